Context: an optimization exercise on an open-source flow, tuned for small area and a short achievable clock period. The choices shown serve that exercise and are no tape-out recipe.
Where RTL was checked, it was by simulation tests only, not by an equivalence proof against the original.
Runs are listed by start time; runs that overlapped did not see each other's results, and the first one shown may already differ from the original design.
Some runs may be left out. An edit can pass the tests and still lose a function that they never use.
The RTL of runs 9 to 14, 18, 20 to 26, 30 to 36, 38 and 39 was laid out without a check of its function.

==> flow/design.v <==
module LDL_crc32_d8 (
  input      [ 7:0] data,
  input      [31:0] crc_in,
  output reg [31:0] crc_out
);
always @(*) begin
    crc_out[0] = crc_in[24] ^ crc_in[30] ^ data[0] ^ data[6];
    crc_out[1] = crc_in[24] ^ crc_in[25] ^ crc_in[30] ^ crc_in[31] ^ data[0] ^ data[1] ^ data[6] ^ data[7];
    crc_out[2] = crc_in[24] ^ crc_in[25] ^ crc_in[26] ^ crc_in[30] ^ crc_in[31] ^ data[0] ^ data[1] ^ data[2] ^ data[6] ^ data[7];
    crc_out[3] = crc_in[25] ^ crc_in[26] ^ crc_in[27] ^ crc_in[31] ^ data[1] ^ data[2] ^ data[3] ^ data[7];
    crc_out[4] = crc_in[24] ^ crc_in[26] ^ crc_in[27] ^ crc_in[28] ^ crc_in[30] ^ data[0] ^ data[2] ^ data[3] ^ data[4] ^ data[6];
    crc_out[5] = crc_in[24] ^ crc_in[25] ^ crc_in[27] ^ crc_in[28] ^ crc_in[29] ^ crc_in[30] ^ crc_in[31] ^ data[0] ^ data[1] ^ data[3] ^ data[4] ^ data[5] ^ data[6] ^ data[7];
    crc_out[6] = crc_in[25] ^ crc_in[26] ^ crc_in[28] ^ crc_in[29] ^ crc_in[30] ^ crc_in[31] ^ data[1] ^ data[2] ^ data[4] ^ data[5] ^ data[6] ^ data[7];
    crc_out[7] = crc_in[24] ^ crc_in[26] ^ crc_in[27] ^ crc_in[29] ^ crc_in[31] ^ data[0] ^ data[2] ^ data[3] ^ data[5] ^ data[7];
    crc_out[8] = crc_in[0] ^ crc_in[24] ^ crc_in[25] ^ crc_in[27] ^ crc_in[28] ^ data[0] ^ data[1] ^ data[3] ^ data[4];
    crc_out[9] = crc_in[1] ^ crc_in[25] ^ crc_in[26] ^ crc_in[28] ^ crc_in[29] ^ data[1] ^ data[2] ^ data[4] ^ data[5];
    crc_out[10] = crc_in[2] ^ crc_in[24] ^ crc_in[26] ^ crc_in[27] ^ crc_in[29] ^ data[0] ^ data[2] ^ data[3] ^ data[5];
    crc_out[11] = crc_in[3] ^ crc_in[24] ^ crc_in[25] ^ crc_in[27] ^ crc_in[28] ^ data[0] ^ data[1] ^ data[3] ^ data[4];
    crc_out[12] = crc_in[4] ^ crc_in[24] ^ crc_in[25] ^ crc_in[26] ^ crc_in[28] ^ crc_in[29] ^ crc_in[30] ^ data[0] ^ data[1] ^ data[2] ^ data[4] ^ data[5] ^ data[6];
    crc_out[13] = crc_in[5] ^ crc_in[25] ^ crc_in[26] ^ crc_in[27] ^ crc_in[29] ^ crc_in[30] ^ crc_in[31] ^ data[1] ^ data[2] ^ data[3] ^ data[5] ^ data[6] ^ data[7];
    crc_out[14] = crc_in[6] ^ crc_in[26] ^ crc_in[27] ^ crc_in[28] ^ crc_in[30] ^ crc_in[31] ^ data[2] ^ data[3] ^ data[4] ^ data[6] ^ data[7];
    crc_out[15] = crc_in[7] ^ crc_in[27] ^ crc_in[28] ^ crc_in[29] ^ crc_in[31] ^ data[3] ^ data[4] ^ data[5] ^ data[7];
    crc_out[16] = crc_in[8] ^ crc_in[24] ^ crc_in[28] ^ crc_in[29] ^ data[0] ^ data[4] ^ data[5];
    crc_out[17] = crc_in[9] ^ crc_in[25] ^ crc_in[29] ^ crc_in[30] ^ data[1] ^ data[5] ^ data[6];
    crc_out[18] = crc_in[10] ^ crc_in[26] ^ crc_in[30] ^ crc_in[31] ^ data[2] ^ data[6] ^ data[7];
    crc_out[19] = crc_in[11] ^ crc_in[27] ^ crc_in[31] ^ data[3] ^ data[7];
    crc_out[20] = crc_in[12] ^ crc_in[28] ^ data[4];
    crc_out[21] = crc_in[13] ^ crc_in[29] ^ data[5];
    crc_out[22] = crc_in[14] ^ crc_in[24] ^ data[0];
    crc_out[23] = crc_in[15] ^ crc_in[24] ^ crc_in[25] ^ crc_in[30] ^ data[0] ^ data[1] ^ data[6];
    crc_out[24] = crc_in[16] ^ crc_in[25] ^ crc_in[26] ^ crc_in[31] ^ data[1] ^ data[2] ^ data[7];
    crc_out[25] = crc_in[17] ^ crc_in[26] ^ crc_in[27] ^ data[2] ^ data[3];
    crc_out[26] = crc_in[18] ^ crc_in[24] ^ crc_in[27] ^ crc_in[28] ^ crc_in[30] ^ data[0] ^ data[3] ^ data[4] ^ data[6];
    crc_out[27] = crc_in[19] ^ crc_in[25] ^ crc_in[28] ^ crc_in[29] ^ crc_in[31] ^ data[1] ^ data[4] ^ data[5] ^ data[7];
    crc_out[28] = crc_in[20] ^ crc_in[26] ^ crc_in[29] ^ crc_in[30] ^ data[2] ^ data[5] ^ data[6];
    crc_out[29] = crc_in[21] ^ crc_in[27] ^ crc_in[30] ^ crc_in[31] ^ data[3] ^ data[6] ^ data[7];
    crc_out[30] = crc_in[22] ^ crc_in[28] ^ crc_in[31] ^ data[4] ^ data[7];
    crc_out[31] = crc_in[23] ^ crc_in[29] ^ data[5];
end  
endmodule  
module LDL_crc32_dn
#(parameter
  NUM = 4
)(
  input  [NUM -1:0][7:0] data ,
  input  [$clog2(NUM) -1:0]  bnum,  
  input  [31:0]          crc_in,
  output [31:0]          crc_out
);
wire [NUM-1:0][ 7:0]  d_inv;
wire [NUM  :0][31:0]  connect;
generate
    genvar i;
    for (i=0; i<NUM; i++) begin  
        assign  d_inv[i] = {data[i][0], data[i][1], data[i][2], data[i][3],
                            data[i][4], data[i][5], data[i][6], data[i][7]};
        LDL_crc32_d8  crc32_d8 (
            .data                   ( d_inv[i]               ),  
            .crc_in                 ( connect[i+1]           ),  
            .crc_out                ( connect[i]             )   
        );
    end
endgenerate
assign  connect[NUM] = crc_in;
wire [$clog2(NUM) -1:0]  sel = (bnum == 0) ? 0 : (NUM - bnum);
assign  crc_out = connect[sel];
endmodule  
module LDL_crc32_dn_check
#(parameter
  NUM = 16
)(
  input  [8*NUM -1:0]        data,  
  input  [$clog2(NUM) -1:0]  bnum,  
  input         valid,
  input         eof  ,
  output reg    err  ,
  input         rst_n,
  input         clk
);
reg  [31:0]  crc_in ;
wire [31:0]  crc_out;
always @(posedge clk) begin
    if (!rst_n) begin
        crc_in  <=  '1;
        err  <=  0;
    end
    else if (valid) begin
        crc_in  <= eof ? '1 : crc_out;
        err  <= eof ? (crc_out != 32'hc704dd7b) : 0;
    end
    else
        err  <=  0;
end
LDL_crc32_dn #(
        .NUM                    ( NUM                    )
    ) crc32_dn (
        .data                   ( data                   ),  
        .bnum                   ( eof ? bnum : 0         ),  
        .crc_in                 ( crc_in                 ),  
        .crc_out                ( crc_out                )   
    );
endmodule  
==> flow/run.sh <==
#!/bin/bash
# synth_recipe.tcl (not shown) runs the flow's synth.tcl, then flattens the netlist and writes it again
# the make line also repeats each setting of config.mk as NAME=value (left out here)
make -C /OpenROAD-flow-scripts/flow DESIGN_CONFIG=/design/flow/config.mk WORK_HOME=/design/flow/orfs CLKGATE_MAP_FILE= SYNTH_SCRIPT=/design/flow/synth_recipe.tcl finish
==> flow/config.mk <==
export PLATFORM = sky130hd
export DESIGN_NAME = LDL_crc32_dn_check
export DESIGN_NICKNAME = LDL_crc32_dn_check
export VERILOG_FILES = /design/flow/design.v
export SDC_FILE = /design/flow/constraint.sdc
export NUM_CORES = 4
export LEC_CHECK = 0
export CAP_MARGIN = 20
export CORE_MARGIN = 2
export CORE_UTILIZATION = 40
export SLEW_MARGIN = 20
==> flow/constraint.sdc <==
create_clock -name core_clock -period 24.0 [get_ports {clk}]
set_input_delay 4.8000 -clock core_clock [delete_from_list [all_inputs] [get_ports {clk}]]
set_output_delay 4.8000 -clock core_clock [all_outputs]
set_load 0.01 [all_outputs]
==> summary.txt, run 1 <==
Worst setup path
  – Critical path's largest stage delay: 0.89 ns
  – R2R cell count: 31
  – Slowest CP cell: xnor2_1
  – Reg2reg start: crc_in[27]
  – Required @ worst endpoint: 24.14 ns
  – Critical path type: in2reg
  – Startpoint Class: input port
  – Worst-path fanout max: 16
  – CP arrival: 21.92 ns
  – Most used cell, CP: xnor3_1
  – CP endpoint kind: flop
  – Crit. Startpoint: data[124]

CTS
  – Clock net sink count: 33
  – Later-pin clock latency in the skew report: 0.27 ns
  – CTS tree: yes
  – TritonCTS Buffers: 5
  – Depth of the CTS H-tree: 2
  – Post-CTS sizing: 0
  – CTS clk-pin slew, worst paths: 0.05 ns
  – CTS Buffer Depth: 2
  – Cts hold-fix bufs: 0
  – Setup bufs post-CTS: 0
  – Root buffer cell: clkbuf_16

Logic synthesis
  – Combinational family with the most area after synthesis: XOR/XNOR gates
  – Netlist cell types: 70
  – Top cell type's share of synthesized area: 30.2%
  – Synth async-reset ratio: 0%
  – Synth Area in Simple Gates: 4.12%
  – Mux share of post-synthesis cell area: 5.94%
  – YS warnings: 3
  – XOR/XNOR share of the synthesized area: 79.7%
  – Synth Area in Compound Gates: 5.81%
  – Post-synth top area cell: xnor3_1
  – Synth Flop Type: dfxtp_1
  – Largest cells by area after synthesis: xnor3_1 30%, xnor2_1 23%, xor2_1 8.1%
  – Syn Std Cell Area: 0.0294 sq mm
  – Adder-Cell Fraction of Synth Area: 0.0426%
  – Syn avg cell area: 11.6 sq um
  – Gate Count Post-Synth: 2542
  – Post-synth EDFFs: 0
  – Register bit total from synthesis: 33
  – Syn nets: 2679
  – Sequential-to-total area share from yosys stat: 2.25%

Finish
  – Final instance area: 0.0319 sq mm
  – Layout Area Growth over Synthesis: 8.56%
  – Most common cell after layout, fill and taps aside: xnor2_1
  – Commonest cells after routing, fill and taps aside: 782 x xnor2_1, 394 x xnor3_1, 271 x xor2_1, 140 x nand2_1, 135 x clkdlybuf4s50_1
  – Filler Cell Count: 6898
  – Share of cells above drive strength 1: 12.2%
  – Post-Layout Cell Count: 3561
  – Layout net count: 2735

Hold path
  – Hold Crit Depth: 2
  – Worst Hold Class: reg2reg
  – Origin of the worst min-delay path: crc_in[19]

Placed design
  – Post-DP HPWL: 98.7 mm
  – Port Buffer Count: 136
  – DP Area: 0.0317 sq mm
  – GP Congestion: 1.02
  – Placed insts: 3550

STA
  – Slew @ Worst Pin: 1.21 ns
  – # setup viols final: 0
  – Final hold violations: 0
  – Fin Hold WS: 0.497 ns
  – Post-route setup TNS: 0 ns
  – RSZ-0062 raised after global routing: no
  – Min Tclk post-route: 21.78 ns
  – Fin. max-slew vios: 0
  – Worst Clk Skew: 0.00404 ns
  – Slew headroom: 18.6%
  – Final period utilization: 90.8%
  – Fmax: 45.9 MHz

GRT
  – Number of global-route vias before repair: 20800
  – Grt total ovfl: 0
  – Antenna violations before repair: 7
  – Largest net degree at the start of global routing: 71
  – Total global-route track usage: 30.9%
  – First-pass GRT wire length: 165 mm

Route
  – Antenna-violating nets left: 0
  – DRC viols: 0
  – Routed WL per cell: 33.2 um
  – Final WL: 118 mm
  – Drt pass-1 iters: 5
  – Vias per inst: 5.85
  – Vias: 20800
  – First DRT Iteration DRCs: 2529

Die
  – I/O pins: 137
  – Row count: 99
  – Die height: 275 um
  – Die area: 0.0757 sq mm
  – Core ar.: 0.0728 sq mm
  – Starting Density: 40.4%
  – Die width: 275 um

Flow run
  – Max-cap check violation count: 0

Run status
  – Status: timing/DRC/antenna clean
registers in the layout (all words and copies together) (netlist names):
name and count:
err 1, crc_in 32
cell type report:
type	instances	area (sq um)	area share, %
Timing Repair Buffer	171	1620	5.07
Multi-Input combinational cell	2375	28200	88.4
Antenna cell	3	7.51	0.0235
Clock buffer	7	143	0.447
Tap cell	959	1200	3.76
Inverter	12	50.0	0.157
Clock inverter	1	30.0	0.0941
Sequential cell	33	661	2.07
final timing paths:
path	to	slack (ns)
worst max register to register	err	6.88
worst min-delay path	crc_in[19]	0.50
worst max-delay path	err	2.22
worst min register to register	crc_in[19]	0.50
routing by layer:
metal,track usage (%),share of wire (%),up-vias
met5,0,0.045,-
met4,9.35,3.5,8
met3,5.12,9.4,204
met2,48.4,45,1219
met1,43.6,42,10600
li1,-,-,8819
cells by family after synthesis:
family	Yosys count
buf+inv	134
flops	33
fa+ha+maj	1
simple gates	295
compound gates	286
mux	89
xor+xnor	1704
critical path: cells and delay by family:
kind	cells	cell delay, ns
compound gates	3	1.02
buf+inv	2	0.79
xor+xnor	26	14.94
simple gates	1	0.29
Yosys cell counts (all sizes together) (33+ instances only):
| cell type | count |
|---|---|
| clkbuf | 74 |
| nand2 | 140 |
| buf | 48 |
| xor3 | 74 |
| xnor3 | 440 |
| xor2 | 323 |
| mux4 | 68 |
| o21ai | 122 |
| nor2 | 112 |
| a21oi | 75 |
| xnor2 | 867 |
| dfxtp | 33 |
metrics by stage:
step	worst slack, ns	util [%]
5_1_grt	1.98	43.8
4_1_cts	2.56	43.8
3_3_place_gp	2.45	43.6
6_report	2.22	43.8
3_5_place_dp	2.33	43.6
2_1_floorplan	7.29	-
Power of run 1 is not shown: default switching activity piles up to over one toggle a cycle in this logic, so the estimate is an artifact.
==> run 2: too many edits to list; what changed since run 1 <==
flow/design.v: 102 -> 1060 lines; modules unchanged: 2
  LDL_crc32_dn_check: edited, 35 -> 993 lines, shown in part
==> module LDL_crc32_dn_check, changes in run 2, first 24 of 1015 lines <==
@@ -1,6 +1,3 @@
-module LDL_crc32_dn_check
-#(parameter
-  NUM = 16
-)(
+module LDL_crc32_dn_check #(parameter NUM = 16)(
   input  [8*NUM -1:0]        data,  
   input  [$clog2(NUM) -1:0]  bnum,  
@@ -11,25 +8,986 @@
   input         clk
 );
-reg  [31:0]  crc_in ;
-wire [31:0]  crc_out;
+reg  [31:0] s;       
+wire [15:0] en;      
+assign en[0] = 1'b1;
+assign en[1] = !eof || (bnum == 4'd0) || (bnum > 4'd1);
+assign en[2] = !eof || (bnum == 4'd0) || (bnum > 4'd2);
+assign en[3] = !eof || (bnum == 4'd0) || (bnum > 4'd3);
+assign en[4] = !eof || (bnum == 4'd0) || (bnum > 4'd4);
+assign en[5] = !eof || (bnum == 4'd0) || (bnum > 4'd5);
+assign en[6] = !eof || (bnum == 4'd0) || (bnum > 4'd6);
+assign en[7] = !eof || (bnum == 4'd0) || (bnum > 4'd7);
+assign en[8] = !eof || (bnum == 4'd0) || (bnum > 4'd8);
==> run 2 against run 1 <==
Effect of this change:
- sequential share of layout area rose by 2.2 points
- first-iteration DRC count fell by 27%
- global-route usage grew 10 points
- clock-buffer cell count down 2
- die area decreased by 53%
- critical endpoint unchanged
- worst setup slack better by 10 ns
- still clean on timing, DRC and antenna
- synthesized area fell by 54%
- cell area fell by 51%
- maximum frequency rose by 91%
- sequential cell count did not move
- highest routed layer is now met4
- wire length fell by 38%
- core utilization grew 2.8 points
==> summary.txt, run 2 <==
Run status
  – Status: timing/DRC/antenna clean (unchanged)

GRT
  – Grt total ovfl: 0 (unchanged)
  – First-pass GRT wire length: 98.3 mm (was 165 mm)
  – Total global-route track usage: 41.4% (was 30.9%)
  – Antenna violations before repair: 1 (was 7)
  – Number of global-route vias before repair: 11500 (was 20800)
  – Largest net degree at the start of global routing: 92 (was 71)

Finish
  – Most flops, register: s (was crc_in)
  – Antenna diodes: 0 (was 3)
  – Commonest cells after routing, fill and taps aside: 425 x xnor2_1, 197 x xor2_1, 140 x nand2_1, 132 x clkdlybuf4s50_1, 126 x xnor3_1 (was 782 x xnor2_1, 394 x xnor3_1, 271 x xor2_1, 140 x nand2_1, 135 x clkdlybuf4s50_1)
  – Layout Area Growth over Synthesis: 15.4% (was 8.56%)
  – Layout net count: 1728 (was 2735)
  – Share of cells above drive strength 1: 6.24% (was 12.2%)
  – Max reg flops: 32 (unchanged)
  – Most common cell after layout, fill and taps aside: xnor2_1 (unchanged)
  – Largest regs: s (32), err (1) (was crc_in (32), err (1))

Die
  – Row count: 67 (was 99)
  – Starting Density: 40.4% (about the same)
  – Die height: 188 um (was 275 um)
  – I/O pins: 137 (unchanged)
  – Die width: 188 um (was 275 um)
  – Core ar.: 0.0334 sq mm (was 0.0728 sq mm)
  – Die area: 0.0353 sq mm (was 0.0757 sq mm)

Worst setup path
  – Crit. Startpoint: bnum[1] (was data[124])
  – Startpoint Class: input port (unchanged)
  – Required @ worst endpoint: 24.15 ns (was 24.14 ns)
  – Worst-path fanout max: 34 (was 16)
  – CP endpoint kind: flop (unchanged)
  – Reg2reg start: s[5] (was crc_in[27])
  – CP cell instances: clkdlybuf4s50_1 -> inv_1 -> ha_1 -> buf_4 -> or3b_1 -> buf_4 -> a31oi_1 -> xnor2_1 -> xor3_1 -> xor3_1 -> xnor3_1 -> xnor3_1 -> xnor2_1 -> nor4b_2 -> nand4_1 -> nor4_1 -> a41oi_1
  – R2R Setup Slk: 18.74 ns (was 6.88 ns)
  – Slowest CP cell: xnor2_1 (unchanged)
  – CP arrival: 11.55 ns (was 21.92 ns)
  – R2R cell count: 12 (was 31)
  – Critical path's largest stage delay: 1.12 ns (was 0.89 ns)
  – Critical path type: in2reg (unchanged)

Route
  – Met2 WL: 30.9 mm (was 53.4 mm)
  – Final WL: 73.8 mm (was 118 mm)
  – DR top layer: met4 (was met5)
  – Antenna-violating nets left: 0 (unchanged)
  – First DRT Iteration DRCs: 1834 (was 2529)
  – Vias per inst: 5.97 (was 5.85)
  – Routed WL per cell: 36.2 um (was 33.2 um)
  – Drt pass-1 iters: 5 (unchanged)
  – DRC viols: 0 (unchanged)
  – Vias: 12100 (was 20800)
  – Routed length on met1: 30.2 mm (was 49.5 mm)
  – Metal3 WL: 8.56 mm (was 11.1 mm)

Logic synthesis
  – Post-synth EDFFs: 0 (unchanged)
  – Synth Flop Type: dfxtp_1 (unchanged)
  – Post-synth top area cell: xnor2_1 (was xnor3_1)
  – Syn Std Cell Area: 0.0135 sq mm (was 0.0294 sq mm)
  – Register bit total from synthesis: 33 (unchanged)
  – Syn avg cell area: 9.12 sq um (was 11.6 sq um)
  – Synth async-reset ratio: 0% (unchanged)
  – YS warnings: 1 (was 3)
  – Syn nets: 1624 (was 2679)
  – Top-count cell post-synth: xnor2_1 (unchanged)
  – Gate Count Post-Synth: 1482 (was 2542)
  – Synth top cells by count: 428 x xnor2_1, 198 x xor2_1, 140 x nand2_1, 126 x xnor3_1, 64 x o21ai_0 (was 787 x xnor2_1, 394 x xnor3_1, 272 x xor2_1, 140 x nand2_1, 118 x o21ai_0)
  – Top cell type's share of synthesized area: 27.7% (was 30.2%)
  – Largest cells by area after synthesis: xnor2_1 28%, xnor3_1 21%, xor2_1 13% (was xnor3_1 30%, xnor2_1 23%, xor2_1 8.1%)
  – Netlist cell types: 79 (was 70)
  – Sequential-to-total area share from yosys stat: 4.89% (was 2.25%)

STA
  – RSZ-0062 raised after global routing: no (unchanged)
  – Post-route setup TNS: 0 ns (unchanged)
  – Fmax: 87.7 MHz (was 45.9 MHz)
  – Final hold violations: 0 (unchanged)
  – Min Tclk post-route: 11.40 ns (was 21.78 ns)
  – # setup viols final: 0 (unchanged)
  – Final period utilization: 47.5% (was 90.8%)
  – Slew headroom: 14.3% (was 18.6%)
  – Fin. max-slew vios: 0 (unchanged)
  – Slew @ Worst Pin: 1.28 ns (was 1.21 ns)
  – Worst Clk Skew: 0.00560 ns (was 0.00404 ns)

Placed design
  – Post-DP HPWL: 63.8 mm (was 98.7 mm)
  – GP Congestion: 1.11 (was 1.02)
  – Port Buffer Count: 136 (unchanged)

CTS
  – Post-CTS sizing: 0 (unchanged)
  – Depth of the CTS H-tree: 2 (unchanged)
  – Cts hold-fix bufs: 0 (unchanged)
  – Later-pin clock latency in the skew report: 0.30 ns (was 0.27 ns)
  – Clock net sink count: 33 (unchanged)
  – TritonCTS Buffers: 5 (unchanged)
  – Root buffer cell: clkbuf_16 (unchanged)
  – CTS clk-pin slew, worst paths: 0.06 ns (was 0.05 ns)
  – CTS tree: yes (unchanged)
  – CTS Buffer Depth: 2 (unchanged)
  – Setup bufs post-CTS: 0 (unchanged)

Hold path
  – Hold Crit Depth: 2 (unchanged)
  – Worst Hold Class: reg2reg (unchanged)
  – Origin of the worst min-delay path: s[1] (was crc_in[19])

Flow run
  – Max-cap check violation count: 0 (unchanged)
run 2: logic make-up (layout without fill, tap and decap cells):
family                   count (synthesis)  in the layout  synth area share, %
AO/OA/AOI/OAI                          251            251                 12.3
multiplexers                            13             13                0.972
XOR/XNOR                               791            791                 67.9
AND/OR/NAND/NOR                        271            271                 9.69
flip-flops                              33             33                 4.89
adder cells (fa/ha/maj)                  6              6                0.555
buffers and inverters                  117            222                 3.68
run 2: routing by layer:
layer	up-vias	GRT usage [%]
met1	5991	56.6
met2	823	61.1
met4	0	18.7
met5	-	0
met3	146	10.7
li1	5185	-
run 2: area by class of cell:
type / instances / area, sq um
clock buffer: 5 / 125
clock inverter: 3 / 46.3
fill: 3270 / 17800
inverter: 33 / 124
multi-input combinational: 1332 / 12400
sequential: 33 / 661
tap: 448 / 561
timing repair buffer: 181 / 1680
run 2: per-stage QoR:
stage	area, sq um	hold WS (ns)	util (%)	setup WS, ns	cells
after global routing	15600	0.525	46.6	12.49	2035
after floorplan	13500	0.464	-	14.64	1482
after global placement	15400	0.480	46.1	12.55	2026
after detailed placement	15400	0.487	46.1	12.59	2027
after CTS	15600	0.504	46.6	12.90	2035
final	15600	0.504	46.6	12.60	2035
run 2: path summary, 6_finish.rpt:
path,end
worst min-delay path,s[1]
worst max register to register,err
worst max-delay path,err
worst min register to register,s[1]
run 2: worst max-delay path: cells and delay by family:
family                   cells  cell delay [ns]
XOR/XNOR                     6             3.30
adder cells (fa/ha/maj)      1             0.25
AND/OR/NAND/NOR              4             0.89
AO/OA/AOI/OAI                2             0.48
buffers and inverters        4             1.80
Power of run 2 is left out for the same reason.
## Run 3: large edit since run 2, in outline
flow/design.v: 1060 -> 1108 lines; modules unchanged: 2
  LDL_crc32_dn_check: edited, 993 -> 1038 lines, shown in part
  crc_x2: new, 3 lines
==> module LDL_crc32_dn_check as of run 3, first 16 of 1038 lines <==
module LDL_crc32_dn_check #(parameter NUM = 16)(
  input  [8*NUM -1:0]        data,  
  input  [$clog2(NUM) -1:0]  bnum,  
  input         valid,
  input         eof  ,
  output reg    err  ,
  input         rst_n,
  input         clk
);
reg  [31:0] s;       
wire [15:1] en;
assign en[1] = !eof || (bnum == 4'd0) || (bnum > 4'd1);
assign en[2] = !eof || (bnum == 4'd0) || (bnum > 4'd2);
assign en[3] = !eof || (bnum == 4'd0) || (bnum > 4'd3);
assign en[4] = !eof || (bnum == 4'd0) || (bnum > 4'd4);
assign en[5] = !eof || (bnum == 4'd0) || (bnum > 4'd5);
==> module crc_x2 as of run 3 <==
module crc_x2 (input a, input b, output y);
assign y = a ^ b;
endmodule
--- a/flow/config.mk
+++ b/flow/config.mk
@@ -10,2 +10,4 @@
 export CORE_UTILIZATION = 40
 export SLEW_MARGIN = 20
+export SYNTH_HIERARCHICAL = 1
+export SYNTH_MINIMUM_KEEP_SIZE = 0
==> run 3 against run 2 <==
Effect of this change:
- still clean on timing, DRC and antenna
- non-clock buffer count fell by 19
- global-route usage grew 0.96 points
- synthesized cell count is 13% lower
- final cell count fell by 14%
- synthesized area decreased by 23%
- sequential cell count unchanged
- via count down 18%
- die area shrank 22%
- maximum frequency down 4.0%
- cell area shrank 20%
- wire length decreased by 21%
==> summary.txt, run 3 <==
STA
  – Slew headroom: 21.5% (was 14.3%)
  – Min Tclk post-route: 11.87 ns (was 11.40 ns)
  – Post-route setup TNS: 0 ns (unchanged)
  – Setup WS post-layout: 12.13 ns (was 12.60 ns)
  – RSZ-0062 raised after global routing: no (unchanged)
  – # setup viols final: 0 (unchanged)
  – Fin. max-slew vios: 0 (unchanged)
  – Final period utilization: 49.5% (was 47.5%)
  – Final hold violations: 0 (unchanged)
  – Fmax: 84.2 MHz (was 87.7 MHz)
  – Slew @ Worst Pin: 1.17 ns (was 1.28 ns)
  – Worst Clk Skew: 0.00744 ns (was 0.00560 ns)

Die
  – Die area: 0.0274 sq mm (was 0.0353 sq mm)
  – Row count: 59 (was 67)
  – Die height: 166 um (was 188 um)
  – Die width: 166 um (was 188 um)
  – I/O pins: 137 (unchanged)
  – Starting Density: 40.4% (about the same)
  – Core ar.: 0.0258 sq mm (was 0.0334 sq mm)

Worst setup path
  – CP endpoint kind: flop (unchanged)
  – CP arrival: 12.06 ns (was 11.55 ns)
  – Worst-path fanout max: 24 (was 34)
  – Startpoint Class: input port (unchanged)
  – Critical path type: in2reg (unchanged)
  – Required @ worst endpoint: 24.19 ns (was 24.15 ns)

Finish
  – Layout net count: 1566 (was 1728)
  – Antenna diodes: 0 (unchanged)
  – Share of cells above drive strength 1: 3.94% (was 6.24%)
  – Most flops, register: s (unchanged)
  – Most common cell after layout, fill and taps aside: xor2_1 (was xnor2_1)
  – Layout Area Growth over Synthesis: 19.0% (was 15.4%)
  – Max reg flops: 32 (unchanged)
  – Commonest cells after routing, fill and taps aside: 879 x xor2_1, 141 x nand2_1, 135 x clkdlybuf4s50_1, 33 x dfxtp_1, 31 x o22ai_1 (was 425 x xnor2_1, 197 x xor2_1, 140 x nand2_1, 132 x clkdlybuf4s50_1, 126 x xnor3_1)
  – Largest regs: s (32), err (1) (unchanged)
  – Final instance area: 0.0124 sq mm (was 0.0156 sq mm)

CTS
  – CTS clk-pin slew, worst paths: 0.06 ns (about the same)
  – CTS Buffer Depth: 2 (unchanged)
  – Clock net sink count: 33 (unchanged)
  – Later-pin clock latency in the skew report: 0.30 ns (about the same)
  – Setup bufs post-CTS: 0 (unchanged)
  – Post-CTS sizing: 0 (unchanged)
  – TritonCTS Buffers: 5 (unchanged)
  – Cts hold-fix bufs: 0 (unchanged)
  – Depth of the CTS H-tree: 2 (unchanged)
  – Root buffer cell: clkbuf_16 (unchanged)
  – CTS tree: yes (unchanged)

Flow run
  – Max-cap check violation count: 0 (unchanged)

Logic synthesis
  – Syn avg cell area: 8.08 sq um (was 9.12 sq um)
  – Top cell type's share of synthesized area: 73.9% (was 27.7%)
  – Gate Count Post-Synth: 1291 (was 1482)
  – Top-count cell post-synth: xor2_1 (was xnor2_1)
  – Synth Flop Type: dfxtp_1 (unchanged)
  – Synth top cells by count: 881 x xor2_1, 141 x nand2_1, 33 x dfxtp_1, 31 x o22ai_1, 26 x clkbuf_1 (was 428 x xnor2_1, 198 x xor2_1, 140 x nand2_1, 126 x xnor3_1, 64 x o21ai_0)
  – Synth async-reset ratio: 0% (unchanged)
  – Post-synth EDFFs: 0 (unchanged)
  – Netlist cell types: 53 (was 79)
  – Syn Std Cell Area: 0.0104 sq mm (was 0.0135 sq mm)
  – Register bit total from synthesis: 33 (unchanged)
  – Syn nets: 1435 (was 1624)
  – Post-synth top area cell: xor2_1 (was xnor2_1)
  – Largest cells by area after synthesis: xor2_1 74%, dfxtp_1 6.3%, nand2_1 5.1% (was xnor2_1 28%, xnor3_1 21%, xor2_1 13%)
  – YS warnings: 7 (was 1)
  – Sequential-to-total area share from yosys stat: 6.33% (was 4.89%)

Route
  – Routed WL per cell: 33.1 um (was 36.2 um)
  – DRC viols: 0 (unchanged)
  – Final WL: 58.2 mm (was 73.8 mm)
  – Antenna-violating nets left: 0 (unchanged)
  – First DRT Iteration DRCs: 1250 (was 1834)
  – Vias: 9989 (was 12100)
  – Vias per inst: 5.68 (was 5.97)
  – Drt pass-1 iters: 6 (was 5)

GRT
  – Antenna violations before repair: 1 (unchanged)
  – Total global-route track usage: 42.3% (was 41.4%)
  – Number of global-route vias before repair: 9927 (was 11500)
  – Largest net degree at the start of global routing: 46 (was 92)
  – First-pass GRT wire length: 77.7 mm (was 98.3 mm)
  – Grt total ovfl: 0 (unchanged)

Placed design
  – Worst setup slack after placement: 11.99 ns (was 12.59 ns)
  – GP Congestion: 1.15 (was 1.11)
  – Port Buffer Count: 136 (unchanged)
  – DP Area: 0.0123 sq mm (was 0.0154 sq mm)
  – Post-DP HPWL: 50.9 mm (was 63.8 mm)

Hold path
  – Worst Hold Class: reg2reg (unchanged)

Run status
  – Status: timing/DRC/antenna clean (unchanged)
## run 3: layout make-up
class / instances / area [sq um]
Fill cell: 2697 / 13400
Inverter: 7 / 26.3
Clock buffer: 5 / 125
Clock inverter: 3 / 46.3
Sequential cell: 33 / 661
Tap cell: 335 / 419
Timing Repair Buffer: 162 / 1550
Multi-Input combinational cell: 1213 / 9590
## run 3: worst paths after layout
check / from / slack, ns / cells after the start / end
worst min-delay path: s[28] / 0.51 / 2 / s[28]
worst max-delay path: bnum[0] / 12.13 / 16 / err
worst max register to register: s[8] / 18.91 / 11 / err
worst min register to register: s[28] / 0.51 / 2 / s[28]
## run 3: modules after synthesis, one instance, submodules excluded
module,flops+latches,cells inside,times used
LDL_crc32_dn_check,33,442,1
crc_x2,0,1,849
## run 3: worst max-delay path: stages
cell             delay [ns]
clkdlybuf4s50_1        0.82
inv_1                  0.30
ha_1                   0.42
or4b_4                 0.81
o21ai_2                0.23
xor2_1                 0.70
xor2_1                 0.75
xor2_1                 0.64
xor2_1                 0.46
xor2_1                 0.59
xor2_1                 0.30
xor2_1                 0.11
xor2_1                 0.19
nor4_1                 0.45
nand4_1                0.17
o2111a_1               0.27
## run 3: cells by family (layout without fill, tap and decap cells)
logic type | count (synthesis) | after routing | share of synthesized area, %
buffers and inverters | 45 | 177 | 1.95
xor gates and xnor gates | 882 | 882 | 74.0
AOI/OAI and AO/OA | 120 | 120 | 7.86
adders and majority gates | 8 | 8 | 0.959
and+or+nand+nor | 199 | 199 | 8.37
muxes | 4 | 4 | 0.515
DFF | 33 | 33 | 6.33
## run 3: stage by stage
step / hold WS (ns) / cells / util (%)
after CTS: 0.509 / 1758 / 48.1
after global routing: 0.527 / 1758 / 48.1
final: 0.512 / 1758 / 48.1
after floorplan: 0.472 / 1291 / -
after global placement: 0.482 / 1750 / 47.4
after detailed placement: 0.495 / 1750 / 47.4
## run 3: metal layers
layer	vias up	wire, um	global-route usage (%)
met4	2	5520	33.8
met5	-	15	0
li1	4371	-	-
met2	660	24900	65.4
met3	218	4940	7.54
met1	4738	22800	51.5
Power of run 3 is not shown: the default activity estimate is doubtful for this run.
==> run 4, diff against run 3 <==
--- a/flow/config.mk
+++ b/flow/config.mk
@@ -6,8 +6,8 @@
 export NUM_CORES = 4
 export LEC_CHECK = 0
-export CAP_MARGIN = 20
+export CAP_MARGIN = 60
 export CORE_MARGIN = 2
-export CORE_UTILIZATION = 40
-export SLEW_MARGIN = 20
+export CORE_UTILIZATION = 70
+export SLEW_MARGIN = 60
 export SYNTH_HIERARCHICAL = 1
 export SYNTH_MINIMUM_KEEP_SIZE = 0
==> run 4 against run 3 <==
Effect of this change:
- the flow now stops in global routing
- synthesized area unchanged
- synthesized cell count stayed put
==> summary.txt, run 4 <==
Logic synthesis
  – Adder-Cell Fraction of Synth Area: 0.959% (unchanged)
  – Register bit total from synthesis: 33 (unchanged)
  – Largest cells by area after synthesis: xor2_1 74%, dfxtp_1 6.3%, nand2_1 5.1% (unchanged)
  – XOR/XNOR share of the synthesized area: 74.0% (unchanged)
  – Top cell type's share of synthesized area: 73.9% (unchanged)
  – Netlist cell types: 53 (unchanged)
  – Syn avg cell area: 8.08 sq um (unchanged)
  – Synth Area in Simple Gates: 8.37% (unchanged)
  – Post-synth top area cell: xor2_1 (unchanged)
  – Top-count cell post-synth: xor2_1 (unchanged)
  – Sequential-to-total area share from yosys stat: 6.33% (unchanged)
  – Syn nets: 1435 (unchanged)
  – Synth Flop Type: dfxtp_1 (unchanged)
  – YS warnings: 7 (unchanged)
  – Synth Area in Compound Gates: 7.86% (unchanged)
  – Synth top cells by count: 881 x xor2_1, 141 x nand2_1, 33 x dfxtp_1, 31 x o22ai_1, 26 x clkbuf_1 (unchanged)
  – Gate Count Post-Synth: 1291 (unchanged)
  – Combinational family with the most area after synthesis: XOR/XNOR gates (unchanged)
  – Mux share of post-synthesis cell area: 0.515% (unchanged)
  – Synth async-reset ratio: 0% (unchanged)
  – Post-synth EDFFs: 0 (unchanged)
  – Syn Std Cell Area: 0.0104 sq mm (unchanged)

CTS
  – Post-CTS sizing: 0 (unchanged)
  – Root buffer cell: clkbuf_16 (unchanged)
  – Depth of the CTS H-tree: 2 (unchanged)
  – Clock net sink count: 33 (unchanged)
  – TritonCTS Buffers: 5 (unchanged)
  – CTS Buffer Depth: 2 (unchanged)
  – Setup bufs post-CTS: 0 (unchanged)
  – Cts hold-fix bufs: 0 (unchanged)

Die
  – Die height: 126 um (was 166 um)
  – I/O pins: 137 (unchanged)
  – Row count: 44 (was 59)
  – Die width: 126 um (was 166 um)
  – Starting Density: 71.8% (was 40.4%)

Placed design
  – Port Buffer Count: 136 (unchanged)
  – GP Congestion: 1.33 (was 1.15)
  – Post-DP HPWL: 39.5 mm (was 50.9 mm)

Run status
  – Status: stopped before the end (was timing/DRC/antenna clean)
  – Run Error: [ERROR GRT-0232] Routing congestion too high. Check the congestion heatmap in the GUI.
  – Halt Stage: global routing

GRT
  – Grt total ovfl: 4
  – Total global-route track usage: 71.7%
  – Largest net degree at the start of global routing: 46
-- run 4: cell counts after synthesis --
No cell type changed its count.
-- run 4: kinds of logic after synthesis --
group	after synthesis
xor gates and xnor gates	882
and+or+nand+nor	199
muxes	4
adders and majority gates	8
DFF	33
AOI/OAI and AO/OA	120
buffers and inverters	45
-- run 4: how the worst max path moves through the flow --
stage | startpoint | end | slack (ns)
2_1_floorplan | bnum[1] | err | 14.91
3_3_place_gp | bnum[0] | err | 12.47
3_5_place_dp | bnum[0] | err | 12.72
4_1_cts | bnum[0] | err | 12.93
-- run 4: layer usage --
metal | GRT usage [%] | GRT overflow
met5 | 21.1 | 0
met4 | 64.9 | 3
met3 | 56.7 | 0
met2 | 89.0 | 1
met1 | 73.6 | 0
-- run 4: metrics by stage --
step                area (sq um)  hold WS, ns  utilization, %  std cells  worst slack, ns
detailed placement         12300        0.491            84.9       1591            12.72
global placement           12000        0.483            82.3       1587            12.47
CTS                        12500        0.508            86.0       1598            12.93
floorplan                  10400        0.472               -       1291            14.91
-- run 4: per-module statistics from Yosys (local to each module, per instance) --
module / cell area [sq um] / cells inside
LDL_crc32_dn_check: 3000 / 442
crc_x2: 8.76 / 1
==> run 5, diff against run 4 <==
--- a/flow/config.mk
+++ b/flow/config.mk
@@ -6,8 +6,9 @@
 export NUM_CORES = 4
 export LEC_CHECK = 0
-export CAP_MARGIN = 60
+export ABC_CLOCK_PERIOD_IN_PS = 1500
+export CAP_MARGIN = 20
 export CORE_MARGIN = 2
-export CORE_UTILIZATION = 70
-export SLEW_MARGIN = 60
+export CORE_UTILIZATION = 50
+export SLEW_MARGIN = 20
 export SYNTH_HIERARCHICAL = 1
 export SYNTH_MINIMUM_KEEP_SIZE = 0
==> run 5 against run 4 <==
Effect of this change:
- synthesized area stayed put
- now clean on timing, DRC and antenna
- synthesized cell count stayed put
==> summary.txt, run 5 <==
Run status
  – Status: timing/DRC/antenna clean (was stopped before the end)

Route
  – First DRT Iteration DRCs: 1343
  – Antenna-violating nets left: 0
  – Final WL: 53.5 mm
  – Vias per inst: 5.98
  – Drt pass-1 iters: 6
  – DRC viols: 0
  – Routed WL per cell: 31.7 um
  – Vias: 10100

Logic synthesis
  – Netlist cell types: 53 (unchanged)
  – Synth async-reset ratio: 0% (unchanged)
  – Gate Count Post-Synth: 1291 (unchanged)
  – Syn Std Cell Area: 0.0104 sq mm (unchanged)
  – Syn nets: 1435 (unchanged)
  – Post-synth top area cell: xor2_1 (unchanged)
  – Sequential-to-total area share from yosys stat: 6.33% (unchanged)
  – Register bit total from synthesis: 33 (unchanged)
  – Top cell type's share of synthesized area: 73.9% (unchanged)
  – Synth Flop Type: dfxtp_1 (unchanged)
  – Largest cells by area after synthesis: xor2_1 74%, dfxtp_1 6.3%, nand2_1 5.1% (unchanged)
  – Top-count cell post-synth: xor2_1 (unchanged)
  – YS warnings: 7 (unchanged)
  – Synth top cells by count: 881 x xor2_1, 141 x nand2_1, 33 x dfxtp_1, 31 x o22ai_1, 26 x clkbuf_1 (unchanged)
  – Syn avg cell area: 8.08 sq um (unchanged)
  – Post-synth EDFFs: 0 (unchanged)

Die
  – Die area: 0.0220 sq mm
  – Die height: 148 um (was 126 um)
  – Row count: 52 (was 44)
  – Die width: 148 um (was 126 um)
  – Core ar.: 0.0204 sq mm
  – I/O pins: 137 (unchanged)
  – Starting Density: 51.3% (was 71.8%)

Finish
  – Share of cells above drive strength 1: 3.39%
  – Largest regs: s (32), err (1)
  – Final instance area: 0.0123 sq mm
  – Commonest cells after routing, fill and taps aside: 879 x xor2_1, 141 x nand2_1, 135 x clkdlybuf4s50_1, 33 x dfxtp_1, 31 x o22ai_1
  – Antenna diodes: 0
  – Filler Cell Count: 1907
  – Layout net count: 1559
  – Most common cell after layout, fill and taps aside: xor2_1
  – Layout Area Growth over Synthesis: 17.5%
  – Max reg flops: 32
  – Most flops, register: s

Worst setup path
  – Worst-path fanout max: 16
  – Startpoint Class: input port
  – CP arrival: 11.80 ns
  – Crit. Startpoint: bnum[0]
  – FF-to-FF End: err
  – Reg2reg start: s[6]
  – Required @ worst endpoint: 24.17 ns
  – Last element of the critical path: err
  – R2R cell count: 12
  – R2R Setup Slk: 18.58 ns
  – CP endpoint kind: flop
  – Critical path type: in2reg

STA
  – Final hold violations: 0
  – Slew headroom: 16.1%
  – Final period utilization: 48.5%
  – Min Tclk post-route: 11.63 ns
  – Post-route setup TNS: 0 ns
  – # setup viols final: 0
  – Setup WS post-layout: 12.37 ns
  – Slew @ Worst Pin: 1.25 ns
  – Fin. max-slew vios: 0
  – Fmax: 86.0 MHz
  – Worst Clk Skew: 0.00264 ns
  – RSZ-0062 raised after global routing: no

Placed design
  – Worst setup slack after placement: 12.29 ns (was 12.72 ns)
  – Post-DP HPWL: 46.2 mm (was 39.5 mm)
  – Port Buffer Count: 136 (unchanged)
  – GP Congestion: 1.20 (was 1.33)
  – DP Area: 0.0121 sq mm (was 0.0123 sq mm)

CTS
  – Setup bufs post-CTS: 0 (unchanged)
  – Clock net sink count: 33 (unchanged)
  – Depth of the CTS H-tree: 2 (unchanged)
  – TritonCTS Buffers: 5 (unchanged)
  – CTS tree: yes
  – CTS clk-pin slew, worst paths: 0.05 ns
  – Root buffer cell: clkbuf_16 (unchanged)
  – Post-CTS sizing: 0 (unchanged)
  – Later-pin clock latency in the skew report: 0.28 ns
  – CTS Buffer Depth: 2 (unchanged)
  – Cts hold-fix bufs: 0 (unchanged)

Hold path
  – Worst Hold Class: reg2reg
  – Origin of the worst min-delay path: s[25]

GRT
  – Number of global-route vias before repair: 10200
  – Grt total ovfl: 0
  – First-pass GRT wire length: 73.1 mm
  – Total global-route track usage: 47.9%
  – Largest net degree at the start of global routing: 46
  – Antenna violations before repair: 0

Flow run
  – Max-cap check violation count: 0
## run 5: cell counts after synthesis
Identical to the previous run, type by type.
## run 5: worst max-delay path, stage by stage
cell and delay, ns:
clkdlybuf4s50_1 0.69, inv_1 0.42, ha_1 0.45, or3b_1 0.54, o211ai_1 0.40, nand2_1 0.34, xor2_1 0.57, xor2_1 0.74
xor2_1 0.63, xor2_1 0.41, xor2_1 0.21, xor2_1 0.40, xor2_1 0.27, xor2_1 0.14, nor4_1 0.29, nand4_1 0.17
o2111a_1 0.29
## run 5: worst min path at each step
stage | end | slack, ns | depth (start not counted)
3_5_place_dp | s[12] | 0.49 | 2
5_1_grt | s[2] | 0.53 | 2
2_1_floorplan | s[0] | 0.47 | 2
4_1_cts | s[12] | 0.51 | 2
3_3_place_gp | s[14] | 0.48 | 2
6_report | s[25] | 0.51 | 2
## run 5: final cells by class
| class | instances | area (sq um) | area share, % |
|---|---|---|---|
| Tap cell | 270 | 338 | 2.75 |
| Clock buffer | 6 | 139 | 1.13 |
| Inverter | 7 | 26.3 | 0.214 |
| Timing Repair Buffer | 155 | 1500 | 12.2 |
| Clock inverter | 1 | 7.51 | 0.0612 |
| Multi-Input combinational cell | 1213 | 9600 | 78.2 |
| Sequential cell | 33 | 661 | 5.39 |
## run 5: through the flow
stage | utilization (%) | hold WS, ns | std cells
floorplan | - | 0.472 | 1291
global placement | 59.5 | 0.481 | 1678
detailed placement | 59.5 | 0.492 | 1678
CTS | 60.2 | 0.505 | 1685
global route | 60.2 | 0.525 | 1685
finish | 60.2 | 0.506 | 1685
## run 5: cells by family after synthesis
| family | Yosys count | share of synthesized area, % |
|---|---|---|
| xor+xnor | 882 | 74.0 |
| flops | 33 | 6.33 |
| buf+inv | 45 | 1.95 |
| fa+ha+maj | 8 | 0.959 |
| simple gates | 199 | 8.37 |
| mux | 4 | 0.515 |
| compound gates | 120 | 7.86 |
## run 5: routing by layer
| layer | global-route usage, % | share of wire [%] | routed length (um) |
|---|---|---|---|
| met1 | 56.8 | 37 | 19700 |
| met3 | 12.2 | 11 | 6040 |
| met4 | 40.9 | 10 | 5610 |
| met2 | 72.1 | 41 | 22100 |
| met5 | 0 | 0 | 0 |
## run 5: per-module statistics from Yosys (local to each module, per instance)
| module | copies in the design | cells inside |
|---|---|---|
| LDL_crc32_dn_check | 1 | 442 |
| crc_x2 | 849 | 1 |
Power of run 5 is not shown: the default activity estimate is doubtful for this run.
==> run 6, diff against run 5 <==
--- a/flow/config.mk
+++ b/flow/config.mk
@@ -6,9 +6,8 @@
 export NUM_CORES = 4
 export LEC_CHECK = 0
-export ABC_CLOCK_PERIOD_IN_PS = 1500
-export CAP_MARGIN = 20
+export CAP_MARGIN = 70
 export CORE_MARGIN = 2
 export CORE_UTILIZATION = 50
-export SLEW_MARGIN = 20
+export SLEW_MARGIN = 70
 export SYNTH_HIERARCHICAL = 1
 export SYNTH_MINIMUM_KEEP_SIZE = 0
==> run 6 against run 5 <==
Effect of this change:
- core utilization is 11 points higher
- hold slack gained 0.010 ns
- maximum frequency grew 11%
- cell area increased by 19%
- synthesized cell count is the same
- worst setup slack improved by 1.1 ns
- die area unchanged
- final cell count is 0.89% higher
- wire length is 2.2% higher
- non-clock buffer count is 15 higher
- global-route usage grew 1.2 points
==> summary.txt, run 6 <==
Run status
  – Status: timing/DRC/antenna clean (unchanged)

Logic synthesis
  – Sequential-to-total area share from yosys stat: 6.33% (unchanged)
  – Synth top cells by count: 881 x xor2_1, 141 x nand2_1, 33 x dfxtp_1, 31 x o22ai_1, 26 x clkbuf_1 (unchanged)
  – Register bit total from synthesis: 33 (unchanged)
  – Syn nets: 1435 (unchanged)
  – Syn avg cell area: 8.08 sq um (unchanged)
  – Post-synth top area cell: xor2_1 (unchanged)
  – Netlist cell types: 53 (unchanged)
  – Top-count cell post-synth: xor2_1 (unchanged)
  – Post-synth EDFFs: 0 (unchanged)
  – Syn Std Cell Area: 0.0104 sq mm (unchanged)
  – Top cell type's share of synthesized area: 73.9% (unchanged)
  – Largest cells by area after synthesis: xor2_1 74%, dfxtp_1 6.3%, nand2_1 5.1% (unchanged)
  – Synth async-reset ratio: 0% (unchanged)
  – Synth Flop Type: dfxtp_1 (unchanged)
  – Gate Count Post-Synth: 1291 (unchanged)
  – YS warnings: 7 (unchanged)

Die
  – Die area: 0.0220 sq mm (unchanged)
  – I/O pins: 137 (unchanged)
  – Die height: 148 um (unchanged)
  – Starting Density: 51.3% (unchanged)
  – Row count: 52 (unchanged)
  – Die width: 148 um (unchanged)
  – Core ar.: 0.0204 sq mm (unchanged)

Hold path
  – Hold Crit Depth: 2 (unchanged)
  – Worst Hold Class: reg2reg (unchanged)

CTS
  – TritonCTS Buffers: 5 (unchanged)
  – Clock net sink count: 33 (unchanged)
  – Setup bufs post-CTS: 0 (unchanged)
  – CTS tree: yes (unchanged)
  – CTS Buffer Depth: 2 (unchanged)
  – Post-CTS sizing: 0 (unchanged)
  – Root buffer cell: clkbuf_16 (unchanged)
  – Later-pin clock latency in the skew report: 0.28 ns (about the same)
  – Cts hold-fix bufs: 0 (unchanged)
  – Depth of the CTS H-tree: 2 (unchanged)
  – CTS clk-pin slew, worst paths: 0.06 ns (was 0.05 ns)

Worst setup path
  – Required @ worst endpoint: 24.17 ns (about the same)
  – Critical path type: in2reg (unchanged)
  – Worst-path fanout max: 16 (unchanged)
  – CP endpoint kind: flop (unchanged)
  – R2R cell count: 12 (unchanged)
  – CP arrival: 10.68 ns (was 11.80 ns)
  – Startpoint Class: input port (unchanged)

Finish
  – Max reg flops: 32 (unchanged)
  – Antenna diodes: 0 (unchanged)
  – Largest regs: s (32), err (1) (unchanged)
  – Most flops, register: s (unchanged)
  – Filler Cell Count: 1592 (was 1907)
  – Commonest cells after routing, fill and taps aside: 716 x xor2_1, 133 x clkdlybuf4s50_1, 125 x nand2_1, 97 x xor2_2, 68 x xor2_4 (was 879 x xor2_1, 141 x nand2_1, 135 x clkdlybuf4s50_1, 33 x dfxtp_1, 31 x o22ai_1)
  – Layout net count: 1574 (was 1559)
  – Share of cells above drive strength 1: 18.3% (was 3.39%)
  – Layout Area Growth over Synthesis: 39.5% (was 17.5%)
  – Most common cell after layout, fill and taps aside: xor2_1 (unchanged)

STA
  – RSZ-0062 raised after global routing: no (unchanged)
  – Final period utilization: 43.8% (was 48.5%)
  – # setup viols final: 0 (unchanged)
  – Min Tclk post-route: 10.51 ns (was 11.63 ns)
  – Fin. max-slew vios: 0 (unchanged)
  – Slew @ Worst Pin: 0.527 ns (was 1.25 ns)
  – Slew headroom: 64.7% (was 16.1%)
  – Post-route setup TNS: 0 ns (unchanged)
  – Final hold violations: 0 (unchanged)
  – Fmax: 95.2 MHz (was 86.0 MHz)
  – Worst Clk Skew: 0.00660 ns (was 0.00264 ns)

Placed design
  – GP Congestion: 1.20 (unchanged)
  – Post-DP HPWL: 47.7 mm (was 46.2 mm)
  – Port Buffer Count: 136 (unchanged)

GRT
  – Grt total ovfl: 0 (unchanged)
  – Total global-route track usage: 49.1% (was 47.9%)
  – Largest net degree at the start of global routing: 46 (unchanged)
  – First-pass GRT wire length: 74.4 mm (was 73.1 mm)
  – Antenna violations before repair: 0 (unchanged)
  – Number of global-route vias before repair: 10500 (was 10200)

Route
  – Drt pass-1 iters: 6 (unchanged)
  – First DRT Iteration DRCs: 1395 (was 1343)
  – Vias: 10300 (was 10100)
  – Final WL: 54.6 mm (was 53.5 mm)
  – Antenna-violating nets left: 0 (unchanged)
  – DRC viols: 0 (unchanged)
  – Routed WL per cell: 32.1 um (was 31.7 um)
  – Vias per inst: 6.06 (was 5.98)

Flow run
  – Max-cap check violation count: 0 (unchanged)
run 6: cell count changes in the layout (fill, tap and decap cells not counted), sizes merged:
cell and delta:
buf +16, bufinv +1, clkdlybuf4s50 -2, clkinv +1
clkinvlp -1
run 6: layout make-up:
type | count | area (sq um) | area share [%]
Tap cell | 270 | 338 | 2.32
Clock buffer | 5 | 125 | 0.859
Clock inverter | 2 | 35.0 | 0.241
Sequential cell | 33 | 661 | 4.54
Inverter | 7 | 28.8 | 0.198
Timing Repair Buffer | 170 | 1590 | 10.9
Multi-Input combinational cell | 1213 | 11800 | 81.0
run 6: worst max-delay path, stage by stage:
cell and delay [ns]:
buf_2 0.20, inv_1 0.33, ha_1 0.47, or3b_1 0.59
o211ai_1 0.29, buf_1 0.27, nand2_1 0.29, xor2_4 0.46
xor2_4 0.38, xor2_2 0.40, xor2_1 0.43, xor2_1 0.21
xor2_1 0.40, xor2_1 0.25, xor2_1 0.13, nor4_1 0.32
nand4_1 0.17, o2111a_1 0.28
run 6: cell families (layout without fill, tap and decap cells):
group / after synthesis / in the layout / synth area share [%]
buf+inv: 45 / 184 / 1.95
compound gates: 120 / 120 / 7.86
fa+ha+maj: 8 / 8 / 0.959
flops: 33 / 33 / 6.33
xor+xnor: 882 / 882 / 74.0
simple gates: 199 / 199 / 8.37
mux: 4 / 4 / 0.515
run 6: stage by stage:
stage / cell area, sq um / std cells / hold slack, ns / utilization, % / setup WS (ns)
2_1_floorplan: 10400 / 1291 / 0.472 / - / 14.91
3_3_place_gp: 12100 / 1678 / 0.481 / 59.5 / 12.46
3_5_place_dp: 14100 / 1688 / 0.502 / 69.2 / 13.10
4_1_cts: 14200 / 1695 / 0.516 / 70.0 / 13.38
5_1_grt: 14600 / 1700 / 0.544 / 71.5 / 13.36
6_report: 14600 / 1700 / 0.516 / 71.5 / 13.49
run 6: path summary, 6_finish.rpt:
check / start / slack (ns) / endpoint
max reg2reg: s[6] / 19.78 / err
max: bnum[0] / 13.49 / err
min: s[18] / 0.52 / s[18]
min reg2reg: s[18] / 0.52 / s[18]
run 6: per-module statistics from Yosys, one instance, submodules excluded:
module | cells | cell area (sq um) | flip-flops and latches
crc_x2 | 1 | 8.76 | 0
LDL_crc32_dn_check | 442 | 3000 | 33
run 6: layer usage:
layer / GRT usage (%) / wire length [um]
met5: 0 / 0
met2: 73.7 / 22700
met1: 59.0 / 19300
met4: 43.3 / 6380
met3: 10.8 / 6310
Power of run 6 is not shown: the default activity estimate is doubtful for this run.
==> run 7, diff against run 6 <==
==> flow/flow/run.sh (new file) <==
#!/bin/bash
set -euo pipefail
bash standard.sh SETUP_SLACK_MARGIN=17 finish > make_finish.log 2>&1
==> flow/standard.sh (new file) <==
#!/bin/bash
# synth_recipe.tcl (not shown) runs the flow's synth.tcl, then flattens the netlist and writes it again
# the make line also repeats each setting of config.mk as NAME=value (left out here)
make -C /OpenROAD-flow-scripts/flow DESIGN_CONFIG=/design/flow/config.mk WORK_HOME=/design/flow/orfs CLKGATE_MAP_FILE= SYNTH_SCRIPT=/design/flow/synth_recipe.tcl "${@:-finish}"
--- a/flow/config.mk
+++ b/flow/config.mk
@@ -6,8 +6,9 @@
 export NUM_CORES = 4
 export LEC_CHECK = 0
-export CAP_MARGIN = 70
+export ABC_CLOCK_PERIOD_IN_PS = 1500
+export CAP_MARGIN = 20
 export CORE_MARGIN = 2
 export CORE_UTILIZATION = 50
-export SLEW_MARGIN = 70
+export SLEW_MARGIN = 20
 export SYNTH_HIERARCHICAL = 1
 export SYNTH_MINIMUM_KEEP_SIZE = 0
removed: flow/run.sh
==> run 7 against run 6 <==
Effect of this change:
- the run now fails in global routing
- synthesized cell count unchanged
- synthesized area unchanged
==> summary.txt, run 7 <==
Logic synthesis
  – Syn avg cell area: 8.08 sq um (unchanged)
  – YS warnings: 7 (unchanged)
  – Synth top cells by count: 881 x xor2_1, 141 x nand2_1, 33 x dfxtp_1, 31 x o22ai_1, 26 x clkbuf_1 (unchanged)
  – Gate Count Post-Synth: 1291 (unchanged)
  – Syn nets: 1435 (unchanged)
  – Syn Std Cell Area: 0.0104 sq mm (unchanged)
  – Post-synth EDFFs: 0 (unchanged)
  – Post-synth top area cell: xor2_1 (unchanged)
  – Netlist cell types: 53 (unchanged)
  – Largest cells by area after synthesis: xor2_1 74%, dfxtp_1 6.3%, nand2_1 5.1% (unchanged)
  – Top cell type's share of synthesized area: 73.9% (unchanged)
  – Synth async-reset ratio: 0% (unchanged)
  – Top-count cell post-synth: xor2_1 (unchanged)
  – Synth Flop Type: dfxtp_1 (unchanged)
  – Register bit total from synthesis: 33 (unchanged)
  – Sequential-to-total area share from yosys stat: 6.33% (unchanged)

Placed design
  – Port Buffer Count: 136 (unchanged)
  – GP Congestion: 1.17 (was 1.20)
  – DP Area: 0.0127 sq mm (was 0.0141 sq mm)
  – Worst setup slack after placement: 12.73 ns (was 13.10 ns)
  – Post-DP HPWL: 45.1 mm (was 47.7 mm)

Run status
  – Halt Stage: global routing
  – Status: stopped before the end (was timing/DRC/antenna clean)
  – Run Error: [ERROR GRT-0116] Global routing finished with congestion. Check the congestion regions in the DRC Viewer.

CTS
  – Clock net sink count: 33 (unchanged)
  – Cts hold-fix bufs: 0 (unchanged)
  – Depth of the CTS H-tree: 2 (unchanged)
  – Root buffer cell: clkbuf_16 (unchanged)
  – CTS Buffer Depth: 2 (unchanged)
  – TritonCTS Buffers: 5 (unchanged)

GRT
  – First-pass GRT wire length: 116 mm
  – Total global-route track usage: 74.2%
  – Grt total ovfl: 42
  – Largest net degree at the start of global routing: 36
  – Number of global-route vias before repair: 15400

Die
  – I/O pins: 137 (unchanged)
  – Row count: 52 (unchanged)
  – Die height: 148 um (unchanged)
  – Starting Density: 51.3% (unchanged)
  – Die width: 148 um (unchanged)
-- run 7: modules after synthesis, one instance, submodules excluded --
| module | flip-flops and latches | copies in the design |
|---|---|---|
| LDL_crc32_dn_check | 33 | 1 |
| crc_x2 | 0 | 849 |
-- run 7: what timing repair did --
action / CTS
cloned: 10
resized for setup: 546
buffers inserted: 234
pin swaps: 238
endpoints found under the setup margin: 33
-- run 7: cell families after synthesis --
logic type,share of synthesized area [%]
AOI/OAI and AO/OA,7.86
xor gates and xnor gates,74.0
adders and majority gates,0.959
buffers and inverters,1.95
DFF,6.33
muxes,0.515
and+or+nand+nor,8.37
-- run 7: routing by layer --
| layer | overflow | track usage (%) |
|---|---|---|
| met3 | 0 | 58.0 |
| met5 | 0 | 17.7 |
| met1 | 0 | 74.2 |
| met2 | 17 | 91.2 |
| met4 | 25 | 75.9 |
-- run 7: worst max-delay path by stage --
stage,startpoint,to,slack [ns],cells past startpoint
after detailed placement,bnum[0],err,12.73,15
after CTS,bnum[0],err,15.35,19
after global placement,bnum[0],err,12.73,15
after floorplan,bnum[0],err,15.33,17
-- run 7: through the flow --
| step | utilization, % | std cells |
|---|---|---|
| after floorplan | - | 1291 |
| after global placement | 62.4 | 1675 |
| after detailed placement | 62.4 | 1675 |
| after CTS | 93.5 | 1927 |
==> run 8, diff against run 7 <==
==> flow/flow/run.sh (replaced) <==
#!/bin/bash
set -euo pipefail
bash standard.sh SETUP_SLACK_MARGIN=14 finish > make_finish.log 2>&1
==> run 8 against run 7 <==
Effect of this change:
- synthesized cell count unchanged
- the run now finishes clean
- synthesized area unchanged
==> summary.txt, run 8 <==
Run status
  – Status: timing/DRC/antenna clean (was stopped before the end)

Worst setup path
  – CP cell instances: clkdlybuf4s15_1 -> inv_1 -> ha_4 -> nand2b_1 -> xnor2_2 -> o21ai_0 -> xor2_2 -> xor2_1 -> xor2_1 -> xor2_1 -> xor2_1 -> xor2_1 -> xor2_1 -> nor4_1 -> nand4_1 -> o2111a_1
  – Worst path bufs/invs: 2
  – CP arrival: 10.23 ns
  – Startpoint Class: input port
  – FF-to-FF End: err
  – Reg2reg start: s[6]
  – Required @ worst endpoint: 24.17 ns
  – Worst-path fanout max: 12
  – CP endpoint kind: flop
  – Slowest CP cell: o21ai_0
  – Most used cell, CP: xor2_1
  – Levels on crit path: 16
  – Critical path type: in2reg
  – Crit. Startpoint: bnum[1]
  – R2R Setup Slk: 19.63 ns
  – Last element of the critical path: err
  – R2R cell count: 13
  – Critical path's largest stage delay: 0.89 ns
  – Worst path top cell family by delay: XOR/XNOR gates

Logic synthesis
  – Synth top cells by count: 881 x xor2_1, 141 x nand2_1, 33 x dfxtp_1, 31 x o22ai_1, 26 x clkbuf_1 (unchanged)
  – Netlist cell types: 53 (unchanged)
  – Top cell type's share of synthesized area: 73.9% (unchanged)
  – Register bit total from synthesis: 33 (unchanged)
  – Synth async-reset ratio: 0% (unchanged)
  – Post-synth top area cell: xor2_1 (unchanged)
  – Synth Flop Type: dfxtp_1 (unchanged)
  – Gate Count Post-Synth: 1291 (unchanged)
  – Sequential-to-total area share from yosys stat: 6.33% (unchanged)
  – YS warnings: 7 (unchanged)
  – Largest cells by area after synthesis: xor2_1 74%, dfxtp_1 6.3%, nand2_1 5.1% (unchanged)
  – Syn nets: 1435 (unchanged)
  – Top-count cell post-synth: xor2_1 (unchanged)
  – Syn avg cell area: 8.08 sq um (unchanged)
  – Syn Std Cell Area: 0.0104 sq mm (unchanged)
  – Post-synth EDFFs: 0 (unchanged)

Finish
  – Filler Cell Count: 1722
  – Share of cells above drive strength 1: 13.8%
  – Util after Layout: 67.0%
  – Layout net count: 1575
  – Max reg flops: 32
  – Register area: 661 sq um
  – Commonest cells after routing, fill and taps aside: 767 x xor2_1, 133 x clkdlybuf4s50_1, 131 x nand2_1, 88 x xor2_2, 33 x dfxtp_1
  – Post-Layout Cell Count: 1701
  – Most common cell after layout, fill and taps aside: xor2_1
  – Largest regs: s (32), err (1)
  – Multi-input logic area: 0.0108 sq mm
  – Most flops, register: s
  – Layout Area Growth over Synthesis: 30.7%
  – Antenna diodes: 0

STA
  – # setup viols final: 0
  – Final hold violations: 0
  – Final period utilization: 41.9%
  – Min Tclk post-route: 10.05 ns
  – Slew @ Worst Pin: 1.07 ns
  – Fin. max-slew vios: 0
  – Post-route setup TNS: 0 ns
  – Worst Clk Skew: 0.00257 ns
  – Slew headroom: 28.5%
  – RSZ-0062 raised after global routing: no
  – Fmax: 99.5 MHz

Route
  – Final WL: 55.9 mm
  – Vias: 10400
  – First DRT Iteration DRCs: 1437
  – Metal3 WL: 7.53 mm
  – Drt pass-1 iters: 6
  – Vias per inst: 6.11
  – DR top layer: met4
  – Antenna-violating nets left: 0
  – Routed WL per cell: 32.9 um
  – DRC viols: 0
  – Met2 WL: 23.0 mm
  – Routed length on met1: 19.4 mm

Placed design
  – Post-DP HPWL: 46.2 mm (was 45.1 mm)
  – GP Congestion: 1.20 (was 1.17)
  – Placed insts: 1678 (was 1675)
  – Port Buffer Count: 136 (unchanged)

Die
  – Die height: 148 um (unchanged)
  – Row count: 52 (unchanged)
  – Starting Density: 51.3% (unchanged)
  – Die width: 148 um (unchanged)
  – I/O pins: 137 (unchanged)
  – Die area: 0.0220 sq mm
  – Core ar.: 0.0204 sq mm

CTS
  – CTS clk-pin slew, worst paths: 0.05 ns
  – Later-pin clock latency in the skew report: 0.28 ns
  – Depth of the CTS H-tree: 2 (unchanged)
  – TritonCTS Buffers: 5 (unchanged)
  – Root buffer cell: clkbuf_16 (unchanged)
  – Clock net sink count: 33 (unchanged)
  – Cts hold-fix bufs: 0 (unchanged)
  – CTS Buffer Depth: 2 (unchanged)
  – CTS tree: yes

GRT
  – Antenna violations before repair: 0
  – Grt total ovfl: 0
  – Largest net degree at the start of global routing: 47
  – Total global-route track usage: 50.5%
  – First-pass GRT wire length: 76.4 mm
  – Number of global-route vias before repair: 10400

Flow run
  – Max-cap check violation count: 0

Hold path
  – Hold Crit Depth: 2
  – Worst Hold Class: reg2reg
  – Origin of the worst min-delay path: s[25]
[run 8: cell families after synthesis]
group	synth area share, %
buffers and inverters	1.95
DFF	6.33
AOI/OAI and AO/OA	7.86
adders and majority gates	0.959
xor gates and xnor gates	74.0
and+or+nand+nor	8.37
muxes	0.515
[run 8: per-module statistics from Yosys, one instance, submodules excluded]
| module | area [sq um] | flip-flops and latches | cells |
|---|---|---|---|
| LDL_crc32_dn_check | 3000 | 33 | 442 |
| crc_x2 | 8.76 | 0 | 1 |
[run 8: per-layer routing]
layer,vias to the layer above,GRT usage [%]
li1,4304,-
met1,4824,59.5
met2,974,75.5
met3,297,16.8
met4,0,39.6
met5,-,0
[run 8: cell type report]
cell class	instances	share of cell area [%]
Multi-Input combinational cell	1214	79.5
Timing Repair Buffer	170	11.9
Sequential cell	33	4.84
Tap cell	270	2.48
Clock buffer	6	1.02
Inverter	7	0.238
Clock inverter	1	0.0550
[run 8: worst min-delay path by stage]
stage | slack (ns) | endpoint
floorplan | 0.47 | s[0]
global placement | 0.48 | s[14]
detailed placement | 0.49 | s[12]
CTS | 0.51 | s[2]
global route | 0.53 | s[2]
finish | 0.50 | s[25]
[run 8: worst reg2reg max path, delay by kind of cell (launching register included)]
family	cells	cell delay, ns
AOI/OAI and AO/OA	1	0.28
DFF	1	0.37
buffers and inverters	1	0.18
and+or+nand+nor	2	0.50
xor gates and xnor gates	9	2.93
[run 8: stage by stage]
stage / hold WS, ns / area (sq um) / setup WS [ns]
6_report: 0.504 / 13600 / 13.95
5_1_grt: 0.525 / 13600 / 13.99
4_1_cts: 0.505 / 13400 / 14.00
3_5_place_dp: 0.492 / 12100 / 12.29
3_3_place_gp: 0.481 / 12100 / 12.46
2_1_floorplan: 0.472 / 10400 / 14.91
[run 8: what timing repair did]
action	in CTS	in global routing
resized for setup	143	33
endpoints found under the setup margin	33	4
setup buffers	11	4
gates cloned	1	0
pin swaps	12	1
Power of run 8 is not shown: the default activity estimate is doubtful for this run.
## Run 9: large edit since run 8, in outline
flow/design.v: 1108 -> 1098 lines; modules unchanged: 3
  LDL_crc32_dn_check: edited, 1038 -> 1028 lines, shown in part
==> module LDL_crc32_dn_check, changes in run 9, first 16 of 1705 lines <==
@@ -10,20 +10,27 @@
 reg  [31:0] s;       
 wire [15:1] en;
-assign en[1] = !eof || (bnum == 4'd0) || (bnum > 4'd1);
-assign en[2] = !eof || (bnum == 4'd0) || (bnum > 4'd2);
-assign en[3] = !eof || (bnum == 4'd0) || (bnum > 4'd3);
-assign en[4] = !eof || (bnum == 4'd0) || (bnum > 4'd4);
-assign en[5] = !eof || (bnum == 4'd0) || (bnum > 4'd5);
-assign en[6] = !eof || (bnum == 4'd0) || (bnum > 4'd6);
-assign en[7] = !eof || (bnum == 4'd0) || (bnum > 4'd7);
-assign en[8] = !eof || (bnum == 4'd0) || (bnum > 4'd8);
-assign en[9] = !eof || (bnum == 4'd0) || (bnum > 4'd9);
-assign en[10] = !eof || (bnum == 4'd0) || (bnum > 4'd10);
-assign en[11] = !eof || (bnum == 4'd0) || (bnum > 4'd11);
-assign en[12] = !eof || (bnum == 4'd0) || (bnum > 4'd12);
-assign en[13] = !eof || (bnum == 4'd0) || (bnum > 4'd13);
==> run 9 against run 8 <==
Effect of this change:
- critical path depth increased by 1
- sequential share of layout area increased by 0.15 points
- synthesized cell count decreased by 1.2%
- final cell count decreased by 1.5%
- core utilization decreased by 1.6 points
- non-clock buffer count decreased by 15
- synthesized area decreased by 1.3%
- sequential cell count unchanged
- largest cell class unchanged
- highest routed layer unchanged
==> summary.txt, run 9 <==
GRT
  – Number of global-route vias before repair: 9842 (was 10400)
  – Grt total ovfl: 0 (unchanged)
  – First-pass GRT wire length: 69.7 mm (was 76.4 mm)
  – Total global-route track usage: 45.7% (was 50.5%)
  – Antenna violations before repair: 0 (unchanged)
  – Largest net degree at the start of global routing: 48 (was 47)

STA
  – Slew headroom: 27.7% (was 28.5%)
  – Final hold violations: 0 (unchanged)
  – Post-route setup TNS: 0 ns (unchanged)
  – Final period utilization: 41.5% (was 41.9%)
  – Fmax: 100 MHz (was 99.5 MHz)
  – Slew @ Worst Pin: 1.08 ns (was 1.07 ns)
  – RSZ-0062 raised after global routing: no (unchanged)
  – Min Tclk post-route: 9.96 ns (was 10.05 ns)

Finish
  – Most flops, register: s (unchanged)
  – Filler Cell Count: 1769 (was 1722)
  – Layout net count: 1549 (was 1575)
  – Max reg flops: 32 (unchanged)
  – Antenna diodes: 0 (unchanged)
  – Share of cells above drive strength 1: 12.5% (was 13.8%)
  – Commonest cells after routing, fill and taps aside: 762 x xor2_1, 138 x nand2_1, 133 x clkdlybuf4s50_1, 79 x xor2_2, 33 x dfxtp_1 (was 767 x xor2_1, 133 x clkdlybuf4s50_1, 131 x nand2_1, 88 x xor2_2, 33 x dfxtp_1)
  – Most common cell after layout, fill and taps aside: xor2_1 (unchanged)

Logic synthesis
  – Netlist cell types: 53 (unchanged)
  – Syn nets: 1419 (was 1435)
  – Post-synth top area cell: xor2_1 (unchanged)
  – Post-synth EDFFs: 0 (unchanged)
  – Syn Std Cell Area: 0.0103 sq mm (was 0.0104 sq mm)
  – Register bit total from synthesis: 33 (unchanged)
  – Gate Count Post-Synth: 1275 (was 1291)
  – Synth top cells by count: 856 x xor2_1, 155 x nand2_1, 33 x dfxtp_1, 32 x o22ai_1, 16 x clkbuf_1 (was 881 x xor2_1, 141 x nand2_1, 33 x dfxtp_1, 31 x o22ai_1, 26 x clkbuf_1)
  – Synth async-reset ratio: 0% (unchanged)
  – Top-count cell post-synth: xor2_1 (unchanged)
  – Synth Flop Type: dfxtp_1 (unchanged)
  – Top cell type's share of synthesized area: 72.8% (was 73.9%)
  – Sequential-to-total area share from yosys stat: 6.41% (was 6.33%)
  – Largest cells by area after synthesis: xor2_1 73%, dfxtp_1 6.4%, nand2_1 5.6% (was xor2_1 74%, dfxtp_1 6.3%, nand2_1 5.1%)

CTS
  – TritonCTS Buffers: 5 (unchanged)
  – CTS clk-pin slew, worst paths: 0.06 ns (was 0.05 ns)
  – CTS Buffer Depth: 2 (unchanged)
  – CTS tree: yes (unchanged)
  – Clock net sink count: 33 (unchanged)
  – Later-pin clock latency in the skew report: 0.28 ns (about the same)

Placed design
  – GP Congestion: 1.19 (was 1.20)
  – Post-DP HPWL: 43.9 mm (was 46.2 mm)

Die
  – Die width: 148 um (about the same)
  – Starting Density: 50.9% (was 51.3%)
  – Row count: 52 (unchanged)
  – Die area: 0.0218 sq mm (was 0.0220 sq mm)
  – Core ar.: 0.0202 sq mm (was 0.0204 sq mm)
  – I/O pins: 137 (unchanged)

Worst setup path
  – Startpoint Class: input port (unchanged)
  – CP cell instances: clkdlybuf4s15_1 -> inv_2 -> ha_2 -> or3b_4 -> nand3_2 -> nand2_1 -> xor2_2 -> xor2_1 -> xor2_1 -> xor2_1 -> xor2_1 -> xor2_1 -> xor2_1 -> xor2_1 -> nor4_2 -> nand4_1 -> o2111a_1 (was clkdlybuf4s15_1 -> inv_1 -> ha_4 -> nand2b_1 -> xnor2_2 -> o21ai_0 -> xor2_2 -> xor2_1 -> xor2_1 -> xor2_1 -> xor2_1 -> xor2_1 -> xor2_1 -> nor4_1 -> nand4_1 -> o2111a_1)
  – Worst path top cell family by delay: XOR/XNOR gates (unchanged)
  – Reg2reg start: s[6] (unchanged)
  – FF-to-FF End: err (unchanged)
  – Critical path's largest stage delay: 0.50 ns (was 0.89 ns)
  – R2R Setup Slk: 19.36 ns (was 19.63 ns)
  – Worst path bufs/invs: 2 (unchanged)
  – Critical path type: in2reg (unchanged)
  – Required @ worst endpoint: 24.17 ns (about the same)
  – Crit. Startpoint: bnum[0] (was bnum[1])

Route
  – Vias per inst: 5.90 (was 6.11)
  – DRC viols: 0 (unchanged)
  – Vias: 9888 (was 10400)
  – First DRT Iteration DRCs: 1522 (was 1437)

Hold path
  – Worst Hold Class: reg2reg (unchanged)
  – Origin of the worst min-delay path: s[20] (was s[25])
  – Hold Crit Depth: 2 (unchanged)
  – Worst Hold Path EP: s[20] (was s[25])

Run status
  – Status: timing/DRC/antenna clean (unchanged)

Flow run
  – Max-cap check violation count: 0 (unchanged)
run 9: cell count changes after synthesis, sizes merged, moves of 5 or more:
cell and change:
nand2 +23, o21ai -21, xor2 -17, clkbuf -9
o311ai -5
run 9: modules after synthesis (local to each module, per instance):
module	flip-flops and latches	cells inside	copies in the design	area, sq um
LDL_crc32_dn_check	33	443	1	3020
crc_x2	0	1	832	8.76
run 9: final cells by class:
class | instances | area [sq um] | area share, %
well taps | 270 | 338 | 2.55
clock inverters | 2 | 35.0 | 0.265
repair buffers | 155 | 1510 | 11.4
clock buffers | 5 | 125 | 0.946
flip-flops and latches | 33 | 661 | 4.99
inverters | 6 | 22.5 | 0.170
multi-input cells | 1204 | 10500 | 79.6
run 9: metrics by stage:
step	cell area (sq um)	hold slack (ns)	setup slack, ns	cells	utilization, %
2_1_floorplan	10300	0.472	14.95	1275	-
3_3_place_gp	11900	0.482	12.27	1661	59.0
3_5_place_dp	11900	0.487	12.41	1661	59.0
4_1_cts	12900	0.501	14.01	1671	63.9
5_1_grt	13200	0.536	14.00	1675	65.4
6_report	13200	0.502	14.04	1675	65.4
run 9: kinds of logic after synthesis:
family	Yosys count	share of synthesized area, %
compound gates	90	5.98
xor+xnor	864	74.0
mux	2	0.194
buf+inv	38	1.76
flops	33	6.41
fa+ha+maj	8	0.972
simple gates	240	10.7
run 9: repair_timing:
action	in CTS	in global routing
pin swaps	2	6
resized for setup	113	38
setup buffers	3	4
setup endpoints to repair	30	1
run 9: worst register-to-register path, cell delays in order (launching register included):
cell      delay [ns]
dfxtp_1         0.34
xor2_1          0.79
xor2_1          0.54
xor2_1          0.31
xor2_1          0.39
xor2_1          0.42
xor2_1          0.23
xor2_1          0.34
xor2_1          0.23
nor4_2          0.48
nand4_1         0.21
o2111a_1        0.27
run 9: layer usage:
metal | global-route usage [%] | vias up | routed length (um)
met5 | 0 | - | 0
met4 | 33.8 | 0 | 4950
met3 | 12.5 | 234 | 6260
met2 | 68.6 | 826 | 21000
met1 | 56.0 | 4634 | 18700
li1 | - | 4194 | -
run 9: how the worst max path moves through the flow:
stage               end  cells after the start
global route        err                     17
CTS                 err                     17
detailed placement  err                     17
floorplan           err                     18
global placement    err                     17
finish              err                     17
Power of run 9 is not shown: the default activity estimate is doubtful for this run.
==> run 10, diff against run 9 <==
==> flow/run.sh (new file) <==
#!/bin/bash
# synth_recipe.tcl (not shown) runs the flow's synth.tcl, then flattens the netlist and writes it again
# the make line also repeats each setting of config.mk as NAME=value (left out here)
make -C /OpenROAD-flow-scripts/flow DESIGN_CONFIG=/design/flow/config.mk WORK_HOME=/design/flow/orfs CLKGATE_MAP_FILE= SYNTH_SCRIPT=/design/flow/synth_recipe.tcl finish
removed: flow/flow/run.sh
removed: flow/standard.sh
==> run 10 against run 9 <==
Effect of this change:
- still clean
- worst setup slack got worse by 1.6 ns
- first-iteration DRC count shrank 4.9%
- non-clock buffer count is 7 lower
- core utilization down 5.6 points
- hold slack improved by 0.0058 ns
- global-route usage decreased by 0.76 points
- sequential share of layout area rose by 0.47 points
- critical path depth did not move
- synthesized area unchanged
- clock skew about the same
- die area stayed put
- synthesized cell count is the same
- largest cell class unchanged
- highest routed layer unchanged
==> summary.txt, run 10 <==
STA
  – Slew @ Worst Pin: 1.12 ns (was 1.08 ns)
  – Final period utilization: 48.2% (was 41.5%)
  – Fin Hold WS: 0.508 ns (was 0.502 ns)
  – Worst Clk Skew: 0.00587 ns (was 0.00627 ns)
  – RSZ-0062 raised after global routing: no (unchanged)
  – Min Tclk post-route: 11.56 ns (was 9.96 ns)
  – Fin. max-slew vios: 0 (unchanged)
  – Post-route setup TNS: 0 ns (unchanged)
  – # setup viols final: 0 (unchanged)
  – Final hold violations: 0 (unchanged)
  – Fmax: 86.5 MHz (was 100 MHz)
  – Slew headroom: 25.3% (was 27.7%)

Finish
  – Most flops, register: s (unchanged)
  – Commonest cells after routing, fill and taps aside: 856 x xor2_1, 155 x nand2_1, 135 x clkdlybuf4s50_1, 33 x dfxtp_1, 32 x o22ai_1 (was 762 x xor2_1, 138 x nand2_1, 133 x clkdlybuf4s50_1, 79 x xor2_2, 33 x dfxtp_1)
  – Antenna diodes: 0 (unchanged)
  – Filler Cell Count: 1909 (was 1769)
  – Largest regs: s (32), err (1) (unchanged)
  – Max reg flops: 32 (unchanged)
  – Most common cell after layout, fill and taps aside: xor2_1 (unchanged)
  – Register area: 661 sq um (unchanged)
  – Multi-input logic area: 0.00946 sq mm (was 0.0105 sq mm)
  – Layout Area Growth over Synthesis: 17.3% (was 28.4%)
  – Share of cells above drive strength 1: 3.36% (was 12.5%)
  – Layout net count: 1542 (was 1549)

Die
  – Row count: 52 (unchanged)
  – I/O pins: 137 (unchanged)
  – Die area: 0.0218 sq mm (unchanged)
  – Die width: 148 um (unchanged)
  – Die height: 148 um (unchanged)
  – Starting Density: 50.9% (unchanged)
  – Core ar.: 0.0202 sq mm (unchanged)

Logic synthesis
  – Post-synth EDFFs: 0 (unchanged)
  – Top cell type's share of synthesized area: 72.8% (unchanged)
  – Largest cells by area after synthesis: xor2_1 73%, dfxtp_1 6.4%, nand2_1 5.6% (unchanged)
  – Gate Count Post-Synth: 1275 (unchanged)
  – Register bit total from synthesis: 33 (unchanged)
  – Syn nets: 1419 (unchanged)
  – Synth top cells by count: 856 x xor2_1, 155 x nand2_1, 33 x dfxtp_1, 32 x o22ai_1, 16 x clkbuf_1 (unchanged)
  – Synth async-reset ratio: 0% (unchanged)
  – YS warnings: 7 (unchanged)
  – Synth Flop Type: dfxtp_1 (unchanged)
  – Syn Std Cell Area: 0.0103 sq mm (unchanged)
  – Syn avg cell area: 8.08 sq um (unchanged)
  – Netlist cell types: 53 (unchanged)
  – Top-count cell post-synth: xor2_1 (unchanged)
  – Sequential-to-total area share from yosys stat: 6.41% (unchanged)
  – Post-synth top area cell: xor2_1 (unchanged)

GRT
  – Total global-route track usage: 44.9% (was 45.7%)
  – Number of global-route vias before repair: 9726 (was 9842)
  – Antenna violations before repair: 0 (unchanged)
  – Grt total ovfl: 0 (unchanged)
  – Largest net degree at the start of global routing: 48 (unchanged)
  – First-pass GRT wire length: 68.8 mm (was 69.7 mm)

Placed design
  – Port Buffer Count: 136 (unchanged)
  – Post-DP HPWL: 43.9 mm (unchanged)
  – GP Congestion: 1.19 (unchanged)

Hold path
  – Hold Crit Depth: 2 (unchanged)
  – Worst Hold Class: reg2reg (unchanged)

CTS
  – Cts hold-fix bufs: 0 (unchanged)
  – Depth of the CTS H-tree: 2 (unchanged)
  – Root buffer cell: clkbuf_16 (unchanged)
  – TritonCTS Buffers: 5 (unchanged)
  – Clock net sink count: 33 (unchanged)
  – CTS Buffer Depth: 2 (unchanged)
  – Setup bufs post-CTS: 0 (was 3)
  – Post-CTS sizing: 0 (was 113)
  – CTS clk-pin slew, worst paths: 0.06 ns (about the same)
  – Later-pin clock latency in the skew report: 0.28 ns (about the same)
  – CTS tree: yes (unchanged)

Run status
  – Status: timing/DRC/antenna clean (unchanged)

Route
  – Routed WL per cell: 30.1 um (was 30.4 um)
  – First DRT Iteration DRCs: 1447 (was 1522)
  – Drt pass-1 iters: 5 (unchanged)
  – Final WL: 50.2 mm (was 50.9 mm)
  – Antenna-violating nets left: 0 (unchanged)
  – Vias: 9768 (was 9888)
  – DRC viols: 0 (unchanged)
  – Vias per inst: 5.86 (was 5.90)

Worst setup path
  – Required @ worst endpoint: 24.18 ns (was 24.17 ns)
  – Most used cell, CP: xor2_1 (unchanged)
  – Worst-path fanout max: 15 (unchanged)
  – Critical path's largest stage delay: 0.75 ns (was 0.50 ns)
  – CP endpoint kind: flop (unchanged)
  – CP arrival: 11.73 ns (was 10.14 ns)
  – Critical path type: in2reg (unchanged)
  – CP cell instances: clkdlybuf4s50_1 -> inv_1 -> ha_1 -> or3b_1 -> o211ai_2 -> nand2_1 -> xor2_1 -> xor2_1 -> xor2_1 -> xor2_1 -> xor2_1 -> xor2_1 -> xor2_1 -> xor2_1 -> nor4_1 -> nand4_1 -> o2111a_1 (was clkdlybuf4s15_1 -> inv_2 -> ha_2 -> or3b_4 -> nand3_2 -> nand2_1 -> xor2_2 -> xor2_1 -> xor2_1 -> xor2_1 -> xor2_1 -> xor2_1 -> xor2_1 -> xor2_1 -> nor4_2 -> nand4_1 -> o2111a_1)
  – R2R cell count: 11 (unchanged)
  – R2R Setup Slk: 19.13 ns (was 19.36 ns)
  – Startpoint Class: input port (unchanged)
  – Slowest CP cell: xor2_1 (was or3b_4)

Flow run
  – Max-cap check violation count: 0 (unchanged)
[run 10: worst max-delay path: cells and delay by family]
family	cells	cell delay [ns]
and+or+nand+nor	4	1.93
xor gates and xnor gates	8	2.90
buffers and inverters	2	0.98
AOI/OAI and AO/OA	2	0.69
adders and majority gates	1	0.41
[run 10: metal layers]
metal  vias to the layer above  wire [um]  GRT usage (%)
li1                       4250          -              -
met3                       208       5360           9.10
met4                         0       4270           30.9
met5                         -          0              0
met1                      4527      19500           57.2
met2                       783      21000           68.2
[run 10: final cells by class]
class | instances | share of cell area, %
multi-input cells | 1204 | 78.3
repair buffers | 148 | 12.0
flip-flops and latches | 33 | 5.47
well taps | 270 | 2.79
clock buffers | 5 | 1.04
clock inverters | 2 | 0.290
inverters | 6 | 0.186
[run 10: worst paths after layout]
| check | startpoint | end |
|---|---|---|
| setup / recovery | bnum[0] | err |
| hold / removal | s[14] | s[14] |
| setup reg to reg | s[6] | err |
| hold reg to reg | s[14] | s[14] |
[run 10: metrics by stage]
stage               cell area (sq um)  instances  utilization [%]  setup WS [ns]
detailed placement              11900       1661             59.0          12.41
global route                    12100       1668             59.7          12.42
global placement                11900       1661             59.0          12.27
CTS                             12100       1668             59.8          12.70
floorplan                       10300       1275                -          14.95
finish                          12100       1668             59.7          12.44
[run 10: kinds of logic after synthesis]
family,synth area share (%)
DFF,6.41
xor gates and xnor gates,74.0
adders and majority gates,0.972
and+or+nand+nor,10.7
buffers and inverters,1.76
AOI/OAI and AO/OA,5.98
muxes,0.194
[run 10: modules after synthesis (local to each module, per instance)]
module	cells inside	copies in the design
LDL_crc32_dn_check	443	1
crc_x2	1	832
Power of run 10 is not shown: the default activity estimate is doubtful for this run.
==> run 11, diff against run 10 <==
==> flow/flow/run.sh (new file) <==
#!/bin/bash
set -euo pipefail
export BUFFER_PORTS_ARGS="-buffer_cell sky130_fd_sc_hd__buf_1"
bash standard.sh SETUP_SLACK_MARGIN=0 finish > make_finish.log 2>&1
==> flow/standard.sh (new file) <==
#!/bin/bash
# synth_recipe.tcl (not shown) runs the flow's synth.tcl, then flattens the netlist and writes it again
# the make line also repeats each setting of config.mk as NAME=value (left out here)
make -C /OpenROAD-flow-scripts/flow DESIGN_CONFIG=/design/flow/config.mk WORK_HOME=/design/flow/orfs CLKGATE_MAP_FILE= SYNTH_SCRIPT=/design/flow/synth_recipe.tcl "${@:-finish}"
removed: flow/run.sh
==> run 11 against run 10 <==
Effect of this change:
- still clean on timing, DRC and antenna
- worst setup slack better by 0.47 ns
- synthesized cell count unchanged
- clock skew up 0.0012 ns
- die area unchanged
- final cell count grew 0.12%
- critical path depth is 1 lower
- wire length grew 0.51%
- register-to-register slack gained 0.05 ns
- clock-buffer cell count unchanged
- first-iteration DRC count grew 1.7%
- sequential share of layout area increased by 0.38 points
- sequential cell count stayed put
- critical endpoint unchanged
==> summary.txt, run 11 <==
Run status
  – Status: timing/DRC/antenna clean (unchanged)

CTS
  – Setup bufs post-CTS: 0 (unchanged)
  – Depth of the CTS H-tree: 2 (unchanged)
  – Clock net sink count: 33 (unchanged)
  – Later-pin clock latency in the skew report: 0.28 ns (about the same)
  – Root buffer cell: clkbuf_16 (unchanged)
  – CTS tree: yes (unchanged)
  – CTS Buffer Depth: 2 (unchanged)
  – TritonCTS Buffers: 5 (unchanged)
  – CTS clk-pin slew, worst paths: 0.06 ns (about the same)

Finish
  – Most flops, register: s (unchanged)
  – Register area: 661 sq um (unchanged)
  – Filler Cell Count: 2025 (was 1909)
  – Largest regs: s (32), err (1) (unchanged)
  – Share of cells above drive strength 1: 3.71% (was 3.36%)
  – Layout net count: 1543 (was 1542)
  – Max reg flops: 32 (unchanged)
  – Layout Area Growth over Synthesis: 9.64% (was 17.3%)
  – Multi-input logic area: 0.00947 sq mm (was 0.00946 sq mm)
  – Most common cell after layout, fill and taps aside: xor2_1 (unchanged)

Logic synthesis
  – Netlist cell types: 53 (unchanged)
  – Syn nets: 1419 (unchanged)
  – Post-synth EDFFs: 0 (unchanged)
  – Adder-Cell Fraction of Synth Area: 0.972% (unchanged)
  – Synth async-reset ratio: 0% (unchanged)
  – Sequential-to-total area share from yosys stat: 6.41% (unchanged)
  – Register bit total from synthesis: 33 (unchanged)
  – Syn Std Cell Area: 0.0103 sq mm (unchanged)
  – Mux share of post-synthesis cell area: 0.194% (unchanged)
  – Synth Area in Compound Gates: 5.98% (unchanged)
  – Top-count cell post-synth: xor2_1 (unchanged)
  – Largest cells by area after synthesis: xor2_1 73%, dfxtp_1 6.4%, nand2_1 5.6% (unchanged)
  – Gate Count Post-Synth: 1275 (unchanged)
  – YS warnings: 7 (unchanged)
  – Synth Area in Simple Gates: 10.7% (unchanged)
  – Post-synth top area cell: xor2_1 (unchanged)
  – XOR/XNOR share of the synthesized area: 74.0% (unchanged)

Placed design
  – Post-DP HPWL: 44.0 mm (was 43.9 mm)
  – GP Congestion: 1.13 (was 1.19)

Hold path
  – Worst Hold Path EP: s[7] (was s[14])
  – Origin of the worst min-delay path: s[7] (was s[14])

Die
  – Row count: 52 (unchanged)
  – Die width: 148 um (unchanged)
  – Core ar.: 0.0202 sq mm (unchanged)

Route
  – Antenna-violating nets left: 0 (unchanged)
  – Routed WL per cell: 30.2 um (was 30.1 um)
  – Vias per inst: 5.83 (was 5.86)
  – Drt pass-1 iters: 5 (unchanged)

GRT
  – Total global-route track usage: 45.3% (was 44.9%)
  – Number of global-route vias before repair: 9415 (was 9726)
  – Antenna violations before repair: 0 (unchanged)
  – Grt total ovfl: 0 (unchanged)
  – Largest net degree at the start of global routing: 48 (unchanged)

Worst setup path
  – Most used cell, CP: xor2_1 (unchanged)
  – Required @ worst endpoint: 24.18 ns (about the same)
  – FF-to-FF End: err (unchanged)
  – CP endpoint kind: flop (unchanged)
  – Worst-path fanout max: 15 (unchanged)
  – CP cell instances: buf_1 -> inv_1 -> ha_1 -> or4b_1 -> nand2_2 -> xor2_2 -> xor2_1 -> xor2_1 -> xor2_1 -> xor2_1 -> xor2_1 -> xor2_1 -> xor2_1 -> nor4_1 -> nand4_1 -> o2111a_1 (was clkdlybuf4s50_1 -> inv_1 -> ha_1 -> or3b_1 -> o211ai_2 -> nand2_1 -> xor2_1 -> xor2_1 -> xor2_1 -> xor2_1 -> xor2_1 -> xor2_1 -> xor2_1 -> xor2_1 -> nor4_1 -> nand4_1 -> o2111a_1)
  – CP arrival: 11.26 ns (was 11.73 ns)
  – Reg2reg start: s[19] (was s[6])
  – Startpoint Class: input port (unchanged)

STA
  – Final hold violations: 0 (unchanged)
  – # setup viols final: 0 (unchanged)
  – Min Tclk post-route: 11.09 ns (was 11.56 ns)
  – Fin Hold WS: 0.500 ns (was 0.508 ns)
  – Post-route setup TNS: 0 ns (unchanged)
  – Fin. max-slew vios: 0 (unchanged)
  – Final period utilization: 46.2% (was 48.2%)
  – RSZ-0062 raised after global routing: no (unchanged)
  – Slew headroom: 21.4% (was 25.3%)
## run 11: stage by stage
step / util, % / instance area [sq um] / instances / setup WS [ns]
global placement: 54.8 / 11100 / 1662 / 12.81
global route: 55.8 / 11300 / 1670 / 12.82
detailed placement: 54.8 / 11100 / 1662 / 12.77
finish: 55.8 / 11300 / 1670 / 12.91
CTS: 55.8 / 11300 / 1670 / 13.04
floorplan: - / 10300 / 1275 / 14.95
## run 11: worst max-delay path: cells and delay by family
family / cells / cell delay [ns]
buffers and inverters: 2 / 0.74
AOI/OAI and AO/OA: 1 / 0.26
xor gates and xnor gates: 8 / 3.47
and+or+nand+nor: 4 / 1.57
adders and majority gates: 1 / 0.38
## run 11: cell families (layout without fill, tap and decap cells)
logic type	Yosys count	in the layout
xor+xnor	864	864
compound gates	90	90
buf+inv	38	163
mux	2	2
simple gates	240	240
fa+ha+maj	8	8
flops	33	33
## run 11: layout make-up
type / instances / share of cell area (%)
Tap cell: 270 / 2.99
Sequential cell: 33 / 5.85
Timing Repair Buffer: 149 / 5.41
Clock buffer: 5 / 1.11
Inverter: 6 / 0.199
Clock inverter: 3 / 0.609
Multi-Input combinational cell: 1204 / 83.8
## run 11: layer usage
| metal | up-vias | wire (um) | share of wire (%) | GRT usage [%] |
|---|---|---|---|---|
| li1 | 4255 | - | - | - |
| met1 | 4528 | 20200 | 40 | 59.6 |
| met2 | 767 | 20700 | 41 | 66.5 |
| met3 | 187 | 5440 | 11 | 8.92 |
| met4 | 0 | 4150 | 8.2 | 31.0 |
| met5 | - | 0 | 0 | 0 |
## run 11: per-module statistics from Yosys, one instance, submodules excluded
module / cells / area, sq um
crc_x2: 1 / 8.76
LDL_crc32_dn_check: 443 / 3020
## run 11: worst max-delay path by stage
stage               startpoint  endpoint  slack, ns
floorplan              bnum[0]       err      14.95
finish                 bnum[0]       err      12.91
detailed placement     bnum[0]       err      12.77
global route           bnum[0]       err      12.82
global placement       bnum[0]       err      12.81
CTS                    bnum[0]       err      13.04
Power of run 11 is not shown: the default activity estimate is doubtful for this run.
==> run 12, diff against run 11 <==
==> flow/flow/run.sh (replaced) <==
#!/bin/bash
set -euo pipefail
export BUFFER_PORTS_ARGS="-buffer_cell sky130_fd_sc_hd__buf_1"
bash standard.sh SETUP_SLACK_MARGIN=14 finish > make_finish.log 2>&1
==> run 12 against run 11 <==
Effect of this change:
- clock-buffer cell count stayed put
- synthesized area did not move
- die area unchanged
- critical endpoint unchanged
- wire length increased by 0.30%
- synthesized cell count unchanged
- via count is 1.2% lower
- sequential cell count stayed put
==> summary.txt, run 12 <==
Worst setup path
  – Critical path's largest stage delay: 0.52 ns (was 0.84 ns)
  – CP endpoint kind: flop (unchanged)
  – Slowest CP cell: or3b_4 (was or4b_1)
  – Most used cell, CP: xor2_1 (unchanged)
  – CP cell instances: buf_2 -> inv_1 -> ha_1 -> or3b_4 -> o211ai_2 -> nand2_1 -> xor2_4 -> xor2_2 -> xor2_1 -> xor2_1 -> xor2_1 -> xor2_1 -> xor2_1 -> xor2_1 -> nor4_1 -> nand4_1 -> o2111a_1 (was buf_1 -> inv_1 -> ha_1 -> or4b_1 -> nand2_2 -> xor2_2 -> xor2_1 -> xor2_1 -> xor2_1 -> xor2_1 -> xor2_1 -> xor2_1 -> xor2_1 -> nor4_1 -> nand4_1 -> o2111a_1)
  – CP arrival: 10.08 ns (was 11.26 ns)
  – Startpoint Class: input port (unchanged)
  – Worst-path fanout max: 15 (unchanged)
  – Required @ worst endpoint: 24.18 ns (about the same)
  – Worst path bufs/invs: 2 (unchanged)
  – Critical path type: in2reg (unchanged)
  – Worst path top cell family by delay: XOR/XNOR gates (unchanged)

Die
  – Die width: 148 um (unchanged)
  – Core ar.: 0.0202 sq mm (unchanged)
  – Die height: 148 um (unchanged)
  – Starting Density: 50.9% (unchanged)
  – Die area: 0.0218 sq mm (unchanged)
  – I/O pins: 137 (unchanged)
  – Row count: 52 (unchanged)

Logic synthesis
  – Top cell type's share of synthesized area: 72.8% (unchanged)
  – Synth Flop Type: dfxtp_1 (unchanged)
  – Largest cells by area after synthesis: xor2_1 73%, dfxtp_1 6.4%, nand2_1 5.6% (unchanged)
  – Netlist cell types: 53 (unchanged)
  – Top-count cell post-synth: xor2_1 (unchanged)
  – YS warnings: 7 (unchanged)
  – Synth top cells by count: 856 x xor2_1, 155 x nand2_1, 33 x dfxtp_1, 32 x o22ai_1, 16 x clkbuf_1 (unchanged)
  – Gate Count Post-Synth: 1275 (unchanged)
  – Syn nets: 1419 (unchanged)
  – Synth async-reset ratio: 0% (unchanged)
  – Sequential-to-total area share from yosys stat: 6.41% (unchanged)
  – Post-synth top area cell: xor2_1 (unchanged)
  – Syn avg cell area: 8.08 sq um (unchanged)
  – Syn Std Cell Area: 0.0103 sq mm (unchanged)
  – Register bit total from synthesis: 33 (unchanged)
  – Post-synth EDFFs: 0 (unchanged)

Placed design
  – Post-DP HPWL: 44.0 mm (unchanged)
  – Port Buffer Count: 136 (unchanged)
  – GP Congestion: 1.13 (unchanged)

STA
  – # setup viols final: 0 (unchanged)
  – Slew @ Worst Pin: 1.07 ns (was 1.18 ns)
  – Slew headroom: 28.5% (was 21.4%)
  – Post-route setup TNS: 0 ns (unchanged)
  – Fmax: 101 MHz (was 90.2 MHz)
  – Final hold violations: 0 (unchanged)
  – Fin. max-slew vios: 0 (unchanged)
  – Min Tclk post-route: 9.90 ns (was 11.09 ns)
  – Final period utilization: 41.3% (was 46.2%)
  – RSZ-0062 raised after global routing: no (unchanged)
  – Worst Clk Skew: 0.00642 ns (was 0.00707 ns)

GRT
  – Antenna violations before repair: 0 (unchanged)
  – First-pass GRT wire length: 69.2 mm (was 68.9 mm)
  – GRT busiest layer: met2 (unchanged)
  – Met1 Usage GRT: 58.8% (was 59.6%)
  – Largest net degree at the start of global routing: 48 (unchanged)
  – Grt total ovfl: 0 (unchanged)
  – GR met2 Demand/Resource: 67.9% (was 66.5%)
  – Number of global-route vias before repair: 9463 (was 9415)
  – Total global-route track usage: 45.7% (was 45.3%)
  – Grt met3 use: 11.0% (was 8.92%)

Route
  – Antenna-violating nets left: 0 (unchanged)
  – Vias: 9616 (was 9737)
  – Routed WL per cell: 30.3 um (was 30.2 um)
  – First DRT Iteration DRCs: 1309 (was 1472)
  – DRC viols: 0 (unchanged)
  – Drt pass-1 iters: 6 (was 5)
  – Vias per inst: 5.76 (was 5.83)
  – Final WL: 50.6 mm (was 50.4 mm)

Finish
  – Most flops, register: s (unchanged)
  – Most common cell after layout, fill and taps aside: xor2_1 (unchanged)
  – Largest regs: s (32), err (1) (unchanged)
  – Layout net count: 1543 (unchanged)
  – Filler Cell Count: 1974 (was 2025)
  – Antenna diodes: 0 (unchanged)
  – Share of cells above drive strength 1: 7.93% (was 3.71%)
  – Commonest cells after routing, fill and taps aside: 811 x xor2_1, 150 x nand2_1, 132 x buf_1, 43 x xor2_2, 33 x dfxtp_1 (was 855 x xor2_1, 155 x nand2_1, 134 x buf_1, 33 x dfxtp_1, 32 x o22ai_1)
  – Layout Area Growth over Synthesis: 14.5% (was 9.64%)
  – Max reg flops: 32 (unchanged)

CTS
  – Depth of the CTS H-tree: 2 (unchanged)
  – Clock net sink count: 33 (unchanged)
  – CTS Buffer Depth: 2 (unchanged)
  – Root buffer cell: clkbuf_16 (unchanged)
  – Later-pin clock latency in the skew report: 0.28 ns (about the same)
  – CTS clk-pin slew, worst paths: 0.06 ns (about the same)
  – TritonCTS Buffers: 5 (unchanged)
  – Setup bufs post-CTS: 0 (unchanged)
  – CTS tree: yes (unchanged)

Run status
  – Status: timing/DRC/antenna clean (unchanged)

Hold path
  – Worst Hold Class: reg2reg (unchanged)

Flow run
  – Max-cap check violation count: 0 (unchanged)
[run 12: cell counts after synthesis]
Identical to the previous run, type by type.
[run 12: final timing paths]
check	slack (ns)	cells past startpoint	startpoint	to
max	14.10	17	bnum[0]	err
min	0.50	2	s[7]	s[7]
max reg2reg	19.67	11	s[1]	err
min reg2reg	0.50	2	s[7]	s[7]
[run 12: metal layers]
| metal | routed length, um | share of wire, % |
|---|---|---|
| met1 | 19900 | 39 |
| met2 | 21100 | 42 |
| met3 | 5680 | 11 |
| met4 | 3960 | 7.8 |
| met5 | 0 | 0 |
[run 12: cell type report]
class | count | area, sq um | area share (%)
multi-input combinational | 1204 | 9970 | 84.5
sequential | 33 | 661 | 5.60
timing repair buffer | 149 | 613 | 5.20
tap | 270 | 338 | 2.86
clock buffer | 5 | 125 | 1.06
clock inverter | 3 | 68.8 | 0.583
inverter | 6 | 22.5 | 0.191
[run 12: what timing repair did]
action | 4_1_cts | 5_1_grt
endpoints found under the hold margin | 0 | 0
resized for setup | 43 | 28
setup endpoints to repair | 15 | 2
pin swaps | 1 | 1
hold buffers | 0 | 0
[run 12: logic make-up after synthesis]
logic type / after synthesis / share of synthesized area [%]
adders and majority gates: 8 / 0.972
xor gates and xnor gates: 864 / 74.0
AOI/OAI and AO/OA: 90 / 5.98
DFF: 33 / 6.41
and+or+nand+nor: 240 / 10.7
buffers and inverters: 38 / 1.76
muxes: 2 / 0.194
[run 12: stage by stage]
stage,utilization [%],hold slack [ns],cell area (sq um),instances,worst slack (ns)
CTS,57.3,0.500,11600,1670,14.01
detailed placement,54.8,0.486,11100,1662,12.77
global placement,54.8,0.484,11100,1662,12.81
global route,58.3,0.523,11800,1670,14.03
floorplan,-,0.472,10300,1275,14.95
finish,58.3,0.503,11800,1670,14.10
[run 12: per-module statistics from Yosys (local to each module, per instance)]
| module | times used | cells | cell area [sq um] | flops+latches |
|---|---|---|---|---|
| LDL_crc32_dn_check | 1 | 443 | 3020 | 33 |
| crc_x2 | 832 | 1 | 8.76 | 0 |
[run 12: tightest hold or removal path, delay by kind of cell (launching register included)]
kind	cells	cell delay [ns]
flops	1	0.34
compound gates	1	0.08
simple gates	1	0.06
Power of run 12 is not shown: the default activity estimate is doubtful for this run.
--- run 13: outline of the changes from run 12 ---
flow/design.v: 1098 -> 1392 lines; modules unchanged: 3
  LDL_crc32_dn_check: edited, 1028 -> 1291 lines, shown in part
  crc_lanes: new, 25 lines, not shown
  crc_nand2: new, 3 lines
  crc_nor2: new, 3 lines
==> module LDL_crc32_dn_check as of run 13, first 19 of 1291 lines <==
module LDL_crc32_dn_check #(parameter NUM = 16)(
  input  [8*NUM -1:0]        data,  
  input  [$clog2(NUM) -1:0]  bnum,  
  input         valid,
  input         eof  ,
  output reg    err  ,
  input         rst_n,
  input         clk
);
reg  [31:0] s;       
wire [15:1] en, dis;
crc_lanes u_lanes (.eof(eof), .bnum(bnum), .en(en), .dis(dis));
wire [1025:0] t;
assign t[0] = ~data[120] ^ s[0];
assign t[1] = ~data[121] ^ s[1];
assign t[2] = ~data[122] ^ s[2];
assign t[3] = ~data[123] ^ s[3];
assign t[4] = ~data[124] ^ s[4];
assign t[5] = ~data[125] ^ s[5];
==> module crc_nand2 as of run 13 <==
module crc_nand2 (input a, input b, output y);
assign y = ~(a & b);
endmodule
==> module crc_nor2 as of run 13 <==
module crc_nor2 (input a, input b, output y);
assign y = ~(a | b);
endmodule
==> run 13 against run 12 <==
Effect of this change:
- critical path depth did not move
- clock-buffer cell count did not move
- global-route usage rose by 2.0 points
==> summary.txt, run 13 <==
Run status
  – Status: timing/DRC/antenna clean (unchanged)

STA
  – Slew @ Worst Pin: 1.19 ns (was 1.07 ns)
  – # setup viols final: 0 (unchanged)
  – Post-route setup TNS: 0 ns (unchanged)
  – Fin. max-slew vios: 0 (unchanged)
  – Slew headroom: 20.2% (was 28.5%)
  – Final period utilization: 41.7% (was 41.3%)
  – Final hold violations: 0 (unchanged)
  – Fmax: 99.9 MHz (was 101 MHz)

Logic synthesis
  – Register bit total from synthesis: 33 (unchanged)
  – Synth top cells by count: 906 x xor2_1, 87 x nand2_1, 77 x nor2_1, 33 x dfxtp_1, 17 x o22ai_1 (was 856 x xor2_1, 155 x nand2_1, 33 x dfxtp_1, 32 x o22ai_1, 16 x clkbuf_1)
  – Netlist cell types: 36 (was 53)
  – Mux share of post-synthesis cell area: 0% (was 0.194%)
  – Post-synth EDFFs: 0 (unchanged)
  – Combinational family with the most area after synthesis: XOR/XNOR gates (unchanged)
  – Post-synth top area cell: xor2_1 (unchanged)
  – Top-count cell post-synth: xor2_1 (unchanged)
  – Synth Flop Type: dfxtp_1 (unchanged)
  – YS warnings: 8 (was 7)
  – Largest cells by area after synthesis: xor2_1 79%, dfxtp_1 6.6%, nand2_1 3.3% (was xor2_1 73%, dfxtp_1 6.4%, nand2_1 5.6%)
  – Syn avg cell area: 8.29 sq um (was 8.08 sq um)
  – Syn Std Cell Area: 0.0100 sq mm (was 0.0103 sq mm)
  – XOR/XNOR share of the synthesized area: 79.9% (was 74.0%)
  – Synth async-reset ratio: 0% (unchanged)

GRT
  – Antenna violations before repair: 0 (unchanged)
  – Total global-route track usage: 47.7% (was 45.7%)
  – Number of global-route vias before repair: 9416 (was 9463)
  – First-pass GRT wire length: 70.1 mm (was 69.2 mm)
  – Grt total ovfl: 0 (unchanged)

Route
  – DRC viols: 0 (unchanged)
  – Antenna-violating nets left: 0 (unchanged)
  – First DRT Iteration DRCs: 1212 (was 1309)
  – Vias: 9340 (was 9616)
  – Drt pass-1 iters: 7 (was 6)
  – Vias per inst: 5.74 (was 5.76)
  – Final WL: 52.0 mm (was 50.6 mm)

Finish
  – Share of cells above drive strength 1: 4.48% (was 7.93%)
  – Most common cell after layout, fill and taps aside: xor2_1 (unchanged)
  – Filler Cell Count: 1900 (was 1974)
  – Util after Layout: 57.4% (was 58.3%)
  – Layout net count: 1500 (was 1543)
  – Largest regs: s (32), err (1) (unchanged)
  – Max reg flops: 32 (unchanged)
  – Commonest cells after routing, fill and taps aside: 891 x xor2_1, 136 x buf_1, 87 x nand2_1, 74 x nor2_1, 33 x dfxtp_1 (was 811 x xor2_1, 150 x nand2_1, 132 x buf_1, 43 x xor2_2, 33 x dfxtp_1)
  – Final instance area: 0.0112 sq mm (was 0.0118 sq mm)

Hold path
  – Worst Hold Class: reg2reg (unchanged)
  – Origin of the worst min-delay path: s[2] (was s[7])

Die
  – Die area: 0.0212 sq mm (was 0.0218 sq mm)
  – I/O pins: 137 (unchanged)
  – Row count: 51 (was 52)
  – Starting Density: 51.2% (was 50.9%)

Worst setup path
  – FF-to-FF End: err (unchanged)
  – CP cell instances: buf_1 -> inv_1 -> ha_1 -> a21oi_2 -> o21a_1 -> nor2_1 -> xor2_2 -> xor2_1 -> xor2_1 -> xor2_1 -> xor2_1 -> xor2_1 -> xor2_1 -> xor2_1 -> nor4bb_1 -> nand4_1 -> o2111a_1 (was buf_2 -> inv_1 -> ha_1 -> or3b_4 -> o211ai_2 -> nand2_1 -> xor2_4 -> xor2_2 -> xor2_1 -> xor2_1 -> xor2_1 -> xor2_1 -> xor2_1 -> xor2_1 -> nor4_1 -> nand4_1 -> o2111a_1)
  – Worst path top cell family by delay: XOR/XNOR gates (unchanged)
  – Required @ worst endpoint: 24.17 ns (was 24.18 ns)
  – Critical path's largest stage delay: 0.64 ns (was 0.52 ns)
  – Slowest CP cell: xor2_1 (was or3b_4)
  – R2R cell count: 12 (was 11)
  – Reg2reg start: s[4] (was s[1])
  – Last element of the critical path: err (unchanged)
  – Worst path bufs/invs: 2 (unchanged)

CTS
  – CTS clk-pin slew, worst paths: 0.06 ns (about the same)
  – Clock net sink count: 33 (unchanged)
  – Later-pin clock latency in the skew report: 0.29 ns (was 0.28 ns)
  – TritonCTS Buffers: 5 (unchanged)
  – Root buffer cell: clkbuf_16 (unchanged)
  – CTS Buffer Depth: 2 (unchanged)
  – CTS tree: yes (unchanged)

Flow run
  – Max-cap check violation count: 0 (unchanged)

Placed design
  – Port Buffer Count: 136 (unchanged)
  – GP Congestion: 1.19 (was 1.13)
-- run 13: worst min-delay path by stage --
stage | cells after the start | slack [ns] | end
2_1_floorplan | 2 | 0.45 | s[10]
3_3_place_gp | 2 | 0.46 | s[8]
3_5_place_dp | 2 | 0.47 | s[2]
4_1_cts | 2 | 0.49 | s[10]
5_1_grt | 2 | 0.52 | s[21]
6_report | 2 | 0.49 | s[2]
-- run 13: metrics by stage --
stage                     hold WS [ns]  setup WS (ns)
after floorplan                  0.453          15.38
after global placement           0.464          13.53
after detailed placement         0.475          13.47
after CTS                        0.488          14.03
after global routing             0.522          14.02
final                            0.491          13.99
-- run 13: what timing repair did --
item | in CTS | in global routing
gates resized for setup | 3 | 21
endpoints found under the setup margin | 1 | 2
buffers inserted | 0 | 0
hold buffers | 0 | 0
-- run 13: final cells by class --
| type | count | area [sq um] | area share (%) |
|---|---|---|---|
| Clock buffer | 5 | 125 | 1.11 |
| Timing Repair Buffer | 159 | 683 | 6.07 |
| Clock inverter | 3 | 46.3 | 0.412 |
| Tap cell | 265 | 332 | 2.95 |
| Multi-Input combinational cell | 1153 | 9370 | 83.3 |
| Inverter | 8 | 32.5 | 0.289 |
| Sequential cell | 33 | 661 | 5.87 |
-- run 13: worst min-delay path: cells and delay by family, from the launching register on --
family             cells  cell delay [ns]
DFF                    1             0.34
AOI/OAI and AO/OA      1             0.07
and+or+nand+nor        1             0.05
-- run 13: metal layers --
layer  share of wire [%]  GRT usage [%]
met1                  38           58.7
met2                  41           72.9
met5                   0              0
met3                  11           9.66
met4                  10           36.8
-- run 13: cells by family after synthesis --
logic type,after synthesis
and+or+nand+nor,186
buffers and inverters,23
DFF,33
AOI/OAI and AO/OA,49
xor gates and xnor gates,914
adders and majority gates,4
-- run 13: per-module statistics from Yosys, one instance, submodules excluded --
module	cells	area, sq um
LDL_crc32_dn_check	154	1500
crc_lanes	53	347
crc_x2	1	8.76
crc_nand2	1	3.75
crc_nor2	1	3.75
Power of run 13 is not shown: the default activity estimate is doubtful for this run.
==> run 14, diff against run 13 <==
==> flow/flow/run.sh (replaced) <==
#!/bin/bash
set -euo pipefail
export BUFFER_PORTS_ARGS="-buffer_cell sky130_fd_sc_hd__buf_1"
bash standard.sh SETUP_SLACK_MARGIN=16 finish > make_finish.log 2>&1
==> run 14 against run 13 <==
Effect of this change:
- the flow now stops in global routing
- synthesized area unchanged
- synthesized cell count is the same
==> summary.txt, run 14 <==
Run status
  – Status: stopped before the end (was timing/DRC/antenna clean)
  – Halt Stage: global routing
  – Run Error: [ERROR GRT-0232] Routing congestion too high. Check the congestion heatmap in the GUI.

Logic synthesis
  – Synth Flop Type: dfxtp_1 (unchanged)
  – Top-count cell post-synth: xor2_1 (unchanged)
  – Largest cells by area after synthesis: xor2_1 79%, dfxtp_1 6.6%, nand2_1 3.3% (unchanged)
  – YS warnings: 8 (unchanged)
  – Post-synth EDFFs: 0 (unchanged)
  – Register bit total from synthesis: 33 (unchanged)
  – Syn Std Cell Area: 0.0100 sq mm (unchanged)
  – Netlist cell types: 36 (unchanged)
  – Syn avg cell area: 8.29 sq um (unchanged)
  – Synth async-reset ratio: 0% (unchanged)
  – Post-synth top area cell: xor2_1 (unchanged)
  – Top cell type's share of synthesized area: 79.2% (unchanged)
  – Syn nets: 1349 (unchanged)
  – Synth top cells by count: 906 x xor2_1, 87 x nand2_1, 77 x nor2_1, 33 x dfxtp_1, 17 x o22ai_1 (unchanged)
  – Gate Count Post-Synth: 1209 (unchanged)
  – Sequential-to-total area share from yosys stat: 6.59% (unchanged)

Die
  – Die height: 146 um (unchanged)
  – I/O pins: 137 (unchanged)
  – Starting Density: 51.2% (unchanged)
  – Die width: 146 um (unchanged)
  – Row count: 51 (unchanged)

GRT
  – Largest net degree at the start of global routing: 36
  – Total global-route track usage: 70.9%
  – Grt total ovfl: 180

CTS
  – Cts hold-fix bufs: 0 (unchanged)
  – Root buffer cell: clkbuf_16 (unchanged)
  – CTS Buffer Depth: 2 (unchanged)
  – Depth of the CTS H-tree: 2 (unchanged)
  – TritonCTS Buffers: 5 (unchanged)
  – Clock net sink count: 33 (unchanged)

STA
  – Worst_ep grt: err$_SDFF_PN0_/D
  – Worst EP Category: sequential cell input

Placed design
  – Port Buffer Count: 136 (unchanged)
  – GP Congestion: 1.21 (was 1.19)
  – Post-DP HPWL: 46.1 mm (was 45.7 mm)
  – Placed insts: 1608 (was 1618)
-- run 14: cell counts after synthesis --
No cell type changed its count.
-- run 14: worst max path at each step --
stage               startpoint  end  slack [ns]  depth (start not counted)
floorplan              bnum[1]  err       15.86                         15
global placement       bnum[1]  err       13.94                         16
detailed placement     bnum[1]  err       13.87                         16
CTS                    bnum[1]  err       15.50                         19
-- run 14: timing repair --
action	4_1_cts
resized for setup	395
hold endpoints to repair	0
pin swaps	132
gates cloned	1
buffers inserted	172
endpoints found under the setup margin	33
-- run 14: stage by stage --
step	hold slack, ns	util [%]	worst slack [ns]	instance area (sq um)
after CTS	0.493	82.8	15.50	16200
after detailed placement	0.478	59.4	13.87	11600
after global placement	0.466	59.4	13.94	11600
after floorplan	0.453	-	15.86	10800
-- run 14: logic make-up after synthesis --
kind of cell	share of synthesized area [%]
xor gates and xnor gates	79.9
buffers and inverters	1.39
DFF	6.59
AOI/OAI and AO/OA	3.66
adders and majority gates	0.499
and+or+nand+nor	7.98
-- run 14: metal layers --
layer	GRT overflow	GRT usage [%]
met1	2	72.3
met2	98	91.8
met3	0	47.9
met4	80	74.8
met5	0	2.27
-- run 14: Yosys stat by module (local to each module, per instance) --
module              copies in the design  flip-flops and latches  cell area (sq um)  cells
crc_nor2                              71                       0               3.75      1
crc_nand2                             49                       0               3.75      1
crc_lanes                              1                       0                347     53
LDL_crc32_dn_check                     1                      33               1500    154
crc_x2                               882                       0               8.76      1
==> run 15, diff against run 14 <==
--- a/flow/design.v
+++ b/flow/design.v
@@ -1358,27 +1358,79 @@
 endmodule
 module crc_lanes (input eof, input [3:0] bnum, output [15:1] en, output [15:1] dis);
-reg  [15:1] keep;
-always @(*) begin
-    case (bnum)
-    4'd1: keep = 15'h0000;
-    4'd2: keep = 15'h0001;
-    4'd3: keep = 15'h0003;
-    4'd4: keep = 15'h0007;
-    4'd5: keep = 15'h000f;
-    4'd6: keep = 15'h001f;
-    4'd7: keep = 15'h003f;
-    4'd8: keep = 15'h007f;
-    4'd9: keep = 15'h00ff;
-    4'd10: keep = 15'h01ff;
-    4'd11: keep = 15'h03ff;
-    4'd12: keep = 15'h07ff;
-    4'd13: keep = 15'h0fff;
-    4'd14: keep = 15'h1fff;
-    4'd15: keep = 15'h3fff;
-    default: keep = 15'h7fff;
-    endcase
-end
-assign en  = keep | {15{!eof}};
-assign dis = ~en;
+crc_lane1 u1 (.eof(eof), .bnum(bnum), .en(en[1]), .dis(dis[1]));
+crc_lane2 u2 (.eof(eof), .bnum(bnum), .en(en[2]), .dis(dis[2]));
+crc_lane3 u3 (.eof(eof), .bnum(bnum), .en(en[3]), .dis(dis[3]));
+crc_lane4 u4 (.eof(eof), .bnum(bnum), .en(en[4]), .dis(dis[4]));
+crc_lane5 u5 (.eof(eof), .bnum(bnum), .en(en[5]), .dis(dis[5]));
+crc_lane6 u6 (.eof(eof), .bnum(bnum), .en(en[6]), .dis(dis[6]));
+crc_lane7 u7 (.eof(eof), .bnum(bnum), .en(en[7]), .dis(dis[7]));
+crc_lane8 u8 (.eof(eof), .bnum(bnum), .en(en[8]), .dis(dis[8]));
+crc_lane9 u9 (.eof(eof), .bnum(bnum), .en(en[9]), .dis(dis[9]));
+crc_lane10 u10 (.eof(eof), .bnum(bnum), .en(en[10]), .dis(dis[10]));
+crc_lane11 u11 (.eof(eof), .bnum(bnum), .en(en[11]), .dis(dis[11]));
+crc_lane12 u12 (.eof(eof), .bnum(bnum), .en(en[12]), .dis(dis[12]));
+crc_lane13 u13 (.eof(eof), .bnum(bnum), .en(en[13]), .dis(dis[13]));
+crc_lane14 u14 (.eof(eof), .bnum(bnum), .en(en[14]), .dis(dis[14]));
+crc_lane15 u15 (.eof(eof), .bnum(bnum), .en(en[15]), .dis(dis[15]));
+endmodule
+module crc_lane1 (input eof, input [3:0] bnum, output en, output dis);
+assign dis = eof && (bnum != 4'd0) && (bnum <= 4'd1);
+assign en  = !dis;
+endmodule
+module crc_lane2 (input eof, input [3:0] bnum, output en, output dis);
+assign dis = eof && (bnum != 4'd0) && (bnum <= 4'd2);
+assign en  = !dis;
+endmodule
+module crc_lane3 (input eof, input [3:0] bnum, output en, output dis);
+assign dis = eof && (bnum != 4'd0) && (bnum <= 4'd3);
+assign en  = !dis;
+endmodule
+module crc_lane4 (input eof, input [3:0] bnum, output en, output dis);
+assign dis = eof && (bnum != 4'd0) && (bnum <= 4'd4);
+assign en  = !dis;
+endmodule
+module crc_lane5 (input eof, input [3:0] bnum, output en, output dis);
+assign dis = eof && (bnum != 4'd0) && (bnum <= 4'd5);
+assign en  = !dis;
+endmodule
+module crc_lane6 (input eof, input [3:0] bnum, output en, output dis);
+assign dis = eof && (bnum != 4'd0) && (bnum <= 4'd6);
+assign en  = !dis;
+endmodule
+module crc_lane7 (input eof, input [3:0] bnum, output en, output dis);
+assign dis = eof && (bnum != 4'd0) && (bnum <= 4'd7);
+assign en  = !dis;
+endmodule
+module crc_lane8 (input eof, input [3:0] bnum, output en, output dis);
+assign dis = eof && (bnum != 4'd0) && (bnum <= 4'd8);
+assign en  = !dis;
+endmodule
+module crc_lane9 (input eof, input [3:0] bnum, output en, output dis);
+assign dis = eof && (bnum != 4'd0) && (bnum <= 4'd9);
+assign en  = !dis;
+endmodule
+module crc_lane10 (input eof, input [3:0] bnum, output en, output dis);
+assign dis = eof && (bnum != 4'd0) && (bnum <= 4'd10);
+assign en  = !dis;
+endmodule
+module crc_lane11 (input eof, input [3:0] bnum, output en, output dis);
+assign dis = eof && (bnum != 4'd0) && (bnum <= 4'd11);
+assign en  = !dis;
+endmodule
+module crc_lane12 (input eof, input [3:0] bnum, output en, output dis);
+assign dis = eof && (bnum != 4'd0) && (bnum <= 4'd12);
+assign en  = !dis;
+endmodule
+module crc_lane13 (input eof, input [3:0] bnum, output en, output dis);
+assign dis = eof && (bnum != 4'd0) && (bnum <= 4'd13);
+assign en  = !dis;
+endmodule
+module crc_lane14 (input eof, input [3:0] bnum, output en, output dis);
+assign dis = eof && (bnum != 4'd0) && (bnum <= 4'd14);
+assign en  = !dis;
+endmodule
+module crc_lane15 (input eof, input [3:0] bnum, output en, output dis);
+assign dis = eof && (bnum != 4'd0) && (bnum <= 4'd15);
+assign en  = !dis;
 endmodule
 module crc_nand2 (input a, input b, output y);
==> flow/flow/run.sh (replaced) <==
#!/bin/bash
set -euo pipefail
export BUFFER_PORTS_ARGS="-buffer_cell sky130_fd_sc_hd__buf_1"
bash standard.sh SETUP_SLACK_MARGIN=14 finish > make_finish.log 2>&1
==> run 15 against run 14 <==
Effect of this change:
- now clean on timing, DRC and antenna
- synthesized area grew 0.70%
- synthesized cell count grew 0.33%
==> summary.txt, run 15 <==
Run status
  – Status: timing/DRC/antenna clean (was stopped before the end)

STA
  – Slew headroom: 31.1%
  – # setup viols final: 0
  – Post-route setup TNS: 0 ns
  – Worst Clk Skew: 0.00396 ns
  – RSZ-0062 raised after global routing: no
  – Final period utilization: 41.7%
  – Final hold violations: 0
  – Min Tclk post-route: 10.01 ns
  – Fin. max-slew vios: 0
  – Fmax: 99.9 MHz
  – Slew @ Worst Pin: 1.03 ns

Hold path
  – Worst Hold Class: reg2reg

Worst setup path
  – Worst-path fanout max: 27
  – Required @ worst endpoint: 24.17 ns
  – CP endpoint kind: flop
  – CP arrival: 10.17 ns
  – Critical path type: in2reg
  – Startpoint Class: input port

CTS
  – CTS clk-pin slew, worst paths: 0.05 ns
  – CTS tree: yes
  – Clock net sink count: 33 (unchanged)
  – Setup bufs post-CTS: 0 (was 172)
  – Later-pin clock latency in the skew report: 0.28 ns
  – CTS Buffer Depth: 2 (unchanged)
  – Root buffer cell: clkbuf_16 (unchanged)
  – TritonCTS Buffers: 5 (unchanged)
  – Cts hold-fix bufs: 0 (unchanged)
  – Depth of the CTS H-tree: 2 (unchanged)

Route
  – DRC viols: 0
  – Drt pass-1 iters: 5
  – Antenna-violating nets left: 0
  – First DRT Iteration DRCs: 1261
  – Routed WL per cell: 32.1 um
  – Vias per inst: 5.87
  – Vias: 9625
  – Final WL: 52.7 mm

Finish
  – Antenna diodes: 0
  – Share of cells above drive strength 1: 4.07%
  – Layout net count: 1510
  – Max reg flops: 32
  – Post-Layout Cell Count: 1640
  – Commonest cells after routing, fill and taps aside: 898 x xor2_1, 135 x buf_1, 84 x nand2_1, 72 x nor2_1, 33 x dfxtp_1
  – Largest regs: s (32), err (1)
  – Most common cell after layout, fill and taps aside: xor2_1
  – Layout Area Growth over Synthesis: 12.3%
  – Most flops, register: s

GRT
  – Grt met3 use: 12.8%
  – First-pass GRT wire length: 70.5 mm
  – GRT busiest layer: met2
  – Number of global-route vias before repair: 9289
  – Met1 Usage GRT: 59.1%
  – Antenna violations before repair: 0
  – GR met2 Demand/Resource: 68.8%
  – Largest net degree at the start of global routing: 36
  – Grt total ovfl: 0
  – Total global-route track usage: 47.4%

Logic synthesis
  – Syn avg cell area: 8.32 sq um (was 8.29 sq um)
  – Post-synth top area cell: xor2_1 (unchanged)
  – Synth top cells by count: 907 x xor2_1, 84 x nand2_1, 72 x nor2_1, 33 x dfxtp_1, 17 x o22ai_1 (was 906 x xor2_1, 87 x nand2_1, 77 x nor2_1, 33 x dfxtp_1, 17 x o22ai_1)
  – Largest cells by area after synthesis: xor2_1 79%, dfxtp_1 6.5%, nand2_1 3.1% (was xor2_1 79%, dfxtp_1 6.6%, nand2_1 3.3%)
  – Sequential-to-total area share from yosys stat: 6.55% (was 6.59%)
  – Syn nets: 1349 (unchanged)
  – Synth Flop Type: dfxtp_1 (unchanged)
  – Top cell type's share of synthesized area: 78.7% (was 79.2%)
  – Register bit total from synthesis: 33 (unchanged)
  – Top-count cell post-synth: xor2_1 (unchanged)
  – Netlist cell types: 40 (was 36)
  – Synth async-reset ratio: 0% (unchanged)
  – Gate Count Post-Synth: 1213 (was 1209)
  – YS warnings: 7 (was 8)
  – Post-synth EDFFs: 0 (unchanged)
  – Syn Std Cell Area: 0.0101 sq mm (was 0.0100 sq mm)

Die
  – I/O pins: 137 (unchanged)
  – Row count: 51 (unchanged)
  – Die width: 146 um (about the same)
  – Die area: 0.0213 sq mm
  – Die height: 146 um (about the same)
  – Starting Density: 51.3% (was 51.2%)
  – Core ar.: 0.0197 sq mm

Placed design
  – Placed insts: 1632 (was 1608)
  – Post-DP HPWL: 46.1 mm (about the same)
  – Port Buffer Count: 136 (unchanged)
  – GP Congestion: 1.16 (was 1.21)

Flow run
  – Max-cap check violation count: 0
## run 15: cell type report
type	instances	area, sq um
tap	265	332
inverter	2	7.51
sequential	33	661
clock inverter	3	17.5
multi-input combinational	1166	9450
clock buffer	5	125
fill	1962	8320
timing repair buffer	166	737
## run 15: path summary, 6_finish.rpt
check,from,endpoint,slack (ns),cells past startpoint
hold reg to reg,s[25],s[25],0.50,2
hold / removal,s[25],s[25],0.50,2
setup / recovery,bnum[1],err,13.99,16
setup reg to reg,s[4],err,19.30,12
## run 15: routing by layer
layer / wire, um / part of all wire (%)
met5: 0 / 0
met4: 5200 / 9.9
met3: 6200 / 12
met2: 21000 / 40
met1: 20300 / 38
## run 15: logic make-up (layout without fill, tap and decap cells)
| group | after synthesis | count (layout) | share of synthesized area, % |
|---|---|---|---|
| xor+xnor | 915 | 915 | 79.4 |
| simple gates | 204 | 204 | 9.51 |
| compound gates | 45 | 45 | 3.42 |
| flops | 33 | 33 | 6.55 |
| buf+inv | 14 | 176 | 0.855 |
| mux | 2 | 2 | 0.248 |
## run 15: worst max-delay path, stage by stage
cell      delay [ns]
buf_1           0.06
buf_4           0.27
xor2_1          0.20
and3_1          0.61
nor2_1          0.16
xor2_1          0.67
xor2_1          0.61
xor2_1          0.35
xor2_1          0.49
xor2_1          0.35
xor2_1          0.41
xor2_1          0.21
xor2_1          0.25
nor4bb_1        0.29
nand4_1         0.14
o2111a_1        0.26
## run 15: timing repair
action	in CTS	in global routing
endpoints found under the setup margin	1	1
endpoints found under the hold margin	0	0
resized for setup	2	10
## run 15: through the flow
step	hold slack [ns]	utilization [%]	setup slack, ns	cell area [sq um]
after detailed placement	0.484	56.4	13.66	11100
after CTS	0.501	57.2	14.02	11200
after global placement	0.467	56.4	13.64	11100
after global routing	0.529	57.7	14.00	11300
after floorplan	0.453	-	15.39	10100
final	0.500	57.7	13.99	11300
## run 15: modules after synthesis, one instance, submodules excluded, excerpt
module / cells inside / flip-flops and latches / times used
crc_lane8: 5 / 0 / 1
crc_lane5: 4 / 0 / 1
crc_lane2: 4 / 0 / 1
crc_lane7: 3 / 0 / 1
crc_lane10: 5 / 0 / 1
crc_x2: 1 / 0 / 882
crc_lane1: 3 / 0 / 1
crc_lane12: 4 / 0 / 1
crc_nand2: 1 / 0 / 49
crc_lane3: 3 / 0 / 1
crc_lane11: 4 / 0 / 1
crc_nor2: 1 / 0 / 71
LDL_crc32_dn_check: 154 / 33 / 1
crc_lane13: 4 / 0 / 1
Power of run 15 is not shown: the default activity estimate is doubtful for this run.
==> run 16, diff against run 15 <==
==> flow/flow/run.sh (replaced) <==
#!/bin/bash
set -euo pipefail
export BUFFER_PORTS_ARGS="-buffer_cell sky130_fd_sc_hd__buf_1"
bash standard.sh SETUP_SLACK_MARGIN=15 finish > make_finish.log 2>&1
==> run 16 against run 15 <==
Effect of this change:
- via count up 5.4%
- still clean
- sequential cell count did not move
- synthesized cell count did not move
- wire length rose by 4.1%
- non-clock buffer count rose by 47
- critical path depth is 1 lower
- largest cell class unchanged
==> summary.txt, run 16 <==
Die
  – Die height: 146 um (unchanged)
  – Die width: 146 um (unchanged)
  – Starting Density: 51.3% (unchanged)
  – Core ar.: 0.0197 sq mm (unchanged)
  – Row count: 51 (unchanged)
  – I/O pins: 137 (unchanged)

GRT
  – Number of global-route vias before repair: 9753 (was 9289)
  – First-pass GRT wire length: 73.1 mm (was 70.5 mm)
  – Largest net degree at the start of global routing: 36 (unchanged)

CTS
  – CTS tree: yes (unchanged)
  – CTS Buffer Depth: 2 (unchanged)
  – TritonCTS Buffers: 5 (unchanged)
  – Clock net sink count: 33 (unchanged)
  – Depth of the CTS H-tree: 2 (unchanged)
  – Root buffer cell: clkbuf_16 (unchanged)

STA
  – Final period utilization: 38.3% (was 41.7%)
  – Post-route setup TNS: 0 ns (unchanged)
  – # setup viols final: 0 (unchanged)
  – Slew headroom: 11.7% (was 31.1%)
  – RSZ-0062 raised after global routing: no (unchanged)
  – Worst Clk Skew: 0.00402 ns (was 0.00396 ns)
  – Min Tclk post-route: 9.19 ns (was 10.01 ns)
  – Slew @ Worst Pin: 1.32 ns (was 1.03 ns)
  – Fmax: 109 MHz (was 99.9 MHz)

Finish
  – Antenna diodes: 0 (unchanged)
  – Final instance area: 0.0141 sq mm (was 0.0113 sq mm)
  – Share of cells above drive strength 1: 23.8% (was 4.07%)
  – Layout Area Growth over Synthesis: 39.4% (was 12.3%)
  – Most flops, register: s (unchanged)
  – Largest regs: s (32), err (1) (unchanged)
  – Commonest cells after routing, fill and taps aside: 721 x xor2_1, 135 x buf_1, 120 x xor2_2, 80 x nand2_1, 71 x buf_4 (was 898 x xor2_1, 135 x buf_1, 84 x nand2_1, 72 x nor2_1, 33 x dfxtp_1)
  – Layout net count: 1557 (was 1510)
  – Most common cell after layout, fill and taps aside: xor2_1 (unchanged)
  – Filler Cell Count: 1584 (was 1962)

Worst setup path
  – Most used cell, CP: xor2_1 (unchanged)
  – CP arrival: 9.36 ns (was 10.17 ns)
  – Slowest CP cell: xor2_1 (unchanged)
  – Worst-path fanout max: 27 (unchanged)
  – Required @ worst endpoint: 24.17 ns (about the same)
  – Worst path bufs/invs: 2 (unchanged)
  – Critical path type: in2reg (unchanged)
  – CP endpoint kind: flop (unchanged)

Logic synthesis
  – Top-count cell post-synth: xor2_1 (unchanged)
  – YS warnings: 7 (unchanged)
  – Mux share of post-synthesis cell area: 0.248% (unchanged)
  – Netlist cell types: 40 (unchanged)
  – Synth Flop Type: dfxtp_1 (unchanged)
  – Synth top cells by count: 907 x xor2_1, 84 x nand2_1, 72 x nor2_1, 33 x dfxtp_1, 17 x o22ai_1 (unchanged)
  – Syn avg cell area: 8.32 sq um (unchanged)
  – Synth Area in Compound Gates: 3.42% (unchanged)
  – Sequential-to-total area share from yosys stat: 6.55% (unchanged)
  – Synth async-reset ratio: 0% (unchanged)
  – Largest cells by area after synthesis: xor2_1 79%, dfxtp_1 6.5%, nand2_1 3.1% (unchanged)
  – Post-synth EDFFs: 0 (unchanged)
  – Adder-Cell Fraction of Synth Area: 0% (unchanged)
  – Synth Area in Simple Gates: 9.51% (unchanged)
  – Top cell type's share of synthesized area: 78.7% (unchanged)
  – Syn nets: 1349 (unchanged)
  – Register bit total from synthesis: 33 (unchanged)
  – Syn Std Cell Area: 0.0101 sq mm (unchanged)

Route
  – Vias: 10100 (was 9625)
  – Drt pass-1 iters: 6 (was 5)
  – Vias per inst: 6.01 (was 5.87)
  – Antenna-violating nets left: 0 (unchanged)
  – DRC viols: 0 (unchanged)
  – Routed WL per cell: 32.5 um (was 32.1 um)

Hold path
  – Worst Hold Class: reg2reg (unchanged)

Placed design
  – DP Area: 0.0111 sq mm (unchanged)
  – Post-DP HPWL: 46.1 mm (unchanged)
  – GP Congestion: 1.16 (unchanged)

Run status
  – Status: timing/DRC/antenna clean (unchanged)
[run 16: cell count changes in the layout (fill, tap and decap cells not counted), sizes merged]
cell / change
buf: +46
clkbuf: +1
[run 16: area by class of cell]
cell class	count	area [sq um]	area share (%)
clock inverters	3	17.5	0.125
inverters	2	7.51	0.0534
flip-flops and latches	33	661	4.70
multi-input cells	1166	11800	83.7
repair buffers	213	1150	8.18
clock buffers	5	125	0.890
well taps	265	332	2.36
[run 16: stage by stage]
step | hold slack (ns) | worst slack [ns]
after floorplan | 0.453 | 15.39
after global placement | 0.467 | 13.64
after detailed placement | 0.484 | 13.66
after CTS | 0.502 | 15.00
after global routing | 0.529 | 14.94
final | 0.504 | 14.81
[run 16: per-module statistics from Yosys, one instance, submodules excluded, a selection]
module,cell area [sq um],times used,cells
LDL_crc32_dn_check,1500,1,154
crc_lane1,17.5,1,3
crc_lane10,37.5,1,5
crc_lane13,23.8,1,4
crc_lane15,20.0,1,2
crc_lane2,23.8,1,4
crc_lane8,53.8,1,5
crc_lane9,27.5,1,4
crc_nor2,3.75,71,1
crc_x2,8.76,882,1
[run 16: kinds of logic after synthesis]
family,Yosys count
xor gates and xnor gates,915
AOI/OAI and AO/OA,45
muxes,2
DFF,33
and+or+nand+nor,204
buffers and inverters,14
[run 16: timing repair]
| item | in CTS | in global routing |
|---|---|---|
| buffers inserted | 13 | 34 |
| endpoints found under the setup margin | 30 | 1 |
| hold buffers | 0 | 0 |
| gates resized for setup | 198 | 141 |
| pin swaps | 9 | 40 |
[run 16: layer usage]
metal | share of wire [%] | GRT usage, %
met1 | 35 | 60.5
met2 | 40 | 70.4
met3 | 14 | 16.3
met4 | 11 | 39.7
met5 | 0 | 0
[run 16: tightest hold or removal path: cells and delay by family (launching register included)]
family             cells  cell delay, ns
and+or+nand+nor        1            0.06
DFF                    1            0.35
AOI/OAI and AO/OA      1            0.07
[run 16: worst paths after layout]
check        slack [ns]    end  depth (start not counted)     from
max               14.81    err                         15  bnum[1]
min                0.50  s[25]                          2    s[25]
max reg2reg       19.77    err                         11     s[0]
min reg2reg        0.50  s[25]                          2    s[25]
Power of run 16 is not shown: the default activity estimate is doubtful for this run.
==> run 17, diff against run 16 <==
==> flow/flow/run.sh (replaced) <==
#!/bin/bash
set -euo pipefail
export BUFFER_PORTS_ARGS="-buffer_cell sky130_fd_sc_hd__buf_1"
bash standard.sh SETUP_SLACK_MARGIN=14 finish > make_finish.log 2>&1
--- a/flow/config.mk
+++ b/flow/config.mk
@@ -9,5 +9,6 @@
 export CAP_MARGIN = 20
 export CORE_MARGIN = 2
-export CORE_UTILIZATION = 50
+export CORE_UTILIZATION = 60
+export PLACE_DENSITY = 0.7
 export SLEW_MARGIN = 20
 export SYNTH_HIERARCHICAL = 1
==> run 17 against run 16 <==
Effect of this change:
- highest routed layer is now met5
- via count is 5.1% lower
- wire length is 11% lower
- synthesized cell count stayed put
- critical path depth is 2 lower
- non-clock buffer count is 62 lower
- synthesized area stayed put
- first-iteration DRC count is 3.1% higher
- largest cell class unchanged
- final cell count is 6.3% lower
- maximum frequency is 8.0% lower
- worst setup slack worse by 0.80 ns
==> summary.txt, run 17 <==
CTS
  – CTS tree: yes (unchanged)
  – Cts hold-fix bufs: 0 (unchanged)
  – Root buffer cell: clkbuf_16 (unchanged)
  – CTS Buffer Depth: 2 (unchanged)
  – Setup bufs post-CTS: 0 (was 13)
  – TritonCTS Buffers: 5 (unchanged)
  – Post-CTS sizing: 15 (was 198)
  – Clock net sink count: 33 (unchanged)
  – Depth of the CTS H-tree: 2 (unchanged)
  – CTS clk-pin slew, worst paths: 0.05 ns (about the same)
  – Later-pin clock latency in the skew report: 0.29 ns (was 0.28 ns)

Logic synthesis
  – Post-synth EDFFs: 0 (unchanged)
  – YS warnings: 7 (unchanged)
  – Syn Std Cell Area: 0.0101 sq mm (unchanged)
  – Syn nets: 1349 (unchanged)
  – Synth async-reset ratio: 0% (unchanged)
  – Synth top cells by count: 907 x xor2_1, 84 x nand2_1, 72 x nor2_1, 33 x dfxtp_1, 17 x o22ai_1 (unchanged)
  – Largest cells by area after synthesis: xor2_1 79%, dfxtp_1 6.5%, nand2_1 3.1% (unchanged)
  – Netlist cell types: 40 (unchanged)
  – Sequential-to-total area share from yosys stat: 6.55% (unchanged)
  – Syn avg cell area: 8.32 sq um (unchanged)
  – Post-synth top area cell: xor2_1 (unchanged)
  – Synth Flop Type: dfxtp_1 (unchanged)
  – Gate Count Post-Synth: 1213 (unchanged)
  – Register bit total from synthesis: 33 (unchanged)
  – Top cell type's share of synthesized area: 78.7% (unchanged)
  – Top-count cell post-synth: xor2_1 (unchanged)

Finish
  – Most common cell after layout, fill and taps aside: xor2_1 (unchanged)
  – Most flops, register: s (unchanged)
  – Share of cells above drive strength 1: 4.12% (was 23.8%)
  – Layout Area Growth over Synthesis: 11.9% (was 39.4%)
  – Largest regs: s (32), err (1) (unchanged)
  – Commonest cells after routing, fill and taps aside: 890 x xor2_1, 132 x buf_1, 84 x nand2_1, 71 x nor2_1, 33 x dfxtp_1 (was 721 x xor2_1, 135 x buf_1, 120 x xor2_2, 80 x nand2_1, 71 x buf_4)
  – Layout net count: 1495 (was 1557)
  – Post-Layout Cell Count: 1580 (was 1687)
  – Util after Layout: 68.4% (was 71.5%)
  – Final instance area: 0.0113 sq mm (was 0.0141 sq mm)
  – Filler Cell Count: 1427 (was 1584)
  – Antenna diodes: 0 (unchanged)
  – Max reg flops: 32 (unchanged)

STA
  – # setup viols final: 0 (unchanged)
  – RSZ-0062 raised after global routing: no (unchanged)
  – Post-route setup TNS: 0 ns (unchanged)
  – Slew @ Worst Pin: 1.05 ns (was 1.32 ns)
  – Fin. max-slew vios: 0 (unchanged)
  – Slew headroom: 28.8% (was 11.7%)
  – Final hold violations: 0 (unchanged)
  – Worst Clk Skew: 0.00279 ns (was 0.00402 ns)
  – Final period utilization: 41.6% (was 38.3%)
  – Min Tclk post-route: 9.99 ns (was 9.19 ns)
  – Fmax: 100 MHz (was 109 MHz)

Placed design
  – GP Congestion: 1.23 (was 1.16)
  – DP Area: 0.0109 sq mm (was 0.0111 sq mm)
  – Placed insts: 1572 (was 1632)
  – Post-DP HPWL: 41.9 mm (was 46.1 mm)
  – Port Buffer Count: 136 (unchanged)

GRT
  – Largest net degree at the start of global routing: 36 (unchanged)
  – Number of global-route vias before repair: 9360 (was 9753)
  – Antenna violations before repair: 0 (unchanged)
  – First-pass GRT wire length: 66.4 mm (was 73.1 mm)
  – Grt total ovfl: 0 (unchanged)
  – Total global-route track usage: 53.8% (was 49.3%)

Route
  – Final WL: 48.6 mm (was 54.8 mm)
  – Vias: 9620 (was 10100)
  – Vias per inst: 6.09 (was 6.01)
  – Antenna-violating nets left: 0 (unchanged)
  – Drt pass-1 iters: 11 (was 6)
  – Routed WL per cell: 30.7 um (was 32.5 um)
  – DRC viols: 0 (unchanged)
  – First DRT Iteration DRCs: 1360 (was 1319)

Run status
  – Status: timing/DRC/antenna clean (unchanged)

Die
  – Die height: 134 um (was 146 um)
  – Die width: 134 um (was 146 um)
  – I/O pins: 137 (unchanged)
  – Die area: 0.0179 sq mm (was 0.0213 sq mm)
  – Row count: 47 (was 51)
  – Core ar.: 0.0165 sq mm (was 0.0197 sq mm)
  – Starting Density: 61.1% (was 51.3%)

Worst setup path
  – CP arrival: 10.17 ns (was 9.36 ns)
  – Required @ worst endpoint: 24.18 ns (was 24.17 ns)
  – Critical path type: in2reg (unchanged)
  – CP endpoint kind: flop (unchanged)
  – Startpoint Class: input port (unchanged)
  – Worst-path fanout max: 27 (unchanged)

Hold path
  – Worst Hold Class: reg2reg (unchanged)

Flow run
  – Max-cap check violation count: 0 (unchanged)
## run 17: cell counts after synthesis
Identical to the previous run, type by type.
## run 17: worst paths after layout
| check | start | endpoint | slack (ns) | cells after the start |
|---|---|---|---|---|
| worst max-delay path | bnum[2] | err | 14.01 | 13 |
| worst min-delay path | s[2] | s[2] | 0.49 | 2 |
| worst max register to register | s[4] | err | 19.55 | 12 |
| worst min register to register | s[2] | s[2] | 0.49 | 2 |
## run 17: cell type report
type                       instances  area, sq um  area share (%)
clock buffer                       5          125            1.11
inverter                           2         7.51          0.0665
tap                              220          275            2.44
sequential                        33          661            5.85
timing repair buffer             151          641            5.67
multi-input combinational       1166         9520            84.3
clock inverter                     3         68.8           0.609
## run 17: cell families (layout without fill, tap and decap cells)
| logic type | Yosys count | count (layout) | share of synthesized area, % |
|---|---|---|---|
| AO/OA/AOI/OAI | 45 | 45 | 3.42 |
| multiplexers | 2 | 2 | 0.248 |
| buffers and inverters | 14 | 161 | 0.855 |
| flip-flops | 33 | 33 | 6.55 |
| XOR/XNOR | 915 | 915 | 79.4 |
| AND/OR/NAND/NOR | 204 | 204 | 9.51 |
## run 17: modules after synthesis (local to each module, per instance), a selection
| module | times used | cells | flops+latches |
|---|---|---|---|
| crc_nand2 | 49 | 1 | 0 |
| crc_lane3 | 1 | 3 | 0 |
| crc_nor2 | 71 | 1 | 0 |
| crc_lane8 | 1 | 5 | 0 |
| crc_x2 | 882 | 1 | 0 |
| crc_lane7 | 1 | 3 | 0 |
| crc_lane5 | 1 | 4 | 0 |
| crc_lane4 | 1 | 4 | 0 |
| crc_lane12 | 1 | 4 | 0 |
| crc_lane6 | 1 | 4 | 0 |
| crc_lane14 | 1 | 4 | 0 |
| crc_lane15 | 1 | 2 | 0 |
## run 17: metal layers
layer  vias to the layer above  GRT usage, %  share of wire, %
met5                         -          3.89              0.19
met4                         2          47.2                11
met3                       262          17.6                14
met2                       901          77.5                40
met1                      4369          63.4                35
li1                       4086             -                 -
## run 17: through the flow
step	worst slack (ns)	hold slack, ns
CTS	14.01	0.490
finish	14.01	0.490
floorplan	15.39	0.453
global placement	13.02	0.464
global route	13.96	0.530
detailed placement	12.88	0.476
## run 17: critical path: stages
cell and delay, ns:
clkdlybuf4s15_2 0.42, or4_4 0.62, and3_1 0.36, nor2_1 0.72, xor2_1 0.70, xor2_1 0.41, xor2_1 0.36, xor2_1 0.52
xor2_1 0.25, xor2_1 0.21, nor4bb_1 0.37, nand4_1 0.14, o2111a_1 0.27
Power of run 17 is not shown: the default activity estimate is doubtful for this run.
==> run 18, diff against run 17 <==
--- a/flow/design.v
+++ b/flow/design.v
@@ -1358,79 +1358,84 @@
 endmodule
 module crc_lanes (input eof, input [3:0] bnum, output [15:1] en, output [15:1] dis);
-crc_lane1 u1 (.eof(eof), .bnum(bnum), .en(en[1]), .dis(dis[1]));
-crc_lane2 u2 (.eof(eof), .bnum(bnum), .en(en[2]), .dis(dis[2]));
-crc_lane3 u3 (.eof(eof), .bnum(bnum), .en(en[3]), .dis(dis[3]));
-crc_lane4 u4 (.eof(eof), .bnum(bnum), .en(en[4]), .dis(dis[4]));
-crc_lane5 u5 (.eof(eof), .bnum(bnum), .en(en[5]), .dis(dis[5]));
-crc_lane6 u6 (.eof(eof), .bnum(bnum), .en(en[6]), .dis(dis[6]));
-crc_lane7 u7 (.eof(eof), .bnum(bnum), .en(en[7]), .dis(dis[7]));
-crc_lane8 u8 (.eof(eof), .bnum(bnum), .en(en[8]), .dis(dis[8]));
-crc_lane9 u9 (.eof(eof), .bnum(bnum), .en(en[9]), .dis(dis[9]));
-crc_lane10 u10 (.eof(eof), .bnum(bnum), .en(en[10]), .dis(dis[10]));
-crc_lane11 u11 (.eof(eof), .bnum(bnum), .en(en[11]), .dis(dis[11]));
-crc_lane12 u12 (.eof(eof), .bnum(bnum), .en(en[12]), .dis(dis[12]));
-crc_lane13 u13 (.eof(eof), .bnum(bnum), .en(en[13]), .dis(dis[13]));
-crc_lane14 u14 (.eof(eof), .bnum(bnum), .en(en[14]), .dis(dis[14]));
-crc_lane15 u15 (.eof(eof), .bnum(bnum), .en(en[15]), .dis(dis[15]));
-endmodule
-module crc_lane1 (input eof, input [3:0] bnum, output en, output dis);
-assign dis = eof && (bnum != 4'd0) && (bnum <= 4'd1);
-assign en  = !dis;
-endmodule
-module crc_lane2 (input eof, input [3:0] bnum, output en, output dis);
-assign dis = eof && (bnum != 4'd0) && (bnum <= 4'd2);
-assign en  = !dis;
-endmodule
-module crc_lane3 (input eof, input [3:0] bnum, output en, output dis);
-assign dis = eof && (bnum != 4'd0) && (bnum <= 4'd3);
-assign en  = !dis;
-endmodule
-module crc_lane4 (input eof, input [3:0] bnum, output en, output dis);
-assign dis = eof && (bnum != 4'd0) && (bnum <= 4'd4);
-assign en  = !dis;
-endmodule
-module crc_lane5 (input eof, input [3:0] bnum, output en, output dis);
-assign dis = eof && (bnum != 4'd0) && (bnum <= 4'd5);
-assign en  = !dis;
-endmodule
-module crc_lane6 (input eof, input [3:0] bnum, output en, output dis);
-assign dis = eof && (bnum != 4'd0) && (bnum <= 4'd6);
-assign en  = !dis;
-endmodule
-module crc_lane7 (input eof, input [3:0] bnum, output en, output dis);
-assign dis = eof && (bnum != 4'd0) && (bnum <= 4'd7);
-assign en  = !dis;
-endmodule
-module crc_lane8 (input eof, input [3:0] bnum, output en, output dis);
-assign dis = eof && (bnum != 4'd0) && (bnum <= 4'd8);
-assign en  = !dis;
-endmodule
-module crc_lane9 (input eof, input [3:0] bnum, output en, output dis);
-assign dis = eof && (bnum != 4'd0) && (bnum <= 4'd9);
-assign en  = !dis;
-endmodule
-module crc_lane10 (input eof, input [3:0] bnum, output en, output dis);
-assign dis = eof && (bnum != 4'd0) && (bnum <= 4'd10);
-assign en  = !dis;
-endmodule
-module crc_lane11 (input eof, input [3:0] bnum, output en, output dis);
-assign dis = eof && (bnum != 4'd0) && (bnum <= 4'd11);
-assign en  = !dis;
-endmodule
-module crc_lane12 (input eof, input [3:0] bnum, output en, output dis);
-assign dis = eof && (bnum != 4'd0) && (bnum <= 4'd12);
-assign en  = !dis;
-endmodule
-module crc_lane13 (input eof, input [3:0] bnum, output en, output dis);
-assign dis = eof && (bnum != 4'd0) && (bnum <= 4'd13);
-assign en  = !dis;
-endmodule
-module crc_lane14 (input eof, input [3:0] bnum, output en, output dis);
-assign dis = eof && (bnum != 4'd0) && (bnum <= 4'd14);
-assign en  = !dis;
-endmodule
-module crc_lane15 (input eof, input [3:0] bnum, output en, output dis);
-assign dis = eof && (bnum != 4'd0) && (bnum <= 4'd15);
-assign en  = !dis;
+wire [3:0] b = bnum;
+wire q, p, nb3, w10, w21, w210, x10;
+crc_fn_q  u_q  (.b(b), .e(eof), .y(q));           
+crc_fn_p  u_p  (.b(b), .e(eof), .y(p));           
+crc_fn_or2 u_w10 (.a(b[1]), .b(b[0]), .y(w10));
+crc_fn_or2 u_w21 (.a(b[2]), .b(b[1]), .y(w21));
+crc_fn_or3 u_w210 (.a(b[2]), .b(b[1]), .c(b[0]), .y(w210));
+crc_fn_a21o u_x10 (.a1(b[1]), .a2(b[0]), .b1(b[2]), .y(x10));
+crc_fn_nor3  u_d1  (.a(p), .b(b[2]), .c(b[1]), .y(dis[1]));
+crc_fn_a211oi u_d2 (.a1(b[1]), .a2(b[0]), .b1(b[2]), .c1(p), .y(dis[2]));
+crc_fn_nor2  u_d3  (.a(p), .b(b[2]), .y(dis[3]));
+crc_fn_a21oi u_d4  (.a1(b[2]), .a2(w10), .b1(p), .y(dis[4]));
+crc_fn_a21oi u_d5  (.a1(b[2]), .a2(b[1]), .b1(p), .y(dis[5]));
+crc_fn_a31oi u_d6  (.a1(b[2]), .a2(b[1]), .a3(b[0]), .b1(p), .y(dis[6]));
+crc_fn_d7    u_d7  (.b(b), .e(eof), .y(dis[7]));   
+crc_fn_a21oi u_d8  (.a1(b[3]), .a2(w210), .b1(q), .y(dis[8]));
+crc_fn_a21oi u_d9  (.a1(b[3]), .a2(w21), .b1(q), .y(dis[9]));
+crc_fn_a21oi u_d10 (.a1(b[3]), .a2(x10), .b1(q), .y(dis[10]));
+crc_fn_a21oi u_d11 (.a1(b[3]), .a2(b[2]), .b1(q), .y(dis[11]));
+crc_fn_a31oi u_d12 (.a1(b[3]), .a2(b[2]), .a3(w10), .b1(q), .y(dis[12]));
+crc_fn_a31oi u_d13 (.a1(b[3]), .a2(b[2]), .a3(b[1]), .b1(q), .y(dis[13]));
+crc_fn_a41oi u_d14 (.a1(b[3]), .a2(b[2]), .a3(b[1]), .a4(b[0]), .b1(q), .y(dis[14]));
+crc_fn_d15   u_d15 (.b(b), .e(eof), .y(dis[15]));  
+crc_fn_inv u_e1 (.a(dis[1]), .y(en[1]));
+crc_fn_inv u_e2 (.a(dis[2]), .y(en[2]));
+crc_fn_inv u_e3 (.a(dis[3]), .y(en[3]));
+crc_fn_inv u_e4 (.a(dis[4]), .y(en[4]));
+crc_fn_inv u_e5 (.a(dis[5]), .y(en[5]));
+crc_fn_inv u_e6 (.a(dis[6]), .y(en[6]));
+crc_fn_inv u_e7 (.a(dis[7]), .y(en[7]));
+crc_fn_inv u_e8 (.a(dis[8]), .y(en[8]));
+crc_fn_inv u_e9 (.a(dis[9]), .y(en[9]));
+crc_fn_inv u_e10 (.a(dis[10]), .y(en[10]));
+crc_fn_inv u_e11 (.a(dis[11]), .y(en[11]));
+crc_fn_inv u_e12 (.a(dis[12]), .y(en[12]));
+crc_fn_inv u_e13 (.a(dis[13]), .y(en[13]));
+crc_fn_inv u_e14 (.a(dis[14]), .y(en[14]));
+crc_fn_inv u_e15 (.a(dis[15]), .y(en[15]));
+endmodule
+module crc_fn_q (input [3:0] b, input e, output y);
+assign y = ~(e & (b[3] | b[2] | b[1] | b[0]));
+endmodule
+module crc_fn_p (input [3:0] b, input e, output y);
+assign y = ~(e & ~b[3] & (b[2] | b[1] | b[0]));
+endmodule
+module crc_fn_d7 (input [3:0] b, input e, output y);
+assign y = e & ~b[3] & (b[2] | b[1] | b[0]);
+endmodule
+module crc_fn_d15 (input [3:0] b, input e, output y);
+assign y = e & (b[3] | b[2] | b[1] | b[0]);
+endmodule
+module crc_fn_or2 (input a, input b, output y);
+assign y = a | b;
+endmodule
+module crc_fn_or3 (input a, input b, input c, output y);
+assign y = a | b | c;
+endmodule
+module crc_fn_nor2 (input a, input b, output y);
+assign y = ~(a | b);
+endmodule
+module crc_fn_nor3 (input a, input b, input c, output y);
+assign y = ~(a | b | c);
+endmodule
+module crc_fn_a21o (input a1, input a2, input b1, output y);
+assign y = (a1 & a2) | b1;
+endmodule
+module crc_fn_a21oi (input a1, input a2, input b1, output y);
+assign y = ~((a1 & a2) | b1);
+endmodule
+module crc_fn_a31oi (input a1, input a2, input a3, input b1, output y);
+assign y = ~((a1 & a2 & a3) | b1);
+endmodule
+module crc_fn_a41oi (input a1, input a2, input a3, input a4, input b1, output y);
+assign y = ~((a1 & a2 & a3 & a4) | b1);
+endmodule
+module crc_fn_a211oi (input a1, input a2, input b1, input c1, output y);
+assign y = ~((a1 & a2) | b1 | c1);
+endmodule
+module crc_fn_inv (input a, output y);
+assign y = ~a;
 endmodule
 module crc_nand2 (input a, input b, output y);
--- a/flow/config.mk
+++ b/flow/config.mk
@@ -9,6 +9,6 @@
 export CAP_MARGIN = 20
 export CORE_MARGIN = 2
-export CORE_UTILIZATION = 60
-export PLACE_DENSITY = 0.7
+export CORE_UTILIZATION = 50
+export PLACE_DENSITY = 0.75
 export SLEW_MARGIN = 20
 export SYNTH_HIERARCHICAL = 1
==> run 18 against run 17 <==
Effect of this change:
- hold slack gained 0.0029 ns
- sequential cell count unchanged
- register-to-register slack worse by 0.25 ns
- global-route usage down 7.5 points
- clock skew rose by 0.0061 ns
- die area grew 18%
- final cell count grew 2.4%
- synthesized area down 1.5%
- clock-buffer cell count unchanged
- sequential share of layout area about the same
- core utilization fell by 10 points
- highest routed layer is now met4
==> summary.txt, run 18 <==
Finish
  – Max reg flops: 32 (unchanged)
  – Post-Layout Cell Count: 1618 (was 1580)
  – Layout Area Growth over Synthesis: 13.7% (was 11.9%)
  – Layout net count: 1488 (was 1495)
  – Commonest cells after routing, fill and taps aside: 887 x xor2_1, 132 x buf_1, 81 x nand2_1, 70 x nor2_1, 33 x dfxtp_1 (was 890 x xor2_1, 132 x buf_1, 84 x nand2_1, 71 x nor2_1, 33 x dfxtp_1)
  – Largest regs: s (32), err (1) (unchanged)

STA
  – Fin Hold WS: 0.493 ns (was 0.490 ns)
  – Worst Clk Skew: 0.00889 ns (was 0.00279 ns)
  – Post-route setup TNS: 0 ns (unchanged)
  – RSZ-0062 raised after global routing: no (unchanged)
  – Slew headroom: 23.7% (was 28.8%)
  – Final hold violations: 0 (unchanged)
  – Fmax: 99.6 MHz (was 100 MHz)
  – # setup viols final: 0 (unchanged)
  – Fin. max-slew vios: 0 (unchanged)
  – Slew @ Worst Pin: 1.14 ns (was 1.05 ns)

Route
  – Final WL: 50.1 mm (was 48.6 mm)
  – DR top layer: met4 (was met5)
  – Metal3 WL: 5.68 mm (was 6.85 mm)
  – Drt pass-1 iters: 7 (was 11)
  – Met2 WL: 20.6 mm (was 19.4 mm)
  – Vias per inst: 5.53 (was 6.09)
  – DRC viols: 0 (unchanged)
  – Vias: 8940 (was 9620)
  – Antenna-violating nets left: 0 (unchanged)

Logic synthesis
  – Register bit total from synthesis: 33 (unchanged)
  – Post-synth EDFFs: 0 (unchanged)
  – Synth Flop Type: dfxtp_1 (unchanged)
  – Top-count cell post-synth: xor2_1 (unchanged)
  – YS warnings: 7 (unchanged)
  – Synth Area in Compound Gates: 4.03% (was 3.42%)
  – Adder-Cell Fraction of Synth Area: 0% (unchanged)
  – XOR/XNOR share of the synthesized area: 80.5% (was 79.4%)
  – Post-synth top area cell: xor2_1 (unchanged)
  – Synth async-reset ratio: 0% (unchanged)
  – Combinational family with the most area after synthesis: XOR/XNOR gates (unchanged)
  – Syn Std Cell Area: 0.00994 sq mm (was 0.0101 sq mm)
  – Synth Area in Simple Gates: 7.40% (was 9.51%)
  – Top cell type's share of synthesized area: 79.8% (was 78.7%)
  – Syn nets: 1330 (was 1349)
  – Synth top cells by count: 906 x xor2_1, 81 x nand2_1, 72 x nor2_1, 33 x dfxtp_1, 17 x o22ai_1 (was 907 x xor2_1, 84 x nand2_1, 72 x nor2_1, 33 x dfxtp_1, 17 x o22ai_1)
  – Mux share of post-synthesis cell area: 0% (was 0.248%)
  – Syn avg cell area: 8.33 sq um (was 8.32 sq um)

GRT
  – Largest net degree at the start of global routing: 36 (unchanged)
  – Number of global-route vias before repair: 8810 (was 9360)
  – Total global-route track usage: 46.3% (was 53.8%)
  – Antenna violations before repair: 0 (unchanged)

Die
  – Die height: 145 um (was 134 um)
  – Core ar.: 0.0195 sq mm (was 0.0165 sq mm)
  – Starting Density: 51.1% (was 61.1%)
  – Row count: 51 (was 47)
  – I/O pins: 137 (unchanged)

Worst setup path
  – Most used cell, CP: xor2_1 (unchanged)
  – Required @ worst endpoint: 24.18 ns (about the same)
  – Worst-path fanout max: 10 (was 27)
  – Worst path top cell family by delay: XOR/XNOR gates (unchanged)
  – Critical path's largest stage delay: 0.64 ns (was 0.72 ns)
  – Startpoint Class: input port (unchanged)
  – CP arrival: 10.21 ns (was 10.17 ns)

CTS
  – Cts hold-fix bufs: 0 (unchanged)
  – CTS tree: yes (unchanged)
  – CTS clk-pin slew, worst paths: 0.06 ns (was 0.05 ns)
  – Root buffer cell: clkbuf_16 (unchanged)
  – Depth of the CTS H-tree: 2 (unchanged)
  – Clock net sink count: 33 (unchanged)
  – CTS Buffer Depth: 2 (unchanged)

Placed design
  – Port Buffer Count: 136 (unchanged)
  – GP Congestion: 1.23 (about the same)

Flow run
  – Max-cap check violation count: 0 (unchanged)

Hold path
  – Worst Hold Class: reg2reg (unchanged)

Run status
  – Status: timing/DRC/antenna clean (unchanged)
==> run 18: cell types whose count changed after synthesis, moves of 4 or more <==
cell,delta
nand3_1,-8
a21oi_2,+6
and3_1,-6
inv_1,+14
or4_1,-4
==> run 18: repair_timing <==
item | in CTS | in global routing
gates cloned | 0 | 0
pin swaps | 0 | 1
gates resized for setup | 21 | 12
setup buffers | 0 | 3
setup endpoints to repair | 5 | 1
==> run 18: cell families after synthesis <==
group	after synthesis
AOI/OAI and AO/OA	48
xor gates and xnor gates	914
buffers and inverters	28
DFF	33
and+or+nand+nor	171
==> run 18: final timing paths <==
| path | startpoint | cells after the start | endpoint |
|---|---|---|---|
| setup / recovery | eof | 15 | err |
| hold reg to reg | s[2] | 2 | s[2] |
| hold / removal | s[2] | 2 | s[2] |
| setup reg to reg | s[4] | 12 | err |
==> run 18: layer usage <==
metal,up-vias,global-route usage [%]
li1,3992,-
met1,4069,57.2
met2,662,68.9
met3,217,11.5
met4,0,35.1
met5,-,0
==> run 18: worst min-delay path, stage by stage, from the launching register on <==
cell       delay, ns
dfxtp_1         0.34
o2bb2ai_1       0.06
nand2_1         0.05
==> run 18: area by class of cell <==
cell class                 count  area, sq um  area share, %
timing repair buffer         163          731           6.46
tap                          265          332           2.93
multi-input combinational   1133         9350           82.7
clock inverter                 3         46.3          0.410
inverter                      16         60.1          0.531
clock buffer                   5          125           1.11
sequential                    33          661           5.84
==> run 18: modules after synthesis, one instance, submodules excluded, a selection <==
module / cells / cell area (sq um) / flops+latches
crc_fn_a21o: 1 / 7.51 / 0
crc_fn_or3: 1 / 6.26 / 0
crc_x2: 1 / 8.76 / 0
crc_fn_a41oi: 1 / 16.3 / 0
crc_fn_a21oi: 1 / 8.76 / 0
crc_fn_a31oi: 1 / 6.26 / 0
crc_nand2: 1 / 3.75 / 0
==> run 18: per-stage QoR <==
| step | setup slack [ns] | cell area (sq um) | utilization [%] |
|---|---|---|---|
| CTS | 14.05 | 11200 | 57.5 |
| floorplan | 15.30 | 9940 | - |
| detailed placement | 13.08 | 10900 | 56.0 |
| global route | 13.99 | 11300 | 58.1 |
| global placement | 13.00 | 10900 | 56.0 |
| finish | 13.96 | 11300 | 58.1 |
Power of run 18 is not shown: the default activity estimate is doubtful for this run.
==> run 19, diff against run 18 <==
==> flow/design.v: back to that of run 15 <==
==> run 19 against run 18 <==
Effect of this change:
- cell area fell by 0.72%
- worst setup slack improved by 0.17 ns
- still clean
- wire length rose by 1.1%
- non-clock buffer count fell by 2
- register-to-register slack got worse by 0.16 ns
- largest cell class unchanged
- critical path depth rose by 1
- die area rose by 1.5%
- via count rose by 5.7%
- first-iteration DRC count rose by 31%
==> summary.txt, run 19 <==
Run status
  – Status: timing/DRC/antenna clean (unchanged)

Logic synthesis
  – Top cell type's share of synthesized area: 78.7% (was 79.8%)
  – Post-synth top area cell: xor2_1 (unchanged)
  – Syn avg cell area: 8.32 sq um (was 8.33 sq um)
  – Sequential-to-total area share from yosys stat: 6.55% (was 6.65%)
  – Mux share of post-synthesis cell area: 0.248% (was 0%)
  – Adder-Cell Fraction of Synth Area: 0% (unchanged)
  – Gate Count Post-Synth: 1213 (was 1194)
  – Post-synth EDFFs: 0 (unchanged)
  – Syn Std Cell Area: 0.0101 sq mm (was 0.00994 sq mm)
  – Syn nets: 1349 (was 1330)
  – Synth Flop Type: dfxtp_1 (unchanged)
  – Synth Area in Compound Gates: 3.42% (was 4.03%)
  – Largest cells by area after synthesis: xor2_1 79%, dfxtp_1 6.5%, nand2_1 3.1% (was xor2_1 80%, dfxtp_1 6.6%, nand2_1 3.1%)
  – Register bit total from synthesis: 33 (unchanged)
  – Netlist cell types: 40 (was 31)

CTS
  – Clock net sink count: 33 (unchanged)
  – Cts hold-fix bufs: 0 (unchanged)
  – CTS tree: yes (unchanged)
  – Post-CTS sizing: 0 (was 21)
  – Setup bufs post-CTS: 0 (unchanged)
  – Root buffer cell: clkbuf_16 (unchanged)
  – CTS Buffer Depth: 2 (unchanged)
  – Depth of the CTS H-tree: 2 (unchanged)
  – TritonCTS Buffers: 5 (unchanged)

Route
  – Routed WL per cell: 31.0 um (about the same)
  – Antenna-violating nets left: 0 (unchanged)
  – DRC viols: 0 (unchanged)
  – Drt pass-1 iters: 6 (was 7)
  – Final WL: 50.7 mm (was 50.1 mm)
  – Vias: 9451 (was 8940)

STA
  – Final hold violations: 0 (unchanged)
  – Fmax: 101 MHz (was 99.6 MHz)
  – Post-route setup TNS: 0 ns (unchanged)
  – Final period utilization: 41.1% (was 41.8%)
  – Worst Clk Skew: 0.00419 ns (was 0.00889 ns)
  – Min Tclk post-route: 9.87 ns (was 10.04 ns)
  – Slew @ Worst Pin: 1.19 ns (was 1.14 ns)
  – RSZ-0062 raised after global routing: no (unchanged)
  – Slew headroom: 20.1% (was 23.7%)

Worst setup path
  – Reg2reg start: s[4] (unchanged)
  – R2R Setup Slk: 19.14 ns (was 19.30 ns)
  – Critical path's largest stage delay: 0.49 ns (was 0.64 ns)
  – CP endpoint kind: flop (unchanged)
  – Worst path bufs/invs: 2 (was 1)
  – R2R cell count: 12 (unchanged)
  – Crit. Startpoint: bnum[2] (was eof)
  – Most used cell, CP: xor2_1 (unchanged)
  – Required @ worst endpoint: 24.17 ns (was 24.18 ns)

Finish
  – Filler Cell Count: 1961 (was 1898)
  – Most common cell after layout, fill and taps aside: xor2_1 (unchanged)
  – Register area: 661 sq um (unchanged)
  – Layout Area Growth over Synthesis: 11.2% (was 13.7%)
  – Antenna diodes: 0 (unchanged)
  – Largest regs: s (32), err (1) (unchanged)

GRT
  – Number of global-route vias before repair: 9281 (was 8810)
  – GR met2 Demand/Resource: 68.0% (was 68.9%)
  – Antenna violations before repair: 0 (unchanged)
  – Met1 Usage GRT: 60.5% (was 57.2%)
  – Grt met3 use: 7.63% (was 11.5%)
  – Grt total ovfl: 0 (unchanged)
  – Total global-route track usage: 46.5% (was 46.3%)

Die
  – Core ar.: 0.0197 sq mm (was 0.0195 sq mm)
  – Die area: 0.0213 sq mm (was 0.0210 sq mm)
  – I/O pins: 137 (unchanged)
  – Row count: 51 (unchanged)
  – Die width: 146 um (was 145 um)

Hold path
  – Origin of the worst min-delay path: s[0] (was s[2])
  – Worst Hold Path EP: s[0] (was s[2])
  – Worst Hold Class: reg2reg (unchanged)

Flow run
  – Max-cap check violation count: 0 (unchanged)
[run 19: cell count changes after synthesis, moves of 4 or more]
cell,previous run,this run
a21oi_2,6,0
inv_1,16,2
nand3_1,0,8
and3_1,0,6
or4_1,0,4
[run 19: logic make-up after synthesis]
kind of cell,after synthesis
AO/OA/AOI/OAI,45
XOR/XNOR,915
buffers and inverters,14
flip-flops,33
multiplexers,2
AND/OR/NAND/NOR,204
[run 19: tightest hold or removal path: stages, from the launching register on]
cell       delay (ns)
dfxtp_1          0.34
o2bb2ai_1        0.06
nand2_1          0.05
[run 19: metrics by stage]
step / cell area (sq um) / std cells / setup slack [ns]
after global placement: 11000 / 1627 / 13.71
final: 11200 / 1635 / 14.13
after floorplan: 10100 / 1213 / 15.39
after CTS: 11200 / 1635 / 14.05
after detailed placement: 11000 / 1627 / 13.77
after global routing: 11200 / 1635 / 14.01
[run 19: cell type report]
type,instances,share of cell area [%]
multi-input combinational,1166,83.6
timing repair buffer,161,6.22
sequential,33,5.89
tap,265,2.95
clock buffer,5,1.11
clock inverter,3,0.156
inverter,2,0.0669
[run 19: Yosys stat by module (local to each module, per instance), excerpt]
module / flops+latches / times used / cells inside / area (sq um)
crc_lane7: 0 / 1 / 3 / 22.5
crc_lane13: 0 / 1 / 4 / 23.8
crc_lane15: 0 / 1 / 2 / 20.0
crc_lane6: 0 / 1 / 4 / 30.0
LDL_crc32_dn_check: 33 / 1 / 154 / 1500
crc_lane11: 0 / 1 / 4 / 22.5
[run 19: worst max path at each step]
stage / endpoint / cells past startpoint
after global routing: err / 16
after global placement: err / 16
after detailed placement: err / 16
after CTS: err / 16
final: err / 16
after floorplan: err / 13
[run 19: metal layers]
layer | vias to the layer above | part of all wire, % | wire [um]
li1 | 4119 | - | -
met1 | 4381 | 39 | 20000
met2 | 745 | 41 | 20600
met3 | 206 | 10 | 5210
met4 | 0 | 9.7 | 4930
met5 | - | 0 | 0
Power of run 19 is not shown: the default activity estimate is doubtful for this run.
==> run 20, diff against run 19 <==
==> flow/design.v: back to that of run 18 <==
==> flow/flow/run.sh (replaced) <==
#!/bin/bash
# Layout: the standard ORFS flow (standard.sh), unchanged synthesis, with these changes
# to how the rest of the layout is made:
#  - port buffers are sky130_fd_sc_hd__buf_1 cells (buffer_ports -buffer_cell) instead of
#    the delay-buffer cells buffer_ports picks by default;
#  - the delay cells (clkdlybuf4s*, dlygate*, dlymetal*) are not used by placement and
#    repair (added to DONT_USE_CELLS after synthesis);
set -euo pipefail
bash standard.sh synth > make_synth.log 2>&1
export BUFFER_PORTS_ARGS="-buffer_cell sky130_fd_sc_hd__buf_1"
export DONT_USE_CELLS="sky130_fd_sc_hd__clkdlybuf4s15_1 sky130_fd_sc_hd__clkdlybuf4s15_2 sky130_fd_sc_hd__clkdlybuf4s18_1 sky130_fd_sc_hd__clkdlybuf4s18_2 sky130_fd_sc_hd__clkdlybuf4s25_1 sky130_fd_sc_hd__clkdlybuf4s25_2 sky130_fd_sc_hd__clkdlybuf4s50_1 sky130_fd_sc_hd__clkdlybuf4s50_2 sky130_fd_sc_hd__dlygate4sd1_1 sky130_fd_sc_hd__dlygate4sd2_1 sky130_fd_sc_hd__dlygate4sd3_1 sky130_fd_sc_hd__dlymetal6s2s_1 sky130_fd_sc_hd__dlymetal6s4s_1 sky130_fd_sc_hd__dlymetal6s6s_1"
bash standard.sh SETUP_SLACK_MARGIN=14 finish > make_finish.log 2>&1
==> run 20 against run 19 <==
Effect of this change:
- via count shrank 5.4%
- sequential share of layout area is essentially flat
- clock skew grew 0.0047 ns
- wire length shrank 1.1%
- hold slack gained 0.0069 ns
- global-route usage shrank 0.23 points
- synthesized area shrank 1.5%
- non-clock buffer count grew 2
- die area shrank 1.4%
- maximum frequency shrank 1.7%
- critical path type unchanged
==> summary.txt, run 20 <==
Run status
  – Status: timing/DRC/antenna clean (unchanged)

GRT
  – Number of global-route vias before repair: 8810 (was 9281)
  – Antenna violations before repair: 0 (unchanged)
  – First-pass GRT wire length: 67.5 mm (was 68.9 mm)
  – Total global-route track usage: 46.3% (was 46.5%)
  – Grt total ovfl: 0 (unchanged)

CTS
  – CTS Buffer Depth: 2 (unchanged)
  – TritonCTS Buffers: 5 (unchanged)
  – Depth of the CTS H-tree: 2 (unchanged)
  – Later-pin clock latency in the skew report: 0.28 ns (about the same)
  – Root buffer cell: clkbuf_16 (unchanged)
  – Cts hold-fix bufs: 0 (unchanged)
  – CTS tree: yes (unchanged)
  – CTS clk-pin slew, worst paths: 0.06 ns (about the same)

Die
  – Die width: 145 um (was 146 um)
  – Die height: 145 um (was 146 um)
  – Die area: 0.0210 sq mm (was 0.0213 sq mm)
  – Core ar.: 0.0195 sq mm (was 0.0197 sq mm)
  – Row count: 51 (unchanged)
  – Starting Density: 51.1% (was 51.3%)

Worst setup path
  – Last element of the critical path: err (unchanged)
  – R2R cell count: 12 (unchanged)
  – Required @ worst endpoint: 24.18 ns (was 24.17 ns)
  – Critical path type: in2reg (unchanged)
  – Startpoint Class: input port (unchanged)
  – Crit. Startpoint: eof (was bnum[2])
  – CP endpoint kind: flop (unchanged)
  – FF-to-FF End: err (unchanged)
  – CP arrival: 10.21 ns (was 10.04 ns)
  – R2R Setup Slk: 19.30 ns (was 19.14 ns)

Logic synthesis
  – Synth top cells by count: 906 x xor2_1, 81 x nand2_1, 72 x nor2_1, 33 x dfxtp_1, 17 x o22ai_1 (was 907 x xor2_1, 84 x nand2_1, 72 x nor2_1, 33 x dfxtp_1, 17 x o22ai_1)
  – Synth async-reset ratio: 0% (unchanged)
  – Syn avg cell area: 8.33 sq um (was 8.32 sq um)
  – Top cell type's share of synthesized area: 79.8% (was 78.7%)
  – Post-synth EDFFs: 0 (unchanged)
  – Top-count cell post-synth: xor2_1 (unchanged)
  – Synth Flop Type: dfxtp_1 (unchanged)
  – Sequential-to-total area share from yosys stat: 6.65% (was 6.55%)
  – Gate Count Post-Synth: 1194 (was 1213)
  – Syn Std Cell Area: 0.00994 sq mm (was 0.0101 sq mm)
  – Post-synth top area cell: xor2_1 (unchanged)
  – Largest cells by area after synthesis: xor2_1 80%, dfxtp_1 6.6%, nand2_1 3.1% (was xor2_1 79%, dfxtp_1 6.5%, nand2_1 3.1%)
  – YS warnings: 7 (unchanged)

Flow run
  – Max-cap check violation count: 0 (unchanged)

Route
  – Final WL: 50.1 mm (was 50.7 mm)
  – DRC viols: 0 (unchanged)
  – Antenna-violating nets left: 0 (unchanged)
  – Routed WL per cell: 31.0 um (about the same)
  – First DRT Iteration DRCs: 986 (was 1289)

Finish
  – Layout net count: 1488 (was 1505)
  – Largest regs: s (32), err (1) (unchanged)
  – Max reg flops: 32 (unchanged)
  – Antenna diodes: 0 (unchanged)
  – Most common cell after layout, fill and taps aside: xor2_1 (unchanged)
  – Share of cells above drive strength 1: 5.54% (was 3.36%)
  – Layout Area Growth over Synthesis: 13.7% (was 11.2%)
  – Commonest cells after routing, fill and taps aside: 887 x xor2_1, 132 x buf_1, 81 x nand2_1, 70 x nor2_1, 33 x dfxtp_1 (was 903 x xor2_1, 136 x buf_1, 84 x nand2_1, 72 x nor2_1, 33 x dfxtp_1)

STA
  – Slew headroom: 23.7% (was 20.1%)
  – # setup viols final: 0 (unchanged)
  – Final hold violations: 0 (unchanged)
  – Final period utilization: 41.8% (was 41.1%)
  – Post-route setup TNS: 0 ns (unchanged)
  – RSZ-0062 raised after global routing: no (unchanged)
  – Fmax: 99.6 MHz (was 101 MHz)
  – Slew @ Worst Pin: 1.14 ns (was 1.19 ns)

Placed design
  – Port Buffer Count: 136 (unchanged)
  – DP Area: 0.0109 sq mm (was 0.0110 sq mm)
  – Post-DP HPWL: 44.3 mm (was 44.7 mm)

Hold path
  – Hold Crit Depth: 2 (unchanged)
  – Worst Hold Class: reg2reg (unchanged)
  – Worst Hold Path EP: s[2] (was s[0])
[run 20: changes by cell type after synthesis, moves of 4 or more]
cell / previous run / this run
or4_1: 4 / 0
and3_1: 6 / 0
inv_1: 2 / 16
a21oi_2: 0 / 6
nand3_1: 8 / 0
[run 20: timing repair]
item                       CTS  global route
setup endpoints to repair    5             1
gates resized for setup     21            12
pin swaps                    0             1
setup buffers                0             3
[run 20: cell type report]
cell class / instances / area [sq um] / share of cell area (%)
Timing Repair Buffer: 163 / 731 / 6.46
Tap cell: 265 / 332 / 2.93
Inverter: 16 / 60.1 / 0.531
Clock buffer: 5 / 125 / 1.11
Sequential cell: 33 / 661 / 5.84
Multi-Input combinational cell: 1133 / 9350 / 82.7
Clock inverter: 3 / 46.3 / 0.410
[run 20: cells by family (layout without fill, tap and decap cells)]
| logic type | Yosys count | count (layout) | share of synthesized area [%] |
|---|---|---|---|
| compound gates | 48 | 48 | 4.03 |
| xor+xnor | 914 | 914 | 80.5 |
| flops | 33 | 33 | 6.65 |
| simple gates | 171 | 171 | 7.40 |
| buf+inv | 28 | 187 | 1.40 |
[run 20: through the flow]
stage                     hold WS [ns]  setup WS, ns  util [%]  cells
after floorplan                  0.453         15.30         -   1194
after global placement           0.464         13.00      56.0   1607
after detailed placement         0.479         13.08      56.0   1607
after CTS                        0.494         14.05      57.5   1615
after global routing             0.506         13.99      58.1   1618
final                            0.493         13.96      58.1   1618
[run 20: worst max-delay path, cell delays in order]
cell and delay, ns:
clkdlybuf4s15_2 0.53, o311ai_4 0.28, a21oi_2 0.56, nor2_1 0.31, xor2_1 0.64, xor2_1 0.36, xor2_1 0.22, xor2_1 0.63
xor2_1 0.45, xor2_1 0.26, xor2_1 0.22, xor2_1 0.21, and4b_1 0.30, nand4_1 0.13, o2111a_1 0.27
[run 20: modules after synthesis, one instance, submodules excluded, excerpt]
module         flip-flops and latches  area (sq um)
crc_fn_inv                          0          3.75
crc_x2                              0          8.76
crc_fn_or3                          0          6.26
crc_fn_or2                          0          6.26
crc_fn_nor2                         0          3.75
crc_fn_p                            0          20.0
crc_fn_d7                           0          22.5
crc_nor2                            0          3.75
crc_fn_a211oi                       0          12.5
crc_fn_a21oi                        0          8.76
crc_fn_q                            0          16.3
crc_nand2                           0          3.75
[run 20: metal layers]
layer,vias up,track usage (%),routed length [um],part of all wire (%)
li1,3992,-,-,-
met5,-,0,0,0
met1,4069,57.2,19000,38
met4,0,35.1,4840,9.7
met3,217,11.5,5680,11
met2,662,68.9,20600,41
Power of run 20 is not shown: the default activity estimate is doubtful for this run.
--- run 21: outline of the changes from run 20 ---
flow/design.v: 1449 -> 1442 lines; modules unchanged: 20
  LDL_crc32_dn_check: edited, 1291 -> 1284 lines, shown in part
==> module LDL_crc32_dn_check as of run 21, first 29 of 1284 lines <==
module LDL_crc32_dn_check #(parameter NUM = 16)(
  input  [8*NUM -1:0]        data,  
  input  [$clog2(NUM) -1:0]  bnum,  
  input         valid,
  input         eof  ,
  output reg    err  ,
  input         rst_n,
  input         clk
);
reg  [31:0] s;       
wire [15:1] en, dis;
crc_lanes u_lanes (.eof(eof), .bnum(bnum), .en(en), .dis(dis));
wire [1018:0] t;
assign t[0] = ~data[120] ^ s[0];
assign t[1] = ~data[121] ^ s[1];
assign t[2] = ~data[122] ^ s[2];
assign t[3] = ~data[123] ^ s[3];
assign t[4] = ~data[124] ^ s[4];
assign t[5] = ~data[125] ^ s[5];
assign t[6] = ~data[126] ^ s[6];
assign t[7] = ~data[127] ^ s[7];
wire m8;
crc_nand2 n8 (.a(data[112]), .b(en[1]), .y(m8));
assign t[8] = m8 ^ s[8];
wire m9;
crc_nor2 n9 (.a(data[113]), .b(dis[1]), .y(m9));
assign t[9] = m9 ^ s[9];
wire m10;
crc_nor2 n10 (.a(data[114]), .b(dis[1]), .y(m10));
changed, not shown: flow/flow/run.sh
==> run 21 against run 20 <==
Effect of this change:
- die area shrank 0.78%
- critical path depth unchanged
- core utilization decreased by 0.086 points
- non-clock buffer count rose by 4
- sequential share of layout area about the same
- synthesized area decreased by 0.81%
- register-to-register slack worse by 0.43 ns
- worst setup slack improved by 0.036 ns
- critical endpoint unchanged
==> summary.txt, run 21 <==
Logic synthesis
  – Post-synth EDFFs: 0 (unchanged)
  – Top cell type's share of synthesized area: 79.9% (was 79.8%)
  – Top-count cell post-synth: xor2_1 (unchanged)
  – Syn Std Cell Area: 0.00986 sq mm (was 0.00994 sq mm)
  – Post-synth top area cell: xor2_1 (unchanged)
  – Synth async-reset ratio: 0% (unchanged)
  – Syn avg cell area: 8.29 sq um (was 8.33 sq um)
  – Synth Flop Type: dfxtp_1 (unchanged)
  – Largest cells by area after synthesis: xor2_1 80%, dfxtp_1 6.7%, nand2_1 3.2% (was xor2_1 80%, dfxtp_1 6.6%, nand2_1 3.1%)
  – Register bit total from synthesis: 33 (unchanged)
  – Gate Count Post-Synth: 1190 (was 1194)

Placed design
  – DP Area: 0.0108 sq mm (was 0.0109 sq mm)
  – Post-DP HPWL: 45.4 mm (was 44.3 mm)
  – GP Congestion: 1.17 (was 1.23)
  – Port Buffer Count: 136 (unchanged)

Route
  – Drt pass-1 iters: 7 (unchanged)
  – Antenna-violating nets left: 0 (unchanged)
  – Final WL: 52.0 mm (was 50.1 mm)
  – Vias: 9346 (was 8940)
  – Routed WL per cell: 32.2 um (was 31.0 um)
  – First DRT Iteration DRCs: 1413 (was 986)
  – DRC viols: 0 (unchanged)

Die
  – Die width: 144 um (was 145 um)
  – Core ar.: 0.0194 sq mm (was 0.0195 sq mm)
  – Starting Density: 50.8% (was 51.1%)
  – Die height: 144 um (was 145 um)
  – I/O pins: 137 (unchanged)
  – Row count: 51 (unchanged)

CTS
  – CTS Buffer Depth: 2 (unchanged)
  – TritonCTS Buffers: 5 (unchanged)
  – CTS tree: yes (unchanged)
  – Later-pin clock latency in the skew report: 0.28 ns (about the same)
  – Depth of the CTS H-tree: 2 (unchanged)
  – Root buffer cell: clkbuf_16 (unchanged)
  – Cts hold-fix bufs: 0 (unchanged)

GRT
  – Number of global-route vias before repair: 8986 (was 8810)
  – Total global-route track usage: 49.5% (was 46.3%)
  – Grt total ovfl: 0 (unchanged)
  – Antenna violations before repair: 0 (unchanged)
  – Largest net degree at the start of global routing: 26 (was 36)

Worst setup path
  – CP arrival: 10.15 ns (was 10.21 ns)
  – Worst-path fanout max: 17 (was 10)
  – Worst path top cell family by delay: XOR/XNOR gates (unchanged)
  – Required @ worst endpoint: 24.15 ns (was 24.18 ns)
  – Critical path type: in2reg (unchanged)
  – CP cell instances: buf_2 -> or3_1 -> a21oi_2 -> inv_1 -> nand2_1 -> xor2_1 -> xor2_2 -> xor2_1 -> xor2_1 -> xor2_1 -> xor2_1 -> xor2_1 -> nand4b_1 -> nor4_2 -> a31oi_1 (was clkdlybuf4s15_2 -> o311ai_4 -> a21oi_2 -> nor2_1 -> xor2_1 -> xor2_1 -> xor2_1 -> xor2_1 -> xor2_1 -> xor2_1 -> xor2_1 -> xor2_1 -> and4b_1 -> nand4_1 -> o2111a_1)
  – Critical path's largest stage delay: 0.73 ns (was 0.64 ns)
  – Startpoint Class: input port (unchanged)
  – Most used cell, CP: xor2_1 (unchanged)
  – CP endpoint kind: flop (unchanged)

STA
  – Slew @ Worst Pin: 1.29 ns (was 1.14 ns)
  – Final hold violations: 0 (unchanged)
  – Fin. max-slew vios: 0 (unchanged)
  – # setup viols final: 0 (unchanged)
  – Post-route setup TNS: 0 ns (unchanged)
  – Fin Hold WS: 0.492 ns (was 0.493 ns)
  – Slew headroom: 13.4% (was 23.7%)
  – Fmax: 100 MHz (was 99.6 MHz)
  – RSZ-0062 raised after global routing: no (unchanged)
  – Worst Clk Skew: 0.00243 ns (was 0.00889 ns)

Run status
  – Status: timing/DRC/antenna clean (unchanged)

Finish
  – Antenna diodes: 0 (unchanged)
  – Post-Layout Cell Count: 1617 (was 1618)
  – Most flops, register: s (unchanged)
  – Max reg flops: 32 (unchanged)
  – Share of cells above drive strength 1: 4.81% (was 5.54%)
  – Layout net count: 1488 (unchanged)
  – Largest regs: s (32), err (1) (unchanged)
  – Commonest cells after routing, fill and taps aside: 870 x xor2_1, 156 x buf_1, 83 x nand2_1, 71 x nor2_1, 33 x dfxtp_1 (was 887 x xor2_1, 132 x buf_1, 81 x nand2_1, 70 x nor2_1, 33 x dfxtp_1)
  – Layout Area Growth over Synthesis: 14.1% (was 13.7%)

Hold path
  – Worst Hold Class: reg2reg (unchanged)
==> run 21: worst register-to-register path, cell delays in order (launching register included) <==
cell and delay, ns:
dfxtp_1 0.37, xnor2_1 0.14, buf_1 0.59, xor2_1 0.69
xor2_1 0.64, xor2_2 0.48, xor2_1 0.36, xor2_1 0.29
xor2_1 0.20, xor2_1 0.21, xor2_1 0.14, or4b_4 0.53
nor4_2 0.26, a31oi_1 0.11
==> run 21: repair_timing <==
action / 4_1_cts / 5_1_grt
buffers inserted: 0 / 4
hold endpoints to repair: 0 / 0
setup endpoints to repair: 13 / 2
pin swaps: 0 / 2
resized for setup: 36 / 12
==> run 21: per-module statistics from Yosys, one instance, submodules excluded, a selection <==
module,cells,flops+latches,area (sq um)
crc_fn_a21oi,1,0,8.76
crc_fn_a31oi,1,0,6.26
crc_fn_nor2,1,0,3.75
crc_fn_or2,1,0,6.26
crc_fn_a41oi,1,0,16.3
crc_fn_d7,2,0,22.5
crc_fn_a21o,1,0,7.51
crc_fn_inv,1,0,3.75
crc_fn_q,1,0,16.3
crc_fn_p,2,0,20.0
crc_fn_nor3,1,0,10.0
==> run 21: per-stage QoR <==
| stage | util [%] | setup slack (ns) |
|---|---|---|
| floorplan | - | 14.86 |
| global placement | 55.4 | 12.71 |
| detailed placement | 55.4 | 12.72 |
| CTS | 57.4 | 14.00 |
| global route | 58.0 | 13.97 |
| finish | 58.0 | 14.00 |
==> run 21: layout make-up <==
cell class              count  area [sq um]
flip-flops and latches     33           661
clock buffers               7           143
inverters                  16          60.1
repair buffers            167           659
multi-input cells        1129          9400
well taps                 265           332
fillers                  1880          8150
==> run 21: path summary, 6_finish.rpt <==
check                from  slack [ns]  cells after the start    end
setup / recovery  bnum[2]       14.00                     15    err
hold / removal      s[25]        0.49                      2  s[25]
setup reg to reg     s[4]       18.87                     13    err
hold reg to reg     s[25]        0.49                      2  s[25]
==> run 21: cells by family (layout without fill, tap and decap cells) <==
logic type      Yosys count  count (layout)  share of synthesized area, %
xor+xnor                908             908                          80.6
simple gates            173             173                          7.51
buf+inv                  28             190                          1.13
flops                    33              33                          6.70
compound gates           48              48                          4.01
==> run 21: metal layers <==
layer | part of all wire (%) | wire length [um] | vias up | global-route usage [%]
li1 | - | - | 3973 | -
met1 | 38 | 19600 | 4331 | 61.7
met2 | 39 | 20500 | 812 | 71.0
met3 | 12 | 6490 | 230 | 12.5
met4 | 10 | 5430 | 0 | 41.5
met5 | 0 | 0 | - | 0
Power of run 21 is not shown: the default activity estimate is doubtful for this run.
==> run 22, diff against run 21 <==
--- a/flow/design.v
+++ b/flow/design.v
@@ -1374,19 +1374,22 @@
 crc_fn_a41oi u_d14 (.a1(b[3]), .a2(b[2]), .a3(b[1]), .a4(b[0]), .b1(q), .y(dis[14]));
 crc_fn_d15   u_d15 (.b(b), .e(eof), .y(dis[15]));  
-crc_fn_inv u_e1 (.a(dis[1]), .y(en[1]));
-crc_fn_inv u_e2 (.a(dis[2]), .y(en[2]));
-crc_fn_inv u_e3 (.a(dis[3]), .y(en[3]));
-crc_fn_inv u_e4 (.a(dis[4]), .y(en[4]));
-crc_fn_inv u_e5 (.a(dis[5]), .y(en[5]));
-crc_fn_inv u_e6 (.a(dis[6]), .y(en[6]));
-crc_fn_inv u_e7 (.a(dis[7]), .y(en[7]));
-crc_fn_inv u_e8 (.a(dis[8]), .y(en[8]));
-crc_fn_inv u_e9 (.a(dis[9]), .y(en[9]));
-crc_fn_inv u_e10 (.a(dis[10]), .y(en[10]));
-crc_fn_inv u_e11 (.a(dis[11]), .y(en[11]));
-crc_fn_inv u_e12 (.a(dis[12]), .y(en[12]));
-crc_fn_inv u_e13 (.a(dis[13]), .y(en[13]));
-crc_fn_inv u_e14 (.a(dis[14]), .y(en[14]));
-crc_fn_inv u_e15 (.a(dis[15]), .y(en[15]));
+wire q2, p2;
+crc_fn_q  u_q2 (.b(b), .e(eof), .y(q2));
+crc_fn_p  u_p2 (.b(b), .e(eof), .y(p2));
+crc_fn_or3 u_e1 (.a(p2), .b(b[2]), .c(b[1]), .y(en[1]));
+crc_fn_a211o u_e2 (.a1(b[1]), .a2(b[0]), .b1(b[2]), .c1(p2), .y(en[2]));
+crc_fn_or2 u_e3 (.a(p2), .b(b[2]), .y(en[3]));
+crc_fn_a21o u_e4 (.a1(b[2]), .a2(w10), .b1(p2), .y(en[4]));
+crc_fn_a21o u_e5 (.a1(b[2]), .a2(b[1]), .b1(p2), .y(en[5]));
+crc_fn_a31o u_e6 (.a1(b[2]), .a2(b[1]), .a3(b[0]), .b1(p2), .y(en[6]));
+crc_fn_p u_e7 (.b(b), .e(eof), .y(en[7]));
+crc_fn_a21o u_e8 (.a1(b[3]), .a2(w210), .b1(q2), .y(en[8]));
+crc_fn_a21o u_e9 (.a1(b[3]), .a2(w21), .b1(q2), .y(en[9]));
+crc_fn_a21o u_e10 (.a1(b[3]), .a2(x10), .b1(q2), .y(en[10]));
+crc_fn_a21o u_e11 (.a1(b[3]), .a2(b[2]), .b1(q2), .y(en[11]));
+crc_fn_a31o u_e12 (.a1(b[3]), .a2(b[2]), .a3(w10), .b1(q2), .y(en[12]));
+crc_fn_a31o u_e13 (.a1(b[3]), .a2(b[2]), .a3(b[1]), .b1(q2), .y(en[13]));
+crc_fn_a41o u_e14 (.a1(b[3]), .a2(b[2]), .a3(b[1]), .a4(b[0]), .b1(q2), .y(en[14]));
+crc_fn_q u_e15 (.b(b), .e(eof), .y(en[15]));
 endmodule
 module crc_fn_q (input [3:0] b, input e, output y);
@@ -1429,6 +1432,12 @@
 assign y = ~((a1 & a2) | b1 | c1);
 endmodule
-module crc_fn_inv (input a, output y);
-assign y = ~a;
+module crc_fn_a211o (input a1, input a2, input b1, input c1, output y);
+assign y = (a1 & a2) | b1 | c1;
+endmodule
+module crc_fn_a31o (input a1, input a2, input a3, input b1, output y);
+assign y = (a1 & a2 & a3) | b1;
+endmodule
+module crc_fn_a41o (input a1, input a2, input a3, input a4, input b1, output y);
+assign y = (a1 & a2 & a3 & a4) | b1;
 endmodule
 module crc_nand2 (input a, input b, output y);
==> run 22 against run 21 <==
Effect of this change:
- clock skew grew 0.0011 ns
- still clean
- cell area is 2.6% higher
- synthesized cell count grew 0.34%
- synthesized area is 1.2% higher
- core utilization up 1.1 points
- largest cell class unchanged
- via count increased by 1.4%
==> summary.txt, run 22 <==
Finish
  – Max reg flops: 32 (unchanged)
  – Most common cell after layout, fill and taps aside: xor2_1 (unchanged)
  – Share of cells above drive strength 1: 6.31% (was 4.81%)
  – Filler Cell Count: 1888 (was 1880)
  – Commonest cells after routing, fill and taps aside: 861 x xor2_1, 158 x buf_1, 83 x nand2_1, 68 x nor2_1, 37 x xor2_2 (was 870 x xor2_1, 156 x buf_1, 83 x nand2_1, 71 x nor2_1, 33 x dfxtp_1)
  – Largest regs: s (32), err (1) (unchanged)
  – Most flops, register: s (unchanged)
  – Layout net count: 1498 (was 1488)

CTS
  – Cts hold-fix bufs: 0 (unchanged)
  – CTS clk-pin slew, worst paths: 0.05 ns (about the same)
  – CTS tree: yes (unchanged)
  – Depth of the CTS H-tree: 2 (unchanged)
  – Root buffer cell: clkbuf_16 (unchanged)
  – CTS Buffer Depth: 2 (unchanged)
  – TritonCTS Buffers: 5 (unchanged)

Route
  – Drt pass-1 iters: 5 (was 7)
  – Antenna-violating nets left: 0 (unchanged)
  – Routed WL per cell: 32.7 um (was 32.2 um)
  – First DRT Iteration DRCs: 1198 (was 1413)
  – Final WL: 53.3 mm (was 52.0 mm)
  – Vias per inst: 5.82 (was 5.78)
  – Vias: 9474 (was 9346)

Die
  – Die area: 0.0211 sq mm (was 0.0209 sq mm)
  – I/O pins: 137 (unchanged)
  – Row count: 51 (unchanged)
  – Die height: 145 um (was 144 um)
  – Starting Density: 51.1% (was 50.8%)

Logic synthesis
  – Sequential-to-total area share from yosys stat: 6.62% (was 6.70%)
  – Synth Flop Type: dfxtp_1 (unchanged)
  – Largest cells by area after synthesis: xor2_1 79%, dfxtp_1 6.6%, nand2_1 3.1% (was xor2_1 80%, dfxtp_1 6.7%, nand2_1 3.2%)
  – Post-synth top area cell: xor2_1 (unchanged)
  – Syn avg cell area: 8.36 sq um (was 8.29 sq um)
  – Netlist cell types: 34 (was 31)
  – Top cell type's share of synthesized area: 79.0% (was 79.9%)
  – Gate Count Post-Synth: 1194 (was 1190)
  – YS warnings: 7 (unchanged)
  – Register bit total from synthesis: 33 (unchanged)
  – Synth async-reset ratio: 0% (unchanged)
  – Post-synth EDFFs: 0 (unchanged)
  – Top-count cell post-synth: xor2_1 (unchanged)

Placed design
  – Port Buffer Count: 136 (unchanged)
  – Post-DP HPWL: 46.5 mm (was 45.4 mm)

Hold path
  – Worst Hold Class: reg2reg (unchanged)
  – Worst Hold Path EP: s[8] (was s[25])
  – Hold Crit Depth: 2 (unchanged)

Worst setup path
  – Required @ worst endpoint: 24.15 ns (about the same)
  – Critical path's largest stage delay: 0.62 ns (was 0.73 ns)
  – CP arrival: 10.19 ns (was 10.15 ns)
  – CP endpoint kind: flop (unchanged)
  – R2R cell count: 13 (unchanged)
  – Slowest CP cell: xor2_1 (unchanged)
  – FF-to-FF End: err (unchanged)
  – Critical path type: in2reg (unchanged)
  – R2R Setup Slk: 18.88 ns (was 18.87 ns)
  – CP cell instances: buf_1 -> buf_2 -> o311ai_4 -> or3_1 -> nand2_1 -> xor2_2 -> xor2_1 -> xor2_1 -> xor2_1 -> xor2_1 -> xor2_1 -> xor2_1 -> or4bb_1 -> nor4_2 -> a31oi_1 (was buf_2 -> or3_1 -> a21oi_2 -> inv_1 -> nand2_1 -> xor2_1 -> xor2_2 -> xor2_1 -> xor2_1 -> xor2_1 -> xor2_1 -> xor2_1 -> nand4b_1 -> nor4_2 -> a31oi_1)
  – Most used cell, CP: xor2_1 (unchanged)
  – Worst-path fanout max: 10 (was 17)

STA
  – Slew @ Worst Pin: 1.03 ns (was 1.29 ns)
  – RSZ-0062 raised after global routing: no (unchanged)
  – Fmax: 99.6 MHz (was 100 MHz)
  – # setup viols final: 0 (unchanged)
  – Final period utilization: 41.8% (was 41.7%)
  – Worst Clk Skew: 0.00351 ns (was 0.00243 ns)
  – Post-route setup TNS: 0 ns (unchanged)
  – Final hold violations: 0 (unchanged)
  – Min Tclk post-route: 10.04 ns (was 10.0 ns)

GRT
  – Largest net degree at the start of global routing: 32 (was 26)
  – Grt total ovfl: 0 (unchanged)
  – First-pass GRT wire length: 71.0 mm (was 69.1 mm)

Run status
  – Status: timing/DRC/antenna clean (unchanged)

Flow run
  – Max-cap check violation count: 0 (unchanged)
## run 22: worst max-delay path: cells and delay by family
family | cells | cell delay [ns]
buffers and inverters | 2 | 0.58
XOR/XNOR | 7 | 2.86
AO/OA/AOI/OAI | 2 | 0.34
AND/OR/NAND/NOR | 4 | 1.57
## run 22: worst max-delay path by stage
stage,startpoint,endpoint,slack (ns),cells past startpoint
2_1_floorplan,bnum[2],err,14.88,14
3_3_place_gp,bnum[1],err,12.31,16
3_5_place_dp,bnum[1],err,12.41,16
4_1_cts,bnum[2],err,14.01,17
5_1_grt,bnum[1],err,14.00,18
6_report,eof,err,13.96,15
## run 22: stage by stage
| step | instance area, sq um | cells | hold slack (ns) | util (%) | worst slack, ns |
|---|---|---|---|---|---|
| 2_1_floorplan | 9980 | 1194 | 0.453 | - | 14.88 |
| 3_3_place_gp | 10900 | 1612 | 0.463 | 55.7 | 12.31 |
| 3_5_place_dp | 10900 | 1612 | 0.474 | 55.7 | 12.41 |
| 4_1_cts | 11400 | 1626 | 0.488 | 58.2 | 14.01 |
| 5_1_grt | 11500 | 1629 | 0.512 | 59.1 | 14.00 |
| 6_report | 11500 | 1629 | 0.489 | 59.1 | 13.96 |
## run 22: kinds of logic (layout without fill, tap and decap cells)
logic type	Yosys count	in the layout	synth area share [%]
flip-flops	33	33	6.62
AO/OA/AOI/OAI	63	63	5.52
XOR/XNOR	908	908	79.7
buffers and inverters	15	184	0.627
other	0	1	0
AND/OR/NAND/NOR	175	175	7.55
## run 22: what timing repair did
| item | 4_1_cts | 5_1_grt |
|---|---|---|
| pin swaps | 3 | 4 |
| setup endpoints to repair | 26 | 1 |
| buffers inserted | 6 | 2 |
| gates resized for setup | 44 | 24 |
## run 22: routing by layer
layer | global-route usage, % | share of wire, % | wire length (um) | up-vias
met4 | 43.4 | 12 | 6160 | 0
met2 | 70.4 | 39 | 21000 | 785
met1 | 60.1 | 38 | 20200 | 4404
met3 | 10.7 | 11 | 5920 | 250
met5 | 0 | 0 | 0 | -
li1 | - | - | - | 4035
## run 22: cell type report
class | count | area (sq um) | area share, %
Multi-Input combinational cell | 1146 | 9680 | 83.9
Tap cell | 265 | 332 | 2.87
Clock inverter | 1 | 30.0 | 0.260
Inverter | 3 | 11.3 | 0.0976
Timing Repair Buffer | 173 | 684 | 5.93
Antenna cell | 1 | 2.50 | 0.0217
Sequential cell | 33 | 661 | 5.72
Clock buffer | 7 | 143 | 1.24
Power of run 22 is not shown: the default activity estimate is doubtful for this run.
==> run 23, diff against run 22 <==
==> flow/design.v: back to that of run 21 <==
--- a/flow/flow/run.sh
+++ b/flow/flow/run.sh
@@ -11,3 +11,3 @@
 DU="sky130_fd_sc_hd__probe_p_8 sky130_fd_sc_hd__probec_p_8 sky130_fd_sc_hd__lpflow_bleeder_1 sky130_fd_sc_hd__lpflow_clkbufkapwr_1 sky130_fd_sc_hd__lpflow_clkbufkapwr_16 sky130_fd_sc_hd__lpflow_clkbufkapwr_2 sky130_fd_sc_hd__lpflow_clkbufkapwr_4 sky130_fd_sc_hd__lpflow_clkbufkapwr_8 sky130_fd_sc_hd__lpflow_clkinvkapwr_1 sky130_fd_sc_hd__lpflow_clkinvkapwr_16 sky130_fd_sc_hd__lpflow_clkinvkapwr_2 sky130_fd_sc_hd__lpflow_clkinvkapwr_4 sky130_fd_sc_hd__lpflow_clkinvkapwr_8 sky130_fd_sc_hd__lpflow_decapkapwr_12 sky130_fd_sc_hd__lpflow_decapkapwr_3 sky130_fd_sc_hd__lpflow_decapkapwr_4 sky130_fd_sc_hd__lpflow_decapkapwr_6 sky130_fd_sc_hd__lpflow_decapkapwr_8 sky130_fd_sc_hd__lpflow_inputiso0n_1 sky130_fd_sc_hd__lpflow_inputiso0p_1 sky130_fd_sc_hd__lpflow_inputiso1n_1 sky130_fd_sc_hd__lpflow_inputiso1p_1 sky130_fd_sc_hd__lpflow_inputisolatch_1 sky130_fd_sc_hd__lpflow_isobufsrc_1 sky130_fd_sc_hd__lpflow_isobufsrc_16 sky130_fd_sc_hd__lpflow_isobufsrc_2 sky130_fd_sc_hd__lpflow_isobufsrc_4 sky130_fd_sc_hd__lpflow_isobufsrc_8 sky130_fd_sc_hd__lpflow_isobufsrckapwr_16 sky130_fd_sc_hd__lpflow_lsbuf_lh_hl_isowell_tap_1 sky130_fd_sc_hd__lpflow_lsbuf_lh_hl_isowell_tap_2 sky130_fd_sc_hd__lpflow_lsbuf_lh_hl_isowell_tap_4 sky130_fd_sc_hd__lpflow_lsbuf_lh_isowell_4 sky130_fd_sc_hd__lpflow_lsbuf_lh_isowell_tap_1 sky130_fd_sc_hd__lpflow_lsbuf_lh_isowell_tap_2 sky130_fd_sc_hd__lpflow_lsbuf_lh_isowell_tap_4"
 DU="$DU sky130_fd_sc_hd__clkdlybuf4s15_1 sky130_fd_sc_hd__clkdlybuf4s15_2 sky130_fd_sc_hd__clkdlybuf4s18_1 sky130_fd_sc_hd__clkdlybuf4s18_2 sky130_fd_sc_hd__clkdlybuf4s25_1 sky130_fd_sc_hd__clkdlybuf4s25_2 sky130_fd_sc_hd__clkdlybuf4s50_1 sky130_fd_sc_hd__clkdlybuf4s50_2 sky130_fd_sc_hd__dlygate4sd1_1 sky130_fd_sc_hd__dlygate4sd2_1 sky130_fd_sc_hd__dlygate4sd3_1 sky130_fd_sc_hd__dlymetal6s2s_1 sky130_fd_sc_hd__dlymetal6s4s_1 sky130_fd_sc_hd__dlymetal6s6s_1"
-bash standard.sh "DONT_USE_CELLS=$DU" SETUP_SLACK_MARGIN=14 finish > make_finish.log 2>&1
+bash standard.sh "DONT_USE_CELLS=$DU" SETUP_SLACK_MARGIN=13 finish > make_finish.log 2>&1
==> run 23 against run 22 <==
Effect of this change:
- still clean
- sequential cell count unchanged
- maximum frequency down 8.3%
- hold slack better by 0.00063 ns
- critical path depth is 1 higher
- die area shrank 1.2%
==> summary.txt, run 23 <==
Logic synthesis
  – Post-synth EDFFs: 0 (unchanged)
  – Syn Std Cell Area: 0.00986 sq mm (was 0.00998 sq mm)
  – Netlist cell types: 31 (was 34)
  – Post-synth top area cell: xor2_1 (unchanged)
  – Top-count cell post-synth: xor2_1 (unchanged)
  – Synth async-reset ratio: 0% (unchanged)
  – YS warnings: 7 (unchanged)
  – Register bit total from synthesis: 33 (unchanged)
  – Syn avg cell area: 8.29 sq um (was 8.36 sq um)
  – Synth Flop Type: dfxtp_1 (unchanged)
  – Syn nets: 1326 (was 1330)

Route
  – Met2 WL: 20.9 mm (was 21.0 mm)
  – Final WL: 51.7 mm (was 53.3 mm)
  – Vias: 9246 (was 9474)
  – First DRT Iteration DRCs: 1384 (was 1198)
  – DRC viols: 0 (unchanged)
  – Drt pass-1 iters: 6 (was 5)
  – Metal3 WL: 6.06 mm (was 5.92 mm)
  – Antenna-violating nets left: 0 (unchanged)
  – Routed length on met1: 19.8 mm (was 20.2 mm)
  – Routed WL per cell: 32.0 um (was 32.7 um)

GRT
  – Number of global-route vias before repair: 8930 (was 9333)
  – Antenna violations before repair: 0 (was 1)
  – Total global-route track usage: 49.2% (was 48.6%)
  – First-pass GRT wire length: 68.6 mm (was 71.0 mm)
  – Largest net degree at the start of global routing: 26 (was 32)

Die
  – Die area: 0.0209 sq mm (was 0.0211 sq mm)
  – I/O pins: 137 (unchanged)
  – Row count: 51 (unchanged)
  – Die width: 144 um (was 145 um)
  – Starting Density: 50.8% (was 51.1%)
  – Die height: 144 um (was 145 um)

STA
  – Post-route setup TNS: 0 ns (unchanged)
  – Final period utilization: 45.6% (was 41.8%)
  – RSZ-0062 raised after global routing: no (unchanged)
  – Worst Clk Skew: 0.00302 ns (was 0.00351 ns)
  – Fin. max-slew vios: 0 (unchanged)
  – # setup viols final: 0 (unchanged)
  – Fmax: 91.3 MHz (was 99.6 MHz)
  – Slew @ Worst Pin: 1.21 ns (was 1.03 ns)
  – Min Tclk post-route: 10.95 ns (was 10.04 ns)
  – Final hold violations: 0 (unchanged)

Placed design
  – Post-DP HPWL: 45.4 mm (was 46.5 mm)
  – Port Buffer Count: 136 (unchanged)
  – GP Congestion: 1.17 (was 1.21)

Finish
  – Layout net count: 1484 (was 1498)
  – Most common cell after layout, fill and taps aside: xor2_1 (unchanged)
  – Layout Area Growth over Synthesis: 10.7% (was 15.6%)
  – Share of cells above drive strength 1: 1.85% (was 6.31%)
  – Most flops, register: s (unchanged)
  – Largest regs: s (32), err (1) (unchanged)
  – Commonest cells after routing, fill and taps aside: 898 x xor2_1, 162 x buf_1, 83 x nand2_1, 72 x nor2_1, 33 x dfxtp_1 (was 861 x xor2_1, 158 x buf_1, 83 x nand2_1, 68 x nor2_1, 37 x xor2_2)

CTS
  – Later-pin clock latency in the skew report: 0.28 ns (about the same)
  – CTS tree: yes (unchanged)
  – TritonCTS Buffers: 5 (unchanged)
  – CTS Buffer Depth: 2 (unchanged)
  – Root buffer cell: clkbuf_16 (unchanged)
  – Clock net sink count: 33 (unchanged)
  – Depth of the CTS H-tree: 2 (unchanged)
  – CTS clk-pin slew, worst paths: 0.05 ns (about the same)

Worst setup path
  – Worst path bufs/invs: 2 (unchanged)
  – Slowest CP cell: nor3_4 (was xor2_1)
  – Required @ worst endpoint: 24.15 ns (about the same)
  – Worst path top cell family by delay: XOR/XNOR gates (unchanged)
  – Most used cell, CP: xor2_1 (unchanged)
  – Critical path type: in2reg (unchanged)
  – CP cell instances: buf_1 -> o311ai_2 -> nor3_4 -> inv_1 -> nand2_1 -> xor2_2 -> xor2_1 -> xor2_1 -> xor2_1 -> xor2_1 -> xor2_1 -> xor2_1 -> xor2_1 -> or4b_4 -> nor4_2 -> a31oi_1 (was buf_1 -> buf_2 -> o311ai_4 -> or3_1 -> nand2_1 -> xor2_2 -> xor2_1 -> xor2_1 -> xor2_1 -> xor2_1 -> xor2_1 -> xor2_1 -> or4bb_1 -> nor4_2 -> a31oi_1)
  – Worst-path fanout max: 14 (was 10)
  – CP arrival: 11.10 ns (was 10.19 ns)

Hold path
  – Worst Hold Class: reg2reg (unchanged)

Run status
  – Status: timing/DRC/antenna clean (unchanged)
run 23: worst paths after layout:
check | from | end | slack, ns | cells after the start
worst max-delay path | bnum[1] | err | 13.05 | 16
worst min-delay path | s[25] | s[25] | 0.49 | 2
worst max register to register | s[4] | err | 18.66 | 13
worst min register to register | s[25] | s[25] | 0.49 | 2
run 23: worst min-delay path, stage by stage (launching register included):
cell and delay [ns]:
dfxtp_1 0.34, o2bb2ai_1 0.07, nand2_1 0.05
run 23: cell families (layout without fill, tap and decap cells):
| group | Yosys count | count (layout) | synth area share (%) |
|---|---|---|---|
| AOI/OAI and AO/OA | 48 | 48 | 4.01 |
| xor gates and xnor gates | 908 | 908 | 80.6 |
| buffers and inverters | 28 | 186 | 1.13 |
| DFF | 33 | 33 | 6.70 |
| and+or+nand+nor | 173 | 173 | 7.51 |
run 23: layout make-up:
type | instances | area (sq um)
Inverter | 16 | 60.1
Multi-Input combinational cell | 1129 | 9110
Timing Repair Buffer | 163 | 613
Clock buffer | 7 | 143
Fill cell | 1910 | 8480
Sequential cell | 33 | 661
Tap cell | 265 | 332
run 23: metal layers:
layer	vias to the layer above	track usage, %
met1	4273	61.8
met4	0	38.1
li1	3988	-
met5	-	0
met2	763	72.1
met3	222	11.7
run 23: timing repair:
action	4_1_cts	5_1_grt
gates resized for setup	0	3
endpoints found under the setup margin	0	1
hold buffers	0	0
run 23: per-module statistics from Yosys (local to each module, per instance), a selection:
module / cells inside / cell area, sq um
crc_fn_a41oi: 1 / 16.3
crc_fn_p: 2 / 20.0
crc_x2: 1 / 8.76
LDL_crc32_dn_check: 156 / 1470
crc_nor2: 1 / 3.75
crc_fn_a21o: 1 / 7.51
crc_fn_nor2: 1 / 3.75
crc_fn_a21oi: 1 / 8.76
crc_fn_a31oi: 1 / 6.26
crc_fn_inv: 1 / 3.75
run 23: stage by stage:
| step | hold slack, ns | instances | setup slack, ns | util [%] | area [sq um] |
|---|---|---|---|---|---|
| after floorplan | 0.453 | 1190 | 14.86 | - | 9860 |
| after global routing | 0.510 | 1613 | 13.03 | 56.3 | 10900 |
| after CTS | 0.488 | 1613 | 13.00 | 56.2 | 10900 |
| after global placement | 0.461 | 1606 | 12.71 | 55.4 | 10800 |
| after detailed placement | 0.474 | 1606 | 12.72 | 55.4 | 10800 |
| final | 0.490 | 1613 | 13.05 | 56.3 | 10900 |
Power of run 23 is not shown: the default activity estimate is doubtful for this run.
==> run 24, diff against run 23 <==
--- a/flow/flow/run.sh
+++ b/flow/flow/run.sh
@@ -11,3 +11,3 @@
 DU="sky130_fd_sc_hd__probe_p_8 sky130_fd_sc_hd__probec_p_8 sky130_fd_sc_hd__lpflow_bleeder_1 sky130_fd_sc_hd__lpflow_clkbufkapwr_1 sky130_fd_sc_hd__lpflow_clkbufkapwr_16 sky130_fd_sc_hd__lpflow_clkbufkapwr_2 sky130_fd_sc_hd__lpflow_clkbufkapwr_4 sky130_fd_sc_hd__lpflow_clkbufkapwr_8 sky130_fd_sc_hd__lpflow_clkinvkapwr_1 sky130_fd_sc_hd__lpflow_clkinvkapwr_16 sky130_fd_sc_hd__lpflow_clkinvkapwr_2 sky130_fd_sc_hd__lpflow_clkinvkapwr_4 sky130_fd_sc_hd__lpflow_clkinvkapwr_8 sky130_fd_sc_hd__lpflow_decapkapwr_12 sky130_fd_sc_hd__lpflow_decapkapwr_3 sky130_fd_sc_hd__lpflow_decapkapwr_4 sky130_fd_sc_hd__lpflow_decapkapwr_6 sky130_fd_sc_hd__lpflow_decapkapwr_8 sky130_fd_sc_hd__lpflow_inputiso0n_1 sky130_fd_sc_hd__lpflow_inputiso0p_1 sky130_fd_sc_hd__lpflow_inputiso1n_1 sky130_fd_sc_hd__lpflow_inputiso1p_1 sky130_fd_sc_hd__lpflow_inputisolatch_1 sky130_fd_sc_hd__lpflow_isobufsrc_1 sky130_fd_sc_hd__lpflow_isobufsrc_16 sky130_fd_sc_hd__lpflow_isobufsrc_2 sky130_fd_sc_hd__lpflow_isobufsrc_4 sky130_fd_sc_hd__lpflow_isobufsrc_8 sky130_fd_sc_hd__lpflow_isobufsrckapwr_16 sky130_fd_sc_hd__lpflow_lsbuf_lh_hl_isowell_tap_1 sky130_fd_sc_hd__lpflow_lsbuf_lh_hl_isowell_tap_2 sky130_fd_sc_hd__lpflow_lsbuf_lh_hl_isowell_tap_4 sky130_fd_sc_hd__lpflow_lsbuf_lh_isowell_4 sky130_fd_sc_hd__lpflow_lsbuf_lh_isowell_tap_1 sky130_fd_sc_hd__lpflow_lsbuf_lh_isowell_tap_2 sky130_fd_sc_hd__lpflow_lsbuf_lh_isowell_tap_4"
 DU="$DU sky130_fd_sc_hd__clkdlybuf4s15_1 sky130_fd_sc_hd__clkdlybuf4s15_2 sky130_fd_sc_hd__clkdlybuf4s18_1 sky130_fd_sc_hd__clkdlybuf4s18_2 sky130_fd_sc_hd__clkdlybuf4s25_1 sky130_fd_sc_hd__clkdlybuf4s25_2 sky130_fd_sc_hd__clkdlybuf4s50_1 sky130_fd_sc_hd__clkdlybuf4s50_2 sky130_fd_sc_hd__dlygate4sd1_1 sky130_fd_sc_hd__dlygate4sd2_1 sky130_fd_sc_hd__dlygate4sd3_1 sky130_fd_sc_hd__dlymetal6s2s_1 sky130_fd_sc_hd__dlymetal6s4s_1 sky130_fd_sc_hd__dlymetal6s6s_1"
-bash standard.sh "DONT_USE_CELLS=$DU" SETUP_SLACK_MARGIN=13 finish > make_finish.log 2>&1
+bash standard.sh "DONT_USE_CELLS=$DU" SETUP_SLACK_MARGIN=14.5 finish > make_finish.log 2>&1
==> run 24 against run 23 <==
Effect of this change:
- maximum frequency up 15%
- clock skew down 0.0019 ns
- hold slack gained 0.016 ns
- synthesized area unchanged
- highest routed layer unchanged
- still clean on timing, DRC and antenna
- synthesized cell count is the same
- non-clock buffer count increased by 19
- via count grew 2.4%
- register-to-register slack better by 0.64 ns
- critical path depth is 1 lower
- final cell count increased by 1.2%
- global-route usage up 0.46 points
==> summary.txt, run 24 <==
Finish
  – Layout net count: 1503 (was 1484)
  – Max reg flops: 32 (unchanged)
  – Layout Area Growth over Synthesis: 22.8% (was 10.7%)
  – Filler Cell Count: 1758 (was 1910)
  – Largest regs: s (32), err (1) (unchanged)
  – Most common cell after layout, fill and taps aside: xor2_1 (unchanged)
  – Commonest cells after routing, fill and taps aside: 810 x xor2_1, 154 x buf_1, 83 x nand2_1, 68 x xor2_2, 60 x nor2_1 (was 898 x xor2_1, 162 x buf_1, 83 x nand2_1, 72 x nor2_1, 33 x dfxtp_1)
  – Share of cells above drive strength 1: 11.3% (was 1.85%)
  – Register area: 661 sq um (unchanged)
  – Antenna diodes: 0 (unchanged)
  – Multi-input logic area: 0.0101 sq mm (was 0.00911 sq mm)

Logic synthesis
  – Top-count cell post-synth: xor2_1 (unchanged)
  – Synth async-reset ratio: 0% (unchanged)
  – Syn Std Cell Area: 0.00986 sq mm (unchanged)
  – Sequential-to-total area share from yosys stat: 6.70% (unchanged)
  – Post-synth EDFFs: 0 (unchanged)
  – Synth Flop Type: dfxtp_1 (unchanged)
  – Synth top cells by count: 900 x xor2_1, 83 x nand2_1, 72 x nor2_1, 33 x dfxtp_1, 17 x o22ai_1 (unchanged)
  – YS warnings: 7 (unchanged)
  – Largest cells by area after synthesis: xor2_1 80%, dfxtp_1 6.7%, nand2_1 3.2% (unchanged)
  – Gate Count Post-Synth: 1190 (unchanged)
  – Syn nets: 1326 (unchanged)
  – Post-synth top area cell: xor2_1 (unchanged)
  – Syn avg cell area: 8.29 sq um (unchanged)

STA
  – Slew headroom: 17.3% (was 18.9%)
  – Fin. max-slew vios: 0 (unchanged)
  – Fmax: 105 MHz (was 91.3 MHz)
  – RSZ-0062 raised after global routing: no (unchanged)
  – Min Tclk post-route: 9.53 ns (was 10.95 ns)
  – Worst Clk Skew: 0.00110 ns (was 0.00302 ns)
  – # setup viols final: 0 (unchanged)
  – Post-route setup TNS: 0 ns (unchanged)
  – Final hold violations: 0 (unchanged)
  – Slew @ Worst Pin: 1.24 ns (was 1.21 ns)

CTS
  – CTS tree: yes (unchanged)
  – CTS clk-pin slew, worst paths: 0.05 ns (about the same)
  – Clock net sink count: 33 (unchanged)
  – CTS Buffer Depth: 2 (unchanged)
  – Root buffer cell: clkbuf_16 (unchanged)

Worst setup path
  – Most used cell, CP: xor2_1 (unchanged)
  – CP arrival: 9.69 ns (was 11.10 ns)
  – Worst path top cell family by delay: XOR/XNOR gates (unchanged)
  – Slowest CP cell: xor2_2 (was nor3_4)
  – Critical path type: in2reg (unchanged)
  – CP cell instances: clkbuf_4 -> or3_1 -> a21oi_4 -> inv_1 -> nand2_1 -> xor2_2 -> xor2_2 -> xor2_1 -> xor2_1 -> xor2_1 -> xor2_1 -> xor2_1 -> nand4b_1 -> nor4_2 -> a31oi_1 (was buf_1 -> o311ai_2 -> nor3_4 -> inv_1 -> nand2_1 -> xor2_2 -> xor2_1 -> xor2_1 -> xor2_1 -> xor2_1 -> xor2_1 -> xor2_1 -> xor2_1 -> or4b_4 -> nor4_2 -> a31oi_1)
  – Critical path's largest stage delay: 0.58 ns (was 0.63 ns)
  – Worst path bufs/invs: 2 (unchanged)
  – Worst-path fanout max: 17 (was 14)
  – Startpoint Class: input port (unchanged)
  – Required @ worst endpoint: 24.15 ns (about the same)

GRT
  – GRT busiest layer: met2 (unchanged)
  – Total global-route track usage: 49.7% (was 49.2%)
  – Met1 Usage GRT: 60.8% (was 61.8%)
  – First-pass GRT wire length: 69.3 mm (was 68.6 mm)
  – Largest net degree at the start of global routing: 26 (unchanged)
  – GR met2 Demand/Resource: 72.4% (was 72.1%)

Hold path
  – Worst Hold Class: reg2reg (unchanged)

Route
  – Drt pass-1 iters: 5 (was 6)
  – Final WL: 53.0 mm (was 51.7 mm)
  – DRC viols: 0 (unchanged)
  – Antenna-violating nets left: 0 (unchanged)
  – Vias: 9470 (was 9246)

Die
  – Die height: 144 um (unchanged)
  – Starting Density: 50.8% (unchanged)
  – Die area: 0.0209 sq mm (unchanged)
  – Die width: 144 um (unchanged)
  – Row count: 51 (unchanged)

Placed design
  – Post-DP HPWL: 45.4 mm (unchanged)
  – GP Congestion: 1.17 (unchanged)

Flow run
  – Max-cap check violation count: 0 (unchanged)

Run status
  – Status: timing/DRC/antenna clean (unchanged)
-- run 24: cell counts after synthesis --
No cell type changed its count.
-- run 24: repair_timing --
action,CTS,global route
gates cloned,0,0
setup buffers,6,13
pin swaps,6,4
endpoints found under the setup margin,33,3
gates resized for setup,100,57
-- run 24: logic make-up (layout without fill, tap and decap cells) --
group                     after synthesis  in the layout  share of synthesized area, %
AOI/OAI and AO/OA                      48             48                          4.01
xor gates and xnor gates              908            908                          80.6
buffers and inverters                  28            205                          1.13
and+or+nand+nor                       173            173                          7.51
DFF                                    33             33                          6.70
-- run 24: final cells by class --
type / instances / share of cell area, %
multi-input combinational: 1129 / 83.7
timing repair buffer: 182 / 6.39
tap: 265 / 2.74
sequential: 33 / 5.45
inverter: 16 / 0.496
clock buffer: 7 / 1.18
-- run 24: modules after synthesis (local to each module, per instance), excerpt --
module	area (sq um)	times used	cells inside
LDL_crc32_dn_check	1470	1	156
crc_fn_a21o	7.51	1	1
crc_fn_a21oi	8.76	6	1
crc_fn_q	16.3	1	1
crc_fn_d7	22.5	1	2
crc_nand2	3.75	49	1
crc_fn_nor3	10.0	1	1
crc_fn_nor2	3.75	1	1
crc_x2	8.76	876	1
crc_fn_p	20.0	1	2
-- run 24: worst register-to-register path, cell delays in order (launching register included) --
cell     delay, ns
dfxtp_1       0.37
xnor2_1       0.14
buf_1         0.68
xor2_4        0.37
xor2_2        0.42
xor2_2        0.44
xor2_1        0.37
xor2_1        0.29
xor2_1        0.21
xor2_1        0.21
xor2_1        0.14
or4b_4        0.53
nor4_2        0.27
a31oi_1       0.12
-- run 24: stage by stage --
step | hold slack [ns] | cells | cell area [sq um] | utilization, % | setup WS [ns]
after detailed placement | 0.474 | 1606 | 10800 | 55.4 | 12.72
final | 0.506 | 1632 | 12100 | 62.4 | 14.47
after global placement | 0.461 | 1606 | 10800 | 55.4 | 12.71
after floorplan | 0.453 | 1190 | 9860 | - | 14.86
after global routing | 0.514 | 1632 | 12100 | 62.4 | 14.49
after CTS | 0.488 | 1619 | 11600 | 59.9 | 14.50
-- run 24: path summary, 6_finish.rpt --
kind	start	slack, ns	end	cells after the start
max	bnum[2]	14.47	err	15
min	s[25]	0.51	s[25]	2
max reg2reg	s[4]	19.30	err	13
min reg2reg	s[25]	0.51	s[25]	2
-- run 24: metal layers --
layer | vias up | part of all wire [%]
met1 | 4419 | 37
met5 | - | 0
met2 | 822 | 40
met3 | 276 | 12
met4 | 0 | 11
li1 | 3953 | -
Power of run 24 is not shown: the default activity estimate is doubtful for this run.
==> run 25, diff against run 24 <==
--- a/flow/flow/run.sh
+++ b/flow/flow/run.sh
@@ -11,3 +11,3 @@
 DU="sky130_fd_sc_hd__probe_p_8 sky130_fd_sc_hd__probec_p_8 sky130_fd_sc_hd__lpflow_bleeder_1 sky130_fd_sc_hd__lpflow_clkbufkapwr_1 sky130_fd_sc_hd__lpflow_clkbufkapwr_16 sky130_fd_sc_hd__lpflow_clkbufkapwr_2 sky130_fd_sc_hd__lpflow_clkbufkapwr_4 sky130_fd_sc_hd__lpflow_clkbufkapwr_8 sky130_fd_sc_hd__lpflow_clkinvkapwr_1 sky130_fd_sc_hd__lpflow_clkinvkapwr_16 sky130_fd_sc_hd__lpflow_clkinvkapwr_2 sky130_fd_sc_hd__lpflow_clkinvkapwr_4 sky130_fd_sc_hd__lpflow_clkinvkapwr_8 sky130_fd_sc_hd__lpflow_decapkapwr_12 sky130_fd_sc_hd__lpflow_decapkapwr_3 sky130_fd_sc_hd__lpflow_decapkapwr_4 sky130_fd_sc_hd__lpflow_decapkapwr_6 sky130_fd_sc_hd__lpflow_decapkapwr_8 sky130_fd_sc_hd__lpflow_inputiso0n_1 sky130_fd_sc_hd__lpflow_inputiso0p_1 sky130_fd_sc_hd__lpflow_inputiso1n_1 sky130_fd_sc_hd__lpflow_inputiso1p_1 sky130_fd_sc_hd__lpflow_inputisolatch_1 sky130_fd_sc_hd__lpflow_isobufsrc_1 sky130_fd_sc_hd__lpflow_isobufsrc_16 sky130_fd_sc_hd__lpflow_isobufsrc_2 sky130_fd_sc_hd__lpflow_isobufsrc_4 sky130_fd_sc_hd__lpflow_isobufsrc_8 sky130_fd_sc_hd__lpflow_isobufsrckapwr_16 sky130_fd_sc_hd__lpflow_lsbuf_lh_hl_isowell_tap_1 sky130_fd_sc_hd__lpflow_lsbuf_lh_hl_isowell_tap_2 sky130_fd_sc_hd__lpflow_lsbuf_lh_hl_isowell_tap_4 sky130_fd_sc_hd__lpflow_lsbuf_lh_isowell_4 sky130_fd_sc_hd__lpflow_lsbuf_lh_isowell_tap_1 sky130_fd_sc_hd__lpflow_lsbuf_lh_isowell_tap_2 sky130_fd_sc_hd__lpflow_lsbuf_lh_isowell_tap_4"
 DU="$DU sky130_fd_sc_hd__clkdlybuf4s15_1 sky130_fd_sc_hd__clkdlybuf4s15_2 sky130_fd_sc_hd__clkdlybuf4s18_1 sky130_fd_sc_hd__clkdlybuf4s18_2 sky130_fd_sc_hd__clkdlybuf4s25_1 sky130_fd_sc_hd__clkdlybuf4s25_2 sky130_fd_sc_hd__clkdlybuf4s50_1 sky130_fd_sc_hd__clkdlybuf4s50_2 sky130_fd_sc_hd__dlygate4sd1_1 sky130_fd_sc_hd__dlygate4sd2_1 sky130_fd_sc_hd__dlygate4sd3_1 sky130_fd_sc_hd__dlymetal6s2s_1 sky130_fd_sc_hd__dlymetal6s4s_1 sky130_fd_sc_hd__dlymetal6s6s_1"
-bash standard.sh "DONT_USE_CELLS=$DU" SETUP_SLACK_MARGIN=14.5 finish > make_finish.log 2>&1
+bash standard.sh "DONT_USE_CELLS=$DU" SETUP_SLACK_MARGIN=14 finish > make_finish.log 2>&1
--- a/flow/config.mk
+++ b/flow/config.mk
@@ -10,5 +10,5 @@
 export CORE_MARGIN = 2
 export CORE_UTILIZATION = 50
-export PLACE_DENSITY = 0.75
+export PLACE_DENSITY = 0.85
 export SLEW_MARGIN = 20
 export SYNTH_HIERARCHICAL = 1
==> run 25 against run 24 <==
Effect of this change:
- non-clock buffer count shrank 10
- first-iteration DRC count down 2.6%
- sequential share of layout area increased by 0.36 points
- synthesized area is the same
- critical endpoint unchanged
- clock-buffer cell count decreased by 2
- maximum frequency is 6.1% lower
- cell area fell by 6.1%
- sequential cell count is the same
- worst setup slack worse by 0.62 ns
- still clean on timing, DRC and antenna
==> summary.txt, run 25 <==
Run status
  – Status: timing/DRC/antenna clean (unchanged)

Worst setup path
  – Critical path's largest stage delay: 0.81 ns (was 0.58 ns)
  – Worst-path fanout max: 11 (was 17)
  – Slowest CP cell: o41ai_4 (was xor2_2)
  – Critical path type: in2reg (unchanged)
  – CP cell instances: clkbuf_2 -> o41ai_4 -> a31oi_2 -> buf_2 -> nor2_2 -> xor2_2 -> xor2_1 -> xor2_2 -> xor2_1 -> xor2_1 -> xor2_1 -> xor2_1 -> or4bb_1 -> nor4_1 -> a31oi_1 (was clkbuf_4 -> or3_1 -> a21oi_4 -> inv_1 -> nand2_1 -> xor2_2 -> xor2_2 -> xor2_1 -> xor2_1 -> xor2_1 -> xor2_1 -> xor2_1 -> nand4b_1 -> nor4_2 -> a31oi_1)
  – Required @ worst endpoint: 24.14 ns (was 24.15 ns)
  – Startpoint Class: input port (unchanged)
  – CP arrival: 10.30 ns (was 9.69 ns)
  – Most used cell, CP: xor2_1 (unchanged)
  – CP endpoint kind: flop (unchanged)

Die
  – I/O pins: 137 (unchanged)
  – Row count: 51 (unchanged)
  – Die area: 0.0209 sq mm (unchanged)
  – Die width: 144 um (unchanged)
  – Die height: 144 um (unchanged)
  – Starting Density: 50.8% (unchanged)
  – Core ar.: 0.0194 sq mm (unchanged)

Route
  – DRC viols: 0 (unchanged)
  – First DRT Iteration DRCs: 1209 (was 1241)
  – Vias per inst: 5.72 (was 5.80)
  – Final WL: 52.4 mm (was 53.0 mm)
  – Antenna-violating nets left: 0 (unchanged)
  – Routed WL per cell: 32.3 um (was 32.5 um)
  – Drt pass-1 iters: 5 (unchanged)
  – Vias: 9283 (was 9470)

Placed design
  – GP Congestion: 1.20 (was 1.17)
  – Post-DP HPWL: 46.1 mm (was 45.4 mm)
  – Worst setup slack after placement: 12.63 ns (was 12.72 ns)
  – Port Buffer Count: 136 (unchanged)

Logic synthesis
  – YS warnings: 7 (unchanged)
  – Post-synth EDFFs: 0 (unchanged)
  – Post-synth top area cell: xor2_1 (unchanged)
  – Syn Std Cell Area: 0.00986 sq mm (unchanged)
  – Register bit total from synthesis: 33 (unchanged)
  – Top cell type's share of synthesized area: 79.9% (unchanged)
  – Syn avg cell area: 8.29 sq um (unchanged)
  – Synth async-reset ratio: 0% (unchanged)
  – Top-count cell post-synth: xor2_1 (unchanged)
  – Gate Count Post-Synth: 1190 (unchanged)
  – Sequential-to-total area share from yosys stat: 6.70% (unchanged)
  – Synth Flop Type: dfxtp_1 (unchanged)
  – Netlist cell types: 31 (unchanged)
  – Synth top cells by count: 900 x xor2_1, 83 x nand2_1, 72 x nor2_1, 33 x dfxtp_1, 17 x o22ai_1 (unchanged)
  – Syn nets: 1326 (unchanged)
  – Largest cells by area after synthesis: xor2_1 80%, dfxtp_1 6.7%, nand2_1 3.2% (unchanged)

CTS
  – TritonCTS Buffers: 5 (unchanged)
  – CTS Buffer Depth: 2 (unchanged)
  – Root buffer cell: clkbuf_16 (unchanged)
  – Clock net sink count: 33 (unchanged)
  – CTS clk-pin slew, worst paths: 0.05 ns (about the same)
  – CTS tree: yes (unchanged)
  – Depth of the CTS H-tree: 2 (unchanged)
  – Later-pin clock latency in the skew report: 0.28 ns (about the same)
  – Cts hold-fix bufs: 0 (unchanged)

Hold path
  – Worst Hold Class: reg2reg (unchanged)

STA
  – # setup viols final: 0 (unchanged)
  – Fmax: 98.5 MHz (was 105 MHz)
  – Slew headroom: 31.5% (was 17.3%)
  – Fin. max-slew vios: 0 (unchanged)
  – Min Tclk post-route: 10.15 ns (was 9.53 ns)
  – RSZ-0062 raised after global routing: no (unchanged)
  – Setup WS post-layout: 13.85 ns (was 14.47 ns)
  – Worst Clk Skew: 0.00398 ns (was 0.00110 ns)
  – Final period utilization: 42.3% (was 39.7%)
  – Post-route setup TNS: 0 ns (unchanged)
  – Slew @ Worst Pin: 1.02 ns (was 1.24 ns)
  – Final hold violations: 0 (unchanged)

Flow run
  – Max-cap check violation count: 0 (unchanged)

Finish
  – Most flops, register: s (unchanged)
  – Commonest cells after routing, fill and taps aside: 862 x xor2_1, 158 x buf_1, 83 x nand2_1, 66 x nor2_1, 34 x xor2_2 (was 810 x xor2_1, 154 x buf_1, 83 x nand2_1, 68 x xor2_2, 60 x nor2_1)
  – Antenna diodes: 0 (unchanged)
  – Largest regs: s (32), err (1) (unchanged)
  – Max reg flops: 32 (unchanged)
  – Layout Area Growth over Synthesis: 15.3% (was 22.8%)
  – Share of cells above drive strength 1: 6.11% (was 11.3%)
  – Layout net count: 1493 (was 1503)
  – Most common cell after layout, fill and taps aside: xor2_1 (unchanged)

GRT
  – Grt total ovfl: 0 (unchanged)
  – Largest net degree at the start of global routing: 27 (was 26)
  – Number of global-route vias before repair: 9102 (was 9149)
  – Antenna violations before repair: 1 (was 0)
  – Total global-route track usage: 49.6% (was 49.7%)
  – First-pass GRT wire length: 69.0 mm (was 69.3 mm)
## run 25: cell type report
type	instances	area (sq um)
multi-input combinational	1129	9510
fill	1905	8030
timing repair buffer	172	669
sequential	33	661
tap	265	332
clock buffer	5	125
inverter	16	60.1
clock inverter	3	17.5
## run 25: modules after synthesis, one instance, submodules excluded, a selection
module,cells inside,cell area (sq um)
crc_fn_d7,2,22.5
crc_fn_a31oi,1,6.26
crc_fn_or2,1,6.26
crc_fn_q,1,16.3
crc_fn_or3,1,6.26
crc_fn_a21oi,1,8.76
LDL_crc32_dn_check,156,1470
crc_fn_p,2,20.0
crc_fn_a211oi,1,12.5
crc_fn_nor2,1,3.75
## run 25: per-layer routing
metal	routed length (um)	track usage, %
met1	19800	61.1
met4	5390	40.1
met5	0	0
met3	6010	11.8
met2	21200	73.4
## run 25: through the flow
stage               hold slack [ns]  instance area, sq um  util, %  std cells
finish                        0.493                 11400     58.6       1623
CTS                           0.489                 11100     57.4       1622
floorplan                     0.453                  9860        -       1190
global route                  0.507                 11400     58.6       1623
global placement              0.462                 10800     55.6       1612
detailed placement            0.475                 10800     55.6       1612
## run 25: worst paths after layout
check        slack, ns  cells past startpoint     from     to
max reg2reg      19.01                     14     s[4]    err
min reg2reg       0.49                      2    s[25]  s[25]
max              13.85                     15  bnum[3]    err
min               0.49                      2    s[25]  s[25]
## run 25: worst max-delay path: cells and delay by family
family	cells	cell delay, ns
buffers and inverters	2	0.62
AO/OA/AOI/OAI	3	1.30
AND/OR/NAND/NOR	3	1.26
XOR/XNOR	7	2.29
## run 25: what timing repair did
item,in CTS,in global routing
gates resized for setup,32,34
endpoints found under the setup margin,14,1
pin swaps,2,1
setup buffers,2,1
gates cloned,0,0
## run 25: cell families after synthesis
logic type,Yosys count,share of synthesized area [%]
buf+inv,28,1.13
compound gates,48,4.01
flops,33,6.70
simple gates,173,7.51
xor+xnor,908,80.6
Power of run 25 is not shown: the default activity estimate is doubtful for this run.
==> run 26, diff against run 25 <==
--- a/flow/config.mk
+++ b/flow/config.mk
@@ -9,6 +9,6 @@
 export CAP_MARGIN = 20
 export CORE_MARGIN = 2
-export CORE_UTILIZATION = 50
-export PLACE_DENSITY = 0.85
+export CORE_UTILIZATION = 40
+export PLACE_DENSITY = 0.8
 export SLEW_MARGIN = 20
 export SYNTH_HIERARCHICAL = 1
==> run 26 against run 25 <==
Effect of this change:
- still clean
- final cell count grew 3.3%
- sequential cell count stayed put
- register-to-register slack worse by 0.23 ns
- sequential share of layout area fell by 0.099 points
- synthesized area is the same
- maximum frequency grew 1.4%
- critical path type unchanged
- highest routed layer unchanged
==> summary.txt, run 26 <==
STA
  – Fmax: 99.9 MHz (was 98.5 MHz)
  – Slew headroom: 24.0% (was 31.5%)
  – Final hold violations: 0 (unchanged)
  – Slew @ Worst Pin: 1.14 ns (was 1.02 ns)
  – Post-route setup TNS: 0 ns (unchanged)
  – RSZ-0062 raised after global routing: no (unchanged)
  – Min Tclk post-route: 10.01 ns (was 10.15 ns)
  – Worst Clk Skew: 0.00434 ns (was 0.00398 ns)
  – Final period utilization: 41.7% (was 42.3%)
  – Fin. max-slew vios: 0 (unchanged)
  – # setup viols final: 0 (unchanged)

Worst setup path
  – Slowest CP cell: xor2_1 (was o41ai_4)
  – Worst-path fanout max: 14 (was 11)
  – Startpoint Class: input port (unchanged)
  – Required @ worst endpoint: 24.16 ns (was 24.14 ns)
  – Critical path's largest stage delay: 0.70 ns (was 0.81 ns)
  – CP endpoint kind: flop (unchanged)
  – CP cell instances: buf_2 -> o311ai_4 -> a21oi_2 -> buf_2 -> nor2_1 -> xor2_1 -> xor2_1 -> xor2_1 -> xor2_2 -> xor2_1 -> xor2_1 -> xor2_1 -> xor2_1 -> or4bb_1 -> nor4_1 -> a31oi_1 (was clkbuf_2 -> o41ai_4 -> a31oi_2 -> buf_2 -> nor2_2 -> xor2_2 -> xor2_1 -> xor2_2 -> xor2_1 -> xor2_1 -> xor2_1 -> xor2_1 -> or4bb_1 -> nor4_1 -> a31oi_1)
  – Most used cell, CP: xor2_1 (unchanged)
  – Critical path type: in2reg (unchanged)
  – CP arrival: 10.17 ns (was 10.30 ns)

Route
  – Final WL: 56.1 mm (was 52.4 mm)
  – Vias: 9054 (was 9283)
  – Routed WL per cell: 33.5 um (was 32.3 um)
  – Drt pass-1 iters: 5 (unchanged)
  – Vias per inst: 5.40 (was 5.72)
  – First DRT Iteration DRCs: 1106 (was 1209)
  – DRC viols: 0 (unchanged)
  – Antenna-violating nets left: 0 (unchanged)

Logic synthesis
  – Top cell type's share of synthesized area: 79.9% (unchanged)
  – Syn Std Cell Area: 0.00986 sq mm (unchanged)
  – Netlist cell types: 31 (unchanged)
  – Synth async-reset ratio: 0% (unchanged)
  – Synth Flop Type: dfxtp_1 (unchanged)
  – Gate Count Post-Synth: 1190 (unchanged)
  – Post-synth EDFFs: 0 (unchanged)
  – Register bit total from synthesis: 33 (unchanged)
  – Top-count cell post-synth: xor2_1 (unchanged)
  – Syn avg cell area: 8.29 sq um (unchanged)
  – Largest cells by area after synthesis: xor2_1 80%, dfxtp_1 6.7%, nand2_1 3.2% (unchanged)
  – Post-synth top area cell: xor2_1 (unchanged)
  – Synth top cells by count: 900 x xor2_1, 83 x nand2_1, 72 x nor2_1, 33 x dfxtp_1, 17 x o22ai_1 (unchanged)
  – Syn nets: 1326 (unchanged)
  – YS warnings: 7 (unchanged)
  – Sequential-to-total area share from yosys stat: 6.70% (unchanged)

GRT
  – First-pass GRT wire length: 73.9 mm (was 69.0 mm)
  – Number of global-route vias before repair: 8993 (was 9102)
  – Total global-route track usage: 42.5% (was 49.6%)
  – Antenna violations before repair: 0 (was 1)
  – Largest net degree at the start of global routing: 25 (was 27)
  – Grt total ovfl: 0 (unchanged)

CTS
  – CTS tree: yes (unchanged)
  – Later-pin clock latency in the skew report: 0.29 ns (was 0.28 ns)
  – Clock net sink count: 33 (unchanged)
  – CTS clk-pin slew, worst paths: 0.06 ns (was 0.05 ns)
  – Root buffer cell: clkbuf_16 (unchanged)
  – Cts hold-fix bufs: 0 (unchanged)
  – Depth of the CTS H-tree: 2 (unchanged)
  – TritonCTS Buffers: 5 (unchanged)
  – CTS Buffer Depth: 2 (unchanged)

Finish
  – Largest regs: s (32), err (1) (unchanged)
  – Share of cells above drive strength 1: 7.17% (was 6.11%)
  – Layout net count: 1487 (was 1493)
  – Post-Layout Cell Count: 1676 (was 1623)
  – Antenna diodes: 0 (unchanged)
  – Commonest cells after routing, fill and taps aside: 846 x xor2_1, 151 x buf_1, 83 x nand2_1, 68 x nor2_1, 47 x xor2_2 (was 862 x xor2_1, 158 x buf_1, 83 x nand2_1, 66 x nor2_1, 34 x xor2_2)
  – Util after Layout: 47.7% (was 58.6%)
  – Max reg flops: 32 (unchanged)
  – Most common cell after layout, fill and taps aside: xor2_1 (unchanged)
  – Layout Area Growth over Synthesis: 17.3% (was 15.3%)
  – Most flops, register: s (unchanged)

Placed design
  – GP Congestion: 1.13 (was 1.20)
  – Port Buffer Count: 136 (unchanged)
  – Placed insts: 1664 (was 1612)
  – Post-DP HPWL: 49.7 mm (was 46.1 mm)

Die
  – I/O pins: 137 (unchanged)
  – Die area: 0.0259 sq mm (was 0.0209 sq mm)
  – Die height: 161 um (was 144 um)
  – Starting Density: 40.7% (was 50.8%)
  – Row count: 57 (was 51)
  – Die width: 161 um (was 144 um)
  – Core ar.: 0.0242 sq mm (was 0.0194 sq mm)

Hold path
  – Worst Hold Class: reg2reg (unchanged)

Run status
  – Status: timing/DRC/antenna clean (unchanged)

Flow run
  – Max-cap check violation count: 0 (unchanged)
-- run 26: changes by cell type in the layout (fill, tap and decap cells not counted), sizes merged --
cell | before | now
buf | 167 | 162
clkinvlp | 1 | 0
-- run 26: cell type report --
type / instances / area (sq um)
well taps: 324 / 405
flip-flops and latches: 33 / 661
fillers: 2553 / 12700
clock inverters: 2 / 10.0
repair buffers: 166 / 648
clock buffers: 6 / 129
multi-input cells: 1129 / 9650
inverters: 16 / 60.1
-- run 26: critical path, delay by kind of cell --
family                    cells  cell delay (ns)
and+or+nand+nor               3             1.36
xor gates and xnor gates      8             2.75
buffers and inverters         2             0.53
AOI/OAI and AO/OA             3             0.69
-- run 26: per-module statistics from Yosys (local to each module, per instance), a selection --
module	cells inside	flops+latches
crc_fn_a21o	1	0
crc_fn_d7	2	0
crc_fn_inv	1	0
crc_fn_nor2	1	0
crc_fn_or3	1	0
crc_fn_p	2	0
crc_nand2	1	0
crc_nor2	1	0
-- run 26: routing by layer --
metal,global-route usage [%],wire length [um],up-vias
li1,-,-,3951
met1,54.3,22300,4318
met2,66.3,23900,616
met3,7.78,5440,169
met4,26.1,4400,0
met5,0,0,-
-- run 26: stage by stage --
stage	setup WS [ns]	hold WS, ns	cell area (sq um)
floorplan	14.86	0.453	9860
global placement	12.66	0.464	10800
detailed placement	12.69	0.474	10800
CTS	14.03	0.491	11300
global route	13.99	0.500	11600
finish	13.99	0.494	11600
-- run 26: path summary, 6_finish.rpt --
kind                               from   end  slack (ns)  cells after the start
worst min-delay path               s[3]  s[3]        0.49                      2
worst min register to register     s[3]  s[3]        0.49                      2
worst max register to register     s[4]   err       18.78                     14
worst max-delay path            bnum[1]   err       13.99                     16
-- run 26: cells by family (layout without fill, tap and decap cells) --
family	count (synthesis)	after routing	share of synthesized area (%)
AOI/OAI and AO/OA	48	48	4.01
xor gates and xnor gates	908	908	80.6
DFF	33	33	6.70
and+or+nand+nor	173	173	7.51
buffers and inverters	28	190	1.13
-- run 26: timing repair --
action,4_1_cts,5_1_grt
gates resized for setup,56,30
endpoints found under the setup margin,15,1
pin swaps,2,1
setup buffers,2,2
Power of run 26 is not shown: the default activity estimate is doubtful for this run.
==> run 27: too many edits to list; what changed since run 26 <==
flow/design.v: 1442 -> 1428 lines; modules unchanged: 20
  LDL_crc32_dn_check: edited, 1284 -> 1270 lines, not shown
--- a/flow/config.mk
+++ b/flow/config.mk
@@ -9,6 +9,6 @@
 export CAP_MARGIN = 20
 export CORE_MARGIN = 2
-export CORE_UTILIZATION = 40
-export PLACE_DENSITY = 0.8
+export CORE_UTILIZATION = 50
+export PLACE_DENSITY = 0.75
 export SLEW_MARGIN = 20
 export SYNTH_HIERARCHICAL = 1
==> run 27 against run 26 <==
Effect of this change:
- first-iteration DRC count is 6.4% higher
- hold slack better by 0.0017 ns
- worst setup slack worse by 0.092 ns
- critical path depth is 2 lower
- clock skew is 0.0032 ns higher
- wire length is 7.6% lower
- global-route usage is 7.3 points higher
- clock-buffer cell count is 1 higher
==> summary.txt, run 27 <==
Placed design
  – Placed insts: 1587 (was 1664)
  – GP Congestion: 1.19 (was 1.13)
  – Post-DP HPWL: 45.6 mm (was 49.7 mm)
  – DP Area: 0.0106 sq mm (was 0.0108 sq mm)
  – Port Buffer Count: 136 (unchanged)

Die
  – Starting Density: 50.5% (was 40.7%)
  – I/O pins: 137 (unchanged)
  – Die area: 0.0206 sq mm (was 0.0259 sq mm)
  – Row count: 51 (was 57)
  – Core ar.: 0.0193 sq mm (was 0.0242 sq mm)
  – Die height: 144 um (was 161 um)
  – Die width: 144 um (was 161 um)

Route
  – DRC viols: 0 (unchanged)
  – Drt pass-1 iters: 5 (unchanged)
  – Final WL: 51.8 mm (was 56.1 mm)
  – Vias per inst: 5.72 (was 5.40)
  – Vias: 9118 (was 9054)

STA
  – Fmax: 99.0 MHz (was 99.9 MHz)
  – Slew headroom: 23.3% (was 24.0%)
  – RSZ-0062 raised after global routing: no (unchanged)
  – # setup viols final: 0 (unchanged)
  – Final period utilization: 42.1% (was 41.7%)
  – Worst Clk Skew: 0.00755 ns (was 0.00434 ns)
  – Final hold violations: 0 (unchanged)
  – Post-route setup TNS: 0 ns (unchanged)
  – Slew @ Worst Pin: 1.14 ns (about the same)
  – Fin. max-slew vios: 0 (unchanged)
  – Fin Hold WS: 0.495 ns (was 0.494 ns)

Logic synthesis
  – YS warnings: 7 (unchanged)
  – Adder-Cell Fraction of Synth Area: 0% (unchanged)
  – Synth top cells by count: 886 x xor2_1, 83 x nand2_1, 72 x nor2_1, 33 x dfxtp_1, 17 x o22ai_1 (was 900 x xor2_1, 83 x nand2_1, 72 x nor2_1, 33 x dfxtp_1, 17 x o22ai_1)
  – Post-synth EDFFs: 0 (unchanged)
  – Register bit total from synthesis: 33 (unchanged)
  – Synth async-reset ratio: 0% (unchanged)
  – Synth Area in Compound Gates: 4.06% (was 4.01%)
  – Top cell type's share of synthesized area: 79.7% (was 79.9%)
  – XOR/XNOR share of the synthesized area: 80.4% (was 80.6%)
  – Syn Std Cell Area: 0.00974 sq mm (was 0.00986 sq mm)
  – Synth Area in Simple Gates: 7.61% (was 7.51%)
  – Top-count cell post-synth: xor2_1 (unchanged)
  – Sequential-to-total area share from yosys stat: 6.78% (was 6.70%)
  – Syn avg cell area: 8.28 sq um (was 8.29 sq um)
  – Mux share of post-synthesis cell area: 0% (unchanged)
  – Synth Flop Type: dfxtp_1 (unchanged)

Finish
  – Share of cells above drive strength 1: 5.19% (was 7.17%)
  – Layout net count: 1465 (was 1487)
  – Max reg flops: 32 (unchanged)
  – Layout Area Growth over Synthesis: 13.7% (was 17.3%)
  – Most flops, register: s (unchanged)
  – Post-Layout Cell Count: 1595 (was 1676)

Worst setup path
  – Startpoint Class: input port (unchanged)
  – Critical path type: in2reg (unchanged)
  – Worst path top cell family by delay: XOR/XNOR gates (unchanged)
  – Most used cell, CP: xor2_1 (unchanged)
  – Slowest CP cell: nor2_1 (was xor2_1)
  – Worst path bufs/invs: 2 (unchanged)
  – Worst-path fanout max: 17 (was 14)
  – CP endpoint kind: flop (unchanged)
  – CP arrival: 10.25 ns (was 10.17 ns)

GRT
  – Largest net degree at the start of global routing: 27 (was 25)
  – Grt total ovfl: 0 (unchanged)
  – Number of global-route vias before repair: 8982 (was 8993)
  – Total global-route track usage: 49.8% (was 42.5%)

CTS
  – CTS tree: yes (unchanged)
  – CTS Buffer Depth: 2 (unchanged)
  – Root buffer cell: clkbuf_16 (unchanged)
  – Depth of the CTS H-tree: 2 (unchanged)
  – CTS clk-pin slew, worst paths: 0.06 ns (about the same)
  – Clock net sink count: 33 (unchanged)

Flow run
  – Max-cap check violation count: 0 (unchanged)

Run status
  – Status: timing/DRC/antenna clean (unchanged)
## run 27: cell types whose count changed after synthesis, sizes merged
cell and delta:
xor2 -14
## run 27: cells by family (layout without fill, tap and decap cells)
family / after synthesis / after routing
simple gates: 173 / 173
xor+xnor: 894 / 894
compound gates: 48 / 48
buf+inv: 28 / 182
flops: 33 / 33
## run 27: tightest hold or removal path, stage by stage, from the launching register on
cell       delay (ns)
dfxtp_1          0.35
o2bb2ai_1        0.07
nand2_1          0.05
## run 27: final timing paths
kind,endpoint,from,slack [ns],cells past startpoint
setup / recovery,err,bnum[2],13.90,14
hold / removal,s[1],s[1],0.50,2
hold reg to reg,s[1],s[1],0.50,2
setup reg to reg,err,s[7],19.16,15
## run 27: cell type report
class | instances | area, sq um
sequential | 33 | 661
tap | 265 | 332
inverter | 16 | 60.1
timing repair buffer | 158 | 608
clock inverter | 1 | 30.0
clock buffer | 7 | 143
multi-input combinational | 1115 | 9240
fill | 1884 | 8200
## run 27: per-module statistics from Yosys, one instance, submodules excluded, a selection
module | copies in the design | cell area, sq um | flops+latches
crc_fn_d7 | 1 | 22.5 | 0
crc_fn_p | 1 | 20.0 | 0
crc_fn_a41oi | 1 | 16.3 | 0
crc_fn_nor3 | 1 | 10.0 | 0
crc_x2 | 862 | 8.76 | 0
crc_fn_a21oi | 6 | 8.76 | 0
crc_fn_or2 | 2 | 6.26 | 0
crc_fn_nor2 | 1 | 3.75 | 0
crc_nand2 | 49 | 3.75 | 0
## run 27: routing by layer
metal	global-route usage, %	wire, um	vias up
li1	-	-	3912
met1	62.5	19800	4214
met2	74.2	21100	776
met3	9.96	5760	216
met4	38.9	5090	0
met5	0	0	-
## run 27: through the flow
step / utilization, % / setup slack [ns]
after floorplan: - / 15.14
after global placement: 55.1 / 12.60
after detailed placement: 55.1 / 12.63
after CTS: 56.7 / 14.00
after global routing: 57.5 / 14.00
final: 57.5 / 13.90
## run 27: repair_timing
item,CTS,global route
buffers inserted,0,0
resized for setup,23,28
endpoints found under the setup margin,15,1
pin swaps,0,1
hold buffers,0,0
Power of run 27 is not shown: default switching activity piles up to over one toggle a cycle in this logic, so the estimate is an artifact.
==> run 28, diff against run 27 <==
--- a/flow/config.mk
+++ b/flow/config.mk
@@ -10,4 +10,5 @@
 export CORE_MARGIN = 2
 export CORE_UTILIZATION = 50
+export CTS_BUF_LIST = sky130_fd_sc_hd__clkbuf_4 sky130_fd_sc_hd__clkbuf_8
 export PLACE_DENSITY = 0.75
 export SLEW_MARGIN = 20
==> run 28 against run 27 <==
Effect of this change:
- wire length is 0.12% higher
- worst setup slack better by 0.011 ns
- die area unchanged
- core utilization fell by 0.42 points
- non-clock buffer count did not move
- highest routed layer unchanged
- clock skew increased by 0.0043 ns
- cell area shrank 0.72%
- hold slack gained 0.0017 ns
- register-to-register slack got worse by 0.24 ns
- sequential cell count unchanged
- synthesized area did not move
==> summary.txt, run 28 <==
STA
  – Setup WS post-layout: 13.91 ns (was 13.90 ns)
  – RSZ-0062 raised after global routing: no (unchanged)
  – Fmax: 99.1 MHz (was 99.0 MHz)
  – Fin Hold WS: 0.497 ns (was 0.495 ns)
  – # setup viols final: 0 (unchanged)
  – Final period utilization: 42.0% (was 42.1%)
  – Slew headroom: 23.9% (was 23.3%)
  – Worst Clk Skew: 0.0119 ns (was 0.00755 ns)
  – Final hold violations: 0 (unchanged)
  – Post-route setup TNS: 0 ns (unchanged)
  – Slew @ Worst Pin: 1.13 ns (was 1.14 ns)
  – Fin. max-slew vios: 0 (unchanged)
  – Min Tclk post-route: 10.09 ns (was 10.10 ns)

Logic synthesis
  – Register bit total from synthesis: 33 (unchanged)
  – YS warnings: 7 (unchanged)
  – Post-synth EDFFs: 0 (unchanged)
  – Gate Count Post-Synth: 1176 (unchanged)
  – Syn nets: 1312 (unchanged)
  – Synth Flop Type: dfxtp_1 (unchanged)
  – Top-count cell post-synth: xor2_1 (unchanged)
  – Netlist cell types: 31 (unchanged)
  – Largest cells by area after synthesis: xor2_1 80%, dfxtp_1 6.8%, nand2_1 3.2% (unchanged)
  – Top cell type's share of synthesized area: 79.7% (unchanged)
  – Synth top cells by count: 886 x xor2_1, 83 x nand2_1, 72 x nor2_1, 33 x dfxtp_1, 17 x o22ai_1 (unchanged)
  – Synth async-reset ratio: 0% (unchanged)
  – Post-synth top area cell: xor2_1 (unchanged)
  – Sequential-to-total area share from yosys stat: 6.78% (unchanged)
  – Syn avg cell area: 8.28 sq um (unchanged)
  – Syn Std Cell Area: 0.00974 sq mm (unchanged)

Finish
  – Layout Area Growth over Synthesis: 12.9% (was 13.7%)
  – Filler Cell Count: 1889 (was 1884)
  – Most common cell after layout, fill and taps aside: xor2_1 (unchanged)
  – Max reg flops: 32 (unchanged)
  – Layout net count: 1465 (unchanged)
  – Commonest cells after routing, fill and taps aside: 859 x xor2_1, 147 x buf_1, 83 x nand2_1, 68 x nor2_1, 33 x dfxtp_1 (was 858 x xor2_1, 146 x buf_1, 83 x nand2_1, 65 x nor2_1, 33 x dfxtp_1)
  – Share of cells above drive strength 1: 4.89% (was 5.19%)
  – Most flops, register: s (unchanged)
  – Register area: 661 sq um (unchanged)
  – Antenna diodes: 0 (unchanged)
  – Multi-input logic area: 0.00922 sq mm (was 0.00924 sq mm)
  – Largest regs: s (32), err (1) (unchanged)
  – Final instance area: 0.0110 sq mm (was 0.0111 sq mm)

Placed design
  – Post-DP HPWL: 45.6 mm (unchanged)
  – Worst setup slack after placement: 12.63 ns (unchanged)
  – GP Congestion: 1.19 (unchanged)
  – Port Buffer Count: 136 (unchanged)
  – DP Area: 0.0106 sq mm (unchanged)

CTS
  – Depth of the CTS H-tree: 2 (unchanged)
  – TritonCTS Buffers: 5 (unchanged)
  – CTS Buffer Depth: 2 (unchanged)
  – Cts hold-fix bufs: 0 (unchanged)
  – Root buffer cell: clkbuf_8 (was clkbuf_16)
  – Later-pin clock latency in the skew report: 0.30 ns (was 0.28 ns)
  – CTS tree: yes (unchanged)
  – Setup bufs post-CTS: 0 (unchanged)
  – CTS clk-pin slew, worst paths: 0.07 ns (was 0.06 ns)
  – Clock net sink count: 33 (unchanged)

Route
  – Vias: 9170 (was 9118)
  – Routed WL per cell: 32.5 um (about the same)
  – DRC viols: 0 (unchanged)
  – First DRT Iteration DRCs: 1205 (was 1177)
  – Vias per inst: 5.75 (was 5.72)
  – Drt pass-1 iters: 5 (unchanged)
  – Antenna-violating nets left: 0 (unchanged)
  – Final WL: 51.9 mm (was 51.8 mm)

Worst setup path
  – CP arrival: 10.25 ns (about the same)
  – Reg2reg start: s[7] (unchanged)
  – CP endpoint kind: flop (unchanged)
  – R2R Setup Slk: 18.92 ns (was 19.16 ns)
  – Worst-path fanout max: 17 (unchanged)
  – Required @ worst endpoint: 24.16 ns (was 24.14 ns)
  – Startpoint Class: input port (unchanged)
  – Crit. Startpoint: bnum[2] (unchanged)
  – Critical path type: in2reg (unchanged)

Die
  – Core ar.: 0.0193 sq mm (unchanged)
  – Die width: 144 um (unchanged)
  – I/O pins: 137 (unchanged)
  – Starting Density: 50.5% (unchanged)
  – Row count: 51 (unchanged)
  – Die area: 0.0206 sq mm (unchanged)
  – Die height: 144 um (unchanged)

Hold path
  – Origin of the worst min-delay path: s[1] (unchanged)
  – Worst Hold Class: reg2reg (unchanged)

Flow run
  – Max-cap check violation count: 0 (unchanged)

GRT
  – Antenna violations before repair: 0 (unchanged)
  – Largest net degree at the start of global routing: 27 (unchanged)
  – Grt total ovfl: 0 (unchanged)
  – First-pass GRT wire length: 68.8 mm (was 68.9 mm)
  – Total global-route track usage: 49.8% (about the same)
  – Number of global-route vias before repair: 9016 (was 8982)

Run status
  – Status: timing/DRC/antenna clean (unchanged)
## run 28: cell count changes in the layout (fill, tap and decap cells not counted), sizes merged
cell	before	now
buf	152	153
clkbuf	13	12
## run 28: logic make-up after synthesis
group / Yosys count / synth area share [%]
AO/OA/AOI/OAI: 48 / 4.06
XOR/XNOR: 894 / 80.4
buffers and inverters: 28 / 1.14
flip-flops: 33 / 6.78
AND/OR/NAND/NOR: 173 / 7.61
## run 28: through the flow
| stage | util, % | std cells |
|---|---|---|
| after floorplan | - | 1176 |
| after global placement | 55.1 | 1587 |
| after detailed placement | 55.1 | 1587 |
| after CTS | 56.4 | 1595 |
| after global routing | 57.1 | 1595 |
| final | 57.1 | 1595 |
## run 28: repair_timing
item | in CTS | in global routing
pin swaps | 0 | 0
endpoints found under the setup margin | 15 | 1
hold endpoints to repair | 0 | 0
resized for setup | 23 | 22
## run 28: routing by layer
metal	up-vias	GRT usage (%)	routed length, um	part of all wire (%)
met2	748	73.2	20900	40
met4	0	40.5	5340	10
met1	4255	61.6	20100	39
met3	250	11.8	5540	11
met5	-	0	0	0
li1	3917	-	-	-
## run 28: Yosys stat by module (local to each module, per instance), excerpt
module         cells  flops+latches
crc_fn_a41oi       1              0
crc_fn_a211oi      1              0
crc_fn_d7          2              0
crc_fn_or2         1              0
crc_fn_p           2              0
crc_fn_a21oi       1              0
crc_nor2           1              0
## run 28: worst paths after layout
kind,end,cells after the start
setup reg to reg,err,15
hold reg to reg,s[1],2
setup / recovery,err,15
hold / removal,s[1],2
## run 28: area by class of cell
class                      instances  share of cell area [%]
multi-input combinational       1115                    83.8
sequential                        33                    6.01
timing repair buffer             158                    5.52
tap                              265                    3.02
clock buffer                       7                   0.819
inverter                          16                   0.546
clock inverter                     1                   0.273
## run 28: critical path, stage by stage
cell and delay (ns):
buf_2 0.24, o41ai_4 0.67, a21oi_2 0.18, buf_1 0.29
nor2_1 0.58, xor2_2 0.47, xor2_1 0.66, xor2_1 0.31
xor2_1 0.20, xor2_1 0.23, xor2_1 0.45, xor2_1 0.22
or4bb_1 0.53, nor4_1 0.25, a31oi_1 0.14
Power of run 28 is left out for the same reason.
==> run 29, diff against run 28 <==
--- a/flow/config.mk
+++ b/flow/config.mk
@@ -9,5 +9,5 @@
 export CAP_MARGIN = 20
 export CORE_MARGIN = 2
-export CORE_UTILIZATION = 50
+export CORE_UTILIZATION = 55
 export CTS_BUF_LIST = sky130_fd_sc_hd__clkbuf_4 sky130_fd_sc_hd__clkbuf_8
 export PLACE_DENSITY = 0.75
==> run 29 against run 28 <==
Effect of this change:
- synthesized area did not move
- maximum frequency increased by 1.1%
- first-iteration DRC count decreased by 4.1%
==> summary.txt, run 29 <==
Logic synthesis
  – Synth Flop Type: dfxtp_1 (unchanged)
  – Netlist cell types: 31 (unchanged)
  – Synth Area in Compound Gates: 4.06% (unchanged)
  – Synth top cells by count: 886 x xor2_1, 83 x nand2_1, 72 x nor2_1, 33 x dfxtp_1, 17 x o22ai_1 (unchanged)
  – Post-synth EDFFs: 0 (unchanged)
  – Combinational family with the most area after synthesis: XOR/XNOR gates (unchanged)
  – Largest cells by area after synthesis: xor2_1 80%, dfxtp_1 6.8%, nand2_1 3.2% (unchanged)
  – Mux share of post-synthesis cell area: 0% (unchanged)
  – Register bit total from synthesis: 33 (unchanged)
  – Synth Area in Simple Gates: 7.61% (unchanged)
  – Synth async-reset ratio: 0% (unchanged)
  – Top-count cell post-synth: xor2_1 (unchanged)
  – Syn avg cell area: 8.28 sq um (unchanged)
  – Post-synth top area cell: xor2_1 (unchanged)
  – XOR/XNOR share of the synthesized area: 80.4% (unchanged)
  – Syn nets: 1312 (unchanged)
  – Syn Std Cell Area: 0.00974 sq mm (unchanged)
  – Adder-Cell Fraction of Synth Area: 0% (unchanged)
  – Gate Count Post-Synth: 1176 (unchanged)

CTS
  – CTS Buffer Depth: 2 (unchanged)
  – Depth of the CTS H-tree: 2 (unchanged)
  – Root buffer cell: clkbuf_8 (unchanged)
  – CTS tree: yes (unchanged)
  – Clock net sink count: 33 (unchanged)

GRT
  – Total global-route track usage: 51.4% (was 49.8%)
  – Antenna violations before repair: 0 (unchanged)
  – Grt total ovfl: 0 (unchanged)
  – First-pass GRT wire length: 64.9 mm (was 68.8 mm)

Flow run
  – Max-cap check violation count: 0 (unchanged)

Hold path
  – Hold Crit Depth: 2 (unchanged)
  – Worst Hold Class: reg2reg (unchanged)

Worst setup path
  – Critical path type: in2reg (unchanged)
  – Startpoint Class: input port (unchanged)
  – Required @ worst endpoint: 24.16 ns (about the same)
  – Slowest CP cell: xor2_1 (was o41ai_4)
  – CP endpoint kind: flop (unchanged)
  – CP arrival: 10.14 ns (was 10.25 ns)
  – Worst path top cell family by delay: XOR/XNOR gates (unchanged)
  – R2R Setup Slk: 18.75 ns (was 18.92 ns)
  – R2R cell count: 12 (was 15)
  – Worst-path fanout max: 17 (unchanged)
  – Levels on crit path: 16 (was 15)
  – Most used cell, CP: xor2_1 (unchanged)

Route
  – Vias per inst: 5.85 (was 5.75)
  – Routed WL per cell: 31.2 um (was 32.5 um)
  – First DRT Iteration DRCs: 1155 (was 1205)
  – Final WL: 48.5 mm (was 51.9 mm)

Die
  – I/O pins: 137 (unchanged)
  – Die height: 137 um (was 144 um)
  – Die width: 137 um (was 144 um)
  – Core ar.: 0.0173 sq mm (was 0.0193 sq mm)
  – Die area: 0.0188 sq mm (was 0.0206 sq mm)
  – Starting Density: 56.3% (was 50.5%)

Finish
  – Commonest cells after routing, fill and taps aside: 857 x xor2_1, 146 x buf_1, 83 x nand2_1, 68 x nor2_1, 33 x dfxtp_1 (was 859 x xor2_1, 147 x buf_1, 83 x nand2_1, 68 x nor2_1, 33 x dfxtp_1)
  – Layout net count: 1465 (unchanged)
  – Layout Area Growth over Synthesis: 12.8% (was 12.9%)
  – Max reg flops: 32 (unchanged)
  – Most common cell after layout, fill and taps aside: xor2_1 (unchanged)
  – Most flops, register: s (unchanged)

STA
  – Slew @ Worst Pin: 1.15 ns (was 1.13 ns)
  – Fin. max-slew vios: 0 (unchanged)
  – Final hold violations: 0 (unchanged)
  – Setup WS post-layout: 14.02 ns (was 13.91 ns)
  – Min Tclk post-route: 9.98 ns (was 10.09 ns)
  – Slew headroom: 22.5% (was 23.9%)
  – Final period utilization: 41.6% (was 42.0%)
  – RSZ-0062 raised after global routing: no (unchanged)
  – Worst Clk Skew: 0.00587 ns (was 0.0119 ns)

Placed design
  – GP Congestion: 1.20 (was 1.19)
  – Worst setup slack after placement: 12.78 ns (was 12.63 ns)

Run status
  – Status: timing/DRC/antenna clean (unchanged)
==> run 29: cell counts after synthesis <==
No cell type changed its count.
==> run 29: metrics by stage <==
stage / util (%) / cells / hold WS (ns) / cell area [sq um]
floorplan: - / 1176 / 0.453 / 9740
global placement: 61.0 / 1545 / 0.463 / 10600
detailed placement: 61.0 / 1545 / 0.480 / 10600
CTS: 62.6 / 1555 / 0.495 / 10800
global route: 63.5 / 1555 / 0.520 / 11000
finish: 63.5 / 1555 / 0.497 / 11000
==> run 29: kinds of logic (layout without fill, tap and decap cells) <==
logic type | after synthesis | count (layout)
compound gates | 48 | 48
simple gates | 173 | 173
flops | 33 | 33
buf+inv | 28 | 182
xor+xnor | 894 | 894
==> run 29: worst register-to-register path: cells and delay by family (launching register included) <==
kind | cells | cell delay (ns)
xor gates and xnor gates | 9 | 3.66
and+or+nand+nor | 2 | 0.97
DFF | 1 | 0.33
AOI/OAI and AO/OA | 1 | 0.16
==> run 29: per-module statistics from Yosys, one instance, submodules excluded, excerpt <==
module,flip-flops and latches,cells,area [sq um],times used
crc_fn_nor2,0,1,3.75,1
crc_x2,0,1,8.76,862
crc_fn_d15,0,1,11.3,1
crc_fn_a211oi,0,1,12.5,1
crc_fn_or3,0,1,6.26,1
crc_fn_nor3,0,1,10.0,1
crc_fn_a21o,0,1,7.51,1
LDL_crc32_dn_check,33,156,1470,1
crc_fn_a41oi,0,1,16.3,1
==> run 29: layout make-up <==
| type | count | area, sq um |
|---|---|---|
| Multi-Input combinational cell | 1115 | 9280 |
| Inverter | 16 | 60.1 |
| Clock buffer | 5 | 68.8 |
| Timing Repair Buffer | 158 | 614 |
| Clock inverter | 3 | 17.5 |
| Fill cell | 1639 | 6310 |
| Sequential cell | 33 | 661 |
| Tap cell | 225 | 282 |
==> run 29: metal layers <==
layer	global-route usage (%)	up-vias	part of all wire [%]
met1	61.9	4189	37
met5	0	-	0
met3	15.3	251	13
met2	74.2	743	40
met4	44.0	0	11
li1	-	3920	-
==> run 29: timing repair <==
| action | CTS | global route |
|---|---|---|
| setup endpoints to repair | 7 | 1 |
| hold buffers | 0 | 0 |
| gates resized for setup | 28 | 24 |
| pin swaps | 1 | 0 |
| buffers inserted | 2 | 0 |
==> run 29: final timing paths <==
| path | start | end |
|---|---|---|
| setup / recovery | bnum[2] | err |
| hold / removal | s[6] | s[6] |
| setup reg to reg | s[7] | err |
| hold reg to reg | s[6] | s[6] |
Power of run 29 is not shown: the default activity estimate is doubtful for this run.
==> run 30, diff against run 29 <==
--- a/flow/design.v
+++ b/flow/design.v
@@ -1338,83 +1338,97 @@
 module crc_lanes (input eof, input [3:0] bnum, output [15:1] en, output [15:1] dis);
 wire [3:0] b = bnum;
-wire q, p, nb3, w10, w21, w210, x10;
-crc_fn_q  u_q  (.b(b), .e(eof), .y(q));           
-crc_fn_p  u_p  (.b(b), .e(eof), .y(p));           
-crc_fn_or2 u_w10 (.a(b[1]), .b(b[0]), .y(w10));
-crc_fn_or2 u_w21 (.a(b[2]), .b(b[1]), .y(w21));
-crc_fn_or3 u_w210 (.a(b[2]), .b(b[1]), .c(b[0]), .y(w210));
-crc_fn_a21o u_x10 (.a1(b[1]), .a2(b[0]), .b1(b[2]), .y(x10));
-crc_fn_nor3  u_d1  (.a(p), .b(b[2]), .c(b[1]), .y(dis[1]));
-crc_fn_a211oi u_d2 (.a1(b[1]), .a2(b[0]), .b1(b[2]), .c1(p), .y(dis[2]));
-crc_fn_nor2  u_d3  (.a(p), .b(b[2]), .y(dis[3]));
-crc_fn_a21oi u_d4  (.a1(b[2]), .a2(w10), .b1(p), .y(dis[4]));
-crc_fn_a21oi u_d5  (.a1(b[2]), .a2(b[1]), .b1(p), .y(dis[5]));
-crc_fn_a31oi u_d6  (.a1(b[2]), .a2(b[1]), .a3(b[0]), .b1(p), .y(dis[6]));
-crc_fn_d7    u_d7  (.b(b), .e(eof), .y(dis[7]));   
-crc_fn_a21oi u_d8  (.a1(b[3]), .a2(w210), .b1(q), .y(dis[8]));
-crc_fn_a21oi u_d9  (.a1(b[3]), .a2(w21), .b1(q), .y(dis[9]));
-crc_fn_a21oi u_d10 (.a1(b[3]), .a2(x10), .b1(q), .y(dis[10]));
-crc_fn_a21oi u_d11 (.a1(b[3]), .a2(b[2]), .b1(q), .y(dis[11]));
-crc_fn_a31oi u_d12 (.a1(b[3]), .a2(b[2]), .a3(w10), .b1(q), .y(dis[12]));
-crc_fn_a31oi u_d13 (.a1(b[3]), .a2(b[2]), .a3(b[1]), .b1(q), .y(dis[13]));
-crc_fn_a41oi u_d14 (.a1(b[3]), .a2(b[2]), .a3(b[1]), .a4(b[0]), .b1(q), .y(dis[14]));
-crc_fn_d15   u_d15 (.b(b), .e(eof), .y(dis[15]));  
-crc_fn_inv u_e1 (.a(dis[1]), .y(en[1]));
-crc_fn_inv u_e2 (.a(dis[2]), .y(en[2]));
-crc_fn_inv u_e3 (.a(dis[3]), .y(en[3]));
-crc_fn_inv u_e4 (.a(dis[4]), .y(en[4]));
-crc_fn_inv u_e5 (.a(dis[5]), .y(en[5]));
-crc_fn_inv u_e6 (.a(dis[6]), .y(en[6]));
-crc_fn_inv u_e7 (.a(dis[7]), .y(en[7]));
-crc_fn_inv u_e8 (.a(dis[8]), .y(en[8]));
-crc_fn_inv u_e9 (.a(dis[9]), .y(en[9]));
-crc_fn_inv u_e10 (.a(dis[10]), .y(en[10]));
-crc_fn_inv u_e11 (.a(dis[11]), .y(en[11]));
-crc_fn_inv u_e12 (.a(dis[12]), .y(en[12]));
-crc_fn_inv u_e13 (.a(dis[13]), .y(en[13]));
-crc_fn_inv u_e14 (.a(dis[14]), .y(en[14]));
-crc_fn_inv u_e15 (.a(dis[15]), .y(en[15]));
-endmodule
-module crc_fn_q (input [3:0] b, input e, output y);
-assign y = ~(e & (b[3] | b[2] | b[1] | b[0]));
-endmodule
-module crc_fn_p (input [3:0] b, input e, output y);
-assign y = ~(e & ~b[3] & (b[2] | b[1] | b[0]));
+wire e = eof;
+wire nb3, nz, eb3;
+wire [15:9] y;     
+crc_fn_inv   u_nb3 (.a(b[3]), .y(nb3));
+crc_fn_or3   u_nz  (.a(b[2]), .b(b[1]), .c(b[0]), .y(nz));       
+crc_fn_and2  u_eb3 (.a(e), .b(b[3]), .y(eb3));
+crc_fn_nor2  u_y9  (.a(b[2]), .b(b[1]), .y(y[9]));                
+crc_fn_a21oi u_y10 (.a1(b[1]), .a2(b[0]), .b1(b[2]), .y(y[10]));  
+crc_fn_inv   u_y11 (.a(b[2]), .y(y[11]));                         
+crc_fn_o21ai u_y12 (.a1(b[1]), .a2(b[0]), .b1(b[2]), .y(y[12]));  
+crc_fn_nand2 u_y13 (.a(b[2]), .b(b[1]), .y(y[13]));               
+crc_fn_nand3 u_y14 (.a(b[2]), .b(b[1]), .c(b[0]), .y(y[14]));     
+assign y[15] = 1'b1;
+wire nzn;
+crc_fn_nor3  u_y8  (.a(b[2]), .b(b[1]), .c(b[0]), .y(nzn));      
+crc_fn_nand4 u_e1 (.a(e), .b(nb3), .c(nz), .d(y[9]), .y(en[1]));
+crc_fn_and4  u_d1 (.a(e), .b(nb3), .c(nz), .d(y[9]), .y(dis[1]));
+crc_fn_nand4 u_e2 (.a(e), .b(nb3), .c(nz), .d(y[10]), .y(en[2]));
+crc_fn_and4  u_d2 (.a(e), .b(nb3), .c(nz), .d(y[10]), .y(dis[2]));
+crc_fn_nand4 u_e3 (.a(e), .b(nb3), .c(nz), .d(y[11]), .y(en[3]));
+crc_fn_and4  u_d3 (.a(e), .b(nb3), .c(nz), .d(y[11]), .y(dis[3]));
+crc_fn_nand4 u_e4 (.a(e), .b(nb3), .c(nz), .d(y[12]), .y(en[4]));
+crc_fn_and4  u_d4 (.a(e), .b(nb3), .c(nz), .d(y[12]), .y(dis[4]));
+crc_fn_nand4 u_e5 (.a(e), .b(nb3), .c(nz), .d(y[13]), .y(en[5]));
+crc_fn_and4  u_d5 (.a(e), .b(nb3), .c(nz), .d(y[13]), .y(dis[5]));
+crc_fn_nand4 u_e6 (.a(e), .b(nb3), .c(nz), .d(y[14]), .y(en[6]));
+crc_fn_and4  u_d6 (.a(e), .b(nb3), .c(nz), .d(y[14]), .y(dis[6]));
+crc_fn_nand3 u_e7 (.a(e), .b(nb3), .c(nz), .y(en[7]));
+crc_fn_and3  u_d7 (.a(e), .b(nb3), .c(nz), .y(dis[7]));
+crc_fn_a32oi u_e8 (.a1(e), .a2(nb3), .a3(nz), .b1(eb3), .b2(nzn), .y(en[8]));
+crc_fn_a32o  u_d8 (.a1(e), .a2(nb3), .a3(nz), .b1(eb3), .b2(nzn), .y(dis[8]));
+crc_fn_a32oi u_e9 (.a1(e), .a2(nb3), .a3(nz), .b1(eb3), .b2(y[9]), .y(en[9]));
+crc_fn_a32o  u_d9 (.a1(e), .a2(nb3), .a3(nz), .b1(eb3), .b2(y[9]), .y(dis[9]));
+crc_fn_a32oi u_e10 (.a1(e), .a2(nb3), .a3(nz), .b1(eb3), .b2(y[10]), .y(en[10]));
+crc_fn_a32o  u_d10 (.a1(e), .a2(nb3), .a3(nz), .b1(eb3), .b2(y[10]), .y(dis[10]));
+crc_fn_a32oi u_e11 (.a1(e), .a2(nb3), .a3(nz), .b1(eb3), .b2(y[11]), .y(en[11]));
+crc_fn_a32o  u_d11 (.a1(e), .a2(nb3), .a3(nz), .b1(eb3), .b2(y[11]), .y(dis[11]));
+crc_fn_a32oi u_e12 (.a1(e), .a2(nb3), .a3(nz), .b1(eb3), .b2(y[12]), .y(en[12]));
+crc_fn_a32o  u_d12 (.a1(e), .a2(nb3), .a3(nz), .b1(eb3), .b2(y[12]), .y(dis[12]));
+crc_fn_a32oi u_e13 (.a1(e), .a2(nb3), .a3(nz), .b1(eb3), .b2(y[13]), .y(en[13]));
+crc_fn_a32o  u_d13 (.a1(e), .a2(nb3), .a3(nz), .b1(eb3), .b2(y[13]), .y(dis[13]));
+crc_fn_a32oi u_e14 (.a1(e), .a2(nb3), .a3(nz), .b1(eb3), .b2(y[14]), .y(en[14]));
+crc_fn_a32o  u_d14 (.a1(e), .a2(nb3), .a3(nz), .b1(eb3), .b2(y[14]), .y(dis[14]));
+crc_fn_a31oi u_e15 (.a1(e), .a2(nb3), .a3(nz), .b1(eb3), .y(en[15]));
+crc_fn_a31o  u_d15 (.a1(e), .a2(nb3), .a3(nz), .b1(eb3), .y(dis[15]));
 endmodule
-module crc_fn_d7 (input [3:0] b, input e, output y);
-assign y = e & ~b[3] & (b[2] | b[1] | b[0]);
-endmodule
-module crc_fn_d15 (input [3:0] b, input e, output y);
-assign y = e & (b[3] | b[2] | b[1] | b[0]);
-endmodule
-module crc_fn_or2 (input a, input b, output y);
-assign y = a | b;
+module crc_fn_inv (input a, output y);
+assign y = ~a;
 endmodule
 module crc_fn_or3 (input a, input b, input c, output y);
 assign y = a | b | c;
 endmodule
+module crc_fn_nor3 (input a, input b, input c, output y);
+assign y = ~(a | b | c);
+endmodule
+module crc_fn_and2 (input a, input b, output y);
+assign y = a & b;
+endmodule
+module crc_fn_and3 (input a, input b, input c, output y);
+assign y = a & b & c;
+endmodule
+module crc_fn_and4 (input a, input b, input c, input d, output y);
+assign y = a & b & c & d;
+endmodule
 module crc_fn_nor2 (input a, input b, output y);
 assign y = ~(a | b);
 endmodule
-module crc_fn_nor3 (input a, input b, input c, output y);
-assign y = ~(a | b | c);
+module crc_fn_nand2 (input a, input b, output y);
+assign y = ~(a & b);
 endmodule
-module crc_fn_a21o (input a1, input a2, input b1, output y);
-assign y = (a1 & a2) | b1;
+module crc_fn_nand3 (input a, input b, input c, output y);
+assign y = ~(a & b & c);
+endmodule
+module crc_fn_nand4 (input a, input b, input c, input d, output y);
+assign y = ~(a & b & c & d);
 endmodule
 module crc_fn_a21oi (input a1, input a2, input b1, output y);
 assign y = ~((a1 & a2) | b1);
 endmodule
+module crc_fn_o21ai (input a1, input a2, input b1, output y);
+assign y = ~((a1 | a2) & b1);
+endmodule
 module crc_fn_a31oi (input a1, input a2, input a3, input b1, output y);
 assign y = ~((a1 & a2 & a3) | b1);
 endmodule
-module crc_fn_a41oi (input a1, input a2, input a3, input a4, input b1, output y);
-assign y = ~((a1 & a2 & a3 & a4) | b1);
+module crc_fn_a31o (input a1, input a2, input a3, input b1, output y);
+assign y = (a1 & a2 & a3) | b1;
 endmodule
-module crc_fn_a211oi (input a1, input a2, input b1, input c1, output y);
-assign y = ~((a1 & a2) | b1 | c1);
+module crc_fn_a32oi (input a1, input a2, input a3, input b1, input b2, output y);
+assign y = ~((a1 & a2 & a3) | (b1 & b2));
 endmodule
-module crc_fn_inv (input a, output y);
-assign y = ~a;
+module crc_fn_a32o (input a1, input a2, input a3, input b1, input b2, output y);
+assign y = (a1 & a2 & a3) | (b1 & b2);
 endmodule
 module crc_nand2 (input a, input b, output y);
--- a/flow/config.mk
+++ b/flow/config.mk
@@ -9,5 +9,5 @@
 export CAP_MARGIN = 20
 export CORE_MARGIN = 2
-export CORE_UTILIZATION = 55
+export CORE_UTILIZATION = 50
 export CTS_BUF_LIST = sky130_fd_sc_hd__clkbuf_4 sky130_fd_sc_hd__clkbuf_8
 export PLACE_DENSITY = 0.75
==> run 30 against run 29 <==
Effect of this change:
- still clean
- worst setup slack worse by 0.0048 ns
- cell area down 0.58%
- non-clock buffer count up 1
- die area up 10%
- critical path depth down 1
- synthesized area up 0.39%
- sequential share of layout area about the same
- global-route usage down 1.6 points
- first-iteration DRC count up 5.5%
- final cell count up 2.8%
- sequential cell count unchanged
- critical path type unchanged
- critical endpoint unchanged
- largest cell class unchanged
==> summary.txt, run 30 <==
CTS
  – Root buffer cell: clkbuf_8 (unchanged)
  – Post-CTS sizing: 21 (was 28)
  – TritonCTS Buffers: 5 (unchanged)
  – Cts hold-fix bufs: 0 (unchanged)
  – Setup bufs post-CTS: 0 (was 2)
  – Depth of the CTS H-tree: 2 (unchanged)
  – CTS Buffer Depth: 2 (unchanged)
  – CTS clk-pin slew, worst paths: 0.08 ns (was 0.07 ns)

STA
  – Final period utilization: 41.6% (about the same)
  – Slew @ Worst Pin: 1.11 ns (was 1.15 ns)
  – Worst Clk Skew: 0.0106 ns (was 0.00587 ns)
  – Min Tclk post-route: 9.99 ns (was 9.98 ns)
  – # setup viols final: 0 (unchanged)
  – Fin. max-slew vios: 0 (unchanged)
  – Setup WS post-layout: 14.01 ns (was 14.02 ns)
  – Fmax: 100 MHz (about the same)
  – Final hold violations: 0 (unchanged)
  – RSZ-0062 raised after global routing: no (unchanged)

Route
  – Routed WL per cell: 32.5 um (was 31.2 um)
  – DRC viols: 0 (unchanged)
  – Vias per inst: 5.86 (was 5.85)
  – First DRT Iteration DRCs: 1218 (was 1155)
  – Vias: 9365 (was 9103)
  – Antenna-violating nets left: 0 (unchanged)
  – Drt pass-1 iters: 5 (unchanged)
  – Final WL: 52.0 mm (was 48.5 mm)

Worst setup path
  – CP endpoint kind: flop (unchanged)
  – Required @ worst endpoint: 24.17 ns (was 24.16 ns)
  – FF-to-FF End: err (unchanged)
  – Crit. Startpoint: bnum[1] (was bnum[2])
  – Last element of the critical path: err (unchanged)
  – Reg2reg start: s[1] (was s[7])
  – Critical path type: in2reg (unchanged)
  – Startpoint Class: input port (unchanged)
  – R2R cell count: 12 (unchanged)
  – R2R Setup Slk: 19.20 ns (was 18.75 ns)
  – Most used cell, CP: xor2_1 (unchanged)

Finish
  – Max reg flops: 32 (unchanged)
  – Most common cell after layout, fill and taps aside: xor2_1 (unchanged)
  – Most flops, register: s (unchanged)
  – Post-Layout Cell Count: 1598 (was 1555)
  – Share of cells above drive strength 1: 3.00% (was 5.26%)
  – Antenna diodes: 0 (unchanged)

Die
  – Row count: 51 (was 48)
  – Die height: 144 um (was 137 um)
  – Die area: 0.0207 sq mm (was 0.0188 sq mm)
  – Starting Density: 50.6% (was 56.3%)
  – Die width: 144 um (was 137 um)
  – I/O pins: 137 (unchanged)

Logic synthesis
  – Synth async-reset ratio: 0% (unchanged)
  – Top-count cell post-synth: xor2_1 (unchanged)
  – Gate Count Post-Synth: 1178 (was 1176)
  – Post-synth EDFFs: 0 (unchanged)
  – Synth top cells by count: 886 x xor2_1, 84 x nand2_1, 72 x nor2_1, 33 x dfxtp_1, 17 x o22ai_1 (was 886 x xor2_1, 83 x nand2_1, 72 x nor2_1, 33 x dfxtp_1, 17 x o22ai_1)
  – Syn Std Cell Area: 0.00978 sq mm (was 0.00974 sq mm)
  – Post-synth top area cell: xor2_1 (unchanged)
  – YS warnings: 7 (unchanged)
  – Top cell type's share of synthesized area: 79.4% (was 79.7%)
  – Sequential-to-total area share from yosys stat: 6.76% (was 6.78%)
  – Largest cells by area after synthesis: xor2_1 79%, dfxtp_1 6.8%, nand2_1 3.2% (was xor2_1 80%, dfxtp_1 6.8%, nand2_1 3.2%)

GRT
  – First-pass GRT wire length: 69.5 mm (was 64.9 mm)
  – Grt total ovfl: 0 (unchanged)
  – Largest net degree at the start of global routing: 32 (was 30)
  – Number of global-route vias before repair: 9292 (was 8857)
  – Antenna violations before repair: 0 (unchanged)

Hold path
  – Origin of the worst min-delay path: s[0] (was s[6])
  – Worst Hold Class: reg2reg (unchanged)

Placed design
  – GP Congestion: 1.16 (was 1.20)
  – Placed insts: 1589 (was 1545)
  – Post-DP HPWL: 45.8 mm (was 42.8 mm)

Run status
  – Status: timing/DRC/antenna clean (unchanged)
==> run 30: changes by cell type in the layout (fill, tap and decap cells not counted), moves of 10 or more <==
cell,change
buf_1,+10
inv_1,-15
xor2_1,+11
xor2_2,-11
==> run 30: per-layer routing <==
layer	share of wire (%)	wire length, um	track usage, %	vias to the layer above
met5	0	0	0	-
met4	10	5330	40.2	0
met3	12	6230	12.9	239
met2	40	21000	74.5	809
met1	37	19400	60.2	4323
li1	-	-	-	3994
==> run 30: Yosys stat by module, one instance, submodules excluded, excerpt <==
| module | cells | flip-flops and latches | cell area [sq um] | times used |
|---|---|---|---|---|
| crc_nand2 | 1 | 0 | 3.75 | 49 |
| crc_fn_a21oi | 1 | 0 | 8.76 | 1 |
| crc_fn_nand2 | 1 | 0 | 3.75 | 1 |
| crc_x2 | 1 | 0 | 8.76 | 862 |
| crc_fn_and2 | 1 | 0 | 6.26 | 1 |
| crc_fn_a31o | 1 | 0 | 8.76 | 1 |
| crc_fn_nand4 | 1 | 0 | 6.26 | 6 |
| crc_fn_nor3 | 1 | 0 | 10.0 | 1 |
| crc_fn_a32oi | 1 | 0 | 8.76 | 7 |
| crc_fn_nand3 | 1 | 0 | 5.00 | 2 |
| crc_fn_nor2 | 1 | 0 | 3.75 | 1 |
| crc_fn_a31oi | 1 | 0 | 6.26 | 1 |
==> run 30: cell families after synthesis <==
kind of cell / share of synthesized area (%)
and+or+nand+nor: 8.41
buffers and inverters: 0.602
xor gates and xnor gates: 80.1
AOI/OAI and AO/OA: 4.13
DFF: 6.76
==> run 30: area by class of cell <==
cell class              count  area [sq um]
flip-flops and latches     33           661
clock buffers               5          68.8
multi-input cells        1131          9220
well taps                 265           332
fillers                  1945          8410
repair buffers            159           609
inverters                   2          11.3
clock inverters             3          22.5
==> run 30: per-stage QoR <==
stage | hold WS (ns) | instance area (sq um) | util (%)
floorplan | 0.453 | 9780 | -
global placement | 0.467 | 10600 | 55.1
detailed placement | 0.477 | 10700 | 55.1
CTS | 0.500 | 10900 | 56.2
global route | 0.528 | 10900 | 56.5
finish | 0.501 | 10900 | 56.5
==> run 30: worst min path at each step <==
stage / endpoint / slack (ns) / cells past startpoint
after global placement: s[11] / 0.47 / 2
final: s[0] / 0.50 / 2
after detailed placement: s[6] / 0.48 / 2
after global routing: s[6] / 0.53 / 2
after CTS: s[6] / 0.50 / 2
after floorplan: s[10] / 0.45 / 2
==> run 30: worst max-delay path, delay by kind of cell <==
kind / cells / cell delay [ns]
simple gates: 4 / 1.62
compound gates: 2 / 0.47
xor+xnor: 7 / 2.53
buf+inv: 2 / 0.73
Power of run 30 is not shown: default switching activity piles up to over one toggle a cycle in this logic, so the estimate is an artifact.
==> run 31, diff against run 30 <==
--- a/flow/flow/run.sh
+++ b/flow/flow/run.sh
@@ -11,3 +11,3 @@
 DU="sky130_fd_sc_hd__probe_p_8 sky130_fd_sc_hd__probec_p_8 sky130_fd_sc_hd__lpflow_bleeder_1 sky130_fd_sc_hd__lpflow_clkbufkapwr_1 sky130_fd_sc_hd__lpflow_clkbufkapwr_16 sky130_fd_sc_hd__lpflow_clkbufkapwr_2 sky130_fd_sc_hd__lpflow_clkbufkapwr_4 sky130_fd_sc_hd__lpflow_clkbufkapwr_8 sky130_fd_sc_hd__lpflow_clkinvkapwr_1 sky130_fd_sc_hd__lpflow_clkinvkapwr_16 sky130_fd_sc_hd__lpflow_clkinvkapwr_2 sky130_fd_sc_hd__lpflow_clkinvkapwr_4 sky130_fd_sc_hd__lpflow_clkinvkapwr_8 sky130_fd_sc_hd__lpflow_decapkapwr_12 sky130_fd_sc_hd__lpflow_decapkapwr_3 sky130_fd_sc_hd__lpflow_decapkapwr_4 sky130_fd_sc_hd__lpflow_decapkapwr_6 sky130_fd_sc_hd__lpflow_decapkapwr_8 sky130_fd_sc_hd__lpflow_inputiso0n_1 sky130_fd_sc_hd__lpflow_inputiso0p_1 sky130_fd_sc_hd__lpflow_inputiso1n_1 sky130_fd_sc_hd__lpflow_inputiso1p_1 sky130_fd_sc_hd__lpflow_inputisolatch_1 sky130_fd_sc_hd__lpflow_isobufsrc_1 sky130_fd_sc_hd__lpflow_isobufsrc_16 sky130_fd_sc_hd__lpflow_isobufsrc_2 sky130_fd_sc_hd__lpflow_isobufsrc_4 sky130_fd_sc_hd__lpflow_isobufsrc_8 sky130_fd_sc_hd__lpflow_isobufsrckapwr_16 sky130_fd_sc_hd__lpflow_lsbuf_lh_hl_isowell_tap_1 sky130_fd_sc_hd__lpflow_lsbuf_lh_hl_isowell_tap_2 sky130_fd_sc_hd__lpflow_lsbuf_lh_hl_isowell_tap_4 sky130_fd_sc_hd__lpflow_lsbuf_lh_isowell_4 sky130_fd_sc_hd__lpflow_lsbuf_lh_isowell_tap_1 sky130_fd_sc_hd__lpflow_lsbuf_lh_isowell_tap_2 sky130_fd_sc_hd__lpflow_lsbuf_lh_isowell_tap_4"
 DU="$DU sky130_fd_sc_hd__clkdlybuf4s15_1 sky130_fd_sc_hd__clkdlybuf4s15_2 sky130_fd_sc_hd__clkdlybuf4s18_1 sky130_fd_sc_hd__clkdlybuf4s18_2 sky130_fd_sc_hd__clkdlybuf4s25_1 sky130_fd_sc_hd__clkdlybuf4s25_2 sky130_fd_sc_hd__clkdlybuf4s50_1 sky130_fd_sc_hd__clkdlybuf4s50_2 sky130_fd_sc_hd__dlygate4sd1_1 sky130_fd_sc_hd__dlygate4sd2_1 sky130_fd_sc_hd__dlygate4sd3_1 sky130_fd_sc_hd__dlymetal6s2s_1 sky130_fd_sc_hd__dlymetal6s4s_1 sky130_fd_sc_hd__dlymetal6s6s_1"
-bash standard.sh "DONT_USE_CELLS=$DU" SETUP_SLACK_MARGIN=14 finish > make_finish.log 2>&1
+bash standard.sh "DONT_USE_CELLS=$DU" SETUP_SLACK_MARGIN=15 finish > make_finish.log 2>&1
==> run 31 against run 30 <==
Effect of this change:
- critical endpoint unchanged
- cell area increased by 36%
- worst setup slack improved by 0.88 ns
- synthesized cell count unchanged
- first-iteration DRC count decreased by 0.41%
- die area unchanged
==> summary.txt, run 31 <==
STA
  – Min Tclk post-route: 9.11 ns (was 9.99 ns)
  – Slew headroom: 6.53% (was 25.2%)
  – Final hold violations: 0 (unchanged)
  – # setup viols final: 0 (unchanged)
  – Fin. max-slew vios: 0 (unchanged)
  – Fmax: 110 MHz (was 100 MHz)
  – Post-route setup TNS: 0 ns (unchanged)
  – Final period utilization: 37.9% (was 41.6%)

GRT
  – Grt total ovfl: 0 (unchanged)
  – GR met2 Demand/Resource: 74.4% (was 74.5%)
  – Number of global-route vias before repair: 9833 (was 9292)
  – First-pass GRT wire length: 71.2 mm (was 69.5 mm)
  – Met1 Usage GRT: 60.5% (was 60.2%)
  – Grt met3 use: 14.7% (was 12.9%)
  – GRT busiest layer: met2 (unchanged)
  – Largest net degree at the start of global routing: 29 (was 32)

Finish
  – Antenna diodes: 0 (unchanged)
  – Layout net count: 1590 (was 1468)
  – Share of cells above drive strength 1: 28.9% (was 3.00%)
  – Most common cell after layout, fill and taps aside: xor2_1 (unchanged)
  – Commonest cells after routing, fill and taps aside: 676 x xor2_1, 186 x buf_1, 117 x xor2_2, 93 x xor2_4, 71 x nand2_1 (was 868 x xor2_1, 156 x buf_1, 84 x nand2_1, 69 x nor2_1, 33 x dfxtp_1)
  – Layout Area Growth over Synthesis: 52.0% (was 11.7%)
  – Max reg flops: 32 (unchanged)
  – Largest regs: s (32), err (1) (unchanged)

Logic synthesis
  – Syn avg cell area: 8.30 sq um (unchanged)
  – Synth Flop Type: dfxtp_1 (unchanged)
  – Netlist cell types: 31 (unchanged)
  – Post-synth top area cell: xor2_1 (unchanged)
  – Syn nets: 1314 (unchanged)
  – Post-synth EDFFs: 0 (unchanged)
  – Sequential-to-total area share from yosys stat: 6.76% (unchanged)
  – Synth top cells by count: 886 x xor2_1, 84 x nand2_1, 72 x nor2_1, 33 x dfxtp_1, 17 x o22ai_1 (unchanged)
  – YS warnings: 7 (unchanged)

Route
  – Vias per inst: 5.97 (was 5.86)
  – Vias: 10300 (was 9365)
  – First DRT Iteration DRCs: 1213 (was 1218)
  – Final WL: 55.6 mm (was 52.0 mm)
  – Routed WL per cell: 32.3 um (was 32.5 um)
  – Drt pass-1 iters: 5 (unchanged)
  – Antenna-violating nets left: 0 (unchanged)
  – DRC viols: 0 (unchanged)

Worst setup path
  – CP cell instances: clkbuf_2 -> or3_4 -> and4_4 -> nor2_4 -> xor2_1 -> clkbuf_4 -> xor2_4 -> xor2_1 -> xor2_1 -> xor2_1 -> xor2_1 -> xor2_1 -> xor2_1 -> nand4b_1 -> nor4_4 -> a31oi_1 (was buf_1 -> or3_4 -> a32oi_1 -> buf_1 -> nand2_1 -> xor2_1 -> xor2_1 -> xor2_1 -> xor2_1 -> xor2_1 -> xor2_1 -> xor2_1 -> or4bb_1 -> nor4_2 -> a31oi_1)
  – CP arrival: 9.28 ns (was 10.16 ns)
  – R2R Setup Slk: 19.45 ns (was 19.20 ns)
  – Slowest CP cell: or3_4 (unchanged)
  – CP endpoint kind: flop (unchanged)
  – Required @ worst endpoint: 24.17 ns (about the same)
  – R2R cell count: 11 (was 12)
  – Reg2reg start: s[6] (was s[1])
  – Worst-path fanout max: 10 (was 30)
  – FF-to-FF End: err (unchanged)

Run status
  – Status: timing/DRC/antenna clean (unchanged)

Placed design
  – Post-DP HPWL: 44.3 mm (was 45.8 mm)
  – GP Congestion: 1.24 (was 1.16)

CTS
  – Later-pin clock latency in the skew report: 0.30 ns (about the same)
  – Clock net sink count: 33 (unchanged)
  – CTS clk-pin slew, worst paths: 0.07 ns (was 0.08 ns)
  – Depth of the CTS H-tree: 2 (unchanged)
  – Root buffer cell: clkbuf_8 (unchanged)
  – TritonCTS Buffers: 5 (unchanged)

Die
  – Die area: 0.0207 sq mm (unchanged)
  – Die height: 144 um (unchanged)
  – I/O pins: 137 (unchanged)
  – Starting Density: 50.6% (unchanged)
  – Row count: 51 (unchanged)
  – Core ar.: 0.0193 sq mm (unchanged)
  – Die width: 144 um (unchanged)

Hold path
  – Worst Hold Path EP: s[21] (was s[0])
  – Origin of the worst min-delay path: s[21] (was s[0])
  – Hold Crit Depth: 2 (unchanged)

Flow run
  – Max-cap check violation count: 0 (unchanged)
==> run 31: per-layer routing <==
| layer | vias to the layer above | wire (um) |
|---|---|---|
| met3 | 360 | 7300 |
| met5 | - | 0 |
| li1 | 4125 | - |
| met1 | 4781 | 19000 |
| met2 | 988 | 22700 |
| met4 | 0 | 6500 |
==> run 31: cells by family (layout without fill, tap and decap cells) <==
| kind of cell | count (synthesis) | count (layout) | share of synthesized area [%] |
|---|---|---|---|
| simple gates | 186 | 189 | 8.41 |
| buf+inv | 14 | 287 | 0.602 |
| xor+xnor | 894 | 894 | 80.1 |
| compound gates | 51 | 51 | 4.13 |
| flops | 33 | 33 | 6.76 |
==> run 31: per-stage QoR <==
stage               worst slack (ns)  instance area, sq um  std cells  util [%]  hold WS, ns
CTS                            15.00                 13300       1646      68.6        0.496
floorplan                      15.01                  9790       1178         -        0.453
detailed placement             12.70                 10600       1582      55.0        0.472
global placement               12.73                 10600       1582      55.0        0.464
global route                   14.84                 14900       1719      76.9        0.543
finish                         14.89                 14900       1719      76.9        0.512
==> run 31: modules after synthesis, one instance, submodules excluded, a selection <==
module              area, sq um  flops+latches  copies in the design
LDL_crc32_dn_check         1470             33                     1
crc_fn_a21oi               8.76              0                     1
crc_fn_a31o                8.76              0                     1
crc_fn_a31oi               6.26              0                     1
crc_fn_a32o                10.0              0                     7
crc_fn_a32oi               8.76              0                     7
crc_fn_and4                8.76              0                     6
crc_fn_nand2               3.75              0                     1
crc_fn_nand3               5.00              0                     2
crc_fn_nand4               6.26              0                     6
crc_fn_nor2                3.75              0                     1
crc_fn_nor3                10.0              0                     1
crc_fn_or3                 6.26              0                     1
crc_nand2                  3.75              0                    49
crc_nor2                   3.75              0                    71
crc_x2                     8.76              0                   862
==> run 31: repair_timing <==
action,CTS,global route
hold buffers,0,0
pin swaps,41,55
resized for setup,327,163
cloned,2,2
setup endpoints to repair,33,3
buffers inserted,55,71
==> run 31: layout make-up <==
type	count	area, sq um
Sequential cell	33	661
Inverter	2	11.3
Clock buffer	7	90.1
Multi-Input combinational cell	1134	12300
Timing Repair inverter	1	7.51
Fill cell	1336	4470
Tap cell	265	332
Timing Repair Buffer	277	1440
==> run 31: worst max path at each step <==
stage	start	to	slack [ns]	cells after the start
after detailed placement	eof	err	12.70	15
after global placement	eof	err	12.73	15
after CTS	bnum[1]	err	15.00	15
final	bnum[1]	err	14.89	16
after global routing	bnum[1]	err	14.84	17
after floorplan	bnum[1]	err	15.01	14
Power of run 31 is not shown: the default activity estimate is doubtful for this run.
## Run 32: large edit since run 31, in outline
flow/design.v: 1442 -> 1462 lines; modules unchanged: 22
  LDL_crc32_dn_check: edited, 1270 -> 1284 lines, not shown
  crc_fn_nor4: new, 3 lines
  crc_xn2: new, 3 lines
==> module crc_fn_nor4 as of run 32 <==
module crc_fn_nor4 (input a, input b, input c, input d, output y);
assign y = ~(a | b | c | d);
endmodule
==> module crc_xn2 as of run 32 <==
module crc_xn2 (input a, input b, output y);
assign y = ~(a ^ b);
endmodule
changed, not shown: flow/flow/run.sh
--- a/flow/config.mk
+++ b/flow/config.mk
@@ -11,4 +11,5 @@
 export CORE_UTILIZATION = 50
 export CTS_BUF_LIST = sky130_fd_sc_hd__clkbuf_4 sky130_fd_sc_hd__clkbuf_8
+export GPL_ROUTABILITY_DRIVEN = 0
 export PLACE_DENSITY = 0.75
 export SLEW_MARGIN = 20
==> run 32 against run 31 <==
Effect of this change:
- still clean
- critical path depth decreased by 1
- die area increased by 1.2%
- clock skew about the same
- global-route usage decreased by 8.5 points
- core utilization decreased by 21 points
- sequential share of layout area increased by 1.6 points
- wire length decreased by 18%
- synthesized cell count increased by 1.4%
- hold slack improved by 0.013 ns
- largest cell class unchanged
==> summary.txt, run 32 <==
Run status
  – Status: timing/DRC/antenna clean (unchanged)

Route
  – Vias: 9869 (was 10300)
  – Drt pass-1 iters: 12 (was 5)
  – First DRT Iteration DRCs: 1950 (was 1213)
  – Vias per inst: 6.18 (was 5.97)
  – Antenna-violating nets left: 0 (unchanged)
  – DRC viols: 0 (unchanged)

Finish
  – Post-Layout Cell Count: 1597 (was 1719)
  – Layout net count: 1468 (was 1590)
  – Most common cell after layout, fill and taps aside: xor2_1 (unchanged)
  – Filler Cell Count: 1850 (was 1336)
  – Max reg flops: 32 (unchanged)
  – Antenna diodes: 0 (unchanged)
  – Most flops, register: s (unchanged)
  – Largest regs: s (32), err (1) (unchanged)
  – Commonest cells after routing, fill and taps aside: 855 x xor2_1, 141 x buf_1, 88 x nor2_1, 50 x nand2_1, 33 x dfxtp_1 (was 676 x xor2_1, 186 x buf_1, 117 x xor2_2, 93 x xor2_4, 71 x nand2_1)
  – Share of cells above drive strength 1: 2.93% (was 28.9%)

CTS
  – Depth of the CTS H-tree: 2 (unchanged)
  – Later-pin clock latency in the skew report: 0.29 ns (was 0.30 ns)
  – TritonCTS Buffers: 5 (unchanged)
  – Setup bufs post-CTS: 0 (was 55)
  – Clock net sink count: 33 (unchanged)
  – CTS Buffer Depth: 2 (unchanged)
  – Root buffer cell: clkbuf_8 (unchanged)

Logic synthesis
  – Netlist cell types: 27 (was 31)
  – YS warnings: 7 (unchanged)
  – Largest cells by area after synthesis: xor2_1 77%, dfxtp_1 6.7%, nor2_1 3.4% (was xor2_1 79%, dfxtp_1 6.8%, nand2_1 3.2%)
  – Top cell type's share of synthesized area: 77.1% (was 79.4%)
  – Synth Flop Type: dfxtp_1 (unchanged)
  – Syn Std Cell Area: 0.00990 sq mm (was 0.00978 sq mm)
  – Sequential-to-total area share from yosys stat: 6.67% (was 6.76%)
  – Top-count cell post-synth: xor2_1 (unchanged)
  – Synth async-reset ratio: 0% (unchanged)
  – Synth top cells by count: 871 x xor2_1, 90 x nor2_1, 50 x nand2_1, 33 x dfxtp_1, 32 x nor3b_1 (was 886 x xor2_1, 84 x nand2_1, 72 x nor2_1, 33 x dfxtp_1, 17 x o22ai_1)
  – Syn nets: 1331 (was 1314)
  – Register bit total from synthesis: 33 (unchanged)

Worst setup path
  – R2R cell count: 14 (was 11)
  – Startpoint Class: input port (unchanged)
  – Reg2reg start: s[7] (was s[6])
  – Last element of the critical path: err (unchanged)
  – Crit. Startpoint: bnum[1] (unchanged)
  – Slowest CP cell: or3_2 (was or3_4)
  – Worst path bufs/invs: 1 (was 2)
  – Required @ worst endpoint: 24.17 ns (about the same)
  – FF-to-FF End: err (unchanged)
  – R2R Setup Slk: 19.40 ns (was 19.45 ns)
  – Levels on crit path: 15 (was 16)
  – CP cell instances: buf_1 -> or3_2 -> and4_1 -> nor2_1 -> xor2_2 -> xor2_2 -> xor2_2 -> xor2_1 -> xor2_1 -> xor2_1 -> xor2_1 -> xor2_1 -> nand4_1 -> nor4_2 -> a21oi_2 (was clkbuf_2 -> or3_4 -> and4_4 -> nor2_4 -> xor2_1 -> clkbuf_4 -> xor2_4 -> xor2_1 -> xor2_1 -> xor2_1 -> xor2_1 -> xor2_1 -> xor2_1 -> nand4b_1 -> nor4_4 -> a31oi_1)
  – Worst-path fanout max: 30 (was 10)

Die
  – Starting Density: 50.9% (was 50.6%)
  – Row count: 51 (unchanged)
  – Die area: 0.0209 sq mm (was 0.0207 sq mm)
  – I/O pins: 137 (unchanged)
  – Die width: 145 um (was 144 um)
  – Core ar.: 0.0195 sq mm (was 0.0193 sq mm)
  – Die height: 145 um (was 144 um)

STA
  – Post-route setup TNS: 0 ns (unchanged)
  – Final period utilization: 41.7% (was 37.9%)
  – # setup viols final: 0 (unchanged)
  – Min Tclk post-route: 10.02 ns (was 9.11 ns)
  – Slew headroom: 30.1% (was 6.53%)
  – Final hold violations: 0 (unchanged)
  – Fin. max-slew vios: 0 (unchanged)

GRT
  – Largest net degree at the start of global routing: 53 (was 29)
  – First-pass GRT wire length: 62.2 mm (was 71.2 mm)
  – Number of global-route vias before repair: 9415 (was 9833)
  – Grt total ovfl: 0 (unchanged)
  – Total global-route track usage: 42.5% (was 51.0%)

Hold path
  – Worst Hold Class: reg2reg (unchanged)

Placed design
  – Placed insts: 1590 (was 1582)
  – Post-DP HPWL: 37.7 mm (was 44.3 mm)
-- run 32: worst min-delay path: cells and delay by family, from the launching register on --
family,cells,cell delay [ns]
compound gates,1,0.08
flops,1,0.32
simple gates,1,0.07
-- run 32: metrics by stage --
stage	worst slack, ns	util, %	instance area, sq um	hold WS [ns]
2_1_floorplan	15.19	-	9900	0.489
3_3_place_gp	13.53	55.0	10700	0.506
3_5_place_dp	13.49	55.0	10700	0.512
4_1_cts	14.06	55.5	10800	0.523
5_1_grt	14.02	56.2	10900	0.556
6_report	13.98	56.2	10900	0.524
-- run 32: layer usage --
metal | wire, um | GRT usage (%)
met1 | 15700 | 52.3
met2 | 16900 | 58.9
met3 | 8010 | 17.6
met4 | 4700 | 31.1
met5 | 0 | 0
-- run 32: cells by family after synthesis --
kind of cell	synth area share, %
AOI/OAI and AO/OA	3.50
and+or+nand+nor	9.99
xor gates and xnor gates	79.1
buffers and inverters	0.733
DFF	6.67
-- run 32: cell type report --
cell class / count / area, sq um / share of cell area, %
multi-input combinational: 1147 / 9300 / 85.1
clock buffer: 7 / 90.1 / 0.824
timing repair buffer: 143 / 539 / 4.93
sequential: 33 / 661 / 6.04
inverter: 2 / 11.3 / 0.103
tap: 265 / 332 / 3.03
-- run 32: worst min path at each step --
| stage | from | depth (start not counted) | end | slack [ns] |
|---|---|---|---|---|
| floorplan | s[1] | 2 | s[1] | 0.49 |
| global placement | s[26] | 2 | s[26] | 0.51 |
| detailed placement | s[31] | 2 | s[31] | 0.51 |
| CTS | s[0] | 2 | s[0] | 0.52 |
| global route | s[6] | 2 | s[6] | 0.56 |
| finish | s[0] | 2 | s[0] | 0.52 |
-- run 32: Yosys stat by module (local to each module, per instance), a selection --
module	flip-flops and latches	times used
LDL_crc32_dn_check	33	1
crc_fn_nor4	0	2
crc_fn_nor3	0	1
crc_fn_a21oi	0	2
crc_fn_a32oi	0	7
crc_xn2	0	15
crc_fn_or3	0	1
crc_fn_nand4	0	14
crc_fn_nand3	0	3
crc_fn_o21ai	0	1
crc_fn_inv	0	2
Power of run 32 is left out: the tool's default activity adds up to more than one toggle a clock period on the data nets, which glitch-free logic cannot reach.
==> run 33, diff against run 32 <==
==> flow/design.v: back to that of run 30 <==
==> run 33 against run 32 <==
Effect of this change:
- register-to-register slack worse by 0.24 ns
- clock skew barely moved
- maximum frequency fell by 0.57%
- via count is 0.46% lower
- critical path type unchanged
- cell area up 1.0%
- clock-buffer cell count unchanged
==> summary.txt, run 33 <==
STA
  – RSZ-0062 raised after global routing: no (unchanged)
  – Worst Clk Skew: 0.00623 ns (was 0.00671 ns)
  – Setup WS post-layout: 13.93 ns (was 13.98 ns)
  – Slew @ Worst Pin: 1.26 ns (was 1.05 ns)
  – # setup viols final: 0 (unchanged)
  – Final period utilization: 42.0% (was 41.7%)
  – Fin. max-slew vios: 0 (unchanged)
  – Slew headroom: 15.4% (was 30.1%)
  – Fin Hold WS: 0.489 ns (was 0.524 ns)

Route
  – Final WL: 46.2 mm (was 45.3 mm)
  – Routed WL per cell: 29.2 um (was 28.4 um)
  – Vias: 9824 (was 9869)
  – Antenna-violating nets left: 0 (unchanged)
  – First DRT Iteration DRCs: 1666 (was 1950)

Logic synthesis
  – Synth top cells by count: 886 x xor2_1, 84 x nand2_1, 72 x nor2_1, 33 x dfxtp_1, 17 x o22ai_1 (was 871 x xor2_1, 90 x nor2_1, 50 x nand2_1, 33 x dfxtp_1, 32 x nor3b_1)
  – Synth Area in Compound Gates: 4.13% (was 3.50%)
  – Syn Std Cell Area: 0.00978 sq mm (was 0.00990 sq mm)
  – Synth async-reset ratio: 0% (unchanged)
  – Largest cells by area after synthesis: xor2_1 79%, dfxtp_1 6.8%, nand2_1 3.2% (was xor2_1 77%, dfxtp_1 6.7%, nor2_1 3.4%)
  – Post-synth top area cell: xor2_1 (unchanged)
  – Post-synth EDFFs: 0 (unchanged)
  – Syn nets: 1314 (was 1331)
  – Mux share of post-synthesis cell area: 0% (unchanged)
  – Synth Area in Simple Gates: 8.41% (was 9.99%)
  – Combinational family with the most area after synthesis: XOR/XNOR gates (unchanged)
  – Gate Count Post-Synth: 1178 (was 1195)
  – Synth Flop Type: dfxtp_1 (unchanged)
  – YS warnings: 7 (unchanged)
  – Register bit total from synthesis: 33 (unchanged)
  – Sequential-to-total area share from yosys stat: 6.76% (was 6.67%)

Finish
  – Layout Area Growth over Synthesis: 13.0% (was 10.5%)
  – Largest regs: s (32), err (1) (unchanged)
  – Share of cells above drive strength 1: 4.78% (was 2.93%)
  – Most flops, register: s (unchanged)
  – Most common cell after layout, fill and taps aside: xor2_1 (unchanged)
  – Antenna diodes: 0 (unchanged)
  – Multi-input logic area: 0.00935 sq mm (was 0.00930 sq mm)
  – Post-Layout Cell Count: 1583 (was 1597)

Placed design
  – Placed insts: 1573 (was 1590)
  – Worst setup slack after placement: 13.03 ns (was 13.49 ns)
  – DP Area: 0.0106 sq mm (was 0.0107 sq mm)
  – Port Buffer Count: 136 (unchanged)

CTS
  – Clock net sink count: 33 (unchanged)
  – Later-pin clock latency in the skew report: 0.30 ns (was 0.29 ns)
  – Depth of the CTS H-tree: 2 (unchanged)
  – Root buffer cell: clkbuf_8 (unchanged)
  – CTS tree: yes (unchanged)
  – CTS Buffer Depth: 2 (unchanged)

GRT
  – Number of global-route vias before repair: 9389 (was 9415)
  – First-pass GRT wire length: 62.4 mm (was 62.2 mm)
  – Total global-route track usage: 43.1% (was 42.5%)
  – Grt total ovfl: 0 (unchanged)

Die
  – Starting Density: 50.6% (was 50.9%)
  – Die width: 144 um (was 145 um)
  – Row count: 51 (unchanged)
  – Die height: 144 um (was 145 um)

Worst setup path
  – Slowest CP cell: or3_2 (unchanged)
  – Worst-path fanout max: 30 (unchanged)
  – Levels on crit path: 14 (was 15)
  – R2R Setup Slk: 19.16 ns (was 19.40 ns)
  – Critical path type: in2reg (unchanged)
  – Startpoint Class: input port (unchanged)
  – Critical path's largest stage delay: 0.77 ns (was 0.78 ns)
  – Last element of the critical path: err (unchanged)
  – R2R cell count: 11 (was 14)
  – Reg2reg start: s[1] (was s[7])
  – Most used cell, CP: xor2_1 (unchanged)
  – CP cell instances: buf_1 -> or3_2 -> and4_1 -> nor2_1 -> xor2_1 -> xor2_1 -> xor2_1 -> xor2_1 -> xor2_1 -> xor2_1 -> xor2_1 -> or4bb_1 -> nor4_1 -> a31oi_1 (was buf_1 -> or3_2 -> and4_1 -> nor2_1 -> xor2_2 -> xor2_2 -> xor2_2 -> xor2_1 -> xor2_1 -> xor2_1 -> xor2_1 -> xor2_1 -> nand4_1 -> nor4_2 -> a21oi_2)
  – CP endpoint kind: flop (unchanged)

Run status
  – Status: timing/DRC/antenna clean (unchanged)

Hold path
  – Worst Hold Class: reg2reg (unchanged)
[run 33: changes by cell type in the layout (fill, tap and decap cells not counted), sizes merged, moves of 8 or more]
| cell | change |
|---|---|
| nand2 | +34 |
| o2bb2ai | +15 |
| xor2 | +15 |
| nor3b | -32 |
| o22ai | +17 |
| nand4 | -8 |
| a31oi | -13 |
| nor2 | -18 |
| o21ai | -18 |
| xnor2 | -15 |
[run 33: worst min-delay path by stage]
stage / endpoint / slack, ns / cells past startpoint / startpoint
3_3_place_gp: s[10] / 0.47 / 2 / s[10]
3_5_place_dp: s[11] / 0.47 / 2 / s[11]
6_report: s[1] / 0.49 / 2 / s[1]
4_1_cts: s[31] / 0.49 / 2 / s[31]
5_1_grt: s[31] / 0.51 / 2 / s[31]
2_1_floorplan: s[10] / 0.45 / 2 / s[10]
[run 33: modules after synthesis (local to each module, per instance), excerpt]
module,times used,cells
crc_fn_o21ai,1,1
crc_fn_inv,2,1
crc_fn_a32oi,7,1
crc_nand2,49,1
crc_fn_a31o,1,1
crc_fn_nor2,1,1
crc_fn_a32o,7,1
crc_x2,862,1
LDL_crc32_dn_check,1,156
crc_fn_and2,1,1
crc_fn_nand2,1,1
crc_nor2,71,1
crc_fn_nor3,1,1
crc_fn_nand3,2,1
crc_fn_or3,1,1
crc_fn_nand4,6,1
[run 33: cell families (layout without fill, tap and decap cells)]
logic type,after synthesis,in the layout
xor gates and xnor gates,894,894
and+or+nand+nor,186,186
AOI/OAI and AO/OA,51,51
DFF,33,33
buffers and inverters,14,154
[run 33: worst register-to-register path, stage by stage, from the launching register on]
cell and delay, ns:
dfxtp_1 0.32, xnor2_1 0.97, xor2_2 0.42, xor2_2 0.55, xor2_1 0.22, xor2_1 0.28, xor2_2 0.45, xor2_1 0.37
xor2_1 0.31, or4bb_1 0.43, nor4_1 0.27, a31oi_1 0.13
[run 33: final cells by class]
class,instances,area share [%]
Clock buffer,7,0.816
Clock inverter,1,0.272
Multi-Input combinational cell,1131,84.7
Tap cell,265,3.00
Sequential cell,33,5.98
Inverter,2,0.0680
Timing Repair Buffer,144,5.18
[run 33: repair_timing]
item	CTS	global route
buffers inserted	0	1
endpoints found under the hold margin	0	0
gates resized for setup	14	35
endpoints found under the setup margin	2	1
hold buffers	0	0
pin swaps	0	1
[run 33: routing by layer]
| layer | share of wire [%] | vias to the layer above | GRT usage [%] |
|---|---|---|---|
| met1 | 34 | 4408 | 50.0 |
| met4 | 11 | 0 | 35.1 |
| li1 | - | 3945 | - |
| met5 | 0 | - | 0.251 |
| met3 | 18 | 373 | 21.5 |
| met2 | 38 | 1098 | 58.9 |
Power of run 33 is left out for the same reason.
==> run 34: too many edits to list; what changed since run 33 <==
flow/design.v: 1442 -> 1451 lines; modules unchanged: 22
  LDL_crc32_dn_check: edited, 1270 -> 1273 lines, not shown
  crc_fn_nor4: new, 3 lines
  crc_xn2: new, 3 lines
==> module crc_fn_nor4 as of run 34 <==
module crc_fn_nor4 (input a, input b, input c, input d, output y);
assign y = ~(a | b | c | d);
endmodule
==> module crc_xn2 as of run 34 <==
module crc_xn2 (input a, input b, output y);
assign y = ~(a ^ b);
endmodule
==> run 34 against run 33 <==
Effect of this change:
- still clean on timing, DRC and antenna
- critical path depth grew 1
- hold slack improved by 0.030 ns
- cell area shrank 2.0%
- critical path type unchanged
==> summary.txt, run 34 <==
CTS
  – CTS tree: yes (unchanged)
  – CTS Buffer Depth: 2 (unchanged)
  – CTS clk-pin slew, worst paths: 0.07 ns (about the same)
  – Clock net sink count: 33 (unchanged)
  – TritonCTS Buffers: 5 (unchanged)
  – Later-pin clock latency in the skew report: 0.29 ns (was 0.30 ns)
  – Depth of the CTS H-tree: 2 (unchanged)
  – Root buffer cell: clkbuf_8 (unchanged)

Die
  – I/O pins: 137 (unchanged)
  – Die height: 144 um (about the same)
  – Core ar.: 0.0193 sq mm (unchanged)
  – Die width: 144 um (about the same)
  – Die area: 0.0207 sq mm (about the same)
  – Starting Density: 50.7% (was 50.6%)

STA
  – # setup viols final: 0 (unchanged)
  – Post-route setup TNS: 0 ns (unchanged)
  – Slew headroom: 18.7% (was 15.4%)
  – Min Tclk post-route: 10.07 ns (about the same)
  – Final hold violations: 0 (unchanged)
  – Worst Clk Skew: 0.00505 ns (was 0.00623 ns)
  – Fmax: 99.3 MHz (about the same)
  – RSZ-0062 raised after global routing: no (unchanged)

Logic synthesis
  – Sequential-to-total area share from yosys stat: 6.74% (was 6.76%)
  – YS warnings: 7 (unchanged)
  – Top cell type's share of synthesized area: 76.8% (was 79.4%)
  – Netlist cell types: 27 (was 31)
  – Combinational family with the most area after synthesis: XOR/XNOR gates (unchanged)
  – XOR/XNOR share of the synthesized area: 78.9% (was 80.1%)
  – Syn nets: 1320 (was 1314)
  – Synth async-reset ratio: 0% (unchanged)
  – Synth top cells by count: 860 x xor2_1, 85 x nor2_1, 55 x nand2_1, 33 x dfxtp_1, 32 x nor3b_1 (was 886 x xor2_1, 84 x nand2_1, 72 x nor2_1, 33 x dfxtp_1, 17 x o22ai_1)
  – Synth Area in Simple Gates: 10.1% (was 8.41%)
  – Syn Std Cell Area: 0.00980 sq mm (was 0.00978 sq mm)
  – Syn avg cell area: 8.28 sq um (was 8.30 sq um)
  – Synth Flop Type: dfxtp_1 (unchanged)
  – Largest cells by area after synthesis: xor2_1 77%, dfxtp_1 6.7%, nor2_1 3.3% (was xor2_1 79%, dfxtp_1 6.8%, nand2_1 3.2%)
  – Top-count cell post-synth: xor2_1 (unchanged)
  – Mux share of post-synthesis cell area: 0% (unchanged)
  – Post-synth top area cell: xor2_1 (unchanged)

Finish
  – Max reg flops: 32 (unchanged)
  – Most flops, register: s (unchanged)
  – Filler Cell Count: 1795 (was 1783)
  – Layout Area Growth over Synthesis: 10.4% (was 13.0%)
  – Largest regs: s (32), err (1) (unchanged)
  – Share of cells above drive strength 1: 2.50% (was 4.78%)
  – Antenna diodes: 0 (unchanged)

Hold path
  – Worst Hold Path EP: s[30] (was s[1])
  – Worst Hold Class: reg2reg (unchanged)
  – Origin of the worst min-delay path: s[30] (was s[1])

Run status
  – Status: timing/DRC/antenna clean (unchanged)

Route
  – Final WL: 43.3 mm (was 46.2 mm)
  – Drt pass-1 iters: 7 (was 11)
  – DRC viols: 0 (unchanged)
  – Vias: 9486 (was 9824)
  – First DRT Iteration DRCs: 1592 (was 1666)
  – Routed WL per cell: 27.3 um (was 29.2 um)

GRT
  – Total global-route track usage: 40.8% (was 43.1%)
  – Number of global-route vias before repair: 9202 (was 9389)
  – First-pass GRT wire length: 59.4 mm (was 62.4 mm)
  – Largest net degree at the start of global routing: 53 (was 31)

Worst setup path
  – Worst-path fanout max: 30 (unchanged)
  – CP arrival: 10.24 ns (about the same)
  – Required @ worst endpoint: 24.17 ns (about the same)
  – Most used cell, CP: xor2_1 (unchanged)
  – Critical path's largest stage delay: 0.79 ns (was 0.77 ns)
  – CP cell instances: buf_1 -> or3_2 -> and4_1 -> nor2_1 -> xor2_1 -> xor2_1 -> xor2_1 -> xor2_1 -> xor2_1 -> xor2_1 -> xor2_1 -> xor2_1 -> nand4_1 -> nor4_2 -> a21oi_2 (was buf_1 -> or3_2 -> and4_1 -> nor2_1 -> xor2_1 -> xor2_1 -> xor2_1 -> xor2_1 -> xor2_1 -> xor2_1 -> xor2_1 -> or4bb_1 -> nor4_1 -> a31oi_1)
  – CP endpoint kind: flop (unchanged)
  – Worst path bufs/invs: 1 (unchanged)
  – Worst path top cell family by delay: XOR/XNOR gates (was simple AND/OR/NAND/NOR gates)

Placed design
  – Port Buffer Count: 136 (unchanged)

Flow run
  – Max-cap check violation count: 0 (unchanged)
-- run 34: logic make-up (layout without fill, tap and decap cells) --
family	Yosys count	after routing
flops	33	33
buf+inv	15	152
simple gates	202	202
xor+xnor	883	883
compound gates	51	51
-- run 34: how the worst max path moves through the flow --
| stage | endpoint | start | slack (ns) | cells past startpoint |
|---|---|---|---|---|
| floorplan | err | bnum[1] | 15.15 | 14 |
| global placement | err | bnum[2] | 13.59 | 15 |
| detailed placement | err | bnum[2] | 13.51 | 15 |
| CTS | err | eof | 14.00 | 15 |
| global route | err | bnum[1] | 13.92 | 15 |
| finish | err | bnum[1] | 13.93 | 15 |
-- run 34: metrics by stage --
step | hold slack, ns | area (sq um) | setup slack (ns) | util (%) | std cells
finish | 0.519 | 10800 | 13.93 | 56.0 | 1586
global route | 0.545 | 10800 | 13.92 | 56.0 | 1586
global placement | 0.507 | 10600 | 13.59 | 54.8 | 1578
floorplan | 0.489 | 9800 | 15.15 | - | 1184
detailed placement | 0.512 | 10600 | 13.51 | 54.8 | 1578
CTS | 0.523 | 10700 | 14.00 | 55.5 | 1586
-- run 34: Yosys stat by module, one instance, submodules excluded, a selection --
module / flip-flops and latches / cells
crc_fn_or3: 0 / 1
crc_fn_a32oi: 0 / 1
crc_fn_and3: 0 / 1
crc_xn2: 0 / 1
crc_fn_and4: 0 / 1
crc_fn_a32o: 0 / 1
crc_fn_a31o: 0 / 1
crc_fn_nor2: 0 / 1
crc_x2: 0 / 1
crc_fn_a21oi: 0 / 1
LDL_crc32_dn_check: 33 / 161
crc_nor2: 0 / 1
crc_fn_nor3: 0 / 1
crc_fn_nand3: 0 / 1
-- run 34: timing repair --
item                       CTS  global route
setup endpoints to repair    1             5
gates resized for setup      1            16
hold buffers                 0             0
-- run 34: final cells by class --
class	instances	area (sq um)	share of cell area (%)
clock buffer	7	90.1	0.832
clock inverter	1	30.0	0.277
inverter	2	7.51	0.0694
multi-input combinational	1136	9160	84.7
sequential	33	661	6.10
tap	265	332	3.06
timing repair buffer	142	538	4.97
-- run 34: per-layer routing --
metal / global-route usage [%] / routed length [um] / vias up / part of all wire, %
li1: - / - / 3998 / -
met1: 48.5 / 15400 / 4252 / 36
met2: 56.3 / 16400 / 918 / 38
met3: 17.7 / 7080 / 318 / 16
met4: 33.0 / 4440 / 0 / 10
met5: 0 / 0 / - / 0
Power of run 34 is left out for the same reason.
==> run 35, diff against run 34 <==
--- a/flow/design.v
+++ b/flow/design.v
@@ -77,5 +77,6 @@
 reg  [31:0] s;       
 wire [15:1] en, dis;
-crc_lanes u_lanes (.eof(eof), .bnum(bnum), .en(en), .dis(dis));
+wire [15:1] disl;
+crc_lanes u_lanes (.eof(eof), .bnum(bnum), .en(en), .dis(dis), .disl(disl));
 wire [993:0] t;
 assign t[0] = ~data[120] ^ s[0];
@@ -447,19 +448,19 @@
 crc_nor2 n127 (.a(data[7]), .b(dis[15]), .y(m127));
 assign t[127] = m127;
-assign t[128] = dis[1];
-assign t[129] = dis[2];
-assign t[130] = dis[3];
-assign t[131] = dis[4];
-assign t[132] = dis[5];
-assign t[133] = dis[6];
-assign t[134] = dis[7];
-assign t[135] = dis[8];
-assign t[136] = dis[9];
-assign t[137] = dis[10];
-assign t[138] = dis[11];
-assign t[139] = dis[12];
-assign t[140] = dis[13];
-assign t[141] = dis[14];
-assign t[142] = dis[15];
+assign t[128] = disl[1];
+assign t[129] = disl[2];
+assign t[130] = disl[3];
+assign t[131] = disl[4];
+assign t[132] = disl[5];
+assign t[133] = disl[6];
+assign t[134] = disl[7];
+assign t[135] = disl[8];
+assign t[136] = disl[9];
+assign t[137] = disl[10];
+assign t[138] = disl[11];
+assign t[139] = disl[12];
+assign t[140] = disl[13];
+assign t[141] = disl[14];
+assign t[142] = disl[15];
 crc_x2 g0 (.a(t[5]), .b(t[14]), .y(t[143]));
 crc_x2 g1 (.a(t[4]), .b(t[33]), .y(t[144]));
@@ -1339,12 +1340,24 @@
 end
 endmodule
-module crc_lanes (input eof, input [3:0] bnum, output [15:1] en, output [15:1] dis);
+module crc_lanes (input eof, input [3:0] bnum, output [15:1] en, output [15:1] dis, output [15:1] disl);
 wire [3:0] b = bnum;
 wire e = eof;
-wire nb3, nz, eb3;
+wire nb3_0, nz_0, eb3_0;
+crc_fn_inv   u_nb3_0 (.a(b[3]), .y(nb3_0));
+crc_fn_or3   u_nz_0  (.a(b[2]), .b(b[1]), .c(b[0]), .y(nz_0));       
+crc_fn_and2  u_eb3_0 (.a(e), .b(b[3]), .y(eb3_0));
+wire nb3_1, nz_1, eb3_1;
+crc_fn_inv   u_nb3_1 (.a(b[3]), .y(nb3_1));
+crc_fn_or3   u_nz_1  (.a(b[2]), .b(b[1]), .c(b[0]), .y(nz_1));       
+crc_fn_and2  u_eb3_1 (.a(e), .b(b[3]), .y(eb3_1));
+wire nb3_2, nz_2, eb3_2;
+crc_fn_inv   u_nb3_2 (.a(b[3]), .y(nb3_2));
+crc_fn_or3   u_nz_2  (.a(b[2]), .b(b[1]), .c(b[0]), .y(nz_2));       
+crc_fn_and2  u_eb3_2 (.a(e), .b(b[3]), .y(eb3_2));
+wire nb3_3, nz_3, eb3_3;
+crc_fn_inv   u_nb3_3 (.a(b[3]), .y(nb3_3));
+crc_fn_or3   u_nz_3  (.a(b[2]), .b(b[1]), .c(b[0]), .y(nz_3));       
+crc_fn_and2  u_eb3_3 (.a(e), .b(b[3]), .y(eb3_3));
 wire [15:9] y;     
-crc_fn_inv   u_nb3 (.a(b[3]), .y(nb3));
-crc_fn_or3   u_nz  (.a(b[2]), .b(b[1]), .c(b[0]), .y(nz));       
-crc_fn_and2  u_eb3 (.a(e), .b(b[3]), .y(eb3));
 crc_fn_nor2  u_y9  (.a(b[2]), .b(b[1]), .y(y[9]));                
 crc_fn_a21oi u_y10 (.a1(b[1]), .a2(b[0]), .b1(b[2]), .y(y[10]));  
@@ -1353,37 +1366,51 @@
 crc_fn_nand2 u_y13 (.a(b[2]), .b(b[1]), .y(y[13]));               
 crc_fn_nand3 u_y14 (.a(b[2]), .b(b[1]), .c(b[0]), .y(y[14]));     
-assign y[15] = 1'b1;
 wire nzn;
 crc_fn_nor3  u_y8  (.a(b[2]), .b(b[1]), .c(b[0]), .y(nzn));      
-crc_fn_nand4 u_e1 (.a(e), .b(nb3), .c(nz), .d(y[9]), .y(en[1]));
-crc_fn_and4  u_d1 (.a(e), .b(nb3), .c(nz), .d(y[9]), .y(dis[1]));
-crc_fn_nand4 u_e2 (.a(e), .b(nb3), .c(nz), .d(y[10]), .y(en[2]));
-crc_fn_and4  u_d2 (.a(e), .b(nb3), .c(nz), .d(y[10]), .y(dis[2]));
-crc_fn_nand4 u_e3 (.a(e), .b(nb3), .c(nz), .d(y[11]), .y(en[3]));
-crc_fn_and4  u_d3 (.a(e), .b(nb3), .c(nz), .d(y[11]), .y(dis[3]));
-crc_fn_nand4 u_e4 (.a(e), .b(nb3), .c(nz), .d(y[12]), .y(en[4]));
-crc_fn_and4  u_d4 (.a(e), .b(nb3), .c(nz), .d(y[12]), .y(dis[4]));
-crc_fn_nand4 u_e5 (.a(e), .b(nb3), .c(nz), .d(y[13]), .y(en[5]));
-crc_fn_and4  u_d5 (.a(e), .b(nb3), .c(nz), .d(y[13]), .y(dis[5]));
-crc_fn_nand4 u_e6 (.a(e), .b(nb3), .c(nz), .d(y[14]), .y(en[6]));
-crc_fn_and4  u_d6 (.a(e), .b(nb3), .c(nz), .d(y[14]), .y(dis[6]));
-crc_fn_nand3 u_e7 (.a(e), .b(nb3), .c(nz), .y(en[7]));
-crc_fn_and3  u_d7 (.a(e), .b(nb3), .c(nz), .y(dis[7]));
-crc_fn_a32oi u_e8 (.a1(e), .a2(nb3), .a3(nz), .b1(eb3), .b2(nzn), .y(en[8]));
-crc_fn_a32o  u_d8 (.a1(e), .a2(nb3), .a3(nz), .b1(eb3), .b2(nzn), .y(dis[8]));
-crc_fn_a32oi u_e9 (.a1(e), .a2(nb3), .a3(nz), .b1(eb3), .b2(y[9]), .y(en[9]));
-crc_fn_a32o  u_d9 (.a1(e), .a2(nb3), .a3(nz), .b1(eb3), .b2(y[9]), .y(dis[9]));
-crc_fn_a32oi u_e10 (.a1(e), .a2(nb3), .a3(nz), .b1(eb3), .b2(y[10]), .y(en[10]));
-crc_fn_a32o  u_d10 (.a1(e), .a2(nb3), .a3(nz), .b1(eb3), .b2(y[10]), .y(dis[10]));
-crc_fn_a32oi u_e11 (.a1(e), .a2(nb3), .a3(nz), .b1(eb3), .b2(y[11]), .y(en[11]));
-crc_fn_a32o  u_d11 (.a1(e), .a2(nb3), .a3(nz), .b1(eb3), .b2(y[11]), .y(dis[11]));
-crc_fn_a32oi u_e12 (.a1(e), .a2(nb3), .a3(nz), .b1(eb3), .b2(y[12]), .y(en[12]));
-crc_fn_a32o  u_d12 (.a1(e), .a2(nb3), .a3(nz), .b1(eb3), .b2(y[12]), .y(dis[12]));
-crc_fn_a32oi u_e13 (.a1(e), .a2(nb3), .a3(nz), .b1(eb3), .b2(y[13]), .y(en[13]));
-crc_fn_a32o  u_d13 (.a1(e), .a2(nb3), .a3(nz), .b1(eb3), .b2(y[13]), .y(dis[13]));
-crc_fn_a32oi u_e14 (.a1(e), .a2(nb3), .a3(nz), .b1(eb3), .b2(y[14]), .y(en[14]));
-crc_fn_a32o  u_d14 (.a1(e), .a2(nb3), .a3(nz), .b1(eb3), .b2(y[14]), .y(dis[14]));
-crc_fn_a31oi u_e15 (.a1(e), .a2(nb3), .a3(nz), .b1(eb3), .y(en[15]));
-crc_fn_a31o  u_d15 (.a1(e), .a2(nb3), .a3(nz), .b1(eb3), .y(dis[15]));
+crc_fn_and4  u_dis1 (.a(e), .b(nb3_0), .c(nz_0), .d(y[9]), .y(dis[1]));
+crc_fn_and4  u_disl1 (.a(e), .b(nb3_0), .c(nz_0), .d(y[9]), .y(disl[1]));
+crc_fn_nand4 u_en1 (.a(e), .b(nb3_0), .c(nz_0), .d(y[9]), .y(en[1]));
+crc_fn_and4  u_dis2 (.a(e), .b(nb3_0), .c(nz_0), .d(y[10]), .y(dis[2]));
+crc_fn_and4  u_disl2 (.a(e), .b(nb3_0), .c(nz_0), .d(y[10]), .y(disl[2]));
+crc_fn_nand4 u_en2 (.a(e), .b(nb3_0), .c(nz_0), .d(y[10]), .y(en[2]));
+crc_fn_and4  u_dis3 (.a(e), .b(nb3_0), .c(nz_0), .d(y[11]), .y(dis[3]));
+crc_fn_and4  u_disl3 (.a(e), .b(nb3_0), .c(nz_0), .d(y[11]), .y(disl[3]));
+crc_fn_nand4 u_en3 (.a(e), .b(nb3_0), .c(nz_0), .d(y[11]), .y(en[3]));
+crc_fn_and4  u_dis4 (.a(e), .b(nb3_0), .c(nz_0), .d(y[12]), .y(dis[4]));
+crc_fn_and4  u_disl4 (.a(e), .b(nb3_0), .c(nz_0), .d(y[12]), .y(disl[4]));
+crc_fn_nand4 u_en4 (.a(e), .b(nb3_0), .c(nz_0), .d(y[12]), .y(en[4]));
+crc_fn_and4  u_dis5 (.a(e), .b(nb3_1), .c(nz_1), .d(y[13]), .y(dis[5]));
+crc_fn_and4  u_disl5 (.a(e), .b(nb3_1), .c(nz_1), .d(y[13]), .y(disl[5]));
+crc_fn_nand4 u_en5 (.a(e), .b(nb3_1), .c(nz_1), .d(y[13]), .y(en[5]));
+crc_fn_and4  u_dis6 (.a(e), .b(nb3_1), .c(nz_1), .d(y[14]), .y(dis[6]));
+crc_fn_and4  u_disl6 (.a(e), .b(nb3_1), .c(nz_1), .d(y[14]), .y(disl[6]));
+crc_fn_nand4 u_en6 (.a(e), .b(nb3_1), .c(nz_1), .d(y[14]), .y(en[6]));
+crc_fn_and3  u_dis7 (.a(e), .b(nb3_1), .c(nz_1), .y(dis[7]));
+crc_fn_and3  u_disl7 (.a(e), .b(nb3_1), .c(nz_1), .y(disl[7]));
+crc_fn_nand3 u_en7 (.a(e), .b(nb3_1), .c(nz_1), .y(en[7]));
+crc_fn_a32o  u_dis8 (.a1(e), .a2(nb3_1), .a3(nz_1), .b1(eb3_1), .b2(nzn), .y(dis[8]));
+crc_fn_a32o  u_disl8 (.a1(e), .a2(nb3_1), .a3(nz_1), .b1(eb3_1), .b2(nzn), .y(disl[8]));
+crc_fn_a32oi u_en8 (.a1(e), .a2(nb3_1), .a3(nz_1), .b1(eb3_1), .b2(nzn), .y(en[8]));
+crc_fn_a32o  u_dis9 (.a1(e), .a2(nb3_2), .a3(nz_2), .b1(eb3_2), .b2(y[9]), .y(dis[9]));
+crc_fn_a32o  u_disl9 (.a1(e), .a2(nb3_2), .a3(nz_2), .b1(eb3_2), .b2(y[9]), .y(disl[9]));
+crc_fn_a32oi u_en9 (.a1(e), .a2(nb3_2), .a3(nz_2), .b1(eb3_2), .b2(y[9]), .y(en[9]));
+crc_fn_a32o  u_dis10 (.a1(e), .a2(nb3_2), .a3(nz_2), .b1(eb3_2), .b2(y[10]), .y(dis[10]));
+crc_fn_a32o  u_disl10 (.a1(e), .a2(nb3_2), .a3(nz_2), .b1(eb3_2), .b2(y[10]), .y(disl[10]));
+crc_fn_a32oi u_en10 (.a1(e), .a2(nb3_2), .a3(nz_2), .b1(eb3_2), .b2(y[10]), .y(en[10]));
+crc_fn_a32o  u_dis11 (.a1(e), .a2(nb3_2), .a3(nz_2), .b1(eb3_2), .b2(y[11]), .y(dis[11]));
+crc_fn_a32o  u_disl11 (.a1(e), .a2(nb3_2), .a3(nz_2), .b1(eb3_2), .b2(y[11]), .y(disl[11]));
+crc_fn_a32oi u_en11 (.a1(e), .a2(nb3_2), .a3(nz_2), .b1(eb3_2), .b2(y[11]), .y(en[11]));
+crc_fn_a32o  u_dis12 (.a1(e), .a2(nb3_2), .a3(nz_2), .b1(eb3_2), .b2(y[12]), .y(dis[12]));
+crc_fn_a32o  u_disl12 (.a1(e), .a2(nb3_2), .a3(nz_2), .b1(eb3_2), .b2(y[12]), .y(disl[12]));
+crc_fn_a32oi u_en12 (.a1(e), .a2(nb3_2), .a3(nz_2), .b1(eb3_2), .b2(y[12]), .y(en[12]));
+crc_fn_a32o  u_dis13 (.a1(e), .a2(nb3_3), .a3(nz_3), .b1(eb3_3), .b2(y[13]), .y(dis[13]));
+crc_fn_a32o  u_disl13 (.a1(e), .a2(nb3_3), .a3(nz_3), .b1(eb3_3), .b2(y[13]), .y(disl[13]));
+crc_fn_a32oi u_en13 (.a1(e), .a2(nb3_3), .a3(nz_3), .b1(eb3_3), .b2(y[13]), .y(en[13]));
+crc_fn_a32o  u_dis14 (.a1(e), .a2(nb3_3), .a3(nz_3), .b1(eb3_3), .b2(y[14]), .y(dis[14]));
+crc_fn_a32o  u_disl14 (.a1(e), .a2(nb3_3), .a3(nz_3), .b1(eb3_3), .b2(y[14]), .y(disl[14]));
+crc_fn_a32oi u_en14 (.a1(e), .a2(nb3_3), .a3(nz_3), .b1(eb3_3), .b2(y[14]), .y(en[14]));
+crc_fn_a31o  u_dis15 (.a1(e), .a2(nb3_3), .a3(nz_3), .b1(eb3_3), .y(dis[15]));
+crc_fn_a31o  u_disl15 (.a1(e), .a2(nb3_3), .a3(nz_3), .b1(eb3_3), .y(disl[15]));
+crc_fn_a31oi u_en15 (.a1(e), .a2(nb3_3), .a3(nz_3), .b1(eb3_3), .y(en[15]));
 endmodule
 module crc_fn_inv (input a, output y);
==> run 35 against run 34 <==
Effect of this change:
- core utilization increased by 0.16 points
- clock-buffer cell count unchanged
- hold slack got worse by 0.0019 ns
- synthesized cell count increased by 1.9%
- first-iteration DRC count increased by 6.0%
- sequential cell count unchanged
- critical path type unchanged
- highest routed layer unchanged
==> summary.txt, run 35 <==
Run status
  – Status: timing/DRC/antenna clean (unchanged)

STA
  – # setup viols final: 0 (unchanged)
  – Slew @ Worst Pin: 1.11 ns (was 1.21 ns)
  – RSZ-0062 raised after global routing: no (unchanged)
  – Worst Clk Skew: 0.00316 ns (was 0.00505 ns)
  – Min Tclk post-route: 10.07 ns (about the same)
  – Final hold violations: 0 (unchanged)
  – Fin. max-slew vios: 0 (unchanged)
  – Post-route setup TNS: 0 ns (unchanged)
  – Fmax: 99.3 MHz (about the same)
  – Slew headroom: 25.6% (was 18.7%)
  – Final period utilization: 42.0% (about the same)
  – Fin Hold WS: 0.517 ns (was 0.519 ns)

Route
  – Routed WL per cell: 27.8 um (was 27.3 um)
  – DRC viols: 0 (unchanged)
  – Vias per inst: 6.11 (was 5.98)
  – Antenna-violating nets left: 0 (unchanged)
  – First DRT Iteration DRCs: 1688 (was 1592)
  – Drt pass-1 iters: 9 (was 7)
  – Vias: 9851 (was 9486)
  – Final WL: 44.8 mm (was 43.3 mm)

Finish
  – Largest regs: s (32), err (1) (unchanged)
  – Most common cell after layout, fill and taps aside: xor2_1 (unchanged)
  – Max reg flops: 32 (unchanged)
  – Layout net count: 1482 (was 1456)
  – Commonest cells after routing, fill and taps aside: 852 x xor2_1, 142 x buf_1, 85 x nor2_1, 55 x nand2_1, 33 x dfxtp_1 (was 848 x xor2_1, 138 x buf_1, 84 x nor2_1, 55 x nand2_1, 33 x dfxtp_1)
  – Post-Layout Cell Count: 1612 (was 1586)
  – Most flops, register: s (unchanged)
  – Layout Area Growth over Synthesis: 9.80% (was 10.4%)
  – Antenna diodes: 0 (unchanged)
  – Share of cells above drive strength 1: 1.86% (was 2.50%)

Worst setup path
  – Worst-path fanout max: 12 (was 30)
  – Startpoint Class: input port (unchanged)
  – CP cell instances: buf_1 -> or3_1 -> nand4_1 -> nand2_1 -> xor2_1 -> xor2_1 -> xor2_1 -> xor2_1 -> xor2_1 -> xor2_1 -> xor2_1 -> xnor2_1 -> nand4_1 -> nor4_2 -> a21oi_2 (was buf_1 -> or3_2 -> and4_1 -> nor2_1 -> xor2_1 -> xor2_1 -> xor2_1 -> xor2_1 -> xor2_1 -> xor2_1 -> xor2_1 -> xor2_1 -> nand4_1 -> nor4_2 -> a21oi_2)
  – Critical path's largest stage delay: 0.60 ns (was 0.79 ns)
  – Worst path top cell family by delay: XOR/XNOR gates (unchanged)
  – CP endpoint kind: flop (unchanged)
  – Critical path type: in2reg (unchanged)
  – CP arrival: 10.25 ns (was 10.24 ns)
  – Required @ worst endpoint: 24.18 ns (was 24.17 ns)
  – Slowest CP cell: xor2_1 (was or3_2)
  – Worst path bufs/invs: 1 (unchanged)
  – Most used cell, CP: xor2_1 (unchanged)

Placed design
  – Placed insts: 1604 (was 1578)
  – Port Buffer Count: 136 (unchanged)
  – Post-DP HPWL: 37.9 mm (was 36.3 mm)

Logic synthesis
  – Largest cells by area after synthesis: xor2_1 75%, dfxtp_1 6.6%, nor2_1 3.2% (was xor2_1 77%, dfxtp_1 6.7%, nor2_1 3.3%)
  – Syn avg cell area: 8.27 sq um (was 8.28 sq um)
  – Synth Area in Simple Gates: 10.8% (was 10.1%)
  – Syn Std Cell Area: 0.00998 sq mm (was 0.00980 sq mm)
  – Synth top cells by count: 860 x xor2_1, 85 x nor2_1, 55 x nand2_1, 33 x dfxtp_1, 32 x nor3b_1 (unchanged)
  – Post-synth EDFFs: 0 (unchanged)
  – Synth Area in Compound Gates: 4.26% (was 3.54%)
  – Synth async-reset ratio: 0% (unchanged)
  – Mux share of post-synthesis cell area: 0% (unchanged)
  – Combinational family with the most area after synthesis: XOR/XNOR gates (unchanged)
  – YS warnings: 7 (unchanged)
  – Top-count cell post-synth: xor2_1 (unchanged)
  – XOR/XNOR share of the synthesized area: 77.5% (was 78.9%)
  – Top cell type's share of synthesized area: 75.5% (was 76.8%)
  – Netlist cell types: 27 (unchanged)
  – Post-synth top area cell: xor2_1 (unchanged)
  – Syn nets: 1343 (was 1320)
  – Gate Count Post-Synth: 1207 (was 1184)
  – Adder-Cell Fraction of Synth Area: 0% (unchanged)
  – Synth Flop Type: dfxtp_1 (unchanged)
  – Sequential-to-total area share from yosys stat: 6.62% (was 6.74%)
  – Register bit total from synthesis: 33 (unchanged)

CTS
  – Later-pin clock latency in the skew report: 0.29 ns (about the same)
  – TritonCTS Buffers: 5 (unchanged)
  – Cts hold-fix bufs: 0 (unchanged)
  – CTS Buffer Depth: 2 (unchanged)
  – Setup bufs post-CTS: 0 (unchanged)
  – Root buffer cell: clkbuf_8 (unchanged)
  – CTS clk-pin slew, worst paths: 0.07 ns (about the same)
  – CTS tree: yes (unchanged)
  – Clock net sink count: 33 (unchanged)
  – Depth of the CTS H-tree: 2 (unchanged)

Die
  – Die width: 145 um (was 144 um)
  – Core ar.: 0.0195 sq mm (was 0.0193 sq mm)
  – Die area: 0.0211 sq mm (was 0.0207 sq mm)
  – Die height: 145 um (was 144 um)
  – Starting Density: 51.1% (was 50.7%)
  – Row count: 51 (unchanged)
  – I/O pins: 137 (unchanged)

GRT
  – Largest net degree at the start of global routing: 53 (unchanged)
  – Antenna violations before repair: 0 (unchanged)
  – Total global-route track usage: 40.5% (was 40.8%)
  – Number of global-route vias before repair: 9398 (was 9202)
  – Grt total ovfl: 0 (unchanged)
  – First-pass GRT wire length: 62.2 mm (was 59.4 mm)

Hold path
  – Worst Hold Class: reg2reg (unchanged)

Flow run
  – Max-cap check violation count: 0 (unchanged)
-- run 35: cells by family after synthesis --
family                    count (synthesis)
xor gates and xnor gates                883
buffers and inverters                    18
and+or+nand+nor                         214
AOI/OAI and AO/OA                        59
DFF                                      33
-- run 35: final timing paths --
check	startpoint	end	slack [ns]	cells past startpoint
setup / recovery	bnum[2]	err	13.93	15
hold / removal	s[1]	s[1]	0.52	2
setup reg to reg	s[0]	err	19.11	12
hold reg to reg	s[1]	s[1]	0.52	2
-- run 35: worst min-delay path, stage by stage, from the launching register on --
cell and delay, ns:
dfxtp_1 0.32, nor2_1 0.09, o21ai_1 0.07
-- run 35: modules after synthesis (local to each module, per instance), excerpt --
module              times used  cells inside  flip-flops and latches
LDL_crc32_dn_check           1           161                      33
crc_x2                     836             1                       0
crc_xn2                     15             1                       0
crc_fn_nor3                  1             1                       0
crc_fn_or3                   4             1                       0
crc_fn_a31oi                 1             1                       0
crc_fn_nor4                  2             1                       0
crc_fn_a21oi                 2             1                       0
-- run 35: metal layers --
metal  track usage, %  share of wire [%]  vias to the layer above
li1                 -                  -                     4119
met3             17.5                 16                      322
met1             48.4                 35                     4421
met5             2.38                  0                        -
met2             55.1                 38                      989
met4             33.8                 11                        0
-- run 35: through the flow --
stage               setup slack [ns]  util [%]  instance area, sq um
finish                         13.93      56.1                 11000
global route                   14.02      56.1                 11000
CTS                            14.09      55.8                 10900
detailed placement             13.53      55.3                 10800
global placement               13.58      55.3                 10800
floorplan                      15.39         -                  9980
-- run 35: what timing repair did --
item,in CTS,in global routing
cloned,0,0
endpoints found under the setup margin,1,1
gates resized for setup,1,8
-- run 35: cell type report --
type                            instances  area, sq um
Sequential cell                        33          661
Clock inverter                          1         5.00
Timing Repair Buffer                  145          551
Clock buffer                            7         96.3
Inverter                                5         18.8
Multi-Input combinational cell       1156         9300
Tap cell                              265          332
Fill cell                            1910         8570
Power of run 35 is not shown: the default activity estimate is doubtful for this run.
==> run 36, diff against run 35 <==
--- a/flow/config.mk
+++ b/flow/config.mk
@@ -11,5 +11,4 @@
 export CORE_UTILIZATION = 50
 export CTS_BUF_LIST = sky130_fd_sc_hd__clkbuf_4 sky130_fd_sc_hd__clkbuf_8
-export GPL_ROUTABILITY_DRIVEN = 0
 export PLACE_DENSITY = 0.75
 export SLEW_MARGIN = 20
==> run 36 against run 35 <==
Effect of this change:
- highest routed layer unchanged
- global-route usage up 6.7 points
- sequential cell count unchanged
- core utilization increased by 0.41 points
- maximum frequency is 0.60% higher
==> summary.txt, run 36 <==
Run status
  – Status: timing/DRC/antenna clean (unchanged)

CTS
  – Clock net sink count: 33 (unchanged)
  – CTS Buffer Depth: 2 (unchanged)
  – Root buffer cell: clkbuf_8 (unchanged)
  – CTS tree: yes (unchanged)
  – TritonCTS Buffers: 5 (unchanged)
  – Depth of the CTS H-tree: 2 (unchanged)
  – CTS clk-pin slew, worst paths: 0.07 ns (about the same)
  – Later-pin clock latency in the skew report: 0.30 ns (was 0.29 ns)
  – Cts hold-fix bufs: 0 (unchanged)

Finish
  – Most common cell after layout, fill and taps aside: xor2_1 (unchanged)
  – Antenna diodes: 0 (unchanged)
  – Multi-input logic area: 0.00935 sq mm (was 0.00930 sq mm)
  – Register area: 661 sq um (unchanged)
  – Filler Cell Count: 1932 (was 1910)
  – Post-Layout Cell Count: 1623 (was 1612)
  – Max reg flops: 32 (unchanged)
  – Most flops, register: s (unchanged)
  – Layout Area Growth over Synthesis: 10.6% (was 9.80%)
  – Commonest cells after routing, fill and taps aside: 847 x xor2_1, 152 x buf_1, 85 x nor2_1, 55 x nand2_1, 33 x dfxtp_1 (was 852 x xor2_1, 142 x buf_1, 85 x nor2_1, 55 x nand2_1, 33 x dfxtp_1)
  – Largest regs: s (32), err (1) (unchanged)
  – Layout net count: 1493 (was 1482)
  – Util after Layout: 56.5% (was 56.1%)
  – Share of cells above drive strength 1: 2.43% (was 1.86%)

Logic synthesis
  – Sequential-to-total area share from yosys stat: 6.62% (unchanged)
  – Netlist cell types: 27 (unchanged)
  – Top cell type's share of synthesized area: 75.5% (unchanged)
  – Syn nets: 1343 (unchanged)
  – Largest cells by area after synthesis: xor2_1 75%, dfxtp_1 6.6%, nor2_1 3.2% (unchanged)
  – Synth top cells by count: 860 x xor2_1, 85 x nor2_1, 55 x nand2_1, 33 x dfxtp_1, 32 x nor3b_1 (unchanged)
  – Post-synth EDFFs: 0 (unchanged)
  – XOR/XNOR share of the synthesized area: 77.5% (unchanged)
  – Top-count cell post-synth: xor2_1 (unchanged)
  – Combinational family with the most area after synthesis: XOR/XNOR gates (unchanged)
  – Syn Std Cell Area: 0.00998 sq mm (unchanged)
  – Synth Area in Simple Gates: 10.8% (unchanged)
  – Gate Count Post-Synth: 1207 (unchanged)
  – Mux share of post-synthesis cell area: 0% (unchanged)
  – Synth async-reset ratio: 0% (unchanged)
  – Adder-Cell Fraction of Synth Area: 0% (unchanged)
  – YS warnings: 7 (unchanged)
  – Post-synth top area cell: xor2_1 (unchanged)
  – Synth Area in Compound Gates: 4.26% (unchanged)
  – Register bit total from synthesis: 33 (unchanged)
  – Synth Flop Type: dfxtp_1 (unchanged)
  – Syn avg cell area: 8.27 sq um (unchanged)

Worst setup path
  – CP arrival: 10.19 ns (was 10.25 ns)
  – Worst-path fanout max: 12 (unchanged)
  – Required @ worst endpoint: 24.18 ns (about the same)
  – Startpoint Class: input port (unchanged)
  – CP endpoint kind: flop (unchanged)
  – Critical path type: in2reg (unchanged)
  – R2R cell count: 12 (unchanged)

Placed design
  – Placed insts: 1612 (was 1604)
  – Post-DP HPWL: 45.4 mm (was 37.9 mm)
  – Port Buffer Count: 136 (unchanged)
  – GP Congestion: 1.22

GRT
  – Grt total ovfl: 0 (unchanged)
  – Total global-route track usage: 47.2% (was 40.5%)
  – Number of global-route vias before repair: 9333 (was 9398)
  – First-pass GRT wire length: 69.9 mm (was 62.2 mm)
  – Largest net degree at the start of global routing: 53 (unchanged)
  – Antenna violations before repair: 0 (unchanged)

Route
  – Drt pass-1 iters: 5 (was 9)
  – DRC viols: 0 (unchanged)
  – Antenna-violating nets left: 0 (unchanged)
  – Routed WL per cell: 31.9 um (was 27.8 um)
  – Vias: 9635 (was 9851)
  – First DRT Iteration DRCs: 1284 (was 1688)
  – Vias per inst: 5.94 (was 6.11)
  – Final WL: 51.7 mm (was 44.8 mm)

Die
  – Row count: 51 (unchanged)
  – Starting Density: 51.1% (unchanged)
  – Core ar.: 0.0195 sq mm (unchanged)
  – I/O pins: 137 (unchanged)
  – Die width: 145 um (unchanged)
  – Die height: 145 um (unchanged)
  – Die area: 0.0211 sq mm (unchanged)

Hold path
  – Hold Crit Depth: 2 (unchanged)
  – Worst Hold Class: reg2reg (unchanged)

STA
  – Post-route setup TNS: 0 ns (unchanged)
  – Final period utilization: 41.7% (was 42.0%)
  – RSZ-0062 raised after global routing: no (unchanged)
  – Final hold violations: 0 (unchanged)
  – Worst Clk Skew: 0.00774 ns (was 0.00316 ns)
  – Min Tclk post-route: 10.01 ns (was 10.07 ns)
  – Fin. max-slew vios: 0 (unchanged)
  – Fmax: 99.9 MHz (was 99.3 MHz)
  – Slew @ Worst Pin: 1.17 ns (was 1.11 ns)
  – Slew headroom: 21.8% (was 25.6%)
  – # setup viols final: 0 (unchanged)

Flow run
  – Max-cap check violation count: 0 (unchanged)
run 36: cell families (layout without fill, tap and decap cells):
| group | after synthesis | in the layout |
|---|---|---|
| AOI/OAI and AO/OA | 59 | 59 |
| and+or+nand+nor | 214 | 214 |
| xor gates and xnor gates | 883 | 883 |
| buffers and inverters | 18 | 169 |
| DFF | 33 | 33 |
run 36: metal layers:
layer	routed length, um	vias up	track usage [%]
met1	20000	4475	60.0
met3	5420	228	8.62
met5	0	-	0
met4	5440	0	38.6
li1	-	4136	-
met2	20800	796	69.2
run 36: per-stage QoR:
step / hold WS [ns] / setup WS (ns) / instance area [sq um]
after floorplan: 0.489 / 15.39 / 9980
final: 0.524 / 13.99 / 11000
after CTS: 0.519 / 14.01 / 10900
after global routing: 0.544 / 14.00 / 11000
after detailed placement: 0.505 / 12.86 / 10800
after global placement: 0.509 / 12.88 / 10800
run 36: modules after synthesis, one instance, submodules excluded, excerpt:
module / cells inside / area, sq um / flip-flops and latches
crc_fn_a31oi: 1 / 6.26 / 0
crc_fn_a32oi: 1 / 8.76 / 0
crc_fn_inv: 1 / 3.75 / 0
crc_fn_nand3: 1 / 5.00 / 0
crc_fn_nor2: 1 / 3.75 / 0
crc_nand2: 1 / 3.75 / 0
crc_xn2: 1 / 8.76 / 0
run 36: final cells by class:
| class | count | area share [%] |
|---|---|---|
| tap | 265 | 3.00 |
| clock buffer | 5 | 0.623 |
| clock inverter | 3 | 0.159 |
| timing repair buffer | 156 | 5.37 |
| inverter | 5 | 0.170 |
| multi-input combinational | 1156 | 84.7 |
| sequential | 33 | 5.98 |
run 36: repair_timing:
| action | 4_1_cts | 5_1_grt |
|---|---|---|
| resized for setup | 5 | 11 |
| endpoints found under the setup margin | 14 | 1 |
| buffers inserted | 0 | 3 |
run 36: final timing paths:
path,endpoint,slack [ns],start
max,err,13.99,bnum[2]
min,s[21],0.52,s[21]
max reg2reg,err,19.08,s[7]
min reg2reg,s[21],0.52,s[21]
run 36: critical path: stages:
cell and delay (ns):
buf_1 0.21, or3_1 0.58, and4_1 0.33, nor2_1 0.13
buf_1 0.54, xor2_1 0.45, xor2_1 0.55, xor2_1 0.32
xor2_1 0.63, xor2_1 0.47, xor2_1 0.23, xor2_1 0.19
xor2_1 0.22, nand4_1 0.20, nor4_2 0.24, a21oi_2 0.09
Power of run 36 is not shown: the default activity estimate is doubtful for this run.
==> run 37, diff against run 36 <==
==> flow/design.v: back to that of run 27 <==
--- a/flow/config.mk
+++ b/flow/config.mk
@@ -11,4 +11,5 @@
 export CORE_UTILIZATION = 50
 export CTS_BUF_LIST = sky130_fd_sc_hd__clkbuf_4 sky130_fd_sc_hd__clkbuf_8
+export GPL_ROUTABILITY_DRIVEN = 0
 export PLACE_DENSITY = 0.75
 export SLEW_MARGIN = 20
==> run 37 against run 36 <==
Effect of this change:
- still clean
- synthesized area shrank 2.4%
- critical path type unchanged
- final cell count is 2.3% lower
- global-route usage is 5.5 points lower
- clock skew is 0.0061 ns lower
- first-iteration DRC count up 31%
- clock-buffer cell count is 2 higher
- synthesized cell count decreased by 2.6%
==> summary.txt, run 37 <==
Run status
  – Status: timing/DRC/antenna clean (unchanged)

Die
  – Row count: 51 (unchanged)
  – Core ar.: 0.0193 sq mm (was 0.0195 sq mm)
  – Starting Density: 50.5% (was 51.1%)
  – Die area: 0.0206 sq mm (was 0.0211 sq mm)
  – I/O pins: 137 (unchanged)

Worst setup path
  – Critical path type: in2reg (unchanged)
  – Worst path bufs/invs: 3 (was 2)
  – Critical path's largest stage delay: 0.58 ns (was 0.63 ns)
  – CP arrival: 10.16 ns (was 10.19 ns)
  – Worst path top cell family by delay: XOR/XNOR gates (unchanged)
  – Worst-path fanout max: 17 (was 12)
  – CP endpoint kind: flop (unchanged)
  – Most used cell, CP: xor2_1 (unchanged)
  – Slowest CP cell: xor2_1 (unchanged)
  – Startpoint Class: input port (unchanged)
  – Required @ worst endpoint: 24.16 ns (was 24.18 ns)

Logic synthesis
  – Synth Flop Type: dfxtp_1 (unchanged)
  – Post-synth top area cell: xor2_1 (unchanged)
  – Syn avg cell area: 8.28 sq um (was 8.27 sq um)
  – Mux share of post-synthesis cell area: 0% (unchanged)
  – Combinational family with the most area after synthesis: XOR/XNOR gates (unchanged)
  – Synth Area in Compound Gates: 4.06% (was 4.26%)
  – Largest cells by area after synthesis: xor2_1 80%, dfxtp_1 6.8%, nand2_1 3.2% (was xor2_1 75%, dfxtp_1 6.6%, nor2_1 3.2%)
  – Netlist cell types: 31 (was 27)
  – YS warnings: 7 (unchanged)
  – Top cell type's share of synthesized area: 79.7% (was 75.5%)
  – Adder-Cell Fraction of Synth Area: 0% (unchanged)
  – Synth top cells by count: 886 x xor2_1, 83 x nand2_1, 72 x nor2_1, 33 x dfxtp_1, 17 x o22ai_1 (was 860 x xor2_1, 85 x nor2_1, 55 x nand2_1, 33 x dfxtp_1, 32 x nor3b_1)
  – Syn Std Cell Area: 0.00974 sq mm (was 0.00998 sq mm)
  – Synth Area in Simple Gates: 7.61% (was 10.8%)

Route
  – Final WL: 44.0 mm (was 51.7 mm)
  – Drt pass-1 iters: 8 (was 5)
  – Vias per inst: 5.95 (was 5.94)
  – Routed WL per cell: 27.7 um (was 31.9 um)
  – Routed length on met1: 15.1 mm (was 20.0 mm)
  – Met2 WL: 16.5 mm (was 20.8 mm)
  – First DRT Iteration DRCs: 1684 (was 1284)
  – Vias: 9427 (was 9635)
  – DRC viols: 0 (unchanged)

STA
  – Final period utilization: 41.7% (about the same)
  – Final hold violations: 0 (unchanged)
  – Post-route setup TNS: 0 ns (unchanged)
  – Min Tclk post-route: 10.0 ns (was 10.01 ns)
  – Fmax: 100 MHz (was 99.9 MHz)
  – Slew headroom: 26.1% (was 21.8%)
  – Worst Clk Skew: 0.00161 ns (was 0.00774 ns)

Placed design
  – Post-DP HPWL: 37.0 mm (was 45.4 mm)
  – Port Buffer Count: 136 (unchanged)

CTS
  – Setup bufs post-CTS: 0 (unchanged)
  – Clock net sink count: 33 (unchanged)
  – Depth of the CTS H-tree: 2 (unchanged)
  – CTS Buffer Depth: 2 (unchanged)
  – Later-pin clock latency in the skew report: 0.28 ns (was 0.30 ns)
  – TritonCTS Buffers: 5 (unchanged)
  – CTS clk-pin slew, worst paths: 0.06 ns (was 0.07 ns)

Finish
  – Layout net count: 1456 (was 1493)
  – Most flops, register: s (unchanged)
  – Largest regs: s (32), err (1) (unchanged)
  – Most common cell after layout, fill and taps aside: xor2_1 (unchanged)
  – Filler Cell Count: 1802 (was 1932)
  – Max reg flops: 32 (unchanged)
  – Layout Area Growth over Synthesis: 11.1% (was 10.6%)
  – Commonest cells after routing, fill and taps aside: 873 x xor2_1, 142 x buf_1, 83 x nand2_1, 69 x nor2_1, 33 x dfxtp_1 (was 847 x xor2_1, 152 x buf_1, 85 x nor2_1, 55 x nand2_1, 33 x dfxtp_1)
  – Util after Layout: 56.1% (was 56.5%)

GRT
  – Total global-route track usage: 41.7% (was 47.2%)
  – Largest net degree at the start of global routing: 24 (was 53)
  – Number of global-route vias before repair: 9173 (was 9333)
  – First-pass GRT wire length: 60.3 mm (was 69.9 mm)
  – Grt total ovfl: 0 (unchanged)
  – Antenna violations before repair: 0 (unchanged)
## run 37: cells by family (layout without fill, tap and decap cells)
logic type / after synthesis / after routing
xor gates and xnor gates: 894 / 894
AOI/OAI and AO/OA: 48 / 48
DFF: 33 / 33
buffers and inverters: 28 / 172
and+or+nand+nor: 173 / 173
## run 37: repair_timing
item | in CTS | in global routing
endpoints found under the setup margin | 4 | 1
gates resized for setup | 14 | 13
pin swaps | 0 | 0
hold buffers | 0 | 0
## run 37: path summary, 6_finish.rpt
kind | start | end | slack (ns) | depth (start not counted)
worst max-delay path | bnum[2] | err | 14.00 | 17
worst min-delay path | s[30] | s[30] | 0.49 | 2
worst max register to register | s[7] | err | 19.17 | 13
worst min register to register | s[30] | s[30] | 0.49 | 2
## run 37: layout make-up
type                    count  area [sq um]  share of cell area (%)
inverters                  16          60.1                   0.555
well taps                 265           332                    3.06
flip-flops and latches     33           661                    6.11
clock buffers               7          90.1                   0.833
multi-input cells        1115          9110                    84.2
repair buffers            149           568                    5.25
## run 37: metal layers
metal  global-route usage (%)  vias to the layer above
met5                        0                        -
li1                         -                     3896
met2                     57.2                     1001
met4                     35.4                        0
met3                     17.3                      319
met1                     49.8                     4211
## run 37: tightest hold or removal path, cell delays in order (launching register included)
cell and delay, ns:
dfxtp_1 0.35, o2bb2ai_1 0.07, nand2_1 0.05
## run 37: metrics by stage
stage	setup slack, ns	cell area (sq um)	cells
final	14.00	10800	1585
after detailed placement	13.01	10600	1578
after global routing	14.01	10800	1585
after floorplan	15.14	9740	1176
after global placement	13.14	10600	1578
after CTS	14.01	10800	1585
## run 37: modules after synthesis, one instance, submodules excluded, a selection
module              flip-flops and latches  cells inside  area, sq um
LDL_crc32_dn_check                      33           156         1470
crc_fn_a21o                              0             1         7.51
crc_fn_a21oi                             0             1         8.76
crc_fn_a41oi                             0             1         16.3
crc_fn_d7                                0             2         22.5
crc_fn_inv                               0             1         3.75
crc_fn_nor3                              0             1         10.0
crc_fn_or2                               0             1         6.26
crc_fn_or3                               0             1         6.26
crc_fn_p                                 0             2         20.0
crc_fn_q                                 0             1         16.3
crc_nand2                                0             1         3.75
crc_nor2                                 0             1         3.75
crc_x2                                   0             1         8.76
Power of run 37 is not shown: the default activity estimate is doubtful for this run.
==> run 38: too many edits to list; what changed since run 37 <==
flow/design.v: 1428 -> 1535 lines; modules unchanged: 11
  LDL_crc32_dn_check: edited, 1270 -> 1316 lines, not shown
  crc_lanes: edited, 40 -> 74 lines, not shown
  crc_fn_and2: new, 3 lines, not shown
  crc_fn_and3: new, 3 lines, not shown
  crc_fn_and4: new, 3 lines, not shown
  crc_fn_nand2: new, 3 lines, not shown
  crc_fn_nand3: new, 3 lines, not shown
  crc_fn_nand4: new, 3 lines, not shown
  crc_fn_nor4: new, 3 lines, not shown
  crc_fn_a22o: new, 3 lines, not shown
  crc_fn_a2bb2o: new, 3 lines, not shown
  crc_fn_take: new, 3 lines, not shown
  crc_fn_ntake: new, 3 lines, not shown
  crc_fn_hold: new, 3 lines, not shown
  crc_fn_o21ai: new, 3 lines, not shown
  crc_fn_a31o: new, 3 lines, not shown
  crc_fn_a32oi: new, 3 lines, not shown
  crc_fn_a32o: new, 3 lines, not shown
  and 1 more new or edited module, 1 of them shown
  removed: crc_fn_q, crc_fn_p, crc_fn_d7, crc_fn_d15, crc_fn_or2, crc_fn_a21o, crc_fn_a41oi, crc_fn_a211oi
==> module crc_xn2 as of run 38 <==
module crc_xn2 (input a, input b, output y);
assign y = ~(a ^ b);
endmodule
==> run 38 against run 37 <==
Effect of this change:
- still clean
- via count is 1.7% higher
- clock skew is 0.0041 ns higher
- synthesized cell count is 1.8% lower
- critical endpoint is now err
==> summary.txt, run 38 <==
Run status
  – Status: timing/DRC/antenna clean (unchanged)

Die
  – Die height: 145 um (was 144 um)
  – I/O pins: 137 (unchanged)
  – Die width: 145 um (was 144 um)
  – Row count: 51 (unchanged)
  – Core ar.: 0.0195 sq mm (was 0.0193 sq mm)

STA
  – RSZ-0062 raised after global routing: no (unchanged)
  – Worst Clk Skew: 0.00568 ns (was 0.00161 ns)
  – Min Tclk post-route: 10.02 ns (was 10.0 ns)
  – Final period utilization: 41.7% (about the same)
  – Post-route setup TNS: 0 ns (unchanged)
  – Slew headroom: 16.2% (was 26.1%)
  – Fin Hold WS: 0.487 ns (was 0.491 ns)

Finish
  – Util after Layout: 56.3% (was 56.1%)
  – Register area: 661 sq um (unchanged)
  – Max reg flops: 32 (unchanged)
  – Most flops, register: r (was s)
  – Layout Area Growth over Synthesis: 10.4% (was 11.1%)
  – Largest regs: r (32), err (1) (was s (32), err (1))
  – Commonest cells after routing, fill and taps aside: 836 x xor2_1, 141 x buf_1, 67 x nor2_1, 55 x nand2_1, 36 x xnor2_1 (was 873 x xor2_1, 142 x buf_1, 83 x nand2_1, 69 x nor2_1, 33 x dfxtp_1)
  – Filler Cell Count: 1847 (was 1802)
  – Share of cells above drive strength 1: 3.60% (was 3.48%)
  – Layout net count: 1441 (was 1456)
  – Post-Layout Cell Count: 1569 (was 1585)
  – Multi-input logic area: 0.00934 sq mm (was 0.00911 sq mm)

Worst setup path
  – Slowest CP cell: xor2_1 (unchanged)
  – Worst path top cell family by delay: XOR/XNOR gates (unchanged)
  – Crit. Startpoint: eof (was bnum[2])
  – Startpoint Class: input port (unchanged)
  – Worst path bufs/invs: 2 (was 3)
  – Worst-path fanout max: 32 (was 17)
  – Critical path type: in2reg (unchanged)
  – Reg2reg start: r[6] (was s[7])
  – CP cell instances: clkbuf_2 -> clkbuf_2 -> and2_1 -> a31o_1 -> nor2_1 -> xor2_1 -> xor2_1 -> xor2_1 -> xor2_1 -> xor2_1 -> xor2_1 -> xnor2_1 -> nand4_1 -> nor4_2 -> a21oi_2 (was buf_2 -> o311ai_4 -> nor3_2 -> buf_2 -> inv_1 -> nand2_1 -> xor2_1 -> xor2_1 -> xor2_1 -> xor2_2 -> xor2_1 -> xor2_1 -> xor2_1 -> xor2_1 -> or4b_4 -> nor4_2 -> a31oi_1)
  – Most used cell, CP: xor2_1 (unchanged)

Route
  – DRC viols: 0 (unchanged)
  – Vias: 9586 (was 9427)
  – Routed WL per cell: 28.4 um (was 27.7 um)
  – First DRT Iteration DRCs: 1746 (was 1684)
  – Vias per inst: 6.11 (was 5.95)
  – Antenna-violating nets left: 0 (unchanged)

Logic synthesis
  – Top cell type's share of synthesized area: 74.4% (was 79.7%)
  – Top-count cell post-synth: xor2_1 (unchanged)
  – Register bit total from synthesis: 33 (unchanged)
  – Netlist cell types: 25 (was 31)
  – Synth Flop Type: dfxtp_1 (unchanged)
  – Gate Count Post-Synth: 1155 (was 1176)
  – Largest cells by area after synthesis: xor2_1 74%, dfxtp_1 6.7%, xnor2_1 3.4% (was xor2_1 80%, dfxtp_1 6.8%, nand2_1 3.2%)
  – Sequential-to-total area share from yosys stat: 6.65% (was 6.78%)
  – Post-synth top area cell: xor2_1 (unchanged)
  – Syn avg cell area: 8.60 sq um (was 8.28 sq um)
  – Post-synth EDFFs: 0 (unchanged)
  – YS warnings: 7 (unchanged)
  – Syn Std Cell Area: 0.00993 sq mm (was 0.00974 sq mm)

GRT
  – Number of global-route vias before repair: 9299 (was 9173)
  – Total global-route track usage: 40.5% (was 41.7%)
  – Antenna violations before repair: 0 (unchanged)
  – Largest net degree at the start of global routing: 33 (was 24)
  – Grt total ovfl: 0 (unchanged)
  – First-pass GRT wire length: 61.5 mm (was 60.3 mm)

Hold path
  – Origin of the worst min-delay path: r[6] (was s[30])
  – Worst Hold Class: reg2reg (unchanged)

CTS
  – Cts hold-fix bufs: 0 (unchanged)
  – Depth of the CTS H-tree: 2 (unchanged)
  – CTS tree: yes (unchanged)
  – Setup bufs post-CTS: 0 (unchanged)
  – TritonCTS Buffers: 5 (unchanged)
  – Clock net sink count: 33 (unchanged)

Placed design
  – Port Buffer Count: 136 (unchanged)
  – Placed insts: 1563 (was 1578)

Flow run
  – Max-cap check violation count: 0 (unchanged)
-- run 38: modules after synthesis (local to each module, per instance), excerpt --
module | flops+latches | area (sq um) | times used | cells
crc_fn_nor2 | 0 | 3.75 | 1 | 1
crc_fn_a21oi | 0 | 8.76 | 2 | 1
crc_fn_nor4 | 0 | 12.5 | 2 | 1
crc_xn2 | 0 | 8.76 | 15 | 1
crc_nand2 | 0 | 3.75 | 54 | 1
crc_fn_a32oi | 0 | 8.76 | 7 | 1
crc_fn_a31oi | 0 | 6.26 | 1 | 1
crc_fn_and4 | 0 | 8.76 | 12 | 1
crc_fn_nor3 | 0 | 10.0 | 1 | 1
crc_fn_take | 0 | 8.76 | 4 | 1
crc_fn_a2bb2o | 0 | 15.0 | 18 | 1
crc_fn_nand3 | 0 | 5.00 | 3 | 1
crc_x2 | 0 | 8.76 | 836 | 1
crc_nor2 | 0 | 3.75 | 66 | 1
-- run 38: layout make-up --
| cell class | instances | area share [%] |
|---|---|---|
| clock buffer | 5 | 0.628 |
| clock inverter | 1 | 0.0456 |
| multi-input combinational | 1117 | 85.2 |
| inverter | 5 | 0.171 |
| timing repair buffer | 143 | 4.92 |
| tap | 265 | 3.02 |
| sequential | 33 | 6.02 |
-- run 38: per-layer routing --
metal / track usage [%] / part of all wire [%] / vias to the layer above / wire (um)
met2: 57.1 / 39 / 1045 / 17200
met4: 31.6 / 10 / 0 / 4550
met1: 50.3 / 36 / 4242 / 16000
met5: 0 / 0 / - / 0
met3: 13.6 / 15 / 317 / 6860
li1: - / - / 3982 / -
-- run 38: path summary, 6_finish.rpt --
kind                            slack, ns   end  depth (start not counted)
worst min-delay path                 0.49  r[6]                          1
worst max-delay path                13.98   err                         15
worst min register to register       0.49  r[6]                          1
worst max register to register      18.98   err                         11
-- run 38: kinds of logic (layout without fill, tap and decap cells) --
family                 count (synthesis)  count (layout)  synth area share, %
XOR/XNOR                             883             883                 77.9
flip-flops                            33              33                 6.65
buffers and inverters                  5             154                0.189
AND/OR/NAND/NOR                      175             175                 8.83
AO/OA/AOI/OAI                         59              59                 6.45
-- run 38: worst register-to-register path: stages, from the launching register on --
cell,delay (ns)
dfxtp_1,0.36
xor2_1,0.75
xor2_1,0.76
xor2_1,0.84
xor2_1,0.40
xor2_1,0.23
xor2_1,0.53
xor2_1,0.30
xnor2_1,0.18
nand4_1,0.13
nor4_2,0.34
a21oi_2,0.08
-- run 38: metrics by stage --
stage               setup WS, ns  cell area (sq um)
floorplan                  15.34               9930
global placement           13.59              10800
detailed placement         13.52              10800
CTS                        14.06              10900
global route               13.83              11000
finish                     13.98              11000
Power of run 38 is not shown: the default activity estimate is doubtful for this run.
==> run 39, diff against run 38 <==
--- a/flow/config.mk
+++ b/flow/config.mk
@@ -11,5 +11,4 @@
 export CORE_UTILIZATION = 50
 export CTS_BUF_LIST = sky130_fd_sc_hd__clkbuf_4 sky130_fd_sc_hd__clkbuf_8
-export GPL_ROUTABILITY_DRIVEN = 0
 export PLACE_DENSITY = 0.75
 export SLEW_MARGIN = 20
==> run 39 against run 38 <==
Effect of this change:
- critical path depth decreased by 1
- non-clock buffer count increased by 5
- worst setup slack got worse by 0.038 ns
- synthesized cell count unchanged
- still clean
- highest routed layer unchanged
- critical path type unchanged
==> summary.txt, run 39 <==
Finish
  – Most flops, register: r (unchanged)
  – Antenna diodes: 0 (unchanged)
  – Share of cells above drive strength 1: 4.65% (was 3.60%)
  – Layout Area Growth over Synthesis: 11.6% (was 10.4%)
  – Layout net count: 1446 (was 1441)
  – Final instance area: 0.0111 sq mm (was 0.0110 sq mm)
  – Max reg flops: 32 (unchanged)
  – Commonest cells after routing, fill and taps aside: 827 x xor2_1, 147 x buf_1, 65 x nor2_1, 55 x nand2_1, 35 x xnor2_1 (was 836 x xor2_1, 141 x buf_1, 67 x nor2_1, 55 x nand2_1, 36 x xnor2_1)
  – Largest regs: r (32), err (1) (unchanged)
  – Filler Cell Count: 1917 (was 1847)
  – Most common cell after layout, fill and taps aside: xor2_1 (unchanged)

GRT
  – Antenna violations before repair: 0 (unchanged)
  – Total global-route track usage: 46.1% (was 40.5%)
  – Grt total ovfl: 0 (unchanged)
  – First-pass GRT wire length: 67.8 mm (was 61.5 mm)
  – Largest net degree at the start of global routing: 48 (was 33)
  – Number of global-route vias before repair: 8994 (was 9299)

STA
  – Post-route setup TNS: 0 ns (unchanged)
  – Fin. max-slew vios: 0 (unchanged)
  – RSZ-0062 raised after global routing: no (unchanged)
  – Slew @ Worst Pin: 1.11 ns (was 1.25 ns)
  – Worst Clk Skew: 0.00603 ns (was 0.00568 ns)
  – Fin Hold WS: 0.490 ns (was 0.487 ns)
  – Setup WS post-layout: 13.95 ns (was 13.98 ns)
  – Final period utilization: 41.9% (was 41.7%)
  – Slew headroom: 26.0% (was 16.2%)
  – Final hold violations: 0 (unchanged)
  – Min Tclk post-route: 10.05 ns (was 10.02 ns)
  – Fmax: 99.5 MHz (was 99.8 MHz)
  – # setup viols final: 0 (unchanged)

Logic synthesis
  – Syn nets: 1291 (unchanged)
  – Largest cells by area after synthesis: xor2_1 74%, dfxtp_1 6.7%, xnor2_1 3.4% (unchanged)
  – Gate Count Post-Synth: 1155 (unchanged)
  – Sequential-to-total area share from yosys stat: 6.65% (unchanged)
  – Top-count cell post-synth: xor2_1 (unchanged)
  – Syn Std Cell Area: 0.00993 sq mm (unchanged)
  – Synth async-reset ratio: 0% (unchanged)
  – Synth Flop Type: dfxtp_1 (unchanged)
  – Register bit total from synthesis: 33 (unchanged)
  – Post-synth EDFFs: 0 (unchanged)
  – Netlist cell types: 25 (unchanged)
  – Syn avg cell area: 8.60 sq um (unchanged)
  – Post-synth top area cell: xor2_1 (unchanged)
  – Top cell type's share of synthesized area: 74.4% (unchanged)
  – YS warnings: 7 (unchanged)
  – Synth top cells by count: 844 x xor2_1, 67 x nor2_1, 55 x nand2_1, 39 x xnor2_1, 33 x dfxtp_1 (unchanged)

CTS
  – Depth of the CTS H-tree: 2 (unchanged)
  – Root buffer cell: clkbuf_8 (unchanged)
  – Setup bufs post-CTS: 0 (unchanged)
  – Later-pin clock latency in the skew report: 0.29 ns (about the same)
  – TritonCTS Buffers: 5 (unchanged)
  – Clock net sink count: 33 (unchanged)
  – CTS tree: yes (unchanged)
  – CTS Buffer Depth: 2 (unchanged)
  – CTS clk-pin slew, worst paths: 0.07 ns (was 0.06 ns)

Worst setup path
  – Critical path type: in2reg (unchanged)
  – Worst path bufs/invs: 1 (was 2)
  – Critical path's largest stage delay: 0.89 ns (was 0.69 ns)
  – CP arrival: 10.21 ns (was 10.19 ns)
  – Worst-path fanout max: 12 (was 32)
  – Worst path top cell family by delay: XOR/XNOR gates (unchanged)
  – Startpoint Class: input port (unchanged)
  – Slowest CP cell: xor2_1 (unchanged)
  – Required @ worst endpoint: 24.16 ns (was 24.17 ns)
  – CP cell instances: buf_1 -> or3_1 -> and4_1 -> nor2_1 -> xor2_1 -> xor2_1 -> xor2_1 -> xor2_1 -> xor2_1 -> xor2_1 -> xnor2_1 -> nand4_1 -> nor4_2 -> a21oi_2 (was clkbuf_2 -> clkbuf_2 -> and2_1 -> a31o_1 -> nor2_1 -> xor2_1 -> xor2_1 -> xor2_1 -> xor2_1 -> xor2_1 -> xor2_1 -> xnor2_1 -> nand4_1 -> nor4_2 -> a21oi_2)
  – CP endpoint kind: flop (unchanged)
  – Most used cell, CP: xor2_1 (unchanged)

Die
  – I/O pins: 137 (unchanged)
  – Die area: 0.0210 sq mm (unchanged)
  – Die height: 145 um (unchanged)
  – Core ar.: 0.0195 sq mm (unchanged)
  – Row count: 51 (unchanged)
  – Starting Density: 51.0% (unchanged)
  – Die width: 145 um (unchanged)

Placed design
  – Post-DP HPWL: 44.5 mm (was 38.0 mm)
  – Port Buffer Count: 136 (unchanged)
  – GP Congestion: 1.21
  – Worst setup slack after placement: 13.50 ns (was 13.52 ns)
  – DP Area: 0.0108 sq mm (about the same)

Flow run
  – Max-cap check violation count: 0 (unchanged)

Route
  – First DRT Iteration DRCs: 1390 (was 1746)
  – Routed WL per cell: 31.9 um (was 28.4 um)
  – Final WL: 50.3 mm (was 44.6 mm)
  – Vias: 9440 (was 9586)
  – Antenna-violating nets left: 0 (unchanged)
  – Drt pass-1 iters: 6 (unchanged)
  – DRC viols: 0 (unchanged)
  – Vias per inst: 5.99 (was 6.11)

Run status
  – Status: timing/DRC/antenna clean (unchanged)

Hold path
  – Worst Hold Class: reg2reg (unchanged)
-- run 39: worst paths after layout --
path           start  endpoint  slack [ns]  cells past startpoint
max          bnum[1]       err       13.95                     14
min reg2reg     r[0]      r[0]        0.49                      1
max reg2reg     r[0]       err       19.26                     12
min             r[0]      r[0]        0.49                      1
-- run 39: per-layer routing --
metal | vias to the layer above | wire [um] | GRT usage (%)
li1 | 3980 | - | -
met1 | 4372 | 19100 | 58.4
met2 | 862 | 20600 | 68.4
met3 | 226 | 5660 | 9.06
met4 | 0 | 4880 | 35.7
met5 | - | 0 | 0
-- run 39: cell families after synthesis --
kind of cell	count (synthesis)	synth area share [%]
xor+xnor	883	77.9
compound gates	59	6.45
buf+inv	5	0.189
simple gates	175	8.83
flops	33	6.65
-- run 39: per-stage QoR --
| step | std cells | util, % |
|---|---|---|
| 2_1_floorplan | 1155 | - |
| 3_3_place_gp | 1568 | 55.6 |
| 3_5_place_dp | 1568 | 55.6 |
| 4_1_cts | 1576 | 56.3 |
| 5_1_grt | 1576 | 56.9 |
| 6_report | 1576 | 56.9 |
-- run 39: layout make-up --
type	instances	area, sq um	share of cell area [%]
inverters	5	18.8	0.169
clock inverters	2	10.0	0.0903
clock buffers	6	76.3	0.689
flip-flops and latches	33	661	5.96
multi-input cells	1117	9430	85.1
repair buffers	148	559	5.05
well taps	265	332	2.99
-- run 39: timing repair --
| item | in CTS | in global routing |
|---|---|---|
| gates cloned | 0 | 0 |
| resized for setup | 8 | 18 |
| hold buffers | 0 | 0 |
| endpoints found under the setup margin | 1 | 1 |
-- run 39: per-module statistics from Yosys (local to each module, per instance), a selection --
module | area (sq um) | flip-flops and latches | cells
crc_fn_and2 | 6.26 | 0 | 1
crc_fn_inv | 3.75 | 0 | 1
crc_fn_nand3 | 5.00 | 0 | 1
crc_fn_nor2 | 3.75 | 0 | 1
crc_nor2 | 3.75 | 0 | 1
crc_x2 | 8.76 | 0 | 1
Power of run 39 is not shown: the default activity estimate is doubtful for this run.
## Run 40: large edit since run 39, in outline
flow/design.v: 1535 -> 1500 lines; modules unchanged: 20
  LDL_crc32_dn_check: edited, 1316 -> 1315 lines, not shown
  crc_lanes: edited, 74 -> 40 lines, shown in part
  crc_fn_q: new, 3 lines, not shown
  crc_fn_p: new, 3 lines, not shown
  crc_fn_d7: new, 3 lines, not shown
  crc_fn_d15: new, 3 lines, not shown
  crc_fn_or2: new, 3 lines
  crc_fn_a21o: new, 3 lines
  crc_fn_a41oi: new, 3 lines, not shown
  crc_fn_a211oi: new, 3 lines, not shown
  removed: crc_fn_and2, crc_fn_and3, crc_fn_and4, crc_fn_nand2, crc_fn_o21ai, crc_fn_a31o, crc_fn_a32oi, crc_fn_a32o
==> module crc_lanes as of run 40, first 6 of 40 lines <==
module crc_lanes (input eof, input [3:0] bnum, output [15:1] en, output [15:1] dis);
wire [3:0] b = bnum;
wire q, p, nb3, w10, w21, w210, x10;
crc_fn_q  u_q  (.b(b), .e(eof), .y(q));           
crc_fn_p  u_p  (.b(b), .e(eof), .y(p));           
crc_fn_or2 u_w10 (.a(b[1]), .b(b[0]), .y(w10));
==> module crc_fn_or2 as of run 40 <==
module crc_fn_or2 (input a, input b, output y);
assign y = a | b;
endmodule
==> module crc_fn_a21o as of run 40 <==
module crc_fn_a21o (input a1, input a2, input b1, output y);
assign y = (a1 & a2) | b1;
endmodule
==> run 40 against run 39 <==
Effect of this change:
- core utilization rose by 0.45 points
- worst setup slack better by 0.065 ns
- sequential cell count did not move
- critical endpoint unchanged
- highest routed layer unchanged
- clock skew increased by 0.00069 ns
- via count down 6.0%
- critical path type unchanged
- first-iteration DRC count decreased by 26%
- wire length is 2.1% lower
- hold slack better by 0.0012 ns
==> summary.txt, run 40 <==
Run status
  – Status: timing/DRC/antenna clean (unchanged)

Die
  – Die width: 143 um (was 145 um)
  – Row count: 50 (was 51)
  – Die area: 0.0206 sq mm (was 0.0210 sq mm)
  – I/O pins: 137 (unchanged)
  – Starting Density: 51.4% (was 51.0%)
  – Core ar.: 0.0189 sq mm (was 0.0195 sq mm)
  – Die height: 143 um (was 145 um)

Finish
  – Util after Layout: 57.4% (was 56.9%)
  – Most flops, register: r (unchanged)
  – Final instance area: 0.0108 sq mm (was 0.0111 sq mm)
  – Most common cell after layout, fill and taps aside: xor2_1 (unchanged)
  – Commonest cells after routing, fill and taps aside: 840 x xor2_1, 154 x buf_1, 66 x nor2_1, 54 x nand2_1, 36 x xnor2_1 (was 827 x xor2_1, 147 x buf_1, 65 x nor2_1, 55 x nand2_1, 35 x xnor2_1)
  – Largest regs: r (32), err (1) (unchanged)
  – Layout Area Growth over Synthesis: 11.6% (about the same)
  – Max reg flops: 32 (unchanged)
  – Antenna diodes: 0 (unchanged)
  – Share of cells above drive strength 1: 4.92% (was 4.65%)
  – Layout net count: 1436 (was 1446)

Worst setup path
  – Required @ worst endpoint: 24.18 ns (was 24.16 ns)
  – Worst-path fanout max: 11 (was 12)
  – CP endpoint kind: flop (unchanged)
  – Startpoint Class: input port (unchanged)
  – CP arrival: 10.17 ns (was 10.21 ns)
  – Critical path type: in2reg (unchanged)

CTS
  – Clock net sink count: 33 (unchanged)
  – Post-CTS sizing: 16 (was 8)
  – Depth of the CTS H-tree: 2 (unchanged)
  – CTS tree: yes (unchanged)
  – Later-pin clock latency in the skew report: 0.29 ns (about the same)
  – Setup bufs post-CTS: 0 (unchanged)
  – CTS Buffer Depth: 2 (unchanged)
  – CTS clk-pin slew, worst paths: 0.08 ns (was 0.07 ns)
  – TritonCTS Buffers: 5 (unchanged)
  – Root buffer cell: clkbuf_8 (unchanged)
  – Cts hold-fix bufs: 0 (unchanged)

STA
  – Fin. max-slew vios: 0 (unchanged)
  – Fmax: 100 MHz (was 99.5 MHz)
  – # setup viols final: 0 (unchanged)
  – Final period utilization: 41.6% (was 41.9%)
  – Slew headroom: 27.0% (was 26.0%)
  – Min Tclk post-route: 9.99 ns (was 10.05 ns)
  – Post-route setup TNS: 0 ns (unchanged)
  – Slew @ Worst Pin: 1.09 ns (was 1.11 ns)
  – Worst Clk Skew: 0.00672 ns (was 0.00603 ns)
  – Final hold violations: 0 (unchanged)
  – RSZ-0062 raised after global routing: no (unchanged)

GRT
  – Largest net degree at the start of global routing: 18 (was 48)
  – Antenna violations before repair: 0 (unchanged)
  – Number of global-route vias before repair: 8880 (was 8994)
  – Total global-route track usage: 47.3% (was 46.1%)
  – Grt total ovfl: 0 (unchanged)
  – First-pass GRT wire length: 65.9 mm (was 67.8 mm)

Logic synthesis
  – Gate Count Post-Synth: 1130 (was 1155)
  – Synth top cells by count: 844 x xor2_1, 67 x nor2_1, 54 x nand2_1, 39 x xnor2_1, 33 x dfxtp_1 (was 844 x xor2_1, 67 x nor2_1, 55 x nand2_1, 39 x xnor2_1, 33 x dfxtp_1)
  – Top cell type's share of synthesized area: 76.1% (was 74.4%)
  – Synth Flop Type: dfxtp_1 (unchanged)
  – Post-synth EDFFs: 0 (unchanged)
  – Syn avg cell area: 8.60 sq um (about the same)
  – YS warnings: 7 (unchanged)
  – Top-count cell post-synth: xor2_1 (unchanged)
  – Synth async-reset ratio: 0% (unchanged)
  – Largest cells by area after synthesis: xor2_1 76%, dfxtp_1 6.8%, xnor2_1 3.5% (was xor2_1 74%, dfxtp_1 6.7%, xnor2_1 3.4%)
  – Register bit total from synthesis: 33 (unchanged)
  – Syn Std Cell Area: 0.00971 sq mm (was 0.00993 sq mm)
  – Syn nets: 1266 (was 1291)
  – Post-synth top area cell: xor2_1 (unchanged)
  – Netlist cell types: 26 (was 25)
  – Sequential-to-total area share from yosys stat: 6.80% (was 6.65%)

Placed design
  – GP Congestion: 1.17 (was 1.21)
  – Post-DP HPWL: 43.4 mm (was 44.5 mm)
  – Port Buffer Count: 136 (unchanged)
  – DP Area: 0.0107 sq mm (was 0.0108 sq mm)

Route
  – Metal3 WL: 4.91 mm (was 5.66 mm)
  – Final WL: 49.2 mm (was 50.3 mm)
  – Antenna-violating nets left: 0 (unchanged)
  – DR top layer: met4 (unchanged)
  – Vias: 8873 (was 9440)
  – First DRT Iteration DRCs: 1033 (was 1390)
  – Met2 WL: 20.0 mm (was 20.6 mm)
  – Routed length on met1: 19.3 mm (was 19.1 mm)
  – Drt pass-1 iters: 5 (was 6)
  – Vias per inst: 5.68 (was 5.99)
  – Routed WL per cell: 31.5 um (was 31.9 um)
  – DRC viols: 0 (unchanged)

Hold path
  – Worst Hold Class: reg2reg (unchanged)

Flow run
  – Max-cap check violation count: 0 (unchanged)
[run 40: cell count changes in the layout (fill, tap and decap cells not counted), moves of 7 or more]
| cell | delta |
|---|---|
| a32o_1 | -14 |
| buf_1 | +7 |
| inv_1 | +11 |
| and4_1 | -12 |
| xor2_1 | +13 |
| xor2_2 | -13 |
[run 40: cell type report]
cell class	instances	area (sq um)
Clock buffer	6	76.3
Tap cell	260	325
Clock inverter	2	10.0
Sequential cell	33	661
Inverter	16	60.1
Timing Repair Buffer	163	623
Multi-Input combinational cell	1081	9090
Fill cell	1833	8050
[run 40: worst paths after layout]
kind	startpoint	end	slack, ns	cells past startpoint
max	bnum[3]	err	14.01	15
min	r[29]	r[29]	0.49	1
max reg2reg	r[7]	err	18.87	12
min reg2reg	r[29]	r[29]	0.49	1
[run 40: Yosys stat by module, one instance, submodules excluded, a selection]
| module | cell area [sq um] | flops+latches |
|---|---|---|
| crc_fn_nor3 | 10.0 | 0 |
| crc_fn_a21oi | 8.76 | 0 |
| crc_fn_inv | 3.75 | 0 |
| crc_fn_nand4 | 6.26 | 0 |
| crc_fn_nor2 | 3.75 | 0 |
| crc_fn_ntake | 7.51 | 0 |
| crc_fn_a2bb2o | 15.0 | 0 |
| crc_nor2 | 3.75 | 0 |
| crc_fn_take | 8.76 | 0 |
| crc_fn_nand3 | 5.00 | 0 |
| crc_nand2 | 3.75 | 0 |
[run 40: metal layers]
metal	vias up	global-route usage [%]
met4	0	38.9
met2	692	70.0
li1	3867	-
met1	4091	58.7
met3	223	10.0
met5	-	0
[run 40: worst max-delay path, cell delays in order]
cell and delay, ns:
clkbuf_2 0.25, inv_1 0.17, o311ai_4 0.19, nor3_4 0.48, nor2_1 0.13, xnor2_1 0.79, xor2_1 0.45, xor2_1 0.79
xor2_1 0.29, xor2_1 0.62, xor2_1 0.26, xor2_1 0.26, nand4_1 0.21, nor4_2 0.37, a21oi_2 0.09
[run 40: cells by family after synthesis]
family,count (synthesis),share of synthesized area [%]
buf+inv,16,0.618
simple gates,150,7.27
flops,33,6.80
xor+xnor,883,79.6
compound gates,48,5.69
[run 40: metrics by stage]
| step | worst slack (ns) | cells | hold slack, ns |
|---|---|---|---|
| 6_report | 14.01 | 1561 | 0.492 |
| 5_1_grt | 14.03 | 1561 | 0.499 |
| 3_5_place_dp | 13.15 | 1553 | 0.476 |
| 2_1_floorplan | 15.27 | 1130 | 0.460 |
| 3_3_place_gp | 13.08 | 1553 | 0.474 |
| 4_1_cts | 14.08 | 1561 | 0.489 |
Power of run 40 is not shown: the default activity estimate is doubtful for this run.
==> run 41, diff against run 40 <==
--- a/flow/flow/run.sh
+++ b/flow/flow/run.sh
@@ -11,3 +11,3 @@
 DU="sky130_fd_sc_hd__probe_p_8 sky130_fd_sc_hd__probec_p_8 sky130_fd_sc_hd__lpflow_bleeder_1 sky130_fd_sc_hd__lpflow_clkbufkapwr_1 sky130_fd_sc_hd__lpflow_clkbufkapwr_16 sky130_fd_sc_hd__lpflow_clkbufkapwr_2 sky130_fd_sc_hd__lpflow_clkbufkapwr_4 sky130_fd_sc_hd__lpflow_clkbufkapwr_8 sky130_fd_sc_hd__lpflow_clkinvkapwr_1 sky130_fd_sc_hd__lpflow_clkinvkapwr_16 sky130_fd_sc_hd__lpflow_clkinvkapwr_2 sky130_fd_sc_hd__lpflow_clkinvkapwr_4 sky130_fd_sc_hd__lpflow_clkinvkapwr_8 sky130_fd_sc_hd__lpflow_decapkapwr_12 sky130_fd_sc_hd__lpflow_decapkapwr_3 sky130_fd_sc_hd__lpflow_decapkapwr_4 sky130_fd_sc_hd__lpflow_decapkapwr_6 sky130_fd_sc_hd__lpflow_decapkapwr_8 sky130_fd_sc_hd__lpflow_inputiso0n_1 sky130_fd_sc_hd__lpflow_inputiso0p_1 sky130_fd_sc_hd__lpflow_inputiso1n_1 sky130_fd_sc_hd__lpflow_inputiso1p_1 sky130_fd_sc_hd__lpflow_inputisolatch_1 sky130_fd_sc_hd__lpflow_isobufsrc_1 sky130_fd_sc_hd__lpflow_isobufsrc_16 sky130_fd_sc_hd__lpflow_isobufsrc_2 sky130_fd_sc_hd__lpflow_isobufsrc_4 sky130_fd_sc_hd__lpflow_isobufsrc_8 sky130_fd_sc_hd__lpflow_isobufsrckapwr_16 sky130_fd_sc_hd__lpflow_lsbuf_lh_hl_isowell_tap_1 sky130_fd_sc_hd__lpflow_lsbuf_lh_hl_isowell_tap_2 sky130_fd_sc_hd__lpflow_lsbuf_lh_hl_isowell_tap_4 sky130_fd_sc_hd__lpflow_lsbuf_lh_isowell_4 sky130_fd_sc_hd__lpflow_lsbuf_lh_isowell_tap_1 sky130_fd_sc_hd__lpflow_lsbuf_lh_isowell_tap_2 sky130_fd_sc_hd__lpflow_lsbuf_lh_isowell_tap_4"
 DU="$DU sky130_fd_sc_hd__clkdlybuf4s15_1 sky130_fd_sc_hd__clkdlybuf4s15_2 sky130_fd_sc_hd__clkdlybuf4s18_1 sky130_fd_sc_hd__clkdlybuf4s18_2 sky130_fd_sc_hd__clkdlybuf4s25_1 sky130_fd_sc_hd__clkdlybuf4s25_2 sky130_fd_sc_hd__clkdlybuf4s50_1 sky130_fd_sc_hd__clkdlybuf4s50_2 sky130_fd_sc_hd__dlygate4sd1_1 sky130_fd_sc_hd__dlygate4sd2_1 sky130_fd_sc_hd__dlygate4sd3_1 sky130_fd_sc_hd__dlymetal6s2s_1 sky130_fd_sc_hd__dlymetal6s4s_1 sky130_fd_sc_hd__dlymetal6s6s_1"
-bash standard.sh "DONT_USE_CELLS=$DU" SETUP_SLACK_MARGIN=14 finish > make_finish.log 2>&1
+bash standard.sh "DONT_USE_CELLS=$DU" SETUP_SLACK_MARGIN=14.5 finish > make_finish.log 2>&1
--- a/flow/config.mk
+++ b/flow/config.mk
@@ -11,4 +11,5 @@
 export CORE_UTILIZATION = 50
 export CTS_BUF_LIST = sky130_fd_sc_hd__clkbuf_4 sky130_fd_sc_hd__clkbuf_8
+export GPL_ROUTABILITY_DRIVEN = 0
 export PLACE_DENSITY = 0.75
 export SLEW_MARGIN = 20
==> run 41 against run 40 <==
Effect of this change:
- critical path type unchanged
- final cell count is essentially flat
- synthesized cell count is the same
- first-iteration DRC count grew 34%
- clock-buffer cell count grew 1
- critical endpoint unchanged
- global-route usage shrank 6.5 points
- sequential cell count is the same
- still clean on timing, DRC and antenna
==> summary.txt, run 41 <==
GRT
  – Largest net degree at the start of global routing: 18 (unchanged)
  – First-pass GRT wire length: 58.8 mm (was 65.9 mm)
  – Total global-route track usage: 40.8% (was 47.3%)
  – Number of global-route vias before repair: 8880 (unchanged)
  – Antenna violations before repair: 0 (unchanged)
  – Grt total ovfl: 0 (unchanged)

Finish
  – Most flops, register: r (unchanged)
  – Max reg flops: 32 (unchanged)
  – Largest regs: r (32), err (1) (unchanged)
  – Register area: 661 sq um (unchanged)
  – Filler Cell Count: 1644 (was 1833)
  – Antenna diodes: 0 (unchanged)
  – Commonest cells after routing, fill and taps aside: 799 x xor2_1, 145 x buf_1, 60 x nor2_1, 53 x nand2_1, 41 x xor2_2 (was 840 x xor2_1, 154 x buf_1, 66 x nor2_1, 54 x nand2_1, 36 x xnor2_1)
  – Share of cells above drive strength 1: 9.85% (was 4.92%)
  – Layout net count: 1436 (unchanged)
  – Most common cell after layout, fill and taps aside: xor2_1 (unchanged)

Hold path
  – Worst Hold Path EP: r[0] (was r[29])
  – Hold Crit Depth: 1 (unchanged)
  – Worst Hold Class: reg2reg (unchanged)
  – Origin of the worst min-delay path: r[0] (was r[29])

Logic synthesis
  – Register bit total from synthesis: 33 (unchanged)
  – Gate Count Post-Synth: 1130 (unchanged)
  – Syn nets: 1266 (unchanged)
  – YS warnings: 7 (unchanged)
  – Largest cells by area after synthesis: xor2_1 76%, dfxtp_1 6.8%, xnor2_1 3.5% (unchanged)
  – Netlist cell types: 26 (unchanged)
  – Syn Std Cell Area: 0.00971 sq mm (unchanged)
  – Sequential-to-total area share from yosys stat: 6.80% (unchanged)
  – Synth async-reset ratio: 0% (unchanged)
  – Synth Flop Type: dfxtp_1 (unchanged)

Route
  – Vias: 9325 (was 8873)
  – Routed WL per cell: 28.0 um (was 31.5 um)
  – Final WL: 43.8 mm (was 49.2 mm)
  – Antenna-violating nets left: 0 (unchanged)
  – DRC viols: 0 (unchanged)
  – Vias per inst: 5.98 (was 5.68)

Die
  – Core ar.: 0.0189 sq mm (unchanged)
  – Die area: 0.0206 sq mm (unchanged)
  – Die height: 143 um (unchanged)
  – Starting Density: 51.4% (unchanged)
  – Die width: 143 um (unchanged)

CTS
  – TritonCTS Buffers: 5 (unchanged)
  – Root buffer cell: clkbuf_8 (unchanged)
  – Clock net sink count: 33 (unchanged)
  – Cts hold-fix bufs: 0 (unchanged)
  – Depth of the CTS H-tree: 2 (unchanged)
  – CTS Buffer Depth: 2 (unchanged)
  – CTS tree: yes (unchanged)

STA
  – RSZ-0062 raised after global routing: no (unchanged)
  – Final period utilization: 39.9% (was 41.6%)
  – Slew @ Worst Pin: 1.11 ns (was 1.09 ns)
  – Fmax: 104 MHz (was 100 MHz)
  – # setup viols final: 0 (unchanged)
  – Fin. max-slew vios: 0 (unchanged)
  – Post-route setup TNS: 0 ns (unchanged)
  – Min Tclk post-route: 9.59 ns (was 9.99 ns)
  – Final hold violations: 0 (unchanged)
  – Worst Clk Skew: 0.00426 ns (was 0.00672 ns)

Worst setup path
  – Worst path top cell family by delay: XOR/XNOR gates (unchanged)
  – Most used cell, CP: xor2_1 (unchanged)
  – R2R cell count: 12 (unchanged)
  – Critical path's largest stage delay: 0.49 ns (was 0.79 ns)
  – Reg2reg start: r[7] (unchanged)
  – Slowest CP cell: xor2_1 (was xnor2_1)
  – Worst path bufs/invs: 4 (was 2)
  – FF-to-FF End: err (unchanged)
  – Critical path type: in2reg (unchanged)
  – Startpoint Class: input port (unchanged)

Placed design
  – Post-DP HPWL: 35.9 mm (was 43.4 mm)

Run status
  – Status: timing/DRC/antenna clean (unchanged)

Flow run
  – Max-cap check violation count: 0 (unchanged)
run 41: cell types whose count changed in the layout (fill, tap and decap cells not counted), moves of 4 or more:
cell	previous run	this run
buf_1	154	145
buf_2	5	10
nor2_1	66	60
nor2_2	1	7
xnor2_1	36	28
xnor2_2	3	10
xor2_1	840	799
xor2_2	4	41
xor2_4	0	4
run 41: how the worst max path moves through the flow:
stage | slack [ns] | from | cells after the start | to
2_1_floorplan | 15.27 | bnum[2] | 14 | err
3_5_place_dp | 13.38 | eof | 16 | err
4_1_cts | 14.52 | bnum[2] | 17 | err
6_report | 14.41 | eof | 18 | err
5_1_grt | 14.42 | bnum[2] | 17 | err
3_3_place_gp | 13.14 | eof | 16 | err
run 41: what timing repair did:
| action | 4_1_cts | 5_1_grt |
|---|---|---|
| setup buffers | 2 | 14 |
| pin swaps | 1 | 5 |
| gates resized for setup | 30 | 54 |
| endpoints found under the setup margin | 21 | 3 |
| hold endpoints to repair | 0 | 0 |
run 41: metrics by stage:
step	util, %	setup slack (ns)	hold WS (ns)	cells	instance area [sq um]
after global routing	60.2	14.42	0.501	1560	11400
final	60.2	14.41	0.489	1560	11400
after global placement	56.1	13.14	0.474	1537	10600
after CTS	57.6	14.52	0.488	1546	10900
after detailed placement	56.1	13.38	0.476	1537	10600
after floorplan	-	15.27	0.460	1130	9710
run 41: cell families (layout without fill, tap and decap cells):
| kind of cell | Yosys count | in the layout | share of synthesized area (%) |
|---|---|---|---|
| XOR/XNOR | 883 | 883 | 79.6 |
| AND/OR/NAND/NOR | 150 | 150 | 7.27 |
| AO/OA/AOI/OAI | 48 | 48 | 5.69 |
| flip-flops | 33 | 33 | 6.80 |
| buffers and inverters | 16 | 186 | 0.618 |
run 41: routing by layer:
layer / GRT usage [%] / share of wire (%)
met4: 33.1 / 11
met2: 55.7 / 38
met5: 0 / 0
met1: 49.4 / 34
met3: 17.4 / 17
run 41: layout make-up:
type / instances / area share, %
multi-input cells: 1081 / 84.2
repair buffers: 163 / 5.84
flip-flops and latches: 33 / 5.81
well taps: 260 / 2.86
clock buffers: 7 / 0.792
inverters: 16 / 0.528
run 41: Yosys stat by module, one instance, submodules excluded, excerpt:
| module | flops+latches | cells inside |
|---|---|---|
| crc_fn_inv | 0 | 1 |
| crc_fn_p | 0 | 2 |
| crc_fn_q | 0 | 1 |
| crc_fn_a21oi | 0 | 1 |
| crc_nand2 | 0 | 1 |
| crc_fn_d7 | 0 | 2 |
| crc_fn_nor4 | 0 | 1 |
Power of run 41 is not shown: the default activity estimate is doubtful for this run.
==> run 42, diff against run 41 <==
--- a/flow/flow/run.sh
+++ b/flow/flow/run.sh
@@ -11,3 +11,3 @@
 DU="sky130_fd_sc_hd__probe_p_8 sky130_fd_sc_hd__probec_p_8 sky130_fd_sc_hd__lpflow_bleeder_1 sky130_fd_sc_hd__lpflow_clkbufkapwr_1 sky130_fd_sc_hd__lpflow_clkbufkapwr_16 sky130_fd_sc_hd__lpflow_clkbufkapwr_2 sky130_fd_sc_hd__lpflow_clkbufkapwr_4 sky130_fd_sc_hd__lpflow_clkbufkapwr_8 sky130_fd_sc_hd__lpflow_clkinvkapwr_1 sky130_fd_sc_hd__lpflow_clkinvkapwr_16 sky130_fd_sc_hd__lpflow_clkinvkapwr_2 sky130_fd_sc_hd__lpflow_clkinvkapwr_4 sky130_fd_sc_hd__lpflow_clkinvkapwr_8 sky130_fd_sc_hd__lpflow_decapkapwr_12 sky130_fd_sc_hd__lpflow_decapkapwr_3 sky130_fd_sc_hd__lpflow_decapkapwr_4 sky130_fd_sc_hd__lpflow_decapkapwr_6 sky130_fd_sc_hd__lpflow_decapkapwr_8 sky130_fd_sc_hd__lpflow_inputiso0n_1 sky130_fd_sc_hd__lpflow_inputiso0p_1 sky130_fd_sc_hd__lpflow_inputiso1n_1 sky130_fd_sc_hd__lpflow_inputiso1p_1 sky130_fd_sc_hd__lpflow_inputisolatch_1 sky130_fd_sc_hd__lpflow_isobufsrc_1 sky130_fd_sc_hd__lpflow_isobufsrc_16 sky130_fd_sc_hd__lpflow_isobufsrc_2 sky130_fd_sc_hd__lpflow_isobufsrc_4 sky130_fd_sc_hd__lpflow_isobufsrc_8 sky130_fd_sc_hd__lpflow_isobufsrckapwr_16 sky130_fd_sc_hd__lpflow_lsbuf_lh_hl_isowell_tap_1 sky130_fd_sc_hd__lpflow_lsbuf_lh_hl_isowell_tap_2 sky130_fd_sc_hd__lpflow_lsbuf_lh_hl_isowell_tap_4 sky130_fd_sc_hd__lpflow_lsbuf_lh_isowell_4 sky130_fd_sc_hd__lpflow_lsbuf_lh_isowell_tap_1 sky130_fd_sc_hd__lpflow_lsbuf_lh_isowell_tap_2 sky130_fd_sc_hd__lpflow_lsbuf_lh_isowell_tap_4"
 DU="$DU sky130_fd_sc_hd__clkdlybuf4s15_1 sky130_fd_sc_hd__clkdlybuf4s15_2 sky130_fd_sc_hd__clkdlybuf4s18_1 sky130_fd_sc_hd__clkdlybuf4s18_2 sky130_fd_sc_hd__clkdlybuf4s25_1 sky130_fd_sc_hd__clkdlybuf4s25_2 sky130_fd_sc_hd__clkdlybuf4s50_1 sky130_fd_sc_hd__clkdlybuf4s50_2 sky130_fd_sc_hd__dlygate4sd1_1 sky130_fd_sc_hd__dlygate4sd2_1 sky130_fd_sc_hd__dlygate4sd3_1 sky130_fd_sc_hd__dlymetal6s2s_1 sky130_fd_sc_hd__dlymetal6s4s_1 sky130_fd_sc_hd__dlymetal6s6s_1"
-bash standard.sh "DONT_USE_CELLS=$DU" SETUP_SLACK_MARGIN=14.5 finish > make_finish.log 2>&1
+bash standard.sh "DONT_USE_CELLS=$DU" SETUP_SLACK_MARGIN=13.5 finish > make_finish.log 2>&1
==> run 42 against run 41 <==
Effect of this change:
- first-iteration DRC count is 4.7% lower
- synthesized cell count is the same
- sequential cell count is the same
- highest routed layer unchanged
==> summary.txt, run 42 <==
Run status
  – Status: timing/DRC/antenna clean (unchanged)

CTS
  – Clock net sink count: 33 (unchanged)
  – CTS clk-pin slew, worst paths: 0.06 ns (about the same)
  – CTS Buffer Depth: 2 (unchanged)
  – Setup bufs post-CTS: 0 (was 2)
  – Root buffer cell: clkbuf_8 (unchanged)

Worst setup path
  – Worst path bufs/invs: 1 (was 4)
  – Startpoint Class: input port (unchanged)
  – CP endpoint kind: flop (unchanged)
  – Worst-path fanout max: 11 (was 13)
  – Critical path's largest stage delay: 0.94 ns (was 0.49 ns)
  – Critical path type: in2reg (unchanged)
  – Required @ worst endpoint: 24.17 ns (about the same)
  – Worst path top cell family by delay: XOR/XNOR gates (unchanged)
  – CP arrival: 10.55 ns (was 9.75 ns)

Finish
  – Share of cells above drive strength 1: 4.13% (was 9.85%)
  – Layout Area Growth over Synthesis: 10.4% (was 17.1%)
  – Antenna diodes: 0 (unchanged)
  – Register area: 661 sq um (unchanged)
  – Filler Cell Count: 1741 (was 1644)
  – Commonest cells after routing, fill and taps aside: 842 x xor2_1, 144 x buf_1, 67 x nor2_1, 54 x nand2_1, 37 x xnor2_1 (was 799 x xor2_1, 145 x buf_1, 60 x nor2_1, 53 x nand2_1, 41 x xor2_2)
  – Layout net count: 1420 (was 1436)
  – Most common cell after layout, fill and taps aside: xor2_1 (unchanged)

Placed design
  – Post-DP HPWL: 35.9 mm (unchanged)
  – Port Buffer Count: 136 (unchanged)

Logic synthesis
  – Synth Area in Compound Gates: 5.69% (unchanged)
  – XOR/XNOR share of the synthesized area: 79.6% (unchanged)
  – Synth Area in Simple Gates: 7.27% (unchanged)
  – Synth Flop Type: dfxtp_1 (unchanged)
  – Syn avg cell area: 8.60 sq um (unchanged)
  – YS warnings: 7 (unchanged)
  – Post-synth EDFFs: 0 (unchanged)
  – Largest cells by area after synthesis: xor2_1 76%, dfxtp_1 6.8%, xnor2_1 3.5% (unchanged)
  – Synth async-reset ratio: 0% (unchanged)
  – Post-synth top area cell: xor2_1 (unchanged)
  – Mux share of post-synthesis cell area: 0% (unchanged)
  – Synth top cells by count: 844 x xor2_1, 67 x nor2_1, 54 x nand2_1, 39 x xnor2_1, 33 x dfxtp_1 (unchanged)
  – Netlist cell types: 26 (unchanged)
  – Register bit total from synthesis: 33 (unchanged)
  – Top cell type's share of synthesized area: 76.1% (unchanged)
  – Sequential-to-total area share from yosys stat: 6.80% (unchanged)
  – Gate Count Post-Synth: 1130 (unchanged)
  – Combinational family with the most area after synthesis: XOR/XNOR gates (unchanged)

Hold path
  – Worst Hold Class: reg2reg (unchanged)

STA
  – Worst Clk Skew: 0.00504 ns (was 0.00426 ns)
  – Final period utilization: 43.3% (was 39.9%)
  – # setup viols final: 0 (unchanged)
  – Slew @ Worst Pin: 1.12 ns (was 1.11 ns)
  – Fmax: 96.3 MHz (was 104 MHz)
  – Fin. max-slew vios: 0 (unchanged)
  – Post-route setup TNS: 0 ns (unchanged)
  – Min Tclk post-route: 10.39 ns (was 9.59 ns)

GRT
  – Grt total ovfl: 0 (unchanged)
  – GRT busiest layer: met2 (unchanged)
  – GR met2 Demand/Resource: 56.0% (was 55.7%)
  – First-pass GRT wire length: 58.1 mm (was 58.8 mm)
  – Antenna violations before repair: 0 (unchanged)
  – Grt met3 use: 16.1% (was 17.4%)
  – Largest net degree at the start of global routing: 18 (unchanged)
  – Number of global-route vias before repair: 8792 (was 8880)

Die
  – Die area: 0.0206 sq mm (unchanged)
  – Core ar.: 0.0189 sq mm (unchanged)
  – Starting Density: 51.4% (unchanged)
  – I/O pins: 137 (unchanged)

Route
  – DRC viols: 0 (unchanged)
  – Antenna-violating nets left: 0 (unchanged)
  – First DRT Iteration DRCs: 1316 (was 1381)
  – Vias: 9024 (was 9325)
  – Vias per inst: 5.84 (was 5.98)
  – Drt pass-1 iters: 6 (was 7)
  – Routed WL per cell: 27.3 um (was 28.0 um)
==> run 42: cell counts after synthesis <==
Identical to the previous run, type by type.
==> run 42: cells by family after synthesis <==
logic type	Yosys count
AOI/OAI and AO/OA	48
buffers and inverters	16
and+or+nand+nor	150
DFF	33
xor gates and xnor gates	883
==> run 42: worst register-to-register path, stage by stage, from the launching register on <==
cell	delay, ns
dfxtp_1	0.37
xor2_1	0.84
xor2_1	0.77
xor2_1	0.58
xor2_1	0.44
xor2_1	0.47
xor2_1	0.23
xor2_1	0.19
xor2_1	0.21
xor2_1	0.30
nand4_1	0.16
nor4_2	0.35
a21oi_2	0.08
==> run 42: through the flow <==
step	worst slack, ns	utilization (%)	area (sq um)	hold WS (ns)	instances
6_report	13.61	56.7	10700	0.490	1544
5_1_grt	13.55	56.7	10700	0.501	1544
4_1_cts	13.68	56.6	10700	0.488	1544
3_5_place_dp	13.38	56.1	10600	0.476	1537
3_3_place_gp	13.14	56.1	10600	0.474	1537
2_1_floorplan	15.27	-	9710	0.460	1130
==> run 42: area by class of cell <==
cell class	instances	area share (%)
multi-input cells	1081	84.2
flip-flops and latches	33	6.16
repair buffers	147	5.18
well taps	260	3.03
clock buffers	7	0.840
inverters	16	0.560
==> run 42: final timing paths <==
kind / from / to / slack (ns) / depth (start not counted)
setup / recovery: bnum[3] / err / 13.61 / 15
hold / removal: r[0] / r[0] / 0.49 / 1
setup reg to reg: r[7] / err / 18.90 / 12
hold reg to reg: r[0] / r[0] / 0.49 / 1
==> run 42: modules after synthesis (local to each module, per instance), excerpt <==
module         cell area [sq um]  times used  cells  flip-flops and latches
crc_fn_or2                  6.26           2      1                       0
crc_fn_a2bb2o               15.0          18      1                       0
crc_fn_a22o                 8.76          14      1                       0
crc_fn_take                 8.76           4      1                       0
crc_nand2                   3.75          54      1                       0
crc_fn_nand4                6.26           8      1                       0
crc_fn_d7                   22.5           1      2                       0
crc_fn_hold                 13.8           4      1                       0
crc_fn_or3                  6.26           1      1                       0
==> run 42: repair_timing <==
action / in CTS / in global routing
endpoints found under the hold margin: 0 / 0
setup endpoints to repair: 0 / 1
hold buffers: 0 / 0
resized for setup: 0 / 5
==> run 42: routing by layer <==
layer / vias to the layer above / wire [um]
li1: 3826 / -
met1: 4079 / 15200
met2: 847 / 16200
met3: 272 / 6630
met4: 0 / 3980
met5: - / 0
Power of run 42 is not shown: the default activity estimate is doubtful for this run.
==> run 43, diff against run 42 <==
--- a/flow/flow/run.sh
+++ b/flow/flow/run.sh
@@ -11,3 +11,3 @@
 DU="sky130_fd_sc_hd__probe_p_8 sky130_fd_sc_hd__probec_p_8 sky130_fd_sc_hd__lpflow_bleeder_1 sky130_fd_sc_hd__lpflow_clkbufkapwr_1 sky130_fd_sc_hd__lpflow_clkbufkapwr_16 sky130_fd_sc_hd__lpflow_clkbufkapwr_2 sky130_fd_sc_hd__lpflow_clkbufkapwr_4 sky130_fd_sc_hd__lpflow_clkbufkapwr_8 sky130_fd_sc_hd__lpflow_clkinvkapwr_1 sky130_fd_sc_hd__lpflow_clkinvkapwr_16 sky130_fd_sc_hd__lpflow_clkinvkapwr_2 sky130_fd_sc_hd__lpflow_clkinvkapwr_4 sky130_fd_sc_hd__lpflow_clkinvkapwr_8 sky130_fd_sc_hd__lpflow_decapkapwr_12 sky130_fd_sc_hd__lpflow_decapkapwr_3 sky130_fd_sc_hd__lpflow_decapkapwr_4 sky130_fd_sc_hd__lpflow_decapkapwr_6 sky130_fd_sc_hd__lpflow_decapkapwr_8 sky130_fd_sc_hd__lpflow_inputiso0n_1 sky130_fd_sc_hd__lpflow_inputiso0p_1 sky130_fd_sc_hd__lpflow_inputiso1n_1 sky130_fd_sc_hd__lpflow_inputiso1p_1 sky130_fd_sc_hd__lpflow_inputisolatch_1 sky130_fd_sc_hd__lpflow_isobufsrc_1 sky130_fd_sc_hd__lpflow_isobufsrc_16 sky130_fd_sc_hd__lpflow_isobufsrc_2 sky130_fd_sc_hd__lpflow_isobufsrc_4 sky130_fd_sc_hd__lpflow_isobufsrc_8 sky130_fd_sc_hd__lpflow_isobufsrckapwr_16 sky130_fd_sc_hd__lpflow_lsbuf_lh_hl_isowell_tap_1 sky130_fd_sc_hd__lpflow_lsbuf_lh_hl_isowell_tap_2 sky130_fd_sc_hd__lpflow_lsbuf_lh_hl_isowell_tap_4 sky130_fd_sc_hd__lpflow_lsbuf_lh_isowell_4 sky130_fd_sc_hd__lpflow_lsbuf_lh_isowell_tap_1 sky130_fd_sc_hd__lpflow_lsbuf_lh_isowell_tap_2 sky130_fd_sc_hd__lpflow_lsbuf_lh_isowell_tap_4"
 DU="$DU sky130_fd_sc_hd__clkdlybuf4s15_1 sky130_fd_sc_hd__clkdlybuf4s15_2 sky130_fd_sc_hd__clkdlybuf4s18_1 sky130_fd_sc_hd__clkdlybuf4s18_2 sky130_fd_sc_hd__clkdlybuf4s25_1 sky130_fd_sc_hd__clkdlybuf4s25_2 sky130_fd_sc_hd__clkdlybuf4s50_1 sky130_fd_sc_hd__clkdlybuf4s50_2 sky130_fd_sc_hd__dlygate4sd1_1 sky130_fd_sc_hd__dlygate4sd2_1 sky130_fd_sc_hd__dlygate4sd3_1 sky130_fd_sc_hd__dlymetal6s2s_1 sky130_fd_sc_hd__dlymetal6s4s_1 sky130_fd_sc_hd__dlymetal6s6s_1"
-bash standard.sh "DONT_USE_CELLS=$DU" SETUP_SLACK_MARGIN=13.5 finish > make_finish.log 2>&1
+bash standard.sh "DONT_USE_CELLS=$DU" SETUP_SLACK_MARGIN=14 finish > make_finish.log 2>&1
--- a/flow/config.mk
+++ b/flow/config.mk
@@ -9,8 +9,8 @@
 export CAP_MARGIN = 20
 export CORE_MARGIN = 2
-export CORE_UTILIZATION = 50
+export CORE_UTILIZATION = 60
 export CTS_BUF_LIST = sky130_fd_sc_hd__clkbuf_4 sky130_fd_sc_hd__clkbuf_8
 export GPL_ROUTABILITY_DRIVEN = 0
-export PLACE_DENSITY = 0.75
+export PLACE_DENSITY = 0.8
 export SLEW_MARGIN = 20
 export SYNTH_HIERARCHICAL = 1
==> run 43 against run 42 <==
Effect of this change:
- critical path depth grew 1
- maximum frequency grew 4.1%
- synthesized area is the same
- highest routed layer unchanged
- largest cell class unchanged
- clock-buffer cell count is the same
- hold slack gained 0.00096 ns
- core utilization grew 12 points
==> summary.txt, run 43 <==
Logic synthesis
  – Sequential-to-total area share from yosys stat: 6.80% (unchanged)
  – YS warnings: 7 (unchanged)
  – Register bit total from synthesis: 33 (unchanged)
  – Post-synth EDFFs: 0 (unchanged)
  – Largest cells by area after synthesis: xor2_1 76%, dfxtp_1 6.8%, xnor2_1 3.5% (unchanged)
  – Top-count cell post-synth: xor2_1 (unchanged)
  – Gate Count Post-Synth: 1130 (unchanged)
  – Syn nets: 1266 (unchanged)
  – Netlist cell types: 26 (unchanged)
  – Post-synth top area cell: xor2_1 (unchanged)

Die
  – Starting Density: 61.4% (was 51.4%)
  – Die height: 131 um (was 143 um)
  – I/O pins: 137 (unchanged)
  – Die area: 0.0172 sq mm (was 0.0206 sq mm)
  – Core ar.: 0.0158 sq mm (was 0.0189 sq mm)
  – Row count: 46 (was 50)
  – Die width: 131 um (was 143 um)

Worst setup path
  – Slowest CP cell: o41ai_4 (was o41ai_2)
  – Required @ worst endpoint: 24.17 ns (about the same)
  – Critical path's largest stage delay: 0.64 ns (was 0.94 ns)
  – R2R cell count: 13 (was 12)
  – Critical path type: in2reg (unchanged)
  – CP arrival: 10.15 ns (was 10.55 ns)
  – CP cell instances: buf_2 -> o41ai_4 -> a31oi_1 -> clkbuf_2 -> nor2_1 -> xor2_1 -> xor2_1 -> xor2_1 -> xor2_2 -> xor2_1 -> xor2_1 -> xor2_1 -> xnor2_1 -> nand4_1 -> nor4_2 -> a21oi_2 (was buf_1 -> o41ai_2 -> a31oi_2 -> nor2_1 -> xor2_1 -> xor2_1 -> xor2_1 -> xor2_1 -> xor2_1 -> xor2_1 -> xor2_1 -> xor2_1 -> nand4_1 -> nor4_2 -> a21oi_2)
  – Most used cell, CP: xor2_1 (unchanged)
  – CP endpoint kind: flop (unchanged)

Placed design
  – Post-DP HPWL: 35.1 mm (was 35.9 mm)
  – Port Buffer Count: 136 (unchanged)

Route
  – Final WL: 42.8 mm (was 42.1 mm)
  – Drt pass-1 iters: 8 (was 6)
  – Routed WL per cell: 28.5 um (was 27.3 um)
  – First DRT Iteration DRCs: 1646 (was 1316)
  – Vias per inst: 6.33 (was 5.84)
  – Antenna-violating nets left: 0 (unchanged)
  – Vias: 9500 (was 9024)

Hold path
  – Hold Crit Depth: 1 (unchanged)
  – Worst Hold Class: reg2reg (unchanged)

Finish
  – Most flops, register: r (unchanged)
  – Share of cells above drive strength 1: 5.68% (was 4.13%)
  – Max reg flops: 32 (unchanged)
  – Layout net count: 1420 (unchanged)
  – Layout Area Growth over Synthesis: 11.9% (was 10.4%)
  – Commonest cells after routing, fill and taps aside: 832 x xor2_1, 140 x buf_1, 66 x nor2_1, 54 x nand2_1, 33 x dfxtp_1 (was 842 x xor2_1, 144 x buf_1, 67 x nor2_1, 54 x nand2_1, 37 x xnor2_1)
  – Most common cell after layout, fill and taps aside: xor2_1 (unchanged)
  – Filler Cell Count: 1273 (was 1741)
  – Largest regs: r (32), err (1) (unchanged)
  – Antenna diodes: 0 (unchanged)

STA
  – # setup viols final: 0 (unchanged)
  – Final hold violations: 0 (unchanged)
  – Slew @ Worst Pin: 1.10 ns (was 1.12 ns)
  – Fin. max-slew vios: 0 (unchanged)
  – RSZ-0062 raised after global routing: no (unchanged)
  – Fmax: 100 MHz (was 96.3 MHz)
  – Final period utilization: 41.6% (was 43.3%)
  – Slew headroom: 26.6% (was 25.1%)
  – Worst Clk Skew: 0.00472 ns (was 0.00504 ns)
  – Min Tclk post-route: 9.98 ns (was 10.39 ns)

Flow run
  – Max-cap check violation count: 0 (unchanged)

CTS
  – Clock net sink count: 33 (unchanged)
  – Root buffer cell: clkbuf_8 (unchanged)
  – Cts hold-fix bufs: 0 (unchanged)
  – Setup bufs post-CTS: 0 (unchanged)
  – Post-CTS sizing: 8 (was 0)
  – CTS tree: yes (unchanged)

GRT
  – Total global-route track usage: 47.5% (was 40.2%)
  – Largest net degree at the start of global routing: 18 (unchanged)
  – First-pass GRT wire length: 59.3 mm (was 58.1 mm)
  – Number of global-route vias before repair: 9009 (was 8792)
  – Antenna violations before repair: 0 (unchanged)
  – Grt total ovfl: 0 (unchanged)

Run status
  – Status: timing/DRC/antenna clean (unchanged)
## run 43: changes by cell type in the layout (fill, tap and decap cells not counted), moves of 4 or more
cell	previous run	this run
buf_1	144	140
buf_2	0	4
xnor2_1	37	32
xnor2_2	2	7
xor2_1	842	832
xor2_2	2	12
## run 43: critical path, delay by kind of cell
kind	cells	cell delay [ns]
XOR/XNOR	8	2.98
buffers and inverters	2	0.57
AO/OA/AOI/OAI	3	0.83
AND/OR/NAND/NOR	3	0.98
## run 43: path summary, 6_finish.rpt
kind            from   end  slack (ns)
max          bnum[2]   err       14.02
max reg2reg     r[7]   err       19.18
min reg2reg     r[7]  r[7]        0.49
min             r[7]  r[7]        0.49
## run 43: through the flow
step           instances  instance area, sq um  util, %  hold slack [ns]  setup slack [ns]
2_1_floorplan       1130                  9710        -            0.460             15.27
3_5_place_dp        1492                 10500     66.5            0.475             13.28
4_1_cts             1500                 10700     67.6            0.488             14.00
6_report            1501                 10900     68.6            0.491             14.02
3_3_place_gp        1492                 10500     66.5            0.475             13.35
5_1_grt             1501                 10900     68.6            0.499             14.00
## run 43: logic make-up after synthesis
| kind of cell | after synthesis | share of synthesized area [%] |
|---|---|---|
| XOR/XNOR | 883 | 79.6 |
| AND/OR/NAND/NOR | 150 | 7.27 |
| AO/OA/AOI/OAI | 48 | 5.69 |
| flip-flops | 33 | 6.80 |
| buffers and inverters | 16 | 0.618 |
## run 43: final cells by class
type | instances | area (sq um) | share of cell area, %
clock buffers | 7 | 90.1 | 0.829
repair buffers | 147 | 561 | 5.16
well taps | 216 | 270 | 2.49
flip-flops and latches | 33 | 661 | 6.08
inverters | 16 | 60.1 | 0.553
clock inverters | 1 | 30.0 | 0.276
multi-input cells | 1081 | 9190 | 84.6
## run 43: layer usage
layer | routed length [um] | part of all wire (%) | up-vias
met2 | 16400 | 38 | 1046
met5 | 0 | 0 | -
met3 | 7330 | 17 | 343
li1 | - | - | 3820
met1 | 14600 | 34 | 4291
met4 | 4460 | 10 | 0
## run 43: Yosys stat by module, one instance, submodules excluded, a selection
module         area [sq um]  flip-flops and latches  copies in the design
crc_fn_nor3            10.0                       0                     1
crc_fn_or3             6.26                       0                     1
crc_nor2               3.75                       0                    66
crc_fn_a211oi          12.5                       0                     1
crc_fn_d15             11.3                       0                     1
crc_fn_a31oi           6.26                       0                     3
crc_fn_p               20.0                       0                     1
crc_nand2              3.75                       0                    54
crc_fn_a21o            7.51                       0                     1
crc_fn_take            8.76                       0                     4
Power of run 43 is not shown: the default activity estimate is doubtful for this run.
==> run 44, diff against run 43 <==
--- a/flow/config.mk
+++ b/flow/config.mk
@@ -9,5 +9,5 @@
 export CAP_MARGIN = 20
 export CORE_MARGIN = 2
-export CORE_UTILIZATION = 60
+export CORE_UTILIZATION = 55
 export CTS_BUF_LIST = sky130_fd_sc_hd__clkbuf_4 sky130_fd_sc_hd__clkbuf_8
 export GPL_ROUTABILITY_DRIVEN = 0
==> run 44 against run 43 <==
Effect of this change:
- cell area fell by 0.22%
- still clean
- hold slack got worse by 0.0010 ns
- largest cell class unchanged
- clock-buffer cell count up 1
- synthesized cell count is the same
- sequential cell count unchanged
- clock skew fell by 0.0012 ns
- highest routed layer unchanged
- final cell count grew 0.73%
- critical endpoint unchanged
- critical path type unchanged
==> summary.txt, run 44 <==
Run status
  – Status: timing/DRC/antenna clean (unchanged)

Route
  – Antenna-violating nets left: 0 (unchanged)
  – DRC viols: 0 (unchanged)
  – Final WL: 44.0 mm (was 42.8 mm)
  – First DRT Iteration DRCs: 1597 (was 1646)
  – Drt pass-1 iters: 7 (was 8)
  – Vias per inst: 6.19 (was 6.33)
  – Vias: 9352 (was 9500)
  – Routed WL per cell: 29.1 um (was 28.5 um)

Die
  – Core ar.: 0.0173 sq mm (was 0.0158 sq mm)
  – I/O pins: 137 (unchanged)
  – Die area: 0.0187 sq mm (was 0.0172 sq mm)
  – Starting Density: 56.2% (was 61.4%)
  – Die height: 137 um (was 131 um)
  – Row count: 48 (was 46)

GRT
  – First-pass GRT wire length: 60.2 mm (was 59.3 mm)
  – Total global-route track usage: 46.2% (was 47.5%)
  – Antenna violations before repair: 0 (unchanged)
  – Largest net degree at the start of global routing: 18 (unchanged)
  – Number of global-route vias before repair: 9096 (was 9009)

CTS
  – TritonCTS Buffers: 5 (unchanged)
  – Depth of the CTS H-tree: 2 (unchanged)
  – Cts hold-fix bufs: 0 (unchanged)
  – CTS Buffer Depth: 2 (unchanged)
  – CTS tree: yes (unchanged)
  – Clock net sink count: 33 (unchanged)

Worst setup path
  – Required @ worst endpoint: 24.17 ns (about the same)
  – Worst path top cell family by delay: XOR/XNOR gates (unchanged)
  – CP arrival: 10.32 ns (was 10.15 ns)
  – Critical path's largest stage delay: 0.55 ns (was 0.64 ns)
  – Critical path type: in2reg (unchanged)
  – Slowest CP cell: nand2_1 (was o41ai_4)
  – CP endpoint kind: flop (unchanged)
  – Most used cell, CP: xor2_1 (unchanged)
  – Worst path bufs/invs: 2 (unchanged)
  – Worst-path fanout max: 14 (was 17)

Finish
  – Register area: 661 sq um (unchanged)
  – Multi-input logic area: 0.00917 sq mm (was 0.00919 sq mm)
  – Filler Cell Count: 1532 (was 1273)
  – Layout net count: 1422 (was 1420)
  – Largest regs: r (32), err (1) (unchanged)
  – Most common cell after layout, fill and taps aside: xor2_1 (unchanged)
  – Layout Area Growth over Synthesis: 11.6% (was 11.9%)
  – Max reg flops: 32 (unchanged)
  – Antenna diodes: 0 (unchanged)
  – Share of cells above drive strength 1: 5.67% (was 5.68%)
  – Commonest cells after routing, fill and taps aside: 832 x xor2_1, 141 x buf_1, 67 x nor2_1, 54 x nand2_1 (was 832 x xor2_1, 140 x buf_1, 66 x nor2_1, 54 x nand2_1, 33 x dfxtp_1)

Logic synthesis
  – Register bit total from synthesis: 33 (unchanged)
  – Synth top cells by count: 844 x xor2_1, 67 x nor2_1, 54 x nand2_1, 39 x xnor2_1, 33 x dfxtp_1 (unchanged)
  – Top-count cell post-synth: xor2_1 (unchanged)
  – Gate Count Post-Synth: 1130 (unchanged)
  – Syn nets: 1266 (unchanged)
  – Sequential-to-total area share from yosys stat: 6.80% (unchanged)
  – Synth Flop Type: dfxtp_1 (unchanged)
  – YS warnings: 7 (unchanged)
  – Synth async-reset ratio: 0% (unchanged)
  – Post-synth top area cell: xor2_1 (unchanged)
  – Top cell type's share of synthesized area: 76.1% (unchanged)
  – Syn Std Cell Area: 0.00971 sq mm (unchanged)
  – Syn avg cell area: 8.60 sq um (unchanged)

STA
  – Slew @ Worst Pin: 1.15 ns (was 1.10 ns)
  – Fmax: 98.6 MHz (was 100 MHz)
  – Fin. max-slew vios: 0 (unchanged)
  – RSZ-0062 raised after global routing: no (unchanged)
  – Final period utilization: 42.3% (was 41.6%)
  – Worst Clk Skew: 0.00350 ns (was 0.00472 ns)
  – # setup viols final: 0 (unchanged)

Flow run
  – Max-cap check violation count: 0 (unchanged)

Hold path
  – Worst Hold Class: reg2reg (unchanged)

Placed design
  – Post-DP HPWL: 35.9 mm (was 35.1 mm)
  – Port Buffer Count: 136 (unchanged)
run 44: cell counts after synthesis:
Identical to the previous run, type by type.
run 44: what timing repair did:
action / in CTS / in global routing
gates resized for setup: 7 / 21
pin swaps: 0 / 1
setup buffers: 0 / 3
endpoints found under the setup margin: 1 / 8
run 44: final timing paths:
check	cells after the start	start	to	slack, ns
setup / recovery	15	bnum[1]	err	13.85
hold / removal	1	r[6]	r[6]	0.49
setup reg to reg	12	r[7]	err	18.88
hold reg to reg	1	r[6]	r[6]	0.49
run 44: kinds of logic (layout without fill, tap and decap cells):
group	count (synthesis)	in the layout	share of synthesized area, %
buffers and inverters	16	173	0.618
DFF	33	33	6.80
xor gates and xnor gates	883	883	79.6
and+or+nand+nor	150	150	7.27
AOI/OAI and AO/OA	48	48	5.69
run 44: worst register-to-register path: stages (launching register included):
cell     delay [ns]
dfxtp_1        0.37
xor2_1         0.91
xor2_1         0.66
xor2_1         0.64
xor2_1         0.50
xor2_1         0.38
xor2_1         0.22
xor2_1         0.18
xor2_1         0.23
xor2_1         0.28
nand4_1        0.15
nor4_2         0.39
a21oi_2        0.10
run 44: final cells by class:
class | instances | area share (%)
Clock buffer | 8 | 0.843
Multi-Input combinational cell | 1081 | 84.6
Sequential cell | 33 | 6.09
Tap cell | 225 | 2.60
Timing Repair Buffer | 149 | 5.31
Inverter | 16 | 0.554
run 44: per-layer routing:
layer,vias to the layer above,part of all wire [%],global-route usage [%]
met3,354,17,21.0
met2,1009,39,64.8
met1,4168,33,52.0
met5,-,0,0
li1,3821,-,-
met4,0,12,41.6
run 44: Yosys stat by module (local to each module, per instance), excerpt:
module        cells inside  flops+latches  area (sq um)  times used
crc_fn_or3               1              0          6.26           1
crc_fn_p                 2              0          20.0           1
crc_fn_nand3             1              0          5.00           1
crc_fn_ntake             1              0          7.51           4
crc_fn_a21o              1              0          7.51           1
crc_xn2                  1              0          8.76          15
crc_fn_nand4             1              0          6.26           8
crc_fn_a41oi             1              0          16.3           1
crc_fn_hold              1              0          13.8           4
crc_fn_a21oi             1              0          8.76           7
crc_fn_q                 1              0          16.3           1
run 44: per-stage QoR:
stage	setup WS, ns	cells	utilization (%)	area [sq um]	hold WS (ns)
after CTS	14.00	1509	61.7	10700	0.488
after floorplan	15.27	1130	-	9710	0.460
final	13.85	1512	62.7	10800	0.490
after detailed placement	13.42	1501	61.0	10500	0.476
after global routing	13.91	1512	62.7	10800	0.496
after global placement	13.13	1501	61.0	10500	0.475
Power of run 44 is left out: the tool's default activity adds up to more than one toggle a clock period on the data nets, which glitch-free logic cannot reach.
==> run 45, diff against run 44 <==
--- a/flow/config.mk
+++ b/flow/config.mk
@@ -9,8 +9,8 @@
 export CAP_MARGIN = 20
 export CORE_MARGIN = 2
-export CORE_UTILIZATION = 55
+export CORE_UTILIZATION = 50
 export CTS_BUF_LIST = sky130_fd_sc_hd__clkbuf_4 sky130_fd_sc_hd__clkbuf_8
 export GPL_ROUTABILITY_DRIVEN = 0
-export PLACE_DENSITY = 0.8
+export PLACE_DENSITY = 0.75
 export SLEW_MARGIN = 20
 export SYNTH_HIERARCHICAL = 1
==> run 45 against run 44 <==
Effect of this change:
- still clean
- first-iteration DRC count fell by 17%
- global-route usage down 6.0 points
- worst setup slack gained 0.24 ns
- clock-buffer cell count down 1
- critical endpoint unchanged
- highest routed layer unchanged
==> summary.txt, run 45 <==
Run status
  – Status: timing/DRC/antenna clean (unchanged)

Worst setup path
  – Critical path type: in2reg (unchanged)
  – Required @ worst endpoint: 24.17 ns (about the same)
  – Startpoint Class: input port (unchanged)
  – Worst-path fanout max: 13 (was 14)
  – CP endpoint kind: flop (unchanged)
  – CP arrival: 10.07 ns (was 10.32 ns)

Logic synthesis
  – Post-synth top area cell: xor2_1 (unchanged)
  – Register bit total from synthesis: 33 (unchanged)
  – Netlist cell types: 26 (unchanged)
  – Syn Std Cell Area: 0.00971 sq mm (unchanged)
  – YS warnings: 7 (unchanged)
  – Post-synth EDFFs: 0 (unchanged)
  – Syn nets: 1266 (unchanged)
  – Synth top cells by count: 844 x xor2_1, 67 x nor2_1, 54 x nand2_1, 39 x xnor2_1, 33 x dfxtp_1 (unchanged)
  – Synth async-reset ratio: 0% (unchanged)
  – Synth Flop Type: dfxtp_1 (unchanged)
  – Top cell type's share of synthesized area: 76.1% (unchanged)
  – Top-count cell post-synth: xor2_1 (unchanged)
  – Syn avg cell area: 8.60 sq um (unchanged)
  – Gate Count Post-Synth: 1130 (unchanged)
  – Largest cells by area after synthesis: xor2_1 76%, dfxtp_1 6.8%, xnor2_1 3.5% (unchanged)
  – Sequential-to-total area share from yosys stat: 6.80% (unchanged)

Die
  – Row count: 50 (was 48)
  – Die area: 0.0206 sq mm (was 0.0187 sq mm)
  – I/O pins: 137 (unchanged)
  – Die height: 143 um (was 137 um)
  – Starting Density: 51.4% (was 56.2%)
  – Die width: 143 um (was 137 um)
  – Core ar.: 0.0189 sq mm (was 0.0173 sq mm)

STA
  – RSZ-0062 raised after global routing: no (unchanged)
  – Post-route setup TNS: 0 ns (unchanged)
  – Final hold violations: 0 (unchanged)
  – Worst Clk Skew: 0.00638 ns (was 0.00350 ns)
  – Slew headroom: 26.0% (was 22.8%)
  – Min Tclk post-route: 9.90 ns (was 10.15 ns)
  – # setup viols final: 0 (unchanged)
  – Fmax: 101 MHz (was 98.6 MHz)
  – Slew @ Worst Pin: 1.11 ns (was 1.15 ns)
  – Final period utilization: 41.3% (was 42.3%)
  – Fin. max-slew vios: 0 (unchanged)

Route
  – First DRT Iteration DRCs: 1318 (was 1597)
  – Drt pass-1 iters: 8 (was 7)
  – Final WL: 42.2 mm (was 44.0 mm)
  – Vias: 9043 (was 9352)
  – Routed WL per cell: 27.3 um (was 29.1 um)
  – Antenna-violating nets left: 0 (unchanged)
  – Vias per inst: 5.84 (was 6.19)
  – DRC viols: 0 (unchanged)

Flow run
  – Max-cap check violation count: 0 (unchanged)

Finish
  – Largest regs: r (32), err (1) (unchanged)
  – Max reg flops: 32 (unchanged)
  – Layout net count: 1424 (was 1422)
  – Antenna diodes: 0 (unchanged)
  – Layout Area Growth over Synthesis: 12.0% (was 11.6%)
  – Most flops, register: r (unchanged)
  – Commonest cells after routing, fill and taps aside: 838 x xor2_1, 144 x buf_1, 65 x nor2_1, 54 x nand2_1, 34 x xnor2_1 (was 832 x xor2_1, 141 x buf_1, 67 x nor2_1, 54 x nand2_1)
  – Most common cell after layout, fill and taps aside: xor2_1 (unchanged)
  – Share of cells above drive strength 1: 5.12% (was 5.67%)

CTS
  – CTS tree: yes (unchanged)
  – Depth of the CTS H-tree: 2 (unchanged)
  – Cts hold-fix bufs: 0 (unchanged)
  – Clock net sink count: 33 (unchanged)
  – CTS Buffer Depth: 2 (unchanged)
  – Later-pin clock latency in the skew report: 0.29 ns (about the same)
  – TritonCTS Buffers: 5 (unchanged)
  – CTS clk-pin slew, worst paths: 0.06 ns (about the same)
  – Root buffer cell: clkbuf_8 (unchanged)

Placed design
  – Post-DP HPWL: 35.9 mm (about the same)
  – Port Buffer Count: 136 (unchanged)

GRT
  – First-pass GRT wire length: 58.2 mm (was 60.2 mm)
  – Total global-route track usage: 40.2% (was 46.2%)
  – Largest net degree at the start of global routing: 18 (unchanged)
  – Antenna violations before repair: 0 (unchanged)
  – Number of global-route vias before repair: 8804 (was 9096)
  – Grt total ovfl: 0 (unchanged)

Hold path
  – Worst Hold Class: reg2reg (unchanged)
run 45: cell counts after synthesis:
No cell type changed its count.
run 45: area by class of cell:
| cell class | count | area (sq um) |
|---|---|---|
| timing repair buffer | 151 | 582 |
| inverter | 16 | 60.1 |
| fill | 1726 | 8020 |
| multi-input combinational | 1081 | 9160 |
| clock buffer | 7 | 90.1 |
| sequential | 33 | 661 |
| tap | 260 | 325 |
run 45: logic make-up (layout without fill, tap and decap cells):
family / count (synthesis) / count (layout) / synth area share (%)
xor+xnor: 883 / 883 / 79.6
simple gates: 150 / 150 / 7.27
buf+inv: 16 / 174 / 0.618
compound gates: 48 / 48 / 5.69
flops: 33 / 33 / 6.80
run 45: critical path, cell delays in order:
cell and delay, ns:
buf_2 0.38, o311ai_4 0.29, nor3_2 0.20, clkbuf_2 0.34, nor2_1 0.11, xnor2_1 0.49
xor2_1 0.53, xor2_2 0.48, xor2_1 0.48, xor2_1 0.53, xor2_1 0.17, xor2_1 0.21
xnor2_1 0.44, nand4_1 0.16, nor4_2 0.35, a21oi_2 0.09
run 45: final timing paths:
| check | from | to | slack [ns] | cells past startpoint |
|---|---|---|---|---|
| max reg2reg | r[7] | err | 18.88 | 12 |
| min | r[6] | r[6] | 0.49 | 1 |
| min reg2reg | r[6] | r[6] | 0.49 | 1 |
| max | eof | err | 14.10 | 16 |
run 45: per-stage QoR:
stage	cell area, sq um	util (%)	setup slack, ns	std cells	hold WS (ns)
2_1_floorplan	9710	-	15.27	1130	0.460
3_3_place_gp	10600	56.1	13.14	1537	0.474
3_5_place_dp	10600	56.1	13.38	1537	0.476
4_1_cts	10700	56.7	14.05	1544	0.488
5_1_grt	10900	57.6	13.99	1548	0.501
6_report	10900	57.6	14.10	1548	0.489
run 45: timing repair:
action | CTS | global route
pin swaps | 0 | 2
endpoints found under the setup margin | 1 | 1
gates resized for setup | 6 | 19
buffers inserted | 0 | 4
hold endpoints to repair | 0 | 0
run 45: metal layers:
metal / track usage, % / wire, um
met1: 49.3 / 15200
met2: 56.1 / 16300
met3: 16.0 / 6650
met4: 30.1 / 4040
met5: 0 / 0
run 45: per-module statistics from Yosys (local to each module, per instance), excerpt:
module	flip-flops and latches	area, sq um	cells inside
crc_fn_d7	0	22.5	2
crc_fn_a41oi	0	16.3	1
crc_fn_hold	0	13.8	1
crc_fn_nor4	0	12.5	1
crc_fn_nor3	0	10.0	1
crc_xn2	0	8.76	1
crc_fn_a31oi	0	6.26	1
crc_fn_nand4	0	6.26	1
crc_fn_or2	0	6.26	1
crc_fn_or3	0	6.26	1
Power of run 45 is not shown: the default activity estimate is doubtful for this run.
==> run 46, diff against run 45 <==
--- a/flow/config.mk
+++ b/flow/config.mk
@@ -16,2 +16,3 @@
 export SYNTH_HIERARCHICAL = 1
 export SYNTH_MINIMUM_KEEP_SIZE = 0
+export TNS_END_PERCENT = 20
==> run 46 against run 45 <==
Effect of this change:
- wire length unchanged
- die area stayed put
- clock-buffer cell count unchanged
- sequential cell count is the same
- synthesized cell count stayed put
- critical path depth did not move
- hold slack is the same
- still clean
- via count unchanged
==> summary.txt, run 46 <==
Run status
  – Status: timing/DRC/antenna clean (unchanged)

Placed design
  – Post-DP HPWL: 35.9 mm (unchanged)
  – Port Buffer Count: 136 (unchanged)

Hold path
  – Worst Hold Path EP: r[6] (unchanged)
  – Hold Crit Depth: 1 (unchanged)
  – Origin of the worst min-delay path: r[6] (unchanged)
  – Worst Hold Class: reg2reg (unchanged)

CTS
  – Clock net sink count: 33 (unchanged)
  – CTS Buffer Depth: 2 (unchanged)
  – CTS clk-pin slew, worst paths: 0.06 ns (about the same)
  – TritonCTS Buffers: 5 (unchanged)
  – Depth of the CTS H-tree: 2 (unchanged)
  – Root buffer cell: clkbuf_8 (unchanged)
  – Later-pin clock latency in the skew report: 0.29 ns (about the same)
  – CTS tree: yes (unchanged)

Die
  – Core ar.: 0.0189 sq mm (unchanged)
  – Die area: 0.0206 sq mm (unchanged)
  – I/O pins: 137 (unchanged)
  – Die width: 143 um (unchanged)
  – Die height: 143 um (unchanged)
  – Starting Density: 51.4% (unchanged)
  – Row count: 50 (unchanged)

Worst setup path
  – Reg2reg start: r[7] (unchanged)
  – Most used cell, CP: xor2_1 (unchanged)
  – Required @ worst endpoint: 24.17 ns (about the same)
  – Startpoint Class: input port (unchanged)
  – Worst-path fanout max: 13 (unchanged)
  – CP arrival: 10.07 ns (about the same)
  – CP cell instances: buf_2 -> o311ai_4 -> nor3_2 -> clkbuf_2 -> nor2_1 -> xnor2_1 -> xor2_1 -> xor2_2 -> xor2_1 -> xor2_1 -> xor2_1 -> xor2_1 -> xnor2_1 -> nand4_1 -> nor4_2 -> a21oi_2 (unchanged)
  – Critical path's largest stage delay: 0.53 ns (about the same)
  – CP endpoint kind: flop (unchanged)
  – R2R Setup Slk: 18.88 ns (about the same)
  – Last element of the critical path: err (unchanged)
  – Slowest CP cell: xor2_1 (unchanged)
  – FF-to-FF End: err (unchanged)
  – Critical path type: in2reg (unchanged)
  – Crit. Startpoint: eof (unchanged)
  – R2R cell count: 12 (unchanged)

STA
  – Fmax: 101 MHz (unchanged)
  – Slew @ Worst Pin: 1.11 ns (unchanged)
  – # setup viols final: 0 (unchanged)
  – Final hold violations: 0 (unchanged)
  – Final period utilization: 41.3% (unchanged)
  – Fin. max-slew vios: 0 (unchanged)
  – Post-route setup TNS: 0 ns (unchanged)
  – Slew headroom: 26.0% (unchanged)
  – RSZ-0062 raised after global routing: no (unchanged)
  – Min Tclk post-route: 9.90 ns (unchanged)
  – Worst Clk Skew: 0.00638 ns (unchanged)

Route
  – Vias per inst: 5.84 (unchanged)
  – DRC viols: 0 (unchanged)
  – Drt pass-1 iters: 8 (unchanged)
  – Routed WL per cell: 27.3 um (unchanged)
  – Antenna-violating nets left: 0 (unchanged)
  – First DRT Iteration DRCs: 1318 (unchanged)
  – Final WL: 42.2 mm (unchanged)
  – Vias: 9043 (unchanged)

Finish
  – Max reg flops: 32 (unchanged)
  – Layout net count: 1424 (unchanged)
  – Most flops, register: r (unchanged)
  – Share of cells above drive strength 1: 5.12% (unchanged)
  – Largest regs: r (32), err (1) (unchanged)
  – Commonest cells after routing, fill and taps aside: 838 x xor2_1, 144 x buf_1, 65 x nor2_1, 54 x nand2_1, 34 x xnor2_1 (unchanged)
  – Most common cell after layout, fill and taps aside: xor2_1 (unchanged)
  – Layout Area Growth over Synthesis: 12.0% (unchanged)
  – Antenna diodes: 0 (unchanged)

GRT
  – Grt total ovfl: 0 (unchanged)
  – First-pass GRT wire length: 58.2 mm (unchanged)
  – Largest net degree at the start of global routing: 18 (unchanged)
  – Total global-route track usage: 40.2% (unchanged)
  – Number of global-route vias before repair: 8804 (unchanged)
  – Antenna violations before repair: 0 (unchanged)

Logic synthesis
  – Syn Std Cell Area: 0.00971 sq mm (unchanged)
  – Register bit total from synthesis: 33 (unchanged)
  – Synth top cells by count: 844 x xor2_1, 67 x nor2_1, 54 x nand2_1, 39 x xnor2_1, 33 x dfxtp_1 (unchanged)
  – Top cell type's share of synthesized area: 76.1% (unchanged)
  – Post-synth top area cell: xor2_1 (unchanged)
  – Post-synth EDFFs: 0 (unchanged)
  – YS warnings: 7 (unchanged)
  – Top-count cell post-synth: xor2_1 (unchanged)
  – Netlist cell types: 26 (unchanged)
  – Syn nets: 1266 (unchanged)
  – Synth async-reset ratio: 0% (unchanged)
  – Synth Flop Type: dfxtp_1 (unchanged)
  – Sequential-to-total area share from yosys stat: 6.80% (unchanged)
  – Gate Count Post-Synth: 1130 (unchanged)
  – Largest cells by area after synthesis: xor2_1 76%, dfxtp_1 6.8%, xnor2_1 3.5% (unchanged)
  – Syn avg cell area: 8.60 sq um (unchanged)

Flow run
  – Max-cap check violation count: 0 (unchanged)
==> run 46: cell counts after synthesis <==
No cell type changed its count.
==> run 46: cell families (layout without fill, tap and decap cells) <==
kind of cell              count (synthesis)  count (layout)  share of synthesized area, %
AOI/OAI and AO/OA                        48              48                          5.69
xor gates and xnor gates                883             883                          79.6
buffers and inverters                    16             174                         0.618
DFF                                      33              33                          6.80
and+or+nand+nor                         150             150                          7.27
==> run 46: Yosys stat by module (local to each module, per instance), excerpt <==
| module | flip-flops and latches | cells | times used |
|---|---|---|---|
| crc_fn_a211oi | 0 | 1 | 1 |
| crc_fn_a22o | 0 | 1 | 14 |
| crc_fn_a41oi | 0 | 1 | 1 |
| crc_fn_d7 | 0 | 2 | 1 |
| crc_fn_inv | 0 | 1 | 15 |
| crc_fn_nor2 | 0 | 1 | 1 |
| crc_fn_ntake | 0 | 1 | 4 |
| crc_fn_q | 0 | 1 | 1 |
| crc_nand2 | 0 | 1 | 54 |
| crc_nor2 | 0 | 1 | 66 |
| crc_x2 | 0 | 1 | 836 |
==> run 46: stage by stage <==
step	instance area [sq um]	worst slack (ns)	std cells	util (%)	hold WS, ns
6_report	10900	14.10	1548	57.6	0.489
3_5_place_dp	10600	13.38	1537	56.1	0.476
5_1_grt	10900	13.99	1548	57.6	0.501
3_3_place_gp	10600	13.14	1537	56.1	0.474
2_1_floorplan	9710	15.27	1130	-	0.460
4_1_cts	10700	14.05	1544	56.7	0.488
==> run 46: critical path, delay by kind of cell <==
family / cells / cell delay (ns)
compound gates: 2 / 0.38
xor+xnor: 8 / 3.33
buf+inv: 2 / 0.72
simple gates: 4 / 0.82
==> run 46: cell type report <==
cell class | count | area [sq um]
Clock buffer | 7 | 90.1
Fill cell | 1726 | 8020
Inverter | 16 | 60.1
Multi-Input combinational cell | 1081 | 9160
Sequential cell | 33 | 661
Tap cell | 260 | 325
Timing Repair Buffer | 151 | 582
==> run 46: layer usage <==
metal | vias up | part of all wire, % | wire (um) | GRT usage, %
met5 | - | 0 | 0 | 0
met4 | 0 | 9.6 | 4040 | 30.1
met3 | 281 | 16 | 6650 | 16.0
li1 | 3827 | - | - | -
met2 | 856 | 39 | 16300 | 56.1
met1 | 4079 | 36 | 15200 | 49.3
==> run 46: repair_timing <==
action	in CTS	in global routing
gates cloned	0	0
setup buffers	0	4
setup endpoints to repair	1	1
pin swaps	0	2
gates resized for setup	6	19
hold buffers	0	0
Power of run 46 is not shown: the default activity estimate is doubtful for this run.
==> run 47, diff against run 46 <==
--- a/flow/config.mk
+++ b/flow/config.mk
@@ -12,7 +12,6 @@
 export CTS_BUF_LIST = sky130_fd_sc_hd__clkbuf_4 sky130_fd_sc_hd__clkbuf_8
 export GPL_ROUTABILITY_DRIVEN = 0
-export PLACE_DENSITY = 0.75
+export PLACE_DENSITY = 0.65
 export SLEW_MARGIN = 20
 export SYNTH_HIERARCHICAL = 1
 export SYNTH_MINIMUM_KEEP_SIZE = 0
-export TNS_END_PERCENT = 20
==> run 47 against run 46 <==
Effect of this change:
- cell area decreased by 0.15%
- synthesized area unchanged
- die area stayed put
- final cell count decreased by 0.13%
- wire length grew 2.5%
- highest routed layer unchanged
- worst setup slack improved by 0.052 ns
- sequential share of layout area barely moved
==> summary.txt, run 47 <==
CTS
  – Cts hold-fix bufs: 0 (unchanged)
  – Depth of the CTS H-tree: 2 (unchanged)
  – Clock net sink count: 33 (unchanged)
  – CTS Buffer Depth: 2 (unchanged)
  – CTS tree: yes (unchanged)
  – CTS clk-pin slew, worst paths: 0.06 ns (about the same)
  – TritonCTS Buffers: 5 (unchanged)
  – Root buffer cell: clkbuf_8 (unchanged)
  – Later-pin clock latency in the skew report: 0.30 ns (was 0.29 ns)

Die
  – Die height: 143 um (unchanged)
  – Starting Density: 51.4% (unchanged)
  – Row count: 50 (unchanged)
  – I/O pins: 137 (unchanged)
  – Core ar.: 0.0189 sq mm (unchanged)
  – Die width: 143 um (unchanged)
  – Die area: 0.0206 sq mm (unchanged)

Logic synthesis
  – Synth async-reset ratio: 0% (unchanged)
  – Top-count cell post-synth: xor2_1 (unchanged)
  – Gate Count Post-Synth: 1130 (unchanged)
  – Syn avg cell area: 8.60 sq um (unchanged)
  – Syn nets: 1266 (unchanged)
  – Register bit total from synthesis: 33 (unchanged)
  – Synth top cells by count: 844 x xor2_1, 67 x nor2_1, 54 x nand2_1, 39 x xnor2_1, 33 x dfxtp_1 (unchanged)
  – Top cell type's share of synthesized area: 76.1% (unchanged)
  – Sequential-to-total area share from yosys stat: 6.80% (unchanged)
  – Synth Flop Type: dfxtp_1 (unchanged)
  – Netlist cell types: 26 (unchanged)
  – Syn Std Cell Area: 0.00971 sq mm (unchanged)
  – Post-synth top area cell: xor2_1 (unchanged)
  – Largest cells by area after synthesis: xor2_1 76%, dfxtp_1 6.8%, xnor2_1 3.5% (unchanged)
  – Post-synth EDFFs: 0 (unchanged)
  – YS warnings: 7 (unchanged)

Route
  – Routed WL per cell: 28.0 um (was 27.3 um)
  – Drt pass-1 iters: 6 (was 8)
  – First DRT Iteration DRCs: 1297 (was 1318)
  – Vias: 9019 (was 9043)
  – Final WL: 43.3 mm (was 42.2 mm)
  – Vias per inst: 5.83 (was 5.84)
  – Antenna-violating nets left: 0 (unchanged)
  – DRC viols: 0 (unchanged)

Finish
  – Largest regs: r (32), err (1) (unchanged)
  – Commonest cells after routing, fill and taps aside: 841 x xor2_1, 140 x buf_1, 66 x nor2_1, 54 x nand2_1, 35 x xnor2_1 (was 838 x xor2_1, 144 x buf_1, 65 x nor2_1, 54 x nand2_1, 34 x xnor2_1)
  – Layout net count: 1421 (was 1424)
  – Max reg flops: 32 (unchanged)
  – Share of cells above drive strength 1: 4.90% (was 5.12%)
  – Most common cell after layout, fill and taps aside: xor2_1 (unchanged)
  – Antenna diodes: 0 (unchanged)
  – Layout Area Growth over Synthesis: 11.8% (was 12.0%)
  – Most flops, register: r (unchanged)

Placed design
  – Post-DP HPWL: 37.4 mm (was 35.9 mm)
  – Port Buffer Count: 136 (unchanged)

STA
  – # setup viols final: 0 (unchanged)
  – Final period utilization: 41.0% (was 41.3%)
  – Worst Clk Skew: 0.0137 ns (was 0.00638 ns)
  – Min Tclk post-route: 9.85 ns (was 9.90 ns)
  – Slew headroom: 31.9% (was 26.0%)
  – Slew @ Worst Pin: 1.02 ns (was 1.11 ns)
  – Final hold violations: 0 (unchanged)
  – Fmax: 102 MHz (was 101 MHz)
  – Post-route setup TNS: 0 ns (unchanged)
  – RSZ-0062 raised after global routing: no (unchanged)
  – Fin. max-slew vios: 0 (unchanged)

GRT
  – Number of global-route vias before repair: 8691 (was 8804)
  – Antenna violations before repair: 0 (unchanged)
  – First-pass GRT wire length: 60.0 mm (was 58.2 mm)
  – Total global-route track usage: 41.6% (was 40.2%)
  – Grt total ovfl: 0 (unchanged)
  – Largest net degree at the start of global routing: 18 (unchanged)

Flow run
  – Max-cap check violation count: 0 (unchanged)

Worst setup path
  – Startpoint Class: input port (unchanged)
  – Required @ worst endpoint: 24.16 ns (was 24.17 ns)
  – CP arrival: 10.02 ns (was 10.07 ns)
  – Critical path type: in2reg (unchanged)
  – Worst-path fanout max: 17 (was 13)
  – CP endpoint kind: flop (unchanged)

Hold path
  – Worst Hold Class: reg2reg (unchanged)

Run status
  – Status: timing/DRC/antenna clean (unchanged)
run 47: final cells by class:
class                   instances  area [sq um]
flip-flops and latches         33           661
multi-input cells            1081          9110
inverters                      16          60.1
clock buffers                   6          82.6
repair buffers                148           578
clock inverters                 2          37.5
well taps                     260           325
fillers                      1887          8040
run 47: path summary, 6_finish.rpt:
path                              start  slack, ns  cells past startpoint   end
worst min register to register     r[6]       0.48                      1  r[6]
worst max register to register     r[7]      19.19                     13   err
worst min-delay path               r[6]       0.48                      1  r[6]
worst max-delay path            bnum[2]      14.15                     16   err
run 47: critical path: stages:
cell and delay, ns:
buf_2 0.42, o41ai_4 0.18, buf_6 0.16, a21oi_4 0.47, inv_1 0.15, nand2_1 0.30
xor2_1 0.72, xor2_1 0.59, xor2_1 0.43, xor2_1 0.46, xor2_1 0.21, xor2_1 0.19
xor2_1 0.30, nand4_1 0.15, nor4_2 0.35, a21oi_2 0.09
run 47: what timing repair did:
| item | in CTS | in global routing |
|---|---|---|
| setup endpoints to repair | 1 | 1 |
| resized for setup | 9 | 11 |
| pin swaps | 0 | 1 |
| buffers inserted | 0 | 2 |
run 47: Yosys stat by module, one instance, submodules excluded, a selection:
module         times used  area [sq um]
crc_fn_a41oi            1          16.3
crc_fn_a211oi           1          12.5
crc_x2                836          8.76
crc_fn_ntake            4          7.51
crc_fn_or2              2          6.26
crc_fn_nand3            1          5.00
run 47: kinds of logic (layout without fill, tap and decap cells):
family                 after synthesis  in the layout  synth area share [%]
AND/OR/NAND/NOR                    150            150                  7.27
XOR/XNOR                           883            883                  79.6
AO/OA/AOI/OAI                       48             48                  5.69
flip-flops                          33             33                  6.80
buffers and inverters               16            172                 0.618
run 47: per-layer routing:
| layer | part of all wire, % | global-route usage, % |
|---|---|---|
| met1 | 38 | 53.7 |
| met2 | 38 | 58.6 |
| met3 | 14 | 12.2 |
| met4 | 9.9 | 29.9 |
| met5 | 0 | 0 |
run 47: metrics by stage:
| step | std cells | util, % | hold WS [ns] | setup slack [ns] | cell area [sq um] |
|---|---|---|---|---|---|
| detailed placement | 1536 | 56.1 | 0.477 | 13.38 | 10600 |
| floorplan | 1130 | - | 0.460 | 15.27 | 9710 |
| finish | 1546 | 57.5 | 0.485 | 14.15 | 10900 |
| global placement | 1536 | 56.0 | 0.475 | 13.06 | 10600 |
| global route | 1546 | 57.5 | 0.499 | 14.09 | 10900 |
| CTS | 1544 | 56.9 | 0.489 | 14.06 | 10800 |
Power of run 47 is not shown: the default activity estimate is doubtful for this run.
==> run 48, diff against run 47 <==
--- a/flow/config.mk
+++ b/flow/config.mk
@@ -12,5 +12,5 @@
 export CTS_BUF_LIST = sky130_fd_sc_hd__clkbuf_4 sky130_fd_sc_hd__clkbuf_8
 export GPL_ROUTABILITY_DRIVEN = 0
-export PLACE_DENSITY = 0.65
+export PLACE_DENSITY = 0.9
 export SLEW_MARGIN = 20
 export SYNTH_HIERARCHICAL = 1
==> run 48 against run 47 <==
Effect of this change:
- wire length grew 8.4%
- worst setup slack worse by 0.33 ns
- sequential share of layout area hardly changed
- final cell count down 0.19%
- non-clock buffer count shrank 3
- maximum frequency down 3.2%
- clock skew is 0.0041 ns lower
- still clean
- synthesized area unchanged
- clock-buffer cell count down 1
- largest cell class unchanged
- hold slack better by 0.0056 ns
- highest routed layer is now met5
- register-to-register slack lost 0.28 ns
- sequential cell count stayed put
==> summary.txt, run 48 <==
Run status
  – Status: timing/DRC/antenna clean (unchanged)

CTS
  – Clock net sink count: 33 (unchanged)
  – Post-CTS sizing: 11 (was 9)
  – Setup bufs post-CTS: 0 (unchanged)
  – CTS Buffer Depth: 2 (unchanged)
  – TritonCTS Buffers: 5 (unchanged)
  – Depth of the CTS H-tree: 2 (unchanged)
  – CTS tree: yes (unchanged)
  – CTS clk-pin slew, worst paths: 0.07 ns (was 0.06 ns)
  – Root buffer cell: clkbuf_8 (unchanged)
  – Later-pin clock latency in the skew report: 0.30 ns (about the same)
  – Cts hold-fix bufs: 0 (unchanged)

STA
  – Worst Clk Skew: 0.00954 ns (was 0.0137 ns)
  – Slew headroom: 18.4% (was 31.9%)
  – Fin. max-slew vios: 0 (unchanged)
  – Slew @ Worst Pin: 1.22 ns (was 1.02 ns)
  – Final period utilization: 42.4% (was 41.0%)
  – # setup viols final: 0 (unchanged)
  – RSZ-0062 raised after global routing: no (unchanged)
  – Final hold violations: 0 (unchanged)
  – Fmax: 98.2 MHz (was 102 MHz)

Logic synthesis
  – YS warnings: 7 (unchanged)
  – Synth top cells by count: 844 x xor2_1, 67 x nor2_1, 54 x nand2_1, 39 x xnor2_1, 33 x dfxtp_1 (unchanged)
  – Syn Std Cell Area: 0.00971 sq mm (unchanged)
  – Post-synth top area cell: xor2_1 (unchanged)
  – Synth Flop Type: dfxtp_1 (unchanged)
  – Adder-Cell Fraction of Synth Area: 0% (unchanged)
  – Post-synth EDFFs: 0 (unchanged)
  – Synth Area in Compound Gates: 5.69% (unchanged)
  – Synth Area in Simple Gates: 7.27% (unchanged)
  – Largest cells by area after synthesis: xor2_1 76%, dfxtp_1 6.8%, xnor2_1 3.5% (unchanged)
  – XOR/XNOR share of the synthesized area: 79.6% (unchanged)
  – Sequential-to-total area share from yosys stat: 6.80% (unchanged)
  – Top-count cell post-synth: xor2_1 (unchanged)
  – Syn avg cell area: 8.60 sq um (unchanged)
  – Netlist cell types: 26 (unchanged)
  – Synth async-reset ratio: 0% (unchanged)

Worst setup path
  – CP endpoint kind: flop (unchanged)
  – Required @ worst endpoint: 24.18 ns (was 24.16 ns)
  – Startpoint Class: input port (unchanged)
  – CP arrival: 10.36 ns (was 10.02 ns)
  – Critical path type: in2reg (unchanged)
  – Worst-path fanout max: 17 (unchanged)

Finish
  – Commonest cells after routing, fill and taps aside: 833 x xor2_1, 138 x buf_1, 66 x nor2_1, 53 x nand2_1, 36 x xnor2_1 (was 841 x xor2_1, 140 x buf_1, 66 x nor2_1, 54 x nand2_1, 35 x xnor2_1)
  – Largest regs: r (32), err (1) (unchanged)
  – Layout Area Growth over Synthesis: 12.2% (was 11.8%)
  – Most common cell after layout, fill and taps aside: xor2_1 (unchanged)

Route
  – Drt pass-1 iters: 10 (was 6)
  – Final WL: 46.9 mm (was 43.3 mm)
  – Routed length on met1: 15.0 mm (was 16.5 mm)
  – DR top layer: met5 (was met4)
  – Antenna-violating nets left: 0 (unchanged)
  – Routed WL per cell: 30.4 um (was 28.0 um)
  – Met2 WL: 17.6 mm (was 16.6 mm)
  – DRC viols: 0 (unchanged)
  – Metal3 WL: 8.82 mm (was 5.94 mm)

Die
  – Die width: 143 um (unchanged)
  – Starting Density: 51.4% (unchanged)
  – I/O pins: 137 (unchanged)
  – Die area: 0.0206 sq mm (unchanged)
  – Core ar.: 0.0189 sq mm (unchanged)
  – Die height: 143 um (unchanged)

GRT
  – Number of global-route vias before repair: 9743 (was 8691)
  – Antenna violations before repair: 0 (unchanged)
  – Grt met3 use: 25.5% (was 12.2%)
  – GRT busiest layer: met2 (unchanged)
  – Grt total ovfl: 0 (unchanged)
  – First-pass GRT wire length: 64.2 mm (was 60.0 mm)

Placed design
  – Port Buffer Count: 136 (unchanged)
  – Post-DP HPWL: 37.6 mm (was 37.4 mm)

Hold path
  – Worst Hold Class: reg2reg (unchanged)
## run 48: cell counts after synthesis
No cell type changed its count.
## run 48: worst max-delay path: stages
cell and delay, ns:
buf_2 0.27, o311ai_4 0.57, nor2_1 0.24, inv_1 0.15, nand2_1 0.09, xnor2_1 0.68
xor2_1 0.74, xor2_1 0.56, xor2_1 0.43, xor2_1 0.38, xor2_1 0.35, xor2_1 0.14
xnor2_1 0.32, nand4_1 0.15, nor4_2 0.37, a21oi_2 0.09
## run 48: kinds of logic (layout without fill, tap and decap cells)
kind of cell / count (synthesis) / count (layout)
AOI/OAI and AO/OA: 48 / 48
xor gates and xnor gates: 883 / 883
buffers and inverters: 16 / 169
DFF: 33 / 33
and+or+nand+nor: 150 / 150
## run 48: cell type report
| class | instances | area [sq um] |
|---|---|---|
| repair buffers | 145 | 559 |
| well taps | 260 | 325 |
| inverters | 16 | 60.1 |
| clock buffers | 5 | 68.8 |
| multi-input cells | 1081 | 9200 |
| clock inverters | 3 | 22.5 |
| flip-flops and latches | 33 | 661 |
| fillers | 1620 | 8000 |
## run 48: through the flow
| stage | instance area (sq um) | util [%] | hold WS (ns) | std cells | worst slack [ns] |
|---|---|---|---|---|---|
| 2_1_floorplan | 9710 | - | 0.460 | 1130 | 15.27 |
| 3_3_place_gp | 10600 | 56.0 | 0.475 | 1532 | 13.22 |
| 3_5_place_dp | 10600 | 56.0 | 0.476 | 1532 | 12.91 |
| 4_1_cts | 10700 | 56.8 | 0.490 | 1540 | 14.01 |
| 5_1_grt | 10900 | 57.7 | 0.501 | 1543 | 13.96 |
| 6_report | 10900 | 57.7 | 0.490 | 1543 | 13.82 |
## run 48: path summary, 6_finish.rpt
kind | startpoint | slack (ns) | depth (start not counted) | end
worst min register to register | r[6] | 0.49 | 1 | r[6]
worst min-delay path | r[6] | 0.49 | 1 | r[6]
worst max-delay path | bnum[2] | 13.82 | 16 | err
worst max register to register | r[7] | 18.91 | 13 | err
## run 48: per-module statistics from Yosys, one instance, submodules excluded, excerpt
module	cell area (sq um)	flops+latches
crc_fn_nor3	10.0	0
crc_fn_hold	13.8	0
crc_fn_a22o	8.76	0
crc_fn_a21oi	8.76	0
crc_fn_or2	6.26	0
crc_x2	8.76	0
crc_fn_p	20.0	0
crc_fn_a31oi	6.26	0
crc_fn_ntake	7.51	0
crc_fn_nand3	5.00	0
crc_nand2	3.75	0
crc_fn_inv	3.75	0
crc_fn_d7	22.5	0
crc_fn_q	16.3	0
Power of run 48 is not shown: the default activity estimate is doubtful for this run.
==> run 49, diff against run 48 <==
--- a/flow/config.mk
+++ b/flow/config.mk
@@ -10,7 +10,9 @@
 export CORE_MARGIN = 2
 export CORE_UTILIZATION = 50
-export CTS_BUF_LIST = sky130_fd_sc_hd__clkbuf_4 sky130_fd_sc_hd__clkbuf_8
+export CTS_BUF_LIST = sky130_fd_sc_hd__clkbuf_4
+export CTS_CLUSTER_DIAMETER = 150
+export CTS_CLUSTER_SIZE = 30
 export GPL_ROUTABILITY_DRIVEN = 0
-export PLACE_DENSITY = 0.9
+export PLACE_DENSITY = 0.75
 export SLEW_MARGIN = 20
 export SYNTH_HIERARCHICAL = 1
==> run 49 against run 48 <==
Effect of this change:
- synthesized cell count stayed put
- clock skew decreased by 0.0021 ns
- critical path depth grew 1
- register-to-register slack worse by 0.10 ns
- still clean
- largest cell class unchanged
- global-route usage shrank 4.3 points
==> summary.txt, run 49 <==
GRT
  – Total global-route track usage: 40.2% (was 44.5%)
  – Number of global-route vias before repair: 8789 (was 9743)
  – First-pass GRT wire length: 58.2 mm (was 64.2 mm)
  – Antenna violations before repair: 0 (unchanged)
  – Largest net degree at the start of global routing: 18 (unchanged)
  – Grt total ovfl: 0 (unchanged)

Route
  – Routed WL per cell: 27.3 um (was 30.4 um)
  – Final WL: 42.2 mm (was 46.9 mm)
  – Drt pass-1 iters: 6 (was 10)
  – Antenna-violating nets left: 0 (unchanged)
  – Vias: 9048 (was 9913)
  – DRC viols: 0 (unchanged)
  – First DRT Iteration DRCs: 1412 (was 2105)
  – Vias per inst: 5.85 (was 6.42)

Worst setup path
  – CP arrival: 10.20 ns (was 10.36 ns)
  – Startpoint Class: input port (unchanged)
  – Worst-path fanout max: 13 (was 17)
  – CP endpoint kind: flop (unchanged)
  – Critical path type: in2reg (unchanged)
  – Required @ worst endpoint: 24.23 ns (was 24.18 ns)

Flow run
  – Max-cap check violation count: 0 (unchanged)

Placed design
  – Port Buffer Count: 136 (unchanged)
  – Placed insts: 1537 (was 1532)
  – DP Area: 0.0106 sq mm (about the same)
  – Post-DP HPWL: 35.9 mm (was 37.6 mm)

Run status
  – Status: timing/DRC/antenna clean (unchanged)

STA
  – RSZ-0062 raised after global routing: no (unchanged)
  – Fmax: 100 MHz (was 98.2 MHz)
  – Final period utilization: 41.5% (was 42.4%)
  – Post-route setup TNS: 0 ns (unchanged)
  – # setup viols final: 0 (unchanged)
  – Min Tclk post-route: 9.96 ns (was 10.18 ns)
  – Slew headroom: 21.5% (was 18.4%)
  – Slew @ Worst Pin: 1.17 ns (was 1.22 ns)
  – Worst Clk Skew: 0.00747 ns (was 0.00954 ns)
  – Fin. max-slew vios: 0 (unchanged)
  – Final hold violations: 0 (unchanged)

Logic synthesis
  – Synth Flop Type: dfxtp_1 (unchanged)
  – Register bit total from synthesis: 33 (unchanged)
  – Synth async-reset ratio: 0% (unchanged)
  – XOR/XNOR share of the synthesized area: 79.6% (unchanged)
  – Gate Count Post-Synth: 1130 (unchanged)
  – Combinational family with the most area after synthesis: XOR/XNOR gates (unchanged)
  – Post-synth top area cell: xor2_1 (unchanged)
  – Mux share of post-synthesis cell area: 0% (unchanged)
  – Top-count cell post-synth: xor2_1 (unchanged)
  – Post-synth EDFFs: 0 (unchanged)
  – Synth Area in Compound Gates: 5.69% (unchanged)
  – Syn Std Cell Area: 0.00971 sq mm (unchanged)
  – Synth Area in Simple Gates: 7.27% (unchanged)
  – Adder-Cell Fraction of Synth Area: 0% (unchanged)
  – Sequential-to-total area share from yosys stat: 6.80% (unchanged)
  – Largest cells by area after synthesis: xor2_1 76%, dfxtp_1 6.8%, xnor2_1 3.5% (unchanged)
  – Netlist cell types: 26 (unchanged)
  – Syn avg cell area: 8.60 sq um (unchanged)
  – YS warnings: 7 (unchanged)
  – Top cell type's share of synthesized area: 76.1% (unchanged)
  – Syn nets: 1266 (unchanged)
  – Synth top cells by count: 844 x xor2_1, 67 x nor2_1, 54 x nand2_1, 39 x xnor2_1, 33 x dfxtp_1 (unchanged)

Finish
  – Filler Cell Count: 1739 (was 1620)
  – Most common cell after layout, fill and taps aside: xor2_1 (unchanged)
  – Max reg flops: 32 (unchanged)
  – Post-Layout Cell Count: 1547 (was 1543)
  – Layout net count: 1423 (was 1418)
  – Largest regs: r (32), err (1) (unchanged)
  – Final instance area: 0.0108 sq mm (was 0.0109 sq mm)
  – Antenna diodes: 0 (unchanged)
  – Share of cells above drive strength 1: 4.74% (was 5.46%)
  – Commonest cells after routing, fill and taps aside: 839 x xor2_1, 143 x buf_1, 67 x nor2_1, 54 x nand2_1, 35 x xnor2_1 (was 833 x xor2_1, 138 x buf_1, 66 x nor2_1, 53 x nand2_1, 36 x xnor2_1)
  – Layout Area Growth over Synthesis: 11.2% (was 12.2%)
  – Util after Layout: 57.2% (was 57.7%)
  – Most flops, register: r (unchanged)

Die
  – Die area: 0.0206 sq mm (unchanged)
  – Row count: 50 (unchanged)
  – Die height: 143 um (unchanged)
  – Starting Density: 51.4% (unchanged)
  – Die width: 143 um (unchanged)
  – Core ar.: 0.0189 sq mm (unchanged)
  – I/O pins: 137 (unchanged)

CTS
  – CTS clk-pin slew, worst paths: 0.09 ns (was 0.07 ns)
  – Depth of the CTS H-tree: 2 (unchanged)
  – Root buffer cell: clkbuf_4 (was clkbuf_8)
  – Clock net sink count: 33 (unchanged)
  – Cts hold-fix bufs: 0 (unchanged)
  – CTS tree: yes (unchanged)
  – CTS Buffer Depth: 2 (unchanged)
  – TritonCTS Buffers: 5 (unchanged)
  – Later-pin clock latency in the skew report: 0.35 ns (was 0.30 ns)

Hold path
  – Worst Hold Class: reg2reg (unchanged)
## run 49: final cells by class
class | count | area (sq um) | share of cell area (%)
multi-input combinational | 1081 | 9130 | 84.5
clock buffer | 6 | 45.0 | 0.417
inverter | 16 | 60.1 | 0.556
tap | 260 | 325 | 3.01
clock inverter | 1 | 3.75 | 0.0348
sequential | 33 | 661 | 6.12
timing repair buffer | 150 | 578 | 5.35
## run 49: per-stage QoR
step	hold slack [ns]	setup slack (ns)
2_1_floorplan	0.460	15.27
3_3_place_gp	0.474	13.14
3_5_place_dp	0.476	13.38
4_1_cts	0.492	14.04
5_1_grt	0.506	14.02
6_report	0.495	14.04
## run 49: critical path, cell delays in order
cell	delay (ns)
buf_2	0.38
o311ai_4	0.28
nor2_1	0.56
nor2_1	0.13
xnor2_1	0.19
buf_1	0.44
xor2_1	0.22
buf_1	0.48
xor2_1	0.53
xor2_1	0.52
xor2_1	0.37
xor2_1	0.22
xor2_1	0.28
xor2_1	0.26
nand4_1	0.17
nor4_2	0.26
a21oi_2	0.08
## run 49: final timing paths
| kind | to | slack, ns | from | cells after the start |
|---|---|---|---|---|
| setup reg to reg | err | 18.81 | r[7] | 12 |
| hold reg to reg | r[1] | 0.49 | r[1] | 1 |
| setup / recovery | err | 14.04 | eof | 17 |
| hold / removal | r[1] | 0.49 | r[1] | 1 |
## run 49: kinds of logic (layout without fill, tap and decap cells)
logic type	after synthesis	after routing
XOR/XNOR	883	883
AND/OR/NAND/NOR	150	150
AO/OA/AOI/OAI	48	48
flip-flops	33	33
buffers and inverters	16	173
## run 49: repair_timing
| action | in CTS | in global routing |
|---|---|---|
| gates resized for setup | 4 | 17 |
| pin swaps | 0 | 1 |
| setup endpoints to repair | 1 | 1 |
| buffers inserted | 0 | 3 |
## run 49: per-module statistics from Yosys, one instance, submodules excluded, excerpt
module	cell area (sq um)	cells inside	copies in the design
crc_fn_a22o	8.76	1	14
crc_fn_a21oi	8.76	1	7
crc_fn_a31oi	6.26	1	3
LDL_crc32_dn_check	941	65	1
crc_fn_or3	6.26	1	1
crc_x2	8.76	1	836
crc_fn_d7	22.5	2	1
crc_fn_nand3	5.00	1	1
crc_nor2	3.75	1	66
crc_nand2	3.75	1	54
## run 49: routing by layer
metal / routed length (um) / global-route usage (%) / up-vias
li1: - / - / 3840
met1: 15100 / 50.1 / 4022
met2: 16500 / 56.9 / 908
met3: 6720 / 14.2 / 278
met4: 3870 / 29.4 / 0
met5: 0 / 0 / -
Power of run 49 is not shown: the default activity estimate is doubtful for this run.
==> run 50, diff against run 49 <==
--- a/flow/config.mk
+++ b/flow/config.mk
@@ -10,8 +10,7 @@
 export CORE_MARGIN = 2
 export CORE_UTILIZATION = 50
-export CTS_BUF_LIST = sky130_fd_sc_hd__clkbuf_4
-export CTS_CLUSTER_DIAMETER = 150
-export CTS_CLUSTER_SIZE = 30
+export CTS_BUF_LIST = sky130_fd_sc_hd__clkbuf_4 sky130_fd_sc_hd__clkbuf_8
 export GPL_ROUTABILITY_DRIVEN = 0
+export GPL_TIMING_DRIVEN = 0
 export PLACE_DENSITY = 0.75
 export SLEW_MARGIN = 20
==> run 50 against run 49 <==
Effect of this change:
- hold slack worse by 0.0034 ns
- register-to-register slack improved by 0.17 ns
- still clean on timing, DRC and antenna
- critical path type unchanged
- first-iteration DRC count decreased by 1.1%
==> summary.txt, run 50 <==
Finish
  – Antenna diodes: 0 (unchanged)
  – Layout net count: 1416 (was 1423)
  – Util after Layout: 57.9% (was 57.2%)
  – Share of cells above drive strength 1: 5.93% (was 4.74%)
  – Largest regs: r (32), err (1) (unchanged)
  – Max reg flops: 32 (unchanged)
  – Most common cell after layout, fill and taps aside: xor2_1 (unchanged)
  – Layout Area Growth over Synthesis: 12.7% (was 11.2%)
  – Most flops, register: r (unchanged)

Hold path
  – Origin of the worst min-delay path: r[5] (was r[1])
  – Worst Hold Class: reg2reg (unchanged)
  – Worst Hold Path EP: r[5] (was r[1])

Route
  – DRC viols: 0 (unchanged)
  – Drt pass-1 iters: 6 (unchanged)
  – Vias per inst: 5.83 (was 5.85)
  – Final WL: 40.9 mm (was 42.2 mm)
  – Routed WL per cell: 26.5 um (was 27.3 um)

CTS
  – Depth of the CTS H-tree: 2 (unchanged)
  – CTS tree: yes (unchanged)
  – Clock net sink count: 33 (unchanged)
  – TritonCTS Buffers: 5 (unchanged)
  – Root buffer cell: clkbuf_8 (was clkbuf_4)

Logic synthesis
  – Largest cells by area after synthesis: xor2_1 76%, dfxtp_1 6.8%, xnor2_1 3.5% (unchanged)
  – Gate Count Post-Synth: 1130 (unchanged)
  – Syn nets: 1266 (unchanged)
  – Synth Flop Type: dfxtp_1 (unchanged)
  – Synth async-reset ratio: 0% (unchanged)
  – Syn avg cell area: 8.60 sq um (unchanged)
  – Synth top cells by count: 844 x xor2_1, 67 x nor2_1, 54 x nand2_1, 39 x xnor2_1, 33 x dfxtp_1 (unchanged)
  – Post-synth top area cell: xor2_1 (unchanged)
  – Top cell type's share of synthesized area: 76.1% (unchanged)
  – Top-count cell post-synth: xor2_1 (unchanged)
  – Syn Std Cell Area: 0.00971 sq mm (unchanged)
  – Post-synth EDFFs: 0 (unchanged)
  – YS warnings: 7 (unchanged)

STA
  – Min Tclk post-route: 9.95 ns (was 9.96 ns)
  – Slew @ Worst Pin: 1.25 ns (was 1.17 ns)
  – # setup viols final: 0 (unchanged)
  – RSZ-0062 raised after global routing: no (unchanged)
  – Post-route setup TNS: 0 ns (unchanged)
  – Final period utilization: 41.5% (about the same)
  – Slew headroom: 16.4% (was 21.5%)
  – Fmax: 100 MHz (about the same)

Worst setup path
  – Critical path's largest stage delay: 0.74 ns (was 0.56 ns)
  – R2R cell count: 12 (unchanged)
  – FF-to-FF End: err (unchanged)
  – R2R Setup Slk: 18.98 ns (was 18.81 ns)
  – Critical path type: in2reg (unchanged)
  – Reg2reg start: r[7] (unchanged)
  – CP endpoint kind: flop (unchanged)
  – Worst-path fanout max: 17 (was 13)
  – Slowest CP cell: a31oi_2 (was nor2_1)
  – CP cell instances: buf_2 -> o311ai_4 -> a31oi_2 -> nor2_1 -> xor2_1 -> xor2_1 -> xor2_1 -> xor2_1 -> xor2_1 -> xor2_1 -> xor2_1 -> xor2_1 -> nand4_1 -> nor4_2 -> a21oi_2 (was buf_2 -> o311ai_4 -> nor2_1 -> nor2_1 -> xnor2_1 -> buf_1 -> xor2_1 -> buf_1 -> xor2_1 -> xor2_1 -> xor2_1 -> xor2_1 -> xor2_1 -> xor2_1 -> nand4_1 -> nor4_2 -> a21oi_2)
  – Required @ worst endpoint: 24.18 ns (was 24.23 ns)
  – Most used cell, CP: xor2_1 (unchanged)
  – Worst path top cell family by delay: XOR/XNOR gates (unchanged)
  – Startpoint Class: input port (unchanged)

GRT
  – Total global-route track usage: 39.2% (was 40.2%)
  – Largest net degree at the start of global routing: 18 (unchanged)
  – Grt total ovfl: 0 (unchanged)
  – First-pass GRT wire length: 56.6 mm (was 58.2 mm)
  – Antenna violations before repair: 0 (unchanged)
  – Number of global-route vias before repair: 8719 (was 8789)

Die
  – Die height: 143 um (unchanged)
  – Die width: 143 um (unchanged)
  – Die area: 0.0206 sq mm (unchanged)
  – I/O pins: 137 (unchanged)
  – Core ar.: 0.0189 sq mm (unchanged)

Placed design
  – Post-DP HPWL: 34.4 mm (was 35.9 mm)

Flow run
  – Max-cap check violation count: 0 (unchanged)

Run status
  – Status: timing/DRC/antenna clean (unchanged)
-- run 50: changes by cell type in the layout (fill, tap and decap cells not counted), sizes merged --
cell	change
clkinv	-1
buf	-5
clkbuf	-1
bufinv	+1
-- run 50: area by class of cell --
cell class | instances | area [sq um]
Multi-Input combinational cell | 1081 | 9210
Fill cell | 1776 | 7950
Sequential cell | 33 | 661
Timing Repair Buffer | 143 | 569
Tap cell | 260 | 325
Clock buffer | 7 | 90.1
Inverter | 16 | 60.1
Clock inverter | 1 | 30.0
-- run 50: through the flow --
stage	cell area [sq um]	worst slack (ns)	hold slack (ns)	cells
2_1_floorplan	9710	15.27	0.460	1130
3_3_place_gp	10500	13.07	0.473	1526
3_5_place_dp	10600	13.25	0.476	1527
4_1_cts	10700	14.02	0.488	1535
5_1_grt	10900	14.00	0.494	1541
6_report	10900	14.05	0.491	1541
-- run 50: how the worst max path moves through the flow --
stage / to / startpoint / cells after the start / slack (ns)
after CTS: err / bnum[0] / 16 / 14.02
after floorplan: err / bnum[2] / 14 / 15.27
final: err / bnum[2] / 15 / 14.05
after global placement: err / eof / 15 / 13.07
after global routing: err / bnum[2] / 16 / 14.00
after detailed placement: err / eof / 16 / 13.25
-- run 50: routing by layer --
metal	global-route usage (%)	up-vias	wire length, um
met4	30.4	0	4130
met3	14.7	263	6480
met5	0	-	0
li1	-	3814	-
met1	48.0	4064	14500
met2	54.9	840	15800
-- run 50: timing repair --
item,4_1_cts,5_1_grt
endpoints found under the setup margin,1,1
buffers inserted,0,6
pin swaps,0,2
cloned,0,0
resized for setup,7,25
-- run 50: cell families (layout without fill, tap and decap cells) --
logic type / after synthesis / count (layout) / synth area share, %
AO/OA/AOI/OAI: 48 / 48 / 5.69
buffers and inverters: 16 / 167 / 0.618
XOR/XNOR: 883 / 883 / 79.6
AND/OR/NAND/NOR: 150 / 150 / 7.27
flip-flops: 33 / 33 / 6.80
-- run 50: Yosys stat by module, one instance, submodules excluded, a selection --
module,area [sq um],flip-flops and latches,cells inside,copies in the design
crc_fn_a21oi,8.76,0,1,7
crc_fn_a41oi,16.3,0,1,1
crc_fn_nand3,5.00,0,1,1
crc_fn_nand4,6.26,0,1,8
crc_fn_p,20.0,0,2,1
crc_nor2,3.75,0,1,66
crc_fn_nor4,12.5,0,1,2
crc_fn_d7,22.5,0,2,1
crc_fn_d15,11.3,0,1,1
crc_fn_a211oi,12.5,0,1,1
crc_fn_take,8.76,0,1,4
crc_fn_nor2,3.75,0,1,1
crc_nand2,3.75,0,1,54
Power of run 50 is not shown: the default activity estimate is doubtful for this run.
==> run 51, diff against run 50 <==
--- a/flow/config.mk
+++ b/flow/config.mk
@@ -10,8 +10,9 @@
 export CORE_MARGIN = 2
 export CORE_UTILIZATION = 50
-export CTS_BUF_LIST = sky130_fd_sc_hd__clkbuf_4 sky130_fd_sc_hd__clkbuf_8
+export CTS_BUF_LIST = sky130_fd_sc_hd__clkbuf_4
+export CTS_CLUSTER_DIAMETER = 150
+export CTS_CLUSTER_SIZE = 30
 export GPL_ROUTABILITY_DRIVEN = 0
-export GPL_TIMING_DRIVEN = 0
-export PLACE_DENSITY = 0.75
+export PLACE_DENSITY = 0.65
 export SLEW_MARGIN = 20
 export SYNTH_HIERARCHICAL = 1
==> run 51 against run 50 <==
Effect of this change:
- maximum frequency about the same
- worst setup slack better by 0.0036 ns
- critical path depth is 1 higher
- non-clock buffer count grew 3
- wire length increased by 6.0%
- final cell count up 0.19%
- via count decreased by 0.31%
- synthesized area is the same
- core utilization down 0.81 points
- clock-buffer cell count shrank 2
==> summary.txt, run 51 <==
GRT
  – First-pass GRT wire length: 60.1 mm (was 56.6 mm)
  – Largest net degree at the start of global routing: 18 (unchanged)
  – Grt total ovfl: 0 (unchanged)
  – Number of global-route vias before repair: 8706 (was 8719)
  – Total global-route track usage: 41.6% (was 39.2%)

Finish
  – Largest regs: r (32), err (1) (unchanged)
  – Max reg flops: 32 (unchanged)
  – Layout net count: 1419 (was 1416)
  – Share of cells above drive strength 1: 4.60% (was 5.93%)
  – Commonest cells after routing, fill and taps aside: 841 x xor2_1, 141 x buf_1, 66 x nor2_1, 54 x nand2_1, 35 x xnor2_1 (was 837 x xor2_1, 135 x buf_1, 64 x nor2_1, 54 x nand2_1, 33 x dfxtp_1)
  – Most flops, register: r (unchanged)
  – Most common cell after layout, fill and taps aside: xor2_1 (unchanged)

Worst setup path
  – Most used cell, CP: xor2_1 (unchanged)
  – FF-to-FF End: err (unchanged)
  – Reg2reg start: r[7] (unchanged)
  – Critical path type: in2reg (unchanged)
  – Critical path's largest stage delay: 0.69 ns (was 0.74 ns)
  – Slowest CP cell: xnor2_1 (was a31oi_2)
  – Worst-path fanout max: 10 (was 17)
  – R2R cell count: 13 (was 12)
  – CP cell instances: buf_1 -> o311ai_4 -> a211oi_4 -> inv_1 -> nand2_1 -> xnor2_1 -> xor2_2 -> xor2_1 -> xor2_1 -> xor2_1 -> xor2_1 -> xor2_1 -> xor2_1 -> nand4_1 -> nor4_2 -> a21oi_2 (was buf_2 -> o311ai_4 -> a31oi_2 -> nor2_1 -> xor2_1 -> xor2_1 -> xor2_1 -> xor2_1 -> xor2_1 -> xor2_1 -> xor2_1 -> xor2_1 -> nand4_1 -> nor4_2 -> a21oi_2)
  – CP endpoint kind: flop (unchanged)

STA
  – Fin. max-slew vios: 0 (unchanged)
  – Post-route setup TNS: 0 ns (unchanged)
  – Final period utilization: 41.4% (was 41.5%)
  – RSZ-0062 raised after global routing: no (unchanged)
  – Slew @ Worst Pin: 1.08 ns (was 1.25 ns)
  – Final hold violations: 0 (unchanged)
  – Min Tclk post-route: 9.95 ns (about the same)
  – # setup viols final: 0 (unchanged)
  – Fmax: 101 MHz (was 100 MHz)
  – Worst Clk Skew: 0.0175 ns (was 0.00897 ns)

Logic synthesis
  – Syn nets: 1266 (unchanged)
  – Netlist cell types: 26 (unchanged)
  – Syn avg cell area: 8.60 sq um (unchanged)
  – Post-synth top area cell: xor2_1 (unchanged)
  – XOR/XNOR share of the synthesized area: 79.6% (unchanged)
  – Synth top cells by count: 844 x xor2_1, 67 x nor2_1, 54 x nand2_1, 39 x xnor2_1, 33 x dfxtp_1 (unchanged)
  – Gate Count Post-Synth: 1130 (unchanged)
  – Top-count cell post-synth: xor2_1 (unchanged)
  – Syn Std Cell Area: 0.00971 sq mm (unchanged)
  – Synth Area in Compound Gates: 5.69% (unchanged)
  – Top cell type's share of synthesized area: 76.1% (unchanged)
  – Combinational family with the most area after synthesis: XOR/XNOR gates (unchanged)
  – YS warnings: 7 (unchanged)
  – Mux share of post-synthesis cell area: 0% (unchanged)
  – Sequential-to-total area share from yosys stat: 6.80% (unchanged)

CTS
  – CTS tree: yes (unchanged)
  – TritonCTS Buffers: 5 (unchanged)
  – Setup bufs post-CTS: 0 (unchanged)
  – Clock net sink count: 33 (unchanged)
  – Root buffer cell: clkbuf_4 (was clkbuf_8)
  – Later-pin clock latency in the skew report: 0.34 ns (was 0.29 ns)
  – CTS clk-pin slew, worst paths: 0.09 ns (was 0.07 ns)
  – Depth of the CTS H-tree: 2 (unchanged)

Placed design
  – Post-DP HPWL: 37.4 mm (was 34.4 mm)
  – Port Buffer Count: 136 (unchanged)

Die
  – Starting Density: 51.4% (unchanged)
  – Die area: 0.0206 sq mm (unchanged)
  – I/O pins: 137 (unchanged)
  – Core ar.: 0.0189 sq mm (unchanged)
  – Die width: 143 um (unchanged)
  – Row count: 50 (unchanged)

Run status
  – Status: timing/DRC/antenna clean (unchanged)

Route
  – Routed WL per cell: 28.1 um (was 26.5 um)
  – Final WL: 43.3 mm (was 40.9 mm)
  – First DRT Iteration DRCs: 1239 (was 1396)
  – Vias: 8953 (was 8981)
  – Drt pass-1 iters: 6 (unchanged)

Flow run
  – Max-cap check violation count: 0 (unchanged)

Hold path
  – Origin of the worst min-delay path: r[6] (was r[5])
## run 51: through the flow
| step | std cells | utilization (%) | setup WS (ns) | hold slack [ns] | area, sq um |
|---|---|---|---|---|---|
| 2_1_floorplan | 1130 | - | 15.27 | 0.460 | 9710 |
| 3_3_place_gp | 1536 | 56.0 | 13.06 | 0.475 | 10600 |
| 3_5_place_dp | 1536 | 56.1 | 13.38 | 0.477 | 10600 |
| 4_1_cts | 1544 | 56.7 | 14.01 | 0.494 | 10700 |
| 5_1_grt | 1544 | 57.1 | 14.01 | 0.505 | 10800 |
| 6_report | 1544 | 57.1 | 14.05 | 0.489 | 10800 |
## run 51: final cells by class
| class | count | area [sq um] |
|---|---|---|
| clock buffer | 5 | 37.5 |
| clock inverter | 3 | 41.3 |
| fill | 1895 | 8100 |
| inverter | 16 | 60.1 |
| multi-input combinational | 1081 | 9110 |
| sequential | 33 | 661 |
| tap | 260 | 325 |
| timing repair buffer | 146 | 554 |
## run 51: cells by family after synthesis
family	Yosys count
AOI/OAI and AO/OA	48
buffers and inverters	16
xor gates and xnor gates	883
DFF	33
and+or+nand+nor	150
## run 51: worst max path at each step
stage	from	endpoint	slack, ns	cells after the start
after CTS	bnum[1]	err	14.01	15
final	bnum[0]	err	14.05	16
after global placement	eof	err	13.06	16
after floorplan	bnum[2]	err	15.27	14
after global routing	bnum[0]	err	14.01	16
after detailed placement	eof	err	13.38	17
## run 51: worst reg2reg max path, delay by kind of cell, from the launching register on
family | cells | cell delay, ns
compound gates | 1 | 0.09
buf+inv | 1 | 0.42
flops | 1 | 0.38
simple gates | 2 | 0.49
xor+xnor | 9 | 3.39
## run 51: per-layer routing
layer  up-vias  global-route usage [%]  share of wire (%)
met2       822                    58.7                 38
met1      4064                    53.7                 38
met4         0                    29.5                9.8
li1       3824                       -                  -
met5         -                       0                  0
met3       243                    12.2                 14
## run 51: modules after synthesis (local to each module, per instance), a selection
module | area (sq um) | flops+latches
crc_fn_nor3 | 10.0 | 0
crc_fn_a2bb2o | 15.0 | 0
crc_fn_d15 | 11.3 | 0
crc_fn_nand3 | 5.00 | 0
crc_fn_or2 | 6.26 | 0
crc_nor2 | 3.75 | 0
crc_fn_a211oi | 12.5 | 0
crc_fn_a22o | 8.76 | 0
## run 51: what timing repair did
item                                    in CTS  in global routing
cloned                                       0                  0
endpoints found under the setup margin       1                  1
gates resized for setup                      7                 12
hold endpoints to repair                     0                  0
Power of run 51 is not shown: the default activity estimate is doubtful for this run.

[separate check: timing with driven ports]
Ports are ideal in the flow. The routed layouts listed here were re-timed in OpenROAD.
Step 1 assumes that a clkbuf_16 drives the clock port and a buf_2 every other input.
Step 2 also shifts input and output timing later by t, the mid clock arrival at the registers, as if the neighbouring blocks saw the same clock.
a / b / c = ideal ports / drivers / drivers and shift; a / b = the first two.
run	t, ns	slack for setup (ns)	hold WS [ns]	worst register clock-pin slew, ns	worst data-port slew with drivers (ns)
run 1	0.302	2.218 / 2.223 / 1.921	0.497 / 0.497 / 0.497	0.05 / 0.05	0.06
run 2	0.324	12.600 / 12.608 / 12.284	0.504 / 0.504 / 0.504	0.06 / 0.06	0.08
run 3	0.323	12.127 / 12.135 / 11.812	0.512 / 0.512 / 0.512	0.06 / 0.06	0.05
run 5	0.316	12.368 / 12.377 / 12.061	0.506 / 0.506 / 0.506	0.05 / 0.05	0.05
run 6	0.311	13.491 / 13.507 / 13.196	0.516 / 0.516 / 0.516	0.06 / 0.06	0.06
run 8	0.317	13.945 / 13.957 / 13.640	0.504 / 0.504 / 0.504	0.06 / 0.06	0.06
run 9	0.318	14.036 / 14.052 / 13.734	0.502 / 0.502 / 0.502	0.06 / 0.06	0.04
run 10	0.314	12.443 / 12.454 / 12.140	0.508 / 0.508 / 0.508	0.06 / 0.06	0.05
run 11	0.312	12.913 / 12.921 / 12.609	0.500 / 0.500 / 0.500	0.06 / 0.06	0.05
run 12	0.313	14.098 / 14.112 / 13.799	0.503 / 0.503 / 0.503	0.06 / 0.06	0.05
run 13	0.316	13.988 / 13.996 / 13.681	0.491 / 0.491 / 0.491	0.06 / 0.06	0.05
run 15	0.312	13.994 / 13.991 / 13.679	0.500 / 0.500 / 0.500	0.06 / 0.06	0.05
run 16	0.314	14.809 / 14.812 / 14.498	0.504 / 0.504 / 0.504	0.06 / 0.06	0.05
run 17	0.321	14.012 / 14.025 / 13.705	0.490 / 0.490 / 0.490	0.06 / 0.06	0.06
run 18	0.312	13.965 / 13.976 / 13.664	0.493 / 0.493 / 0.493	0.06 / 0.06	0.05
run 19	0.310	14.132 / 14.142 / 13.832	0.486 / 0.486 / 0.486	0.06 / 0.06	0.06
run 20	0.312	13.965 / 13.976 / 13.664	0.493 / 0.493 / 0.493	0.06 / 0.06	0.05
run 21	0.306	14.001 / 14.011 / 13.705	0.492 / 0.492 / 0.492	0.05 / 0.05	0.06
run 22	0.312	13.958 / 13.970 / 13.658	0.489 / 0.489 / 0.489	0.05 / 0.05	0.06
run 23	0.309	13.049 / 13.055 / 12.746	0.490 / 0.490 / 0.490	0.05 / 0.05	0.06
run 24	0.312	14.465 / 14.476 / 14.163	0.506 / 0.506 / 0.506	0.05 / 0.05	0.06
run 25	0.309	13.847 / 13.851 / 13.542	0.493 / 0.493 / 0.493	0.05 / 0.05	0.05
run 26	0.317	13.991 / 14.003 / 13.686	0.494 / 0.494 / 0.494	0.06 / 0.06	0.05
run 27	0.310	13.899 / 13.908 / 13.598	0.495 / 0.495 / 0.495	0.06 / 0.06	0.05
run 28	0.320	13.910 / 13.917 / 13.597	0.497 / 0.497 / 0.497	0.07 / 0.07	0.05
run 29	0.325	14.016 / 14.021 / 13.696	0.497 / 0.497 / 0.497	0.07 / 0.07	0.05
run 30	0.324	14.011 / 14.009 / 13.685	0.501 / 0.501 / 0.501	0.08 / 0.08	0.05
run 31	0.322	14.892 / 14.898 / 14.576	0.512 / 0.512 / 0.512	0.07 / 0.07	0.04
run 32	0.314	13.983 / 13.988 / 13.674	0.524 / 0.524 / 0.524	0.07 / 0.07	0.04
run 33	0.327	13.926 / 13.937 / 13.610	0.489 / 0.489 / 0.489	0.07 / 0.07	0.04
run 34	0.310	13.929 / 13.936 / 13.626	0.519 / 0.519 / 0.519	0.07 / 0.07	0.04
run 35	0.317	13.932 / 13.932 / 13.615	0.517 / 0.517 / 0.517	0.07 / 0.07	0.04
run 36	0.322	13.992 / 13.997 / 13.675	0.524 / 0.524 / 0.524	0.08 / 0.08	0.04
run 37	0.312	14.003 / 14.006 / 13.694	0.491 / 0.491 / 0.491	0.07 / 0.07	0.04
run 38	0.321	13.983 / 13.995 / 13.674	0.487 / 0.487 / 0.487	0.07 / 0.07	0.04
run 39	0.318	13.945 / 13.952 / 13.634	0.490 / 0.490 / 0.490	0.07 / 0.07	0.04
run 40	0.318	14.011 / 14.013 / 13.696	0.492 / 0.492 / 0.492	0.08 / 0.08	0.05
run 41	0.312	14.413 / 14.418 / 14.106	0.489 / 0.489 / 0.489	0.06 / 0.06	0.04
run 42	0.310	13.613 / 13.615 / 13.305	0.490 / 0.490 / 0.490	0.06 / 0.06	0.04
run 43	0.321	14.017 / 14.030 / 13.709	0.491 / 0.491 / 0.491	0.07 / 0.07	0.04
run 44	0.315	13.853 / 13.860 / 13.545	0.490 / 0.490 / 0.490	0.07 / 0.07	0.04
run 45	0.310	14.097 / 14.101 / 13.791	0.489 / 0.489 / 0.489	0.06 / 0.06	0.04
run 46	0.310	14.097 / 14.101 / 13.791	0.489 / 0.489 / 0.489	0.06 / 0.06	0.04
run 47	0.316	14.149 / 14.153 / 13.838	0.485 / 0.485 / 0.485	0.08 / 0.08	0.04
run 48	0.330	13.821 / 13.829 / 13.500	0.490 / 0.490 / 0.490	0.08 / 0.08	0.05
run 49	0.368	14.038 / 14.041 / 13.673	0.495 / 0.495 / 0.495	0.09 / 0.09	0.04
run 50	0.321	14.049 / 14.060 / 13.740	0.491 / 0.491 / 0.491	0.07 / 0.07	0.04
run 51	0.360	14.052 / 14.056 / 13.696	0.489 / 0.489 / 0.489	0.11 / 0.11	0.04
After both steps every run listed still meets setup and hold. The setup slack of run 49, which loses most, moves by +0.003 ns with the drivers and by -0.365 ns with both steps.
